This design comes from an exercise in tuning for a short achievable clock period and few clock cycles on the open sky130 flow, not from production work.
At most, simulation tests tie the RTL to the original design; equivalence was not proved.
The runs stand in the order in which they began. Some may have run side by side, so a run need not build on the results above it, and the first need not be the original design.
Not every run is shown, and edits may drop behaviour that the tests do not exercise.
Only the layout flow was run in runs 2, 5, 7, 8, 10, 11, 16 to 19, 21, 22, 24 to 26, 28, 30, 31, 33 and 36; the RTL was not checked for function there.
The clock port is modelled as an ideal driver; clocking choices that lean on that would not hold on a real chip.
Power figures rest on the tool's default switching activity, not on a simulated workload.

==> design.v <==
module riscv_if(
	input				clk,
	input				rst,
	input		[4:0]		stall,
	input				br_i,	 
	input		[31:0]	pc_i,	 
	output	reg	[31:0]	pc_o	 
);
always @(posedge clk or posedge rst) begin
	if (rst) begin
		pc_o <= 0;
	end else if (stall[0]) begin
	end else if (br_i) begin
		pc_o <= pc_i;
	end else begin
		pc_o <= pc_o + 4;
	end
end
endmodule
module riscv_id(
	input		[31:0]	pc_i,
	input		[31:0]	inst_i,
	input		[31:0]	rs1_val_i,
	input		[31:0]	rs2_val_i,
	output		[4:0]	rs1_idx_o,
	output		[4:0]	rs2_idx_o,
	output	reg			rs_re_o,
	output		[4:0]	rd_idx_o,
	output	reg			rd_we_o,
	output	reg	[7:0]	alu_op_o,
	output	reg	[31:0]	alu_a_o,
	output	reg	[31:0]	alu_b_o,
	output	reg	[31:0]	offset_o,
	output	reg			br_o,
	output	reg			zero_en_o,
	output		[31:0]	data_o,
	output	reg			data_we_o,
	output	reg			data_re_o
);
wire	[31:0]	I_imm;
wire	[31:0]	S_imm;
wire	[31:0]	B_imm;
wire	[31:0]	J_imm;
wire	[31:0]	U_imm;
assign	I_imm	= {{20{inst_i[31]}}, inst_i[31:20]};
assign	S_imm	= {{20{inst_i[31]}}, inst_i[31:25], inst_i[11:7]};
assign	B_imm	= {{20{inst_i[31]}}, inst_i[7], inst_i[30:25], inst_i[11:8], 1'b0};
assign	J_imm	= {{12{inst_i[31]}}, inst_i[19:12], inst_i[20], inst_i[30:21], 1'b0};
assign	U_imm	= {inst_i[31:12], 12'b0};
assign	rs1_idx_o	= inst_i[19:15];
assign	rs2_idx_o	= inst_i[24:20];
assign	rd_idx_o	= inst_i[11:7];
assign	data_o		= rs2_val_i;
always @(*) begin
	alu_op_o	= 4'b0000;
	alu_a_o		= rs1_val_i;
	alu_b_o		= rs2_val_i;
	offset_o	= 32'b0;
	data_we_o	= 1'b0;
	data_re_o	= 1'b0;
	rs_re_o		= 1'b1;
	rd_we_o		= 1'b1;
	br_o		= 1'b0;
	zero_en_o	= 1'b1;
	if ((inst_i & 32'hfe00707f) == 32'h33) begin  
		alu_op_o	= 4'b0100;
	end else if ((inst_i & 32'hfe00707f) == 32'h40000033) begin  
		alu_op_o	= 4'b0110;
	end else if ((inst_i & 32'hfe00707f) == 32'h4033) begin  
		alu_op_o	= 4'b1001;
	end else if ((inst_i & 32'hfe00707f) == 32'h6033) begin  
		alu_op_o	= 4'b1000;
	end else if ((inst_i & 32'hfe00707f) == 32'h7033) begin  
		alu_op_o	= 4'b0111;
	end else if ((inst_i & 32'hfe00707f) == 32'h1033) begin  
		alu_op_o	= 4'b0001;
	end else if ((inst_i & 32'hfe00707f) == 32'h5033) begin  
		alu_op_o	= 4'b0010;
	end else if ((inst_i & 32'hfe00707f) == 32'h40005033) begin  
		alu_op_o	= 4'b0011;
	end else if ((inst_i & 32'hfe00707f) == 32'h2033) begin  
		alu_op_o	= 4'b1011;
	end else if ((inst_i & 32'hfe00707f) == 32'h3033) begin  
		alu_op_o	= 4'b1010;
	end else if ((inst_i & 32'h707f) == 32'h13) begin  
		alu_op_o	= 4'b0100;
		alu_b_o		= I_imm;
	end else if ((inst_i & 32'h707f) == 32'h4013) begin  
		alu_op_o	= 4'b1001;
		alu_b_o		= I_imm;
	end else if ((inst_i & 32'h707f) == 32'h6013) begin  
		alu_op_o	= 4'b1000;
		alu_b_o		= I_imm;
	end else if ((inst_i & 32'h707f) == 32'h7013) begin  
		alu_op_o	= 4'b0111;
		alu_b_o		= I_imm;
	end else if ((inst_i & 32'hfc00707f) == 32'h1013) begin  
		alu_op_o	= 4'b0001;
		alu_b_o		= I_imm;
	end else if ((inst_i & 32'hfc00707f) == 32'h5013) begin  
		alu_op_o	= 4'b0010;
		alu_b_o		= I_imm;
	end else if ((inst_i & 32'hfc00707f) == 32'h40005013) begin  
		alu_op_o	= 4'b0011;
		alu_b_o		= I_imm;
	end else if ((inst_i & 32'h707f) == 32'h2013) begin  
		alu_op_o	= 4'b1011;
		alu_b_o		= I_imm;
	end else if ((inst_i & 32'h707f) == 32'h3013) begin  
		alu_op_o	= 4'b1010;
		alu_b_o		= I_imm;
	end else if ((inst_i & 32'h707f) == 32'h3) begin  
		alu_op_o	= 4'b0100;
		alu_b_o		= I_imm;
		data_re_o	= 1'b1;
	end else if ((inst_i & 32'h707f) == 32'h1003) begin  
		alu_op_o	= 4'b0100;
		alu_b_o		= I_imm;
		data_re_o	= 1'b1;
	end else if ((inst_i & 32'h707f) == 32'h2003) begin  
		alu_op_o	= 4'b0100;
		alu_b_o		= I_imm;
		data_re_o	= 1'b1;
	end else if ((inst_i & 32'h707f) == 32'h4003) begin  
		alu_op_o	= 4'b0100;
		alu_b_o		= I_imm;
		data_re_o	= 1'b1;
	end else if ((inst_i & 32'h707f) == 32'h5003) begin  
		alu_op_o	= 4'b0100;
		alu_b_o		= I_imm;
		data_re_o	= 1'b1;
	end else if ((inst_i & 32'h707f) == 32'h23) begin  
		alu_op_o	= 4'b0100;
		alu_b_o		= S_imm;
		data_we_o	= 1'b1;
		rd_we_o		= 1'b0;
	end else if ((inst_i & 32'h707f) == 32'h1023) begin  
		alu_op_o	= 4'b0100;
		alu_b_o		= S_imm;
		data_we_o	= 1'b1;
		rd_we_o		= 1'b0;
	end else if ((inst_i & 32'h707f) == 32'h2023) begin  
		alu_op_o	= 4'b0100;
		alu_b_o		= S_imm;
		data_we_o	= 1'b1;
		rd_we_o		= 1'b0;
	end else if ((inst_i & 32'h707f) == 32'h63) begin  
		alu_op_o	= 4'b0110;
		offset_o	= B_imm;
		br_o		= 1'b1;
		rd_we_o		= 1'b0;
	end else if ((inst_i & 32'h707f) == 32'h1063) begin  
		alu_op_o	= 4'b0110;
		offset_o	= B_imm;
		br_o		= 1'b1;
		zero_en_o	= 1'b0;
		rd_we_o		= 1'b0;
	end else if ((inst_i & 32'h707f) == 32'h4063) begin  
		alu_op_o	= 4'b1011;
		offset_o	= B_imm;
		br_o		= 1'b1;
		zero_en_o	= 1'b0;
		rd_we_o		= 1'b0;
	end else if ((inst_i & 32'h707f) == 32'h5063) begin  
		alu_op_o	= 4'b1011;
		offset_o	= B_imm;
		br_o		= 1'b1;
		rd_we_o		= 1'b0;
	end else if ((inst_i & 32'h707f) == 32'h6063) begin  
		alu_op_o	= 4'b1010;
		offset_o	= B_imm;
		br_o		= 1'b1;
		zero_en_o	= 1'b0;
		rd_we_o		= 1'b0;
	end else if ((inst_i & 32'h707f) == 32'h7063) begin  
		alu_op_o	= 4'b1010;
		offset_o	= B_imm;
		br_o		= 1'b1;
		rd_we_o		= 1'b0;
	end else if ((inst_i & 32'h7f) == 32'h6f) begin  
		alu_op_o	= 4'b0100;
		alu_a_o		= pc_i;
		alu_b_o		= 4;
		rs_re_o		= 1'b0;
		offset_o	= J_imm;
		br_o		= 1'b1;
		zero_en_o	= 1'b0;
	end else if ((inst_i & 32'h707f) == 32'h67) begin  
		alu_op_o	= 4'b0100;
		alu_a_o		= pc_i;
		alu_b_o		= 4;
		offset_o	= ((I_imm + rs1_val_i) & 32'hfffffffe) - pc_i;
		br_o		= 1'b1;
		zero_en_o	= 1'b0;
	end else if ((inst_i & 32'h7f) == 32'h37) begin  
		alu_op_o	= 4'b0100;
		alu_a_o		= 32'b0;
		alu_b_o		= U_imm;
		rs_re_o		= 1'b0;
	end else if ((inst_i & 32'h7f) == 32'h17) begin  
		alu_op_o	= 4'b0100;
		alu_a_o		= pc_i;
		alu_b_o		= U_imm;
		rs_re_o		= 1'b0;
	end
end
endmodule
module riscv_alu(
	input	[7:0]	alu_op_i,
	input	[31:0]	alu_a_i,
	input	[31:0]	alu_b_i,
	output			zero_o,
	output	[31:0]	alu_p_o
);
reg	[31:0]	result_r;
reg	[31:16]		shift_right_fill_r;
reg	[31:0]	shift_right_1_r;
reg	[31:0]	shift_right_2_r;
reg	[31:0]	shift_right_4_r;
reg	[31:0]	shift_right_8_r;
reg	[31:0]	shift_left_1_r;
reg	[31:0]	shift_left_2_r;
reg	[31:0]	shift_left_4_r;
reg	[31:0]	shift_left_8_r;
wire	[31:0]	sub_res_w = alu_a_i - alu_b_i;
always @ (*) begin
	shift_right_fill_r = 16'b0;
	shift_right_1_r = 32'b0;
	shift_right_2_r = 32'b0;
	shift_right_4_r = 32'b0;
	shift_right_8_r = 32'b0;
	shift_left_1_r = 32'b0;
	shift_left_2_r = 32'b0;
	shift_left_4_r = 32'b0;
	shift_left_8_r = 32'b0;
	case (alu_op_i)
	4'b0001 : begin
		if (alu_b_i[0] == 1'b1)
			shift_left_1_r = {alu_a_i[30:0],1'b0};
		else
			shift_left_1_r = alu_a_i;
		if (alu_b_i[1] == 1'b1)
			shift_left_2_r = {shift_left_1_r[29:0],2'b00};
		else
			shift_left_2_r = shift_left_1_r;
		if (alu_b_i[2] == 1'b1)
			shift_left_4_r = {shift_left_2_r[27:0],4'b0000};
		else
			shift_left_4_r = shift_left_2_r;
		if (alu_b_i[3] == 1'b1)
			shift_left_8_r = {shift_left_4_r[23:0],8'b00000000};
		else
			shift_left_8_r = shift_left_4_r;
		if (alu_b_i[4] == 1'b1)
			result_r = {shift_left_8_r[15:0],16'b0000000000000000};
		else
			result_r = shift_left_8_r;
	end
	4'b0010, 4'b0011: begin
		if (alu_a_i[31] == 1'b1 && alu_op_i == 4'b0011)
			shift_right_fill_r = 16'b1111111111111111;
		else
			shift_right_fill_r = 16'b0000000000000000;
		if (alu_b_i[0] == 1'b1)
			shift_right_1_r = {shift_right_fill_r[31], alu_a_i[31:1]};
		else
			shift_right_1_r = alu_a_i;
		if (alu_b_i[1] == 1'b1)
			shift_right_2_r = {shift_right_fill_r[31:30], shift_right_1_r[31:2]};
		else
			shift_right_2_r = shift_right_1_r;
		if (alu_b_i[2] == 1'b1)
			shift_right_4_r = {shift_right_fill_r[31:28], shift_right_2_r[31:4]};
		else
			shift_right_4_r = shift_right_2_r;
		if (alu_b_i[3] == 1'b1)
			shift_right_8_r = {shift_right_fill_r[31:24], shift_right_4_r[31:8]};
		else
			shift_right_8_r = shift_right_4_r;
		if (alu_b_i[4] == 1'b1)
			result_r = {shift_right_fill_r[31:16], shift_right_8_r[31:16]};
		else
			result_r = shift_right_8_r;
	end
	4'b0100 : begin
		result_r	= (alu_a_i + alu_b_i);
	end
	4'b0110 : begin
		result_r	= sub_res_w;
	end
	4'b0111 : begin
		result_r	= (alu_a_i & alu_b_i);
	end
	4'b1000  : begin
		result_r	= (alu_a_i | alu_b_i);
	end
	4'b1001 : begin
		result_r	= (alu_a_i ^ alu_b_i);
	end
	4'b1010 : begin
		result_r	  = (alu_a_i < alu_b_i) ? 32'h1 : 32'h0;
	end
	4'b1011  : begin
		if (alu_a_i[31] != alu_b_i[31])
			result_r  = alu_a_i[31] ? 32'h1 : 32'h0;
		else
			result_r  = sub_res_w[31] ? 32'h1 : 32'h0;		
	end
	default  : begin
		result_r	  = alu_a_i;
	end
	endcase
end
assign alu_p_o	= result_r;
assign zero_o	= (result_r == 32'h0);
endmodule
module riscv_ex (
	input		[31:0]	pc_i,
	input		[7:0]	alu_op_i,
	input		[31:0]	alu_a_i,
	input		[31:0]	alu_b_i,
	input		[31:0]	offset_i,
	input				br_i,
	input				zero_en_i,
	output				br_o,
	output		[31:0]	pc_o,
	output		[31:0]	data_addr_o
);
wire	zero;
riscv_alu ALU(
	.alu_op_i(alu_op_i),
	.alu_a_i(alu_a_i),
	.alu_b_i(alu_b_i),
	.zero_o(zero),
	.alu_p_o(data_addr_o)
);
assign br_o = (br_i == 1'b1 && zero == zero_en_i);
assign pc_o = pc_i + offset_i;
endmodule
module riscv_wb(
	input		[31:0]	data_i,
	input		[31:0]	data_addr_i,
	input				data_re_i,
	output	reg	[31:0]	rd_val_o
);
always @(*) begin
	if (data_re_i == 1'b1) begin
		rd_val_o = data_i;
	end else begin
		rd_val_o = data_addr_i;
	end
end
endmodule
module riscv_register(
	input				clk,
	input				rst,
	input		[4:0]	rs1_idx_i,
	input		[4:0]	rs2_idx_i,
	input		[4:0]	rd_idx_i,
	input				rd_we_i,
	input		[31:0]	rd_val_i,
	output	reg	[31:0]	rs1_val_o,
	output	reg	[31:0]	rs2_val_o
);
reg	[31:0]	x0;
reg	[31:0]	x1;
reg	[31:0]	x2;
reg	[31:0]	x3;
reg	[31:0]	x4;
reg	[31:0]	x5;
reg	[31:0]	x6;
reg	[31:0]	x7;
reg	[31:0]	x8;
reg	[31:0]	x9;
reg	[31:0]	x10;
reg	[31:0]	x11;
reg	[31:0]	x12;
reg	[31:0]	x13;
reg	[31:0]	x14;
reg	[31:0]	x15;
reg	[31:0]	x16;
reg	[31:0]	x17;
reg	[31:0]	x18;
reg	[31:0]	x19;
reg	[31:0]	x20;
reg	[31:0]	x21;
reg	[31:0]	x22;
reg	[31:0]	x23;
reg	[31:0]	x24;
reg	[31:0]	x25;
reg	[31:0]	x26;
reg	[31:0]	x27;
reg	[31:0]	x28;
reg	[31:0]	x29;
reg	[31:0]	x30;
reg	[31:0]	x31;
always @(posedge clk or posedge rst) begin
	if (rst) begin
		x0 <= 0;
		x1 <= 0;
		x2 <= 0;
		x3 <= 0;
		x4 <= 0;
		x5 <= 0;
		x6 <= 0;
		x7 <= 0;
		x8 <= 0;
		x9 <= 0;
		x10 <= 0;
		x11 <= 0;
		x12 <= 0;
		x13 <= 0;
		x14 <= 0;
		x15 <= 0;
		x16 <= 0;
		x17 <= 0;
		x18 <= 0;
		x19 <= 0;
		x20 <= 0;
		x21 <= 0;
		x22 <= 0;
		x23 <= 0;
		x24 <= 0;
		x25 <= 0;
		x26 <= 0;
		x27 <= 0;
		x28 <= 0;
		x29 <= 0;
		x30 <= 0;
		x31 <= 0;
	end else if (rd_we_i) begin
		case (rd_idx_i)
			1:	x1 <= rd_val_i;
			2:	x2 <= rd_val_i;
			3:	x3 <= rd_val_i;
			4:	x4 <= rd_val_i;
			5:	x5 <= rd_val_i;
			6:	x6 <= rd_val_i;
			7:	x7 <= rd_val_i;
			8:	x8 <= rd_val_i;
			9:	x9 <= rd_val_i;
			10:	x10 <= rd_val_i;
			11:	x11 <= rd_val_i;
			12:	x12 <= rd_val_i;
			13:	x13 <= rd_val_i;
			14:	x14 <= rd_val_i;
			15:	x15 <= rd_val_i;
			16:	x16 <= rd_val_i;
			17:	x17 <= rd_val_i;
			18:	x18 <= rd_val_i;
			19:	x19 <= rd_val_i;
			20:	x20 <= rd_val_i;
			21:	x21 <= rd_val_i;
			22:	x22 <= rd_val_i;
			23:	x23 <= rd_val_i;
			24:	x24 <= rd_val_i;
			25:	x25 <= rd_val_i;
			26:	x26 <= rd_val_i;
			27:	x27 <= rd_val_i;
			28:	x28 <= rd_val_i;
			29:	x29 <= rd_val_i;
			30:	x30 <= rd_val_i;
			31:	x31 <= rd_val_i;
		endcase
	end
end
always @(*) begin
	case (rs1_idx_i)
		1:	rs1_val_o = x1;
		2:	rs1_val_o = x2;
		3:	rs1_val_o = x3;
		4:	rs1_val_o = x4;
		5:	rs1_val_o = x5;
		6:	rs1_val_o = x6;
		7:	rs1_val_o = x7;
		8:	rs1_val_o = x8;
		9:	rs1_val_o = x9;
		10:	rs1_val_o = x10;
		11:	rs1_val_o = x11;
		12:	rs1_val_o = x12;
		13:	rs1_val_o = x13;
		14:	rs1_val_o = x14;
		15:	rs1_val_o = x15;
		16:	rs1_val_o = x16;
		17:	rs1_val_o = x17;
		18:	rs1_val_o = x18;
		19:	rs1_val_o = x19;
		20:	rs1_val_o = x20;
		21:	rs1_val_o = x21;
		22:	rs1_val_o = x22;
		23:	rs1_val_o = x23;
		24:	rs1_val_o = x24;
		25:	rs1_val_o = x25;
		26:	rs1_val_o = x26;
		27:	rs1_val_o = x27;
		28:	rs1_val_o = x28;
		29:	rs1_val_o = x29;
		30:	rs1_val_o = x30;
		31:	rs1_val_o = x31;
		default: rs1_val_o = 0;
	endcase
	case (rs2_idx_i)
		1:	rs2_val_o = x1;
		2:	rs2_val_o = x2;
		3:	rs2_val_o = x3;
		4:	rs2_val_o = x4;
		5:	rs2_val_o = x5;
		6:	rs2_val_o = x6;
		7:	rs2_val_o = x7;
		8:	rs2_val_o = x8;
		9:	rs2_val_o = x9;
		10:	rs2_val_o = x10;
		11:	rs2_val_o = x11;
		12:	rs2_val_o = x12;
		13:	rs2_val_o = x13;
		14:	rs2_val_o = x14;
		15:	rs2_val_o = x15;
		16:	rs2_val_o = x16;
		17:	rs2_val_o = x17;
		18:	rs2_val_o = x18;
		19:	rs2_val_o = x19;
		20:	rs2_val_o = x20;
		21:	rs2_val_o = x21;
		22:	rs2_val_o = x22;
		23:	rs2_val_o = x23;
		24:	rs2_val_o = x24;
		25:	rs2_val_o = x25;
		26:	rs2_val_o = x26;
		27:	rs2_val_o = x27;
		28:	rs2_val_o = x28;
		29:	rs2_val_o = x29;
		30:	rs2_val_o = x30;
		31:	rs2_val_o = x31;
		default: rs2_val_o = 0;
	endcase
end
endmodule
module riscv_id_ex(
	input				clk,
	input				rst,
	input		[4:0]		stall,
	input		[31:0]	pc_i,
	input		[4:0]	rd_idx_i,
	input				rd_we_i,
	input		[7:0]	alu_op_i,
	input		[31:0]	alu_a_i,
	input		[31:0]	alu_b_i,
	input		[31:0]	offset_i,
	input				br_i,
	input				zero_en_i,
	input		[31:0]	data_i,
	input				data_we_i,
	input				data_re_i,
	output	reg	[31:0]	pc_o,
	output	reg	[4:0]	rd_idx_o,
	output	reg			rd_we_o,
	output	reg	[7:0]	alu_op_o,
	output	reg	[31:0]	alu_a_o,
	output	reg	[31:0]	alu_b_o,
	output	reg	[31:0]	offset_o,
	output	reg			br_o,
	output	reg			zero_en_o,
	output	reg	[31:0]	data_o,
	output	reg			data_we_o,
	output	reg			data_re_o
);
always @(posedge clk or posedge rst) begin
	if (rst) begin
		pc_o		<= 0;
		rd_idx_o	<= 0;
		rd_we_o		<= 0;
		alu_op_o	<= 4'b0000;
		alu_a_o		<= 0;
		alu_b_o		<= 0;
		offset_o	<= 0;
		br_o		<= 0;
		zero_en_o	<= 0;
		data_o		<= 0;
		data_we_o	<= 0;
		data_re_o	<= 0;
	end else if (stall[1] && !stall[2]) begin
		pc_o		<= 0;
		rd_idx_o	<= 0;
		rd_we_o		<= 0;
		alu_op_o	<= 4'b0000;
		alu_a_o		<= 0;
		alu_b_o		<= 0;
		offset_o	<= 0;
		br_o		<= 0;
		zero_en_o	<= 0;
		data_o		<= 0;
		data_we_o	<= 0;
		data_re_o	<= 0;
	end else if (!stall[1]) begin
		pc_o		<= pc_i;
		rd_idx_o	<= rd_idx_i;
		rd_we_o		<= rd_we_i;
		alu_op_o	<= alu_op_i;
		alu_a_o		<= alu_a_i;
		alu_b_o		<= alu_b_i;
		offset_o	<= offset_i;
		br_o		<= br_i;
		zero_en_o	<= zero_en_i;
		data_o		<= data_i;
		data_we_o	<= data_we_i;
		data_re_o	<= data_re_i;
	end
end
endmodule
module riscv_ex_mem(
	input				clk,
	input				rst,
	input		[4:0]		stall,
	input		[4:0]	rd_idx_i,
	input				rd_we_i,
	input		[31:0]	data_i,
	input				data_we_i,
	input				data_re_i,
	input		[31:0]	data_addr_i,
	output	reg	[4:0]	rd_idx_o,
	output	reg			rd_we_o,
	output	reg	[31:0]	data_o,
	output	reg			data_we_o,
	output	reg			data_re_o,
	output	reg	[31:0]	data_addr_o
);
always @(posedge clk or posedge rst) begin
	if (rst) begin
		rd_idx_o <= 0;
		rd_we_o <= 0;
		data_o <= 0;
		data_we_o <= 0;
		data_re_o <= 0;
		data_addr_o <= 0;
	end else if (stall[2] && !stall[3]) begin
		rd_idx_o <= 0;
		rd_we_o <= 0;
		data_o <= 0;
		data_we_o <= 0;
		data_re_o <= 0;
		data_addr_o <= 0;
	end else if (!stall[2]) begin
		rd_idx_o <= rd_idx_i;
		rd_we_o <= rd_we_i;
		data_o <= data_i;
		data_we_o <= data_we_i;
		data_re_o <= data_re_i;
		data_addr_o <= data_addr_i;
	end
end
endmodule
module riscv_mem_wb(
	input				clk,
	input				rst,
	input		[4:0]		stall,
	input		[4:0]	rd_idx_i,
	input				rd_we_i,
	input		[31:0]	data_i,
	input		[31:0]	data_addr_i,
	input				data_re_i,
	output	reg	[4:0]	rd_idx_o,
	output	reg			rd_we_o,
	output	reg	[31:0]	data_o,
	output	reg	[31:0]	data_addr_o,
	output	reg			data_re_o
);
always @(posedge clk or posedge rst) begin
	if (rst) begin
		rd_idx_o <= 0;
		rd_we_o <= 0;
		data_o <= 0;
		data_addr_o <= 0;
		data_re_o <= 0;
	end else if (stall[3] && !stall[4]) begin
		rd_idx_o <= 0;
		rd_we_o <= 0;
		data_o <= 0;
		data_addr_o <= 0;
		data_re_o <= 0;
	end else if (!stall[3]) begin
		rd_idx_o <= rd_idx_i;
		rd_we_o <= rd_we_i;
		data_o <= data_i;
		data_addr_o <= data_addr_i;
		data_re_o <= data_re_i;
	end
end
endmodule
module riscv_stall(
	input				rst,
	input				inst_busy_i,
	input				data_busy_i,
	input				rs_re_id_i,
	input		[4:0]	rs1_idx_id_i,
	input		[4:0]	rs2_idx_id_i,
	input				is_load_ex_i,
	input		[4:0]	rd_idx_ex_i,
	input				br_i,
	output	reg	[4:0]		stall
);
wire	is_data_hazard;
assign	is_data_hazard = rs_re_id_i && is_load_ex_i && (rs1_idx_id_i == rd_idx_ex_i || rs2_idx_id_i == rd_idx_ex_i);
always @ (*) begin
	if (rst) begin
		stall = 5'b00000;
	end else if (data_busy_i) begin
		stall = 5'b01111;
	end else if (is_data_hazard) begin
		stall = 5'b00011;
	end else if (br_i) begin
		stall = 5'b00010;
	end else if (inst_busy_i) begin
		stall = 5'b00001;
	end else begin
		stall = 5'b00000;
	end
end
endmodule
module riscv_forward(
	input				rd_we_ex_i,
	input		[4:0]	rd_idx_ex_i,
	input		[31:0]	rd_val_ex_i,
	input				rd_we_mem_i,
	input		[4:0]	rd_idx_mem_i,
	input				data_re_mem_i,
	input		[31:0]	data_addr_mem_i,
	input		[31:0]	data_mem_i,
	input				rd_we_wb_i,
	input		[4:0]	rd_idx_wb_i,
	input		[31:0]	rd_val_wb_i,
	input		[4:0]	rs1_idx_id_i,
	input		[31:0]	rs1_val_reg_i,
	input		[4:0]	rs2_idx_id_i,
	input		[31:0]	rs2_val_reg_i,
	output	reg	[31:0]	rs1_val_o,
	output	reg	[31:0]	rs2_val_o
);
wire	[31:0]	rd_val_mem;
assign	rd_val_mem = data_re_mem_i ? data_mem_i : data_addr_mem_i;
always @(*) begin
	rs1_val_o = rs1_val_reg_i;
	rs2_val_o = rs2_val_reg_i;
	if (rd_we_wb_i && rd_idx_wb_i != 5'd0) begin		 
		if (rd_idx_wb_i == rs1_idx_id_i) begin	 
			rs1_val_o = rd_val_wb_i;
		end
		if (rd_idx_wb_i == rs2_idx_id_i) begin	 
			rs2_val_o = rd_val_wb_i;
		end
	end
	if (rd_we_mem_i && rd_idx_mem_i != 5'd0) begin		 
		if (rd_idx_mem_i == rs1_idx_id_i) begin	 
			rs1_val_o = rd_val_mem;
		end
		if (rd_idx_mem_i == rs2_idx_id_i) begin	 
			rs2_val_o = rd_val_mem;
		end
	end
	if (rd_we_ex_i && rd_idx_ex_i != 5'd0) begin		 
		if (rd_idx_ex_i == rs1_idx_id_i) begin	 
			rs1_val_o = rd_val_ex_i;
		end
		if (rd_idx_ex_i == rs2_idx_id_i) begin	 
			rs2_val_o = rd_val_ex_i;
		end
	end
end
endmodule
module riscv(
	input	wire		clk,
	input	wire		rst,		 
	input	wire	[31:0]	inst_i,		 
	output	wire	[31:0]	inst_addr_o,	 
	output	wire		inst_ce_o,	 
	input	wire	[31:0]	data_i,		 
	output	wire		data_we_o,	 
	output	wire		data_ce_o,	 
	output	wire	[31:0]	data_addr_o,	 
	output	wire	[31:0]	data_o		 
);
wire	[4:0]		stall;		 
wire			br_o_id;	 
wire			br_i_ex;
wire			br_o_ex;
wire	[31:0]	pc_i_ex;	 
wire	[31:0]	pc_next;
wire	[31:0]	rs1_val_id;	 
wire	[31:0]	rs1_val_reg;
wire	[31:0]	rs2_val_id;	 
wire	[31:0]	rs2_val_reg;
wire	[4:0]	rs1_idx_id;	 
wire	[4:0]	rs2_idx_id;	 
wire			rs_re_id;	 
wire	[4:0]	rd_idx_o_id;	 
wire	[4:0]	rd_idx_ex;
wire	[4:0]	rd_idx_mem;
wire	[4:0]	rd_idx_wb;
wire	[31:0]	rd_val_wb;	 
wire			rd_we_o_id;	 
wire			rd_we_ex;
wire			rd_we_mem;
wire			rd_we_wb;
wire	[7:0]	alu_op_o_id;	 
wire	[7:0]	alu_op_i_ex;
wire	[31:0]	alu_a_o_id;	 
wire	[31:0]	alu_a_i_ex;
wire	[31:0]	alu_b_o_id;	 
wire	[31:0]	alu_b_i_ex;
wire	[31:0]	offset_o_id;	 
wire	[31:0]	offset_i_ex;
wire			zero_en_o_id;	 
wire			zero_en_i_ex;
wire	[31:0]	data_o_id;	 
wire	[31:0]	data_ex;
wire	[31:0]	data_i_wb;	 
wire			data_we_o_id;	 
wire			data_we_ex;
wire			data_re_o_id;	 
wire			data_re_ex;
wire			data_re_mem;
wire	[31:0]	data_addr_o_ex;	 
wire	[31:0]	data_addr_i_wb;	 
wire			data_we_i_wb;	 
wire			data_re_i_wb;	 
assign	inst_ce_o = 1;			 
assign	data_ce_o = 1;			 
riscv_stall STALL(
	.rst(rst),
	.inst_busy_i(1'b0),
	.data_busy_i(1'b0),
	.rs_re_id_i(rs_re_id),
	.rs1_idx_id_i(rs1_idx_id),
	.rs2_idx_id_i(rs2_idx_id),
	.is_load_ex_i(data_re_ex),
	.rd_idx_ex_i(rd_idx_ex),
	.br_i(br_o_ex),
	.stall(stall)
);
riscv_forward FORWARD(
	.rd_we_ex_i(rd_we_ex),
	.rd_idx_ex_i(rd_idx_ex),
	.rd_val_ex_i(data_addr_o_ex),
	.rd_we_mem_i(rd_we_mem),
	.rd_idx_mem_i(rd_idx_mem),
	.data_re_mem_i(data_re_mem),
	.data_addr_mem_i(data_addr_o),
	.data_mem_i(data_i),
	.rd_we_wb_i(rd_we_wb),
	.rd_idx_wb_i(rd_idx_wb),
	.rd_val_wb_i(rd_val_wb),
	.rs1_idx_id_i(rs1_idx_id),
	.rs1_val_reg_i(rs1_val_reg),
	.rs2_idx_id_i(rs2_idx_id),
	.rs2_val_reg_i(rs2_val_reg),
	.rs1_val_o(rs1_val_id),
	.rs2_val_o(rs2_val_id)
);
riscv_if IF(
	.clk(clk),
	.rst(rst),
	.stall(stall),
	.br_i(br_o_ex),
	.pc_i(pc_next),
	.pc_o(inst_addr_o)
);
riscv_id ID(
	.pc_i(inst_addr_o),
	.inst_i(inst_i),
	.rs1_val_i(rs1_val_id),
	.rs2_val_i(rs2_val_id),
	.rs1_idx_o(rs1_idx_id),
	.rs2_idx_o(rs2_idx_id),
	.rs_re_o(rs_re_id),
	.rd_idx_o(rd_idx_o_id),
	.rd_we_o(rd_we_o_id),
	.alu_op_o(alu_op_o_id),
	.alu_a_o(alu_a_o_id),
	.alu_b_o(alu_b_o_id),
	.offset_o(offset_o_id),
	.br_o(br_o_id),
	.zero_en_o(zero_en_o_id),
	.data_o(data_o_id),
	.data_we_o(data_we_o_id),
	.data_re_o(data_re_o_id)
);
riscv_register REG(
	.clk(clk),
	.rst(rst),
	.rs1_idx_i(rs1_idx_id),
	.rs2_idx_i(rs2_idx_id),
	.rd_idx_i(rd_idx_wb),
	.rd_we_i(rd_we_wb),
	.rd_val_i(rd_val_wb),
	.rs1_val_o(rs1_val_reg),
	.rs2_val_o(rs2_val_reg)
);
riscv_id_ex ID_EX(
	.clk(clk),
	.rst(rst),
	.stall(stall),
	.pc_i(inst_addr_o),
	.rd_idx_i(rd_idx_o_id),
	.rd_we_i(rd_we_o_id),
	.alu_op_i(alu_op_o_id),
	.alu_a_i(alu_a_o_id),
	.alu_b_i(alu_b_o_id),
	.offset_i(offset_o_id),
	.br_i(br_o_id),
	.zero_en_i(zero_en_o_id),
	.data_i(data_o_id),
	.data_we_i(data_we_o_id),
	.data_re_i(data_re_o_id),
	.pc_o(pc_i_ex),
	.rd_idx_o(rd_idx_ex),
	.rd_we_o(rd_we_ex),
	.alu_op_o(alu_op_i_ex),
	.alu_a_o(alu_a_i_ex),
	.alu_b_o(alu_b_i_ex),
	.offset_o(offset_i_ex),
	.br_o(br_i_ex),
	.zero_en_o(zero_en_i_ex),
	.data_o(data_ex),
	.data_we_o(data_we_ex),
	.data_re_o(data_re_ex)
);
riscv_ex EX(
	.pc_i(pc_i_ex),
	.alu_op_i(alu_op_i_ex),
	.alu_a_i(alu_a_i_ex),
	.alu_b_i(alu_b_i_ex),
	.offset_i(offset_i_ex),
	.br_i(br_i_ex),
	.zero_en_i(zero_en_i_ex),
	.br_o(br_o_ex),
	.pc_o(pc_next),
	.data_addr_o(data_addr_o_ex)
);
riscv_ex_mem EX_MEM(
	.clk(clk),
	.rst(rst),
	.stall(stall),
	.rd_idx_i(rd_idx_ex),
	.rd_we_i(rd_we_ex),
	.data_i(data_ex),
	.data_we_i(data_we_ex),
	.data_re_i(data_re_ex),
	.data_addr_i(data_addr_o_ex),
	.rd_idx_o(rd_idx_mem),
	.rd_we_o(rd_we_mem),
	.data_o(data_o),
	.data_we_o(data_we_o),
	.data_re_o(data_re_mem),
	.data_addr_o(data_addr_o)
);
riscv_mem_wb MEM_WB(
	.clk(clk),
	.rst(rst),
	.stall(stall),
	.rd_idx_i(rd_idx_mem),
	.rd_we_i(rd_we_mem),
	.data_i(data_i),
	.data_addr_i(data_addr_o),
	.data_re_i(data_re_mem),
	.rd_idx_o(rd_idx_wb),
	.rd_we_o(rd_we_wb),
	.data_o(data_i_wb),
	.data_addr_o(data_addr_i_wb),
	.data_re_o(data_re_i_wb)
);
riscv_wb WB(
	.data_i(data_i_wb),
	.data_addr_i(data_addr_i_wb),
	.data_re_i(data_re_i_wb),
	.rd_val_o(rd_val_wb)
);
endmodule
==> run.sh <==
#!/bin/bash
# synth_recipe.tcl (not shown) runs the flow's synth.tcl, then flattens the netlist and writes it again
# the make line also repeats each setting of config.mk as NAME=value (left out here)
make -C /OpenROAD-flow-scripts/flow DESIGN_CONFIG=/design/flow/config.mk WORK_HOME=/design/flow/orfs CLKGATE_MAP_FILE= SYNTH_SCRIPT=/design/flow/synth_recipe.tcl finish
==> config.mk <==
export PLATFORM = sky130hd
export DESIGN_NAME = riscv
export DESIGN_NICKNAME = riscv
export VERILOG_FILES = /design/flow/design.v
export SDC_FILE = /design/flow/constraint.sdc
export NUM_CORES = 8
export LEC_CHECK = 0
export CAP_MARGIN = 20
export CORE_MARGIN = 2
export CORE_UTILIZATION = 40
export PLACE_DENSITY = 0.6
export SLEW_MARGIN = 20
==> constraint.sdc <==
create_clock -name core_clock -period 10.0 [get_ports {clk}]
set_input_delay 2.0000 -clock core_clock [delete_from_list [all_inputs] [get_ports {clk}]]
set_output_delay 2.0000 -clock core_clock [all_outputs]
set_load 0.01 [all_outputs]
==> results of run 1 <==
## worst max-delay path: cells and delay by family (launching register included)
family	cells	cell delay, ns
simple gates	7	1.06
xor+xnor	2	0.39
fa+ha+maj	4	1.50
compound gates	22	5.37
flops	1	0.41
buf+inv	1	0.56
## stage by stage
step	power [W]	hold WS, ns	utilization [%]	setup WS [ns]
2_1_floorplan	0.0132	0.331	-	-14.53
3_3_place_gp	0.0176	0.335	44.4	0.0105
3_5_place_dp	0.0176	0.335	44.4	0.0456
4_1_cts	0.0234	0.341	47.1	0.237
5_1_grt	0.0248	0.353	47.3	0.00126
6_report	0.0239	0.345	47.3	0.525
## cells by family after synthesis
logic type	after synthesis	share of synthesized area, %
buffers and inverters	917	4.77
adders and majority gates	198	3.33
and+or+nand+nor	2552	15.4
DFF	1341	44.3
xor gates and xnor gates	121	1.40
muxes	223	3.62
other	1	0.00495
AOI/OAI and AO/OA	3086	27.2
## synthesized netlist by cell type (46+ instances only)
| cell | instances |
|---|---|
| nand3_1 | 193 |
| a221oi_1 | 315 |
| ha_1 | 192 |
| a222oi_1 | 59 |
| nand4_1 | 115 |
| nand2b_1 | 46 |
| a211oi_1 | 49 |
| dfrtp_1 | 1341 |
| buf_2 | 51 |
| mux2i_1 | 150 |
| o21ai_0 | 598 |
| o211ai_1 | 53 |
| clkbuf_1 | 628 |
| and2_1 | 90 |
| a21o_1 | 47 |
| a22o_1 | 295 |
| o22ai_1 | 98 |
| nor2b_1 | 85 |
| xnor2_1 | 89 |
| a22oi_1 | 368 |
| nand2_1 | 658 |
| inv_1 | 174 |
| nor2_1 | 995 |
| nor3_1 | 124 |
| a21oi_1 | 874 |
## repair_timing
item                                    4_1_cts  5_1_grt
setup buffers                                 0        0
hold buffers                                  0        0
endpoints found under the setup margin        0        8
gates resized for setup                       0        6
## power breakdown
part	switching (W)	leakage [nW]	internal, W
Clock	0.00249	2.52	0.00338
Sequential	0.00180	16.3	0.00695
Combinational	0.00583	18.1	0.00350
Total	0.0101	36.9	0.0138
## worst max path at each step
stage / slack [ns] / endpoint / depth (start not counted)
floorplan: -14.53 / IF.pc_o[31]$_DFFE_PP0N_ / 8
global placement: 0.01 / ID_EX.offset_o[24]$_DFF_PP0_ / 37
detailed placement: 0.05 / ID_EX.offset_o[24]$_DFF_PP0_ / 37
CTS: 0.24 / ID_EX.offset_o[24]$_DFF_PP0_ / 44
global route: 0.001 / ID_EX.offset_o[24]$_DFF_PP0_ / 45
finish: 0.53 / ID_EX.offset_o[29]$_DFF_PP0_ / 36
## layout make-up
| class | instances | area (sq um) | share of cell area [%] |
|---|---|---|---|
| Inverter | 176 | 664 | 0.747 |
| Clock inverter | 58 | 786 | 0.884 |
| Multi-Input combinational cell | 6182 | 39800 | 44.7 |
| Antenna cell | 19 | 47.5 | 0.0535 |
| Timing Repair Buffer | 757 | 6560 | 7.38 |
| Tap cell | 2495 | 3120 | 3.51 |
| Sequential cell | 1341 | 33600 | 37.8 |
| Clock buffer | 214 | 4370 | 4.92 |
## routing by layer
metal	share of wire [%]	routed length, um	up-vias	global-route usage [%]
met1	39	161000	38112	56.3
met4	7.9	32900	28	25.8
met3	14	59300	1788	15.8
met5	0.048	198	-	0.273
li1	-	-	31599	-
met2	39	163000	6611	56.8
==> qor.yml, run 1 <==
outcome:
  run_status: "no timing/DRC/antenna violations"
clocking:
  clk_path_buf_depth: 3
  htreeDepth: 4
  cts_made_buffers: 150
  cts_tree: "built"
  cts_root_buffer: "clkbuf_16"
  clk_pin_slew_worst_paths_ns: 0.07
  worstSkewPairLatency_ns: 0.85
  cts.sinks: 1341
sta:
  skew_ns: 0.0392
  timing.fmax_ghz: 0.106
  finalHoldViolCount: 0
  setup_violations: 0
  fin_setup_tns_ns: 0
  worstMarginPinSlew_ns: 1.24
  relSlewSlack_pct: 16.6
  finalCritPeriodShare_pct: 94.7
  grt_setup_unrepaired: "false"
  fin_crit_ns: 9.47
  drv_slew: 0
cells_and_area:
  area_growth_pct: 17.3
  final_common_cell: "dfrtp_1"
  drive_gt1_share_pct: 13.0
  fin_cells: 11242
  fill_cells: 17854
  final_cell_mix: "1335 x dfrtp_1, 916 x nor2_1, 873 x a21oi_1, 647 x nand2_1, 597 x o21ai_0"
  post-route-cell-area_sq_um: 88900
  nNetsFinal: 8872
synth:
  synth.area.top_cells: "dfrtp_1 44%, a21oi_1 5.8%, nor2_1 4.9%"
  synthArstFlopShare_pct: 100
  synth_largest_area_cell: "dfrtp_1"
  yosys.cell_types.count: 97
  synth_area_sq_um: 75800
  yosys_warnings: 10
  yosys.area.top_type_share_pct: 44.3
  synthFlopType: "dfrtp_1"
  synth_edf_count: 0
  syn_inst: 8439
  ys_seq_area_share_pct: 44.3
  synth_seq_cells: 1341
  syn_area_per_cell_sq_um: 8.98
power:
  leakage_nw: 36.9
  vdd_ir_drop_max_uv: 196
  p_per_area_nw_per_um2: 269
global_routing:
  grt_antenna_before_repair: 32
  grt_max_degree: 156
  overflow: 0
  grt_pass1_vias: 73061
  grt_util_all_layers_pct: 42.0
  grt_pass1_wl_um: 576000
worst_hold_path:
  holdCritStartpoint: "ID_EX.data_o[25]$_DFF_PP0_"
  worstHoldPathCells: 0
  whs_endpoint: "EX_MEM.data_o[25]$_DFF_PP0_"
  hp-class: "flop to flop"
routing:
  drcViolationCount: 0
  vias_per_cell: 6.95
  drtIter0Drc: 14075
  ant_nets: 0
  vias: 78138
  drtPass1Iterations: 12
  routed_wl_um: 417000
  wl_per_cell_um: 37.1
worst_setup_path:
  worst_ep_required_time_ns: 10.68
  rrSetupSlack_ns: 0.53
  arrival_ns: 10.15
  rr_worst_depth: 36
  crit_type: "flop to flop"
  crit_start: "ID_EX.alu_b_o[0]$_DFF_PP0_"
  r2r-start: "ID_EX.alu_b_o[0]$_DFF_PP0_"
  critPathMaxFanout: 39
  cpPeakStageDelay_ns: 0.66
  rr_endpoint: "ID_EX.offset_o[29]$_DFF_PP0_"
  worst_setup_path_end_kind: "flop"
  slowest_stage: "o21ai_0"
  cp-start-kind: "flop"
placed_design:
  placed_cell_area_sq_um: 83400
  dp_cells: 10944
  place_congestion: 1.09
  port_buffers: 162
  dp.final_hpwl_um: 281000
die:
  dieArea_sq_um: 193000
  pin_count: 165
  die_width_um: 439
  die_h_um: 439
  core-area_sq_um: 188000
  initial_utilization_pct: 40.3
  num_rows: 159
flow_run:
  maxCapViolCount: 0
Testbench counts, summed over its fixed seeds: cycles 172,680.
==> run 2, diff against run 1 <==
==> design.v (replaced) <==
module riscv_if(
	input	[31:0]			pc_i,
	input	[32-1:0]		v_i,
	input	[32-1:0]		unc_i,
	input	[32-1:0]		ret_i,
	input	[32*7-1:0]	tag_i,
	input	[32*12-1:0]	tgt_i,
	input	[32*2-1:0]		ctr_i,
	input	[12+1:2]		ras_i,
	output				hit_o,
	output				pred_o,
	output	[1:0]			ctr_o,
	output	[12+1:2]		ptgt_o
);
wire	[5-1:0]	idx = pc_i[5+1:2];
wire	[7-1:0]	tag = pc_i[5+7+1:5+2];
assign	hit_o  = v_i[idx] & (tag_i[idx*7 +: 7] == tag);
assign	ctr_o  = ctr_i[idx*2 +: 2];
assign	pred_o = hit_o & (unc_i[idx] | ctr_o[1]);
assign	ptgt_o = ret_i[idx] ? ras_i : tgt_i[idx*12 +: 12];
endmodule
module riscv_id(
	input	[31:0]		inst_i,
	output	[4:0]		rd_o,
	output	[4:0]		rs1_o,
	output	[4:0]		rs2_o,
	output			lui_o,
	output			auipc_o,
	output			jal_o,
	output			jalr_o,
	output			br_o,
	output			load_o,
	output			store_o,
	output			use1_o,		 
	output			use2_o,		 
	output			wr_o,		 
	output			rs2b_o,		 
	output			call_o,
	output			ret_o,
	output	[31:0]		imm_o,		 
	output	[31:0]		timm_o,		 
	output	[5:0]		brc_o,		 
	output	[11-1:0]	op_o
);
wire	[31:0]	inst = inst_i;
wire	[4:0]	opc  = inst[6:2];
wire	[2:0]	f3   = inst[14:12];
assign	rd_o  = inst[11:7];
assign	rs1_o = inst[19:15];
assign	rs2_o = inst[24:20];
wire	opimm = (opc == 5'b00100);
wire	op    = (opc == 5'b01100);
assign	lui_o   = (opc == 5'b01101);
assign	auipc_o = (opc == 5'b00101);
assign	jal_o   = (opc == 5'b11011);
assign	jalr_o  = (opc == 5'b11001);
assign	br_o    = (opc == 5'b11000);
assign	load_o  = (opc == 5'b00000);
assign	store_o = (opc == 5'b01000);
assign	use1_o  = jalr_o | br_o | load_o | store_o | opimm | op;
assign	use2_o  = br_o | store_o | op;
assign	wr_o    = lui_o | auipc_o | jal_o | jalr_o | load_o | opimm | op;
assign	rs2b_o  = br_o | op;
wire	rd_link  = (rd_o == 5'd1) | (rd_o == 5'd5);
wire	rs1_link = (rs1_o == 5'd1) | (rs1_o == 5'd5);
assign	call_o  = (jal_o | jalr_o) & rd_link;
assign	ret_o   = jalr_o & rs1_link & ~rd_link;
wire	[31:0]	imm_i = {{20{inst[31]}}, inst[31:20]};
wire	[31:0]	imm_s = {{20{inst[31]}}, inst[31:25], inst[11:7]};
wire	[31:0]	imm_b = {{20{inst[31]}}, inst[7], inst[30:25], inst[11:8], 1'b0};
wire	[31:0]	imm_u = {inst[31:12], 12'b0};
wire	[31:0]	imm_j = {{12{inst[31]}}, inst[19:12], inst[20], inst[30:21], 1'b0};
assign	imm_o  = store_o ? imm_s : (lui_o | auipc_o) ? imm_u : imm_i;
assign	timm_o = jal_o ? imm_j : imm_b;
assign	brc_o = {f3 == 3'd7, f3 == 3'd6, f3 == 3'd5, f3 == 3'd4, f3 == 3'd1, f3 == 3'd0} & {6{br_o}};
wire	alu = op | opimm;
assign	op_o[0]  = lui_o | auipc_o | load_o | store_o | (opimm & f3 == 3'd0) | (op & f3 == 3'd0 & ~inst[30]);
assign	op_o[1]  = op & f3 == 3'd0 & inst[30];
assign	op_o[2]  = alu & f3 == 3'd2;
assign	op_o[3] = alu & f3 == 3'd3;
assign	op_o[4]  = alu & f3 == 3'd4;
assign	op_o[5]   = alu & f3 == 3'd6;
assign	op_o[6]  = alu & f3 == 3'd7;
assign	op_o[7]  = alu & f3 == 3'd1;
assign	op_o[8]  = alu & f3 == 3'd5 & ~inst[30];
assign	op_o[9]  = alu & f3 == 3'd5 & inst[30];
assign	op_o[10] = jal_o | jalr_o;
endmodule
module riscv_alu(
	input	[31:0]		a_i,
	input	[31:0]		b_i,
	input	[11-1:0]	op_i,
	input	[31:0]		pc4_i,
	output	[31:0]		res_o
);
wire	[31:0]	a = a_i;
wire	[31:0]	b = b_i;
wire	[31:0]	sum  = a + b;
wire	[31:0]	diff = a - b;
wire		ltu  = (a < b);
wire		lts  = (a[31] != b[31]) ? a[31] : ltu;
wire	[31:0]	sll  = a << b[4:0];
wire	[31:0]	srl  = a >> b[4:0];
wire	[31:0]	sra  = $signed(a) >>> b[4:0];
assign	res_o = ({32{op_i[0]}}  & sum) |
		({32{op_i[1]}}  & diff) |
		{31'd0, (op_i[2] & lts) | (op_i[3] & ltu)} |
		({32{op_i[4]}}  & (a ^ b)) |
		({32{op_i[5]}}   & (a | b)) |
		({32{op_i[6]}}  & (a & b)) |
		({32{op_i[7]}}  & sll) |
		({32{op_i[8]}}  & srl) |
		({32{op_i[9]}}  & sra) |
		({32{op_i[10]}} & pc4_i);
endmodule
module riscv_ex(
	input		valid_i,
	input	[31:0]	a_i,
	input	[31:0]	b_i,
	input	[31:0]	pc_i,
	input	[31:0]	pc4_i,
	input	[31:0]	timm_i,
	input		br_i,
	input		jal_i,
	input		jalr_i,
	input	[5:0]	brc_i,
	input		pred_i,		 
	input	[31:2]	ptgt_i,		 
	output		mispred_o,
	output		taken_o,
	output	[31:0]	tgt_o,
	output	[31:0]	redir_o
);
function automatic sum_eq;
	input [31:0] a;
	input [31:0] b;
	input [31:0] k;
	reg   [31:0] r;
	reg   [31:0] g;
	integer i;
	begin
		r = a ^ b ^ k;			 
		g = (a & b) | ((a ^ b) & r);	 
		sum_eq = (r[1] == (a[0] & b[0]));
		for (i = 1; i < 31; i = i + 1)
			sum_eq = sum_eq & (r[i+1] == g[i]);
	end
endfunction
wire	eq  = (a_i == b_i);
wire	ltu = (a_i < b_i);
wire	lts = (a_i[31] != b_i[31]) ? a_i[31] : ltu;
wire	taken = (brc_i[0] & eq) | (brc_i[1] & ~eq) | (brc_i[2] & lts) | (brc_i[3] & ~lts) |
		(brc_i[4] & ltu) | (brc_i[5] & ~ltu);
wire	[31:0]	jalr_sum = a_i + b_i;
wire	[31:0]	br_tgt   = pc_i + timm_i;
assign	taken_o = jal_i | jalr_i | (br_i & taken);
assign	tgt_o   = jalr_i ? {jalr_sum[31:1], 1'b0} : br_tgt;
wire	tgt_ok = jalr_i ? sum_eq(a_i, b_i, {ptgt_i, 2'b00}) : sum_eq(pc_i, timm_i, {ptgt_i, 2'b00});
assign	mispred_o = valid_i & ((taken_o != pred_i) | (taken_o & ~tgt_ok));
assign	redir_o = taken_o ? tgt_o : pc4_i;
endmodule
module riscv_wb(
	input	[31:0]		pc_i,
	input			mispred_i,
	input	[31:0]		redir_i,
	input			stall_i,
	input			pred_i,
	input	[12+1:2]	ptgt_i,
	output	[31:0]		next_o,
	output	[31:0]		pc4_o
);
assign	pc4_o  = pc_i + 32'd4;
assign	next_o = mispred_i ? redir_i :
		 stall_i   ? pc_i :
		 pred_i    ? {pc_i[31:12+2], ptgt_i, 2'b00} : pc4_o;
endmodule
module riscv_register(
	input	[32*32-1:0]	rf_i,
	input	[4:0]		idx_i,
	output	[31:0]		val_o
);
assign	val_o = rf_i[idx_i*32 +: 32];
endmodule
module riscv_stall(
	input	[4:0]	rs1_i,
	input	[4:0]	rs2_i,
	input		use1_i,
	input		use2_i,
	input		e_fwd_i,	 
	input		e_load_i,	 
	input	[4:0]	e_rd_i,
	input		m_fwd_i,	 
	input	[4:0]	m_rd_i,
	output		s1_e_o,
	output		s1_m_o,
	output		s1_r_o,
	output		s2_e_o,
	output		s2_m_o,
	output		s2_r_o,
	output		stall_o
);
wire	h1e = e_fwd_i & (e_rd_i == rs1_i);
wire	h1m = m_fwd_i & (m_rd_i == rs1_i);
wire	h2e = e_fwd_i & (e_rd_i == rs2_i);
wire	h2m = m_fwd_i & (m_rd_i == rs2_i);
assign	s1_e_o = h1e;
assign	s1_m_o = ~h1e & h1m;
assign	s1_r_o = ~h1e & ~h1m;
assign	s2_e_o = h2e;
assign	s2_m_o = ~h2e & h2m;
assign	s2_r_o = ~h2e & ~h2m;
assign	stall_o = e_load_i & ((use1_i & (e_rd_i == rs1_i)) | (use2_i & (e_rd_i == rs2_i)));
endmodule
module riscv_forward(
	input		sel_e_i,	 
	input		sel_m_i,	 
	input		sel_r_i,	 
	input		sel_x_i,	 
	input	[31:0]	e_i,
	input	[31:0]	m_i,
	input	[31:0]	r_i,
	input	[31:0]	x_i,
	output	[31:0]	val_o
);
assign	val_o = ({32{sel_e_i}} & e_i) | ({32{sel_m_i}} & m_i) |
		({32{sel_r_i}} & r_i) | ({32{sel_x_i}} & x_i);
endmodule
module riscv(
	input	wire		clk,
	input	wire		rst,		 
	input	wire	[31:0]	inst_i,		 
	output	wire	[31:0]	inst_addr_o,	 
	output	wire		inst_ce_o,	 
	input	wire	[31:0]	data_i,		 
	output	wire		data_we_o,	 
	output	wire		data_ce_o,	 
	output	wire	[31:0]	data_addr_o,	 
	output	wire	[31:0]	data_o		 
);
assign	inst_ce_o = 1'b1;
assign	data_ce_o = 1'b1;
reg	[31:0]	pc_out;
reg	[31:0]	pc_n;
wire	[31:0]	pc = ~pc_n;
reg		e_valid;
reg	[31:0]	e_pc;
reg	[31:0]	e_pc4;
reg	[31:0]	e_a;		 
reg	[31:0]	e_b;		 
reg	[31:0]	e_s;		 
reg	[31:0]	e_timm;		 
reg	[4:0]	e_rd;
reg		e_we;		 
reg		e_load;
reg		e_store;
reg		e_br;
reg		e_jal;
reg		e_jalr;
reg		e_call;
reg		e_ret;
reg	[5:0]	e_brc;		 
reg	[11-1:0]	e_op;	 
reg		e_pred;		 
reg	[31:2]	e_ptgt;		 
reg		e_hit;		 
reg	[1:0]	e_ctr;		 
reg		m_valid;
reg	[31:0]	m_addr;
reg	[31:0]	m_res_n;
reg	[31:0]	m_sd;
reg		m_we_mem;
reg	[4:0]	m_rd;
reg		m_we;
reg		m_load;
reg	[31:0]	rf [1:31];
reg		btb_v   [0:32-1];
reg	[7-1:0]	btb_tag [0:32-1];
reg	[12+1:2]	btb_tgt [0:32-1];
reg	[1:0]	btb_ctr [0:32-1];
reg		btb_unc [0:32-1];	 
reg		btb_ret [0:32-1];	 
reg	[12+1:2]	ras0, ras1, ras2, ras3;
reg		u_btb;
reg	[5-1:0]	u_idx;
reg	[7-1:0]	u_tag;
reg	[12+1:2]	u_tgt;
reg		u_v, u_unc, u_ret;
reg	[1:0]	u_ctr;
reg		u_call, u_pop;
reg	[12+1:2]	u_link;
wire	[31:0]	m_res = ~m_res_n;
wire	[31:0]	m_val = m_load ? data_i : m_res;
wire	[31:0]	res;
riscv_alu ALU(
	.a_i(e_a),
	.b_i(e_b),
	.op_i(e_op),
	.pc4_i(e_pc4),
	.res_o(res)
);
wire		mispred;
wire		act_taken;
wire	[31:0]	act_tgt;
wire	[31:0]	redir_pc;
riscv_ex BR(
	.valid_i(e_valid),
	.a_i(e_a),
	.b_i(e_b),
	.pc_i(e_pc),
	.pc4_i(e_pc4),
	.timm_i(e_timm),
	.br_i(e_br),
	.jal_i(e_jal),
	.jalr_i(e_jalr),
	.brc_i(e_brc),
	.pred_i(e_pred),
	.ptgt_i({e_pc[31:12+2], e_ptgt[12+1:2]}),
	.mispred_o(mispred),
	.taken_o(act_taken),
	.tgt_o(act_tgt),
	.redir_o(redir_pc)
);
wire	[4:0]	rd, rs1, rs2;
wire		d_lui, d_auipc, d_jal, d_jalr, d_br, d_load, d_store;
wire		d_use1, d_use2, d_wr, d_rs2b, d_call, d_ret;
wire	[31:0]	d_imm, d_timm;
wire	[5:0]	d_brc;
wire	[11-1:0]	d_op;
riscv_id DEC(
	.inst_i(inst_i),
	.rd_o(rd),
	.rs1_o(rs1),
	.rs2_o(rs2),
	.lui_o(d_lui),
	.auipc_o(d_auipc),
	.jal_o(d_jal),
	.jalr_o(d_jalr),
	.br_o(d_br),
	.load_o(d_load),
	.store_o(d_store),
	.use1_o(d_use1),
	.use2_o(d_use2),
	.wr_o(d_wr),
	.rs2b_o(d_rs2b),
	.call_o(d_call),
	.ret_o(d_ret),
	.imm_o(d_imm),
	.timm_o(d_timm),
	.brc_o(d_brc),
	.op_o(d_op)
);
wire	[32*32-1:0]	rf_flat;
assign	rf_flat[31:0] = 32'd0;
genvar gi;
generate
	for (gi = 1; gi < 32; gi = gi + 1) begin : g_rf
		assign rf_flat[gi*32 +: 32] = rf[gi];
	end
endgenerate
wire	[31:0]	rf1, rf2;
riscv_register RD1(.rf_i(rf_flat), .idx_i(rs1), .val_o(rf1));
riscv_register RD2(.rf_i(rf_flat), .idx_i(rs2), .val_o(rf2));
wire	s1_e, s1_m, s1_r, s2_e, s2_m, s2_r, stall;
riscv_stall HAZ(
	.rs1_i(rs1),
	.rs2_i(rs2),
	.use1_i(d_use1),
	.use2_i(d_use2),
	.e_fwd_i(e_valid & e_we),
	.e_load_i(e_valid & e_load & e_we),
	.e_rd_i(e_rd),
	.m_fwd_i(m_valid & m_we),
	.m_rd_i(m_rd),
	.s1_e_o(s1_e),
	.s1_m_o(s1_m),
	.s1_r_o(s1_r),
	.s2_e_o(s2_e),
	.s2_m_o(s2_m),
	.s2_r_o(s2_r),
	.stall_o(stall)
);
wire	[31:0]	opa, opb, ops;
riscv_forward FA(
	.sel_e_i(s1_e & ~d_auipc & ~d_lui),
	.sel_m_i(s1_m & ~d_auipc & ~d_lui),
	.sel_r_i(s1_r & ~d_auipc & ~d_lui),
	.sel_x_i(d_auipc),
	.e_i(res),
	.m_i(m_val),
	.r_i(rf1),
	.x_i(pc),
	.val_o(opa)
);
riscv_forward FB(
	.sel_e_i(s2_e & d_rs2b),
	.sel_m_i(s2_m & d_rs2b),
	.sel_r_i(s2_r & d_rs2b),
	.sel_x_i(~d_rs2b),
	.e_i(res),
	.m_i(m_val),
	.r_i(rf2),
	.x_i(d_imm),
	.val_o(opb)
);
riscv_forward FS(
	.sel_e_i(s2_e),
	.sel_m_i(s2_m),
	.sel_r_i(s2_r),
	.sel_x_i(1'b0),
	.e_i(res),
	.m_i(m_val),
	.r_i(rf2),
	.x_i(32'd0),
	.val_o(ops)
);
wire	[32-1:0]		bv_flat, bu_flat, br_flat;
wire	[32*7-1:0]	bt_flat;
wire	[32*12-1:0]	bg_flat;
wire	[32*2-1:0]		bc_flat;
generate
	for (gi = 0; gi < 32; gi = gi + 1) begin : g_btb
		assign bv_flat[gi] = btb_v[gi];
		assign bu_flat[gi] = btb_unc[gi];
		assign br_flat[gi] = btb_ret[gi];
		assign bt_flat[gi*7 +: 7] = btb_tag[gi];
		assign bg_flat[gi*12 +: 12] = btb_tgt[gi];
		assign bc_flat[gi*2 +: 2] = btb_ctr[gi];
	end
endgenerate
wire		f_hit, f_pred;
wire	[1:0]	f_ctr;
wire	[12+1:2]	f_ptgt;
riscv_if BTB(
	.pc_i(pc),
	.v_i(bv_flat),
	.unc_i(bu_flat),
	.ret_i(br_flat),
	.tag_i(bt_flat),
	.tgt_i(bg_flat),
	.ctr_i(bc_flat),
	.ras_i(ras0),
	.hit_o(f_hit),
	.pred_o(f_pred),
	.ctr_o(f_ctr),
	.ptgt_o(f_ptgt)
);
wire	[31:0]	next_pc, pc4;
riscv_wb NPC(
	.pc_i(pc),
	.mispred_i(mispred),
	.redir_i(redir_pc),
	.stall_i(stall),
	.pred_i(f_pred),
	.ptgt_i(f_ptgt),
	.next_o(next_pc),
	.pc4_o(pc4)
);
always @(posedge clk or posedge rst) begin
	if (rst) begin
		pc_out <= 32'd0;
		pc_n   <= 32'hffffffff;
	end else begin
		pc_out <= next_pc;
		pc_n   <= ~next_pc;
	end
end
assign	inst_addr_o = pc_out;
always @(posedge clk or posedge rst) begin
	if (rst) begin
		e_valid <= 1'b0;
	end else begin
		e_valid <= ~mispred & ~stall;
	end
end
always @(posedge clk) begin
	e_pc    <= pc;
	e_pc4   <= pc4;
	e_a     <= opa;
	e_b     <= opb;
	e_s     <= ops;
	e_timm  <= d_timm;
	e_rd    <= rd;
	e_we    <= d_wr & (rd != 5'd0);
	e_load  <= d_load;
	e_store <= d_store;
	e_br    <= d_br;
	e_jal   <= d_jal;
	e_jalr  <= d_jalr;
	e_call  <= d_call;
	e_ret   <= d_ret;
	e_brc   <= d_brc;
	e_op    <= d_op;
	e_pred  <= f_pred;
	e_ptgt  <= {pc[31:12+2], f_ptgt};
	e_hit   <= f_hit;
	e_ctr   <= f_ctr;
end
always @(posedge clk or posedge rst) begin
	if (rst) begin
		m_valid  <= 1'b0;
		m_we_mem <= 1'b0;
	end else begin
		m_valid  <= e_valid;
		m_we_mem <= e_valid & e_store;
	end
end
always @(posedge clk) begin
	m_addr  <= res;
	m_res_n <= ~res;
	m_sd    <= e_s;
	m_rd    <= e_rd;
	m_we    <= e_we;
	m_load  <= e_load;
end
assign	data_addr_o = m_addr;
assign	data_o      = m_sd;
assign	data_we_o   = m_we_mem;
integer k;
always @(posedge clk or posedge rst) begin
	if (rst) begin
		for (k = 1; k < 32; k = k + 1)
			rf[k] <= 32'd0;
	end else if (m_valid & m_we) begin
		rf[m_rd] <= m_val;
	end
end
wire	e_ctl = e_br | e_jal | e_jalr;
always @(posedge clk or posedge rst) begin
	if (rst) begin
		u_btb  <= 1'b0;
		u_call <= 1'b0;
		u_pop  <= 1'b0;
	end else begin
		u_btb  <= e_valid & (act_taken | e_hit);
		u_call <= e_valid & e_call;
		u_pop  <= e_valid & e_ret;
	end
end
always @(posedge clk) begin
	u_idx  <= e_pc[5+1:2];
	u_tag  <= e_pc[5+7+1:5+2];
	u_tgt  <= act_taken ? act_tgt[12+1:2] : e_ptgt[12+1:2];
	u_v    <= e_ctl;
	u_unc  <= e_jal | e_jalr;
	u_ret  <= e_ret;
	u_ctr  <= ~e_hit ? 2'd2 :
		  act_taken ? ((e_ctr == 2'd3) ? 2'd3 : e_ctr + 2'd1) :
			      ((e_ctr == 2'd0) ? 2'd0 : e_ctr - 2'd1);
	u_link <= e_pc4[12+1:2];
end
integer j;
always @(posedge clk or posedge rst) begin
	if (rst) begin
		for (j = 0; j < 32; j = j + 1)
			btb_v[j] <= 1'b0;
	end else if (u_btb) begin
		btb_v[u_idx] <= u_v;
	end
end
always @(posedge clk) begin
	if (u_btb) begin
		btb_tag[u_idx] <= u_tag;
		btb_tgt[u_idx] <= u_tgt;
		btb_unc[u_idx] <= u_unc;
		btb_ret[u_idx] <= u_ret;
		btb_ctr[u_idx] <= u_ctr;
	end
end
always @(posedge clk or posedge rst) begin
	if (rst) begin
		ras0 <= {12{1'b0}};
		ras1 <= {12{1'b0}};
		ras2 <= {12{1'b0}};
		ras3 <= {12{1'b0}};
	end else if (u_call & u_pop) begin
		ras0 <= u_link;
	end else if (u_call) begin
		ras0 <= u_link;
		ras1 <= ras0;
		ras2 <= ras1;
		ras3 <= ras2;
	end else if (u_pop) begin
		ras0 <= ras1;
		ras1 <= ras2;
		ras2 <= ras3;
	end
end
endmodule
==> flow/run.sh (new file) <==
#!/bin/bash
set -u
bash standard.sh SETUP_SLACK_MARGIN=6.7 finish > standard_flow.log 2>&1
==> standard.sh (new file) <==
#!/bin/bash
# synth_recipe.tcl (not shown) runs the flow's synth.tcl, then flattens the netlist and writes it again
# the make line also repeats each setting of config.mk as NAME=value (left out here)
make -C /OpenROAD-flow-scripts/flow DESIGN_CONFIG=/design/flow/config.mk WORK_HOME=/design/flow/orfs CLKGATE_MAP_FILE= SYNTH_SCRIPT=/design/flow/synth_recipe.tcl "${@:-finish}"
--- a/config.mk
+++ b/config.mk
@@ -12 +12,3 @@
 export SLEW_MARGIN = 20
+export SYNTH_HIERARCHICAL = 1
+export TNS_END_PERCENT = 100
removed: run.sh
==> run 2 against run 1 <==
  * Still clean
  * Combinational power up 6.9%
  * Critical path depth down 17
  * Clock power up 61%
  * Hold slack worse by 0.053 ns
  * Final cell count up 28%
  * Register-to-register slack better by 5.2 ns
  * Utilization up 2.0 points
  * Sequential power up 43%
  * Final area up 63%
  * Critical endpoint is now pc_n[17]$_DFF_PP1_
  * Largest cell class unchanged
==> qor.yml, run 2 <==
worst_setup_path:
  crit_start: "e_b[19]$_DFF_P_"
  rr_worst_depth: 19  # -47%
  cp_cell_sequence: "buf_8 -> inv_4 -> ha_4 -> a21o_1 -> a221o_1 -> a211oi_2 -> o21ai_2 -> o31ai_4 -> mux2_4 -> o41a_4 -> nand3_2 -> o211a_4 -> buf_12 -> clkinvlp_4 -> buf_12 -> buf_8 -> o211ai_1 -> nand3_4 -> inv_2"
  cpLargestDelayFamily: "compound AO/OA/AOI/OAI gates"
  crit_type: "flop to flop"
  cpPeakStageDelay_ns: 0.45  # -0.21 ns
  critPathBufInv: 7  # +6
  rr_endpoint: "pc_n[17]$_DFF_PP1_"
  r2r-start: "e_b[19]$_DFF_P_"
  cp-start-kind: "flop"
  arrival_ns: 5.07  # -5.08 ns
  rrSetupSlack_ns: 5.77  # +5.24 ns
  worst_setup_path_end_kind: "flop"
  critPathMaxFanout: 7  # -82%
  worst_ep_required_time_ns: 10.84  # +0.16 ns
  slowest_stage: "o41a_4"
die:
  core-area_sq_um: 294000  # +57%
  die_h_um: 548  # +25%
  pin_count: 165  # unchanged
  die_width_um: 548  # +25%
  num_rows: 199  # +25%
  dieArea_sq_um: 301000  # +56%
  initial_utilization_pct: 40.3  # about the same
routing:
  routed_wl_um: 506000  # +21%
  ant_nets: 0  # unchanged
  drcViolationCount: 0  # unchanged
  vias_per_cell: 6.28  # -9.6%
  wl_per_cell_um: 35.3  # -4.8%
  vias: 90131  # +15%
  drtPass1Iterations: 6  # -6
  drtIter0Drc: 10710  # -24%
global_routing:
  grt_pass1_wl_um: 687000  # +19%
  grt_max_degree: 178  # +14%
  grt-busiest-layer: "met2"
  grt_antenna_before_repair: 42  # +31%
  grt_util_all_layers_pct: 32.2  # -9.8 points
  grt_use_met2_pct: 49.0  # -7.8 points
  grt_use_met3_pct: 6.91  # -8.8 points
  use_met1_pct: 41.2  # -15 points
  overflow: 0  # unchanged
  grt_pass1_vias: 88666  # +21%
clocking:
  cts_tree: "built"
  worstSkewPairLatency_ns: 0.95  # +0.10 ns
  hold_buffers: 0  # unchanged
  clk_pin_slew_worst_paths_ns: 0.07  # about the same
  clk_path_buf_depth: 4  # +1
  cts_root_buffer: "clkbuf_16"
  cts_made_buffers: 243  # +62%
  htreeDepth: 4  # unchanged
  cts.sinks: 2260  # +69%
cells_and_area:
  fin_cells: 14351  # +28%
  largest_register: "rf"
  area_growth_pct: 22.3
  top_regs: "rf x992, btb_tgt x384, btb_tag x224"
  final_common_cell: "mux2i_1"
  final_cell_mix: "1115 x mux2i_1, 1108 x dfrtp_1, 1084 x mux2_2, 736 x edfxtp_1, 617 x nand2_1"
  drive_gt1_share_pct: 33.1  # +20 points
  nNetsFinal: 10524  # +19%
  largest_register_ff_count: 992
flow_run:
  maxCapViolCount: 0  # unchanged
sta:
  fin_crit_ns: 4.23  # -5.24 ns
  relSlewSlack_pct: 21.2  # +4.6 points
  timing.fmax_ghz: 0.236  # +120%
  whs_ns: 0.292  # -0.0526 ns
  finalCritPeriodShare_pct: 42.3  # -52 points
  finalHoldViolCount: 0  # unchanged
  setup_violations: 0  # unchanged
  worstMarginPinSlew_ns: 1.18  # -0.0596 ns
  skew_ns: 0.112  # +0.0732 ns
  drv_slew: 0  # unchanged
  finalWorstSetupSlack_ns: 5.77  # +5.24 ns
  grt_setup_unrepaired: "true"
power:
  vdd_ir_drop_max_uv: 209  # +6.9%
  leakage_nw: 58.1  # +57%
  p_per_area_nw_per_um2: 220  # -18%
outcome:
  run_status: "no timing/DRC/antenna violations"
placed_design:
  place_congestion: 1.03  # -5.4%
  dp_cells: 13375  # +22%
  dp.final_hpwl_um: 295000  # +5.1%
  dp_slack_ns: 3.75  # +3.71 ns
  port_buffers: 160  # -1.2%
worst_hold_path:
  whs_endpoint: "m_sd[4]$_DFF_P_"
  hp-class: "flop to flop"
  worstHoldPathCells: 0  # unchanged
  holdCritStartpoint: "e_s[4]$_DFF_P_"
synth:
  synth_area_sq_um: 119000  # +56%
  syn_area_per_cell_sq_um: 12.3  # +37%
  syn_inst: 9673  # +15%
  yosys_warnings: 10  # unchanged
-- run 2: through the flow --
stage          power [W]  setup TNS [ns]  utilization (%)  instance area (sq um)
3_5_place_dp      0.0208               0             42.3                 124000
3_3_place_gp      0.0206               0             42.3                 124000
4_1_cts           0.0313               0             48.0                 141000
2_1_floorplan     0.0176        -8692.29                -                 119000
6_report          0.0319               0             49.3                 145000
5_1_grt           0.0329               0             49.3                 145000
-- run 2: timing repair --
item | CTS | global route
endpoints found under the setup margin | 712 | 587
buffers inserted | 270 | 122
gates resized for setup | 1389 | 451
gates cloned | 75 | 29
pin swaps | 177 | 209
-- run 2: worst max-delay path by stage --
stage	depth (start not counted)	slack, ns	endpoint
after detailed placement	10	3.75	e_s[10]$_DFF_P_
after floorplan	1	-7.74	btb_v[0]$_DFFE_PP0P_
after global placement	9	3.64	e_s[30]$_DFF_P_
after global routing	15	5.73	pc_n[16]$_DFF_PP1_
after CTS	18	5.84	pc_n[22]$_DFF_PP1_
final	19	5.77	pc_n[17]$_DFF_PP1_
-- run 2: final cells by class --
type                            count  area [sq um]
Inverter                          342          1370
Multi-Input combinational cell   6413         59600
Antenna cell                       32          80.1
Fill cell                       25697        149000
Clock buffer                      330          6930
Timing Repair inverter              4          35.0
Sequential cell                  2260         58500
Clock inverter                    116          1380
Tap cell                         3919          4900
Timing Repair Buffer              935         12200
-- run 2: power by group --
group / total (W) / switching [W] / leakage (nW) / internal, W
Combinational: 0.00998 / 0.00570 / 31.2 / 0.00428
Clock: 0.00945 / 0.00392 / 4.08 / 0.00554
Sequential: 0.0125 / 0.00138 / 22.8 / 0.0111
-- run 2: per-layer routing --
metal / part of all wire [%] / routed length [um]
met1: 39 / 195000
met2: 44 / 222000
met3: 9.4 / 47400
met4: 8.2 / 41300
met5: 0.033 / 165
==> run 3, diff against run 2 <==
--- a/design.v
+++ b/design.v
@@ -103,3 +103,3 @@
 wire	[31:0]	srl  = a >> b[4:0];
-wire	[31:0]	sra  = $signed(a) >>> b[4:0];
+wire	[31:0]	sra  = srl | ({32{a[31]}} & ~(32'hffffffff >> b[4:0]));
 assign	res_o = ({32{op_i[0]}}  & sum) |
==> run 3 against run 2 <==
  * Routed wire length fell by 6.8%
  * Still clean
  * Final cell count fell by 0.13%
  * Critical path depth fell by 2
  * Highest routed layer unchanged
  * Largest cell class unchanged
  * Hold slack improved by 0.035 ns
  * Utilization fell by 0.39 points
  * Non-clock buffer count fell by 12
  * Global-route usage fell by 2.0 points
==> qor.yml, run 3 <==
sta:
  finalCritPeriodShare_pct: 40.4  # -2.0 points
  grt_setup_unrepaired: "true"
  finalHoldViolCount: 0  # unchanged
  drv_slew: 0  # unchanged
  setup_violations: 0  # unchanged
  worstMarginPinSlew_ns: 1.26  # +0.0738 ns
  fin_crit_ns: 4.04  # -0.197 ns
  timing.fmax_ghz: 0.248  # +4.9%
  relSlewSlack_pct: 16.2  # -5.0 points
  fin_setup_tns_ns: 0  # unchanged
  whs_ns: 0.327  # +0.0350 ns
  skew_ns: 0.0895  # -0.0229 ns
power:
  p_per_area_nw_per_um2: 219  # -0.34%
  leakage_nw: 57.7  # -0.70%
  vdd_ir_drop_max_uv: 199  # -5.1%
  power_w: 0.0315  # -1.1%
cells_and_area:
  post-route-util_pct: 48.9  # -0.39 points
  top_regs: "rf x992, btb_tgt x384, btb_tag x224"
  multiInputGateArea_sq_um: 59200  # -0.64%
  fill_cells: 25485  # -0.82%
  final_common_cell: "mux2i_1"
  nNetsFinal: 10518  # -0.057%
  post-route-cell-area_sq_um: 144000  # -0.80%
  seq_area_sq_um: 58600  # +0.12%
  final_cell_mix: "1151 x mux2i_1, 1108 x dfrtp_1, 1071 x mux2_2, 736 x edfxtp_1, 618 x nand2_1"
  area_growth_pct: 21.5
  largest_register_ff_count: 992  # unchanged
  largest_register: "rf"
  drive_gt1_share_pct: 33.1  # about the same
synth:
  synth_area_sq_um: 118000  # -0.12%
  syn_area_per_cell_sq_um: 12.2  # -0.19%
  syn_inst: 9680  # +0.072%
  yosys_warnings: 10  # unchanged
worst_setup_path:
  critPathMaxFanout: 6  # -1
  worst_setup_path_end_kind: "flop"
  cp-start-kind: "flop"
  arrival_ns: 4.85  # -0.22 ns
  rrSetupSlack_ns: 5.96  # +0.20 ns
  cp_cell_sequence: "inv_1 -> ha_4 -> nand4_1 -> nor3_4 -> nand4_1 -> buf_6 -> a21oi_4 -> nor2_4 -> mux2_4 -> o41a_4 -> nand3_2 -> o211a_4 -> buf_12 -> clkinvlp_4 -> buf_12 -> buf_8 -> mux2_4"
  cpLargestDelayFamily: "compound AO/OA/AOI/OAI gates"
  cpPeakStageDelay_ns: 0.56  # +0.11 ns
  worst_ep_required_time_ns: 10.82  # -0.02 ns
  crit_type: "flop to flop"
  slowest_stage: "o41a_4"
  critPathBufInv: 6  # -1
routing:
  drtIter0Drc: 11164  # +4.2%
  vias: 89005  # -1.2%
  ant_nets: 0  # unchanged
  drcViolationCount: 0  # unchanged
  routed_wl_um: 472000  # -6.8%
  wl_per_cell_um: 32.9  # -6.7%
  drtPass1Iterations: 6  # unchanged
  vias_per_cell: 6.21  # -1.1%
outcome:
  run_status: "no timing/DRC/antenna violations"
die:
  num_rows: 199  # unchanged
  die_width_um: 548  # about the same
  die_h_um: 548  # about the same
  pin_count: 165  # unchanged
  core-area_sq_um: 294000  # unchanged
  dieArea_sq_um: 300000  # -0.11%
  initial_utilization_pct: 40.2  # -0.047 points
clocking:
  clk_pin_slew_worst_paths_ns: 0.06  # about the same
  cts.sinks: 2260  # unchanged
  clk_path_buf_depth: 4  # unchanged
  hold_buffers: 0  # unchanged
  cts_tree: "built"
  cts_root_buffer: "clkbuf_16"
  htreeDepth: 4  # unchanged
  worstSkewPairLatency_ns: 0.94  # about the same
  cts_made_buffers: 241  # -0.82%
placed_design:
  placed_cell_area_sq_um: 124000  # -0.34%
  place_congestion: 1.03  # -0.21%
  dp.final_hpwl_um: 268000  # -9.1%
  port_buffers: 160  # unchanged
global_routing:
  grt_max_degree: 162  # -9.0%
  grt_pass1_wl_um: 654000  # -4.7%
  grt_pass1_vias: 87237  # -1.6%
  overflow: 0  # unchanged
  grt_util_all_layers_pct: 30.2  # -2.0 points
  grt_antenna_before_repair: 21  # -50%
worst_hold_path:
  hp-class: "flop to flop"
flow_run:
  maxCapViolCount: 0  # unchanged
## run 3: final timing paths
check	depth (start not counted)	start	end
worst max-delay path	17	e_b[25]$_DFF_P_	pc_out[2]$_DFF_PP0_
worst max register to register	17	e_b[25]$_DFF_P_	pc_out[2]$_DFF_PP0_
worst min-delay path	0	e_s[28]$_DFF_P_	m_sd[28]$_DFF_P_
min in group asynchronous	2	rst	rf[22][7]$_DFFE_PP0P_
worst min register to register	0	e_s[28]$_DFF_P_	m_sd[28]$_DFF_P_
max in group asynchronous	4	rst	rf[17][13]$_DFFE_PP0P_
## run 3: power by group
| part | total, W | internal (W) | leakage [nW] | switching, W |
|---|---|---|---|---|
| logic | 0.00982 | 0.00430 | 30.8 | 0.00552 |
| registers | 0.0125 | 0.0111 | 22.9 | 0.00137 |
| clock network | 0.00926 | 0.00534 | 4.00 | 0.00391 |
| total | 0.0315 | 0.0207 | 57.7 | 0.0108 |
## run 3: routing by layer
layer / global-route usage, % / wire length, um
met1: 39.7 / 187000
met5: 0 / 99
met3: 6.91 / 45500
met2: 45.0 / 207000
met4: 18.8 / 32400
## run 3: area by class of cell
class / count / area share, %
sequential: 2260 / 40.7
multi-input combinational: 6424 / 41.2
clock buffer: 352 / 4.88
clock inverter: 96 / 0.797
timing repair inverter: 5 / 0.0330
timing repair buffer: 923 / 8.01
tap: 3919 / 3.41
inverter: 338 / 0.940
antenna: 15 / 0.0261
## run 3: repair_timing
action                                  4_1_cts  5_1_grt
endpoints found under the setup margin      718      832
resized for setup                          1497      326
gates cloned                                 78       17
buffers inserted                            284      140
pin swaps                                   202      199
## run 3: per-stage QoR
stage | cells | setup WS [ns]
CTS | 14159 | 6.09
detailed placement | 13349 | 3.68
floorplan | 9781 | -7.74
global placement | 13349 | 3.65
global route | 14319 | 5.94
finish | 14332 | 5.96
Testbench counts for the RTL of run 3, summed over its fixed seeds: cycles 155,029.
==> run 4, diff against run 3 <==
==> design.v (replaced) <==
module riscv_if(
	input	[12+1:2]		pc_i,
	input	[16-1:0]		v_i,
	input	[16-1:0]		tk_i,	 
	input	[16-1:0]		ret_i,
	input	[16*12-1:0]	tag_i,
	input	[16*12-1:0]	tgt_i,
	input	[16*2-1:0]		ctr_i,
	input	[12+1:2]		ras_i,
	output	[16-1:0]		match_o,
	output				hit_o,
	output				pred_o,
	output	[1:0]			ctr_o,
	output	[12+1:2]		ptgt_o
);
integer i;
reg	[12+1:2]	t;
reg	[1:0]		c;
reg			r;
always @(*) begin
	t = {12{1'b0}};
	c = 2'd0;
	r = 1'b0;
	for (i = 0; i < 16; i = i + 1) begin
		t = t | ({12{match_o[i]}} & tgt_i[i*12 +: 12]);
		c = c | ({2{match_o[i]}} & ctr_i[i*2 +: 2]);
		r = r | (match_o[i] & ret_i[i]);
	end
end
genvar gi;
generate
	for (gi = 0; gi < 16; gi = gi + 1) begin : g_m
		assign match_o[gi] = v_i[gi] & (tag_i[gi*12 +: 12] == pc_i);
	end
endgenerate
assign	hit_o  = |match_o;
assign	pred_o = |(match_o & tk_i);
assign	ctr_o  = c;
assign	ptgt_o = r ? ras_i : t;
endmodule
module riscv_if_static(
	input	[31:0]		pc_i,
	input	[31:0]		inst_i,
	input	[12+1:2]	ras_i,
	output			pred_o,
	output	[31:2]		tgt_o
);
wire	[4:0]	opc = inst_i[6:2];
wire	[4:0]	rd  = inst_i[11:7];
wire	[4:0]	rs1 = inst_i[19:15];
wire	s   = inst_i[31];
wire	jal = (opc == 5'b11011) & (inst_i[19:12] == {8{s}});
wire	bb  = (opc == 5'b11000) & s;
wire	ret = (opc == 5'b11001) & ((rs1 == 5'd1) | (rs1 == 5'd5)) & ~((rd == 5'd1) | (rd == 5'd5));
wire	[12:1]	jimm = {s, inst_i[20], inst_i[30:21]};
wire	[12:1]	bimm = {s, inst_i[7], inst_i[30:25], inst_i[11:8]};
wire	[12:1]	jlo, blo;
wire		jc, bc;
riscv_if_add12 JA(.a_i(pc_i[12:1]), .b_i(jimm), .s_o(jlo), .c_o(jc));
riscv_if_add12 BA(.a_i(pc_i[12:1]), .b_i(bimm), .s_o(blo), .c_o(bc));
wire	[31:13]	hi_p, hi_m;
riscv_if_inc19 HI(.pc_i(pc_i[31:13]), .inc_o(hi_p), .dec_o(hi_m));
riscv_if_ssel SEL(
	.jal_i(jal),
	.bb_i(bb),
	.s_i(s),
	.jc_i(jc),
	.bc_i(bc),
	.jlo_i(jlo[12:2]),
	.blo_i(blo[12:2]),
	.hi_i(pc_i[31:13]),
	.hi_p_i(hi_p),
	.hi_m_i(hi_m),
	.ret_i({pc_i[31:12+2], ras_i}),
	.tgt_o(tgt_o)
);
assign	pred_o = jal | bb | ret;
endmodule
module riscv_if_ssel(
	input		jal_i,
	input		bb_i,
	input		s_i,
	input		jc_i,
	input		bc_i,
	input	[12:2]	jlo_i,
	input	[12:2]	blo_i,
	input	[31:13]	hi_i,
	input	[31:13]	hi_p_i,
	input	[31:13]	hi_m_i,
	input	[31:2]	ret_i,
	output	[31:2]	tgt_o
);
wire	[31:13]	jhi = (jc_i == s_i) ? hi_i : jc_i ? hi_p_i : hi_m_i;
wire	[31:13]	bhi = bc_i ? hi_i : hi_m_i;
assign	tgt_o = jal_i ? {jhi, jlo_i} : bb_i ? {bhi, blo_i} : ret_i;
endmodule
module riscv_if_inc19(
	input	[31:13]	pc_i,
	output	[31:13]	inc_o,
	output	[31:13]	dec_o
);
assign	inc_o = pc_i + 19'd1;
assign	dec_o = pc_i - 19'd1;
endmodule
module riscv_if_add12(
	input	[11:0]	a_i,
	input	[11:0]	b_i,
	output	[11:0]	s_o,
	output		c_o
);
wire	[11:0]	g0, p0, g1, p1, g2, p2, g3, p3, g4, p4;
riscv_if_pg12 PG(.a_i(a_i), .b_i(b_i), .g_o(g0), .p_o(p0));
riscv_alu_pfx #(.D(1), .INV(0), .W(12)) L1(.g_i(g0), .p_i(p0), .g_o(g1), .p_o(p1));
riscv_alu_pfx #(.D(2), .INV(1), .W(12)) L2(.g_i(g1), .p_i(p1), .g_o(g2), .p_o(p2));
riscv_alu_pfx #(.D(4), .INV(0), .W(12)) L3(.g_i(g2), .p_i(p2), .g_o(g3), .p_o(p3));
riscv_alu_pfx #(.D(8), .INV(1), .W(12)) L4(.g_i(g3), .p_i(p3), .g_o(g4), .p_o(p4));
riscv_if_sum12 SU(.p_i(p0), .c_i(g4), .s_o(s_o), .c_o(c_o));
endmodule
module riscv_if_pg12(
	input	[11:0]	a_i,
	input	[11:0]	b_i,
	output	[11:0]	g_o,
	output	[11:0]	p_o
);
assign	g_o = a_i & b_i;
assign	p_o = a_i ^ b_i;
endmodule
module riscv_if_sum12(
	input	[11:0]	p_i,
	input	[11:0]	c_i,
	output	[11:0]	s_o,
	output		c_o
);
assign	s_o = p_i ^ {c_i[10:0], 1'b0};
assign	c_o = c_i[11];
endmodule
module riscv_id(
	input	[31:0]		inst_i,
	output	[4:0]		rd_o,
	output	[4:0]		rs1_o,
	output	[4:0]		rs2_o,
	output			lui_o,
	output			auipc_o,
	output			jal_o,
	output			jalr_o,
	output			br_o,
	output			load_o,
	output			store_o,
	output			use1_o,		 
	output			use2_o,		 
	output			wr_o,		 
	output			rs2b_o,		 
	output			call_o,
	output			ret_o,
	output	[31:0]		imm_o,		 
	output	[31:0]		timm_o,		 
	output	[5:0]		brc_o,		 
	output	[11-1:0]	op_o
);
wire	[31:0]	inst = inst_i;
wire	[4:0]	opc  = inst[6:2];
wire	[2:0]	f3   = inst[14:12];
assign	rd_o  = inst[11:7];
assign	rs1_o = inst[19:15];
assign	rs2_o = inst[24:20];
wire	opimm = (opc == 5'b00100);
wire	op    = (opc == 5'b01100);
assign	lui_o   = (opc == 5'b01101);
assign	auipc_o = (opc == 5'b00101);
assign	jal_o   = (opc == 5'b11011);
assign	jalr_o  = (opc == 5'b11001);
assign	br_o    = (opc == 5'b11000);
assign	load_o  = (opc == 5'b00000);
assign	store_o = (opc == 5'b01000);
assign	use1_o  = jalr_o | br_o | load_o | store_o | opimm | op;
assign	use2_o  = br_o | store_o | op;
assign	wr_o    = lui_o | auipc_o | jal_o | jalr_o | load_o | opimm | op;
assign	rs2b_o  = br_o | op;
wire	rd_link  = (rd_o == 5'd1) | (rd_o == 5'd5);
wire	rs1_link = (rs1_o == 5'd1) | (rs1_o == 5'd5);
assign	call_o  = (jal_o | jalr_o) & rd_link;
assign	ret_o   = jalr_o & rs1_link & ~rd_link;
wire	[31:0]	imm_i = {{20{inst[31]}}, inst[31:20]};
wire	[31:0]	imm_s = {{20{inst[31]}}, inst[31:25], inst[11:7]};
wire	[31:0]	imm_b = {{20{inst[31]}}, inst[7], inst[30:25], inst[11:8], 1'b0};
wire	[31:0]	imm_u = {inst[31:12], 12'b0};
wire	[31:0]	imm_j = {{12{inst[31]}}, inst[19:12], inst[20], inst[30:21], 1'b0};
assign	imm_o  = store_o ? imm_s : (lui_o | auipc_o) ? imm_u : imm_i;
assign	timm_o = jal_o ? imm_j : imm_b;
assign	brc_o = {f3 == 3'd7, f3 == 3'd6, f3 == 3'd5, f3 == 3'd4, f3 == 3'd1, f3 == 3'd0} & {6{br_o}};
wire	alu = op | opimm;
assign	op_o[0]  = lui_o | auipc_o | load_o | store_o | (opimm & f3 == 3'd0) | (op & f3 == 3'd0 & ~inst[30]);
assign	op_o[1]  = op & f3 == 3'd0 & inst[30];
assign	op_o[2]  = alu & f3 == 3'd2;
assign	op_o[3] = alu & f3 == 3'd3;
assign	op_o[4]  = alu & f3 == 3'd4;
assign	op_o[5]   = alu & f3 == 3'd6;
assign	op_o[6]  = alu & f3 == 3'd7;
assign	op_o[7]  = alu & f3 == 3'd1;
assign	op_o[8]  = alu & f3 == 3'd5 & ~inst[30];
assign	op_o[9]  = alu & f3 == 3'd5 & inst[30];
assign	op_o[10] = jal_o | jalr_o;
endmodule
module riscv_alu(
	input	[31:0]		a_i,
	input	[31:0]		b_i,
	input	[11-1:0]	op_i,
	input	[31:0]		pc4_i,
	input	[31:0]		sum_i,		 
	input	[31:0]		diff_i,		 
	input			ltu_i,
	input			lts_i,
	output	[31:0]		res_o
);
wire	[31:0]	sh;
riscv_alu_shift SH(
	.a_i(a_i),
	.sh_i(b_i[4:0]),
	.left_i(op_i[7]),
	.arith_i(op_i[9]),
	.res_o(sh)
);
wire	[31:0]	other;
riscv_alu_other OTH(
	.a_i(a_i),
	.b_i(b_i),
	.op_i(op_i),
	.pc4_i(pc4_i),
	.sh_i(sh),
	.res_o(other)
);
riscv_alu_mux MUX(
	.add_i(op_i[0]),
	.sub_i(op_i[1]),
	.slt_i(op_i[2]),
	.sltu_i(op_i[3]),
	.sum_i(sum_i),
	.diff_i(diff_i),
	.lts_i(lts_i),
	.ltu_i(ltu_i),
	.other_i(other),
	.res_o(res_o)
);
endmodule
module riscv_alu_other(
	input	[31:0]		a_i,
	input	[31:0]		b_i,
	input	[11-1:0]	op_i,
	input	[31:0]		pc4_i,
	input	[31:0]		sh_i,
	output	[31:0]		res_o
);
assign	res_o = ({32{op_i[4]}}  & (a_i ^ b_i)) |
		({32{op_i[5]}}   & (a_i | b_i)) |
		({32{op_i[6]}}  & (a_i & b_i)) |
		({32{op_i[7] | op_i[8] | op_i[9]}} & sh_i) |
		({32{op_i[10]}} & pc4_i);
endmodule
module riscv_alu_mux(
	input		add_i,
	input		sub_i,
	input		slt_i,
	input		sltu_i,
	input	[31:0]	sum_i,
	input	[31:0]	diff_i,
	input		lts_i,
	input		ltu_i,
	input	[31:0]	other_i,
	output	[31:0]	res_o
);
assign	res_o = ({32{add_i}} & sum_i) | ({32{sub_i}} & diff_i) | other_i |
		{31'd0, (slt_i & lts_i) | (sltu_i & ltu_i)};
endmodule
module riscv_alu_shift(
	input	[31:0]	a_i,
	input	[4:0]	sh_i,
	input		left_i,
	input		arith_i,
	output	[31:0]	res_o
);
wire	[31:0]	sl  = a_i << sh_i;
wire	[31:0]	sr  = a_i >> sh_i;
wire	[31:0]	sra = sr | ({32{a_i[31]}} & ~(32'hffffffff >> sh_i));
assign	res_o = left_i ? sl : arith_i ? sra : sr;
endmodule
module riscv_alu_add #(
	parameter SUB = 0
)(
	input	[31:0]	a_i,
	input	[31:0]	b_i,
	output	[31:0]	s_o
);
wire	[31:0]	p0, g0, g1, p1, g2, p2, g3, p3, g4, p4, g5, p5;
riscv_alu_pg #(.SUB(SUB)) PG(.a_i(a_i), .b_i(b_i), .g_o(g0), .p_o(p0));
riscv_alu_pfx #(.D(1),  .INV(0)) L1(.g_i(g0), .p_i(p0), .g_o(g1), .p_o(p1));
riscv_alu_pfx #(.D(2),  .INV(1)) L2(.g_i(g1), .p_i(p1), .g_o(g2), .p_o(p2));
riscv_alu_pfx #(.D(4),  .INV(0)) L3(.g_i(g2), .p_i(p2), .g_o(g3), .p_o(p3));
riscv_alu_pfx #(.D(8),  .INV(1)) L4(.g_i(g3), .p_i(p3), .g_o(g4), .p_o(p4));
riscv_alu_pfx #(.D(16), .INV(0)) L5(.g_i(g4), .p_i(p4), .g_o(g5), .p_o(p5));
riscv_alu_xsum #(.SUB(SUB)) XS(.p_i(p0), .nc_i(g5), .s_o(s_o));
endmodule
module riscv_alu_pg #(
	parameter SUB = 0
)(
	input	[31:0]	a_i,
	input	[31:0]	b_i,
	output	[31:0]	g_o,
	output	[31:0]	p_o
);
wire	[31:0]	b = SUB ? ~b_i : b_i;
assign	p_o = a_i ^ b;
assign	g_o = SUB ? {a_i[31:1] & b[31:1], a_i[0] | b[0]} : (a_i & b);
endmodule
module riscv_alu_pfx #(
	parameter D = 1,
	parameter INV = 0,
	parameter W = 32
)(
	input	[W-1:0]	g_i,
	input	[W-1:0]	p_i,
	output	[W-1:0]	g_o,
	output	[W-1:0]	p_o
);
genvar i;
generate
	for (i = 0; i < W; i = i + 1) begin : g_b
		if (i < D) begin : g_pass
			assign g_o[i] = ~g_i[i];
			assign p_o[i] = ~p_i[i];
		end else if (INV == 0) begin : g_aoi
			assign g_o[i] = ~(g_i[i] | (p_i[i] & g_i[i-D]));
			assign p_o[i] = ~(p_i[i] & p_i[i-D]);
		end else begin : g_oai
			assign g_o[i] = ~(g_i[i] & (p_i[i] | g_i[i-D]));
			assign p_o[i] = ~(p_i[i] | p_i[i-D]);
		end
	end
endgenerate
endmodule
module riscv_alu_xsum #(
	parameter SUB = 0
)(
	input	[31:0]	p_i,
	input	[31:0]	nc_i,
	output	[31:0]	s_o
);
assign	s_o = p_i ^ {~nc_i[30:0], SUB ? 1'b1 : 1'b0};
endmodule
module riscv_ex(
	input		valid_i,
	input		btaken_i,	 
	input	[31:0]	jsum_i,		 
	input		jok_i,		 
	input	[31:0]	btgt_i,		 
	input		bok_i,		 
	input	[31:0]	pc4_i,
	input		br_i,
	input		jal_i,
	input		jalr_i,
	input		pred_i,		 
	output		mispred_o,
	output		taken_o,
	output	[31:0]	tgt_o,
	output	[31:0]	redir_o
);
wire	mis_t   = ~(pred_i & bok_i);
wire	mis_oth = jal_i  ? mis_t :
		  jalr_i ? ~(pred_i & jok_i) : pred_i;
wire	mis_br  = btaken_i ? mis_t : pred_i;
assign	mispred_o = valid_i & (br_i ? mis_br : mis_oth);
assign	taken_o   = jal_i | jalr_i | (br_i & btaken_i);
assign	tgt_o     = jalr_i ? {jsum_i[31:1], 1'b0} : btgt_i;
assign	redir_o   = br_i ? (btaken_i ? btgt_i : pc4_i) : (jal_i | jalr_i) ? tgt_o : pc4_i;
endmodule
module riscv_ex_cmp(
	input	[31:0]	a_i,
	input	[31:0]	b_i,
	input	[5:0]	brc_i,		 
	output		eq_o,
	output		ltu_o,
	output		lts_o,
	output		taken_o		 
);
wire	[31:0]	g0 = {1'b0, ~a_i[30:0] & b_i[30:0]};
wire	[31:0]	e0 = {1'b1, ~(a_i[30:0] ^ b_i[30:0])};
wire	[15:0]	g1, e1;
wire	[7:0]	g2, e2;
wire	[3:0]	g3, e3;
wire	[1:0]	g4, e4;
wire		g5, e5;
riscv_ex_cmpl #(.W(16), .INV(0)) C1(.g_i(g0), .e_i(e0), .g_o(g1), .e_o(e1));
riscv_ex_cmpl #(.W(8),  .INV(1)) C2(.g_i(g1), .e_i(e1), .g_o(g2), .e_o(e2));
riscv_ex_cmpl #(.W(4),  .INV(0)) C3(.g_i(g2), .e_i(e2), .g_o(g3), .e_o(e3));
riscv_ex_cmpl #(.W(2),  .INV(1)) C4(.g_i(g3), .e_i(e3), .g_o(g4), .e_o(e4));
riscv_ex_cmpl #(.W(1),  .INV(0)) C5(.g_i(g4), .e_i(e4), .g_o(g5), .e_o(e5));
riscv_ex_cmpf CF(.a31_i(a_i[31]), .b31_i(b_i[31]), .ng_i(g5), .ne_i(e5), .brc_i(brc_i),
	.eq_o(eq_o), .ltu_o(ltu_o), .lts_o(lts_o), .taken_o(taken_o));
endmodule
module riscv_ex_cmpl #(
	parameter W = 1,
	parameter INV = 0
)(
	input	[2*W-1:0]	g_i,
	input	[2*W-1:0]	e_i,
	output	[W-1:0]		g_o,
	output	[W-1:0]		e_o
);
genvar i;
generate
	for (i = 0; i < W; i = i + 1) begin : g_b
		if (INV == 0) begin : g_aoi
			assign g_o[i] = ~(g_i[2*i+1] | (e_i[2*i+1] & g_i[2*i]));
			assign e_o[i] = ~(e_i[2*i+1] & e_i[2*i]);
		end else begin : g_oai
			assign g_o[i] = ~(g_i[2*i+1] & (e_i[2*i+1] | g_i[2*i]));
			assign e_o[i] = ~(e_i[2*i+1] | e_i[2*i]);
		end
	end
endgenerate
endmodule
module riscv_ex_cmpf(
	input		a31_i,
	input		b31_i,
	input		ng_i,
	input		ne_i,
	input	[5:0]	brc_i,
	output		eq_o,
	output		ltu_o,
	output		lts_o,
	output		taken_o
);
wire	e31 = ~(a31_i ^ b31_i);
assign	eq_o  = e31 & ~ne_i;
assign	ltu_o = (~a31_i & b31_i) | (e31 & ~ng_i);
assign	lts_o = (a31_i & ~b31_i) | (e31 & ~ng_i);
assign	taken_o = (brc_i[0] & eq_o) | (brc_i[1] & ~eq_o) | (brc_i[2] & lts_o) | (brc_i[3] & ~lts_o) |
		  (brc_i[4] & ltu_o) | (brc_i[5] & ~ltu_o);
endmodule
module riscv_ex_sumeq(
	input	[31:0]	a_i,
	input	[31:0]	b_i,
	input	[31:0]	k_i,
	output		eq_o
);
wire	[31:0]	x, r, g;
wire	[30:0]	ok;
riscv_ex_xor2 X1(.a_i(a_i), .b_i(b_i), .y_o(x));
riscv_ex_xor2 X2(.a_i(x), .b_i(k_i), .y_o(r));
riscv_ex_sumeq_g G(.a_i(a_i), .b_i(b_i), .x_i(x), .r_i(r), .g_o(g));
riscv_ex_sumeq_ok K(.r_i(r), .g_i(g), .a0_i(a_i[0]), .b0_i(b_i[0]), .ok_o(ok));
riscv_ex_and31 A(.x_i(ok), .y_o(eq_o));
endmodule
module riscv_ex_xor2(
	input	[31:0]	a_i,
	input	[31:0]	b_i,
	output	[31:0]	y_o
);
assign	y_o = a_i ^ b_i;
endmodule
module riscv_ex_sumeq_g(
	input	[31:0]	a_i,
	input	[31:0]	b_i,
	input	[31:0]	x_i,
	input	[31:0]	r_i,
	output	[31:0]	g_o
);
assign	g_o = (a_i & b_i) | (x_i & r_i);
endmodule
module riscv_ex_sumeq_ok(
	input	[31:0]	r_i,
	input	[31:0]	g_i,
	input		a0_i,
	input		b0_i,
	output	[30:0]	ok_o
);
assign	ok_o = {~(r_i[31:2] ^ g_i[30:1]), ~(r_i[1] ^ (a0_i & b0_i))};
endmodule
module riscv_ex_and31(
	input	[30:0]	x_i,
	output		y_o
);
wire	[7:0]	n1;
wire	[1:0]	a2;
wire		n3;
riscv_ex_nand4 #(.W(8)) L1(.x_i({1'b1, x_i}), .y_o(n1));
riscv_ex_nor4  #(.W(2)) L2(.x_i(n1), .y_o(a2));
riscv_ex_nand2 #(.W(1)) L3(.x_i(a2), .y_o(n3));
assign	y_o = ~n3;
endmodule
module riscv_ex_nand4 #(
	parameter W = 1
)(
	input	[4*W-1:0]	x_i,
	output	[W-1:0]		y_o
);
genvar i;
generate
	for (i = 0; i < W; i = i + 1) begin : g_b
		assign y_o[i] = ~&x_i[4*i +: 4];
	end
endgenerate
endmodule
module riscv_ex_nor4 #(
	parameter W = 1
)(
	input	[4*W-1:0]	x_i,
	output	[W-1:0]		y_o
);
genvar i;
generate
	for (i = 0; i < W; i = i + 1) begin : g_b
		assign y_o[i] = ~|x_i[4*i +: 4];
	end
endgenerate
endmodule
module riscv_ex_nor2 #(
	parameter W = 1
)(
	input	[2*W-1:0]	x_i,
	output	[W-1:0]		y_o
);
genvar i;
generate
	for (i = 0; i < W; i = i + 1) begin : g_b
		assign y_o[i] = ~|x_i[2*i +: 2];
	end
endgenerate
endmodule
module riscv_ex_nand2 #(
	parameter W = 1
)(
	input	[2*W-1:0]	x_i,
	output	[W-1:0]		y_o
);
genvar i;
generate
	for (i = 0; i < W; i = i + 1) begin : g_b
		assign y_o[i] = ~&x_i[2*i +: 2];
	end
endgenerate
endmodule
module riscv_wb(
	input	[31:0]		pc_i,
	input			stall_i,
	input			pred_i,
	input	[12+1:2]	ptgt_i,
	output	[31:0]		next_o,
	output	[31:0]		pc4_o
);
assign	pc4_o  = pc_i + 32'd4;
assign	next_o = stall_i ? pc_i :
		 pred_i  ? {pc_i[31:12+2], ptgt_i, 2'b00} : pc4_o;
endmodule
module riscv_wb_s(
	input			en_i,
	input			stall_i,
	input			pred_i,		 
	input			spred_i,	 
	input	[31:2]		stgt_i,
	input	[31:0]		next_i,
	output	[31:0]		next_o
);
wire	use_s = ~stall_i & ~pred_i & spred_i;
wire	sel_s = en_i & use_s;
wire	sel_o = en_i & ~use_s;
assign	next_o = ({32{sel_s}} & {stgt_i, 2'b00}) | ({32{sel_o}} & next_i);
endmodule
module riscv_wb_f(
	input			mispred_i,
	input	[31:0]		redir_i,
	input	[31:0]		next_i,
	output	[31:0]		next_o
);
assign	next_o = mispred_i ? redir_i : next_i;
endmodule
module riscv_register(
	input	[32*32-1:0]	rf_i,
	input	[4:0]		idx_i,
	output	[31:0]		val_o
);
wire	[31:0]	sel;
riscv_register_dec DEC(.idx_i(idx_i), .sel_o(sel));
genvar b;
generate
	for (b = 0; b < 32; b = b + 1) begin : g_bit
		wire	[31:0]	col;
		wire	[15:0]	l1;
		wire	[3:0]	l2;
		wire	[1:0]	l3;
		genvar r;
		for (r = 0; r < 32; r = r + 1) begin : g_col
			assign col[r] = rf_i[r*32 + b];
		end
		riscv_register_aoi22 L1(.s_i(sel), .d_i(col), .y_o(l1));
		riscv_ex_nand4 #(.W(4)) L2(.x_i(l1), .y_o(l2));
		riscv_ex_nor2  #(.W(2)) L3(.x_i(l2), .y_o(l3));
		riscv_ex_nand2 #(.W(1)) L4(.x_i(l3), .y_o(val_o[b]));
	end
endgenerate
endmodule
module riscv_register_dec(
	input	[4:0]	idx_i,
	output	[31:0]	sel_o
);
genvar i;
generate
	for (i = 0; i < 32; i = i + 1) begin : g_d
		assign sel_o[i] = (i != 0) && (idx_i == i);
	end
endgenerate
endmodule
module riscv_register_aoi22(
	input	[31:0]	s_i,
	input	[31:0]	d_i,
	output	[15:0]	y_o
);
genvar i;
generate
	for (i = 0; i < 16; i = i + 1) begin : g_b
		assign y_o[i] = ~((s_i[2*i] & d_i[2*i]) | (s_i[2*i+1] & d_i[2*i+1]));
	end
endgenerate
endmodule
module riscv_stall(
	input	[4:0]	rs1_i,
	input	[4:0]	rs2_i,
	input		use1_i,
	input		use2_i,
	input		e_fwd_i,	 
	input		e_load_i,	 
	input	[4:0]	e_rd_i,
	input		m_fwd_i,	 
	input	[4:0]	m_rd_i,
	output		h1e_o,
	output		h1m_o,
	output		h2e_o,
	output		h2m_o,
	output		stall_o
);
wire	eq1 = (e_rd_i == rs1_i);
wire	eq2 = (e_rd_i == rs2_i);
assign	h1e_o = e_fwd_i & eq1;
assign	h1m_o = m_fwd_i & (m_rd_i == rs1_i);
assign	h2e_o = e_fwd_i & eq2;
assign	h2m_o = m_fwd_i & (m_rd_i == rs2_i);
assign	stall_o = e_load_i & ((use1_i & eq1) | (use2_i & eq2));
endmodule
module riscv_forward(
	input		sel_e_i,
	input	[31:0]	e_i,
	input	[31:0]	pre_i,
	output	[31:0]	val_o
);
assign	val_o = sel_e_i ? e_i : pre_i;
endmodule
module riscv_forward_pre(
	input		sel_m_i,	 
	input		sel_r_i,	 
	input		sel_x_i,	 
	input	[31:0]	m_i,
	input	[31:0]	r_i,
	input	[31:0]	x_i,
	output	[31:0]	val_o
);
assign	val_o = ({32{sel_m_i}} & m_i) | ({32{sel_r_i}} & r_i) | ({32{sel_x_i}} & x_i);
endmodule
module riscv(
	input	wire		clk,
	input	wire		rst,		 
	input	wire	[31:0]	inst_i,		 
	output	wire	[31:0]	inst_addr_o,	 
	output	wire		inst_ce_o,	 
	input	wire	[31:0]	data_i,		 
	output	wire		data_we_o,	 
	output	wire		data_ce_o,	 
	output	wire	[31:0]	data_addr_o,	 
	output	wire	[31:0]	data_o		 
);
assign	inst_ce_o = 1'b1;
assign	data_ce_o = 1'b1;
reg	[31:0]	pc_out;
reg	[31:0]	pc;
reg		e_valid;
reg	[31:0]	e_pc;
reg	[31:0]	e_pc4;
reg	[31:0]	e_a;		 
reg	[31:0]	e_b;		 
reg	[31:0]	e_s;		 
reg	[31:0]	e_timm;		 
reg	[4:0]	e_rd;
reg		e_we;		 
reg		e_load;
reg		e_store;
reg		e_br;
reg		e_jal;
reg		e_jalr;
reg		e_call;
reg		e_ret;
reg	[5:0]	e_brc;		 
reg	[11-1:0]	e_op;	 
reg		e_pred;		 
reg	[31:2]	e_ptgt;		 
reg		e_hit;		 
reg	[16-1:0]	e_match;	 
reg	[1:0]	e_ctr;		 
reg		m_valid;
reg	[31:0]	m_addr;
reg	[31:0]	m_res_n;
reg	[31:0]	m_sd;
reg		m_we_mem;
reg	[4:0]	m_rd;
reg		m_we;
reg		m_load;
reg	[31:0]	rf [1:31];
reg	[16-1:0]	btb_v;
reg	[16-1:0]	btb_tk;		 
reg	[16-1:0]	btb_ret;	 
reg	[12+1:2]	btb_tag [0:16-1];
reg	[12+1:2]	btb_tgt [0:16-1];
reg	[1:0]	btb_ctr [0:16-1];
reg	[16-1:0]	btb_rr;		 
reg	[12+1:2]	ras0, ras1, ras2, ras3;
reg		u_btb;
reg		u_alloc;
reg	[16-1:0]	u_sel;
reg	[12+1:2]	u_tag;
reg	[12+1:2]	u_atgt;		 
reg	[12+1:2]	u_ptgt;		 
reg		u_taken, u_hit, u_v, u_jmp, u_ret;
reg	[1:0]	u_octr;
reg		u_call, u_pop;
reg	[12+1:2]	u_link;
wire	[31:0]	m_res = ~m_res_n;
wire	[31:0]	m_val = m_load ? data_i : m_res;
wire	[31:0]	sum, diff;
wire		ltu, lts, eq, btaken;
riscv_alu_add #(.SUB(0)) ADD(.a_i(e_a), .b_i(e_b), .s_o(sum));
riscv_alu_add #(.SUB(1)) SUB(.a_i(e_a), .b_i(e_b), .s_o(diff));
riscv_ex_cmp CMP(.a_i(e_a), .b_i(e_b), .brc_i(e_brc), .eq_o(eq), .ltu_o(ltu), .lts_o(lts), .taken_o(btaken));
wire	[31:0]	res;
riscv_alu ALU(
	.a_i(e_a),
	.b_i(e_b),
	.op_i(e_op),
	.pc4_i(e_pc4),
	.sum_i(sum),
	.diff_i(diff),
	.ltu_i(ltu),
	.lts_i(lts),
	.res_o(res)
);
wire	[31:0]	e_pfull = {e_ptgt, 2'b00};
wire	[31:0]	btgt;
wire		jok, bok;
riscv_alu_add BTGT(.a_i(e_pc), .b_i(e_timm), .s_o(btgt));
riscv_ex_sumeq JOK(.a_i(e_a), .b_i(e_b), .k_i(e_pfull), .eq_o(jok));
riscv_ex_sumeq BOK(.a_i(e_pc), .b_i(e_timm), .k_i(e_pfull), .eq_o(bok));
wire		mispred;
wire		act_taken;
wire	[31:0]	act_tgt;
wire	[31:0]	redir_pc;
riscv_ex BR(
	.valid_i(e_valid),
	.btaken_i(btaken),
	.jsum_i(sum),
	.jok_i(jok),
	.btgt_i(btgt),
	.bok_i(bok),
	.pc4_i(e_pc4),
	.br_i(e_br),
	.jal_i(e_jal),
	.jalr_i(e_jalr),
	.pred_i(e_pred),
	.mispred_o(mispred),
	.taken_o(act_taken),
	.tgt_o(act_tgt),
	.redir_o(redir_pc)
);
wire	[4:0]	rd, rs1, rs2;
wire		d_lui, d_auipc, d_jal, d_jalr, d_br, d_load, d_store;
wire		d_use1, d_use2, d_wr, d_rs2b, d_call, d_ret;
wire	[31:0]	d_imm, d_timm;
wire	[5:0]	d_brc;
wire	[11-1:0]	d_op;
riscv_id DEC(
	.inst_i(inst_i),
	.rd_o(rd),
	.rs1_o(rs1),
	.rs2_o(rs2),
	.lui_o(d_lui),
	.auipc_o(d_auipc),
	.jal_o(d_jal),
	.jalr_o(d_jalr),
	.br_o(d_br),
	.load_o(d_load),
	.store_o(d_store),
	.use1_o(d_use1),
	.use2_o(d_use2),
	.wr_o(d_wr),
	.rs2b_o(d_rs2b),
	.call_o(d_call),
	.ret_o(d_ret),
	.imm_o(d_imm),
	.timm_o(d_timm),
	.brc_o(d_brc),
	.op_o(d_op)
);
wire	[32*32-1:0]	rf_flat;
assign	rf_flat[31:0] = 32'd0;
genvar gi;
generate
	for (gi = 1; gi < 32; gi = gi + 1) begin : g_rf
		assign rf_flat[gi*32 +: 32] = rf[gi];
	end
endgenerate
wire	[31:0]	rf1, rf2;
riscv_register RD1(.rf_i(rf_flat), .idx_i(rs1), .val_o(rf1));
riscv_register RD2(.rf_i(rf_flat), .idx_i(rs2), .val_o(rf2));
wire	h1e, h1m, h2e, h2m, stall;
riscv_stall HAZ(
	.rs1_i(rs1),
	.rs2_i(rs2),
	.use1_i(d_use1),
	.use2_i(d_use2),
	.e_fwd_i(e_valid & e_we),
	.e_load_i(e_valid & e_load & e_we),
	.e_rd_i(e_rd),
	.m_fwd_i(m_valid & m_we),
	.m_rd_i(m_rd),
	.h1e_o(h1e),
	.h1m_o(h1m),
	.h2e_o(h2e),
	.h2m_o(h2m),
	.stall_o(stall)
);
wire	a_reg = ~d_auipc & ~d_lui;
wire	[31:0]	pre_a, pre_b, pre_s, opa, opb, ops;
riscv_forward_pre PA(
	.sel_m_i(a_reg & h1m),
	.sel_r_i(a_reg & ~h1m),
	.sel_x_i(d_auipc),
	.m_i(m_val),
	.r_i(rf1),
	.x_i(pc),
	.val_o(pre_a)
);
riscv_forward_pre PB(
	.sel_m_i(d_rs2b & h2m),
	.sel_r_i(d_rs2b & ~h2m),
	.sel_x_i(~d_rs2b),
	.m_i(m_val),
	.r_i(rf2),
	.x_i(d_imm),
	.val_o(pre_b)
);
riscv_forward_pre PS(
	.sel_m_i(h2m),
	.sel_r_i(~h2m),
	.sel_x_i(1'b0),
	.m_i(m_val),
	.r_i(rf2),
	.x_i(32'd0),
	.val_o(pre_s)
);
riscv_forward FA(.sel_e_i(a_reg & h1e), .e_i(res), .pre_i(pre_a), .val_o(opa));
riscv_forward FB(.sel_e_i(d_rs2b & h2e), .e_i(res), .pre_i(pre_b), .val_o(opb));
riscv_forward FS(.sel_e_i(h2e), .e_i(res), .pre_i(pre_s), .val_o(ops));
wire	[16*12-1:0]	bt_flat;
wire	[16*12-1:0]	bg_flat;
wire	[16*2-1:0]		bc_flat;
generate
	for (gi = 0; gi < 16; gi = gi + 1) begin : g_btb
		assign bt_flat[gi*12 +: 12] = btb_tag[gi];
		assign bg_flat[gi*12 +: 12] = btb_tgt[gi];
		assign bc_flat[gi*2 +: 2] = btb_ctr[gi];
	end
endgenerate
wire	[16-1:0]	f_match;
wire		f_hit, f_pred;
wire	[1:0]	f_ctr;
wire	[12+1:2]	f_ptgt;
riscv_if BTB(
	.pc_i(pc[12+1:2]),
	.v_i(btb_v),
	.tk_i(btb_tk),
	.ret_i(btb_ret),
	.tag_i(bt_flat),
	.tgt_i(bg_flat),
	.ctr_i(bc_flat),
	.ras_i(ras0),
	.match_o(f_match),
	.hit_o(f_hit),
	.pred_o(f_pred),
	.ctr_o(f_ctr),
	.ptgt_o(f_ptgt)
);
wire		s_pred;
wire	[31:2]	s_tgt;
riscv_if_static SP(
	.pc_i(pc),
	.inst_i(inst_i),
	.ras_i(ras0),
	.pred_o(s_pred),
	.tgt_o(s_tgt)
);
wire	s_use = ~f_hit & s_pred;
wire	[31:0]	next_pc, next_pc_out, next_pc_b, next_pc_s, next_pc_so, pc4;
riscv_wb NPC(
	.pc_i(pc),
	.stall_i(stall),
	.pred_i(f_pred),
	.ptgt_i(f_ptgt),
	.next_o(next_pc_b),
	.pc4_o(pc4)
);
riscv_wb_s NPCS(
	.en_i(1'b1),
	.stall_i(stall),
	.pred_i(f_pred),
	.spred_i(s_use),
	.stgt_i(s_tgt),
	.next_i(next_pc_b),
	.next_o(next_pc_s)
);
riscv_wb_f NPCF(.mispred_i(mispred), .redir_i(redir_pc), .next_i(next_pc_s), .next_o(next_pc));
riscv_wb_s NPCSO(
	.en_i(~rst),
	.stall_i(stall),
	.pred_i(f_pred),
	.spred_i(s_use),
	.stgt_i(s_tgt),
	.next_i(next_pc_b),
	.next_o(next_pc_so)
);
riscv_wb_f NPCFO(.mispred_i(mispred), .redir_i(redir_pc), .next_i(next_pc_so), .next_o(next_pc_out));
always @(posedge clk) begin
	pc_out <= next_pc_out;
end
always @(posedge clk or posedge rst) begin
	if (rst) begin
		pc <= 32'd0;
	end else begin
		pc <= next_pc;
	end
end
assign	inst_addr_o = pc_out;
always @(posedge clk or posedge rst) begin
	if (rst) begin
		e_valid <= 1'b0;
	end else begin
		e_valid <= ~mispred & ~stall;
	end
end
always @(posedge clk) begin
	e_pc    <= pc;
	e_pc4   <= pc4;
	e_a     <= opa;
	e_b     <= opb;
	e_s     <= ops;
	e_timm  <= d_timm;
	e_rd    <= rd;
	e_we    <= d_wr & (rd != 5'd0);
	e_load  <= d_load;
	e_store <= d_store;
	e_br    <= d_br;
	e_jal   <= d_jal;
	e_jalr  <= d_jalr;
	e_call  <= d_call;
	e_ret   <= d_ret;
	e_brc   <= d_brc;
	e_op    <= d_op;
	e_pred  <= f_pred | s_use;
	e_ptgt  <= f_hit ? {pc[31:12+2], f_ptgt} : s_tgt;
	e_hit   <= f_hit;
	e_match <= f_match;
	e_ctr   <= f_ctr;
end
always @(posedge clk or posedge rst) begin
	if (rst) begin
		m_valid  <= 1'b0;
	end else begin
		m_valid  <= e_valid;
	end
end
always @(posedge clk) begin
	m_we_mem <= ~rst & e_valid & e_store;
	m_addr   <= res;
	m_res_n  <= ~res;
	m_sd     <= e_s;
	m_rd     <= e_rd;
	m_we     <= e_we;
	m_load   <= e_load;
end
assign	data_addr_o = m_addr;
assign	data_o      = m_sd;
assign	data_we_o   = m_we_mem;
integer k;
always @(posedge clk or posedge rst) begin
	if (rst) begin
		for (k = 1; k < 32; k = k + 1)
			rf[k] <= 32'd0;
	end else if (m_valid & m_we) begin
		rf[m_rd] <= m_val;
	end
end
wire	e_ctl = e_br | e_jal | e_jalr;
always @(posedge clk or posedge rst) begin
	if (rst) begin
		u_btb   <= 1'b0;
		u_alloc <= 1'b0;
		u_call  <= 1'b0;
		u_pop   <= 1'b0;
	end else begin
		u_btb   <= e_valid & (act_taken | e_hit);
		u_alloc <= e_valid & act_taken & ~e_hit;
		u_call  <= e_valid & e_call;
		u_pop   <= e_valid & e_ret;
	end
end
always @(posedge clk) begin
	u_sel   <= e_hit ? e_match : btb_rr;
	u_tag   <= e_pc[12+1:2];
	u_atgt  <= act_tgt[12+1:2];
	u_ptgt  <= e_ptgt[12+1:2];
	u_taken <= act_taken;
	u_hit   <= e_hit;
	u_octr  <= e_ctr;
	u_v     <= e_ctl;
	u_jmp   <= e_jal | e_jalr;
	u_ret   <= e_ret;
	u_link  <= e_pc4[12+1:2];
end
wire	[1:0]	u_ctr = ~u_hit ? 2'd2 :
			u_taken ? ((u_octr == 2'd3) ? 2'd3 : u_octr + 2'd1) :
				  ((u_octr == 2'd0) ? 2'd0 : u_octr - 2'd1);
wire		u_tk  = u_jmp | u_ctr[1];
wire	[12+1:2]	u_tgt = u_taken ? u_atgt : u_ptgt;
integer j;
always @(posedge clk or posedge rst) begin
	if (rst) begin
		btb_v  <= {16{1'b0}};
		btb_rr <= {{(16-1){1'b0}}, 1'b1};
	end else begin
		if (u_btb)
			btb_v <= (btb_v & ~u_sel) | ({16{u_v}} & u_sel);
		if (u_alloc)
			btb_rr <= {btb_rr[16-2:0], btb_rr[16-1]};
	end
end
always @(posedge clk) begin
	for (j = 0; j < 16; j = j + 1) begin
		if (u_btb & u_sel[j]) begin
			btb_tk[j]  <= u_tk;
			btb_ret[j] <= u_ret;
			btb_tag[j] <= u_tag;
			btb_tgt[j] <= u_tgt;
			btb_ctr[j] <= u_ctr;
		end
	end
end
always @(posedge clk or posedge rst) begin
	if (rst) begin
		ras0 <= {12{1'b0}};
		ras1 <= {12{1'b0}};
		ras2 <= {12{1'b0}};
		ras3 <= {12{1'b0}};
	end else if (u_call & u_pop) begin
		ras0 <= u_link;
	end else if (u_call) begin
		ras0 <= u_link;
		ras1 <= ras0;
		ras2 <= ras1;
		ras3 <= ras2;
	end else if (u_pop) begin
		ras0 <= ras1;
		ras1 <= ras2;
		ras2 <= ras3;
	end
end
endmodule
--- a/config.mk
+++ b/config.mk
@@ -10,2 +10,4 @@
 export CORE_UTILIZATION = 40
+export CTS_CLUSTER_DIAMETER = 100
+export CTS_CLUSTER_SIZE = 24
 export PLACE_DENSITY = 0.6
==> run 4 against run 3 <==
  * Sequential power is 18% lower
  * Clock skew is 0.0024 ns lower
  * Flip-flop and latch count is 223 lower
  * Via count up 3.7%
  * Clock-buffer cell count decreased by 192
  * Sequential share of layout area fell by 3.8 points
  * Critical path depth fell by 3
  * Utilization fell by 0.91 points
  * Critical path type is now input pin to flop
  * Largest power group unchanged
==> qor.yml, run 4 <==
cells_and_area:
  final_cell_mix: "1097 x mux2_2, 1096 x dfrtp_1, 1041 x a22oi_2, 577 x nand2_1, 448 x edfxtp_1"
  final_common_cell: "mux2_2"
  largest_register: "rf"
  area_growth_pct: 19.3
  fin_cells: 14341  # +0.063%
  top_regs: "rf x992, btb_tag x192, btb_tgt x192"
  nNetsFinal: 10758  # +2.3%
  fill_cells: 25281  # -0.80%
  seq_area_sq_um: 51000  # -13%
  post-route-cell-area_sq_um: 138000  # -3.9%
  drive_gt1_share_pct: 41.7  # +8.7 points
  multiInputGateArea_sq_um: 64000  # +8.1%
  largest_register_ff_count: 992  # unchanged
die:
  dieArea_sq_um: 294000  # -2.2%
  die_h_um: 542  # -1.1%
  core-area_sq_um: 288000  # -2.1%
  num_rows: 197  # -1.0%
  initial_utilization_pct: 40.2  # about the same
  pin_count: 165  # unchanged
  die_width_um: 542  # -1.1%
worst_setup_path:
  critPathBufInv: 6  # unchanged
  worst_setup_path_end_kind: "flop"
  cp-start-kind: "input pin"
  rr_endpoint: "pc_out[30]$_DFF_P_"
  crit_type: "input pin to flop"
  cp_cell_sequence: "buf_12 -> buf_16 -> or3b_4 -> buf_12 -> nor2_4 -> buf_6 -> buf_16 -> a22oi_2 -> nand4_1 -> nor2_4 -> nand2_4 -> a222oi_1 -> inv_1 -> mux2_4"
  rr_worst_depth: 18  # +1
  worst_ep_required_time_ns: 10.72  # -0.10 ns
  slowest_stage: "a222oi_1"
  r2r-start: "pc[9]$_DFF_PP0_"
  cpPeakStageDelay_ns: 0.31  # -0.25 ns
  cpLargestDelayFamily: "simple AND/OR/NAND/NOR gates"
  arrival_ns: 4.74  # -0.11 ns
  rrSetupSlack_ns: 6.12  # +0.16 ns
  critPathMaxFanout: 8  # +2
sta:
  finalCritPeriodShare_pct: 40.2  # -0.13 points
  fin_setup_tns_ns: 0  # unchanged
  finalHoldViolCount: 0  # unchanged
  setup_violations: 0  # unchanged
  relSlewSlack_pct: 13.0  # -3.2 points
  fin_crit_ns: 4.02  # -0.0128 ns
  grt_setup_unrepaired: "true"
  finalWorstSetupSlack_ns: 5.98  # +0.0128 ns
  worstMarginPinSlew_ns: 1.30  # +0.0472 ns
  drv_slew: 0  # unchanged
  timing.fmax_ghz: 0.249  # +0.32%
  skew_ns: 0.0871  # -0.00236 ns
synth:
  syn_area_per_cell_sq_um: 11.8  # -3.4%
  syn_inst: 9799  # +1.2%
  yosys_warnings: 12  # +2
  synth_area_sq_um: 116000  # -2.2%
placed_design:
  dp_slack_ns: 3.49  # -0.193 ns
  place_congestion: 1.00  # -2.6%
  dp.final_hpwl_um: 289000  # +7.7%
  dp_cells: 13559  # +1.6%
  placed_cell_area_sq_um: 122000  # -1.9%
  port_buffers: 160  # unchanged
worst_hold_path:
  worstHoldPathCells: 0  # unchanged
  hp-class: "flop to flop"
  holdCritStartpoint: "e_s[0]$_DFF_P_"
  whs_endpoint: "m_sd[0]$_DFF_P_"
routing:
  ant_nets: 0  # unchanged
  drcViolationCount: 0  # unchanged
  drtIter0Drc: 11659  # +4.4%
  vias_per_cell: 6.44  # +3.6%
  routed_wl_um: 502000  # +6.5%
  vias: 92305  # +3.7%
  drtPass1Iterations: 11  # +5
  wl_per_cell_um: 35.0  # +6.4%
global_routing:
  grt_pass1_wl_um: 687000  # +5.1%
  grt_antenna_before_repair: 50  # +140%
  grt_pass1_vias: 89243  # +2.3%
  grt_max_degree: 172  # +6.2%
  grt_util_all_layers_pct: 32.7  # +2.6 points
  overflow: 0  # unchanged
clocking:
  clk_pin_slew_worst_paths_ns: 0.10  # +0.04 ns
  cts_tree: "built"
  htreeDepth: 3  # -1
  clk_path_buf_depth: 3  # -1
  cts.sinks: 2037  # -9.9%
  cts_root_buffer: "clkbuf_16"
  hold_buffers: 0  # unchanged
  cts_made_buffers: 102  # -58%
  worstSkewPairLatency_ns: 0.83  # -0.11 ns
power:
  leakage_nw: 51.9  # -10%
  p_per_area_nw_per_um2: 151  # -31%
  vdd_ir_drop_max_uv: 142  # -28%
outcome:
  run_status: "no timing/DRC/antenna violations"
flow_run:
  maxCapViolCount: 0  # unchanged
[run 4: what timing repair did]
| item | in CTS | in global routing |
|---|---|---|
| gates cloned | 101 | 21 |
| endpoints found under the setup margin | 940 | 716 |
| setup buffers | 310 | 150 |
| pin swaps | 414 | 327 |
| gates resized for setup | 1722 | 320 |
[run 4: area by class of cell]
| type | count | area share (%) |
|---|---|---|
| multi-input cells | 6867 | 46.3 |
| flip-flops and latches | 2037 | 36.9 |
| repair buffers | 1017 | 9.82 |
| well taps | 3781 | 3.42 |
| clock buffers | 160 | 2.08 |
| inverters | 444 | 1.22 |
| clock inverters | 17 | 0.242 |
| diodes | 18 | 0.0326 |
[run 4: worst reg2reg max path, stage by stage (launching register included)]
cell	delay [ns]
dfrtp_2	0.53
buf_12	0.19
buf_12	0.14
buf_8	0.13
xnor2_4	0.12
nand3_2	0.09
and4bb_4	0.30
a22o_1	0.24
a221oi_2	0.20
nand4_1	0.21
buf_12	0.20
or2_4	0.28
buf_12	0.14
nor2_4	0.13
nand4_1	0.16
xnor2_2	0.24
nand2_1	0.11
mux2i_1	0.08
mux2_4	0.29
[run 4: report_power, final]
| group | internal (W) | switching (W) | total, W | leakage, nW |
|---|---|---|---|---|
| clock | 0.00208 | 0.00295 | 0.00502 | 1.53 |
| combinational | 0.00231 | 0.00332 | 0.00563 | 29.3 |
| sequential | 0.00927 | 0.000920 | 0.0102 | 21.1 |
| total | 0.0137 | 0.00719 | 0.0209 | 51.9 |
[run 4: worst max path at each step]
| stage | to | cells past startpoint | from |
|---|---|---|---|
| 2_1_floorplan | m_we_mem$_DFF_P_ | 2 | rst |
| 3_3_place_gp | pc[26]$_DFF_PP0_ | 11 | inst_i[4] |
| 3_5_place_dp | pc[26]$_DFF_PP0_ | 11 | inst_i[5] |
| 4_1_cts | e_s[2]$_DFF_P_ | 14 | inst_i[21] |
| 5_1_grt | e_b[29]$_DFF_P_ | 14 | inst_i[21] |
| 6_report | e_b[29]$_DFF_P_ | 14 | inst_i[21] |
[run 4: routing by layer]
metal  wire (um)  GRT usage, %  vias to the layer above
li1            -             -                    37902
met1      187000          40.5                    47107
met2      221000          50.1                     5638
met3       51400          8.07                     1624
met5         379             0                        -
met4       41800          22.8                       34
[run 4: through the flow]
step | utilization, % | hold WS [ns] | total power [W]
2_1_floorplan | - | 0.310 | 0.0132
5_1_grt | 48.0 | 0.314 | 0.0215
3_3_place_gp | 42.2 | 0.313 | 0.0149
3_5_place_dp | 42.2 | 0.312 | 0.0150
6_report | 48.0 | 0.315 | 0.0209
4_1_cts | 46.8 | 0.316 | 0.0205
Testbench counts for the RTL of run 4, summed over its fixed seeds: cycles 151,806.
==> run 5, diff against run 4 <==
--- a/design.v
+++ b/design.v
@@ -1,3 +1,3 @@
 module riscv_if(
-	input	[12+1:2]		pc_i,
+	input	[12+1:2]		pcn_i,	 
 	input	[16-1:0]		v_i,
@@ -32,3 +32,3 @@
 	for (gi = 0; gi < 16; gi = gi + 1) begin : g_m
-		assign match_o[gi] = v_i[gi] & (tag_i[gi*12 +: 12] == pc_i);
+		assign match_o[gi] = v_i[gi] & (tag_i[gi*12 +: 12] == ~pcn_i);
 	end
@@ -44,2 +44,5 @@
 	input	[12+1:2]	ras_i,
+	input			fus_i,		 
+	input	[31:0]		epc_i,		 
+	input	[31:12]		esum_i,		 
 	output			pred_o,
@@ -60,7 +63,13 @@
 riscv_if_add12 BA(.a_i(pc_i[12:1]), .b_i(bimm), .s_o(blo), .c_o(bc));
-wire	[31:13]	hi_p, hi_m;
-riscv_if_inc19 HI(.pc_i(pc_i[31:13]), .inc_o(hi_p), .dec_o(hi_m));
+wire	[11:0]	flo;
+wire		fc;
+riscv_if_add12 FA(.a_i(epc_i[11:0]), .b_i(inst_i[31:20]), .s_o(flo), .c_o(fc));
 riscv_if_ssel SEL(
+	.fus_i(fus_i),
+	.fc_i(fc),
+	.flo_i(flo[11:2]),
+	.fhi_i(esum_i),
 	.jal_i(jal),
 	.bb_i(bb),
+	.ret_i(ret),
 	.s_i(s),
@@ -71,12 +80,15 @@
 	.hi_i(pc_i[31:13]),
-	.hi_p_i(hi_p),
-	.hi_m_i(hi_m),
-	.ret_i({pc_i[31:12+2], ras_i}),
+	.ras_i(ras_i),
+	.pred_o(pred_o),
 	.tgt_o(tgt_o)
 );
-assign	pred_o = jal | bb | ret;
 endmodule
 module riscv_if_ssel(
+	input		fus_i,
+	input		fc_i,
+	input	[11:2]	flo_i,
+	input	[31:12]	fhi_i,
 	input		jal_i,
 	input		bb_i,
+	input		ret_i,
 	input		s_i,
@@ -87,18 +99,9 @@
 	input	[31:13]	hi_i,
-	input	[31:13]	hi_p_i,
-	input	[31:13]	hi_m_i,
-	input	[31:2]	ret_i,
+	input	[12+1:2]	ras_i,
+	output		pred_o,
 	output	[31:2]	tgt_o
 );
-wire	[31:13]	jhi = (jc_i == s_i) ? hi_i : jc_i ? hi_p_i : hi_m_i;
-wire	[31:13]	bhi = bc_i ? hi_i : hi_m_i;
-assign	tgt_o = jal_i ? {jhi, jlo_i} : bb_i ? {bhi, blo_i} : ret_i;
-endmodule
-module riscv_if_inc19(
-	input	[31:13]	pc_i,
-	output	[31:13]	inc_o,
-	output	[31:13]	dec_o
-);
-assign	inc_o = pc_i + 19'd1;
-assign	dec_o = pc_i - 19'd1;
+assign	pred_o = (jal_i & (jc_i == s_i)) | (bb_i & bc_i) | (fus_i & (fc_i == s_i)) | ret_i;
+assign	tgt_o  = jal_i ? {hi_i, jlo_i} : bb_i ? {hi_i, blo_i} : fus_i ? {fhi_i, flo_i} :
+		 {hi_i[31:12+2], ras_i};
 endmodule
@@ -577,2 +580,3 @@
 	input	[32*32-1:0]	rf_i,
+	input	[31:0]		v_i,		 
 	input	[4:0]		idx_i,
@@ -581,3 +585,3 @@
 wire	[31:0]	sel;
-riscv_register_dec DEC(.idx_i(idx_i), .sel_o(sel));
+riscv_register_dec DEC(.idx_i(idx_i), .v_i(v_i), .sel_o(sel));
 genvar b;
@@ -602,2 +606,3 @@
 	input	[4:0]	idx_i,
+	input	[31:0]	v_i,
 	output	[31:0]	sel_o
@@ -607,3 +612,3 @@
 	for (i = 0; i < 32; i = i + 1) begin : g_d
-		assign sel_o[i] = (i != 0) && (idx_i == i);
+		assign sel_o[i] = (i != 0) && (idx_i == i) && v_i[i];
 	end
@@ -650,6 +655,8 @@
 	input	[31:0]	e_i,
-	input	[31:0]	pre_i,
+	input		sel_r_i,
+	input	[31:0]	r_i,
+	input	[31:0]	o_i,
 	output	[31:0]	val_o
 );
-assign	val_o = sel_e_i ? e_i : pre_i;
+assign	val_o = sel_e_i ? e_i : sel_r_i ? r_i : o_i;
 endmodule
@@ -657,6 +664,4 @@
 	input		sel_m_i,	 
-	input		sel_r_i,	 
 	input		sel_x_i,	 
 	input	[31:0]	m_i,
-	input	[31:0]	r_i,
 	input	[31:0]	x_i,
@@ -664,3 +669,3 @@
 );
-assign	val_o = ({32{sel_m_i}} & m_i) | ({32{sel_r_i}} & r_i) | ({32{sel_x_i}} & x_i);
+assign	val_o = ({32{sel_m_i}} & m_i) | ({32{sel_x_i}} & x_i);
 endmodule
@@ -682,2 +687,3 @@
 reg	[31:0]	pc;
+reg	[12+1:2]	pc_btb_n;	 
 reg		e_valid;
@@ -696,2 +702,3 @@
 reg		e_jalr;
+reg		e_auipc;
 reg		e_call;
@@ -714,2 +721,3 @@
 reg	[31:0]	rf [1:31];
+reg	[31:0]	rf_v;		 
 reg	[16-1:0]	btb_v;
@@ -816,4 +824,4 @@
 wire	[31:0]	rf1, rf2;
-riscv_register RD1(.rf_i(rf_flat), .idx_i(rs1), .val_o(rf1));
-riscv_register RD2(.rf_i(rf_flat), .idx_i(rs2), .val_o(rf2));
+riscv_register RD1(.rf_i(rf_flat), .v_i(rf_v), .idx_i(rs1), .val_o(rf1));
+riscv_register RD2(.rf_i(rf_flat), .v_i(rf_v), .idx_i(rs2), .val_o(rf2));
 wire	h1e, h1m, h2e, h2m, stall;
@@ -837,32 +845,8 @@
 wire	[31:0]	pre_a, pre_b, pre_s, opa, opb, ops;
-riscv_forward_pre PA(
-	.sel_m_i(a_reg & h1m),
-	.sel_r_i(a_reg & ~h1m),
-	.sel_x_i(d_auipc),
-	.m_i(m_val),
-	.r_i(rf1),
-	.x_i(pc),
-	.val_o(pre_a)
-);
-riscv_forward_pre PB(
-	.sel_m_i(d_rs2b & h2m),
-	.sel_r_i(d_rs2b & ~h2m),
-	.sel_x_i(~d_rs2b),
-	.m_i(m_val),
-	.r_i(rf2),
-	.x_i(d_imm),
-	.val_o(pre_b)
-);
-riscv_forward_pre PS(
-	.sel_m_i(h2m),
-	.sel_r_i(~h2m),
-	.sel_x_i(1'b0),
-	.m_i(m_val),
-	.r_i(rf2),
-	.x_i(32'd0),
-	.val_o(pre_s)
-);
-riscv_forward FA(.sel_e_i(a_reg & h1e), .e_i(res), .pre_i(pre_a), .val_o(opa));
-riscv_forward FB(.sel_e_i(d_rs2b & h2e), .e_i(res), .pre_i(pre_b), .val_o(opb));
-riscv_forward FS(.sel_e_i(h2e), .e_i(res), .pre_i(pre_s), .val_o(ops));
+riscv_forward_pre PA(.sel_m_i(a_reg & h1m), .sel_x_i(d_auipc), .m_i(m_val), .x_i(pc), .val_o(pre_a));
+riscv_forward_pre PB(.sel_m_i(d_rs2b & h2m), .sel_x_i(~d_rs2b), .m_i(m_val), .x_i(d_imm), .val_o(pre_b));
+riscv_forward_pre PS(.sel_m_i(h2m), .sel_x_i(1'b0), .m_i(m_val), .x_i(32'd0), .val_o(pre_s));
+riscv_forward FA(.sel_e_i(a_reg & h1e), .e_i(res), .sel_r_i(a_reg & ~h1m), .r_i(rf1), .o_i(pre_a), .val_o(opa));
+riscv_forward FB(.sel_e_i(d_rs2b & h2e), .e_i(res), .sel_r_i(d_rs2b & ~h2m), .r_i(rf2), .o_i(pre_b), .val_o(opb));
+riscv_forward FS(.sel_e_i(h2e), .e_i(res), .sel_r_i(~h2m), .r_i(rf2), .o_i(pre_s), .val_o(ops));
 wire	[16*12-1:0]	bt_flat;
@@ -882,3 +866,3 @@
 riscv_if BTB(
-	.pc_i(pc[12+1:2]),
+	.pcn_i(pc_btb_n),
 	.v_i(btb_v),
@@ -902,2 +886,5 @@
 	.ras_i(ras0),
+	.fus_i(d_jalr & e_auipc & h1e),
+	.epc_i(e_pc),
+	.esum_i(sum[31:12]),
 	.pred_o(s_pred),
@@ -936,3 +923,4 @@
 always @(posedge clk) begin
-	pc_out <= next_pc_out;
+	pc_out   <= next_pc_out;
+	pc_btb_n <= ~next_pc_out[12+1:2];
 end
@@ -967,2 +955,3 @@
 	e_jalr  <= d_jalr;
+	e_auipc <= d_auipc;
 	e_call  <= d_call;
@@ -996,2 +985,6 @@
 assign	data_we_o   = m_we_mem;
+always @(posedge clk) begin
+	if (m_valid & m_we)
+		rf[m_rd] <= m_val;
+end
 integer k;
@@ -999,6 +992,7 @@
 	if (rst) begin
-		for (k = 1; k < 32; k = k + 1)
-			rf[k] <= 32'd0;
+		rf_v <= 32'd0;
 	end else if (m_valid & m_we) begin
-		rf[m_rd] <= m_val;
+		for (k = 1; k < 32; k = k + 1)
+			if (m_rd == k)
+				rf_v[k] <= 1'b1;
 	end
==> run 5 against run 4 <==
  * Combinational power decreased by 24%
  * Via count is 0.75% higher
  * Sequential power is essentially flat
  * Global-route usage grew 4.5 points
  * Utilization increased by 2.9 points
  * Synthesized cell count decreased by 8.6%
  * Hold slack gained 0.0025 ns
  * Power down 7.1%
  * Fmax is 3.2% lower
  * Non-clock buffer count up 483
  * Final area increased by 0.89%
  * Clock power up 4%
==> qor.yml, run 5 <==
sta:
  timing.fmax_ghz: 0.241  # -3.2%
  relSlewSlack_pct: 10.4  # -2.6 points
  finalHoldViolCount: 0  # unchanged
  worstMarginPinSlew_ns: 1.34  # +0.0409 ns
  skew_ns: 0.100  # +0.0132 ns
  grt_setup_unrepaired: "true"
  whs_ns: 0.318  # +0.00249 ns
  fin_setup_tns_ns: 0  # unchanged
  fin_crit_ns: 4.15  # +0.132 ns
  drv_slew: 0  # unchanged
  finalCritPeriodShare_pct: 41.5  # +1.3 points
  setup_violations: 0  # unchanged
worst_setup_path:
  rr_worst_depth: 16  # -2
  cpPeakStageDelay_ns: 0.71  # +0.40 ns
  worst_ep_required_time_ns: 10.73  # about the same
  cp_cell_sequence: "buf_6 -> buf_12 -> buf_4 -> buf_12 -> buf_4 -> nor2b_4 -> buf_12 -> and3_2 -> buf_4 -> a22oi_2 -> nand4_1 -> nor2_4 -> nand2_2 -> mux2i_1 -> o21ai_2"
  critPathMaxFanout: 8  # unchanged
  worst_setup_path_end_kind: "flop"
  slowest_stage: "and3_2"
  path_depth: 15  # +1
  cpLargestDelayFamily: "simple AND/OR/NAND/NOR gates"
  critPathBufInv: 7  # +1
  crit_type: "input pin to flop"
  cp-start-kind: "input pin"
  arrival_ns: 4.89  # +0.15 ns
clocking:
  cts_tree: "built"
  hold_buffers: 0  # unchanged
  cts_made_buffers: 106  # +3.9%
  htreeDepth: 3  # unchanged
  clk_pin_slew_worst_paths_ns: 0.10  # about the same
  clk_path_buf_depth: 3  # unchanged
  cts_root_buffer: "clkbuf_16"
  worstSkewPairLatency_ns: 0.87  # +0.04 ns
  cts.sinks: 2081  # +2.2%
placed_design:
  placed_cell_area_sq_um: 117000  # -3.6%
  port_buffers: 160  # unchanged
  place_congestion: 0.949  # -5.5%
  dp.final_hpwl_um: 295000  # +2.1%
cells_and_area:
  largest_register_ff_count: 992  # unchanged
  final_cell_mix: "1440 x edfxtp_1, 1025 x a22oi_2, 795 x buf_4, 640 x nand2_1, 503 x nand4_1"
  final_common_cell: "edfxtp_1"
  post-route-cell-area_sq_um: 139000  # +0.89%
  top_regs: "rf x992, btb_tag x192, btb_tgt x192"
  largest_register: "rf"
  area_growth_pct: 26.5
  nNetsFinal: 10665  # -0.86%
  post-route-util_pct: 50.9  # +2.9 points
  drive_gt1_share_pct: 38.8  # -2.9 points
worst_hold_path:
  hp-class: "flop to flop"
  worstHoldPathCells: 0  # unchanged
global_routing:
  grt_util_all_layers_pct: 37.3  # +4.5 points
  overflow: 0  # unchanged
  grt_pass1_wl_um: 724000  # +5.3%
  grt_antenna_before_repair: 38  # -24%
  grt_max_degree: 73  # -58%
  grt_pass1_vias: 87671  # -1.8%
routing:
  dr_wl_met2_um: 237000  # +6.9%
  vias: 92998  # +0.75%
  drtPass1Iterations: 7  # -4
  ant_nets: 0  # unchanged
  vias_per_cell: 6.61  # +2.7%
  routed_wl_um: 543000  # +8.1%
  wl_per_cell_um: 38.6  # +10%
  drt-met1-wl_um: 182000  # -3.1%
  drtIter0Drc: 14066  # +21%
  top_layer_used: "met5"
  met3_length_um: 60100  # +17%
  drcViolationCount: 0  # unchanged
power:
  vdd_ir_drop_max_uv: 163  # +15%
  power_w: 0.0194  # -7.1%
  p_per_area_nw_per_um2: 139  # -7.9%
  leakage_nw: 49.9  # -4.0%
flow_run:
  maxCapViolCount: 0  # unchanged
die:
  die_h_um: 529  # -2.4%
  initial_utilization_pct: 40.3  # +0.057 points
  num_rows: 192  # -2.5%
  die_width_um: 529  # -2.4%
  dieArea_sq_um: 280000  # -4.8%
  core-area_sq_um: 274000  # -5.0%
  pin_count: 165  # unchanged
synth:
  syn_area_per_cell_sq_um: 12.3  # +4.1%
  synth_area_sq_um: 110000  # -4.8%
  yosys_warnings: 11  # -1
  syn_inst: 8957  # -8.6%
outcome:
  run_status: "no timing/DRC/antenna violations"
==> run 5: where the power goes <==
group | internal, W | switching (W) | total [W] | leakage (nW)
sequential | 0.00948 | 0.000401 | 0.00988 | 19.5
clock | 0.00211 | 0.00310 | 0.00521 | 1.61
combinational | 0.00156 | 0.00273 | 0.00429 | 28.8
==> run 5: cell type report <==
class,instances,area (sq um)
Antenna cell,26,65.1
Multi-Input combinational cell,6279,55300
Clock inverter,32,458
Tap cell,3589,4490
Timing Repair Buffer,1500,17600
Inverter,398,1520
Sequential cell,2081,57100
Clock buffer,168,2920
Fill cell,23352,134000
==> run 5: layer usage <==
metal	up-vias	global-route usage [%]
met5	-	0.364
met4	26	35.5
met3	2444	10.8
met2	7200	56.8
met1	45976	41.6
li1	37352	-
==> run 5: metrics by stage <==
stage	std cells	worst slack, ns
2_1_floorplan	9062	4.89
3_5_place_dp	12660	3.25
5_1_grt	14054	5.95
4_1_cts	13787	6.06
3_3_place_gp	12660	3.28
6_report	14073	5.85
==> run 5: timing repair <==
action,4_1_cts,5_1_grt
gates resized for setup,1688,389
pin swaps,480,352
endpoints found under the setup margin,473,302
gates cloned,139,15
setup buffers,788,242
==> run 5: worst paths after layout <==
| kind | startpoint | endpoint | slack (ns) |
|---|---|---|---|
| max in group asynchronous | rst | ras2[3]$_DFFE_PP0P_ | 7.23 |
| worst min-delay path | e_s[29]$_DFF_P_ | m_sd[29]$_DFF_P_ | 0.32 |
| worst max register to register | pc_btb_n[4]$_DFF_P_ | pc_out[12]$_DFF_P_ | 6.01 |
| min in group asynchronous | rst | asynchronous set/reset pin | 1.71 |
| worst max-delay path | inst_i[24] | e_s[23]$_DFF_P_ | 5.85 |
| worst min register to register | e_s[29]$_DFF_P_ | m_sd[29]$_DFF_P_ | 0.32 |
==> run 6, diff against run 5 <==
==> design.v: back to that of run 4 <==
--- a/config.mk
+++ b/config.mk
@@ -10,4 +10,4 @@
 export CORE_UTILIZATION = 40
-export CTS_CLUSTER_DIAMETER = 100
-export CTS_CLUSTER_SIZE = 24
+export CTS_CLUSTER_DIAMETER = 150
+export CTS_CLUSTER_SIZE = 20
 export PLACE_DENSITY = 0.6
==> run 6 against run 5 <==
  * Power increased by 7.8%
  * Combinational power up about 30%
  * Still clean
  * Sequential share of layout area fell by 3.8 points
  * Routed wire length is 8.4% lower
  * Critical path depth is 2 lower
  * Global-route usage down 4.7 points
  * Flip-flop and latch count down 44
  * Hold slack worse by 0.0030 ns
  * Sequential power barely moved
  * Highest routed layer unchanged
  * Synthesized area rose by 5.1%
==> qor.yml, run 6 <==
routing:
  drcViolationCount: 0  # unchanged
  wl_per_cell_um: 34.8  # -9.9%
  drtIter0Drc: 11133  # -21%
  drtPass1Iterations: 10  # +3
  vias_per_cell: 6.42  # -2.8%
  vias: 91919  # -1.2%
  ant_nets: 0  # unchanged
  routed_wl_um: 498000  # -8.4%
worst_setup_path:
  worst_ep_required_time_ns: 10.74  # about the same
  cp-start-kind: "input pin"
  worst_setup_path_end_kind: "flop"
  arrival_ns: 4.68  # -0.21 ns
  critPathMaxFanout: 6  # -2
  crit_type: "input pin to flop"
die:
  pin_count: 165  # unchanged
  die_h_um: 542  # +2.5%
  die_width_um: 542  # +2.5%
  initial_utilization_pct: 40.2  # -0.057 points
  core-area_sq_um: 288000  # +5.2%
  dieArea_sq_um: 294000  # +5.0%
  num_rows: 197  # +2.6%
cells_and_area:
  nNetsFinal: 10722  # +0.53%
  final_common_cell: "dfrtp_1"
  post-route-util_pct: 47.7  # -3.3 points
  multiInputGateArea_sq_um: 63700  # +15%
  area_growth_pct: 18.6
  largest_register_ff_count: 992  # unchanged
  top_regs: "rf x992, btb_tag x192, btb_tgt x192"
  largest_register: "rf"
  seq_area_sq_um: 51000  # -11%
  fin_cells: 14313  # +1.7%
  final_cell_mix: "1096 x dfrtp_1, 1094 x mux2_2, 1038 x a22oi_2, 577 x nand2_1, 448 x edfxtp_1"
  drive_gt1_share_pct: 41.1  # +2.3 points
  fill_cells: 25419  # +8.9%
sta:
  skew_ns: 0.136  # +0.0352 ns
  drv_slew: 0  # unchanged
  finalWorstSetupSlack_ns: 6.06  # +0.214 ns
  fin_setup_tns_ns: 0  # unchanged
  relSlewSlack_pct: 13.0  # +2.6 points
  finalHoldViolCount: 0  # unchanged
  grt_setup_unrepaired: "true"
  finalCritPeriodShare_pct: 39.4  # -2.1 points
  worstMarginPinSlew_ns: 1.30  # -0.0412 ns
  timing.fmax_ghz: 0.254  # +5.4%
  setup_violations: 0  # unchanged
  whs_ns: 0.315  # -0.00297 ns
  fin_crit_ns: 3.94  # -0.214 ns
global_routing:
  grt_pass1_vias: 89444  # +2.0%
  overflow: 0  # unchanged
  grt_pass1_wl_um: 686000  # -5.2%
  grt_max_degree: 172  # +140%
  grt_antenna_before_repair: 42  # +11%
  grt_util_all_layers_pct: 32.6  # -4.7 points
clocking:
  cts_tree: "built"
  hold_buffers: 0  # unchanged
  htreeDepth: 3  # unchanged
  clk_path_buf_depth: 4  # +1
  worstSkewPairLatency_ns: 0.95  # +0.08 ns
  cts_made_buffers: 116  # +9.4%
  clk_pin_slew_worst_paths_ns: 0.09  # about the same
  cts.sinks: 2037  # -2.1%
  cts_root_buffer: "clkbuf_16"
power:
  p_int_w: 0.0138  # +4.6%
  power_frac_seq_pct: 48.8  # -2.2 points
  clock_power_share_pct: 24.5  # -2.4 points
  p_sw_w: 0.00714  # +15%
  vdd_ir_drop_max_uv: 160  # -2.1%
  p_per_area_nw_per_um2: 152  # +9.5%
  p_sw_share_pct: 34.2  # +2.0 points
  leakage_nw: 51.5  # +3.2%
  combPwrFrac_pct: 26.7  # +4.6 points
synth:
  synth_area_sq_um: 116000  # +5.1%
  syn_inst: 9799  # +9.4%
  syn_area_per_cell_sq_um: 11.8  # -4.0%
  yosys_warnings: 12  # +1
worst_hold_path:
  hp-class: "flop to flop"
placed_design:
  dp_slack_ns: 3.49  # +0.241 ns
  dp_cells: 13559  # +7.1%
  dp.final_hpwl_um: 289000  # -2.1%
  place_congestion: 1.00  # +5.8%
  port_buffers: 160  # unchanged
flow_run:
  maxCapViolCount: 0  # unchanged
outcome:
  run_status: "no timing/DRC/antenna violations"
run 6: worst paths after layout:
| kind | startpoint | end | slack [ns] | depth (start not counted) |
|---|---|---|---|---|
| worst max-delay path | inst_i[21] | e_b[4]$_DFF_P_ | 6.06 | 13 |
| worst min-delay path | e_s[0]$_DFF_P_ | m_sd[0]$_DFF_P_ | 0.31 | 0 |
| worst max register to register | pc[13]$_DFF_PP0_ | pc_out[3]$_DFF_P_ | 6.14 | 16 |
| worst min register to register | e_s[0]$_DFF_P_ | m_sd[0]$_DFF_P_ | 0.31 | 0 |
| max in group asynchronous | rst | rf[10][4]$_DFFE_PP0P_ | 6.79 | 4 |
| min in group asynchronous | rst | rf[28][30]$_DFFE_PP0P_ | 2.12 | 3 |
run 6: per-stage QoR:
stage               total power (W)  instance area [sq um]
CTS                          0.0205                 135000
finish                       0.0209                 137000
detailed placement           0.0150                 122000
floorplan                    0.0132                 116000
global placement             0.0149                 122000
global route                 0.0215                 137000
run 6: metal layers:
metal	vias up	track usage, %	wire, um
met5	-	0	157
met4	24	23.2	43400
met3	1712	7.67	48900
met2	5396	50.1	218000
met1	46962	40.3	187000
li1	37825	-	-
run 6: repair_timing:
action,in CTS,in global routing
gates cloned,96,11
buffers inserted,299,127
setup endpoints to repair,940,864
pin swaps,404,311
hold endpoints to repair,0,0
gates resized for setup,1695,304
run 6: power by group through the flow:
stage / combinational [W] / sequential (W) / clock, W
final: 0.00557 / 0.0102 / 0.00513
after global routing: 0.00578 / 0.0103 / 0.00546
after CTS: 0.00520 / 0.0102 / 0.00516
after detailed placement: 0.00470 / 0.0103 / 0
after global placement: 0.00463 / 0.0102 / 0
after floorplan: 0.00304 / 0.0101 / 0
run 6: critical path: stages:
cell	delay, ns
buf_8	0.10
buf_12	0.14
buf_12	0.14
or3b_4	0.31
nor2_4	0.12
buf_12	0.18
a22oi_2	0.16
nand4_1	0.20
nor2_4	0.34
nand2_2	0.13
a222oi_1	0.44
inv_1	0.10
mux2_4	0.28
run 6: final cells by class:
class                           count  area share [%]
Antenna cell                       27          0.0492
Clock buffer                      185            2.33
Clock inverter                      5          0.0583
Inverter                          444            1.23
Multi-Input combinational cell   6865            46.4
Sequential cell                  2037            37.1
Tap cell                         3781            3.45
Timing Repair Buffer              969            9.37
Testbench counts for the RTL of run 6, summed over its fixed seeds: cycles 151,806.
==> run 7, diff against run 6 <==
--- a/design.v
+++ b/design.v
@@ -1,3 +1,3 @@
 module riscv_if(
-	input	[12+1:2]		pc_i,
+	input	[12+1:2]		pcn_i,	 
 	input	[16-1:0]		v_i,
@@ -32,3 +32,3 @@
 	for (gi = 0; gi < 16; gi = gi + 1) begin : g_m
-		assign match_o[gi] = v_i[gi] & (tag_i[gi*12 +: 12] == pc_i);
+		assign match_o[gi] = v_i[gi] & (tag_i[gi*12 +: 12] == ~pcn_i);
 	end
@@ -44,2 +44,5 @@
 	input	[12+1:2]	ras_i,
+	input			fus_i,		 
+	input	[31:0]		epc_i,		 
+	input	[31:12]		esum_i,		 
 	output			pred_o,
@@ -60,7 +63,13 @@
 riscv_if_add12 BA(.a_i(pc_i[12:1]), .b_i(bimm), .s_o(blo), .c_o(bc));
-wire	[31:13]	hi_p, hi_m;
-riscv_if_inc19 HI(.pc_i(pc_i[31:13]), .inc_o(hi_p), .dec_o(hi_m));
+wire	[11:0]	flo;
+wire		fc;
+riscv_if_add12 FA(.a_i(epc_i[11:0]), .b_i(inst_i[31:20]), .s_o(flo), .c_o(fc));
 riscv_if_ssel SEL(
+	.fus_i(fus_i),
+	.fc_i(fc),
+	.flo_i(flo[11:2]),
+	.fhi_i(esum_i),
 	.jal_i(jal),
 	.bb_i(bb),
+	.ret_i(ret),
 	.s_i(s),
@@ -71,12 +80,15 @@
 	.hi_i(pc_i[31:13]),
-	.hi_p_i(hi_p),
-	.hi_m_i(hi_m),
-	.ret_i({pc_i[31:12+2], ras_i}),
+	.ras_i(ras_i),
+	.pred_o(pred_o),
 	.tgt_o(tgt_o)
 );
-assign	pred_o = jal | bb | ret;
 endmodule
 module riscv_if_ssel(
+	input		fus_i,
+	input		fc_i,
+	input	[11:2]	flo_i,
+	input	[31:12]	fhi_i,
 	input		jal_i,
 	input		bb_i,
+	input		ret_i,
 	input		s_i,
@@ -87,18 +99,9 @@
 	input	[31:13]	hi_i,
-	input	[31:13]	hi_p_i,
-	input	[31:13]	hi_m_i,
-	input	[31:2]	ret_i,
+	input	[12+1:2]	ras_i,
+	output		pred_o,
 	output	[31:2]	tgt_o
 );
-wire	[31:13]	jhi = (jc_i == s_i) ? hi_i : jc_i ? hi_p_i : hi_m_i;
-wire	[31:13]	bhi = bc_i ? hi_i : hi_m_i;
-assign	tgt_o = jal_i ? {jhi, jlo_i} : bb_i ? {bhi, blo_i} : ret_i;
-endmodule
-module riscv_if_inc19(
-	input	[31:13]	pc_i,
-	output	[31:13]	inc_o,
-	output	[31:13]	dec_o
-);
-assign	inc_o = pc_i + 19'd1;
-assign	dec_o = pc_i - 19'd1;
+assign	pred_o = (jal_i & (jc_i == s_i)) | (bb_i & bc_i) | (fus_i & (fc_i == s_i)) | ret_i;
+assign	tgt_o  = jal_i ? {hi_i, jlo_i} : bb_i ? {hi_i, blo_i} : fus_i ? {fhi_i, flo_i} :
+		 {hi_i[31:12+2], ras_i};
 endmodule
@@ -577,2 +580,3 @@
 	input	[32*32-1:0]	rf_i,
+	input	[31:0]		v_i,		 
 	input	[4:0]		idx_i,
@@ -580,4 +584,5 @@
 );
-wire	[31:0]	sel;
-riscv_register_dec DEC(.idx_i(idx_i), .sel_o(sel));
+wire	[31:0]	sel_lo, sel_hi;
+riscv_register_dec DECL(.idx_i(idx_i), .v_i(v_i), .sel_o(sel_lo));
+riscv_register_dec DECH(.idx_i(idx_i), .v_i(v_i), .sel_o(sel_hi));
 genvar b;
@@ -593,3 +598,3 @@
 		end
-		riscv_register_aoi22 L1(.s_i(sel), .d_i(col), .y_o(l1));
+		riscv_register_aoi22 L1(.s_i(b < 16 ? sel_lo : sel_hi), .d_i(col), .y_o(l1));
 		riscv_ex_nand4 #(.W(4)) L2(.x_i(l1), .y_o(l2));
@@ -602,2 +607,3 @@
 	input	[4:0]	idx_i,
+	input	[31:0]	v_i,
 	output	[31:0]	sel_o
@@ -607,3 +613,3 @@
 	for (i = 0; i < 32; i = i + 1) begin : g_d
-		assign sel_o[i] = (i != 0) && (idx_i == i);
+		assign sel_o[i] = (i != 0) && (idx_i == i) && v_i[i];
 	end
@@ -650,6 +656,8 @@
 	input	[31:0]	e_i,
-	input	[31:0]	pre_i,
+	input		sel_r_i,
+	input	[31:0]	r_i,
+	input	[31:0]	o_i,
 	output	[31:0]	val_o
 );
-assign	val_o = sel_e_i ? e_i : pre_i;
+assign	val_o = sel_e_i ? e_i : sel_r_i ? r_i : o_i;
 endmodule
@@ -657,6 +665,4 @@
 	input		sel_m_i,	 
-	input		sel_r_i,	 
 	input		sel_x_i,	 
 	input	[31:0]	m_i,
-	input	[31:0]	r_i,
 	input	[31:0]	x_i,
@@ -664,3 +670,3 @@
 );
-assign	val_o = ({32{sel_m_i}} & m_i) | ({32{sel_r_i}} & r_i) | ({32{sel_x_i}} & x_i);
+assign	val_o = ({32{sel_m_i}} & m_i) | ({32{sel_x_i}} & x_i);
 endmodule
@@ -682,2 +688,3 @@
 reg	[31:0]	pc;
+reg	[12+1:2]	pc_btb_n;	 
 reg		e_valid;
@@ -696,2 +703,3 @@
 reg		e_jalr;
+reg		e_auipc;
 reg		e_call;
@@ -705,2 +713,4 @@
 reg	[1:0]	e_ctr;		 
+reg	[2:0]	e_it, e_tr;	 
+reg		e_lc;
 reg		m_valid;
@@ -714,2 +724,3 @@
 reg	[31:0]	rf [1:31];
+reg	[31:0]	rf_v;		 
 reg	[16-1:0]	btb_v;
@@ -720,2 +731,5 @@
 reg	[1:0]	btb_ctr [0:16-1];
+reg	[2:0]	btb_it  [0:16-1];
+reg	[2:0]	btb_tr  [0:16-1];
+reg	[16-1:0]	btb_lc;
 reg	[16-1:0]	btb_rr;		 
@@ -730,2 +744,5 @@
 reg	[1:0]	u_octr;
+reg		u_bwd;
+reg	[2:0]	u_oit, u_otr;
+reg		u_olc;
 reg		u_call, u_pop;
@@ -816,4 +833,4 @@
 wire	[31:0]	rf1, rf2;
-riscv_register RD1(.rf_i(rf_flat), .idx_i(rs1), .val_o(rf1));
-riscv_register RD2(.rf_i(rf_flat), .idx_i(rs2), .val_o(rf2));
+riscv_register RD1(.rf_i(rf_flat), .v_i(rf_v), .idx_i(rs1), .val_o(rf1));
+riscv_register RD2(.rf_i(rf_flat), .v_i(rf_v), .idx_i(rs2), .val_o(rf2));
 wire	h1e, h1m, h2e, h2m, stall;
@@ -837,32 +854,8 @@
 wire	[31:0]	pre_a, pre_b, pre_s, opa, opb, ops;
-riscv_forward_pre PA(
-	.sel_m_i(a_reg & h1m),
-	.sel_r_i(a_reg & ~h1m),
-	.sel_x_i(d_auipc),
-	.m_i(m_val),
-	.r_i(rf1),
-	.x_i(pc),
-	.val_o(pre_a)
-);
-riscv_forward_pre PB(
-	.sel_m_i(d_rs2b & h2m),
-	.sel_r_i(d_rs2b & ~h2m),
-	.sel_x_i(~d_rs2b),
-	.m_i(m_val),
-	.r_i(rf2),
-	.x_i(d_imm),
-	.val_o(pre_b)
-);
-riscv_forward_pre PS(
-	.sel_m_i(h2m),
-	.sel_r_i(~h2m),
-	.sel_x_i(1'b0),
-	.m_i(m_val),
-	.r_i(rf2),
-	.x_i(32'd0),
-	.val_o(pre_s)
-);
-riscv_forward FA(.sel_e_i(a_reg & h1e), .e_i(res), .pre_i(pre_a), .val_o(opa));
-riscv_forward FB(.sel_e_i(d_rs2b & h2e), .e_i(res), .pre_i(pre_b), .val_o(opb));
-riscv_forward FS(.sel_e_i(h2e), .e_i(res), .pre_i(pre_s), .val_o(ops));
+riscv_forward_pre PA(.sel_m_i(a_reg & h1m), .sel_x_i(d_auipc), .m_i(m_val), .x_i(pc), .val_o(pre_a));
+riscv_forward_pre PB(.sel_m_i(d_rs2b & h2m), .sel_x_i(~d_rs2b), .m_i(m_val), .x_i(d_imm), .val_o(pre_b));
+riscv_forward_pre PS(.sel_m_i(h2m), .sel_x_i(1'b0), .m_i(m_val), .x_i(32'd0), .val_o(pre_s));
+riscv_forward FA(.sel_e_i(a_reg & h1e), .e_i(res), .sel_r_i(a_reg & ~h1m), .r_i(rf1), .o_i(pre_a), .val_o(opa));
+riscv_forward FB(.sel_e_i(d_rs2b & h2e), .e_i(res), .sel_r_i(d_rs2b & ~h2m), .r_i(rf2), .o_i(pre_b), .val_o(opb));
+riscv_forward FS(.sel_e_i(h2e), .e_i(res), .sel_r_i(~h2m), .r_i(rf2), .o_i(pre_s), .val_o(ops));
 wire	[16*12-1:0]	bt_flat;
@@ -878,2 +871,12 @@
 wire	[16-1:0]	f_match;
+reg	[2:0]	f_it, f_tr;
+integer fi;
+always @(*) begin
+	f_it = 3'd0;
+	f_tr = 3'd0;
+	for (fi = 0; fi < 16; fi = fi + 1) begin
+		f_it = f_it | ({3{f_match[fi]}} & btb_it[fi]);
+		f_tr = f_tr | ({3{f_match[fi]}} & btb_tr[fi]);
+	end
+end
 wire		f_hit, f_pred;
@@ -882,3 +885,3 @@
 riscv_if BTB(
-	.pc_i(pc[12+1:2]),
+	.pcn_i(pc_btb_n),
 	.v_i(btb_v),
@@ -902,2 +905,5 @@
 	.ras_i(ras0),
+	.fus_i(d_jalr & e_auipc & h1e),
+	.epc_i(e_pc),
+	.esum_i(sum[31:12]),
 	.pred_o(s_pred),
@@ -936,3 +942,4 @@
 always @(posedge clk) begin
-	pc_out <= next_pc_out;
+	pc_out   <= next_pc_out;
+	pc_btb_n <= ~next_pc_out[12+1:2];
 end
@@ -967,2 +974,3 @@
 	e_jalr  <= d_jalr;
+	e_auipc <= d_auipc;
 	e_call  <= d_call;
@@ -976,2 +984,5 @@
 	e_ctr   <= f_ctr;
+	e_it    <= f_it;
+	e_tr    <= f_tr;
+	e_lc    <= |(f_match & btb_lc);
 end
@@ -996,2 +1007,6 @@
 assign	data_we_o   = m_we_mem;
+always @(posedge clk) begin
+	if (m_valid & m_we)
+		rf[m_rd] <= m_val;
+end
 integer k;
@@ -999,6 +1014,7 @@
 	if (rst) begin
-		for (k = 1; k < 32; k = k + 1)
-			rf[k] <= 32'd0;
+		rf_v <= 32'd0;
 	end else if (m_valid & m_we) begin
-		rf[m_rd] <= m_val;
+		for (k = 1; k < 32; k = k + 1)
+			if (m_rd == k)
+				rf_v[k] <= 1'b1;
 	end
@@ -1027,2 +1043,6 @@
 	u_octr  <= e_ctr;
+	u_bwd   <= e_br & e_timm[31];
+	u_oit   <= e_it;
+	u_otr   <= e_tr;
+	u_olc   <= e_lc;
 	u_v     <= e_ctl;
@@ -1035,3 +1055,6 @@
 				  ((u_octr == 2'd0) ? 2'd0 : u_octr - 2'd1);
-wire		u_tk  = u_jmp | u_ctr[1];
+wire	[2:0]	u_it  = ~u_taken ? 3'd0 : ~u_hit ? 3'd1 : (u_oit == 3'd7) ? 3'd7 : u_oit + 3'd1;
+wire	[2:0]	u_tr  = ~u_hit ? 3'd7 : ~u_taken ? u_oit : u_otr;
+wire		u_lc  = ~u_hit ? 1'b0 : u_taken ? u_olc : (u_oit == u_otr) & (u_oit != 3'd7);
+wire		u_tk  = u_jmp | (u_ctr[1] & ~(u_bwd & u_lc & (u_it == u_tr)));
 wire	[12+1:2]	u_tgt = u_taken ? u_atgt : u_ptgt;
@@ -1057,2 +1080,5 @@
 			btb_ctr[j] <= u_ctr;
+			btb_it[j]  <= u_it;
+			btb_tr[j]  <= u_tr;
+			btb_lc[j]  <= u_lc;
 		end
==> run 7 against run 6 <==
  * Largest cell class is now flip-flops and latches
  * Power fell by 2.5%
  * First-iteration DRC count increased by 9.9%
  * Routed wire length decreased by 1.8%
  * Non-clock buffer count rose by 218
  * Critical endpoint is now pc_out[8]$_DFF_P_
==> qor.yml, run 7 <==
sta:
  setup_violations: 0  # unchanged
  finalCritPeriodShare_pct: 41.3  # +1.9 points
  timing.fmax_ghz: 0.242  # -4.7%
  worstMarginPinSlew_ns: 1.15  # -0.151 ns
  fin_crit_ns: 4.13  # +0.193 ns
  finalHoldViolCount: 0  # unchanged
  skew_ns: 0.0748  # -0.0608 ns
  drv_slew: 0  # unchanged
  fin_setup_tns_ns: 0  # unchanged
  finalWorstSetupSlack_ns: 5.87  # -0.193 ns
  grt_setup_unrepaired: "true"
  relSlewSlack_pct: 22.9  # +9.9 points
global_routing:
  grt_use_met2_pct: 49.6  # -0.50 points
  grt_pass1_vias: 87310  # -2.4%
  grt_util_all_layers_pct: 31.7  # -0.92 points
  grt_max_degree: 163  # -5.2%
  overflow: 0  # unchanged
  use_met1_pct: 39.9  # -0.41 points
  grt_use_met3_pct: 7.32  # -0.35 points
  grt_pass1_wl_um: 663000  # -3.3%
  grt_antenna_before_repair: 43  # +2.4%
  grt-busiest-layer: "met2"
clocking:
  cts_made_buffers: 134  # +16%
  cts.sinks: 2208  # +8.4%
  worstSkewPairLatency_ns: 0.88  # -0.07 ns
  hold_buffers: 0  # unchanged
  htreeDepth: 4  # +1
  clk_path_buf_depth: 4  # unchanged
  cts_tree: "built"
  cts_root_buffer: "clkbuf_16"
  clk_pin_slew_worst_paths_ns: 0.09  # about the same
worst_setup_path:
  critPathMaxFanout: 8  # +2
  worst_ep_required_time_ns: 10.69  # -0.05 ns
  cp-start-kind: "input pin"
  crit_type: "input pin to flop"
  worst_setup_path_end_kind: "flop"
  rrSetupSlack_ns: 6.07  # -0.07 ns
  arrival_ns: 4.83  # +0.15 ns
cells_and_area:
  multiInputGateArea_sq_um: 55600  # -13%
  seq_area_sq_um: 60700  # +19%
  nNetsFinal: 10652  # -0.65%
  top_regs: "rf x992, btb_tag x192, btb_tgt x192"
  final_cell_mix: "1552 x edfxtp_1, 1025 x a22oi_2, 650 x nand2_1, 649 x buf_4, 517 x nand4_1"
  drive_gt1_share_pct: 35.8  # -5.3 points
  largest_register_ff_count: 992  # unchanged
  area_growth_pct: 21.1
  fill_cells: 25057  # -1.4%
  post-route-util_pct: 48.6  # +0.95 points
  largest_register: "rf"
  final_common_cell: "edfxtp_1"
placed_design:
  dp.final_hpwl_um: 299000  # +3.2%
  port_buffers: 160  # unchanged
  place_congestion: 0.965  # -3.9%
  dp_slack_ns: 3.80  # +0.313 ns
die:
  dieArea_sq_um: 293000  # -0.30%
  initial_utilization_pct: 40.1  # -0.052 points
  die_width_um: 541  # -0.15%
  core-area_sq_um: 288000  # -0.17%
  die_h_um: 541  # -0.15%
  num_rows: 197  # unchanged
  pin_count: 165  # unchanged
routing:
  drcViolationCount: 0  # unchanged
  routed_wl_um: 489000  # -1.8%
  vias_per_cell: 6.37  # -0.89%
  ant_nets: 0  # unchanged
  drtIter0Drc: 12239  # +9.9%
  drtPass1Iterations: 9  # -1
  vias: 90689  # -1.3%
  wl_per_cell_um: 34.3  # -1.4%
power:
  leakage_nw: 49.1  # -4.6%
  p_int_w: 0.0142  # +3.3%
  p_per_area_nw_per_um2: 146  # -4.3%
  power_frac_seq_pct: 51.1  # +2.3 points
  p_sw_w: 0.00616  # -14%
  combPwrFrac_pct: 20.0  # -6.7 points
  p_sw_share_pct: 30.2  # -4.0 points
  power_w: 0.0204  # -2.5%
  clock_power_share_pct: 28.8  # +4.3 points
  vdd_ir_drop_max_uv: 136  # -15%
synth:
  synth_area_sq_um: 115000  # -0.30%
  syn_inst: 9297  # -5.1%
  yosys_warnings: 13  # +1
  syn_area_per_cell_sq_um: 12.4  # +5.1%
outcome:
  run_status: "no timing/DRC/antenna violations"
flow_run:
  maxCapViolCount: 0  # unchanged
worst_hold_path:
  hp-class: "flop to flop"
[run 7: worst max-delay path, stage by stage]
cell and delay, ns:
buf_12 0.10, buf_12 0.14, ha_4 0.29, a21oi_4 0.06
o21ai_2 0.18, inv_2 0.07, o21ai_4 0.17, xnor2_2 0.09
a221oi_2 0.37, nand2_1 0.10, nor2b_4 0.15, nor3b_4 0.17
buf_12 0.16, buf_4 0.15, buf_16 0.16, mux2i_1 0.12
mux2_4 0.29
[run 7: final timing paths]
path | startpoint | to | cells past startpoint
setup / recovery | inst_i[22] | pc_out[8]$_DFF_P_ | 17
hold / removal | e_s[29]$_DFF_P_ | m_sd[29]$_DFF_P_ | 0
setup reg to reg | pc_btb_n[12]$_DFF_P_ | pc_out[1]$_DFF_P_ | 19
hold reg to reg | e_s[29]$_DFF_P_ | m_sd[29]$_DFF_P_ | 0
max in group asynchronous | rst | rf_v[6]$_DFFE_PP0P_ | 4
min in group asynchronous | rst | u_call$_DFF_PP0_ | 3
[run 7: final cells by class]
cell class	instances	share of cell area, %
multi-input cells	6417	39.7
repair buffers	1187	9.49
well taps	3781	3.38
clock inverters	14	0.150
inverters	402	1.12
diodes	25	0.0447
repair inverters	2	0.0134
flip-flops and latches	2208	43.4
clock buffers	212	2.66
[run 7: what timing repair did]
item / in CTS / in global routing
pin swaps: 342 / 345
cloned: 56 / 22
endpoints found under the setup margin: 375 / 333
setup buffers: 546 / 181
gates resized for setup: 1634 / 325
[run 7: layer usage]
layer / part of all wire, % / wire length (um) / vias up
met4: 7.3 / 35500 / 18
met2: 45 / 219000 / 5562
met1: 38 / 184000 / 45759
met3: 10 / 49700 / 1454
li1: - / - / 37896
met5: 0.056 / 272 / -
[run 7: stage by stage]
| stage | std cells | hold slack [ns] | cell area [sq um] |
|---|---|---|---|
| after floorplan | 9402 | 0.310 | 117000 |
| after global placement | 13192 | 0.313 | 123000 |
| after detailed placement | 13192 | 0.313 | 123000 |
| after CTS | 14020 | 0.325 | 137000 |
| after global routing | 14239 | 0.333 | 140000 |
| final | 14248 | 0.326 | 140000 |
[run 7: power groups by stage]
stage,Clock [W],Combinational (W),Sequential (W)
after floorplan,0,0.00199,0.0104
after global placement,0,0.00327,0.0105
after detailed placement,0,0.00330,0.0105
after CTS,0.00592,0.00374,0.0104
after global routing,0.00621,0.00422,0.0104
final,0.00587,0.00408,0.0104
==> run 8, diff against run 7 <==
--- a/design.v
+++ b/design.v
@@ -103,3 +103,3 @@
 );
-assign	pred_o = (jal_i & (jc_i == s_i)) | (bb_i & bc_i) | (fus_i & (fc_i == s_i)) | ret_i;
+assign	pred_o = jal_i | bb_i | fus_i | ret_i;
 assign	tgt_o  = jal_i ? {hi_i, jlo_i} : bb_i ? {hi_i, blo_i} : fus_i ? {fhi_i, flo_i} :
@@ -580,3 +580,2 @@
 	input	[32*32-1:0]	rf_i,
-	input	[31:0]		v_i,		 
 	input	[4:0]		idx_i,
@@ -585,4 +584,4 @@
 wire	[31:0]	sel_lo, sel_hi;
-riscv_register_dec DECL(.idx_i(idx_i), .v_i(v_i), .sel_o(sel_lo));
-riscv_register_dec DECH(.idx_i(idx_i), .v_i(v_i), .sel_o(sel_hi));
+riscv_register_dec DECL(.idx_i(idx_i), .sel_o(sel_lo));
+riscv_register_dec DECH(.idx_i(idx_i), .sel_o(sel_hi));
 genvar b;
@@ -607,3 +606,2 @@
 	input	[4:0]	idx_i,
-	input	[31:0]	v_i,
 	output	[31:0]	sel_o
@@ -613,3 +611,3 @@
 	for (i = 0; i < 32; i = i + 1) begin : g_d
-		assign sel_o[i] = (i != 0) && (idx_i == i) && v_i[i];
+		assign sel_o[i] = (i != 0) && (idx_i == i);
 	end
@@ -689,2 +687,13 @@
 reg	[12+1:2]	pc_btb_n;	 
+reg		d_valid;
+reg	[31:0]	d_inst;
+reg	[31:0]	d_pc;
+reg	[31:0]	d_pc4;
+reg		d_pred;		 
+reg	[31:2]	d_ptgt;		 
+reg		d_hit;
+reg	[16-1:0]	d_match;
+reg	[1:0]	d_ctr;
+reg	[2:0]	d_it, d_tr;
+reg		d_lc;
 reg		e_valid;
@@ -802,3 +811,3 @@
 riscv_id DEC(
-	.inst_i(inst_i),
+	.inst_i(d_inst),
 	.rd_o(rd),
@@ -829,3 +838,3 @@
 	for (gi = 1; gi < 32; gi = gi + 1) begin : g_rf
-		assign rf_flat[gi*32 +: 32] = rf[gi];
+		assign rf_flat[gi*32 +: 32] = rf[gi] & {32{rf_v[gi]}};
 	end
@@ -833,5 +842,5 @@
 wire	[31:0]	rf1, rf2;
-riscv_register RD1(.rf_i(rf_flat), .v_i(rf_v), .idx_i(rs1), .val_o(rf1));
-riscv_register RD2(.rf_i(rf_flat), .v_i(rf_v), .idx_i(rs2), .val_o(rf2));
-wire	h1e, h1m, h2e, h2m, stall;
+riscv_register RD1(.rf_i(rf_flat), .idx_i(rs1), .val_o(rf1));
+riscv_register RD2(.rf_i(rf_flat), .idx_i(rs2), .val_o(rf2));
+wire	h1e, h1m, h2e, h2m, stall_raw;
 riscv_stall HAZ(
@@ -850,7 +859,8 @@
 	.h2m_o(h2m),
-	.stall_o(stall)
+	.stall_o(stall_raw)
 );
+wire	stall = d_valid & stall_raw;
 wire	a_reg = ~d_auipc & ~d_lui;
 wire	[31:0]	pre_a, pre_b, pre_s, opa, opb, ops;
-riscv_forward_pre PA(.sel_m_i(a_reg & h1m), .sel_x_i(d_auipc), .m_i(m_val), .x_i(pc), .val_o(pre_a));
+riscv_forward_pre PA(.sel_m_i(a_reg & h1m), .sel_x_i(d_auipc), .m_i(m_val), .x_i(d_pc), .val_o(pre_a));
 riscv_forward_pre PB(.sel_m_i(d_rs2b & h2m), .sel_x_i(~d_rs2b), .m_i(m_val), .x_i(d_imm), .val_o(pre_b));
@@ -902,4 +912,4 @@
 riscv_if_static SP(
-	.pc_i(pc),
-	.inst_i(inst_i),
+	.pc_i(d_pc),
+	.inst_i(d_inst),
 	.ras_i(ras0),
@@ -911,3 +921,4 @@
 );
-wire	s_use = ~f_hit & s_pred;
+wire	s_use = ~d_hit & s_pred;
+wire	dred  = d_valid & s_use & ~stall;
 wire	[31:0]	next_pc, next_pc_out, next_pc_b, next_pc_s, next_pc_so, pc4;
@@ -923,5 +934,5 @@
 	.en_i(1'b1),
-	.stall_i(stall),
-	.pred_i(f_pred),
-	.spred_i(s_use),
+	.stall_i(1'b0),
+	.pred_i(1'b0),
+	.spred_i(dred),
 	.stgt_i(s_tgt),
@@ -933,5 +944,5 @@
 	.en_i(~rst),
-	.stall_i(stall),
-	.pred_i(f_pred),
-	.spred_i(s_use),
+	.stall_i(1'b0),
+	.pred_i(1'b0),
+	.spred_i(dred),
 	.stgt_i(s_tgt),
@@ -953,2 +964,27 @@
 assign	inst_addr_o = pc_out;
+wire	d_take = ~stall | mispred;
+always @(posedge clk or posedge rst) begin
+	if (rst) begin
+		d_valid <= 1'b0;
+	end else if (mispred | dred) begin
+		d_valid <= 1'b0;
+	end else if (~stall) begin
+		d_valid <= 1'b1;
+	end
+end
+always @(posedge clk) begin
+	if (d_take) begin
+		d_inst  <= inst_i;
+		d_pc    <= pc;
+		d_pc4   <= pc4;
+		d_pred  <= f_pred;
+		d_ptgt  <= {pc[31:12+2], f_ptgt};
+		d_hit   <= f_hit;
+		d_match <= f_match;
+		d_ctr   <= f_ctr;
+		d_it    <= f_it;
+		d_tr    <= f_tr;
+		d_lc    <= |(f_match & btb_lc);
+	end
+end
 always @(posedge clk or posedge rst) begin
@@ -957,3 +993,3 @@
 	end else begin
-		e_valid <= ~mispred & ~stall;
+		e_valid <= d_valid & ~mispred & ~stall;
 	end
@@ -961,4 +997,4 @@
 always @(posedge clk) begin
-	e_pc    <= pc;
-	e_pc4   <= pc4;
+	e_pc    <= d_pc;
+	e_pc4   <= d_pc4;
 	e_a     <= opa;
@@ -979,10 +1015,10 @@
 	e_op    <= d_op;
-	e_pred  <= f_pred | s_use;
-	e_ptgt  <= f_hit ? {pc[31:12+2], f_ptgt} : s_tgt;
-	e_hit   <= f_hit;
-	e_match <= f_match;
-	e_ctr   <= f_ctr;
-	e_it    <= f_it;
-	e_tr    <= f_tr;
-	e_lc    <= |(f_match & btb_lc);
+	e_pred  <= d_pred | s_use;
+	e_ptgt  <= d_hit ? d_ptgt : s_tgt;
+	e_hit   <= d_hit;
+	e_match <= d_match;
+	e_ctr   <= d_ctr;
+	e_it    <= d_it;
+	e_tr    <= d_tr;
+	e_lc    <= d_lc;
 end
@@ -1086,2 +1122,4 @@
 end
+wire	r_call = e_valid & e_call;
+wire	r_pop  = e_valid & e_ret;
 always @(posedge clk or posedge rst) begin
@@ -1092,6 +1130,6 @@
 		ras3 <= {12{1'b0}};
-	end else if (u_call & u_pop) begin
-		ras0 <= u_link;
-	end else if (u_call) begin
-		ras0 <= u_link;
+	end else if (r_call & r_pop) begin
+		ras0 <= e_pc4[12+1:2];
+	end else if (r_call) begin
+		ras0 <= e_pc4[12+1:2];
 		ras1 <= ras0;
@@ -1099,3 +1137,3 @@
 		ras3 <= ras2;
-	end else if (u_pop) begin
+	end else if (r_pop) begin
 		ras0 <= ras1;
==> run 8 against run 7 <==
  * Fmax increased by 9.7%
  * Critical path depth decreased by 2
  * Utilization decreased by 1.7 points
  * Worst setup slack improved by 0.36 ns
  * Routed wire length increased by 4.9%
  * Highest routed layer unchanged
  * Die area increased by 8.3%
  * Clock-buffer cell count increased by 20
  * Still clean
  * Flip-flop and latch count increased by 120
  * Sequential power increased by 7%
  * Via count increased by 4.9%
==> qor.yml, run 8 <==
worst_setup_path:
  worst_setup_path_end_kind: "flop"
  crit_type: "flop to flop"
  cpPeakStageDelay_ns: 0.51  # +0.14 ns
  critPathMaxFanout: 9  # +1
  cp_cell_sequence: "xor2_4 -> xor2_2 -> a22o_1 -> xnor2_1 -> nand4_1 -> nor4_4 -> nand2_2 -> inv_2 -> nand2_2 -> o311ai_4 -> a21boi_4 -> nand3b_1 -> buf_4 -> buf_12 -> clkbuf_16"
  slowest_stage: "nor4_4"
  arrival_ns: 4.35  # -0.48 ns
  crit_path_frequent_cell: "nand2_2"
  cp-start-kind: "flop"
  worst_ep_required_time_ns: 10.59  # -0.10 ns
routing:
  vias_per_cell: 6.16  # -3.3%
  dr_wl_met2_um: 221000  # +0.66%
  drcViolationCount: 0  # unchanged
  drtIter0Drc: 11842  # -3.2%
  ant_nets: 0  # unchanged
  drt-met1-wl_um: 211000  # +15%
  drtPass1Iterations: 6  # -3
  met3_length_um: 50600  # +1.9%
  vias: 95099  # +4.9%
  wl_per_cell_um: 33.2  # -3.3%
  top_layer_used: "met5"
  routed_wl_um: 513000  # +4.9%
sta:
  setup_violations: 0  # unchanged
  relSlewSlack_pct: 25.2  # +2.3 points
  fin_setup_tns_ns: 0  # unchanged
  timing.fmax_ghz: 0.265  # +9.7%
  finalCritPeriodShare_pct: 37.7  # -3.6 points
  finalHoldViolCount: 0  # unchanged
  drv_slew: 0  # unchanged
  grt_setup_unrepaired: "true"
  worstMarginPinSlew_ns: 1.12  # -0.0311 ns
  fin_crit_ns: 3.77  # -0.364 ns
  skew_ns: 0.0924  # +0.0177 ns
synth:
  syn_area_per_cell_sq_um: 12.0  # -3.7%
  synth_area_sq_um: 125000  # +8.4%
  yosys_warnings: 13  # unchanged
  syn_inst: 10464  # +13%
die:
  core-area_sq_um: 312000  # +8.3%
  pin_count: 165  # unchanged
  die_h_um: 563  # +4.1%
  die_width_um: 563  # +4.1%
  dieArea_sq_um: 317000  # +8.3%
  initial_utilization_pct: 40.2  # about the same
  num_rows: 205  # +4.1%
cells_and_area:
  final_common_cell: "edfxtp_1"
  fill_cells: 27957  # +12%
  nNetsFinal: 11494  # +7.9%
  area_growth_pct: 16.7
  top_regs: "rf x992, btb_tag x192, btb_tgt x192"
  largest_register_ff_count: 992  # unchanged
  drive_gt1_share_pct: 30.5  # -5.3 points
  final_cell_mix: "1685 x edfxtp_1, 1028 x a22oi_2, 1004 x and2_1, 682 x nand2_1, 621 x buf_4"
  multiInputGateArea_sq_um: 60400  # +8.8%
  post-route-cell-area_sq_um: 146000  # +4.5%
  seq_area_sq_um: 64600  # +6.4%
  largest_register: "rf"
clocking:
  cts_made_buffers: 140  # +4.5%
  hold_buffers: 0  # unchanged
  htreeDepth: 4  # unchanged
  clk_pin_slew_worst_paths_ns: 0.10  # about the same
  clk_path_buf_depth: 4  # unchanged
  cts_root_buffer: "clkbuf_16"
  cts_tree: "built"
  worstSkewPairLatency_ns: 0.88  # about the same
  cts.sinks: 2328  # +5.4%
placed_design:
  placed_cell_area_sq_um: 133000  # +8.6%
  port_buffers: 160  # unchanged
  dp.final_hpwl_um: 336000  # +12%
  place_congestion: 1.01  # +4.6%
flow_run:
  maxCapViolCount: 0  # unchanged
power:
  power_w: 0.0222  # +8.9%
  p_per_area_nw_per_um2: 152  # +4.3%
  leakage_nw: 52.0  # +5.9%
  vdd_ir_drop_max_uv: 150  # +10%
global_routing:
  grt_util_all_layers_pct: 31.0  # -0.74 points
  overflow: 0  # unchanged
  grt_pass1_wl_um: 699000  # +5.3%
  grt_max_degree: 66  # -60%
  grt_pass1_vias: 89782  # +2.8%
  grt_antenna_before_repair: 40  # -7.0%
worst_hold_path:
  hp-class: "flop to flop"
outcome:
  run_status: "no timing/DRC/antenna violations"
==> run 8: cell types whose count changed in the layout (fill, tap and decap cells not counted), sizes merged, moves of 11 or more <==
cell	delta
dfxtp	-12
buf	-233
a211oi	+11
nor2	+116
clkbuf	+21
edfxtp	+133
and2	+978
and3b	-11
nand3b	+12
a21oi	-11
and3	-151
clkdlybuf4s50	+30
or3b	+11
o21ai	-23
==> run 8: final cells by class <==
type	count	share of cell area, %
Tap cell	4140	3.55
Timing Repair Buffer	988	7.02
Antenna cell	17	0.0291
Inverter	400	1.05
Clock inverter	8	0.0694
Timing Repair inverter	1	0.00514
Clock buffer	232	2.69
Multi-Input combinational cell	7336	41.4
Sequential cell	2328	44.2
==> run 8: per-layer routing <==
layer,up-vias,track usage (%)
met5,-,0
met4,10,15.1
met3,989,6.96
met2,5262,46.4
met1,48256,42.2
li1,40582,-
==> run 8: final timing paths <==
path | startpoint | to | slack, ns | cells after the start
setup / recovery | e_b[16]$_DFF_P_ | d_ptgt[6]$_DFFE_PP_ | 6.23 | 15
hold / removal | d_pc4[20]$_DFFE_PP_ | e_pc4[20]$_DFF_P_ | 0.32 | 0
setup reg to reg | e_b[16]$_DFF_P_ | d_ptgt[6]$_DFFE_PP_ | 6.23 | 15
hold reg to reg | d_pc4[20]$_DFFE_PP_ | e_pc4[20]$_DFF_P_ | 0.32 | 0
max in group asynchronous | rst | ras1[11]$_DFFE_PP0P_ | 6.92 | 6
min in group asynchronous | rst | pc[3]$_DFF_PP0_ | 1.65 | 4
==> run 8: report_power, final <==
part | total (W) | internal, W | switching, W
Clock | 0.00608 | 0.00273 | 0.00335
Sequential | 0.0111 | 0.0106 | 0.000488
Combinational | 0.00500 | 0.00175 | 0.00325
Total | 0.0222 | 0.0151 | 0.00709
==> run 8: metrics by stage <==
stage          std cells  util (%)  worst slack [ns]  hold WS (ns)
2_1_floorplan      10573         -              3.47         0.310
3_3_place_gp       14718      42.7              4.46         0.310
3_5_place_dp       14721      42.7              4.45         0.312
4_1_cts            15264      45.9              6.35         0.325
5_1_grt            15434      46.9              6.16         0.331
6_report           15450      46.9              6.23         0.322
==> run 8: worst max-delay path, delay by kind of cell, from the launching register on <==
family	cells	cell delay, ns
AOI/OAI and AO/OA	3	0.63
xor gates and xnor gates	3	0.57
buffers and inverters	4	0.65
DFF	1	0.43
and+or+nand+nor	5	1.16
==> run 8: repair_timing <==
item	CTS	global route
gates resized for setup	1034	336
setup buffers	270	151
gates cloned	33	16
pin swaps	77	125
endpoints found under the setup margin	575	506
==> run 9, diff against run 8 <==
--- a/design.v
+++ b/design.v
@@ -687,13 +687,2 @@
 reg	[12+1:2]	pc_btb_n;	 
-reg		d_valid;
-reg	[31:0]	d_inst;
-reg	[31:0]	d_pc;
-reg	[31:0]	d_pc4;
-reg		d_pred;		 
-reg	[31:2]	d_ptgt;		 
-reg		d_hit;
-reg	[16-1:0]	d_match;
-reg	[1:0]	d_ctr;
-reg	[2:0]	d_it, d_tr;
-reg		d_lc;
 reg		e_valid;
@@ -811,3 +800,3 @@
 riscv_id DEC(
-	.inst_i(d_inst),
+	.inst_i(inst_i),
 	.rd_o(rd),
@@ -844,3 +833,3 @@
 riscv_register RD2(.rf_i(rf_flat), .idx_i(rs2), .val_o(rf2));
-wire	h1e, h1m, h2e, h2m, stall_raw;
+wire	h1e, h1m, h2e, h2m, stall;
 riscv_stall HAZ(
@@ -859,8 +848,7 @@
 	.h2m_o(h2m),
-	.stall_o(stall_raw)
+	.stall_o(stall)
 );
-wire	stall = d_valid & stall_raw;
 wire	a_reg = ~d_auipc & ~d_lui;
 wire	[31:0]	pre_a, pre_b, pre_s, opa, opb, ops;
-riscv_forward_pre PA(.sel_m_i(a_reg & h1m), .sel_x_i(d_auipc), .m_i(m_val), .x_i(d_pc), .val_o(pre_a));
+riscv_forward_pre PA(.sel_m_i(a_reg & h1m), .sel_x_i(d_auipc), .m_i(m_val), .x_i(pc), .val_o(pre_a));
 riscv_forward_pre PB(.sel_m_i(d_rs2b & h2m), .sel_x_i(~d_rs2b), .m_i(m_val), .x_i(d_imm), .val_o(pre_b));
@@ -912,4 +900,4 @@
 riscv_if_static SP(
-	.pc_i(d_pc),
-	.inst_i(d_inst),
+	.pc_i(pc),
+	.inst_i(inst_i),
 	.ras_i(ras0),
@@ -921,4 +909,3 @@
 );
-wire	s_use = ~d_hit & s_pred;
-wire	dred  = d_valid & s_use & ~stall;
+wire	s_use = ~f_hit & s_pred;
 wire	[31:0]	next_pc, next_pc_out, next_pc_b, next_pc_s, next_pc_so, pc4;
@@ -934,5 +921,5 @@
 	.en_i(1'b1),
-	.stall_i(1'b0),
-	.pred_i(1'b0),
-	.spred_i(dred),
+	.stall_i(stall),
+	.pred_i(f_pred),
+	.spred_i(s_use),
 	.stgt_i(s_tgt),
@@ -944,5 +931,5 @@
 	.en_i(~rst),
-	.stall_i(1'b0),
-	.pred_i(1'b0),
-	.spred_i(dred),
+	.stall_i(stall),
+	.pred_i(f_pred),
+	.spred_i(s_use),
 	.stgt_i(s_tgt),
@@ -964,27 +951,2 @@
 assign	inst_addr_o = pc_out;
-wire	d_take = ~stall | mispred;
-always @(posedge clk or posedge rst) begin
-	if (rst) begin
-		d_valid <= 1'b0;
-	end else if (mispred | dred) begin
-		d_valid <= 1'b0;
-	end else if (~stall) begin
-		d_valid <= 1'b1;
-	end
-end
-always @(posedge clk) begin
-	if (d_take) begin
-		d_inst  <= inst_i;
-		d_pc    <= pc;
-		d_pc4   <= pc4;
-		d_pred  <= f_pred;
-		d_ptgt  <= {pc[31:12+2], f_ptgt};
-		d_hit   <= f_hit;
-		d_match <= f_match;
-		d_ctr   <= f_ctr;
-		d_it    <= f_it;
-		d_tr    <= f_tr;
-		d_lc    <= |(f_match & btb_lc);
-	end
-end
 always @(posedge clk or posedge rst) begin
@@ -993,3 +955,3 @@
 	end else begin
-		e_valid <= d_valid & ~mispred & ~stall;
+		e_valid <= ~mispred & ~stall;
 	end
@@ -997,4 +959,4 @@
 always @(posedge clk) begin
-	e_pc    <= d_pc;
-	e_pc4   <= d_pc4;
+	e_pc    <= pc;
+	e_pc4   <= pc4;
 	e_a     <= opa;
@@ -1015,10 +977,10 @@
 	e_op    <= d_op;
-	e_pred  <= d_pred | s_use;
-	e_ptgt  <= d_hit ? d_ptgt : s_tgt;
-	e_hit   <= d_hit;
-	e_match <= d_match;
-	e_ctr   <= d_ctr;
-	e_it    <= d_it;
-	e_tr    <= d_tr;
-	e_lc    <= d_lc;
+	e_pred  <= f_pred | s_use;
+	e_ptgt  <= f_hit ? {pc[31:12+2], f_ptgt} : s_tgt;
+	e_hit   <= f_hit;
+	e_match <= f_match;
+	e_ctr   <= f_ctr;
+	e_it    <= f_it;
+	e_tr    <= f_tr;
+	e_lc    <= |(f_match & btb_lc);
 end
@@ -1122,4 +1084,2 @@
 end
-wire	r_call = e_valid & e_call;
-wire	r_pop  = e_valid & e_ret;
 always @(posedge clk or posedge rst) begin
@@ -1130,6 +1090,6 @@
 		ras3 <= {12{1'b0}};
-	end else if (r_call & r_pop) begin
-		ras0 <= e_pc4[12+1:2];
-	end else if (r_call) begin
-		ras0 <= e_pc4[12+1:2];
+	end else if (u_call & u_pop) begin
+		ras0 <= u_link;
+	end else if (u_call) begin
+		ras0 <= u_link;
 		ras1 <= ras0;
@@ -1137,3 +1097,3 @@
 		ras3 <= ras2;
-	end else if (r_pop) begin
+	end else if (u_pop) begin
 		ras0 <= ras1;
==> run 9 against run 8 <==
  * Hold slack improved by 0.0064 ns
  * Die area decreased by 2.9%
  * Synthesized area decreased by 2.9%
  * Highest routed layer unchanged
  * Register-to-register slack about the same
  * Largest cell class is now multi-input gates
==> qor.yml, run 9 <==
cells_and_area:
  area_growth_pct: 24.6
  final_common_cell: "edfxtp_1"
  final_cell_mix: "1552 x edfxtp_1, 1028 x a22oi_2, 1007 x and2_1, 716 x buf_4, 635 x nand2_1"
  post-route-util_pct: 50.1  # +3.2 points
  fin_cells: 15641  # +1.2%
  nNetsFinal: 11864  # +3.2%
  largest_register: "rf"
  largest_register_ff_count: 992  # unchanged
  fill_cells: 26176  # -6.4%
  seq_area_sq_um: 60800  # -5.8%
  drive_gt1_share_pct: 35.3  # +4.7 points
  multiInputGateArea_sq_um: 62200  # +3.0%
  top_regs: "rf x992, btb_tag x192, btb_tgt x192"
worst_setup_path:
  critPathMaxFanout: 8  # -1
  cp-start-kind: "input pin"
  arrival_ns: 4.55  # +0.20 ns
  rr_worst_depth: 18  # +3
  crit_type: "input pin to flop"
  worst_ep_required_time_ns: 10.77  # +0.18 ns
  worst_setup_path_end_kind: "flop"
routing:
  ant_nets: 0  # unchanged
  wl_per_cell_um: 34.0  # +2.5%
  vias: 97419  # +2.4%
  vias_per_cell: 6.23  # +1.2%
  drcViolationCount: 0  # unchanged
  drtPass1Iterations: 8  # +2
  drtIter0Drc: 11499  # -2.9%
  routed_wl_um: 532000  # +3.7%
power:
  power_w: 0.0216  # -2.6%
  vdd_ir_drop_max_uv: 161  # +7.3%
  p_per_area_nw_per_um2: 143  # -6.1%
  leakage_nw: 53.8  # +3.5%
global_routing:
  grt_pass1_wl_um: 723000  # +3.5%
  overflow: 0  # unchanged
  grt_antenna_before_repair: 37  # -7.5%
  grt_util_all_layers_pct: 33.0  # +2.0 points
  grt_pass1_vias: 93816  # +4.5%
  grt_max_degree: 74  # +12%
worst_hold_path:
  hp-class: "flop to flop"
  worstHoldPathCells: 0  # unchanged
placed_design:
  place_congestion: 0.973  # -3.6%
  dp.final_hpwl_um: 322000  # -4.2%
  dp_cells: 14345  # -2.6%
  port_buffers: 160  # unchanged
sta:
  setup_violations: 0  # unchanged
  finalHoldViolCount: 0  # unchanged
  fin_crit_ns: 3.78  # +0.0131 ns
  grt_setup_unrepaired: "true"
  timing.fmax_ghz: 0.264  # -0.35%
  worstMarginPinSlew_ns: 1.18  # +0.0577 ns
  finalCritPeriodShare_pct: 37.8  # +0.13 points
  skew_ns: 0.0733  # -0.0191 ns
  relSlewSlack_pct: 21.3  # -3.9 points
  fin_setup_tns_ns: 0  # unchanged
  whs_ns: 0.329  # +0.00635 ns
  drv_slew: 0  # unchanged
clocking:
  clk_pin_slew_worst_paths_ns: 0.09  # about the same
  clk_path_buf_depth: 4  # unchanged
  cts_made_buffers: 134  # -4.3%
  cts.sinks: 2208  # -5.2%
  cts_tree: "built"
  htreeDepth: 4  # unchanged
  cts_root_buffer: "clkbuf_16"
  worstSkewPairLatency_ns: 0.89  # about the same
die:
  pin_count: 165  # unchanged
  core-area_sq_um: 303000  # -2.9%
  num_rows: 202  # -1.5%
  initial_utilization_pct: 40.2  # about the same
  die_width_um: 555  # -1.5%
  die_h_um: 555  # -1.5%
  dieArea_sq_um: 308000  # -2.9%
flow_run:
  maxCapViolCount: 0  # unchanged
synth:
  syn_inst: 10351  # -1.1%
  syn_area_per_cell_sq_um: 11.7  # -1.9%
  yosys_warnings: 13  # unchanged
  synth_area_sq_um: 122000  # -2.9%
outcome:
  run_status: "no timing/DRC/antenna violations"
## run 9: per-layer routing
metal	GRT usage [%]	part of all wire [%]
met5	0	0.0098
met4	21.4	8.1
met3	5.94	8.7
met2	54.3	47
met1	39.7	36
## run 9: cell type report
class,count,share of cell area [%]
Sequential cell,2208,40.2
Tap cell,3978,3.29
Timing Repair Buffer,1474,11.9
Clock inverter,12,0.101
Multi-Input combinational cell,7344,41.1
Inverter,402,1.02
Antenna cell,14,0.0231
Clock buffer,209,2.46
## run 9: critical path: stages
cell	delay [ns]
buf_16	0.13
buf_12	0.14
buf_16	0.16
nand3b_1	0.15
buf_4	0.14
buf_6	0.11
nor2_4	0.04
buf_12	0.12
buf_12	0.14
a22oi_2	0.15
nand4_1	0.46
nor2_2	0.31
nand2_4	0.17
mux2i_1	0.20
o21ai_1	0.08
## run 9: metrics by stage
| step | worst slack, ns | area (sq um) |
|---|---|---|
| after floorplan | 4.89 | 123000 |
| after CTS | 6.36 | 147000 |
| after detailed placement | 3.45 | 129000 |
| after global routing | 6.16 | 151000 |
| after global placement | 3.52 | 129000 |
| final | 6.22 | 151000 |
## run 9: timing repair
action,4_1_cts,5_1_grt
pin swaps,407,430
hold buffers,0,0
resized for setup,1710,474
gates cloned,57,11
setup endpoints to repair,447,334
setup buffers,777,213
## run 9: final timing paths
path | startpoint | to | slack [ns]
max in group asynchronous | rst | btb_rr[12]$_DFFE_PP0P_ | 7.22
max | inst_i[22] | e_b[6]$_DFF_P_ | 6.22
min in group asynchronous | rst | e_valid$_DFF_PP0_ | 1.62
min | e_s[27]$_DFF_P_ | m_sd[27]$_DFF_P_ | 0.33
min reg2reg | e_s[27]$_DFF_P_ | m_sd[27]$_DFF_P_ | 0.33
max reg2reg | pc_btb_n[4]$_DFF_P_ | pc_out[30]$_DFF_P_ | 6.23
## run 9: power by group
part           leakage (nW)  switching, W  internal (W)
Sequential             20.6      0.000582        0.0101
Combinational          31.4       0.00316       0.00196
Clock                  1.86       0.00322       0.00261
Testbench counts for the RTL of run 9, summed over its fixed seeds: cycles 149,965.
==> run 10, diff against run 9 <==
--- a/design.v
+++ b/design.v
@@ -687,2 +687,13 @@
 reg	[12+1:2]	pc_btb_n;	 
+reg		d_valid;
+reg	[31:0]	d_inst;
+reg	[31:0]	d_pc;
+reg	[31:0]	d_pc4;
+reg		d_pred;		 
+reg	[31:2]	d_ptgt;		 
+reg		d_hit;
+reg	[16-1:0]	d_match;
+reg	[1:0]	d_ctr;
+reg	[2:0]	d_it, d_tr;
+reg		d_lc;
 reg		e_valid;
@@ -800,3 +811,3 @@
 riscv_id DEC(
-	.inst_i(inst_i),
+	.inst_i(d_inst),
 	.rd_o(rd),
@@ -833,3 +844,3 @@
 riscv_register RD2(.rf_i(rf_flat), .idx_i(rs2), .val_o(rf2));
-wire	h1e, h1m, h2e, h2m, stall;
+wire	h1e, h1m, h2e, h2m, stall_raw;
 riscv_stall HAZ(
@@ -848,7 +859,8 @@
 	.h2m_o(h2m),
-	.stall_o(stall)
+	.stall_o(stall_raw)
 );
+wire	stall = d_valid & stall_raw;
 wire	a_reg = ~d_auipc & ~d_lui;
 wire	[31:0]	pre_a, pre_b, pre_s, opa, opb, ops;
-riscv_forward_pre PA(.sel_m_i(a_reg & h1m), .sel_x_i(d_auipc), .m_i(m_val), .x_i(pc), .val_o(pre_a));
+riscv_forward_pre PA(.sel_m_i(a_reg & h1m), .sel_x_i(d_auipc), .m_i(m_val), .x_i(d_pc), .val_o(pre_a));
 riscv_forward_pre PB(.sel_m_i(d_rs2b & h2m), .sel_x_i(~d_rs2b), .m_i(m_val), .x_i(d_imm), .val_o(pre_b));
@@ -900,4 +912,4 @@
 riscv_if_static SP(
-	.pc_i(pc),
-	.inst_i(inst_i),
+	.pc_i(d_pc),
+	.inst_i(d_inst),
 	.ras_i(ras0),
@@ -909,3 +921,4 @@
 );
-wire	s_use = ~f_hit & s_pred;
+wire	s_use = ~d_hit & s_pred;
+wire	dred  = d_valid & s_use & ~stall;
 wire	[31:0]	next_pc, next_pc_out, next_pc_b, next_pc_s, next_pc_so, pc4;
@@ -921,5 +934,5 @@
 	.en_i(1'b1),
-	.stall_i(stall),
-	.pred_i(f_pred),
-	.spred_i(s_use),
+	.stall_i(1'b0),
+	.pred_i(1'b0),
+	.spred_i(dred),
 	.stgt_i(s_tgt),
@@ -931,5 +944,5 @@
 	.en_i(~rst),
-	.stall_i(stall),
-	.pred_i(f_pred),
-	.spred_i(s_use),
+	.stall_i(1'b0),
+	.pred_i(1'b0),
+	.spred_i(dred),
 	.stgt_i(s_tgt),
@@ -951,2 +964,27 @@
 assign	inst_addr_o = pc_out;
+wire	d_take = ~stall;
+always @(posedge clk or posedge rst) begin
+	if (rst) begin
+		d_valid <= 1'b0;
+	end else if (mispred | dred) begin
+		d_valid <= 1'b0;
+	end else if (~stall) begin
+		d_valid <= 1'b1;
+	end
+end
+always @(posedge clk) begin
+	if (d_take) begin
+		d_inst  <= inst_i;
+		d_pc    <= pc;
+		d_pc4   <= pc4;
+		d_pred  <= f_pred;
+		d_ptgt  <= {pc[31:12+2], f_ptgt};
+		d_hit   <= f_hit;
+		d_match <= f_match;
+		d_ctr   <= f_ctr;
+		d_it    <= f_it;
+		d_tr    <= f_tr;
+		d_lc    <= |(f_match & btb_lc);
+	end
+end
 always @(posedge clk or posedge rst) begin
@@ -955,3 +993,3 @@
 	end else begin
-		e_valid <= ~mispred & ~stall;
+		e_valid <= d_valid & ~mispred & ~stall;
 	end
@@ -959,4 +997,4 @@
 always @(posedge clk) begin
-	e_pc    <= pc;
-	e_pc4   <= pc4;
+	e_pc    <= d_pc;
+	e_pc4   <= d_pc4;
 	e_a     <= opa;
@@ -977,10 +1015,10 @@
 	e_op    <= d_op;
-	e_pred  <= f_pred | s_use;
-	e_ptgt  <= f_hit ? {pc[31:12+2], f_ptgt} : s_tgt;
-	e_hit   <= f_hit;
-	e_match <= f_match;
-	e_ctr   <= f_ctr;
-	e_it    <= f_it;
-	e_tr    <= f_tr;
-	e_lc    <= |(f_match & btb_lc);
+	e_pred  <= d_pred | s_use;
+	e_ptgt  <= d_hit ? d_ptgt : s_tgt;
+	e_hit   <= d_hit;
+	e_match <= d_match;
+	e_ctr   <= d_ctr;
+	e_it    <= d_it;
+	e_tr    <= d_tr;
+	e_lc    <= d_lc;
 end
@@ -1084,2 +1122,4 @@
 end
+wire	r_call = e_valid & e_call;
+wire	r_pop  = e_valid & e_ret;
 always @(posedge clk or posedge rst) begin
@@ -1090,6 +1130,6 @@
 		ras3 <= {12{1'b0}};
-	end else if (u_call & u_pop) begin
-		ras0 <= u_link;
-	end else if (u_call) begin
-		ras0 <= u_link;
+	end else if (r_call & r_pop) begin
+		ras0 <= e_pc4[12+1:2];
+	end else if (r_call) begin
+		ras0 <= e_pc4[12+1:2];
 		ras1 <= ras0;
@@ -1097,3 +1137,3 @@
 		ras3 <= ras2;
-	end else if (u_pop) begin
+	end else if (r_pop) begin
 		ras0 <= ras1;
==> run 10 against run 9 <==
  * Clock power grew 5.5%
  * Routed wire length shrank 4.7%
  * First-iteration DRC count grew 15%
  * Sequential share of layout area grew 4.2 points
  * Global-route usage shrank 2.3 points
  * Synthesized area grew 3.0%
  * Combinational power shrank 5.5%
  * Register-to-register slack gained 0.08 ns
  * Worst setup slack gained 0.092 ns
  * Flip-flop and latch count grew 120
  * Largest cell class is now flip-flops and latches
==> qor.yml, run 10 <==
routing:
  ant_nets: 0  # unchanged
  routed_wl_um: 507000  # -4.7%
  drtIter0Drc: 13267  # +15%
  vias: 95584  # -1.9%
  drtPass1Iterations: 8  # unchanged
  drcViolationCount: 0  # unchanged
  wl_per_cell_um: 32.8  # -3.5%
  vias_per_cell: 6.19  # -0.64%
worst_setup_path:
  worst_ep_required_time_ns: 10.76  # about the same
  rr_worst_depth: 16  # -2
  r2r-start: "e_a[16]$_DFF_P_"
  worst_setup_path_end_kind: "flop"
  rrSetupSlack_ns: 6.31  # +0.08 ns
  rr_endpoint: "pc[3]$_DFF_PP0_"
  cp-start-kind: "flop"
  critPathMaxFanout: 8  # unchanged
  slowest_stage: "nor4_4"
  crit_type: "flop to flop"
  arrival_ns: 4.45  # -0.10 ns
  cpPeakStageDelay_ns: 0.53  # +0.07 ns
  crit_path_frequent_cell: "buf_12"
  cp_cell_sequence: "buf_12 -> xor2_2 -> xor2_1 -> a22o_1 -> xnor2_1 -> nand4_1 -> nor4_4 -> nand2_1 -> inv_1 -> nand2_2 -> o311ai_4 -> a21boi_4 -> buf_12 -> buf_12 -> buf_16 -> mux2_4"
cells_and_area:
  drive_gt1_share_pct: 30.3  # -5.0 points
  post-route-cell-area_sq_um: 145000  # -3.9%
  final_cell_mix: "1685 x edfxtp_1, 1027 x a22oi_2, 1001 x and2_1, 679 x nand2_1, 639 x buf_4"
  top_regs: "rf x992, btb_tag x192, btb_tgt x192"
  fill_cells: 27866  # +6.5%
  largest_register: "rf"
  largest_register_ff_count: 992  # unchanged
  nNetsFinal: 11493  # -3.1%
  fin_cells: 15446  # -1.2%
  final_common_cell: "edfxtp_1"
  area_growth_pct: 16.2
global_routing:
  grt_max_degree: 137  # +85%
  grt_antenna_before_repair: 29  # -22%
  grt_util_all_layers_pct: 30.7  # -2.3 points
  overflow: 0  # unchanged
  grt_pass1_vias: 89449  # -4.7%
  grt_pass1_wl_um: 695000  # -3.9%
die:
  dieArea_sq_um: 317000  # +3.0%
  initial_utilization_pct: 40.2  # about the same
  pin_count: 165  # unchanged
  num_rows: 205  # +1.5%
  die_h_um: 563  # +1.5%
  core-area_sq_um: 312000  # +3.0%
  die_width_um: 563  # +1.5%
synth:
  syn_inst: 10465  # +1.1%
  yosys_warnings: 13  # unchanged
  synth_area_sq_um: 125000  # +3.0%
  syn_area_per_cell_sq_um: 12.0  # +1.9%
power:
  leakage_nw: 51.5  # -4.4%
  power_w: 0.0220  # +1.8%
  p_per_area_nw_per_um2: 151  # +5.9%
  vdd_ir_drop_max_uv: 152  # -5.5%
sta:
  fin_crit_ns: 3.69  # -0.0922 ns
  setup_violations: 0  # unchanged
  finalHoldViolCount: 0  # unchanged
  timing.fmax_ghz: 0.271  # +2.5%
  worstMarginPinSlew_ns: 1.36  # +0.182 ns
  fin_setup_tns_ns: 0  # unchanged
  skew_ns: 0.0916  # +0.0183 ns
  finalCritPeriodShare_pct: 36.9  # -0.92 points
  grt_setup_unrepaired: "true"
  drv_slew: 0  # unchanged
  relSlewSlack_pct: 8.59  # -13 points
clocking:
  cts_made_buffers: 141  # +5.2%
  worstSkewPairLatency_ns: 0.88  # about the same
  cts_tree: "built"
  cts.sinks: 2328  # +5.4%
  htreeDepth: 4  # unchanged
  clk_path_buf_depth: 4  # unchanged
  clk_pin_slew_worst_paths_ns: 0.09  # about the same
  cts_root_buffer: "clkbuf_16"
worst_hold_path:
  whs_endpoint: "m_sd[12]$_DFF_P_"
  worstHoldPathCells: 0  # unchanged
  holdCritStartpoint: "e_s[12]$_DFF_P_"
  hp-class: "flop to flop"
placed_design:
  port_buffers: 160  # unchanged
  dp.final_hpwl_um: 332000  # +3.2%
  placed_cell_area_sq_um: 133000  # +3.2%
  dp_cells: 14762  # +2.9%
  place_congestion: 1.00  # +3.1%
outcome:
  run_status: "no timing/DRC/antenna violations"
flow_run:
  maxCapViolCount: 0  # unchanged
run 10: report_power, final:
part	total, W	switching [W]	leakage (nW)	internal (W)
sequential	0.0110	0.000383	22.0	0.0106
combinational	0.00484	0.00314	27.5	0.00170
clock	0.00615	0.00341	1.95	0.00274
total	0.0220	0.00694	51.5	0.0150
run 10: how the worst max path moves through the flow:
stage	from	slack [ns]	cells past startpoint	endpoint
after detailed placement	pc_btb_n[13]$_DFF_P_	4.17	15	pc_btb_n[12]$_DFF_P_
after global placement	pc_btb_n[13]$_DFF_P_	4.25	15	pc_btb_n[12]$_DFF_P_
after global routing	pc_btb_n[11]$_DFF_P_	6.23	17	pc_out[18]$_DFF_P_
after floorplan	rst	4.91	6	pc_out[2]$_DFF_P_
final	e_a[16]$_DFF_P_	6.31	16	pc[3]$_DFF_PP0_
after CTS	e_a[16]$_DFF_P_	6.39	15	pc_out[2]$_DFF_P_
run 10: what timing repair did:
| action | in CTS | in global routing |
|---|---|---|
| resized for setup | 998 | 451 |
| gates cloned | 29 | 10 |
| setup endpoints to repair | 504 | 307 |
| setup buffers | 241 | 146 |
| pin swaps | 76 | 112 |
| hold buffers | 0 | 0 |
| hold endpoints to repair | 0 | 0 |
run 10: layer usage:
layer | routed length, um | GRT usage (%) | vias to the layer above | share of wire, %
met5 | 167 | 0 | - | 0.033
met1 | 210000 | 43.0 | 48367 | 41
met4 | 27100 | 13.3 | 14 | 5.3
li1 | - | - | 40603 | -
met3 | 53600 | 6.74 | 1011 | 11
met2 | 216000 | 45.5 | 5589 | 43
run 10: cell type report:
type	count	area, sq um	share of cell area [%]
sequential	2328	64500	44.3
clock buffer	228	3920	2.69
timing repair buffer	983	9960	6.84
clock inverter	13	173	0.119
antenna	14	35.0	0.0241
inverter	400	1540	1.06
multi-input combinational	7340	60200	41.4
tap	4140	5180	3.56
run 10: worst max-delay path: cells and delay by family (launching register included):
kind | cells | cell delay, ns
AO/OA/AOI/OAI | 3 | 0.66
XOR/XNOR | 3 | 0.52
buffers and inverters | 5 | 0.68
flip-flops | 1 | 0.39
multiplexers | 1 | 0.30
AND/OR/NAND/NOR | 4 | 1.01
run 10: stage by stage:
step	utilization (%)	worst slack (ns)	hold WS (ns)
detailed placement	42.7	4.17	0.312
CTS	45.5	6.39	0.320
global placement	42.7	4.25	0.313
floorplan	-	4.91	0.310
global route	46.7	6.23	0.329
finish	46.7	6.31	0.316
==> run 11, diff against run 10 <==
--- a/design.v
+++ b/design.v
@@ -29,2 +29,16 @@
 end
+wire	[16-1:0]	match_p;
+riscv_if_match MP(.pcn_i(pcn_i), .v_i(v_i), .tag_i(tag_i), .match_o(match_p));
+riscv_if_match MT(.pcn_i(pcn_i), .v_i(v_i), .tag_i(tag_i), .match_o(match_o));
+assign	hit_o  = |match_p;
+assign	pred_o = |(match_p & tk_i);
+assign	ctr_o  = c;
+assign	ptgt_o = r ? ras_i : t;
+endmodule
+module riscv_if_match(
+	input	[12+1:2]		pcn_i,	 
+	input	[16-1:0]		v_i,
+	input	[16*12-1:0]	tag_i,
+	output	[16-1:0]		match_o
+);
 genvar gi;
@@ -35,6 +49,2 @@
 endgenerate
-assign	hit_o  = |match_o;
-assign	pred_o = |(match_o & tk_i);
-assign	ctr_o  = c;
-assign	ptgt_o = r ? ras_i : t;
 endmodule
@@ -355,5 +365,5 @@
 	input	[31:0]	jsum_i,		 
-	input		jok_i,		 
+	input		jne_i,		 
 	input	[31:0]	btgt_i,		 
-	input		bok_i,		 
+	input		bne_i,		 
 	input	[31:0]	pc4_i,
@@ -368,5 +378,5 @@
 );
-wire	mis_t   = ~(pred_i & bok_i);
+wire	mis_t   = ~pred_i | bne_i;
 wire	mis_oth = jal_i  ? mis_t :
-		  jalr_i ? ~(pred_i & jok_i) : pred_i;
+		  jalr_i ? (~pred_i | jne_i) : pred_i;
 wire	mis_br  = btaken_i ? mis_t : pred_i;
@@ -445,3 +455,3 @@
 	input	[31:0]	k_i,
-	output		eq_o
+	output		ne_o
 );
@@ -453,3 +463,3 @@
 riscv_ex_sumeq_ok K(.r_i(r), .g_i(g), .a0_i(a_i[0]), .b0_i(b_i[0]), .ok_o(ok));
-riscv_ex_and31 A(.x_i(ok), .y_o(eq_o));
+riscv_ex_and31 A(.x_i(ok), .yn_o(ne_o));
 endmodule
@@ -482,11 +492,9 @@
 	input	[30:0]	x_i,
-	output		y_o
+	output		yn_o
 );
 wire	[7:0]	n1;
-wire	[1:0]	a2;
-wire		n3;
+wire	[3:0]	a2;
 riscv_ex_nand4 #(.W(8)) L1(.x_i({1'b1, x_i}), .y_o(n1));
-riscv_ex_nor4  #(.W(2)) L2(.x_i(n1), .y_o(a2));
-riscv_ex_nand2 #(.W(1)) L3(.x_i(a2), .y_o(n3));
-assign	y_o = ~n3;
+riscv_ex_nor2  #(.W(4)) L2(.x_i(n1), .y_o(a2));
+riscv_ex_nand4 #(.W(1)) L3(.x_i(a2), .y_o(yn_o));
 endmodule
@@ -545,6 +553,7 @@
 module riscv_wb(
+	input			en_i,
 	input	[31:0]		pc_i,
+	input			dred_i,
+	input	[31:2]		stgt_i,
 	input			stall_i,
-	input			pred_i,
-	input	[12+1:2]	ptgt_i,
 	output	[31:0]		next_o,
@@ -553,11 +562,10 @@
 assign	pc4_o  = pc_i + 32'd4;
-assign	next_o = stall_i ? pc_i :
-		 pred_i  ? {pc_i[31:12+2], ptgt_i, 2'b00} : pc4_o;
+assign	next_o = ~en_i   ? 32'd0 :
+		 dred_i  ? {stgt_i, 2'b00} :
+		 stall_i ? pc_i : pc4_o;
 endmodule
 module riscv_wb_s(
-	input			en_i,
-	input			stall_i,
-	input			pred_i,		 
-	input			spred_i,	 
-	input	[31:2]		stgt_i,
+	input			sel_i,
+	input	[31:12+2]	hi_i,
+	input	[12+1:2]	ptgt_i,
 	input	[31:0]		next_i,
@@ -565,6 +573,3 @@
 );
-wire	use_s = ~stall_i & ~pred_i & spred_i;
-wire	sel_s = en_i & use_s;
-wire	sel_o = en_i & ~use_s;
-assign	next_o = ({32{sel_s}} & {stgt_i, 2'b00}) | ({32{sel_o}} & next_i);
+assign	next_o = sel_i ? {hi_i, ptgt_i, 2'b00} : next_i;
 endmodule
@@ -779,6 +784,6 @@
 wire	[31:0]	btgt;
-wire		jok, bok;
+wire		jne, bne;
 riscv_alu_add BTGT(.a_i(e_pc), .b_i(e_timm), .s_o(btgt));
-riscv_ex_sumeq JOK(.a_i(e_a), .b_i(e_b), .k_i(e_pfull), .eq_o(jok));
-riscv_ex_sumeq BOK(.a_i(e_pc), .b_i(e_timm), .k_i(e_pfull), .eq_o(bok));
+riscv_ex_sumeq JOK(.a_i(e_a), .b_i(e_b), .k_i(e_pfull), .ne_o(jne));
+riscv_ex_sumeq BOK(.a_i(e_pc), .b_i(e_timm), .k_i(e_pfull), .ne_o(bne));
 wire		mispred;
@@ -791,5 +796,5 @@
 	.jsum_i(sum),
-	.jok_i(jok),
+	.jne_i(jne),
 	.btgt_i(btgt),
-	.bok_i(bok),
+	.bne_i(bne),
 	.pc4_i(e_pc4),
@@ -923,31 +928,11 @@
 wire	dred  = d_valid & s_use & ~stall;
-wire	[31:0]	next_pc, next_pc_out, next_pc_b, next_pc_s, next_pc_so, pc4;
-riscv_wb NPC(
-	.pc_i(pc),
-	.stall_i(stall),
-	.pred_i(f_pred),
-	.ptgt_i(f_ptgt),
-	.next_o(next_pc_b),
-	.pc4_o(pc4)
-);
-riscv_wb_s NPCS(
-	.en_i(1'b1),
-	.stall_i(1'b0),
-	.pred_i(1'b0),
-	.spred_i(dred),
-	.stgt_i(s_tgt),
-	.next_i(next_pc_b),
-	.next_o(next_pc_s)
-);
-riscv_wb_f NPCF(.mispred_i(mispred), .redir_i(redir_pc), .next_i(next_pc_s), .next_o(next_pc));
-riscv_wb_s NPCSO(
-	.en_i(~rst),
-	.stall_i(1'b0),
-	.pred_i(1'b0),
-	.spred_i(dred),
-	.stgt_i(s_tgt),
-	.next_i(next_pc_b),
-	.next_o(next_pc_so)
-);
-riscv_wb_f NPCFO(.mispred_i(mispred), .redir_i(redir_pc), .next_i(next_pc_so), .next_o(next_pc_out));
+wire	[31:0]	next_pc, next_pc_out, next_x, next_xo, next_b, next_bo, pc4;
+wire	btb_q = ~dred & ~stall;
+riscv_wb NPCX(.en_i(1'b1), .pc_i(pc), .dred_i(dred), .stgt_i(s_tgt), .stall_i(stall), .next_o(next_x), .pc4_o(pc4));
+riscv_wb_s NPCB(.sel_i(f_pred & btb_q), .hi_i(pc[31:12+2]), .ptgt_i(f_ptgt), .next_i(next_x), .next_o(next_b));
+riscv_wb_f NPCF(.mispred_i(mispred), .redir_i(redir_pc), .next_i(next_b), .next_o(next_pc));
+wire	[31:0]	pc4_unused;
+riscv_wb NPCXO(.en_i(~rst), .pc_i(pc), .dred_i(dred), .stgt_i(s_tgt), .stall_i(stall), .next_o(next_xo), .pc4_o(pc4_unused));
+riscv_wb_s NPCBO(.sel_i(f_pred & btb_q & ~rst), .hi_i(pc[31:12+2]), .ptgt_i(f_ptgt), .next_i(next_xo), .next_o(next_bo));
+riscv_wb_f NPCFO(.mispred_i(mispred), .redir_i(redir_pc), .next_i(next_bo), .next_o(next_pc_out));
 always @(posedge clk) begin
==> run 11 against run 10 <==
  * Clock power about the same
  * Sequential power barely moved
  * Die area grew 1.4%
  * Clock-buffer cell count down 1
  * Largest cell class unchanged
  * Largest power group unchanged
==> qor.yml, run 11 <==
outcome:
  run_status: "no timing/DRC/antenna violations"
global_routing:
  grt_pass1_wl_um: 697000  # +0.30%
  use_met1_pct: 39.8  # -3.2 points
  grt_use_met3_pct: 6.46  # -0.27 points
  grt-busiest-layer: "met2"
  overflow: 0  # unchanged
  grt_use_met2_pct: 46.1  # +0.57 points
  grt_pass1_vias: 91737  # +2.6%
  grt_max_degree: 66  # -52%
  grt_antenna_before_repair: 36  # +24%
  grt_util_all_layers_pct: 30.3  # -0.45 points
clocking:
  clk_path_buf_depth: 4  # unchanged
  worstSkewPairLatency_ns: 0.89  # about the same
  hold_buffers: 0  # unchanged
  clk_pin_slew_worst_paths_ns: 0.11  # +0.02 ns
  cts_root_buffer: "clkbuf_16"
  cts_made_buffers: 139  # -1.4%
  cts.sinks: 2328  # unchanged
  cts_tree: "built"
  htreeDepth: 4  # unchanged
worst_setup_path:
  r2r-start: "e_a[26]$_DFF_P_"
  crit_type: "flop to flop"
  cpLargestDelayFamily: "simple AND/OR/NAND/NOR gates"
  slowest_stage: "or4b_1"
  worst_setup_path_end_kind: "flop"
  cp-start-kind: "flop"
  rrSetupSlack_ns: 6.20  # -0.11 ns
  worst_ep_required_time_ns: 10.76  # about the same
  crit_path_frequent_cell: "buf_12"
  critPathMaxFanout: 7  # -1
  cpPeakStageDelay_ns: 0.60  # +0.07 ns
  cp_cell_sequence: "buf_12 -> xor2_4 -> xor2_2 -> a22o_1 -> xnor2_2 -> nand4_1 -> nor2_4 -> nand4_1 -> or4b_1 -> o211ai_1 -> a21boi_4 -> buf_12 -> buf_12 -> buf_16 -> mux2_4"
  rr_worst_depth: 15  # -1
  critPathBufInv: 4  # -1
  rr_endpoint: "pc_out[29]$_DFF_P_"
  arrival_ns: 4.56  # +0.11 ns
worst_hold_path:
  hp-class: "flop to flop"
  worstHoldPathCells: 0  # unchanged
  whs_endpoint: "m_sd[31]$_DFF_P_"
  holdCritStartpoint: "e_s[31]$_DFF_P_"
sta:
  finalHoldViolCount: 0  # unchanged
  timing.fmax_ghz: 0.263  # -2.9%
  grt_setup_unrepaired: "true"
  finalCritPeriodShare_pct: 38.0  # +1.1 points
  setup_violations: 0  # unchanged
  relSlewSlack_pct: 19.2  # +11 points
  fin_setup_tns_ns: 0  # unchanged
  worstMarginPinSlew_ns: 1.21  # -0.150 ns
  skew_ns: 0.0931  # +0.00151 ns
  fin_crit_ns: 3.80  # +0.110 ns
  drv_slew: 0  # unchanged
routing:
  drcViolationCount: 0  # unchanged
  drtIter0Drc: 12224  # -7.9%
  wl_per_cell_um: 33.2  # +1.1%
  ant_nets: 0  # unchanged
  vias_per_cell: 6.21  # +0.37%
  drtPass1Iterations: 8  # unchanged
  routed_wl_um: 509000  # +0.35%
  vias: 95268  # -0.33%
flow_run:
  maxCapViolCount: 0  # unchanged
synth:
  synth_area_sq_um: 127000  # +1.4%
  syn_area_per_cell_sq_um: 12.1  # +1.0%
  yosys_warnings: 13  # unchanged
  syn_inst: 10505  # +0.38%
cells_and_area:
  top_regs: "rf x992, btb_tag x192, btb_tgt x192"
  largest_register: "rf"
  nNetsFinal: 11363  # -1.1%
  final_cell_mix: "1685 x edfxtp_1, 1027 x a22oi_2, 1002 x and2_1, 622 x nand2_1, 536 x xor2_1"
  largest_register_ff_count: 992  # unchanged
  final_common_cell: "edfxtp_1"
  drive_gt1_share_pct: 28.5  # -1.8 points
  multiInputGateArea_sq_um: 61000  # +1.3%
  seq_area_sq_um: 64500  # about the same
  area_growth_pct: 13.9
  fill_cells: 28521  # +2.4%
power:
  vdd_ir_drop_max_uv: 160  # +5.3%
  power_w: 0.0221  # +0.39%
  leakage_nw: 50.4  # -2.0%
  p_per_area_nw_per_um2: 153  # +0.97%
die:
  die_h_um: 567  # +0.71%
  die_width_um: 567  # +0.71%
  initial_utilization_pct: 40.2  # +0.078 points
  core-area_sq_um: 315000  # +1.2%
  pin_count: 165  # unchanged
  dieArea_sq_um: 322000  # +1.4%
  num_rows: 206  # +0.49%
placed_design:
  port_buffers: 160  # unchanged
  dp.final_hpwl_um: 325000  # -2.0%
  place_congestion: 0.981  # -2.2%
==> run 11: final cells by class <==
class,count,share of cell area [%]
diodes,18,0.0311
clock buffers,227,2.69
clock inverters,11,0.131
inverters,379,1.00
multi-input cells,7409,42.1
flip-flops and latches,2328,44.6
well taps,4160,3.60
repair buffers,805,5.80
repair inverters,1,0.00519
==> run 11: worst max path at each step <==
| stage | from | end | slack [ns] | depth (start not counted) |
|---|---|---|---|---|
| 6_report | e_a[26]$_DFF_P_ | pc_out[29]$_DFF_P_ | 6.20 | 15 |
| 2_1_floorplan | rst | pc_out[10]$_DFF_P_ | 4.30 | 6 |
| 3_5_place_dp | d_inst[4]$_DFFE_PN_ | pc[31]$_DFF_PP0_ | 4.63 | 16 |
| 3_3_place_gp | d_inst[4]$_DFFE_PN_ | pc[31]$_DFF_PP0_ | 4.70 | 16 |
| 5_1_grt | e_a[22]$_DFF_P_ | pc_out[29]$_DFF_P_ | 6.20 | 15 |
| 4_1_cts | e_a[24]$_DFF_P_ | pc_out[5]$_DFF_P_ | 6.26 | 14 |
==> run 11: layer usage <==
layer  routed length (um)  part of all wire (%)
met3                50200                   9.9
met4                34400                   6.8
met1               202000                    40
met2               222000                    44
met5                  270                 0.053
==> run 11: through the flow <==
stage | instances | hold WS [ns] | setup WS, ns | area (sq um) | util (%)
floorplan | 10610 | 0.310 | 4.30 | 128000 | -
global placement | 14787 | 0.312 | 4.70 | 135000 | 42.7
detailed placement | 14787 | 0.313 | 4.63 | 135000 | 42.7
CTS | 15202 | 0.299 | 6.26 | 142000 | 45.0
global route | 15328 | 0.284 | 6.20 | 145000 | 45.8
finish | 15338 | 0.290 | 6.20 | 145000 | 45.9
==> run 11: timing repair <==
item	4_1_cts	5_1_grt
setup buffers	150	95
endpoints found under the setup margin	431	267
hold endpoints to repair	0	0
cloned	27	14
gates resized for setup	878	290
pin swaps	42	41
==> run 11: where the power goes <==
part	internal, W	total [W]	switching (W)	leakage (nW)
Sequential	0.0106	0.0111	0.000426	22.1
Clock	0.00274	0.00613	0.00339	1.94
Combinational	0.00171	0.00487	0.00316	26.3
==> run 12, diff against run 11 <==
==> design.v: back to that of run 9 <==
--- a/config.mk
+++ b/config.mk
@@ -7,3 +7,3 @@
 export LEC_CHECK = 0
-export CAP_MARGIN = 20
+export CAP_MARGIN = 40
 export CORE_MARGIN = 2
@@ -13,3 +13,3 @@
 export PLACE_DENSITY = 0.6
-export SLEW_MARGIN = 20
+export SLEW_MARGIN = 60
 export SYNTH_HIERARCHICAL = 1
==> run 12 against run 11 <==
  * Routed wire length increased by 3.2%
  * Synthesized area decreased by 4.3%
  * Register-to-register slack about the same
  * Die area decreased by 4.2%
  * Combinational power increased by 3%
  * Highest routed layer unchanged
==> qor.yml, run 12 <==
synth:
  synth_area_sq_um: 122000  # -4.3%
  syn_area_per_cell_sq_um: 11.7  # -2.9%
  syn_inst: 10351  # -1.5%
  yosys_warnings: 13  # unchanged
cells_and_area:
  largest_register_ff_count: 992  # unchanged
  final_cell_mix: "1552 x edfxtp_1, 1029 x a22oi_2, 1007 x and2_1, 619 x nand2_1, 572 x buf_4"
  final_common_cell: "edfxtp_1"
  fin_cells: 15600  # +1.7%
  drive_gt1_share_pct: 35.7  # +7.2 points
  area_growth_pct: 24.3
  nNetsFinal: 11809  # +3.9%
  top_regs: "rf x992, btb_tag x192, btb_tgt x192"
  largest_register: "rf"
die:
  pin_count: 165  # unchanged
  initial_utilization_pct: 40.2  # -0.072 points
  die_width_um: 555  # -2.1%
  core-area_sq_um: 303000  # -4.1%
  dieArea_sq_um: 308000  # -4.2%
  die_h_um: 555  # -2.1%
  num_rows: 202  # -1.9%
power:
  vdd_ir_drop_max_uv: 188  # +18%
  p_per_area_nw_per_um2: 142  # -6.7%
  leakage_nw: 53.6  # +6.4%
  clock_power_share_pct: 27.2  # -0.6 points
  p_sw_share_pct: 32.2  # +0.60 points
  combPwrFrac_pct: 23.4  # +1.3 points
  power_w: 0.0215  # -2.5%
  p_int_w: 0.0146  # -3.4%
  p_sw_w: 0.00692  # -0.68%
  power_frac_seq_pct: 49.4  # -0.7 points
routing:
  vias_per_cell: 6.20  # -0.14%
  drcViolationCount: 0  # unchanged
  ant_nets: 0  # unchanged
  vias: 96760  # +1.6%
  drtPass1Iterations: 9  # +1
  drtIter0Drc: 11652  # -4.7%
  wl_per_cell_um: 33.6  # +1.5%
  routed_wl_um: 525000  # +3.2%
outcome:
  run_status: "no timing/DRC/antenna violations"
clocking:
  cts.sinks: 2208  # -5.2%
  worstSkewPairLatency_ns: 0.89  # about the same
  clk_path_buf_depth: 4  # unchanged
  htreeDepth: 4  # unchanged
  cts_made_buffers: 135  # -2.9%
  cts_root_buffer: "clkbuf_16"
  cts_tree: "built"
  clk_pin_slew_worst_paths_ns: 0.09  # -0.02 ns
sta:
  worstMarginPinSlew_ns: 0.676  # -0.534 ns
  grt_setup_unrepaired: "true"
  setup_violations: 0  # unchanged
  skew_ns: 0.0931  # +0.0000645 ns
  relSlewSlack_pct: 54.6  # +35 points
  timing.fmax_ghz: 0.263  # -0.19%
  finalHoldViolCount: 0  # unchanged
  fin_setup_tns_ns: 0  # unchanged
  drv_slew: 0  # unchanged
  fin_crit_ns: 3.81  # +0.00716 ns
  finalCritPeriodShare_pct: 38.1  # +0.072 points
worst_setup_path:
  critPathMaxFanout: 6  # -1
  worst_ep_required_time_ns: 10.72  # -0.04 ns
  rr_worst_depth: 19  # +4
  worst_setup_path_end_kind: "flop"
  rr_endpoint: "pc_out[30]$_DFF_P_"
  rrSetupSlack_ns: 6.19  # about the same
  arrival_ns: 4.53  # -0.03 ns
  r2r-start: "pc_btb_n[5]$_DFF_P_"
  cp-start-kind: "flop"
  crit_type: "flop to flop"
global_routing:
  grt_antenna_before_repair: 33  # -8.3%
  grt_util_all_layers_pct: 32.7  # +2.4 points
  grt_pass1_wl_um: 717000  # +2.9%
  overflow: 0  # unchanged
  grt_max_degree: 74  # +12%
  grt_pass1_vias: 93516  # +1.9%
worst_hold_path:
  worstHoldPathCells: 0  # unchanged
  hp-class: "flop to flop"
  whs_endpoint: "m_sd[25]$_DFF_P_"
  holdCritStartpoint: "e_s[25]$_DFF_P_"
flow_run:
  maxCapViolCount: 0  # unchanged
placed_design:
  place_congestion: 0.973  # -0.79%
  dp.final_hpwl_um: 340000  # +4.6%
  dp_cells: 14610  # -1.2%
  port_buffers: 160  # unchanged
-- run 12: how the worst max path moves through the flow --
stage	depth (start not counted)	slack, ns	startpoint	to
after detailed placement	10	4.27	inst_i[5]	pc_out[27]$_DFF_P_
after global placement	12	3.52	inst_i[15]	pc[0]$_DFF_PP0_
final	19	6.19	pc_btb_n[5]$_DFF_P_	pc_out[30]$_DFF_P_
after floorplan	6	4.89	rst	pc_out[2]$_DFF_P_
after global routing	20	6.06	pc_btb_n[8]$_DFF_P_	pc[30]$_DFF_PP0_
after CTS	19	6.27	pc_btb_n[4]$_DFF_P_	pc_out[30]$_DFF_P_
-- run 12: critical path: stages (launching register included) --
cell	delay [ns]
dfxtp_4	0.37
buf_12	0.15
buf_4	0.17
xnor2_2	0.16
nor4_2	0.08
buf_4	0.15
nand4_1	0.22
o32ai_2	0.15
a221oi_2	0.20
nand4_1	0.23
buf_12	0.21
or2_4	0.28
nor4_4	0.15
buf_6	0.19
buf_6	0.14
nand4_1	0.14
xnor2_2	0.20
nand2_1	0.09
mux2i_1	0.06
mux2_4	0.26
-- run 12: power groups by stage --
stage	Clock, W	Sequential [W]	Combinational [W]
2_1_floorplan	0	0.0104	0.00265
3_3_place_gp	0	0.0108	0.00397
3_5_place_dp	0	0.0108	0.00416
4_1_cts	0.00591	0.0106	0.00468
5_1_grt	0.00620	0.0106	0.00522
6_report	0.00584	0.0106	0.00504
-- run 12: per-stage QoR --
step / worst slack (ns) / util [%] / instance area (sq um) / hold slack (ns)
detailed placement: 4.27 / 43.9 / 133000 / 0.312
floorplan: 4.89 / - / 123000 / 0.310
global placement: 3.52 / 42.7 / 129000 / 0.312
global route: 6.06 / 49.9 / 151000 / 0.334
finish: 6.19 / 49.9 / 151000 / 0.330
CTS: 6.27 / 48.6 / 147000 / 0.330
-- run 12: cell type report --
class | instances | area [sq um]
Antenna cell | 26 | 65.1
Clock buffer | 211 | 3730
Clock inverter | 13 | 176
Fill cell | 26296 | 151000
Inverter | 402 | 1540
Multi-Input combinational cell | 7340 | 62500
Sequential cell | 2208 | 60900
Tap cell | 3978 | 4980
Timing Repair Buffer | 1422 | 17100
-- run 12: what timing repair did --
action,CTS,global route
cloned,61,11
setup endpoints to repair,374,318
hold buffers,0,0
buffers inserted,457,208
pin swaps,430,427
resized for setup,1649,435
-- run 12: per-layer routing --
| metal | global-route usage, % | up-vias | wire, um |
|---|---|---|---|
| li1 | - | 41009 | - |
| met1 | 39.5 | 48919 | 194000 |
| met2 | 53.6 | 5397 | 247000 |
| met3 | 5.47 | 1429 | 41700 |
| met4 | 21.8 | 6 | 42100 |
| met5 | 0 | - | 37 |
Testbench counts for the RTL of run 12, summed over its fixed seeds: cycles 149,965.
==> run 13, diff against run 12 <==
--- a/design.v
+++ b/design.v
@@ -29,2 +29,16 @@
 end
+wire	[16-1:0]	match_p;
+riscv_if_match MP(.pcn_i(pcn_i), .v_i(v_i), .tag_i(tag_i), .match_o(match_p));
+riscv_if_match MT(.pcn_i(pcn_i), .v_i(v_i), .tag_i(tag_i), .match_o(match_o));
+assign	hit_o  = |match_p;
+assign	pred_o = |(match_p & tk_i);
+assign	ctr_o  = c;
+assign	ptgt_o = r ? ras_i : t;
+endmodule
+module riscv_if_match(
+	input	[12+1:2]		pcn_i,	 
+	input	[16-1:0]		v_i,
+	input	[16*12-1:0]	tag_i,
+	output	[16-1:0]		match_o
+);
 genvar gi;
@@ -35,6 +49,2 @@
 endgenerate
-assign	hit_o  = |match_o;
-assign	pred_o = |(match_o & tk_i);
-assign	ctr_o  = c;
-assign	ptgt_o = r ? ras_i : t;
 endmodule
@@ -355,5 +365,5 @@
 	input	[31:0]	jsum_i,		 
-	input		jok_i,		 
+	input		jne_i,		 
 	input	[31:0]	btgt_i,		 
-	input		bok_i,		 
+	input		bne_i,		 
 	input	[31:0]	pc4_i,
@@ -368,5 +378,5 @@
 );
-wire	mis_t   = ~(pred_i & bok_i);
+wire	mis_t   = ~pred_i | bne_i;
 wire	mis_oth = jal_i  ? mis_t :
-		  jalr_i ? ~(pred_i & jok_i) : pred_i;
+		  jalr_i ? (~pred_i | jne_i) : pred_i;
 wire	mis_br  = btaken_i ? mis_t : pred_i;
@@ -445,3 +455,3 @@
 	input	[31:0]	k_i,
-	output		eq_o
+	output		ne_o
 );
@@ -453,3 +463,3 @@
 riscv_ex_sumeq_ok K(.r_i(r), .g_i(g), .a0_i(a_i[0]), .b0_i(b_i[0]), .ok_o(ok));
-riscv_ex_and31 A(.x_i(ok), .y_o(eq_o));
+riscv_ex_and31 A(.x_i(ok), .yn_o(ne_o));
 endmodule
@@ -482,11 +492,9 @@
 	input	[30:0]	x_i,
-	output		y_o
+	output		yn_o
 );
 wire	[7:0]	n1;
-wire	[1:0]	a2;
-wire		n3;
+wire	[3:0]	a2;
 riscv_ex_nand4 #(.W(8)) L1(.x_i({1'b1, x_i}), .y_o(n1));
-riscv_ex_nor4  #(.W(2)) L2(.x_i(n1), .y_o(a2));
-riscv_ex_nand2 #(.W(1)) L3(.x_i(a2), .y_o(n3));
-assign	y_o = ~n3;
+riscv_ex_nor2  #(.W(4)) L2(.x_i(n1), .y_o(a2));
+riscv_ex_nand4 #(.W(1)) L3(.x_i(a2), .y_o(yn_o));
 endmodule
@@ -768,6 +776,6 @@
 wire	[31:0]	btgt;
-wire		jok, bok;
+wire		jne, bne;
 riscv_alu_add BTGT(.a_i(e_pc), .b_i(e_timm), .s_o(btgt));
-riscv_ex_sumeq JOK(.a_i(e_a), .b_i(e_b), .k_i(e_pfull), .eq_o(jok));
-riscv_ex_sumeq BOK(.a_i(e_pc), .b_i(e_timm), .k_i(e_pfull), .eq_o(bok));
+riscv_ex_sumeq JOK(.a_i(e_a), .b_i(e_b), .k_i(e_pfull), .ne_o(jne));
+riscv_ex_sumeq BOK(.a_i(e_pc), .b_i(e_timm), .k_i(e_pfull), .ne_o(bne));
 wire		mispred;
@@ -780,5 +788,5 @@
 	.jsum_i(sum),
-	.jok_i(jok),
+	.jne_i(jne),
 	.btgt_i(btgt),
-	.bok_i(bok),
+	.bne_i(bne),
 	.pc4_i(e_pc4),
--- a/config.mk
+++ b/config.mk
@@ -7,3 +7,3 @@
 export LEC_CHECK = 0
-export CAP_MARGIN = 40
+export CAP_MARGIN = 20
 export CORE_MARGIN = 2
@@ -13,3 +13,3 @@
 export PLACE_DENSITY = 0.6
-export SLEW_MARGIN = 60
+export SLEW_MARGIN = 20
 export SYNTH_HIERARCHICAL = 1
==> run 13 against run 12 <==
  * Register-to-register slack improved by 0.21 ns
  * Largest power group unchanged
  * Utilization rose by 0.58 points
  * Via count rose by 1.1%
  * Flip-flop and latch count did not move
  * Critical endpoint is now e_a[29]$_DFF_P_
==> qor.yml, run 13 <==
die:
  pin_count: 165  # unchanged
  die_width_um: 556  # +0.11%
  initial_utilization_pct: 40.2  # +0.059 points
  die_h_um: 556  # +0.11%
  core-area_sq_um: 303000  # about the same
  dieArea_sq_um: 309000  # +0.23%
  num_rows: 202  # unchanged
placed_design:
  dp_cells: 14206  # -2.8%
  dp.final_hpwl_um: 306000  # -10%
  place_congestion: 0.998  # +2.5%
  port_buffers: 160  # unchanged
worst_hold_path:
  whs_endpoint: "u_oit[2]$_DFF_P_"
  worstHoldPathCells: 0  # unchanged
  holdCritStartpoint: "e_it[2]$_DFF_P_"
  hp-class: "flop to flop"
cells_and_area:
  largest_register_ff_count: 992  # unchanged
  largest_register: "rf"
  fin_cells: 15640  # +0.26%
  final_cell_mix: "1552 x edfxtp_1, 1030 x a22oi_2, 1004 x and2_1, 710 x buf_4, 657 x nand2_1"
  fill_cells: 25793  # -1.9%
  nNetsFinal: 11836  # +0.23%
  top_regs: "rf x992, btb_tag x192, btb_tgt x192"
  drive_gt1_share_pct: 35.5  # -0.23 points
  final_common_cell: "edfxtp_1"
  area_growth_pct: 25.6
power:
  p_sw_w: 0.00688  # -0.58%
  power_w: 0.0213  # -0.95%
  leakage_nw: 53.9  # +0.51%
  power_frac_seq_pct: 49.8  # +0.4 points
  p_per_area_nw_per_um2: 139  # -2.2%
  p_sw_share_pct: 32.3  # +0.12 points
  vdd_ir_drop_max_uv: 152  # -19%
  combPwrFrac_pct: 24.0  # +0.6 points
  p_int_w: 0.0144  # -1.1%
  clock_power_share_pct: 26.2  # -1.0 points
global_routing:
  grt_pass1_vias: 94038  # +0.56%
  grt_max_degree: 72  # -2.7%
  overflow: 0  # unchanged
  grt_util_all_layers_pct: 32.5  # -0.18 points
  grt_antenna_before_repair: 46  # +39%
  grt_pass1_wl_um: 717000  # -0.11%
flow_run:
  maxCapViolCount: 0  # unchanged
clocking:
  htreeDepth: 3  # -1
  clk_pin_slew_worst_paths_ns: 0.09  # about the same
  cts_tree: "built"
  clk_path_buf_depth: 4  # unchanged
  worstSkewPairLatency_ns: 0.97  # +0.08 ns
  cts_root_buffer: "clkbuf_16"
  cts_made_buffers: 125  # -7.4%
  hold_buffers: 0  # unchanged
  cts.sinks: 2208  # unchanged
routing:
  vias: 97810  # +1.1%
  ant_nets: 0  # unchanged
  routed_wl_um: 530000  # +0.97%
  vias_per_cell: 6.25  # +0.83%
  drcViolationCount: 0  # unchanged
  drtIter0Drc: 12423  # +6.6%
  drtPass1Iterations: 6  # -3
  wl_per_cell_um: 33.9  # +0.71%
sta:
  fin_setup_tns_ns: 0  # unchanged
  finalHoldViolCount: 0  # unchanged
  grt_setup_unrepaired: "true"
  timing.fmax_ghz: 0.264  # +0.51%
  skew_ns: 0.123  # +0.0303 ns
  worstMarginPinSlew_ns: 1.23  # +0.554 ns
  fin_crit_ns: 3.79  # -0.0192 ns
  drv_slew: 0  # unchanged
  setup_violations: 0  # unchanged
  finalCritPeriodShare_pct: 37.9  # -0.19 points
  relSlewSlack_pct: 17.9  # -37 points
outcome:
  run_status: "no timing/DRC/antenna violations"
worst_setup_path:
  crit_type: "input pin to flop"
  worst_ep_required_time_ns: 10.73  # about the same
  rr_endpoint: "pc_out[30]$_DFF_P_"
  rrSetupSlack_ns: 6.40  # +0.21 ns
  cp-start-kind: "input pin"
  critPathMaxFanout: 5  # -1
  worst_setup_path_end_kind: "flop"
  rr_worst_depth: 16  # -3
  r2r-start: "pc_btb_n[4]$_DFF_P_"
  arrival_ns: 4.52  # about the same
synth:
  syn_area_per_cell_sq_um: 11.9  # +1.4%
  synth_area_sq_um: 122000  # +0.23%
  syn_inst: 10231  # -1.2%
  yosys_warnings: 13  # unchanged
[run 13: what timing repair did]
item | in CTS | in global routing
hold endpoints to repair | 0 | 0
setup endpoints to repair | 368 | 363
resized for setup | 1712 | 462
cloned | 90 | 29
pin swaps | 431 | 476
buffers inserted | 789 | 261
[run 13: power groups by stage]
stage	logic [W]	clock network (W)	registers (W)
after detailed placement	0.00402	0	0.0108
after global routing	0.00529	0.00593	0.0106
final	0.00510	0.00559	0.0106
after CTS	0.00468	0.00562	0.0106
after floorplan	0.00267	0	0.0104
after global placement	0.00396	0	0.0108
[run 13: stage by stage]
stage | instance area (sq um) | hold WS [ns] | setup slack, ns | utilization (%)
2_1_floorplan | 123000 | 0.310 | 4.89 | -
3_3_place_gp | 129000 | 0.316 | 3.58 | 42.5
3_5_place_dp | 129000 | 0.313 | 3.59 | 42.6
4_1_cts | 148000 | 0.308 | 6.46 | 48.8
5_1_grt | 153000 | 0.309 | 6.19 | 50.5
6_report | 153000 | 0.301 | 6.21 | 50.5
[run 13: cell type report]
cell class	count	area (sq um)	share of cell area, %
multi-input cells	7291	62100	40.6
clock inverters	6	92.6	0.0605
repair buffers	1537	19900	13.0
inverters	373	1420	0.930
clock buffers	219	3520	2.30
diodes	28	70.1	0.0458
flip-flops and latches	2208	60800	39.8
well taps	3978	4980	3.25
[run 13: worst max-delay path by stage]
stage / to / slack (ns) / cells past startpoint / startpoint
finish: e_a[29]$_DFF_P_ / 6.21 / 15 / inst_i[15]
global route: e_a[29]$_DFF_P_ / 6.19 / 15 / inst_i[15]
CTS: pc_out[0]$_DFF_P_ / 6.46 / 13 / inst_i[14]
detailed placement: pc_out[0]$_DFF_P_ / 3.59 / 12 / inst_i[16]
global placement: pc_out[0]$_DFF_P_ / 3.58 / 12 / inst_i[16]
floorplan: pc_out[2]$_DFF_P_ / 4.89 / 6 / rst
[run 13: critical path, cell delays in order]
cell,delay [ns]
buf_12,0.10
buf_12,0.14
buf_6,0.12
buf_12,0.14
or3b_4,0.29
buf_12,0.12
buf_4,0.12
nor2_4,0.05
buf_12,0.15
a22oi_2,0.15
nand4_1,0.35
nor2_1,0.31
nand2_2,0.20
mux2i_1,0.18
o21ai_1,0.08
[run 13: per-layer routing]
| metal | GRT usage [%] | wire length, um | vias to the layer above |
|---|---|---|---|
| met5 | 0 | 131 | - |
| met1 | 41.2 | 200000 | 49490 |
| li1 | - | - | 40760 |
| met4 | 19.1 | 37700 | 20 |
| met2 | 50.8 | 238000 | 6059 |
| met3 | 7.27 | 54200 | 1481 |
Testbench counts for the RTL of run 13, summed over its fixed seeds: cycles 149,965.
==> run 14, diff against run 13 <==
--- a/design.v
+++ b/design.v
@@ -591,5 +591,7 @@
 );
-wire	[31:0]	sel_lo, sel_hi;
-riscv_register_dec DECL(.idx_i(idx_i), .sel_o(sel_lo));
-riscv_register_dec DECH(.idx_i(idx_i), .sel_o(sel_hi));
+wire	[31:0]	sel0, sel1, sel2, sel3;
+riscv_register_dec DEC0(.idx_i(idx_i), .sel_o(sel0));
+riscv_register_dec DEC1(.idx_i(idx_i), .sel_o(sel1));
+riscv_register_dec DEC2(.idx_i(idx_i), .sel_o(sel2));
+riscv_register_dec DEC3(.idx_i(idx_i), .sel_o(sel3));
 genvar b;
@@ -605,3 +607,3 @@
 		end
-		riscv_register_aoi22 L1(.s_i(b < 16 ? sel_lo : sel_hi), .d_i(col), .y_o(l1));
+		riscv_register_aoi22 L1(.s_i(b < 8 ? sel0 : b < 16 ? sel1 : b < 24 ? sel2 : sel3), .d_i(col), .y_o(l1));
 		riscv_ex_nand4 #(.W(4)) L2(.x_i(l1), .y_o(l2));
==> flow/run.sh (replaced) <==
#!/bin/bash
set -u
bash standard.sh SETUP_SLACK_MARGIN=6.3 finish > standard_flow.log 2>&1
==> run 14 against run 13 <==
  * Combinational power is 6.5% lower
  * Non-clock buffer count fell by 887
  * Global-route usage decreased by 3.1 points
  * Highest routed layer unchanged
  * Final area shrank 8.2%
  * Critical path depth decreased by 4
  * Routed wire length shrank 9.5%
  * Sequential power hardly changed
  * Flip-flop and latch count did not move
  * Utilization decreased by 4.6 points
  * Clock skew increased by 0.00082 ns
  * Power decreased by 1.4%
  * Clock power is 5.0% higher
==> qor.yml, run 14 <==
cells_and_area:
  largest_register_ff_count: 992  # unchanged
  fin_cells: 15055  # -3.7%
  area_growth_pct: 14.4
  final_cell_mix: "1552 x edfxtp_1, 1025 x a22oi_2, 1006 x and2_1, 721 x nand2_1, 552 x xor2_1"
  nNetsFinal: 11130  # -6.0%
  largest_register: "rf"
  drive_gt1_share_pct: 26.4  # -9.1 points
  final_common_cell: "edfxtp_1"
  top_regs: "rf x992, btb_tag x192, btb_tgt x192"
routing:
  ant_nets: 0  # unchanged
  vias_per_cell: 6.06  # -3.1%
  wl_per_cell_um: 31.9  # -6.0%
  drtPass1Iterations: 7  # +1
  drtIter0Drc: 10343  # -17%
  drcViolationCount: 0  # unchanged
  vias: 91199  # -6.8%
  routed_wl_um: 480000  # -9.5%
power:
  p_per_area_nw_per_um2: 150  # +7.4%
  leakage_nw: 47.7  # -11%
  vdd_ir_drop_max_uv: 133  # -12%
die:
  initial_utilization_pct: 40.2  # -0.065 points
  die_width_um: 558  # +0.37%
  dieArea_sq_um: 311000  # +0.75%
  core-area_sq_um: 306000  # +0.91%
  die_h_um: 558  # +0.37%
  num_rows: 203  # +0.50%
  pin_count: 165  # unchanged
global_routing:
  overflow: 0  # unchanged
  grt_util_all_layers_pct: 29.4  # -3.1 points
  grt_antenna_before_repair: 39  # -15%
  grt_pass1_wl_um: 659000  # -8.0%
  grt_max_degree: 154  # +110%
  grt_pass1_vias: 88547  # -5.8%
flow_run:
  maxCapViolCount: 0  # unchanged
sta:
  worstMarginPinSlew_ns: 1.21  # -0.0175 ns
  timing.fmax_ghz: 0.260  # -1.6%
  fin_setup_tns_ns: 0  # unchanged
  drv_slew: 0  # unchanged
  skew_ns: 0.124  # +0.000821 ns
  whs_ns: 0.318  # +0.0170 ns
  setup_violations: 0  # unchanged
  finalHoldViolCount: 0  # unchanged
  relSlewSlack_pct: 19.1  # +1.2 points
  grt_setup_unrepaired: "true"
  fin_crit_ns: 3.85  # +0.0632 ns
  finalCritPeriodShare_pct: 38.5  # +0.63 points
synth:
  yosys_warnings: 13  # unchanged
  syn_inst: 10423  # +1.9%
  syn_area_per_cell_sq_um: 11.8  # -1.1%
  synth_area_sq_um: 123000  # +0.75%
outcome:
  run_status: "no timing/DRC/antenna violations"
clocking:
  htreeDepth: 4  # +1
  cts_tree: "built"
  cts_made_buffers: 134  # +7.2%
  worstSkewPairLatency_ns: 0.93  # -0.04 ns
  cts_root_buffer: "clkbuf_16"
  clk_path_buf_depth: 4  # unchanged
  clk_pin_slew_worst_paths_ns: 0.09  # about the same
  cts.sinks: 2208  # unchanged
placed_design:
  dp.final_hpwl_um: 320000  # +4.7%
  dp_cells: 14522  # +2.2%
  place_congestion: 0.989  # -0.82%
  port_buffers: 160  # unchanged
worst_setup_path:
  crit_type: "input pin to flop"
  cp-start-kind: "input pin"
  critPathMaxFanout: 18  # +13
  worst_ep_required_time_ns: 10.71  # -0.02 ns
  arrival_ns: 4.56  # +0.04 ns
  worst_setup_path_end_kind: "flop"
worst_hold_path:
  hp-class: "flop to flop"
run 14: power breakdown:
part           switching [W]  total (W)  internal (W)
sequential          0.000311     0.0104        0.0101
combinational        0.00315    0.00477       0.00161
clock                0.00323    0.00587       0.00263
run 14: per-layer routing:
layer	vias up	part of all wire, %	GRT usage (%)	wire (um)
met5	-	0.012	0	58
met4	8	5.2	12.9	24800
met3	869	7.3	4.11	34900
met2	4082	46	47.3	222000
met1	46803	41	39.3	198000
li1	39437	-	-	-
run 14: final timing paths:
| path | start | to | slack [ns] | cells past startpoint |
|---|---|---|---|---|
| max | inst_i[19] | e_a[28]$_DFF_P_ | 6.15 | 11 |
| min | e_s[22]$_DFF_P_ | m_sd[22]$_DFF_P_ | 0.32 | 0 |
| max reg2reg | e_b[1]$_DFF_P_ | e_s[19]$_DFF_P_ | 6.30 | 13 |
| min reg2reg | e_s[22]$_DFF_P_ | m_sd[22]$_DFF_P_ | 0.32 | 0 |
| max in group asynchronous | rst | pc[27]$_DFF_PP0_ | 6.96 | 4 |
| min in group asynchronous | rst | rf_v[24]$_DFFE_PP0P_ | 1.68 | 3 |
run 14: metrics by stage:
| step | util, % | area [sq um] | power [W] | worst slack (ns) |
|---|---|---|---|---|
| 6_report | 46.0 | 140000 | 0.0210 | 6.15 |
| 5_1_grt | 45.9 | 140000 | 0.0216 | 6.21 |
| 4_1_cts | 44.9 | 137000 | 0.0208 | 6.26 |
| 3_5_place_dp | 42.3 | 129000 | 0.0148 | 3.49 |
| 3_3_place_gp | 42.3 | 129000 | 0.0147 | 3.58 |
| 2_1_floorplan | - | 124000 | 0.0131 | 4.89 |
run 14: critical path: stages:
cell and delay, ns:
buf_4 0.25, buf_16 0.29, nand2b_4 0.34, nor2_4 0.08
buf_12 0.15, a22oi_2 0.17, nand4_1 0.21, nor2_1 0.43
nand2_1 0.28, mux2i_1 0.21, o21ai_1 0.07
run 14: final cells by class:
class	instances	area [sq um]
diodes	33	82.6
clock buffers	218	3770
clock inverters	10	130
fillers	27795	165000
inverters	373	1420
multi-input cells	7462	61600
flip-flops and latches	2208	60600
well taps	4100	5130
repair buffers	650	7640
repair inverters	1	5.00
run 14: what timing repair did:
action	in CTS	in global routing
gates resized for setup	827	327
setup buffers	104	105
setup endpoints to repair	366	177
pin swaps	48	54
hold buffers	0	0
gates cloned	27	27
Testbench counts for the RTL of run 14, summed over its fixed seeds: cycles 149,965.
==> run 15, diff against run 14 <==
==> flow/run.sh (replaced) <==
#!/bin/bash
set -u
bash standard.sh SETUP_SLACK_MARGIN=7.2 finish > standard_flow.log 2>&1
==> run 15 against run 14 <==
  * Still clean
  * Clock power shrank 6.6%
  * Clock-buffer cell count down 7
  * Hold slack worse by 0.012 ns
  * Fmax up 3.0%
  * Die area stayed put
  * Sequential power barely moved
  * Combinational power rose by 18%
  * Non-clock buffer count grew 608
  * Final cell count rose by 3.9%
  * Critical path type unchanged
  * Critical endpoint is now pc_out[24]$_DFF_P_
  * Largest power group unchanged
  * Highest routed layer unchanged
==> qor.yml, run 15 <==
outcome:
  run_status: "no timing/DRC/antenna violations"
clocking:
  cts_tree: "built"
  worstSkewPairLatency_ns: 0.99  # +0.06 ns
  cts_made_buffers: 124  # -7.5%
  cts.sinks: 2208  # unchanged
  cts_root_buffer: "clkbuf_16"
  htreeDepth: 3  # -1
  clk_pin_slew_worst_paths_ns: 0.10  # about the same
  clk_path_buf_depth: 4  # unchanged
worst_hold_path:
  whs_endpoint: "m_load$_DFF_P_"
  hp-class: "flop to flop"
  worstHoldPathCells: 0  # unchanged
  holdCritStartpoint: "e_load$_DFF_P_"
cells_and_area:
  largest_register: "rf"
  final_common_cell: "edfxtp_1"
  final_cell_mix: "1552 x edfxtp_1, 1029 x a22oi_2, 1002 x and2_1, 627 x nand2_1, 562 x buf_4"
  largest_register_ff_count: 992  # unchanged
  nNetsFinal: 11739  # +5.5%
  area_growth_pct: 24.0
  post-route-cell-area_sq_um: 152000  # +8.4%
  top_regs: "rf x992, btb_tag x192, btb_tgt x192"
  post-route-util_pct: 49.8  # +3.9 points
  drive_gt1_share_pct: 36.5  # +10 points
flow_run:
  maxCapViolCount: 0  # unchanged
synth:
  synth_area_sq_um: 123000  # unchanged
  yosys_warnings: 13  # unchanged
  syn_inst: 10423  # unchanged
  syn_area_per_cell_sq_um: 11.8  # unchanged
worst_setup_path:
  rrSetupSlack_ns: 6.29  # about the same
  rr_worst_depth: 18  # +5
  rr_endpoint: "pc_out[24]$_DFF_P_"
  worst_ep_required_time_ns: 10.77  # +0.06 ns
  worst_setup_path_end_kind: "flop"
  crit_type: "input pin to flop"
  r2r-start: "pc_btb_n[5]$_DFF_P_"
  arrival_ns: 4.51  # -0.05 ns
  cp-start-kind: "input pin"
  critPathMaxFanout: 5  # -13
sta:
  finalCritPeriodShare_pct: 37.4  # -1.1 points
  worstMarginPinSlew_ns: 1.21  # -0.00185 ns
  fin_crit_ns: 3.74  # -0.111 ns
  fin_setup_tns_ns: 0  # unchanged
  grt_setup_unrepaired: "true"
  timing.fmax_ghz: 0.267  # +3.0%
  whs_ns: 0.306  # -0.0121 ns
  finalHoldViolCount: 0  # unchanged
  relSlewSlack_pct: 19.2  # +0.12 points
  skew_ns: 0.122  # -0.00191 ns
  drv_slew: 0  # unchanged
  setup_violations: 0  # unchanged
die:
  initial_utilization_pct: 40.2  # unchanged
  core-area_sq_um: 306000  # unchanged
  die_width_um: 558  # unchanged
  num_rows: 203  # unchanged
  dieArea_sq_um: 311000  # unchanged
  die_h_um: 558  # unchanged
  pin_count: 165  # unchanged
power:
  p_per_area_nw_per_um2: 141  # -5.5%
  power_w: 0.0215  # +2.4%
  vdd_ir_drop_max_uv: 202  # +52%
  leakage_nw: 52.4  # +9.8%
routing:
  drtIter0Drc: 12143  # +17%
  drcViolationCount: 0  # unchanged
  wl_per_cell_um: 33.0  # +3.6%
  drtPass1Iterations: 6  # -1
  ant_nets: 0  # unchanged
  routed_wl_um: 516000  # +7.7%
  vias: 96047  # +5.3%
  vias_per_cell: 6.14  # +1.3%
global_routing:
  grt_antenna_before_repair: 39  # unchanged
  grt_pass1_wl_um: 699000  # +6.0%
  grt_max_degree: 73  # -53%
  grt_util_all_layers_pct: 31.4  # +2.0 points
  grt_pass1_vias: 92080  # +4.0%
  overflow: 0  # unchanged
placed_design:
  port_buffers: 160  # unchanged
  place_congestion: 1.00  # +1.1%
  placed_cell_area_sq_um: 130000  # +0.85%
  dp.final_hpwl_um: 323000  # +0.75%
[run 15: stage by stage]
stage,setup slack (ns),std cells
2_1_floorplan,4.89,10528
3_3_place_gp,3.80,14510
3_5_place_dp,3.76,14512
4_1_cts,6.36,15354
5_1_grt,6.25,15639
6_report,6.26,15646
[run 15: timing repair]
action,4_1_cts,5_1_grt
buffers inserted,552,241
pin swaps,547,502
resized for setup,2088,489
cloned,76,27
hold buffers,0,0
endpoints found under the setup margin,620,599
[run 15: worst max path at each step]
| stage | endpoint | startpoint |
|---|---|---|
| finish | pc_out[24]$_DFF_P_ | inst_i[17] |
| global placement | pc_out[1]$_DFF_P_ | inst_i[31] |
| CTS | pc_out[24]$_DFF_P_ | inst_i[2] |
| detailed placement | pc_out[0]$_DFF_P_ | inst_i[31] |
| floorplan | pc_out[2]$_DFF_P_ | rst |
| global route | pc_out[30]$_DFF_P_ | inst_i[17] |
[run 15: per-layer routing]
metal  global-route usage (%)  share of wire (%)
met1                     40.6                 39
met2                     50.5                 46
met3                     5.17                8.3
met4                     16.5                6.7
met5                        0              0.013
[run 15: power breakdown]
part           leakage [nW]  internal (W)  total, W  switching [W]
clock                  1.66       0.00236   0.00548        0.00312
sequential             20.6        0.0101    0.0104       0.000346
combinational          30.1       0.00211   0.00561        0.00350
[run 15: critical path, cell delays in order]
cell	delay, ns
buf_16	0.11
buf_16	0.15
buf_8	0.14
xnor2_4	0.13
nand3_2	0.10
o22ai_4	0.08
and2_4	0.21
or2_4	0.27
nor4_4	0.22
buf_6	0.18
buf_12	0.14
nand4_1	0.12
xnor2_1	0.20
nand2_1	0.10
mux2i_1	0.08
mux2_4	0.27
[run 15: final cells by class]
cell class              instances  area [sq um]
fillers                     26641        153000
multi-input cells            7474         65300
flip-flops and latches       2208         60800
repair buffers               1258         15900
well taps                    4100          5130
clock buffers                 211          3470
inverters                     373          1480
diodes                         19          47.5
clock inverters                 3          21.3
==> run 16, diff against run 15 <==
--- a/design.v
+++ b/design.v
@@ -552,2 +552,29 @@
 endmodule
+module riscv_ex_opmux(
+	input		sel_i,
+	input	[31:0]	m_i,
+	input	[31:0]	r_i,
+	output	[31:0]	val_o
+);
+assign	val_o = sel_i ? m_i : r_i;
+endmodule
+module riscv_ex_csel(
+	input		fa_i,
+	input		fb_i,
+	input	[5:0]	brc_i,
+	input	[3:0]	c0_i,
+	input	[3:0]	c1_i,
+	input	[3:0]	c2_i,
+	output		eq_o,
+	output		ltu_o,
+	output		lts_o,
+	output		taken_o
+);
+wire	[3:0]	c3 = {brc_i[0] | brc_i[3] | brc_i[5], 1'b0, 1'b0, 1'b1};
+wire	[3:0]	c  = (fa_i & fb_i) ? c3 : fa_i ? c1_i : fb_i ? c2_i : c0_i;
+assign	eq_o    = c[0];
+assign	ltu_o   = c[1];
+assign	lts_o   = c[2];
+assign	taken_o = c[3];
+endmodule
 module riscv_wb(
@@ -662,4 +689,2 @@
 module riscv_forward(
-	input		sel_e_i,
-	input	[31:0]	e_i,
 	input		sel_r_i,
@@ -669,3 +694,3 @@
 );
-assign	val_o = sel_e_i ? e_i : sel_r_i ? r_i : o_i;
+assign	val_o = sel_r_i ? r_i : o_i;
 endmodule
@@ -703,2 +728,3 @@
 reg	[31:0]	e_s;		 
+reg		e_fa, e_fb, e_fs;	 
 reg	[31:0]	e_timm;		 
@@ -759,11 +785,19 @@
 wire	[31:0]	m_val = m_load ? data_i : m_res;
+wire	[31:0]	opa, opb;
+riscv_ex_opmux OA(.sel_i(e_fa), .m_i(m_res), .r_i(e_a), .val_o(opa));
+riscv_ex_opmux OB(.sel_i(e_fb), .m_i(m_res), .r_i(e_b), .val_o(opb));
 wire	[31:0]	sum, diff;
 wire		ltu, lts, eq, btaken;
-riscv_alu_add #(.SUB(0)) ADD(.a_i(e_a), .b_i(e_b), .s_o(sum));
-riscv_alu_add #(.SUB(1)) SUB(.a_i(e_a), .b_i(e_b), .s_o(diff));
-riscv_ex_cmp CMP(.a_i(e_a), .b_i(e_b), .brc_i(e_brc), .eq_o(eq), .ltu_o(ltu), .lts_o(lts), .taken_o(btaken));
+riscv_alu_add #(.SUB(0)) ADD(.a_i(opa), .b_i(opb), .s_o(sum));
+riscv_alu_add #(.SUB(1)) SUB(.a_i(opa), .b_i(opb), .s_o(diff));
+wire	[3:0]	c0, c1, c2;
+riscv_ex_cmp CMP0(.a_i(e_a), .b_i(e_b), .brc_i(e_brc), .eq_o(c0[0]), .ltu_o(c0[1]), .lts_o(c0[2]), .taken_o(c0[3]));
+riscv_ex_cmp CMP1(.a_i(m_res), .b_i(e_b), .brc_i(e_brc), .eq_o(c1[0]), .ltu_o(c1[1]), .lts_o(c1[2]), .taken_o(c1[3]));
+riscv_ex_cmp CMP2(.a_i(e_a), .b_i(m_res), .brc_i(e_brc), .eq_o(c2[0]), .ltu_o(c2[1]), .lts_o(c2[2]), .taken_o(c2[3]));
+riscv_ex_csel CS(.fa_i(e_fa), .fb_i(e_fb), .brc_i(e_brc), .c0_i(c0), .c1_i(c1), .c2_i(c2),
+	.eq_o(eq), .ltu_o(ltu), .lts_o(lts), .taken_o(btaken));
 wire	[31:0]	res;
 riscv_alu ALU(
-	.a_i(e_a),
-	.b_i(e_b),
+	.a_i(opa),
+	.b_i(opb),
 	.op_i(e_op),
@@ -780,3 +814,6 @@
 riscv_alu_add BTGT(.a_i(e_pc), .b_i(e_timm), .s_o(btgt));
-riscv_ex_sumeq JOK(.a_i(e_a), .b_i(e_b), .k_i(e_pfull), .ne_o(jne));
+wire		jne0, jne1;
+riscv_ex_sumeq JOK0(.a_i(e_a), .b_i(e_b), .k_i(e_pfull), .ne_o(jne0));
+riscv_ex_sumeq JOK1(.a_i(m_res), .b_i(e_b), .k_i(e_pfull), .ne_o(jne1));
+assign	jne = e_fa ? jne1 : jne0;
 riscv_ex_sumeq BOK(.a_i(e_pc), .b_i(e_timm), .k_i(e_pfull), .ne_o(bne));
@@ -861,3 +898,3 @@
 wire	a_reg = ~d_auipc & ~d_lui;
-wire	[31:0]	pre_a, pre_b, pre_s, opa, opb, ops;
+wire	[31:0]	pre_a, pre_b, pre_s;
 riscv_forward_pre PA(.sel_m_i(a_reg & h1m), .sel_x_i(d_auipc), .m_i(m_val), .x_i(pc), .val_o(pre_a));
@@ -865,5 +902,6 @@
 riscv_forward_pre PS(.sel_m_i(h2m), .sel_x_i(1'b0), .m_i(m_val), .x_i(32'd0), .val_o(pre_s));
-riscv_forward FA(.sel_e_i(a_reg & h1e), .e_i(res), .sel_r_i(a_reg & ~h1m), .r_i(rf1), .o_i(pre_a), .val_o(opa));
-riscv_forward FB(.sel_e_i(d_rs2b & h2e), .e_i(res), .sel_r_i(d_rs2b & ~h2m), .r_i(rf2), .o_i(pre_b), .val_o(opb));
-riscv_forward FS(.sel_e_i(h2e), .e_i(res), .sel_r_i(~h2m), .r_i(rf2), .o_i(pre_s), .val_o(ops));
+wire	[31:0]	fopa, fopb, fops;
+riscv_forward FA(.sel_r_i(a_reg & ~h1m), .r_i(rf1), .o_i(pre_a), .val_o(fopa));
+riscv_forward FB(.sel_r_i(d_rs2b & ~h2m), .r_i(rf2), .o_i(pre_b), .val_o(fopb));
+riscv_forward FS(.sel_r_i(~h2m), .r_i(rf2), .o_i(pre_s), .val_o(fops));
 wire	[16*12-1:0]	bt_flat;
@@ -971,5 +1009,8 @@
 	e_pc4   <= pc4;
-	e_a     <= opa;
-	e_b     <= opb;
-	e_s     <= ops;
+	e_a     <= fopa;
+	e_b     <= fopb;
+	e_s     <= fops;
+	e_fa    <= a_reg & h1e;
+	e_fb    <= d_rs2b & h2e;
+	e_fs    <= h2e;
 	e_timm  <= d_timm;
@@ -1007,3 +1048,3 @@
 	m_res_n  <= ~res;
-	m_sd     <= e_s;
+	m_sd     <= e_fs ? m_res : e_s;
 	m_rd     <= e_rd;
==> flow/run.sh (replaced) <==
#!/bin/bash
set -u
bash standard.sh SETUP_SLACK_MARGIN=6.7 finish > standard_flow.log 2>&1
==> run 16 against run 15 <==
  * Critical endpoint is now pc_btb_n[12]$_DFF_P_
  * Final cell count rose by 0.58%
  * Worst setup slack got worse by 0.12 ns
  * Largest power group unchanged
  * Still clean on timing, DRC and antenna
  * Die area rose by 3.6%
  * Sequential share of layout area rose by 0.45 points
  * Hold slack improved by 0.022 ns
  * Clock skew fell by 0.053 ns
  * Clock power rose by 8.6%
  * Critical path type is now flop to flop
  * Power rose by 3.0%
  * Synthesized cell count rose by 3.5%
==> qor.yml, run 16 <==
outcome:
  run_status: "no timing/DRC/antenna violations"
placed_design:
  port_buffers: 160  # unchanged
  dp_slack_ns: 3.89  # +0.138 ns
  dp.final_hpwl_um: 335000  # +3.7%
  place_congestion: 0.946  # -5.4%
power:
  power_w: 0.0222  # +3.0%
  leakage_nw: 51.8  # -1.2%
  vdd_ir_drop_max_uv: 117  # -42%
  clock_power_share_pct: 26.8  # +1.3 points
  p_per_area_nw_per_um2: 147  # +4.1%
  power_frac_seq_pct: 47.2  # -1.2 points
  combPwrFrac_pct: 25.9  # -0.2 points
  p_sw_w: 0.00727  # +4.4%
  p_sw_share_pct: 32.8  # +0.42 points
  p_int_w: 0.0149  # +2.4%
routing:
  routed_wl_um: 502000  # -2.8%
  drcViolationCount: 0  # unchanged
  vias_per_cell: 6.06  # -1.3%
  drtPass1Iterations: 8  # +2
  drtIter0Drc: 10390  # -14%
  ant_nets: 0  # unchanged
  vias: 95359  # -0.72%
  wl_per_cell_um: 31.9  # -3.3%
sta:
  drv_slew: 0  # unchanged
  grt_setup_unrepaired: "true"
  timing.fmax_ghz: 0.259  # -3.0%
  fin_setup_tns_ns: 0  # unchanged
  setup_violations: 0  # unchanged
  worstMarginPinSlew_ns: 1.23  # +0.0205 ns
  finalHoldViolCount: 0  # unchanged
  finalWorstSetupSlack_ns: 6.14  # -0.117 ns
  finalCritPeriodShare_pct: 38.6  # +1.2 points
  relSlewSlack_pct: 17.8  # -1.4 points
  fin_crit_ns: 3.86  # +0.117 ns
  skew_ns: 0.0694  # -0.0530 ns
die:
  pin_count: 165  # unchanged
  num_rows: 207  # +2.0%
  core-area_sq_um: 317000  # +3.8%
  die_width_um: 568  # +1.8%
  die_h_um: 568  # +1.8%
  initial_utilization_pct: 40.1  # -0.081 points
  dieArea_sq_um: 322000  # +3.6%
synth:
  syn_area_per_cell_sq_um: 11.8  # +0.15%
  syn_inst: 10785  # +3.5%
  yosys_warnings: 13  # unchanged
  synth_area_sq_um: 127000  # +3.6%
clocking:
  cts_root_buffer: "clkbuf_16"
  cts_made_buffers: 136  # +9.7%
  cts.sinks: 2211  # +0.14%
  clk_pin_slew_worst_paths_ns: 0.09  # about the same
  hold_buffers: 0  # unchanged
  htreeDepth: 4  # +1
  clk_path_buf_depth: 4  # unchanged
  cts_tree: "built"
  worstSkewPairLatency_ns: 0.89  # -0.10 ns
cells_and_area:
  final_common_cell: "edfxtp_1"
  final_cell_mix: "1552 x edfxtp_1, 1027 x a22oi_2, 1004 x and2_1, 607 x xor2_1, 597 x nand2_1"
  top_regs: "rf x992, btb_tag x192, btb_tgt x192"
  drive_gt1_share_pct: 35.1  # -1.3 points
  largest_register: "rf"
  area_growth_pct: 18.4
  largest_register_ff_count: 992  # unchanged
  nNetsFinal: 11801  # +0.53%
  fill_cells: 28131  # +5.6%
  post-route-util_pct: 47.5  # -2.3 points
global_routing:
  overflow: 0  # unchanged
  grt_pass1_wl_um: 694000  # -0.69%
  grt_util_all_layers_pct: 29.8  # -1.6 points
  grt_pass1_vias: 94076  # +2.2%
  grt_antenna_before_repair: 46  # +18%
  grt_max_degree: 70  # -4.1%
worst_setup_path:
  crit_start: "e_b[3]$_DFF_P_"
  arrival_ns: 4.64  # +0.13 ns
  worst_ep_required_time_ns: 10.78  # about the same
  rrSetupSlack_ns: 6.14  # -0.15 ns
  r2r-start: "e_b[3]$_DFF_P_"
  crit_type: "flop to flop"
  worst_setup_path_end_kind: "flop"
  critPathMaxFanout: 9  # +4
  cp-start-kind: "flop"
worst_hold_path:
  hp-class: "flop to flop"
  holdCritStartpoint: "e_ctr[0]$_DFF_P_"
flow_run:
  maxCapViolCount: 0  # unchanged
==> run 16: changes by cell type in the layout (fill, tap and decap cells not counted), sizes merged, moves of 41 or more <==
cell,change
ha,+66
inv,+108
xor2,+63
nand2,-52
mux2,+200
o21ai,-77
mux2i,-91
a21oi,+41
buf,-367
==> run 16: layout make-up <==
class	instances	area, sq um	share of cell area, %
clock inverter	10	146	0.0972
antenna	38	95.1	0.0631
timing repair buffer	877	10300	6.83
multi-input combinational	7734	68300	45.3
tap	4180	5230	3.47
clock buffer	211	3790	2.52
inverter	475	1880	1.25
sequential	2211	60900	40.4
==> run 16: path summary, 6_finish.rpt <==
check	cells past startpoint	end
min in group asynchronous	3	e_valid$_DFF_PP0_
setup reg to reg	18	pc_btb_n[12]$_DFF_P_
setup / recovery	18	pc_btb_n[12]$_DFF_P_
hold reg to reg	0	u_octr[0]$_DFF_P_
max in group asynchronous	4	pc[25]$_DFF_PP0_
hold / removal	0	u_octr[0]$_DFF_P_
==> run 16: metrics by stage <==
stage / hold WS [ns] / std cells / area, sq um
2_1_floorplan: 0.310 / 10893 / 128000
3_3_place_gp: 0.316 / 14920 / 134000
3_5_place_dp: 0.312 / 14923 / 134000
4_1_cts: 0.329 / 15533 / 147000
5_1_grt: 0.335 / 15726 / 151000
6_report: 0.328 / 15736 / 151000
==> run 16: what timing repair did <==
| action | CTS | global route |
|---|---|---|
| buffers inserted | 334 | 141 |
| gates cloned | 55 | 17 |
| endpoints found under the setup margin | 381 | 367 |
| pin swaps | 259 | 343 |
| resized for setup | 1875 | 450 |
==> run 16: power by group through the flow <==
stage,combinational [W],clock [W],sequential (W)
after floorplan,0.00311,0,0.0104
after global placement,0.00456,0,0.0106
after detailed placement,0.00463,0,0.0106
after CTS,0.00533,0.00604,0.0104
after global routing,0.00598,0.00635,0.0105
final,0.00575,0.00595,0.0105
==> run 16: critical path, cell delays in order (launching register included) <==
cell,delay [ns]
dfxtp_4,0.54
ha_1,0.32
a21oi_2,0.15
o21ai_2,0.08
a21oi_2,0.25
o21ai_4,0.13
a21oi_2,0.14
nand2b_4,0.15
o221a_1,0.18
o211ai_2,0.09
mux2i_1,0.15
o22ai_1,0.10
buf_4,0.20
and2_4,0.21
buf_12,0.17
nor2b_4,0.39
a221o_1,0.26
mux2_4,0.21
inv_1,0.05
==> run 16: layer usage <==
metal  vias to the layer above  GRT usage (%)  wire length, um
met1                     48599           37.8           199000
li1                      41124              -                -
met5                         -              0              151
met3                      1180           5.17            38000
met2                      4438           48.8           234000
met4                        18           15.4            30800
==> run 17, diff against run 16 <==
--- a/design.v
+++ b/design.v
@@ -552,32 +552,4 @@
 endmodule
-module riscv_ex_opmux(
-	input		sel_i,
-	input	[31:0]	m_i,
-	input	[31:0]	r_i,
-	output	[31:0]	val_o
-);
-assign	val_o = sel_i ? m_i : r_i;
-endmodule
-module riscv_ex_csel(
-	input		fa_i,
-	input		fb_i,
-	input	[5:0]	brc_i,
-	input	[3:0]	c0_i,
-	input	[3:0]	c1_i,
-	input	[3:0]	c2_i,
-	output		eq_o,
-	output		ltu_o,
-	output		lts_o,
-	output		taken_o
-);
-wire	[3:0]	c3 = {brc_i[0] | brc_i[3] | brc_i[5], 1'b0, 1'b0, 1'b1};
-wire	[3:0]	c  = (fa_i & fb_i) ? c3 : fa_i ? c1_i : fb_i ? c2_i : c0_i;
-assign	eq_o    = c[0];
-assign	ltu_o   = c[1];
-assign	lts_o   = c[2];
-assign	taken_o = c[3];
-endmodule
 module riscv_wb(
 	input	[31:0]		pc_i,
-	input			stall_i,
 	input			pred_i,
@@ -588,4 +560,3 @@
 assign	pc4_o  = pc_i + 32'd4;
-assign	next_o = stall_i ? pc_i :
-		 pred_i  ? {pc_i[31:12+2], ptgt_i, 2'b00} : pc4_o;
+assign	next_o = pred_i ? {pc_i[31:12+2], ptgt_i, 2'b00} : pc4_o;
 endmodule
@@ -593,4 +564,4 @@
 	input			en_i,
+	input	[31:0]		pc_i,
 	input			stall_i,
-	input			pred_i,		 
 	input			spred_i,	 
@@ -600,6 +571,6 @@
 );
-wire	use_s = ~stall_i & ~pred_i & spred_i;
-wire	sel_s = en_i & use_s;
-wire	sel_o = en_i & ~use_s;
-assign	next_o = ({32{sel_s}} & {stgt_i, 2'b00}) | ({32{sel_o}} & next_i);
+wire	sel_p = en_i & stall_i;
+wire	sel_s = en_i & ~stall_i & spred_i;
+wire	sel_o = en_i & ~stall_i & ~spred_i;
+assign	next_o = ({32{sel_p}} & pc_i) | ({32{sel_s}} & {stgt_i, 2'b00}) | ({32{sel_o}} & next_i);
 endmodule
@@ -689,2 +660,4 @@
 module riscv_forward(
+	input		sel_e_i,
+	input	[31:0]	e_i,
 	input		sel_r_i,
@@ -694,3 +667,3 @@
 );
-assign	val_o = sel_r_i ? r_i : o_i;
+assign	val_o = sel_e_i ? e_i : sel_r_i ? r_i : o_i;
 endmodule
@@ -728,3 +701,2 @@
 reg	[31:0]	e_s;		 
-reg		e_fa, e_fb, e_fs;	 
 reg	[31:0]	e_timm;		 
@@ -785,19 +757,11 @@
 wire	[31:0]	m_val = m_load ? data_i : m_res;
-wire	[31:0]	opa, opb;
-riscv_ex_opmux OA(.sel_i(e_fa), .m_i(m_res), .r_i(e_a), .val_o(opa));
-riscv_ex_opmux OB(.sel_i(e_fb), .m_i(m_res), .r_i(e_b), .val_o(opb));
 wire	[31:0]	sum, diff;
 wire		ltu, lts, eq, btaken;
-riscv_alu_add #(.SUB(0)) ADD(.a_i(opa), .b_i(opb), .s_o(sum));
-riscv_alu_add #(.SUB(1)) SUB(.a_i(opa), .b_i(opb), .s_o(diff));
-wire	[3:0]	c0, c1, c2;
-riscv_ex_cmp CMP0(.a_i(e_a), .b_i(e_b), .brc_i(e_brc), .eq_o(c0[0]), .ltu_o(c0[1]), .lts_o(c0[2]), .taken_o(c0[3]));
-riscv_ex_cmp CMP1(.a_i(m_res), .b_i(e_b), .brc_i(e_brc), .eq_o(c1[0]), .ltu_o(c1[1]), .lts_o(c1[2]), .taken_o(c1[3]));
-riscv_ex_cmp CMP2(.a_i(e_a), .b_i(m_res), .brc_i(e_brc), .eq_o(c2[0]), .ltu_o(c2[1]), .lts_o(c2[2]), .taken_o(c2[3]));
-riscv_ex_csel CS(.fa_i(e_fa), .fb_i(e_fb), .brc_i(e_brc), .c0_i(c0), .c1_i(c1), .c2_i(c2),
-	.eq_o(eq), .ltu_o(ltu), .lts_o(lts), .taken_o(btaken));
+riscv_alu_add #(.SUB(0)) ADD(.a_i(e_a), .b_i(e_b), .s_o(sum));
+riscv_alu_add #(.SUB(1)) SUB(.a_i(e_a), .b_i(e_b), .s_o(diff));
+riscv_ex_cmp CMP(.a_i(e_a), .b_i(e_b), .brc_i(e_brc), .eq_o(eq), .ltu_o(ltu), .lts_o(lts), .taken_o(btaken));
 wire	[31:0]	res;
 riscv_alu ALU(
-	.a_i(opa),
-	.b_i(opb),
+	.a_i(e_a),
+	.b_i(e_b),
 	.op_i(e_op),
@@ -814,6 +778,3 @@
 riscv_alu_add BTGT(.a_i(e_pc), .b_i(e_timm), .s_o(btgt));
-wire		jne0, jne1;
-riscv_ex_sumeq JOK0(.a_i(e_a), .b_i(e_b), .k_i(e_pfull), .ne_o(jne0));
-riscv_ex_sumeq JOK1(.a_i(m_res), .b_i(e_b), .k_i(e_pfull), .ne_o(jne1));
-assign	jne = e_fa ? jne1 : jne0;
+riscv_ex_sumeq JOK(.a_i(e_a), .b_i(e_b), .k_i(e_pfull), .ne_o(jne));
 riscv_ex_sumeq BOK(.a_i(e_pc), .b_i(e_timm), .k_i(e_pfull), .ne_o(bne));
@@ -898,3 +859,3 @@
 wire	a_reg = ~d_auipc & ~d_lui;
-wire	[31:0]	pre_a, pre_b, pre_s;
+wire	[31:0]	pre_a, pre_b, pre_s, opa, opb, ops;
 riscv_forward_pre PA(.sel_m_i(a_reg & h1m), .sel_x_i(d_auipc), .m_i(m_val), .x_i(pc), .val_o(pre_a));
@@ -902,6 +863,5 @@
 riscv_forward_pre PS(.sel_m_i(h2m), .sel_x_i(1'b0), .m_i(m_val), .x_i(32'd0), .val_o(pre_s));
-wire	[31:0]	fopa, fopb, fops;
-riscv_forward FA(.sel_r_i(a_reg & ~h1m), .r_i(rf1), .o_i(pre_a), .val_o(fopa));
-riscv_forward FB(.sel_r_i(d_rs2b & ~h2m), .r_i(rf2), .o_i(pre_b), .val_o(fopb));
-riscv_forward FS(.sel_r_i(~h2m), .r_i(rf2), .o_i(pre_s), .val_o(fops));
+riscv_forward FA(.sel_e_i(a_reg & h1e), .e_i(res), .sel_r_i(a_reg & ~h1m), .r_i(rf1), .o_i(pre_a), .val_o(opa));
+riscv_forward FB(.sel_e_i(d_rs2b & h2e), .e_i(res), .sel_r_i(d_rs2b & ~h2m), .r_i(rf2), .o_i(pre_b), .val_o(opb));
+riscv_forward FS(.sel_e_i(h2e), .e_i(res), .sel_r_i(~h2m), .r_i(rf2), .o_i(pre_s), .val_o(ops));
 wire	[16*12-1:0]	bt_flat;
@@ -961,3 +921,2 @@
 	.pc_i(pc),
-	.stall_i(stall),
 	.pred_i(f_pred),
@@ -969,4 +928,4 @@
 	.en_i(1'b1),
+	.pc_i(pc),
 	.stall_i(stall),
-	.pred_i(f_pred),
 	.spred_i(s_use),
@@ -979,4 +938,4 @@
 	.en_i(~rst),
+	.pc_i(pc),
 	.stall_i(stall),
-	.pred_i(f_pred),
 	.spred_i(s_use),
@@ -1009,8 +968,5 @@
 	e_pc4   <= pc4;
-	e_a     <= fopa;
-	e_b     <= fopb;
-	e_s     <= fops;
-	e_fa    <= a_reg & h1e;
-	e_fb    <= d_rs2b & h2e;
-	e_fs    <= h2e;
+	e_a     <= opa;
+	e_b     <= opb;
+	e_s     <= ops;
 	e_timm  <= d_timm;
@@ -1048,3 +1004,3 @@
 	m_res_n  <= ~res;
-	m_sd     <= e_fs ? m_res : e_s;
+	m_sd     <= e_s;
 	m_rd     <= e_rd;
==> flow/run.sh (replaced) <==
#!/bin/bash
set -u
here=$(pwd)
bash standard.sh SETUP_SLACK_MARGIN=6.7 POST_CTS_TCL="$here/flow/post_cts.tcl" finish > standard_flow.log 2>&1
==> flow/post_cts.tcl (new file) <==
# Sourced by ORFS at the end of its CTS step: one more setup repair, this
# time without the platform's cell-footprint restriction, then legalize.
puts "post_cts.tcl: extra repair_timing"
repair_timing -setup -setup_margin 6.7 -repair_tns 100 -max_passes 50 -verbose
detailed_placement
check_placement -verbose
==> run 17 against run 16 <==
  * Still clean on timing, DRC and antenna
  * First-iteration DRC count grew 6.8%
  * Synthesized cell count down 3.6%
  * Fmax grew 2.1%
  * Die area shrank 2.9%
  * Flip-flop and latch count down 3
  * Combinational power is 13% lower
  * Global-route usage increased by 1.4 points
  * Synthesized area is 3.0% lower
  * Clock-buffer cell count grew 1
  * Utilization up 2.0 points
  * Worst setup slack improved by 0.078 ns
  * Via count down 0.45%
  * Critical path type unchanged
  * Critical endpoint is now pc_btb_n[11]$_DFF_P_
  * Largest cell class unchanged
  * Largest power group unchanged
==> qor.yml, run 17 <==
die:
  dieArea_sq_um: 313000  # -2.9%
  num_rows: 203  # -1.9%
  core-area_sq_um: 306000  # -3.5%
  die_h_um: 559  # -1.5%
  pin_count: 165  # unchanged
  initial_utilization_pct: 40.3  # +0.20 points
  die_width_um: 559  # -1.5%
power:
  vdd_ir_drop_max_uv: 133  # +13%
  clock_power_share_pct: 27.4  # +0.6 points
  p_sw_w: 0.00680  # -6.6%
  p_sw_share_pct: 31.9  # -0.88 points
  combPwrFrac_pct: 23.6  # -2.3 points
  p_int_w: 0.0145  # -2.7%
  p_per_area_nw_per_um2: 140  # -4.6%
  leakage_nw: 53.7  # +3.7%
  power_frac_seq_pct: 49.0  # +1.8 points
sta:
  fin_crit_ns: 3.78  # -0.0777 ns
  finalHoldViolCount: 0  # unchanged
  timing.fmax_ghz: 0.265  # +2.1%
  setup_violations: 0  # unchanged
  worstMarginPinSlew_ns: 1.21  # -0.0186 ns
  relSlewSlack_pct: 18.5  # +0.66 points
  finalWorstSetupSlack_ns: 6.22  # +0.0777 ns
  fin_setup_tns_ns: 0  # unchanged
  finalCritPeriodShare_pct: 37.8  # -0.78 points
  grt_setup_unrepaired: "true"
  drv_slew: 0  # unchanged
  skew_ns: 0.122  # +0.0524 ns
routing:
  drtPass1Iterations: 6  # -2
  routed_wl_um: 510000  # +1.6%
  drcViolationCount: 0  # unchanged
  wl_per_cell_um: 32.7  # +2.4%
  vias_per_cell: 6.08  # +0.35%
  ant_nets: 0  # unchanged
  vias: 94928  # -0.45%
  drtIter0Drc: 11099  # +6.8%
worst_setup_path:
  arrival_ns: 4.59  # -0.05 ns
  cpPeakStageDelay_ns: 0.47  # -0.07 ns
  crit_path_frequent_cell: "mux2_4"
  worst_setup_path_end_kind: "flop"
  slowest_stage: "nor4_4"
  critPathBufInv: 5  # +2
  rr_endpoint: "pc_btb_n[11]$_DFF_P_"
  cp_cell_sequence: "buf_12 -> buf_6 -> xor2_1 -> nand4_1 -> nor4_4 -> buf_12 -> a221oi_4 -> buf_6 -> and4_4 -> mux2_4 -> mux2_4 -> mux2_4 -> o211a_1 -> mux2_4 -> inv_2"
  cp-start-kind: "flop"
  cpLargestDelayFamily: "multiplexers"
  crit_type: "flop to flop"
  rrSetupSlack_ns: 6.22  # +0.08 ns
  r2r-start: "pc_btb_n[13]$_DFF_P_"
  critPathMaxFanout: 8  # -1
  worst_ep_required_time_ns: 10.81  # +0.03 ns
  rr_worst_depth: 15  # -3
global_routing:
  overflow: 0  # unchanged
  grt_pass1_vias: 93090  # -1.0%
  grt_antenna_before_repair: 36  # -22%
  grt_max_degree: 125  # +79%
  grt_pass1_wl_um: 704000  # +1.5%
  grt_util_all_layers_pct: 31.2  # +1.4 points
cells_and_area:
  largest_register_ff_count: 992  # unchanged
  post-route-util_pct: 49.5  # +2.0 points
  top_regs: "rf x992, btb_tag x192, btb_tgt x192"
  nNetsFinal: 11702  # -0.84%
  largest_register: "rf"
  drive_gt1_share_pct: 34.9  # -0.25 points
  final_common_cell: "edfxtp_1"
  final_cell_mix: "1552 x edfxtp_1, 1026 x a22oi_2, 1003 x and2_1, 578 x xor2_1, 556 x buf_4"
  fill_cells: 26896  # -4.4%
  area_growth_pct: 22.8
placed_design:
  dp_slack_ns: 2.97  # -0.929 ns
  port_buffers: 160  # unchanged
  place_congestion: 0.989  # +4.5%
  dp.final_hpwl_um: 326000  # -2.7%
worst_hold_path:
  hp-class: "flop to flop"
  worstHoldPathCells: 0  # unchanged
  whs_endpoint: "u_otr[2]$_DFF_P_"
  holdCritStartpoint: "e_tr[2]$_DFF_P_"
flow_run:
  maxCapViolCount: 0  # unchanged
clocking:
  cts_tree: "built"
  cts.sinks: 2208  # -0.14%
  worstSkewPairLatency_ns: 0.90  # about the same
  clk_pin_slew_worst_paths_ns: 0.08  # about the same
outcome:
  run_status: "no timing/DRC/antenna violations"
synth:
  synth_area_sq_um: 123000  # -3.0%
  syn_area_per_cell_sq_um: 11.9  # +0.70%
  syn_inst: 10392  # -3.6%
  yosys_warnings: 13  # unchanged
[run 17: power groups by stage]
stage,Sequential [W],Combinational [W],Clock [W]
final,0.0104,0.00501,0.00584
after detailed placement,0.0106,0.00413,0
after global placement,0.0106,0.00407,0
after floorplan,0.0104,0.00267,0
after global routing,0.0104,0.00522,0.00620
[run 17: final cells by class]
class	count	area, sq um	area share (%)
Multi-Input combinational cell	7435	64700	42.7
Sequential cell	2208	60700	40.1
Timing Repair Buffer	1253	15700	10.4
Tap cell	4100	5130	3.39
Clock buffer	212	3710	2.45
Inverter	370	1410	0.927
Clock inverter	13	170	0.112
Antenna cell	19	47.5	0.0314
[run 17: metal layers]
layer  routed length [um]  global-route usage (%)  share of wire (%)  vias up
met5                   22                       0             0.0043        -
met4                31100                    16.2                6.1        4
met3                38600                    4.63                7.6     1066
met2               234000                    50.0                 46     4525
met1               206000                    40.8                 40    48632
li1                     -                       -                  -    40701
[run 17: worst max path at each step]
stage	startpoint	to	slack, ns	cells after the start
2_1_floorplan	rst	pc_out[10]$_DFF_P_	4.97	4
3_5_place_dp	inst_i[31]	pc[23]$_DFF_PP0_	2.97	14
6_report	pc_btb_n[13]$_DFF_P_	pc_btb_n[11]$_DFF_P_	6.22	15
5_1_grt	pc_btb_n[13]$_DFF_P_	pc_btb_n[11]$_DFF_P_	6.20	15
3_3_place_gp	inst_i[31]	pc[26]$_DFF_PP0_	2.96	14
[run 17: stage by stage]
| stage | total power (W) | cell area [sq um] | std cells | hold WS (ns) |
|---|---|---|---|---|
| final | 0.0213 | 152000 | 15610 | 0.311 |
| after global routing | 0.0219 | 152000 | 15605 | 0.330 |
| after detailed placement | 0.0147 | 131000 | 14484 | 0.312 |
| after global placement | 0.0147 | 131000 | 14481 | 0.314 |
| after floorplan | 0.0131 | 126000 | 10501 | 0.310 |
==> run 18, diff against run 17 <==
--- a/config.mk
+++ b/config.mk
@@ -9,6 +9,6 @@
 export CORE_MARGIN = 2
-export CORE_UTILIZATION = 40
+export CORE_UTILIZATION = 35
 export CTS_CLUSTER_DIAMETER = 150
 export CTS_CLUSTER_SIZE = 20
-export PLACE_DENSITY = 0.6
+export PLACE_DENSITY = 0.5
 export SLEW_MARGIN = 20
==> run 18 against run 17 <==
  * Fmax shrank 6.1%
  * Clock-buffer cell count shrank 2
  * Critical path depth grew 3
==> qor.yml, run 18 <==
outcome:
  run_status: "no timing/DRC/antenna violations"
die:
  dieArea_sq_um: 357000  # +14%
  die_h_um: 598  # +6.9%
  pin_count: 165  # unchanged
  num_rows: 218  # +7.4%
  die_width_um: 598  # +6.9%
  initial_utilization_pct: 35.1  # -5.2 points
  core-area_sq_um: 352000  # +15%
worst_setup_path:
  crit_type: "input pin to flop"
  worst_ep_required_time_ns: 10.78  # -0.03 ns
  arrival_ns: 4.80  # +0.21 ns
  cp-start-kind: "input pin"
  cp_cell_sequence: "buf_16 -> buf_12 -> buf_8 -> buf_6 -> xnor2_4 -> nand3_2 -> nor2_2 -> and3_4 -> buf_6 -> nor2_4 -> nand2_2 -> nor2b_4 -> buf_12 -> buf_8 -> buf_16 -> mux2_4 -> o211a_1 -> mux2_4"
  critPathMaxFanout: 8  # unchanged
  cpPeakStageDelay_ns: 0.30  # -0.17 ns
  worst_setup_path_end_kind: "flop"
  slowest_stage: "mux2_4"
routing:
  ant_nets: 0  # unchanged
  routed_wl_um: 528000  # +3.6%
  vias: 92719  # -2.3%
  vias_per_cell: 5.80  # -4.6%
  drcViolationCount: 0  # unchanged
  drtIter0Drc: 9550  # -14%
  drtPass1Iterations: 5  # -1
  wl_per_cell_um: 33.1  # +1.2%
sta:
  grt_setup_unrepaired: "true"
  drv_slew: 0  # unchanged
  worstMarginPinSlew_ns: 1.17  # -0.0418 ns
  skew_ns: 0.147  # +0.0256 ns
  timing.fmax_ghz: 0.248  # -6.1%
  setup_violations: 0  # unchanged
  finalCritPeriodShare_pct: 40.3  # +2.5 points
  fin_crit_ns: 4.03  # +0.246 ns
  fin_setup_tns_ns: 0  # unchanged
  relSlewSlack_pct: 21.3  # +2.8 points
  finalHoldViolCount: 0  # unchanged
power:
  vdd_ir_drop_max_uv: 196  # +47%
  p_per_area_nw_per_um2: 142  # +0.99%
  power_w: 0.0212  # -0.38%
  leakage_nw: 52.4  # -2.3%
cells_and_area:
  final_cell_mix: "1552 x edfxtp_1, 1026 x a22oi_2, 1002 x and2_1, 578 x xor2_1, 552 x nand2_1"
  post-route-util_pct: 42.5  # -7.0 points
  nNetsFinal: 11544  # -1.4%
  largest_register: "rf"
  drive_gt1_share_pct: 33.8  # -1.1 points
  final_common_cell: "edfxtp_1"
  top_regs: "rf x992, btb_tag x192, btb_tgt x192"
  area_growth_pct: 21.1
  largest_register_ff_count: 992  # unchanged
global_routing:
  overflow: 0  # unchanged
  grt_util_all_layers_pct: 28.5  # -2.7 points
  grt_antenna_before_repair: 38  # +5.6%
  grt_pass1_vias: 91393  # -1.8%
  grt_pass1_wl_um: 723000  # +2.6%
  grt_max_degree: 80  # -36%
flow_run:
  maxCapViolCount: 0  # unchanged
synth:
  synth_area_sq_um: 123000  # unchanged
  yosys_warnings: 13  # unchanged
  syn_inst: 10392  # unchanged
  syn_area_per_cell_sq_um: 11.9  # unchanged
placed_design:
  port_buffers: 160  # unchanged
  place_congestion: 0.950  # -3.9%
  dp.final_hpwl_um: 339000  # +4.1%
worst_hold_path:
  hp-class: "flop to flop"
clocking:
  cts.sinks: 2208  # unchanged
  cts_tree: "built"
  worstSkewPairLatency_ns: 0.98  # +0.08 ns
  clk_pin_slew_worst_paths_ns: 0.09  # about the same
[run 18: area by class of cell]
class | count | area, sq um
clock inverters | 5 | 101
multi-input cells | 7436 | 64300
flip-flops and latches | 2208 | 60800
repair buffers | 1104 | 13600
diodes | 23 | 57.6
inverters | 370 | 1430
fillers | 32694 | 202000
clock buffers | 210 | 3460
well taps | 4620 | 5780
[run 18: final timing paths]
kind                                 startpoint                endpoint  slack (ns)  cells past startpoint
setup / recovery                     inst_i[18]      pc_out[17]$_DFF_P_        5.97                     18
hold / removal                  e_tr[2]$_DFF_P_        u_otr[2]$_DFF_P_        0.27                      0
setup reg to reg           pc_btb_n[10]$_DFF_P_        pc[25]$_DFF_PP0_        6.12                     16
hold reg to reg                 e_tr[2]$_DFF_P_        u_otr[2]$_DFF_P_        0.27                      0
max in group asynchronous                   rst    rf_v[14]$_DFFE_PP0P_        7.16                      4
min in group asynchronous                   rst  btb_rr[15]$_DFFE_PP0P_        1.51                      3
[run 18: worst max-delay path, delay by kind of cell]
kind / cells / cell delay [ns]
multiplexers: 2 / 0.56
AO/OA/AOI/OAI: 1 / 0.22
XOR/XNOR: 1 / 0.18
buffers and inverters: 8 / 1.07
AND/OR/NAND/NOR: 6 / 0.72
[run 18: through the flow]
step | cells | cell area [sq um] | hold slack [ns] | setup WS (ns)
6_report | 15976 | 149000 | 0.268 | 5.97
5_1_grt | 15970 | 149000 | 0.277 | 5.97
3_5_place_dp | 15019 | 132000 | 0.312 | 3.61
3_3_place_gp | 15018 | 132000 | 0.317 | 3.67
2_1_floorplan | 10501 | 126000 | 0.310 | 4.97
[run 18: report_power, final]
group	internal (W)	switching, W	total, W	leakage (nW)
Sequential	0.0101	0.000395	0.0104	20.9
Combinational	0.00189	0.00327	0.00516	29.8
Clock	0.00241	0.00318	0.00559	1.69
Total	0.0143	0.00684	0.0212	52.4
[run 18: metal layers]
metal	track usage [%]	up-vias	routed length, um
li1	-	40305	-
met1	38.0	47868	222000
met2	46.2	3679	244000
met3	4.03	857	34500
met4	12.5	10	27400
met5	0	-	72
==> run 19, diff against run 18 <==
--- a/config.mk
+++ b/config.mk
@@ -9,6 +9,6 @@
 export CORE_MARGIN = 2
-export CORE_UTILIZATION = 35
+export CORE_UTILIZATION = 45
 export CTS_CLUSTER_DIAMETER = 150
 export CTS_CLUSTER_SIZE = 20
-export PLACE_DENSITY = 0.5
+export PLACE_DENSITY = 0.65
 export SLEW_MARGIN = 20
==> run 19 against run 18 <==
  * Still clean
  * Final cell count fell by 6.9%
  * Utilization increased by 11 points
  * First-iteration DRC count rose by 19%
  * Die area fell by 22%
  * Largest power group unchanged
==> qor.yml, run 19 <==
global_routing:
  grt_antenna_before_repair: 46  # +21%
  grt_pass1_vias: 91408  # +0.016%
  grt_max_degree: 115  # +44%
  overflow: 0  # unchanged
  grt_util_all_layers_pct: 33.5  # +5.0 points
  grt_pass1_wl_um: 674000  # -6.8%
cells_and_area:
  fill_cells: 22935  # -30%
  largest_register: "rf"
  nNetsFinal: 11471  # -0.63%
  area_growth_pct: 18.9
  drive_gt1_share_pct: 32.9  # -0.88 points
  largest_register_ff_count: 992  # unchanged
  final_common_cell: "edfxtp_1"
  post-route-cell-area_sq_um: 147000  # -1.8%
  final_cell_mix: "1552 x edfxtp_1, 1026 x a22oi_2, 1004 x and2_1, 581 x xor2_1, 541 x nand2_1"
  top_regs: "rf x992, btb_tag x192, btb_tgt x192"
power:
  vdd_ir_drop_max_uv: 167  # -15%
  p_per_area_nw_per_um2: 141  # -0.25%
  leakage_nw: 51.7  # -1.4%
clocking:
  cts.sinks: 2208  # unchanged
  cts_tree: "built"
  worstSkewPairLatency_ns: 0.89  # -0.09 ns
  clk_pin_slew_worst_paths_ns: 0.09  # about the same
routing:
  drtIter0Drc: 11355  # +19%
  vias_per_cell: 6.29  # +8.4%
  wl_per_cell_um: 32.4  # -2.0%
  ant_nets: 0  # unchanged
  vias: 93544  # +0.89%
  drtPass1Iterations: 6  # +1
  drcViolationCount: 0  # unchanged
  routed_wl_um: 482000  # -8.8%
sta:
  finalCritPeriodShare_pct: 39.6  # -0.62 points
  skew_ns: 0.0706  # -0.0766 ns
  drv_slew: 0  # unchanged
  fin_crit_ns: 3.96  # -0.0624 ns
  fin_setup_tns_ns: 0  # unchanged
  worstMarginPinSlew_ns: 1.21  # +0.0382 ns
  finalHoldViolCount: 0  # unchanged
  timing.fmax_ghz: 0.252  # +1.6%
  grt_setup_unrepaired: "true"
  finalWorstSetupSlack_ns: 6.04  # +0.0624 ns
  relSlewSlack_pct: 19.3  # -2.0 points
  setup_violations: 0  # unchanged
worst_setup_path:
  worst_ep_required_time_ns: 10.73  # -0.05 ns
  worst_setup_path_end_kind: "flop"
  critPathMaxFanout: 13  # +5
  r2r-start: "pc_btb_n[12]$_DFF_P_"
  rr_endpoint: "pc_out[25]$_DFF_P_"
  cp-start-kind: "input pin"
  crit_type: "input pin to flop"
  rrSetupSlack_ns: 6.17  # +0.05 ns
  rr_worst_depth: 15  # -1
  arrival_ns: 4.70  # -0.10 ns
worst_hold_path:
  holdCritStartpoint: "e_tr[2]$_DFF_P_"
  whs_endpoint: "u_otr[2]$_DFF_P_"
  worstHoldPathCells: 0  # unchanged
  hp-class: "flop to flop"
die:
  die_width_um: 528  # -12%
  initial_utilization_pct: 45.2  # +10 points
  die_h_um: 528  # -12%
  core-area_sq_um: 273000  # -22%
  num_rows: 192  # -12%
  dieArea_sq_um: 278000  # -22%
  pin_count: 165  # unchanged
placed_design:
  port_buffers: 160  # unchanged
  dp.final_hpwl_um: 312000  # -7.9%
  placed_cell_area_sq_um: 130000  # -1.1%
  dp_slack_ns: 3.41  # -0.199 ns
  place_congestion: 0.999  # +5.2%
flow_run:
  maxCapViolCount: 0  # unchanged
synth:
  syn_area_per_cell_sq_um: 11.9  # unchanged
  syn_inst: 10392  # unchanged
  synth_area_sq_um: 123000  # unchanged
  yosys_warnings: 13  # unchanged
outcome:
  run_status: "no timing/DRC/antenna violations"
run 19: cell count changes in the layout (fill, tap and decap cells not counted), moves of 12 or more:
| cell | delta |
|---|---|
| inv_2 | -22 |
| o2111ai_1 | +14 |
| inv_1 | +27 |
| o21ai_2 | +17 |
| nor2_1 | -20 |
| buf_4 | -72 |
| dfxtp_4 | -24 |
| nor2_2 | +15 |
| o2111ai_2 | -12 |
| dfxtp_1 | +22 |
| buf_12 | -17 |
| clkbuf_16 | -24 |
| o21ai_1 | -20 |
| buf_6 | +48 |
run 19: power by group:
group          switching, W  total [W]  internal, W  leakage [nW]
Clock               0.00315    0.00544      0.00229          1.66
Sequential         0.000357     0.0104       0.0101          20.9
Combinational       0.00314    0.00490      0.00176          29.2
run 19: final cells by class:
cell class	instances	area, sq um	area share (%)
sequential	2208	60700	41.3
timing repair buffer	1037	12500	8.53
tap	3589	4490	3.06
clock buffer	204	3320	2.26
timing repair inverter	1	7.51	0.00512
antenna	18	45.0	0.0307
clock inverter	9	215	0.147
multi-input combinational	7433	64100	43.7
inverter	370	1410	0.961
run 19: critical path, stage by stage:
cell             delay (ns)
clkdlybuf4s15_2        0.36
inv_1                  0.13
nor3b_4                0.24
and3_4                 0.26
nor3b_4                0.22
buf_12                 0.18
buf_12                 0.12
buf_16                 0.11
mux2_4                 0.31
mux2_4                 0.26
o211a_1                0.22
mux2_4                 0.26
run 19: metrics by stage:
stage          power, W  util [%]  cells  hold WS, ns
3_3_place_gp     0.0146      47.7  13969        0.315
2_1_floorplan    0.0131         -  10501        0.310
5_1_grt          0.0213      53.7  14863        0.331
3_5_place_dp     0.0147      47.7  13970        0.312
6_report         0.0207      53.7  14869        0.324
run 19: per-layer routing:
| metal | part of all wire (%) | vias to the layer above | track usage [%] |
|---|---|---|---|
| li1 | - | 40165 | - |
| met1 | 40 | 47442 | 43.8 |
| met2 | 46 | 4743 | 53.1 |
| met3 | 8.6 | 1182 | 5.84 |
| met4 | 6.1 | 12 | 17.8 |
| met5 | 0.015 | - | 0 |
run 19: how the worst max path moves through the flow:
stage | cells after the start | slack (ns) | end | from
detailed placement | 11 | 3.41 | pc_out[31]$_DFF_P_ | inst_i[5]
finish | 12 | 6.04 | pc_out[26]$_DFF_P_ | inst_i[2]
global placement | 11 | 3.45 | pc_out[31]$_DFF_P_ | inst_i[5]
floorplan | 4 | 4.97 | pc_out[10]$_DFF_P_ | rst
global route | 15 | 6.00 | pc_out[19]$_DFF_P_ | inst_i[15]
==> run 20, diff against run 19 <==
--- a/design.v
+++ b/design.v
@@ -554,2 +554,3 @@
 	input	[31:0]		pc_i,
+	input			stall_i,
 	input			pred_i,
@@ -560,3 +561,4 @@
 assign	pc4_o  = pc_i + 32'd4;
-assign	next_o = pred_i ? {pc_i[31:12+2], ptgt_i, 2'b00} : pc4_o;
+assign	next_o = stall_i ? pc_i :
+		 pred_i  ? {pc_i[31:12+2], ptgt_i, 2'b00} : pc4_o;
 endmodule
@@ -564,4 +566,4 @@
 	input			en_i,
-	input	[31:0]		pc_i,
 	input			stall_i,
+	input			pred_i,		 
 	input			spred_i,	 
@@ -571,6 +573,6 @@
 );
-wire	sel_p = en_i & stall_i;
-wire	sel_s = en_i & ~stall_i & spred_i;
-wire	sel_o = en_i & ~stall_i & ~spred_i;
-assign	next_o = ({32{sel_p}} & pc_i) | ({32{sel_s}} & {stgt_i, 2'b00}) | ({32{sel_o}} & next_i);
+wire	use_s = ~stall_i & ~pred_i & spred_i;
+wire	sel_s = en_i & use_s;
+wire	sel_o = en_i & ~use_s;
+assign	next_o = ({32{sel_s}} & {stgt_i, 2'b00}) | ({32{sel_o}} & next_i);
 endmodule
@@ -921,2 +923,3 @@
 	.pc_i(pc),
+	.stall_i(stall),
 	.pred_i(f_pred),
@@ -928,4 +931,4 @@
 	.en_i(1'b1),
-	.pc_i(pc),
 	.stall_i(stall),
+	.pred_i(f_pred),
 	.spred_i(s_use),
@@ -938,4 +941,4 @@
 	.en_i(~rst),
-	.pc_i(pc),
 	.stall_i(stall),
+	.pred_i(f_pred),
 	.spred_i(s_use),
==> flow/run.sh (replaced) <==
#!/bin/bash
set -u
bash standard.sh SETUP_SLACK_MARGIN=6.7 finish > standard_flow.log 2>&1
--- a/config.mk
+++ b/config.mk
@@ -9,6 +9,6 @@
 export CORE_MARGIN = 2
-export CORE_UTILIZATION = 45
+export CORE_UTILIZATION = 40
 export CTS_CLUSTER_DIAMETER = 150
 export CTS_CLUSTER_SIZE = 20
-export PLACE_DENSITY = 0.65
+export PLACE_DENSITY = 0.6
 export SLEW_MARGIN = 20
removed: flow/post_cts.tcl
==> run 20 against run 19 <==
  * Via count grew 1.0%
  * Register-to-register slack gained 0.16 ns
  * Clock-buffer cell count grew 5
  * Worst setup slack gained 0.25 ns
  * Final cell count grew 4.3%
  * Fmax grew 6.6%
  * Clock skew grew 0.080 ns
  * Combinational power grew 8.0%
  * Still clean
  * Final area grew 1.9%
  * Sequential power is essentially flat
  * Flip-flop and latch count is the same
  * Critical path depth grew 4
==> qor.yml, run 20 <==
outcome:
  run_status: "no timing/DRC/antenna violations"
routing:
  wl_per_cell_um: 32.4  # +0.11%
  ant_nets: 0  # unchanged
  routed_wl_um: 503000  # +4.4%
  drtIter0Drc: 11185  # -1.5%
  vias: 94499  # +1.0%
  drcViolationCount: 0  # unchanged
  vias_per_cell: 6.09  # -3.1%
  drtPass1Iterations: 8  # +2
worst_hold_path:
  whs_endpoint: "u_otr[1]$_DFF_P_"
  worstHoldPathCells: 0  # unchanged
  holdCritStartpoint: "e_tr[1]$_DFF_P_"
  hp-class: "flop to flop"
cells_and_area:
  area_growth_pct: 21.9
  top_regs: "rf x992, btb_tag x192, btb_tgt x192"
  final_cell_mix: "1552 x edfxtp_1, 1031 x a22oi_2, 1001 x and2_1, 631 x nand2_1, 549 x xor2_1"
  largest_register_ff_count: 992  # unchanged
  drive_gt1_share_pct: 34.5  # +1.6 points
  final_common_cell: "edfxtp_1"
  post-route-util_pct: 49.0  # -4.8 points
  nNetsFinal: 11596  # +1.1%
  post-route-cell-area_sq_um: 150000  # +1.9%
  largest_register: "rf"
global_routing:
  grt_antenna_before_repair: 39  # -15%
  grt_pass1_vias: 90916  # -0.54%
  grt_util_all_layers_pct: 31.0  # -2.6 points
  grt_pass1_wl_um: 690000  # +2.3%
  overflow: 0  # unchanged
  grt_max_degree: 69  # -40%
sta:
  fin_crit_ns: 3.72  # -0.247 ns
  setup_violations: 0  # unchanged
  timing.fmax_ghz: 0.269  # +6.6%
  drv_slew: 0  # unchanged
  fin_setup_tns_ns: 0  # unchanged
  finalCritPeriodShare_pct: 37.2  # -2.5 points
  finalHoldViolCount: 0  # unchanged
  worstMarginPinSlew_ns: 1.22  # +0.00710 ns
  whs_ns: 0.280  # -0.0436 ns
  relSlewSlack_pct: 18.8  # -0.47 points
  grt_setup_unrepaired: "true"
  skew_ns: 0.150  # +0.0798 ns
worst_setup_path:
  arrival_ns: 4.50  # -0.20 ns
  critPathMaxFanout: 8  # -5
  crit_start: "inst_i[15]"
  rr_endpoint: "pc_out[30]$_DFF_P_"
  worst_setup_path_end_kind: "flop"
  rrSetupSlack_ns: 6.33  # +0.16 ns
  worst_ep_required_time_ns: 10.78  # +0.05 ns
  crit_type: "input pin to flop"
  crit_path_frequent_cell: "buf_6"
  cp-start-kind: "input pin"
  cp_cell_sequence: "buf_6 -> buf_12 -> buf_6 -> xnor2_2 -> nand3_2 -> o22ai_4 -> and2_4 -> or2_4 -> nor4_4 -> buf_6 -> buf_12 -> nand4_1 -> xnor2_1 -> nand2_1 -> mux2i_1 -> mux2_4"
  rr_worst_depth: 18  # +3
  slowest_stage: "or2_4"
  r2r-start: "pc_btb_n[2]$_DFF_P_"
  cpPeakStageDelay_ns: 0.28  # -0.08 ns
clocking:
  cts.sinks: 2208  # unchanged
  clk_pin_slew_worst_paths_ns: 0.09  # about the same
  cts_made_buffers: 125
  cts_tree: "built"
  worstSkewPairLatency_ns: 0.98  # +0.09 ns
  htreeDepth: 3
  cts_root_buffer: "clkbuf_16"
  clk_path_buf_depth: 4
placed_design:
  placed_cell_area_sq_um: 130000  # about the same
  place_congestion: 1.02  # +2.6%
  dp.final_hpwl_um: 325000  # +4.0%
  port_buffers: 160  # unchanged
die:
  die_h_um: 558  # +5.7%
  pin_count: 165  # unchanged
  die_width_um: 558  # +5.7%
  initial_utilization_pct: 40.2  # -5.0 points
  dieArea_sq_um: 311000  # +12%
  core-area_sq_um: 306000  # +12%
  num_rows: 203  # +5.7%
synth:
  syn_area_per_cell_sq_um: 11.8  # -0.85%
  yosys_warnings: 13  # unchanged
  synth_area_sq_um: 123000  # -0.55%
  syn_inst: 10423  # +0.30%
power:
  leakage_nw: 51.3  # -0.70%
  p_per_area_nw_per_um2: 142  # +0.37%
  vdd_ir_drop_max_uv: 153  # -8.3%
flow_run:
  maxCapViolCount: 0  # unchanged
[run 20: per-stage QoR]
stage          worst slack (ns)  power, W  std cells
2_1_floorplan              4.89    0.0132      10528
3_3_place_gp               3.34    0.0148      14505
3_5_place_dp               3.34    0.0148      14509
4_1_cts                    6.36    0.0209      15222
5_1_grt                    6.20    0.0218      15498
6_report                   6.28    0.0212      15505
[run 20: how the worst max path moves through the flow]
stage	endpoint	slack (ns)	cells after the start
after global placement	pc_out[1]$_DFF_P_	3.34	11
after detailed placement	pc_out[1]$_DFF_P_	3.34	11
final	pc_out[30]$_DFF_P_	6.28	16
after global routing	pc_out[30]$_DFF_P_	6.20	18
after floorplan	pc_out[2]$_DFF_P_	4.89	6
after CTS	pc_out[30]$_DFF_P_	6.36	17
[run 20: layout make-up]
class / instances / area (sq um)
Antenna cell: 20 / 50.0
Clock buffer: 209 / 3460
Clock inverter: 7 / 92.6
Fill cell: 26757 / 156000
Inverter: 373 / 1430
Multi-Input combinational cell: 7461 / 64200
Sequential cell: 2208 / 60700
Tap cell: 4100 / 5130
Timing Repair Buffer: 1127 / 14500
[run 20: power by group]
group          switching [W]  internal [W]  total [W]
registers           0.000359        0.0101     0.0104
clock network        0.00312       0.00239    0.00551
logic                0.00334       0.00195    0.00529
[run 20: metal layers]
layer	up-vias	track usage, %	part of all wire, %
met3	1067	4.48	7.9
met4	16	14.2	5.8
met1	48316	41.0	40
li1	40389	-	-
met2	4711	50.0	46
met5	-	0	0.018
[run 20: worst max-delay path, delay by kind of cell]
family          cells  cell delay (ns)
compound gates      1             0.09
xor+xnor            2             0.32
buf+inv             5             0.71
mux                 2             0.35
simple gates        6             0.98
[run 20: timing repair]
| action | CTS | global route |
|---|---|---|
| setup endpoints to repair | 423 | 328 |
| gates resized for setup | 1733 | 519 |
| setup buffers | 415 | 240 |
| cloned | 82 | 17 |
| pin swaps | 256 | 431 |
| hold buffers | 0 | 0 |
Testbench counts for the RTL of run 20, summed over its fixed seeds: cycles 149,965.
==> run 21, diff against run 20 <==
--- a/design.v
+++ b/design.v
@@ -554,3 +554,2 @@
 	input	[31:0]		pc_i,
-	input			stall_i,
 	input			pred_i,
@@ -561,4 +560,3 @@
 assign	pc4_o  = pc_i + 32'd4;
-assign	next_o = stall_i ? pc_i :
-		 pred_i  ? {pc_i[31:12+2], ptgt_i, 2'b00} : pc4_o;
+assign	next_o = pred_i ? {pc_i[31:12+2], ptgt_i, 2'b00} : pc4_o;
 endmodule
@@ -566,4 +564,4 @@
 	input			en_i,
+	input	[31:0]		pc_i,
 	input			stall_i,
-	input			pred_i,		 
 	input			spred_i,	 
@@ -573,6 +571,6 @@
 );
-wire	use_s = ~stall_i & ~pred_i & spred_i;
-wire	sel_s = en_i & use_s;
-wire	sel_o = en_i & ~use_s;
-assign	next_o = ({32{sel_s}} & {stgt_i, 2'b00}) | ({32{sel_o}} & next_i);
+wire	sel_p = en_i & stall_i;
+wire	sel_s = en_i & ~stall_i & spred_i;
+wire	sel_o = en_i & ~stall_i & ~spred_i;
+assign	next_o = ({32{sel_p}} & pc_i) | ({32{sel_s}} & {stgt_i, 2'b00}) | ({32{sel_o}} & next_i);
 endmodule
@@ -695,3 +693,3 @@
 reg	[31:0]	pc_out;
-reg	[31:0]	pc;
+wire	[31:0]	pc = pc_out;
 reg	[12+1:2]	pc_btb_n;	 
@@ -920,6 +918,5 @@
 wire	s_use = ~f_hit & s_pred;
-wire	[31:0]	next_pc, next_pc_out, next_pc_b, next_pc_s, next_pc_so, pc4;
+wire	[31:0]	next_pc_out, next_pc_b, next_pc_so, pc4;
 riscv_wb NPC(
 	.pc_i(pc),
-	.stall_i(stall),
 	.pred_i(f_pred),
@@ -929,16 +926,6 @@
 );
-riscv_wb_s NPCS(
-	.en_i(1'b1),
-	.stall_i(stall),
-	.pred_i(f_pred),
-	.spred_i(s_use),
-	.stgt_i(s_tgt),
-	.next_i(next_pc_b),
-	.next_o(next_pc_s)
-);
-riscv_wb_f NPCF(.mispred_i(mispred), .redir_i(redir_pc), .next_i(next_pc_s), .next_o(next_pc));
 riscv_wb_s NPCSO(
 	.en_i(~rst),
+	.pc_i(pc),
 	.stall_i(stall),
-	.pred_i(f_pred),
 	.spred_i(s_use),
@@ -953,9 +940,2 @@
 end
-always @(posedge clk or posedge rst) begin
-	if (rst) begin
-		pc <= 32'd0;
-	end else begin
-		pc <= next_pc;
-	end
-end
 assign	inst_addr_o = pc_out;
==> flow/run.sh (replaced) <==
#!/bin/bash
set -u
here=$(pwd)
bash standard.sh SETUP_SLACK_MARGIN=6.7 POST_CTS_TCL="$here/flow/post_cts.tcl" finish > standard_flow.log 2>&1
==> flow/post_cts.tcl (new file) <==
# Sourced by ORFS at the end of its CTS step: one more setup repair, this
# time without the platform's cell-footprint restriction, then legalize.
puts "post_cts.tcl: extra repair_timing"
repair_timing -setup -setup_margin 6.7 -repair_tns 100 -max_passes 50 -verbose
detailed_placement
check_placement -verbose
==> run 21 against run 20 <==
  * Still clean on timing, DRC and antenna
  * Non-clock buffer count down 98
  * Sequential power about the same
  * Fmax down 4.2%
  * Worst setup slack worse by 0.16 ns
  * Sequential share of layout area up 0.72 points
  * Register-to-register slack worse by 0.10 ns
  * Utilization down 0.65 points
  * Clock skew down 0.025 ns
  * Routed wire length down 2.7%
  * Synthesized cell count down 1.9%
  * Critical path depth down 2
  * Critical endpoint is now pc_out[17]$_DFF_P_
  * Largest power group unchanged
==> qor.yml, run 21 <==
outcome:
  run_status: "no timing/DRC/antenna violations"
die:
  initial_utilization_pct: 40.3  # +0.11 points
  die_h_um: 554  # -0.68%
  core-area_sq_um: 301000  # -1.6%
  dieArea_sq_um: 307000  # -1.4%
  die_width_um: 554  # -0.68%
  pin_count: 165  # unchanged
  num_rows: 201  # -0.99%
sta:
  grt_setup_unrepaired: "true"
  fin_crit_ns: 3.88  # +0.163 ns
  finalHoldViolCount: 0  # unchanged
  setup_violations: 0  # unchanged
  worstMarginPinSlew_ns: 1.26  # +0.0484 ns
  finalWorstSetupSlack_ns: 6.12  # -0.163 ns
  skew_ns: 0.125  # -0.0249 ns
  drv_slew: 0  # unchanged
  timing.fmax_ghz: 0.258  # -4.2%
  relSlewSlack_pct: 15.6  # -3.2 points
  fin_setup_tns_ns: 0  # unchanged
  finalCritPeriodShare_pct: 38.8  # +1.6 points
worst_hold_path:
  hp-class: "flop to flop"
  whs_endpoint: "u_oit[0]$_DFF_P_"
  holdCritStartpoint: "e_it[0]$_DFF_P_"
  worstHoldPathCells: 0  # unchanged
global_routing:
  grt_max_degree: 67  # -2.9%
  grt_util_all_layers_pct: 30.4  # -0.56 points
  grt_antenna_before_repair: 40  # +2.6%
  grt_pass1_vias: 88752  # -2.4%
  grt_pass1_wl_um: 672000  # -2.5%
  overflow: 0  # unchanged
routing:
  wl_per_cell_um: 32.5  # about the same
  ant_nets: 0  # unchanged
  vias: 92304  # -2.3%
  drtPass1Iterations: 8  # unchanged
  drtIter0Drc: 10937  # -2.2%
  drt-met1-wl_um: 195000  # -3.7%
  drcViolationCount: 0  # unchanged
  top_layer_used: "met5"
  dr_wl_met2_um: 224000  # -2.9%
  routed_wl_um: 489000  # -2.7%
  met3_length_um: 40400  # +1.0%
  vias_per_cell: 6.12  # +0.45%
cells_and_area:
  largest_register_ff_count: 992  # unchanged
  largest_register: "rf"
  area_growth_pct: 19.9
  nNetsFinal: 11317  # -2.4%
  top_regs: "rf x992, btb_tag x192, btb_tgt x192"
  final_cell_mix: "1552 x edfxtp_1, 1026 x a22oi_2, 1003 x and2_1, 582 x xor2_1, 547 x nand2_1"
  drive_gt1_share_pct: 32.8  # -1.7 points
  fin_cells: 15077  # -2.8%
  final_common_cell: "edfxtp_1"
worst_setup_path:
  critPathMaxFanout: 9  # +1
  worst_ep_required_time_ns: 10.78  # about the same
  cpPeakStageDelay_ns: 0.31  # +0.03 ns
  path_depth: 14  # -2
  crit_type: "input pin to flop"
  arrival_ns: 4.65  # +0.15 ns
  worst_setup_path_end_kind: "flop"
  rr_worst_depth: 16  # -2
  rr_endpoint: "pc_out[19]$_DFF_P_"
  r2r-start: "pc_btb_n[13]$_DFF_P_"
  cp-start-kind: "input pin"
  crit_path_frequent_cell: "buf_12"
  slowest_stage: "mux2_4"
  cpLargestDelayFamily: "multiplexers"
  cp_cell_sequence: "buf_12 -> buf_12 -> buf_12 -> xnor2_4 -> nand3_2 -> nor2_2 -> and3_4 -> nor3b_4 -> buf_12 -> buf_16 -> mux2_4 -> mux2_4 -> o211a_1 -> mux2_4"
  rrSetupSlack_ns: 6.23  # -0.10 ns
  critPathBufInv: 5  # unchanged
placed_design:
  place_congestion: 0.968  # -5.6%
  port_buffers: 160  # unchanged
  dp.final_hpwl_um: 315000  # -3.1%
  dp_cells: 14202  # -2.1%
  dp_slack_ns: 3.74  # +0.394 ns
clocking:
  clk_pin_slew_worst_paths_ns: 0.09  # about the same
  cts_tree: "built"
  worstSkewPairLatency_ns: 0.97  # about the same
  cts.sinks: 2176  # -1.4%
synth:
  syn_inst: 10227  # -1.9%
  yosys_warnings: 13  # unchanged
  synth_area_sq_um: 121000  # -1.4%
  syn_area_per_cell_sq_um: 11.8  # +0.52%
flow_run:
  maxCapViolCount: 0  # unchanged
power:
  p_per_area_nw_per_um2: 143  # +0.44%
  power_w: 0.0207  # -2.5%
  vdd_ir_drop_max_uv: 185  # +21%
  leakage_nw: 50.6  # -1.5%
[run 21: cell count changes in the layout (fill, tap and decap cells not counted), sizes merged, moves of 17 or more]
| cell | before | now |
|---|---|---|
| or2b | 2 | 20 |
| xnor2 | 208 | 179 |
| nand3 | 101 | 83 |
| nand2b | 65 | 83 |
| nand2 | 742 | 624 |
| xor2 | 560 | 587 |
| mux2i | 245 | 185 |
| buf | 1040 | 936 |
| dfrtp | 148 | 116 |
| o211a | 1 | 31 |
| bufbuf | 30 | 13 |
| clkbuf | 231 | 249 |
[run 21: worst max path at each step]
| stage | from | endpoint | slack, ns |
|---|---|---|---|
| after floorplan | rst | pc_out[10]$_DFF_P_ | 5.44 |
| after detailed placement | inst_i[31] | pc_out[31]$_DFF_P_ | 3.74 |
| after global placement | inst_i[31] | pc_out[2]$_DFF_P_ | 3.78 |
| final | inst_i[19] | pc_out[17]$_DFF_P_ | 6.12 |
| after global routing | inst_i[19] | pc_out[16]$_DFF_P_ | 6.10 |
[run 21: metal layers]
metal  track usage, %  vias to the layer above
li1                 -                    39603
met1             40.1                    46990
met2             48.7                     4665
met3             4.76                     1036
met4             14.7                       10
met5                0                        -
[run 21: report_power, final]
group,internal [W],switching (W),total (W)
clock,0.00238,0.00312,0.00550
sequential,0.00992,0.000308,0.0102
combinational,0.00178,0.00318,0.00496
total,0.0141,0.00661,0.0207
[run 21: area by class of cell]
cell class                 count  area, sq um
fill                       26386       155000
multi-input combinational   7314        62300
sequential                  2176        60000
timing repair buffer        1029        12900
tap                         3958         4950
clock buffer                 204         3470
inverter                     370         1420
clock inverter                 6         93.8
antenna                       19         47.5
timing repair inverter         1         7.51
[run 21: through the flow]
step	utilization, %	cell area [sq um]	hold slack, ns
detailed placement	42.8	129000	0.312
global route	48.3	145000	0.274
floorplan	-	123000	0.310
global placement	42.8	129000	0.313
finish	48.3	145000	0.261
==> run 22, diff against run 21 <==
--- a/design.v
+++ b/design.v
@@ -54,3 +54,4 @@
 	input	[12+1:2]	ras_i,
-	input			fus_i,		 
+	input			eauipc_i,	 
+	input	[4:0]		erd_i,		 
 	input	[31:0]		epc_i,		 
@@ -67,2 +68,3 @@
 wire	ret = (opc == 5'b11001) & ((rs1 == 5'd1) | (rs1 == 5'd5)) & ~((rd == 5'd1) | (rd == 5'd5));
+wire	fus_i = (opc == 5'b11001) & eauipc_i & (rs1 == erd_i);
 wire	[12:1]	jimm = {s, inst_i[20], inst_i[30:21]};
@@ -114,4 +116,5 @@
 assign	pred_o = jal_i | bb_i | fus_i | ret_i;
-assign	tgt_o  = jal_i ? {hi_i, jlo_i} : bb_i ? {hi_i, blo_i} : fus_i ? {fhi_i, flo_i} :
-		 {hi_i[31:12+2], ras_i};
+wire	ret_s = ret_i & ~fus_i;
+assign	tgt_o  = ({30{jal_i}} & {hi_i, jlo_i}) | ({30{bb_i}} & {hi_i, blo_i}) |
+		 ({30{fus_i}} & {fhi_i, flo_i}) | ({30{ret_s}} & {hi_i[31:12+2], ras_i});
 endmodule
@@ -693,3 +696,3 @@
 reg	[31:0]	pc_out;
-wire	[31:0]	pc = pc_out;
+reg	[31:0]	pc;
 reg	[12+1:2]	pc_btb_n;	 
@@ -911,3 +914,4 @@
 	.ras_i(ras0),
-	.fus_i(d_jalr & e_auipc & h1e),
+	.eauipc_i(e_valid & e_we & e_auipc),
+	.erd_i(e_rd),
 	.epc_i(e_pc),
@@ -918,3 +922,3 @@
 wire	s_use = ~f_hit & s_pred;
-wire	[31:0]	next_pc_out, next_pc_b, next_pc_so, pc4;
+wire	[31:0]	next_pc, next_pc_out, next_pc_b, next_pc_s, next_pc_so, pc4;
 riscv_wb NPC(
@@ -926,2 +930,12 @@
 );
+riscv_wb_s NPCS(
+	.en_i(1'b1),
+	.pc_i(pc),
+	.stall_i(stall),
+	.spred_i(s_use),
+	.stgt_i(s_tgt),
+	.next_i(next_pc_b),
+	.next_o(next_pc_s)
+);
+riscv_wb_f NPCF(.mispred_i(mispred), .redir_i(redir_pc), .next_i(next_pc_s), .next_o(next_pc));
 riscv_wb_s NPCSO(
@@ -940,2 +954,9 @@
 end
+always @(posedge clk or posedge rst) begin
+	if (rst) begin
+		pc <= 32'd0;
+	end else begin
+		pc <= next_pc;
+	end
+end
 assign	inst_addr_o = pc_out;
==> run 22 against run 21 <==
  * Register-to-register slack got worse by 0.11 ns
  * Largest cell class unchanged
  * Fmax decreased by 5.4%
  * Non-clock buffer count decreased by 107
==> qor.yml, run 22 <==
sta:
  setup_violations: 0  # unchanged
  finalHoldViolCount: 0  # unchanged
  relSlewSlack_pct: 21.8  # +6.2 points
  finalCritPeriodShare_pct: 41.0  # +2.2 points
  finalWorstSetupSlack_ns: 5.90  # -0.221 ns
  grt_setup_unrepaired: "true"
  timing.fmax_ghz: 0.244  # -5.4%
  fin_crit_ns: 4.10  # +0.221 ns
  skew_ns: 0.150  # +0.0246 ns
  worstMarginPinSlew_ns: 1.17  # -0.0930 ns
  drv_slew: 0  # unchanged
  fin_setup_tns_ns: 0  # unchanged
clocking:
  cts.sinks: 2208  # +1.5%
  cts_tree: "built"
  worstSkewPairLatency_ns: 0.96  # about the same
  clk_pin_slew_worst_paths_ns: 0.09  # about the same
synth:
  syn_inst: 10387  # +1.6%
  syn_area_per_cell_sq_um: 11.9  # +0.21%
  yosys_warnings: 13  # unchanged
  synth_area_sq_um: 123000  # +1.8%
worst_setup_path:
  worst_ep_required_time_ns: 10.85  # +0.07 ns
  slowest_stage: "a222oi_1"
  crit_type: "input pin to flop"
  cpPeakStageDelay_ns: 0.77  # +0.46 ns
  critPathMaxFanout: 3  # -6
  cp_cell_sequence: "buf_16 -> buf_16 -> ha_4 -> buf_6 -> a21oi_4 -> o21ai_2 -> a21oi_2 -> o21ai_2 -> xor2_1 -> a222oi_1 -> nand2_1 -> mux2_4 -> o211a_1 -> mux2_4"
  worst_setup_path_end_kind: "flop"
  arrival_ns: 4.95  # +0.30 ns
  cp-start-kind: "input pin"
global_routing:
  grt_util_all_layers_pct: 29.9  # -0.50 points
  grt_pass1_vias: 90941  # +2.5%
  grt_max_degree: 108  # +61%
  overflow: 0  # unchanged
  grt_pass1_wl_um: 678000  # +0.87%
  grt_antenna_before_repair: 28  # -30%
placed_design:
  port_buffers: 160  # unchanged
  dp.final_hpwl_um: 322000  # +2.2%
  placed_cell_area_sq_um: 131000  # +2.1%
  dp_slack_ns: 3.51  # -0.229 ns
  place_congestion: 0.985  # +1.8%
routing:
  ant_nets: 0  # unchanged
  drt-met1-wl_um: 199000  # +2.0%
  dr_wl_met2_um: 224000  # -0.32%
  drtPass1Iterations: 8  # unchanged
  routed_wl_um: 486000  # -0.68%
  vias_per_cell: 6.06  # -1.0%
  met3_length_um: 36300  # -10%
  top_layer_used: "met5"
  drcViolationCount: 0  # unchanged
  vias: 92565  # +0.28%
  wl_per_cell_um: 31.8  # -1.9%
  drtIter0Drc: 10585  # -3.2%
cells_and_area:
  area_growth_pct: 18.6
  largest_register: "rf"
  nNetsFinal: 11358  # +0.36%
  top_regs: "rf x992, btb_tag x192, btb_tgt x192"
  largest_register_ff_count: 992  # unchanged
  final_common_cell: "edfxtp_1"
  post-route-cell-area_sq_um: 146000  # +0.66%
  final_cell_mix: "1552 x edfxtp_1, 1026 x a22oi_2, 1004 x and2_1, 586 x xor2_1, 565 x nand2_1"
  drive_gt1_share_pct: 32.4  # -0.41 points
  post-route-util_pct: 47.7  # -0.56 points
flow_run:
  maxCapViolCount: 0  # unchanged
worst_hold_path:
  hp-class: "flop to flop"
power:
  p_per_area_nw_per_um2: 142  # -0.43%
  leakage_nw: 51.1  # +1.0%
  vdd_ir_drop_max_uv: 176  # -4.7%
die:
  die_width_um: 559  # +0.88%
  dieArea_sq_um: 312000  # +1.8%
  core-area_sq_um: 306000  # +1.8%
  pin_count: 165  # unchanged
  die_h_um: 559  # +0.88%
  initial_utilization_pct: 40.2  # about the same
  num_rows: 203  # +1.0%
outcome:
  run_status: "no timing/DRC/antenna violations"
## run 22: final cells by class
type | count | area, sq um
Antenna cell | 24 | 60.1
Sequential cell | 2208 | 60700
Tap cell | 4100 | 5130
Clock inverter | 7 | 88.8
Inverter | 372 | 1420
Multi-Input combinational cell | 7429 | 63800
Timing Repair Buffer | 922 | 11400
Fill cell | 27097 | 160000
Clock buffer | 210 | 3470
## run 22: path summary, 6_finish.rpt
check / from / end / slack, ns / depth (start not counted)
setup / recovery: inst_i[23] / pc_out[10]$_DFF_P_ / 5.90 / 14
hold / removal: e_tr[2]$_DFF_P_ / u_otr[2]$_DFF_P_ / 0.27 / 0
setup reg to reg: pc_btb_n[9]$_DFF_P_ / pc_out[23]$_DFF_P_ / 6.12 / 15
hold reg to reg: e_tr[2]$_DFF_P_ / u_otr[2]$_DFF_P_ / 0.27 / 0
max in group asynchronous: rst / btb_rr[0]$_DFFE_PP1P_ / 6.90 / 4
min in group asynchronous: rst / ras1[5]$_DFFE_PP0P_ / 1.42 / 2
## run 22: critical path: cells and delay by family
kind	cells	cell delay, ns
adder cells (fa/ha/maj)	1	0.17
XOR/XNOR	1	0.14
multiplexers	2	0.58
AND/OR/NAND/NOR	1	0.24
buffers and inverters	3	0.37
AO/OA/AOI/OAI	6	1.42
## run 22: layer usage
metal  vias up  GRT usage [%]
met2      4334           48.1
li1      39958              -
met1     47319           39.8
met4         8           14.1
met5         -              0
met3       946           4.25
## run 22: per-stage QoR
step / instances / total power [W] / hold slack, ns
after floorplan: 10496 / 0.0131 / 0.310
after global placement: 14480 / 0.0146 / 0.315
after detailed placement: 14481 / 0.0147 / 0.313
final: 15272 / 0.0207 / 0.269
after global routing: 15265 / 0.0214 / 0.272
## run 22: power by group
group          internal [W]  switching (W)  total [W]
logic               0.00175        0.00313    0.00488
registers            0.0100       0.000326     0.0104
clock network       0.00239        0.00310    0.00550
total                0.0142        0.00656     0.0207
==> run 23, diff against run 22 <==
--- a/design.v
+++ b/design.v
@@ -54,4 +54,3 @@
 	input	[12+1:2]	ras_i,
-	input			eauipc_i,	 
-	input	[4:0]		erd_i,		 
+	input			fus_i,		 
 	input	[31:0]		epc_i,		 
@@ -68,3 +67,2 @@
 wire	ret = (opc == 5'b11001) & ((rs1 == 5'd1) | (rs1 == 5'd5)) & ~((rd == 5'd1) | (rd == 5'd5));
-wire	fus_i = (opc == 5'b11001) & eauipc_i & (rs1 == erd_i);
 wire	[12:1]	jimm = {s, inst_i[20], inst_i[30:21]};
@@ -116,5 +114,4 @@
 assign	pred_o = jal_i | bb_i | fus_i | ret_i;
-wire	ret_s = ret_i & ~fus_i;
-assign	tgt_o  = ({30{jal_i}} & {hi_i, jlo_i}) | ({30{bb_i}} & {hi_i, blo_i}) |
-		 ({30{fus_i}} & {fhi_i, flo_i}) | ({30{ret_s}} & {hi_i[31:12+2], ras_i});
+assign	tgt_o  = jal_i ? {hi_i, jlo_i} : bb_i ? {hi_i, blo_i} : fus_i ? {fhi_i, flo_i} :
+		 {hi_i[31:12+2], ras_i};
 endmodule
@@ -557,2 +554,3 @@
 	input	[31:0]		pc_i,
+	input			stall_i,
 	input			pred_i,
@@ -563,3 +561,4 @@
 assign	pc4_o  = pc_i + 32'd4;
-assign	next_o = pred_i ? {pc_i[31:12+2], ptgt_i, 2'b00} : pc4_o;
+assign	next_o = stall_i ? pc_i :
+		 pred_i  ? {pc_i[31:12+2], ptgt_i, 2'b00} : pc4_o;
 endmodule
@@ -567,4 +566,4 @@
 	input			en_i,
-	input	[31:0]		pc_i,
 	input			stall_i,
+	input			pred_i,		 
 	input			spred_i,	 
@@ -574,6 +573,6 @@
 );
-wire	sel_p = en_i & stall_i;
-wire	sel_s = en_i & ~stall_i & spred_i;
-wire	sel_o = en_i & ~stall_i & ~spred_i;
-assign	next_o = ({32{sel_p}} & pc_i) | ({32{sel_s}} & {stgt_i, 2'b00}) | ({32{sel_o}} & next_i);
+wire	use_s = ~stall_i & ~pred_i & spred_i;
+wire	sel_s = en_i & use_s;
+wire	sel_o = en_i & ~use_s;
+assign	next_o = ({32{sel_s}} & {stgt_i, 2'b00}) | ({32{sel_o}} & next_i);
 endmodule
@@ -914,4 +913,3 @@
 	.ras_i(ras0),
-	.eauipc_i(e_valid & e_we & e_auipc),
-	.erd_i(e_rd),
+	.fus_i(d_jalr & e_auipc & h1e),
 	.epc_i(e_pc),
@@ -925,2 +923,3 @@
 	.pc_i(pc),
+	.stall_i(stall),
 	.pred_i(f_pred),
@@ -932,4 +931,4 @@
 	.en_i(1'b1),
-	.pc_i(pc),
 	.stall_i(stall),
+	.pred_i(f_pred),
 	.spred_i(s_use),
@@ -942,4 +941,4 @@
 	.en_i(~rst),
-	.pc_i(pc),
 	.stall_i(stall),
+	.pred_i(f_pred),
 	.spred_i(s_use),
==> run 23 against run 22 <==
  * Clock power is essentially flat
  * Synthesized area shrank 0.37%
  * Largest cell class unchanged
  * Power increased by 2.3%
  * Combinational power grew 8.0%
  * Via count rose by 1.7%
  * Fmax is 10% higher
  * Non-clock buffer count rose by 149
  * Final area rose by 2.0%
  * Global-route usage up 1.3 points
==> qor.yml, run 23 <==
sta:
  whs_ns: 0.282  # +0.0136 ns
  timing.fmax_ghz: 0.269  # +10%
  setup_violations: 0  # unchanged
  worstMarginPinSlew_ns: 1.22  # +0.0520 ns
  relSlewSlack_pct: 18.3  # -3.5 points
  fin_crit_ns: 3.71  # -0.386 ns
  skew_ns: 0.140  # -0.00980 ns
  fin_setup_tns_ns: 0  # unchanged
  finalWorstSetupSlack_ns: 6.29  # +0.386 ns
  finalHoldViolCount: 0  # unchanged
  finalCritPeriodShare_pct: 37.1  # -3.9 points
  grt_setup_unrepaired: "true"
  drv_slew: 0  # unchanged
global_routing:
  grt_use_met3_pct: 4.69  # +0.44 points
  grt_pass1_wl_um: 694000  # +2.4%
  grt_use_met2_pct: 50.2  # +2.2 points
  overflow: 0  # unchanged
  grt-busiest-layer: "met2"
  grt_pass1_vias: 91395  # +0.50%
  grt_antenna_before_repair: 38  # +36%
  grt_util_all_layers_pct: 31.2  # +1.3 points
  grt_max_degree: 69  # -36%
  use_met1_pct: 41.1  # +1.4 points
worst_hold_path:
  hp-class: "flop to flop"
  holdCritStartpoint: "e_tr[1]$_DFF_P_"
  whs_endpoint: "u_otr[1]$_DFF_P_"
  worstHoldPathCells: 0  # unchanged
die:
  pin_count: 165  # unchanged
  initial_utilization_pct: 40.2  # -0.084 points
  num_rows: 203  # unchanged
  die_width_um: 558  # -0.19%
  dieArea_sq_um: 311000  # -0.37%
  core-area_sq_um: 306000  # -0.17%
  die_h_um: 558  # -0.19%
worst_setup_path:
  worst_setup_path_end_kind: "flop"
  slowest_stage: "or2_4"
  rr_worst_depth: 18  # +3
  cpLargestDelayFamily: "simple AND/OR/NAND/NOR gates"
  rrSetupSlack_ns: 6.35  # +0.23 ns
  cpPeakStageDelay_ns: 0.28  # -0.49 ns
  critPathMaxFanout: 6  # +3
  worst_ep_required_time_ns: 10.78  # -0.07 ns
  cp-start-kind: "input pin"
  rr_endpoint: "pc_out[30]$_DFF_P_"
  cp_cell_sequence: "buf_6 -> buf_12 -> buf_6 -> xnor2_2 -> nand3_2 -> o22ai_4 -> and2_4 -> or2_4 -> nor4_4 -> buf_4 -> buf_12 -> nand4_1 -> xnor2_1 -> nand2_1 -> mux2i_1 -> mux2_4"
  critPathBufInv: 5  # +2
  r2r-start: "pc_btb_n[9]$_DFF_P_"
  arrival_ns: 4.50  # -0.45 ns
  crit_type: "input pin to flop"
routing:
  vias_per_cell: 6.09  # +0.51%
  wl_per_cell_um: 32.5  # +2.1%
  drcViolationCount: 0  # unchanged
  routed_wl_um: 502000  # +3.3%
  drtIter0Drc: 11129  # +5.1%
  ant_nets: 0  # unchanged
  drtPass1Iterations: 6  # -2
  vias: 94124  # +1.7%
synth:
  syn_area_per_cell_sq_um: 11.8  # -0.72%
  syn_inst: 10423  # +0.35%
  synth_area_sq_um: 123000  # -0.37%
  yosys_warnings: 13  # unchanged
cells_and_area:
  largest_register_ff_count: 992  # unchanged
  fill_cells: 26795  # -1.1%
  nNetsFinal: 11540  # +1.6%
  area_growth_pct: 21.4
  largest_register: "rf"
  final_cell_mix: "1552 x edfxtp_1, 1030 x a22oi_2, 1001 x and2_1, 637 x nand2_1, 550 x xor2_1"
  drive_gt1_share_pct: 34.1  # +1.8 points
  final_common_cell: "edfxtp_1"
  top_regs: "rf x992, btb_tag x192, btb_tgt x192"
clocking:
  clk_pin_slew_worst_paths_ns: 0.09  # about the same
  worstSkewPairLatency_ns: 0.97  # about the same
  cts.sinks: 2208  # unchanged
  cts_tree: "built"
power:
  power_w: 0.0212  # +2.3%
  vdd_ir_drop_max_uv: 153  # -13%
  p_per_area_nw_per_um2: 142  # +0.33%
  leakage_nw: 51.0  # about the same
placed_design:
  place_congestion: 1.02  # +4.1%
  port_buffers: 160  # unchanged
  dp.final_hpwl_um: 325000  # +0.96%
  dp_slack_ns: 3.34  # -0.165 ns
flow_run:
  maxCapViolCount: 0  # unchanged
outcome:
  run_status: "no timing/DRC/antenna violations"
[run 23: per-stage QoR]
stage | util [%] | instance area, sq um | cells
floorplan | - | 125000 | 10528
global placement | 42.6 | 130000 | 14505
detailed placement | 42.6 | 130000 | 14509
global route | 48.8 | 149000 | 15443
finish | 48.8 | 149000 | 15450
[run 23: worst max-delay path by stage]
| stage | slack, ns | startpoint | to | cells after the start |
|---|---|---|---|---|
| 6_report | 6.29 | inst_i[15] | pc_out[30]$_DFF_P_ | 16 |
| 5_1_grt | 6.18 | pc_btb_n[9]$_DFF_P_ | pc_out[30]$_DFF_P_ | 18 |
| 3_5_place_dp | 3.34 | inst_i[5] | pc_out[1]$_DFF_P_ | 11 |
| 3_3_place_gp | 3.34 | inst_i[5] | pc_out[1]$_DFF_P_ | 11 |
| 2_1_floorplan | 4.89 | rst | pc_out[2]$_DFF_P_ | 6 |
[run 23: layout make-up]
| type | count | area [sq um] | area share [%] |
|---|---|---|---|
| diodes | 21 | 52.6 | 0.0353 |
| clock buffers | 209 | 3460 | 2.33 |
| clock inverters | 7 | 92.6 | 0.0621 |
| inverters | 373 | 1430 | 0.962 |
| multi-input cells | 7461 | 64100 | 43.0 |
| flip-flops and latches | 2208 | 60700 | 40.8 |
| well taps | 4100 | 5130 | 3.44 |
| repair buffers | 1071 | 13900 | 9.36 |
[run 23: routing by layer]
layer  wire (um)  share of wire, %
met5          79             0.016
met4       28500               5.7
met3       39900               7.9
met2      231000                46
met1      203000                40
[run 23: power breakdown]
part | internal, W | total (W) | switching [W] | leakage, nW
combinational | 0.00193 | 0.00527 | 0.00334 | 28.7
clock | 0.00239 | 0.00552 | 0.00313 | 1.69
sequential | 0.0101 | 0.0104 | 0.000355 | 20.6
Testbench counts for the RTL of run 23, summed over its fixed seeds: cycles 149,965.
==> run 24, diff against run 23 <==
--- a/design.v
+++ b/design.v
@@ -54,3 +54,4 @@
 	input	[12+1:2]	ras_i,
-	input			fus_i,		 
+	input			eauipc_i,	 
+	input	[4:0]		erd_i,		 
 	input	[31:0]		epc_i,		 
@@ -67,2 +68,3 @@
 wire	ret = (opc == 5'b11001) & ((rs1 == 5'd1) | (rs1 == 5'd5)) & ~((rd == 5'd1) | (rd == 5'd5));
+wire	fus_i = (opc == 5'b11001) & eauipc_i & (rs1 == erd_i);
 wire	[12:1]	jimm = {s, inst_i[20], inst_i[30:21]};
@@ -554,3 +556,2 @@
 	input	[31:0]		pc_i,
-	input			stall_i,
 	input			pred_i,
@@ -561,4 +562,3 @@
 assign	pc4_o  = pc_i + 32'd4;
-assign	next_o = stall_i ? pc_i :
-		 pred_i  ? {pc_i[31:12+2], ptgt_i, 2'b00} : pc4_o;
+assign	next_o = pred_i ? {pc_i[31:12+2], ptgt_i, 2'b00} : pc4_o;
 endmodule
@@ -566,4 +566,4 @@
 	input			en_i,
+	input	[31:0]		pc_i,
 	input			stall_i,
-	input			pred_i,		 
 	input			spred_i,	 
@@ -573,6 +573,6 @@
 );
-wire	use_s = ~stall_i & ~pred_i & spred_i;
-wire	sel_s = en_i & use_s;
-wire	sel_o = en_i & ~use_s;
-assign	next_o = ({32{sel_s}} & {stgt_i, 2'b00}) | ({32{sel_o}} & next_i);
+wire	sel_p = en_i & stall_i;
+wire	sel_s = en_i & ~stall_i & spred_i;
+wire	sel_o = en_i & ~stall_i & ~spred_i;
+assign	next_o = ({32{sel_p}} & pc_i) | ({32{sel_s}} & {stgt_i, 2'b00}) | ({32{sel_o}} & next_i);
 endmodule
@@ -589,3 +589,3 @@
 	input	[4:0]		idx_i,
-	output	[31:0]		val_o
+	output	[63:0]		nval_o		 
 );
@@ -602,3 +602,2 @@
 		wire	[3:0]	l2;
-		wire	[1:0]	l3;
 		genvar r;
@@ -609,4 +608,3 @@
 		riscv_ex_nand4 #(.W(4)) L2(.x_i(l1), .y_o(l2));
-		riscv_ex_nor2  #(.W(2)) L3(.x_i(l2), .y_o(l3));
-		riscv_ex_nand2 #(.W(1)) L4(.x_i(l3), .y_o(val_o[b]));
+		riscv_ex_nor2  #(.W(2)) L3(.x_i(l2), .y_o(nval_o[2*b +: 2]));
 	end
@@ -665,3 +663,3 @@
 	input		sel_r_i,
-	input	[31:0]	r_i,
+	input	[63:0]	nr_i,		 
 	input	[31:0]	o_i,
@@ -669,3 +667,9 @@
 );
-assign	val_o = sel_e_i ? e_i : sel_r_i ? r_i : o_i;
+genvar i;
+generate
+	for (i = 0; i < 32; i = i + 1) begin : g_b
+		wire	r = ~(nr_i[2*i] & nr_i[2*i+1]);
+		assign val_o[i] = sel_e_i ? e_i[i] : sel_r_i ? r : o_i[i];
+	end
+endgenerate
 endmodule
@@ -840,5 +844,5 @@
 endgenerate
-wire	[31:0]	rf1, rf2;
-riscv_register RD1(.rf_i(rf_flat), .idx_i(rs1), .val_o(rf1));
-riscv_register RD2(.rf_i(rf_flat), .idx_i(rs2), .val_o(rf2));
+wire	[63:0]	rf1n, rf2n;
+riscv_register RD1(.rf_i(rf_flat), .idx_i(rs1), .nval_o(rf1n));
+riscv_register RD2(.rf_i(rf_flat), .idx_i(rs2), .nval_o(rf2n));
 wire	h1e, h1m, h2e, h2m, stall;
@@ -865,5 +869,5 @@
 riscv_forward_pre PS(.sel_m_i(h2m), .sel_x_i(1'b0), .m_i(m_val), .x_i(32'd0), .val_o(pre_s));
-riscv_forward FA(.sel_e_i(a_reg & h1e), .e_i(res), .sel_r_i(a_reg & ~h1m), .r_i(rf1), .o_i(pre_a), .val_o(opa));
-riscv_forward FB(.sel_e_i(d_rs2b & h2e), .e_i(res), .sel_r_i(d_rs2b & ~h2m), .r_i(rf2), .o_i(pre_b), .val_o(opb));
-riscv_forward FS(.sel_e_i(h2e), .e_i(res), .sel_r_i(~h2m), .r_i(rf2), .o_i(pre_s), .val_o(ops));
+riscv_forward FA(.sel_e_i(a_reg & h1e), .e_i(res), .sel_r_i(a_reg & ~h1m), .nr_i(rf1n), .o_i(pre_a), .val_o(opa));
+riscv_forward FB(.sel_e_i(d_rs2b & h2e), .e_i(res), .sel_r_i(d_rs2b & ~h2m), .nr_i(rf2n), .o_i(pre_b), .val_o(opb));
+riscv_forward FS(.sel_e_i(h2e), .e_i(res), .sel_r_i(~h2m), .nr_i(rf2n), .o_i(pre_s), .val_o(ops));
 wire	[16*12-1:0]	bt_flat;
@@ -913,3 +917,4 @@
 	.ras_i(ras0),
-	.fus_i(d_jalr & e_auipc & h1e),
+	.eauipc_i(e_valid & e_we & e_auipc),
+	.erd_i(e_rd),
 	.epc_i(e_pc),
@@ -923,3 +928,2 @@
 	.pc_i(pc),
-	.stall_i(stall),
 	.pred_i(f_pred),
@@ -931,4 +935,4 @@
 	.en_i(1'b1),
+	.pc_i(pc),
 	.stall_i(stall),
-	.pred_i(f_pred),
 	.spred_i(s_use),
@@ -941,4 +945,4 @@
 	.en_i(~rst),
+	.pc_i(pc),
 	.stall_i(stall),
-	.pred_i(f_pred),
 	.spred_i(s_use),
==> run 24 against run 23 <==
  * Still clean on timing, DRC and antenna
  * Critical path depth is 1 higher
  * Combinational power is 9.3% lower
  * Synthesized cell count is 0.15% higher
  * Routed wire length is 2.0% lower
  * Global-route usage is 1.0 points lower
  * Final cell count is 0.16% higher
  * Register-to-register slack worse by 0.38 ns
  * Utilization is 0.75 points lower
  * Final area is 0.64% lower
  * Synthesized area is 0.91% higher
  * Non-clock buffer count is 3 lower
  * Largest cell class unchanged
  * Largest power group unchanged
  * Highest routed layer unchanged
==> qor.yml, run 24 <==
outcome:
  run_status: "no timing/DRC/antenna violations"
die:
  die_width_um: 560  # +0.45%
  dieArea_sq_um: 314000  # +0.91%
  num_rows: 204  # +0.49%
  die_h_um: 560  # +0.45%
  core-area_sq_um: 308000  # +0.91%
  pin_count: 165  # unchanged
  initial_utilization_pct: 40.2  # about the same
cells_and_area:
  nNetsFinal: 11537  # -0.026%
  top_regs: "rf x992, btb_tag x192, btb_tgt x192"
  drive_gt1_share_pct: 33.3  # -0.87 points
  final_cell_mix: "1552 x edfxtp_1, 1025 x a22oi_2, 1004 x and2_1, 579 x xor2_1, 548 x nand2_1"
  area_growth_pct: 19.5
  multiInputGateArea_sq_um: 64100  # -0.10%
  final_common_cell: "edfxtp_1"
  largest_register_ff_count: 992  # unchanged
  fill_cells: 27274  # +1.8%
  seq_area_sq_um: 60700  # about the same
  largest_register: "rf"
power:
  power_w: 0.0207  # -2.5%
  vdd_ir_drop_max_uv: 181  # +18%
  p_per_area_nw_per_um2: 140  # -1.8%
  leakage_nw: 51.4  # +0.81%
worst_setup_path:
  worst_ep_required_time_ns: 10.73  # -0.05 ns
  critPathMaxFanout: 7  # +1
  cp-start-kind: "input pin"
  worst_setup_path_end_kind: "flop"
  arrival_ns: 4.92  # +0.42 ns
  crit_type: "input pin to flop"
synth:
  yosys_warnings: 13  # unchanged
  synth_area_sq_um: 124000  # +0.91%
  syn_area_per_cell_sq_um: 11.9  # +0.76%
  syn_inst: 10439  # +0.15%
global_routing:
  grt_max_degree: 72  # +4.3%
  grt_antenna_before_repair: 36  # -5.3%
  overflow: 0  # unchanged
  grt_pass1_vias: 92468  # +1.2%
  grt_util_all_layers_pct: 30.1  # -1.0 points
  grt_pass1_wl_um: 686000  # -1.1%
worst_hold_path:
  hp-class: "flop to flop"
routing:
  ant_nets: 0  # unchanged
  routed_wl_um: 492000  # -2.0%
  vias: 94515  # +0.42%
  wl_per_cell_um: 31.8  # -2.2%
  drcViolationCount: 0  # unchanged
  drtPass1Iterations: 7  # +1
  drtIter0Drc: 10749  # -3.4%
  vias_per_cell: 6.11  # +0.25%
sta:
  skew_ns: 0.0845  # -0.0558 ns
  relSlewSlack_pct: 17.8  # -0.56 points
  whs_ns: 0.268  # -0.0144 ns
  fin_crit_ns: 4.19  # +0.478 ns
  finalCritPeriodShare_pct: 41.9  # +4.8 points
  setup_violations: 0  # unchanged
  finalHoldViolCount: 0  # unchanged
  fin_setup_tns_ns: 0  # unchanged
  grt_setup_unrepaired: "true"
  drv_slew: 0  # unchanged
  timing.fmax_ghz: 0.239  # -11%
  worstMarginPinSlew_ns: 1.23  # +0.00836 ns
placed_design:
  port_buffers: 160  # unchanged
  place_congestion: 1.00  # -2.0%
  dp.final_hpwl_um: 320000  # -1.5%
clocking:
  clk_pin_slew_worst_paths_ns: 0.09  # about the same
  worstSkewPairLatency_ns: 0.89  # -0.08 ns
  cts_tree: "built"
  cts.sinks: 2208  # unchanged
flow_run:
  maxCapViolCount: 0  # unchanged
==> run 24: layout make-up <==
class                   count  share of cell area (%)
clock inverters             9                   0.151
repair buffers           1068                    8.81
inverters                 372                   0.957
multi-input cells        7467                    43.3
well taps                4120                    3.48
clock buffers             208                    2.25
flip-flops and latches   2208                    41.0
diodes                     23                  0.0389
==> run 24: where the power goes <==
part           internal, W  switching (W)
logic              0.00175        0.00303
registers           0.0100       0.000381
clock network      0.00229        0.00318
==> run 24: critical path, stage by stage <==
cell and delay, ns:
buf_16 0.13, buf_16 0.15, buf_6 0.11, buf_8 0.13
nor2_4 0.08, nand3_2 0.10, a2111oi_4 0.48, buf_6 0.18
nor2_4 0.03, nand2_1 0.05, nor2b_4 0.18, buf_12 0.17
buf_12 0.14, buf_16 0.14, mux2_4 0.30, o211a_1 0.21
mux2_4 0.26
==> run 24: stage by stage <==
stage | utilization, % | area (sq um) | worst slack [ns] | std cells
3_5_place_dp | 42.9 | 132000 | 3.01 | 14539
5_1_grt | 48.0 | 148000 | 5.75 | 15463
2_1_floorplan | - | 127000 | 4.97 | 10548
3_3_place_gp | 42.9 | 132000 | 3.10 | 14536
6_report | 48.0 | 148000 | 5.81 | 15475
==> run 24: layer usage <==
| metal | track usage [%] | part of all wire (%) | vias to the layer above |
|---|---|---|---|
| li1 | - | - | 40414 |
| met1 | 38.8 | 40 | 48339 |
| met2 | 48.0 | 46 | 4683 |
| met3 | 6.01 | 8.4 | 1077 |
| met4 | 15.6 | 6.2 | 2 |
| met5 | 0 | 0.0028 | - |
==> run 24: path summary, 6_finish.rpt <==
check | from | endpoint | slack (ns) | cells past startpoint
max | inst_i[17] | pc_out[28]$_DFF_P_ | 5.81 | 17
min | e_tr[2]$_DFF_P_ | u_otr[2]$_DFF_P_ | 0.27 | 0
max reg2reg | pc_btb_n[7]$_DFF_P_ | pc[1]$_DFF_PP0_ | 5.97 | 17
min reg2reg | e_tr[2]$_DFF_P_ | u_otr[2]$_DFF_P_ | 0.27 | 0
max in group asynchronous | rst | pc[21]$_DFF_PP0_ | 6.89 | 4
min in group asynchronous | rst | rf_v[3]$_DFFE_PP0P_ | 1.74 | 3
==> run 25, diff against run 24 <==
--- a/design.v
+++ b/design.v
@@ -65,6 +65,6 @@
 wire	s   = inst_i[31];
-wire	jal = (opc == 5'b11011) & (inst_i[19:12] == {8{s}});
-wire	bb  = (opc == 5'b11000) & s;
-wire	ret = (opc == 5'b11001) & ((rs1 == 5'd1) | (rs1 == 5'd5)) & ~((rd == 5'd1) | (rd == 5'd5));
-wire	fus_i = (opc == 5'b11001) & eauipc_i & (rs1 == erd_i);
+wire	jal  = (opc == 5'b11011);
+wire	jalr = (opc == 5'b11001);
+wire	bb   = (opc == 5'b11000) & s;
+wire	fus_i = eauipc_i & (rs1 == erd_i);
 wire	[12:1]	jimm = {s, inst_i[20], inst_i[30:21]};
@@ -85,3 +85,2 @@
 	.bb_i(bb),
-	.ret_i(ret),
 	.s_i(s),
@@ -93,2 +92,3 @@
 	.ras_i(ras_i),
+	.jalr_i(jalr),
 	.pred_o(pred_o),
@@ -104,3 +104,2 @@
 	input		bb_i,
-	input		ret_i,
 	input		s_i,
@@ -112,2 +111,3 @@
 	input	[12+1:2]	ras_i,
+	input		jalr_i,
 	output		pred_o,
@@ -115,3 +115,3 @@
 );
-assign	pred_o = jal_i | bb_i | fus_i | ret_i;
+assign	pred_o = jal_i | bb_i | jalr_i;
 assign	tgt_o  = jal_i ? {hi_i, jlo_i} : bb_i ? {hi_i, blo_i} : fus_i ? {fhi_i, flo_i} :
==> run 25 against run 24 <==
  * Sequential power about the same
  * Power grew 3.1%
  * Synthesized area barely moved
  * Utilization grew 1.4 points
  * Critical endpoint is now e_a[3]$_DFF_P_
  * Highest routed layer unchanged
==> qor.yml, run 25 <==
worst_setup_path:
  r2r-start: "pc_btb_n[8]$_DFF_P_"
  worst_ep_required_time_ns: 10.73  # about the same
  crit_path_frequent_cell: "buf_8"
  cpPeakStageDelay_ns: 0.30  # -0.18 ns
  crit_type: "input pin to flop"
  critPathMaxFanout: 8  # +1
  cp_cell_sequence: "buf_12 -> buf_16 -> buf_4 -> buf_8 -> buf_6 -> buf_8 -> buf_8 -> or3b_4 -> buf_4 -> nor2_4 -> buf_12 -> a22oi_2 -> nand4_1 -> nor2_4 -> and3_4 -> o31ai_2"
  cp-start-kind: "input pin"
  worst_setup_path_end_kind: "flop"
  crit_start: "inst_i[16]"
  critPathBufInv: 9  # +1
  slowest_stage: "a22oi_2"
  arrival_ns: 4.70  # -0.22 ns
  cpLargestDelayFamily: "buffers and inverters"
cells_and_area:
  nNetsFinal: 11702  # +1.4%
  fin_cells: 15634  # +1.0%
  largest_register: "rf"
  post-route-cell-area_sq_um: 152000  # +2.8%
  final_common_cell: "edfxtp_1"
  final_cell_mix: "1552 x edfxtp_1, 1026 x a22oi_2, 1003 x and2_1, 584 x xor2_1, 574 x buf_4"
  largest_register_ff_count: 992  # unchanged
  top_regs: "rf x992, btb_tag x192, btb_tgt x192"
  drive_gt1_share_pct: 35.8  # +2.6 points
  area_growth_pct: 23.0
placed_design:
  port_buffers: 160  # unchanged
  placed_cell_area_sq_um: 132000  # +0.19%
  dp_slack_ns: 3.56  # +0.551 ns
  place_congestion: 0.986  # -1.8%
  dp_cells: 14531  # -0.055%
  dp.final_hpwl_um: 320000  # +0.16%
global_routing:
  grt_pass1_wl_um: 708000  # +3.2%
  overflow: 0  # unchanged
  grt_pass1_vias: 93733  # +1.4%
  grt_antenna_before_repair: 27  # -25%
  grt_max_degree: 68  # -5.6%
  grt_util_all_layers_pct: 31.3  # +1.1 points
synth:
  syn_inst: 10426  # -0.12%
  syn_area_per_cell_sq_um: 11.9  # about the same
  yosys_warnings: 13  # unchanged
  synth_area_sq_um: 124000  # about the same
worst_hold_path:
  holdCritStartpoint: "e_s[27]$_DFF_P_"
  hp-class: "flop to flop"
flow_run:
  maxCapViolCount: 0  # unchanged
clocking:
  cts.sinks: 2208  # unchanged
  clk_pin_slew_worst_paths_ns: 0.08  # about the same
  worstSkewPairLatency_ns: 0.97  # +0.08 ns
  cts_tree: "built"
sta:
  skew_ns: 0.112  # +0.0275 ns
  drv_slew: 0  # unchanged
  finalHoldViolCount: 0  # unchanged
  worstMarginPinSlew_ns: 1.22  # -0.0107 ns
  relSlewSlack_pct: 18.5  # +0.71 points
  setup_violations: 0  # unchanged
  grt_setup_unrepaired: "true"
  fin_setup_tns_ns: 0  # unchanged
  finalCritPeriodShare_pct: 39.6  # -2.3 points
  finalWorstSetupSlack_ns: 6.04  # +0.229 ns
  timing.fmax_ghz: 0.252  # +5.8%
  fin_crit_ns: 3.96  # -0.229 ns
power:
  power_w: 0.0213  # +3.1%
  vdd_ir_drop_max_uv: 178  # -1.4%
  leakage_nw: 53.6  # +4.2%
  p_per_area_nw_per_um2: 140  # +0.30%
routing:
  wl_per_cell_um: 32.8  # +3.2%
  routed_wl_um: 512000  # +4.2%
  drtPass1Iterations: 6  # -1
  drtIter0Drc: 10799  # +0.47%
  vias: 95734  # +1.3%
  drcViolationCount: 0  # unchanged
  ant_nets: 0  # unchanged
  vias_per_cell: 6.12  # +0.26%
die:
  num_rows: 204  # unchanged
  pin_count: 165  # unchanged
  die_h_um: 560  # about the same
  core-area_sq_um: 308000  # unchanged
  die_width_um: 560  # about the same
  dieArea_sq_um: 314000  # about the same
  initial_utilization_pct: 40.1  # about the same
outcome:
  run_status: "no timing/DRC/antenna violations"
-- run 25: final timing paths --
kind	endpoint	slack (ns)	cells past startpoint
hold reg to reg	m_sd[27]$_DFF_P_	0.33	0
setup / recovery	e_a[3]$_DFF_P_	6.04	16
max in group asynchronous	pc[15]$_DFF_PP0_	7.17	4
hold / removal	m_sd[27]$_DFF_P_	0.33	0
min in group asynchronous	pc[2]$_DFF_PP0_	1.66	3
setup reg to reg	pc[25]$_DFF_PP0_	6.16	16
-- run 25: where the power goes --
group	total, W	internal, W	switching [W]
logic	0.00531	0.00202	0.00328
registers	0.0105	0.0101	0.000422
clock network	0.00553	0.00238	0.00315
total	0.0213	0.0145	0.00686
-- run 25: layout make-up --
cell class                 instances  area, sq um
timing repair inverter             1         5.00
tap                             4120         5150
multi-input combinational       7463        65400
inverter                         370         1420
sequential                      2208        60800
clock buffer                     215         3490
antenna                           19         47.5
timing repair buffer            1233        15900
clock inverter                     5         70.1
fill                           26941       156000
-- run 25: layer usage --
layer  share of wire [%]  routed length (um)  GRT usage [%]
met3                 8.6               44200           5.45
met2                  46              233000           49.9
met4                 6.3               32000           16.0
met5               0.012                  62              0
met1                  40              203000           40.7
-- run 25: per-stage QoR --
step / util (%) / hold slack (ns)
5_1_grt: 49.4 / 0.335
6_report: 49.4 / 0.329
3_3_place_gp: 42.9 / 0.316
2_1_floorplan: - / 0.310
3_5_place_dp: 42.9 / 0.312
==> run 26, diff against run 25 <==
--- a/design.v
+++ b/design.v
@@ -85,2 +85,3 @@
 	.bb_i(bb),
+	.jalr_i(jalr),
 	.s_i(s),
@@ -92,3 +93,2 @@
 	.ras_i(ras_i),
-	.jalr_i(jalr),
 	.pred_o(pred_o),
@@ -104,2 +104,3 @@
 	input		bb_i,
+	input		jalr_i,
 	input		s_i,
@@ -111,3 +112,2 @@
 	input	[12+1:2]	ras_i,
-	input		jalr_i,
 	output		pred_o,
@@ -556,2 +556,3 @@
 	input	[31:0]		pc_i,
+	input			stall_i,
 	input			pred_i,
@@ -562,3 +563,4 @@
 assign	pc4_o  = pc_i + 32'd4;
-assign	next_o = pred_i ? {pc_i[31:12+2], ptgt_i, 2'b00} : pc4_o;
+assign	next_o = stall_i ? pc_i :
+		 pred_i  ? {pc_i[31:12+2], ptgt_i, 2'b00} : pc4_o;
 endmodule
@@ -566,4 +568,4 @@
 	input			en_i,
-	input	[31:0]		pc_i,
 	input			stall_i,
+	input			pred_i,		 
 	input			spred_i,	 
@@ -573,6 +575,6 @@
 );
-wire	sel_p = en_i & stall_i;
-wire	sel_s = en_i & ~stall_i & spred_i;
-wire	sel_o = en_i & ~stall_i & ~spred_i;
-assign	next_o = ({32{sel_p}} & pc_i) | ({32{sel_s}} & {stgt_i, 2'b00}) | ({32{sel_o}} & next_i);
+wire	use_s = ~stall_i & ~pred_i & spred_i;
+wire	sel_s = en_i & use_s;
+wire	sel_o = en_i & ~use_s;
+assign	next_o = ({32{sel_s}} & {stgt_i, 2'b00}) | ({32{sel_o}} & next_i);
 endmodule
@@ -589,3 +591,3 @@
 	input	[4:0]		idx_i,
-	output	[63:0]		nval_o		 
+	output	[31:0]		val_o
 );
@@ -602,2 +604,3 @@
 		wire	[3:0]	l2;
+		wire	[1:0]	l3;
 		genvar r;
@@ -608,3 +611,4 @@
 		riscv_ex_nand4 #(.W(4)) L2(.x_i(l1), .y_o(l2));
-		riscv_ex_nor2  #(.W(2)) L3(.x_i(l2), .y_o(nval_o[2*b +: 2]));
+		riscv_ex_nor2  #(.W(2)) L3(.x_i(l2), .y_o(l3));
+		riscv_ex_nand2 #(.W(1)) L4(.x_i(l3), .y_o(val_o[b]));
 	end
@@ -663,3 +667,3 @@
 	input		sel_r_i,
-	input	[63:0]	nr_i,		 
+	input	[31:0]	r_i,
 	input	[31:0]	o_i,
@@ -667,9 +671,3 @@
 );
-genvar i;
-generate
-	for (i = 0; i < 32; i = i + 1) begin : g_b
-		wire	r = ~(nr_i[2*i] & nr_i[2*i+1]);
-		assign val_o[i] = sel_e_i ? e_i[i] : sel_r_i ? r : o_i[i];
-	end
-endgenerate
+assign	val_o = sel_e_i ? e_i : sel_r_i ? r_i : o_i;
 endmodule
@@ -844,5 +842,5 @@
 endgenerate
-wire	[63:0]	rf1n, rf2n;
-riscv_register RD1(.rf_i(rf_flat), .idx_i(rs1), .nval_o(rf1n));
-riscv_register RD2(.rf_i(rf_flat), .idx_i(rs2), .nval_o(rf2n));
+wire	[31:0]	rf1, rf2;
+riscv_register RD1(.rf_i(rf_flat), .idx_i(rs1), .val_o(rf1));
+riscv_register RD2(.rf_i(rf_flat), .idx_i(rs2), .val_o(rf2));
 wire	h1e, h1m, h2e, h2m, stall;
@@ -869,5 +867,5 @@
 riscv_forward_pre PS(.sel_m_i(h2m), .sel_x_i(1'b0), .m_i(m_val), .x_i(32'd0), .val_o(pre_s));
-riscv_forward FA(.sel_e_i(a_reg & h1e), .e_i(res), .sel_r_i(a_reg & ~h1m), .nr_i(rf1n), .o_i(pre_a), .val_o(opa));
-riscv_forward FB(.sel_e_i(d_rs2b & h2e), .e_i(res), .sel_r_i(d_rs2b & ~h2m), .nr_i(rf2n), .o_i(pre_b), .val_o(opb));
-riscv_forward FS(.sel_e_i(h2e), .e_i(res), .sel_r_i(~h2m), .nr_i(rf2n), .o_i(pre_s), .val_o(ops));
+riscv_forward FA(.sel_e_i(a_reg & h1e), .e_i(res), .sel_r_i(a_reg & ~h1m), .r_i(rf1), .o_i(pre_a), .val_o(opa));
+riscv_forward FB(.sel_e_i(d_rs2b & h2e), .e_i(res), .sel_r_i(d_rs2b & ~h2m), .r_i(rf2), .o_i(pre_b), .val_o(opb));
+riscv_forward FS(.sel_e_i(h2e), .e_i(res), .sel_r_i(~h2m), .r_i(rf2), .o_i(pre_s), .val_o(ops));
 wire	[16*12-1:0]	bt_flat;
@@ -928,2 +926,3 @@
 	.pc_i(pc),
+	.stall_i(stall),
 	.pred_i(f_pred),
@@ -935,4 +934,4 @@
 	.en_i(1'b1),
-	.pc_i(pc),
 	.stall_i(stall),
+	.pred_i(f_pred),
 	.spred_i(s_use),
@@ -945,4 +944,4 @@
 	.en_i(~rst),
-	.pc_i(pc),
 	.stall_i(stall),
+	.pred_i(f_pred),
 	.spred_i(s_use),
==> flow/run.sh (replaced) <==
#!/bin/bash
set -u
bash standard.sh SETUP_SLACK_MARGIN=6.7 finish > standard_flow.log 2>&1
removed: flow/post_cts.tcl
==> run 26 against run 25 <==
  * Clock power barely moved
  * Final area fell by 0.93%
  * Synthesized cell count hardly changed
  * Via count down 0.90%
  * Clock-buffer cell count is 5 lower
  * Routed wire length fell by 1.2%
  * Utilization barely moved
  * Non-clock buffer count is 26 higher
  * Hold slack got worse by 0.054 ns
  * Critical path type is now flop to flop
==> qor.yml, run 26 <==
outcome:
  run_status: "no timing/DRC/antenna violations"
clocking:
  cts.sinks: 2208  # unchanged
  clk_path_buf_depth: 4
  clk_pin_slew_worst_paths_ns: 0.10  # +0.02 ns
  hold_buffers: 0
  cts_made_buffers: 125
  cts_root_buffer: "clkbuf_16"
  worstSkewPairLatency_ns: 0.97  # about the same
  cts_tree: "built"
  htreeDepth: 3
routing:
  met3_length_um: 42800  # -3.3%
  vias: 94871  # -0.90%
  drtPass1Iterations: 6  # unchanged
  drt-met1-wl_um: 201000  # -1.1%
  vias_per_cell: 6.07  # -0.92%
  routed_wl_um: 506000  # -1.2%
  top_layer_used: "met5"
  wl_per_cell_um: 32.4  # -1.2%
  dr_wl_met2_um: 231000  # -0.81%
  drtIter0Drc: 11338  # +5.0%
  drcViolationCount: 0  # unchanged
  ant_nets: 0  # unchanged
cells_and_area:
  post-route-cell-area_sq_um: 151000  # -0.93%
  nNetsFinal: 11721  # +0.16%
  area_growth_pct: 22.9  # about the same
  drive_gt1_share_pct: 34.5  # -1.3 points
  top_regs: "rf x992, btb_tag x192, btb_tgt x192"
  final_common_cell: "edfxtp_1"
  largest_register: "rf"
  final_cell_mix: "1552 x edfxtp_1, 1029 x a22oi_2, 1004 x and2_1, 643 x nand2_1, 608 x buf_4"
  post-route-util_pct: 49.3  # about the same
  fill_cells: 26662  # -1.0%
  fin_cells: 15637  # +0.019%
  largest_register_ff_count: 992  # unchanged
worst_hold_path:
  holdCritStartpoint: "e_tr[1]$_DFF_P_"
  worstHoldPathCells: 0  # unchanged
  hp-class: "flop to flop"
  whs_endpoint: "u_otr[1]$_DFF_P_"
placed_design:
  place_congestion: 0.976  # -1.1%
  placed_cell_area_sq_um: 130000  # -1.5%
  port_buffers: 160  # unchanged
  dp.final_hpwl_um: 320000  # -0.22%
  dp_cells: 14512  # -0.13%
sta:
  whs_ns: 0.275  # -0.0544 ns
  relSlewSlack_pct: 16.7  # -1.7 points
  timing.fmax_ghz: 0.265  # +5.2%
  drv_slew: 0  # unchanged
  skew_ns: 0.124  # +0.0121 ns
  fin_setup_tns_ns: 0  # unchanged
  setup_violations: 0  # unchanged
  fin_crit_ns: 3.77  # -0.195 ns
  finalHoldViolCount: 0  # unchanged
  worstMarginPinSlew_ns: 1.25  # +0.0262 ns
  finalCritPeriodShare_pct: 37.7  # -1.9 points
  grt_setup_unrepaired: "true"
global_routing:
  grt_antenna_before_repair: 48  # +78%
  grt_pass1_wl_um: 699000  # -1.3%
  grt_max_degree: 128  # +88%
  grt_util_all_layers_pct: 31.5  # +0.21 points
  grt_pass1_vias: 92048  # -1.8%
  overflow: 0  # unchanged
flow_run:
  maxCapViolCount: 0  # unchanged
worst_setup_path:
  crit_type: "flop to flop"
  rr_worst_depth: 10  # -6
  worst_ep_required_time_ns: 10.75  # +0.02 ns
  critPathMaxFanout: 8  # unchanged
  arrival_ns: 4.51  # -0.19 ns
  rr_endpoint: "pc_out[20]$_DFF_P_"
  rrSetupSlack_ns: 6.23  # +0.07 ns
  r2r-start: "pc[2]$_DFF_PP0_"
  cp-start-kind: "flop"
  worst_setup_path_end_kind: "flop"
synth:
  yosys_warnings: 13  # unchanged
  syn_area_per_cell_sq_um: 11.8  # -0.76%
  syn_inst: 10416  # -0.096%
  synth_area_sq_um: 123000  # -0.85%
die:
  core-area_sq_um: 306000  # -0.90%
  die_h_um: 558  # -0.42%
  pin_count: 165  # unchanged
  num_rows: 203  # -0.49%
  die_width_um: 558  # -0.42%
  dieArea_sq_um: 311000  # -0.85%
  initial_utilization_pct: 40.2  # about the same
power:
  vdd_ir_drop_max_uv: 194  # +9.1%
  p_per_area_nw_per_um2: 138  # -1.2%
  leakage_nw: 52.2  # -2.6%
[run 26: per-stage QoR]
stage	setup WS [ns]	total power, W
after floorplan	4.89	0.0130
after global placement	4.01	0.0145
after detailed placement	4.06	0.0145
after CTS	6.37	0.0207
after global routing	6.18	0.0214
final	6.23	0.0209
[run 26: critical path, cell delays in order (launching register included)]
cell     delay, ns
dfrtp_1       0.82
ha_1          0.46
nand4_1       0.69
nor4_4        0.45
buf_6         0.19
buf_12        0.15
nand3_2       0.10
xnor2_2       0.19
nand2_1       0.10
mux2i_1       0.09
mux2_4        0.30
[run 26: worst max path at each step]
stage,cells past startpoint,startpoint,slack (ns),endpoint
global placement,14,inst_i[4],4.01,pc_out[24]$_DFF_P_
floorplan,6,rst,4.89,pc_out[10]$_DFF_P_
detailed placement,14,inst_i[4],4.06,pc_out[24]$_DFF_P_
global route,17,pc_btb_n[5]$_DFF_P_,6.18,pc_out[24]$_DFF_P_
CTS,18,pc_btb_n[2]$_DFF_P_,6.37,pc_out[24]$_DFF_P_
finish,10,pc[2]$_DFF_PP0_,6.23,pc_out[20]$_DFF_P_
[run 26: layer usage]
metal / vias up / track usage, %
met5: - / 0
met1: 48340 / 40.9
li1: 40661 / -
met3: 1128 / 5.46
met4: 12 / 16.7
met2: 4730 / 49.9
[run 26: repair_timing]
action,in CTS,in global routing
setup endpoints to repair,392,329
hold endpoints to repair,0,0
pin swaps,370,408
setup buffers,583,189
resized for setup,1782,336
gates cloned,98,5
[run 26: area by class of cell]
cell class	instances	area, sq um	share of cell area (%)
Timing Repair Buffer	1259	16100	10.7
Timing Repair inverter	1	5.00	0.00332
Clock buffer	210	3480	2.31
Multi-Input combinational cell	7453	63700	42.2
Tap cell	4100	5130	3.40
Antenna cell	28	70.1	0.0465
Inverter	373	1430	0.949
Sequential cell	2208	60800	40.3
Clock inverter	5	91.3	0.0606
[run 26: power by group]
group | switching [W] | internal (W)
registers | 0.000376 | 0.0100
clock network | 0.00315 | 0.00238
logic | 0.00308 | 0.00185
total | 0.00660 | 0.0143
==> run 27, diff against run 26 <==
--- a/design.v
+++ b/design.v
@@ -54,4 +54,3 @@
 	input	[12+1:2]	ras_i,
-	input			eauipc_i,	 
-	input	[4:0]		erd_i,		 
+	input			fus_i,		 
 	input	[31:0]		epc_i,		 
@@ -68,3 +67,2 @@
 wire	bb   = (opc == 5'b11000) & s;
-wire	fus_i = eauipc_i & (rs1 == erd_i);
 wire	[12:1]	jimm = {s, inst_i[20], inst_i[30:21]};
@@ -915,4 +913,3 @@
 	.ras_i(ras0),
-	.eauipc_i(e_valid & e_we & e_auipc),
-	.erd_i(e_rd),
+	.fus_i(d_jalr & e_auipc & h1e),
 	.epc_i(e_pc),
==> run 27 against run 26 <==
  * Synthesized area hardly changed
  * Routed wire length is 2.3% lower
  * Still clean
  * Worst setup slack gained 0.12 ns
  * Critical path type unchanged
==> qor.yml, run 27 <==
routing:
  vias_per_cell: 6.10  # +0.56%
  vias: 94045  # -0.87%
  drcViolationCount: 0  # unchanged
  drt-met1-wl_um: 197000  # -1.9%
  routed_wl_um: 494000  # -2.3%
  drtIter0Drc: 11193  # -1.3%
  wl_per_cell_um: 32.1  # -0.93%
  drtPass1Iterations: 8  # +2
  met3_length_um: 39700  # -7.1%
  dr_wl_met2_um: 229000  # -1.1%
  ant_nets: 0  # unchanged
  top_layer_used: "met5"
global_routing:
  grt_pass1_vias: 90544  # -1.6%
  grt_pass1_wl_um: 675000  # -3.4%
  grt_antenna_before_repair: 48  # unchanged
  grt_max_degree: 74  # -42%
  overflow: 0  # unchanged
  grt_util_all_layers_pct: 30.2  # -1.3 points
die:
  num_rows: 203  # unchanged
  pin_count: 165  # unchanged
  die_width_um: 558  # about the same
  die_h_um: 558  # about the same
  initial_utilization_pct: 40.1  # about the same
  core-area_sq_um: 306000  # unchanged
  dieArea_sq_um: 311000  # about the same
placed_design:
  dp.final_hpwl_um: 319000  # -0.10%
  port_buffers: 160  # unchanged
  place_congestion: 0.997  # +2.2%
  placed_cell_area_sq_um: 130000  # -0.22%
clocking:
  clk_pin_slew_worst_paths_ns: 0.09  # about the same
  cts_made_buffers: 125  # unchanged
  cts_root_buffer: "clkbuf_16"
  htreeDepth: 3  # unchanged
  cts.sinks: 2208  # unchanged
  worstSkewPairLatency_ns: 0.97  # about the same
  clk_path_buf_depth: 4  # unchanged
  cts_tree: "built"
worst_setup_path:
  arrival_ns: 4.47  # -0.04 ns
  rrSetupSlack_ns: 6.35  # +0.12 ns
  critPathMaxFanout: 7  # -1
  crit_type: "flop to flop"
  critPathBufInv: 5  # +3
  worst_setup_path_end_kind: "flop"
  cp_cell_sequence: "buf_12 -> xor2_2 -> xor2_1 -> a22o_1 -> xnor2_1 -> nand4_1 -> nor2_2 -> nand4_1 -> or4b_1 -> o211ai_1 -> a21boi_4 -> buf_12 -> buf_12 -> buf_12 -> buf_16 -> mux2_4"
  cpPeakStageDelay_ns: 0.49  # -0.33 ns
  slowest_stage: "or4b_1"
  cp-start-kind: "flop"
  crit_path_frequent_cell: "buf_12"
  worst_ep_required_time_ns: 10.82  # +0.07 ns
  cpLargestDelayFamily: "simple AND/OR/NAND/NOR gates"
sta:
  fin_crit_ns: 3.65  # -0.118 ns
  skew_ns: 0.124  # +0.0000130 ns
  relSlewSlack_pct: 20.7  # +4.0 points
  fin_setup_tns_ns: 0  # unchanged
  drv_slew: 0  # unchanged
  setup_violations: 0  # unchanged
  finalCritPeriodShare_pct: 36.5  # -1.2 points
  grt_setup_unrepaired: "true"
  finalHoldViolCount: 0  # unchanged
  timing.fmax_ghz: 0.274  # +3.2%
  worstMarginPinSlew_ns: 1.19  # -0.0599 ns
cells_and_area:
  largest_register_ff_count: 992  # unchanged
  nNetsFinal: 11504  # -1.9%
  final_cell_mix: "1552 x edfxtp_1, 1027 x a22oi_2, 1004 x and2_1, 655 x nand2_1, 538 x xor2_1"
  top_regs: "rf x992, btb_tag x192, btb_tgt x192"
  largest_register: "rf"
  post-route-cell-area_sq_um: 147000  # -2.2%
  post-route-util_pct: 48.2  # -1.1 points
  drive_gt1_share_pct: 32.6  # -1.9 points
  fill_cells: 27121  # +1.7%
  final_common_cell: "edfxtp_1"
  area_growth_pct: 20.2
synth:
  yosys_warnings: 13  # unchanged
  syn_area_per_cell_sq_um: 11.8  # about the same
  syn_inst: 10409  # -0.067%
  synth_area_sq_um: 123000  # about the same
power:
  leakage_nw: 50.5  # -3.3%
  p_per_area_nw_per_um2: 141  # +1.5%
  vdd_ir_drop_max_uv: 177  # -8.8%
flow_run:
  maxCapViolCount: 0  # unchanged
outcome:
  run_status: "no timing/DRC/antenna violations"
worst_hold_path:
  hp-class: "flop to flop"
==> run 27: final cells by class <==
class                           instances  area, sq um  area share, %
Inverter                              373         1420          0.964
Clock buffer                          211         3470           2.36
Sequential cell                      2208        60700           41.2
Clock inverter                          3         52.6         0.0356
Multi-Input combinational cell       7449        63400           43.0
Antenna cell                           24         60.1         0.0407
Tap cell                             4100         5130           3.48
Timing Repair Buffer                 1047        13200           8.95
==> run 27: report_power, final <==
part           switching (W)  internal (W)  total (W)
Sequential          0.000344        0.0100     0.0104
Combinational        0.00309       0.00177    0.00485
Clock                0.00310       0.00237    0.00547
Total                0.00653        0.0142     0.0207
==> run 27: repair_timing <==
item                       in CTS  in global routing
resized for setup            1635                359
gates cloned                   50                 30
pin swaps                     361                327
setup endpoints to repair     410                319
buffers inserted              390                197
hold buffers                    0                  0
==> run 27: final timing paths <==
kind | startpoint | endpoint | cells after the start
max | e_b[3]$_DFF_P_ | pc_out[2]$_DFF_P_ | 16
min | e_tr[2]$_DFF_P_ | u_otr[2]$_DFF_P_ | 0
max reg2reg | e_b[3]$_DFF_P_ | pc_out[2]$_DFF_P_ | 16
min reg2reg | e_tr[2]$_DFF_P_ | u_otr[2]$_DFF_P_ | 0
max in group asynchronous | rst | rf_v[2]$_DFFE_PP0P_ | 5
min in group asynchronous | rst | e_valid$_DFF_PP0_ | 3
==> run 27: layer usage <==
layer / GRT usage (%) / up-vias
met4: 13.8 / 16
met3: 4.45 / 1064
li1: - / 40208
met1: 39.6 / 48009
met2: 49.2 / 4748
met5: 0 / -
==> run 27: per-stage QoR <==
| stage | hold WS, ns | setup WS (ns) | std cells | total power [W] |
|---|---|---|---|---|
| 3_3_place_gp | 0.313 | 4.06 | 14498 | 0.0144 |
| 2_1_floorplan | 0.310 | 4.89 | 10514 | 0.0130 |
| 6_report | 0.309 | 6.35 | 15415 | 0.0207 |
| 4_1_cts | 0.315 | 6.43 | 15156 | 0.0204 |
| 5_1_grt | 0.319 | 6.28 | 15406 | 0.0213 |
| 3_5_place_dp | 0.313 | 4.08 | 14502 | 0.0145 |
Testbench counts for the RTL of run 27, summed over its fixed seeds: cycles 149,965.
==> run 28, diff against run 27 <==
--- a/design.v
+++ b/design.v
@@ -552,5 +552,28 @@
 endmodule
+module riscv_ex_mt(
+	input		valid_i,
+	input		br_i,
+	input		jal_i,
+	input		jalr_i,
+	input		pred_i,
+	output	[4:0]	t_o
+);
+assign	t_o[0] = valid_i & br_i & ~pred_i;
+assign	t_o[1] = valid_i & br_i & pred_i;
+assign	t_o[2] = valid_i & ((jal_i | jalr_i) & ~pred_i | ~(br_i | jal_i | jalr_i) & pred_i);
+assign	t_o[3] = valid_i & jal_i & pred_i;
+assign	t_o[4] = valid_i & jalr_i & pred_i;
+endmodule
+module riscv_ex_fin(
+	input	[4:0]	t_i,
+	input		btaken_i,
+	input		bne_i,
+	input		jne_i,
+	output		mispred_o
+);
+assign	mispred_o = (btaken_i & (t_i[0] | (t_i[1] & bne_i))) | (~btaken_i & t_i[1]) | t_i[2] |
+		    (t_i[3] & bne_i) | (t_i[4] & jne_i);
+endmodule
 module riscv_wb(
 	input	[31:0]		pc_i,
-	input			stall_i,
 	input			pred_i,
@@ -560,5 +583,4 @@
 );
-assign	pc4_o  = pc_i + 32'd4;
-assign	next_o = stall_i ? pc_i :
-		 pred_i  ? {pc_i[31:12+2], ptgt_i, 2'b00} : pc4_o;
+riscv_wb_inc INC(.pc_i(pc_i), .pc4_o(pc4_o));
+assign	next_o = pred_i ? {pc_i[31:12+2], ptgt_i, 2'b00} : pc4_o;
 endmodule
@@ -566,4 +588,4 @@
 	input			en_i,
+	input	[31:0]		pc_i,
 	input			stall_i,
-	input			pred_i,		 
 	input			spred_i,	 
@@ -573,6 +595,4 @@
 );
-wire	use_s = ~stall_i & ~pred_i & spred_i;
-wire	sel_s = en_i & use_s;
-wire	sel_o = en_i & ~use_s;
-assign	next_o = ({32{sel_s}} & {stgt_i, 2'b00}) | ({32{sel_o}} & next_i);
+wire	[31:0]	n = stall_i ? pc_i : spred_i ? {stgt_i, 2'b00} : next_i;
+assign	next_o = n & {32{en_i}};
 endmodule
@@ -586,2 +606,8 @@
 endmodule
+module riscv_wb_inc(
+	input	[31:0]	pc_i,
+	output	[31:0]	pc4_o
+);
+assign	pc4_o = pc_i + 32'd4;
+endmodule
 module riscv_register(
@@ -798,3 +824,3 @@
 	.pred_i(e_pred),
-	.mispred_o(mispred),
+	.mispred_o(),
 	.taken_o(act_taken),
@@ -803,2 +829,7 @@
 );
+wire	[4:0]	mt;
+wire		mispred_o;
+riscv_ex_mt MT(.valid_i(e_valid), .br_i(e_br), .jal_i(e_jal), .jalr_i(e_jalr), .pred_i(e_pred), .t_o(mt));
+riscv_ex_fin MF(.t_i(mt), .btaken_i(btaken), .bne_i(bne), .jne_i(jne), .mispred_o(mispred));
+riscv_ex_fin MFO(.t_i(mt), .btaken_i(btaken), .bne_i(bne), .jne_i(jne), .mispred_o(mispred_o));
 wire	[4:0]	rd, rs1, rs2;
@@ -923,3 +954,2 @@
 	.pc_i(pc),
-	.stall_i(stall),
 	.pred_i(f_pred),
@@ -931,4 +961,4 @@
 	.en_i(1'b1),
+	.pc_i(pc),
 	.stall_i(stall),
-	.pred_i(f_pred),
 	.spred_i(s_use),
@@ -941,4 +971,4 @@
 	.en_i(~rst),
+	.pc_i(pc),
 	.stall_i(stall),
-	.pred_i(f_pred),
 	.spred_i(s_use),
@@ -948,3 +978,3 @@
 );
-riscv_wb_f NPCFO(.mispred_i(mispred), .redir_i(redir_pc), .next_i(next_pc_so), .next_o(next_pc_out));
+riscv_wb_f NPCFO(.mispred_i(mispred_o), .redir_i(redir_pc), .next_i(next_pc_so), .next_o(next_pc_out));
 always @(posedge clk) begin
==> run 28 against run 27 <==
  * Combinational power grew 1%
  * Largest cell class unchanged
  * Register-to-register slack lost 0.19 ns
  * Highest routed layer unchanged
  * Clock power is essentially flat
  * Still clean
  * Hold slack gained 0.018 ns
  * Flip-flop and latch count is the same
  * Fmax shrank 5.0%
  * Utilization shrank 0.63 points
  * Critical path type is now input pin to flop
  * Sequential power is essentially flat
  * Non-clock buffer count shrank 156
==> qor.yml, run 28 <==
outcome:
  run_status: "no timing/DRC/antenna violations"
routing:
  ant_nets: 0  # unchanged
  drcViolationCount: 0  # unchanged
  vias_per_cell: 6.07  # -0.47%
  routed_wl_um: 491000  # -0.70%
  top_layer_used: "met5"
  drtIter0Drc: 10810  # -3.4%
  dr_wl_met2_um: 229000  # about the same
  drt-met1-wl_um: 201000  # +2.1%
  vias: 92269  # -1.9%
  drtPass1Iterations: 6  # -2
  met3_length_um: 37700  # -5.2%
  wl_per_cell_um: 32.3  # +0.73%
die:
  core-area_sq_um: 306000  # +0.25%
  dieArea_sq_um: 313000  # +0.59%
  die_width_um: 559  # +0.29%
  die_h_um: 559  # +0.29%
  pin_count: 165  # unchanged
  num_rows: 203  # unchanged
  initial_utilization_pct: 40.3  # +0.14 points
global_routing:
  grt_pass1_vias: 89165  # -1.5%
  grt_pass1_wl_um: 671000  # -0.57%
  grt_antenna_before_repair: 29  # -40%
  grt_max_degree: 71  # -4.1%
  grt_util_all_layers_pct: 29.6  # -0.55 points
  overflow: 0  # unchanged
placed_design:
  place_congestion: 1.00  # +0.28%
  placed_cell_area_sq_um: 131000  # +0.54%
  dp.final_hpwl_um: 319000  # about the same
  port_buffers: 160  # unchanged
worst_setup_path:
  cp_cell_sequence: "buf_2 -> and3b_2 -> nor3b_4 -> and3_4 -> nor3b_4 -> buf_12 -> buf_16 -> mux2_4 -> mux2_4 -> o211a_1 -> mux2_4"
  cpPeakStageDelay_ns: 0.33  # -0.16 ns
  arrival_ns: 4.60  # +0.13 ns
  slowest_stage: "mux2_4"
  crit_type: "input pin to flop"
  worst_ep_required_time_ns: 10.76  # -0.06 ns
  cpLargestDelayFamily: "simple AND/OR/NAND/NOR gates"
  worst_setup_path_end_kind: "flop"
  critPathMaxFanout: 10  # +3
  crit_path_frequent_cell: "mux2_4"
  critPathBufInv: 3  # -2
  cp-start-kind: "input pin"
clocking:
  htreeDepth: 3  # unchanged
  hold_buffers: 0  # unchanged
  cts_root_buffer: "clkbuf_16"
  cts_made_buffers: 125  # unchanged
  clk_pin_slew_worst_paths_ns: 0.09  # about the same
  cts.sinks: 2208  # unchanged
  clk_path_buf_depth: 4  # unchanged
  cts_tree: "built"
  worstSkewPairLatency_ns: 0.97  # about the same
cells_and_area:
  post-route-util_pct: 47.6  # -0.63 points
  largest_register_ff_count: 992  # unchanged
  nNetsFinal: 11300  # -1.8%
  final_common_cell: "edfxtp_1"
  final_cell_mix: "1552 x edfxtp_1, 1026 x a22oi_2, 1002 x and2_1, 553 x xor2_1, 545 x nand2_1"
  area_growth_pct: 18.2
  multiInputGateArea_sq_um: 63800  # +0.74%
  fill_cells: 27310  # +0.70%
  seq_area_sq_um: 60700  # about the same
  drive_gt1_share_pct: 32.0  # -0.69 points
  top_regs: "rf x992, btb_tag x192, btb_tgt x192"
  post-route-cell-area_sq_um: 146000  # -1.1%
  largest_register: "rf"
power:
  vdd_ir_drop_max_uv: 181  # +1.9%
  power_w: 0.0208  # +0.47%
  leakage_nw: 50.9  # +0.76%
  p_per_area_nw_per_um2: 143  # +1.6%
sta:
  setup_violations: 0  # unchanged
  timing.fmax_ghz: 0.260  # -5.0%
  grt_setup_unrepaired: "true"
  relSlewSlack_pct: 18.9  # -1.9 points
  skew_ns: 0.118  # -0.00623 ns
  finalCritPeriodShare_pct: 38.4  # +1.9 points
  worstMarginPinSlew_ns: 1.22  # +0.0280 ns
  drv_slew: 0  # unchanged
  fin_setup_tns_ns: 0  # unchanged
  finalHoldViolCount: 0  # unchanged
  fin_crit_ns: 3.84  # +0.191 ns
  whs_ns: 0.328  # +0.0183 ns
synth:
  syn_area_per_cell_sq_um: 11.9  # +1.1%
  syn_inst: 10353  # -0.54%
  synth_area_sq_um: 123000  # +0.59%
  yosys_warnings: 13  # unchanged
flow_run:
  maxCapViolCount: 0  # unchanged
worst_hold_path:
  hp-class: "flop to flop"
run 28: cell types whose count changed in the layout (fill, tap and decap cells not counted), moves of 14 or more:
cell and delta:
buf_12 -53, buf_4 -50, buf_6 -46, dfxtp_1 +18, dfxtp_2 -21, diode_2 -15, mux2_4 +88, mux2i_1 -56
nand2_1 -110, nand2_2 -14, nand2b_1 +29, o211a_1 +60, or2b_1 +36, xor2_1 +15
run 28: path summary, 6_finish.rpt:
path / startpoint / end / slack, ns / cells after the start
min: e_it[1]$_DFF_P_ / u_oit[1]$_DFF_P_ / 0.33 / 0
max reg2reg: pc_btb_n[13]$_DFF_P_ / pc_out[16]$_DFF_P_ / 6.16 / 14
min reg2reg: e_it[1]$_DFF_P_ / u_oit[1]$_DFF_P_ / 0.33 / 0
min in group asynchronous: rst / rf_v[14]$_DFFE_PP0P_ / 1.69 / 4
max: inst_i[6] / pc[17]$_DFF_PP0_ / 6.16 / 11
max in group asynchronous: rst / pc[25]$_DFF_PP0_ / 7.38 / 5
run 28: layout make-up:
class	count	area share [%]
antenna	9	0.0154
clock buffer	209	2.38
clock inverter	5	0.0420
inverter	371	0.969
multi-input combinational	7403	43.8
sequential	2208	41.6
tap	4100	3.52
timing repair buffer	891	7.68
run 28: report_power, final:
part,internal [W],switching (W)
logic,0.00175,0.00315
registers,0.0101,0.000351
clock network,0.00236,0.00313
run 28: worst reg2reg max path: stages (launching register included):
cell and delay [ns]:
dfxtp_4 0.42, bufbuf_16 0.37, xor2_1 0.19, nand4_1 0.15, nor4_2 0.48, nor4_1 0.11
nand4_1 0.16, buf_12 0.24, nor2b_4 0.18, buf_12 0.15, buf_12 0.15, bufbuf_16 0.28
mux2_4 0.29, o211a_1 0.21, mux2_4 0.27
run 28: stage by stage:
stage	setup slack, ns	cells
after floorplan	4.97	10462
after global placement	3.26	14455
after detailed placement	3.20	14456
after CTS	6.20	15004
after global routing	6.13	15191
final	6.16	15196
run 28: what timing repair did:
action,CTS,global route
gates cloned,48,33
gates resized for setup,1472,389
pin swaps,182,278
endpoints found under the setup margin,378,313
setup buffers,286,143
run 28: per-layer routing:
metal	track usage (%)	vias to the layer above
met3	4.16	853
met2	48.0	4310
met5	0	-
li1	-	39739
met4	12.6	2
met1	39.5	47365
==> run 29, diff against run 28 <==
--- a/design.v
+++ b/design.v
@@ -578,2 +578,3 @@
 	input	[31:0]		pc_i,
+	input			stall_i,
 	input			pred_i,
@@ -584,3 +585,4 @@
 riscv_wb_inc INC(.pc_i(pc_i), .pc4_o(pc4_o));
-assign	next_o = pred_i ? {pc_i[31:12+2], ptgt_i, 2'b00} : pc4_o;
+assign	next_o = stall_i ? pc_i :
+		 pred_i  ? {pc_i[31:12+2], ptgt_i, 2'b00} : pc4_o;
 endmodule
@@ -588,4 +590,4 @@
 	input			en_i,
-	input	[31:0]		pc_i,
 	input			stall_i,
+	input			pred_i,		 
 	input			spred_i,	 
@@ -595,4 +597,6 @@
 );
-wire	[31:0]	n = stall_i ? pc_i : spred_i ? {stgt_i, 2'b00} : next_i;
-assign	next_o = n & {32{en_i}};
+wire	use_s = ~stall_i & ~pred_i & spred_i;
+wire	sel_s = en_i & use_s;
+wire	sel_o = en_i & ~use_s;
+assign	next_o = ({32{sel_s}} & {stgt_i, 2'b00}) | ({32{sel_o}} & next_i);
 endmodule
@@ -954,2 +958,3 @@
 	.pc_i(pc),
+	.stall_i(stall),
 	.pred_i(f_pred),
@@ -961,4 +966,4 @@
 	.en_i(1'b1),
-	.pc_i(pc),
 	.stall_i(stall),
+	.pred_i(f_pred),
 	.spred_i(s_use),
@@ -971,4 +976,4 @@
 	.en_i(~rst),
-	.pc_i(pc),
 	.stall_i(stall),
+	.pred_i(f_pred),
 	.spred_i(s_use),
==> run 29 against run 28 <==
  * Routed wire length grew 3.3%
  * Clock skew decreased by 0.020 ns
  * Sequential share of layout area is 1.1 points lower
  * Clock-buffer cell count stayed put
  * Still clean on timing, DRC and antenna
  * Worst setup slack improved by 0.29 ns
  * Sequential power is essentially flat
  * Flip-flop and latch count is the same
  * Clock power about the same
  * Fmax increased by 8.1%
  * Synthesized area decreased by 0.68%
  * Die area fell by 0.68%
  * Largest cell class unchanged
  * Highest routed layer unchanged
  * Combinational power up 5.1%
==> qor.yml, run 29 <==
outcome:
  run_status: "no timing/DRC/antenna violations"
worst_setup_path:
  rrSetupSlack_ns: 6.53  # +0.37 ns
  cp-start-kind: "input pin"
  rr_endpoint: "pc_out[31]$_DFF_P_"
  worst_ep_required_time_ns: 10.76  # about the same
  critPathMaxFanout: 8  # -2
  slowest_stage: "or3b_4"
  arrival_ns: 4.31  # -0.29 ns
  rr_worst_depth: 8  # -6
  crit_type: "input pin to flop"
  cp_cell_sequence: "buf_16 -> buf_16 -> buf_12 -> buf_12 -> buf_8 -> or3b_4 -> nor2_4 -> a22oi_2 -> nand4_1 -> nor2_4 -> nand2_2 -> mux2i_2 -> o21ai_2"
  r2r-start: "pc[13]$_DFF_PP0_"
  worst_setup_path_end_kind: "flop"
  cpPeakStageDelay_ns: 0.34  # about the same
  crit_start: "inst_i[15]"
clocking:
  htreeDepth: 3  # unchanged
  worstSkewPairLatency_ns: 0.96  # about the same
  cts_root_buffer: "clkbuf_16"
  clk_pin_slew_worst_paths_ns: 0.09  # about the same
  cts_made_buffers: 125  # unchanged
  clk_path_buf_depth: 4  # unchanged
  cts_tree: "built"
  cts.sinks: 2208  # unchanged
power:
  power_frac_seq_pct: 49.5  # -0.6 points
  p_sw_share_pct: 32.1  # +0.29 points
  p_sw_w: 0.00680  # +2.6%
  clock_power_share_pct: 26.1  # -0.3 points
  leakage_nw: 52.0  # +2.3%
  power_w: 0.0212  # +1.7%
  vdd_ir_drop_max_uv: 194  # +7.5%
  combPwrFrac_pct: 24.3  # +0.8 points
  p_int_w: 0.0144  # +1.3%
  p_per_area_nw_per_um2: 141  # -1.1%
die:
  pin_count: 165  # unchanged
  dieArea_sq_um: 311000  # -0.68%
  num_rows: 203  # unchanged
  die_width_um: 558  # -0.34%
  core-area_sq_um: 305000  # -0.33%
  initial_utilization_pct: 40.1  # -0.14 points
  die_h_um: 558  # -0.34%
worst_hold_path:
  holdCritStartpoint: "e_tr[1]$_DFF_P_"
  worstHoldPathCells: 0  # unchanged
  whs_endpoint: "u_otr[1]$_DFF_P_"
  hp-class: "flop to flop"
sta:
  relSlewSlack_pct: 15.7  # -3.2 points
  setup_violations: 0  # unchanged
  drv_slew: 0  # unchanged
  finalHoldViolCount: 0  # unchanged
  timing.fmax_ghz: 0.281  # +8.1%
  fin_setup_tns_ns: 0  # unchanged
  grt_setup_unrepaired: "true"
  fin_crit_ns: 3.55  # -0.287 ns
  skew_ns: 0.0980  # -0.0199 ns
  worstMarginPinSlew_ns: 1.26  # +0.0474 ns
  finalCritPeriodShare_pct: 35.5  # -2.9 points
global_routing:
  grt_pass1_wl_um: 688000  # +2.4%
  grt_util_all_layers_pct: 30.9  # +1.3 points
  grt_antenna_before_repair: 47  # +62%
  grt_pass1_vias: 90762  # +1.8%
  grt_max_degree: 78  # +9.9%
  overflow: 0  # unchanged
synth:
  syn_inst: 10357  # +0.039%
  yosys_warnings: 13  # unchanged
  syn_area_per_cell_sq_um: 11.8  # -0.72%
  synth_area_sq_um: 123000  # -0.68%
routing:
  routed_wl_um: 507000  # +3.3%
  vias_per_cell: 6.11  # +0.55%
  wl_per_cell_um: 32.7  # +1.2%
  vias: 94746  # +2.7%
  drcViolationCount: 0  # unchanged
  drtPass1Iterations: 7  # +1
  ant_nets: 0  # unchanged
  drtIter0Drc: 11703  # +8.3%
flow_run:
  maxCapViolCount: 0  # unchanged
cells_and_area:
  largest_register_ff_count: 992  # unchanged
  fin_cells: 15518  # +2.1%
  multiInputGateArea_sq_um: 63900  # +0.17%
  seq_area_sq_um: 60800  # about the same
  top_regs: "rf x992, btb_tag x192, btb_tgt x192"
  largest_register: "rf"
  nNetsFinal: 11610  # +2.7%
  drive_gt1_share_pct: 34.8  # +2.9 points
  fill_cells: 26798  # -1.9%
  area_growth_pct: 22.4
  final_common_cell: "edfxtp_1"
  post-route-util_pct: 49.1  # +1.5 points
  final_cell_mix: "1552 x edfxtp_1, 1026 x a22oi_2, 1003 x and2_1, 624 x nand2_1, 601 x buf_4"
  post-route-cell-area_sq_um: 150000  # +2.8%
placed_design:
  port_buffers: 160  # unchanged
  place_congestion: 0.993  # -0.72%
  dp_cells: 14449  # -0.048%
  placed_cell_area_sq_um: 130000  # -0.67%
  dp.final_hpwl_um: 316000  # -1.0%
run 29: how the worst max path moves through the flow:
stage	end	slack, ns	depth (start not counted)
finish	e_a[12]$_DFF_P_	6.45	13
global route	pc_out[19]$_DFF_P_	6.46	13
detailed placement	e_b[2]$_DFF_P_	4.12	11
CTS	inst_addr_o[5]	6.51	1
floorplan	pc_out[10]$_DFF_P_	4.89	6
global placement	e_b[0]$_DFF_P_	4.18	11
run 29: final cells by class:
cell class	instances	share of cell area, %
Clock inverter	7	0.0701
Clock buffer	209	2.30
Multi-Input combinational cell	7413	42.6
Tap cell	4100	3.42
Sequential cell	2208	40.5
Timing Repair Buffer	1190	10.0
Timing Repair inverter	1	0.00334
Inverter	371	0.949
Antenna cell	19	0.0317
run 29: timing repair:
action                                  in CTS  in global routing
pin swaps                                  216                500
hold buffers                                 0                  0
resized for setup                         1721                483
endpoints found under the hold margin        0                  0
setup buffers                              406                307
endpoints found under the setup margin     402                346
gates cloned                                81                 32
run 29: layer usage:
layer	up-vias	global-route usage [%]	share of wire [%]
met5	-	0	0.020
met4	16	15.1	6.1
met3	1175	5.62	8.9
met2	5027	49.8	46
met1	48195	39.9	39
li1	40333	-	-
run 29: worst max-delay path: cells and delay by family:
kind | cells | cell delay (ns)
and+or+nand+nor | 5 | 1.16
buffers and inverters | 5 | 0.67
AOI/OAI and AO/OA | 2 | 0.23
muxes | 1 | 0.21
run 29: power groups by stage:
stage               Clock [W]  Combinational [W]  Sequential [W]
floorplan                   0            0.00268          0.0104
global placement            0            0.00395          0.0107
detailed placement          0            0.00401          0.0107
CTS                   0.00558            0.00469          0.0105
global route          0.00588            0.00533          0.0105
finish                0.00553            0.00515          0.0105
run 29: per-stage QoR:
stage / hold WS (ns) / worst slack [ns]
5_1_grt: 0.295 / 6.46
6_report: 0.276 / 6.45
2_1_floorplan: 0.310 / 4.89
3_5_place_dp: 0.312 / 4.12
3_3_place_gp: 0.314 / 4.18
4_1_cts: 0.283 / 6.51
Testbench counts for the RTL of run 29, summed over its fixed seeds: cycles 149,965.
==> run 30, diff against run 29 <==
--- a/design.v
+++ b/design.v
@@ -578,3 +578,2 @@
 	input	[31:0]		pc_i,
-	input			stall_i,
 	input			pred_i,
@@ -585,4 +584,3 @@
 riscv_wb_inc INC(.pc_i(pc_i), .pc4_o(pc4_o));
-assign	next_o = stall_i ? pc_i :
-		 pred_i  ? {pc_i[31:12+2], ptgt_i, 2'b00} : pc4_o;
+assign	next_o = pred_i ? {pc_i[31:12+2], ptgt_i, 2'b00} : pc4_o;
 endmodule
@@ -590,4 +588,4 @@
 	input			en_i,
+	input	[31:0]		pc_i,
 	input			stall_i,
-	input			pred_i,		 
 	input			spred_i,	 
@@ -597,6 +595,4 @@
 );
-wire	use_s = ~stall_i & ~pred_i & spred_i;
-wire	sel_s = en_i & use_s;
-wire	sel_o = en_i & ~use_s;
-assign	next_o = ({32{sel_s}} & {stgt_i, 2'b00}) | ({32{sel_o}} & next_i);
+wire	[31:0]	n = stall_i ? pc_i : spred_i ? {stgt_i, 2'b00} : next_i;
+assign	next_o = n & {32{en_i}};
 endmodule
@@ -619,3 +615,3 @@
 	input	[4:0]		idx_i,
-	output	[31:0]		val_o
+	output	[63:0]		nval_o		 
 );
@@ -632,3 +628,2 @@
 		wire	[3:0]	l2;
-		wire	[1:0]	l3;
 		genvar r;
@@ -639,4 +634,3 @@
 		riscv_ex_nand4 #(.W(4)) L2(.x_i(l1), .y_o(l2));
-		riscv_ex_nor2  #(.W(2)) L3(.x_i(l2), .y_o(l3));
-		riscv_ex_nand2 #(.W(1)) L4(.x_i(l3), .y_o(val_o[b]));
+		riscv_ex_nor2  #(.W(2)) L3(.x_i(l2), .y_o(nval_o[2*b +: 2]));
 	end
@@ -695,3 +689,3 @@
 	input		sel_r_i,
-	input	[31:0]	r_i,
+	input	[63:0]	nr_i,		 
 	input	[31:0]	o_i,
@@ -699,3 +693,9 @@
 );
-assign	val_o = sel_e_i ? e_i : sel_r_i ? r_i : o_i;
+genvar i;
+generate
+	for (i = 0; i < 32; i = i + 1) begin : g_b
+		wire	r = ~(nr_i[2*i] & nr_i[2*i+1]);
+		assign val_o[i] = sel_e_i ? e_i[i] : sel_r_i ? r : o_i[i];
+	end
+endgenerate
 endmodule
@@ -875,5 +875,5 @@
 endgenerate
-wire	[31:0]	rf1, rf2;
-riscv_register RD1(.rf_i(rf_flat), .idx_i(rs1), .val_o(rf1));
-riscv_register RD2(.rf_i(rf_flat), .idx_i(rs2), .val_o(rf2));
+wire	[63:0]	rf1n, rf2n;
+riscv_register RD1(.rf_i(rf_flat), .idx_i(rs1), .nval_o(rf1n));
+riscv_register RD2(.rf_i(rf_flat), .idx_i(rs2), .nval_o(rf2n));
 wire	h1e, h1m, h2e, h2m, stall;
@@ -900,5 +900,5 @@
 riscv_forward_pre PS(.sel_m_i(h2m), .sel_x_i(1'b0), .m_i(m_val), .x_i(32'd0), .val_o(pre_s));
-riscv_forward FA(.sel_e_i(a_reg & h1e), .e_i(res), .sel_r_i(a_reg & ~h1m), .r_i(rf1), .o_i(pre_a), .val_o(opa));
-riscv_forward FB(.sel_e_i(d_rs2b & h2e), .e_i(res), .sel_r_i(d_rs2b & ~h2m), .r_i(rf2), .o_i(pre_b), .val_o(opb));
-riscv_forward FS(.sel_e_i(h2e), .e_i(res), .sel_r_i(~h2m), .r_i(rf2), .o_i(pre_s), .val_o(ops));
+riscv_forward FA(.sel_e_i(a_reg & h1e), .e_i(res), .sel_r_i(a_reg & ~h1m), .nr_i(rf1n), .o_i(pre_a), .val_o(opa));
+riscv_forward FB(.sel_e_i(d_rs2b & h2e), .e_i(res), .sel_r_i(d_rs2b & ~h2m), .nr_i(rf2n), .o_i(pre_b), .val_o(opb));
+riscv_forward FS(.sel_e_i(h2e), .e_i(res), .sel_r_i(~h2m), .nr_i(rf2n), .o_i(pre_s), .val_o(ops));
 wire	[16*12-1:0]	bt_flat;
@@ -958,3 +958,2 @@
 	.pc_i(pc),
-	.stall_i(stall),
 	.pred_i(f_pred),
@@ -966,4 +965,4 @@
 	.en_i(1'b1),
+	.pc_i(pc),
 	.stall_i(stall),
-	.pred_i(f_pred),
 	.spred_i(s_use),
@@ -976,4 +975,4 @@
 	.en_i(~rst),
+	.pc_i(pc),
 	.stall_i(stall),
-	.pred_i(f_pred),
 	.spred_i(s_use),
==> run 30 against run 29 <==
  * Still clean
  * Clock skew shrank 0.0032 ns
  * Fmax fell by 6.5%
  * Power increased by 3.1%
  * Final cell count is 0.19% higher
  * Sequential share of layout area decreased by 0.19 points
  * Flip-flop and latch count unchanged
  * Critical path type unchanged
==> qor.yml, run 30 <==
placed_design:
  port_buffers: 160  # unchanged
  place_congestion: 0.986  # -0.71%
  dp_cells: 14485  # +0.25%
  dp.final_hpwl_um: 316000  # +0.11%
synth:
  syn_inst: 10382  # +0.24%
  synth_area_sq_um: 124000  # +0.95%
  yosys_warnings: 13  # unchanged
  syn_area_per_cell_sq_um: 11.9  # +0.70%
cells_and_area:
  final_common_cell: "edfxtp_1"
  largest_register_ff_count: 992  # unchanged
  final_cell_mix: "1552 x edfxtp_1, 1025 x a22oi_2, 1003 x and2_1, 556 x xor2_1, 553 x buf_4"
  drive_gt1_share_pct: 34.7  # -0.19 points
  top_regs: "rf x992, btb_tag x192, btb_tgt x192"
  largest_register: "rf"
  area_growth_pct: 21.7
  fill_cells: 27071  # +1.0%
  nNetsFinal: 11625  # +0.13%
  fin_cells: 15548  # +0.19%
worst_setup_path:
  arrival_ns: 4.54  # +0.23 ns
  slowest_stage: "mux2_4"
  critPathMaxFanout: 5  # -3
  cp_cell_sequence: "buf_12 -> buf_16 -> xnor2_4 -> nand3_4 -> nor2_4 -> and3_4 -> nor3b_4 -> buf_12 -> buf_16 -> mux2_4 -> mux2_4 -> o211a_1 -> mux2_4"
  crit_path_frequent_cell: "mux2_4"
  worst_setup_path_end_kind: "flop"
  rr_worst_depth: 13  # +5
  cpPeakStageDelay_ns: 0.32  # -0.02 ns
  worst_ep_required_time_ns: 10.74  # -0.02 ns
  cp-start-kind: "input pin"
  crit_type: "input pin to flop"
outcome:
  run_status: "no timing/DRC/antenna violations"
routing:
  top_layer_used: "met5"
  dr_wl_met2_um: 229000  # -1.6%
  ant_nets: 0  # unchanged
  drtPass1Iterations: 8  # +1
  vias: 95382  # +0.67%
  drtIter0Drc: 10288  # -12%
  drt-met1-wl_um: 198000  # about the same
  routed_wl_um: 507000  # -0.13%
  drcViolationCount: 0  # unchanged
  met3_length_um: 45800  # +1.8%
  vias_per_cell: 6.13  # +0.48%
  wl_per_cell_um: 32.6  # -0.32%
clocking:
  clk_pin_slew_worst_paths_ns: 0.09  # about the same
  worstSkewPairLatency_ns: 0.91  # -0.05 ns
  htreeDepth: 4  # +1
  clk_path_buf_depth: 4  # unchanged
  cts_tree: "built"
  hold_buffers: 0  # unchanged
  cts_made_buffers: 138  # +10%
  cts_root_buffer: "clkbuf_16"
  cts.sinks: 2208  # unchanged
power:
  p_per_area_nw_per_um2: 145  # +2.6%
  leakage_nw: 52.9  # +1.7%
  vdd_ir_drop_max_uv: 151  # -22%
die:
  die_width_um: 560  # +0.47%
  initial_utilization_pct: 40.1  # about the same
  num_rows: 204  # +0.49%
  pin_count: 165  # unchanged
  dieArea_sq_um: 314000  # +0.94%
  die_h_um: 560  # +0.47%
  core-area_sq_um: 308000  # +0.99%
worst_hold_path:
  worstHoldPathCells: 0  # unchanged
  hp-class: "flop to flop"
global_routing:
  grt_pass1_wl_um: 701000  # +1.9%
  grt_util_all_layers_pct: 31.0  # +0.080 points
  overflow: 0  # unchanged
  grt_pass1_vias: 93140  # +2.6%
  grt_antenna_before_repair: 36  # -23%
  grt_max_degree: 72  # -7.7%
sta:
  fin_setup_tns_ns: 0  # unchanged
  finalHoldViolCount: 0  # unchanged
  worstMarginPinSlew_ns: 1.18  # -0.0851 ns
  drv_slew: 0  # unchanged
  relSlewSlack_pct: 21.4  # +5.7 points
  finalCritPeriodShare_pct: 38.0  # +2.5 points
  grt_setup_unrepaired: "true"
  timing.fmax_ghz: 0.263  # -6.5%
  fin_crit_ns: 3.80  # +0.245 ns
  skew_ns: 0.0948  # -0.00319 ns
  setup_violations: 0  # unchanged
flow_run:
  maxCapViolCount: 0  # unchanged
## run 30: path summary, 6_finish.rpt
kind                                      from              endpoint  slack [ns]
max in group asynchronous                  rst  ras2[11]$_DFFE_PP0P_        7.36
setup / recovery                    inst_i[19]      pc[15]$_DFF_PP0_        6.20
min in group asynchronous                  rst     u_alloc$_DFF_PP0_        1.81
hold reg to reg                e_tr[1]$_DFF_P_      u_otr[1]$_DFF_P_        0.30
hold / removal                 e_tr[1]$_DFF_P_      u_otr[1]$_DFF_P_        0.30
setup reg to reg           pc_btb_n[3]$_DFF_P_    pc_out[13]$_DFF_P_        6.23
## run 30: per-stage QoR
stage / hold WS [ns] / total power (W) / utilization (%) / worst slack, ns / instance area [sq um]
final: 0.301 / 0.0218 / 48.8 / 6.20 / 151000
after global routing: 0.291 / 0.0224 / 48.8 / 6.19 / 151000
after CTS: 0.296 / 0.0215 / 47.8 / 6.23 / 147000
after detailed placement: 0.314 / 0.0151 / 42.8 / 3.33 / 132000
after global placement: 0.315 / 0.0150 / 42.8 / 3.39 / 132000
after floorplan: 0.310 / 0.0134 / - / 4.97 / 127000
## run 30: area by class of cell
class                           count  area, sq um  share of cell area, %
Antenna cell                       18         45.0                 0.0299
Clock buffer                      216         3810                   2.53
Clock inverter                      9          114                 0.0756
Inverter                          371         1410                  0.936
Multi-Input combinational cell   7428        64600                   42.9
Sequential cell                  2208        60700                   40.3
Tap cell                         4120         5150                   3.42
Timing Repair Buffer             1178        14800                   9.80
## run 30: what timing repair did
action / CTS / global route
gates cloned: 62 / 6
pin swaps: 406 / 334
buffers inserted: 587 / 159
endpoints found under the setup margin: 403 / 372
gates resized for setup: 1591 / 268
hold endpoints to repair: 0 / 0
## run 30: critical path: cells and delay by family
family                    cells  cell delay (ns)
buffers and inverters         4             0.61
xor gates and xnor gates      1             0.17
muxes                         3             0.84
AOI/OAI and AO/OA             1             0.22
and+or+nand+nor               4             0.67
## run 30: metal layers
layer | GRT usage [%] | vias up
met4 | 17.1 | 10
met3 | 6.23 | 1248
li1 | - | 40564
met2 | 49.0 | 4934
met1 | 39.8 | 48626
met5 | 0 | -
## run 30: report_power, final
group | switching (W) | internal, W
clock network | 0.00326 | 0.00266
logic | 0.00331 | 0.00202
registers | 0.000465 | 0.0101
==> run 31, diff against run 30 <==
--- a/design.v
+++ b/design.v
@@ -578,2 +578,3 @@
 	input	[31:0]		pc_i,
+	input			stall_i,
 	input			pred_i,
@@ -584,3 +585,4 @@
 riscv_wb_inc INC(.pc_i(pc_i), .pc4_o(pc4_o));
-assign	next_o = pred_i ? {pc_i[31:12+2], ptgt_i, 2'b00} : pc4_o;
+assign	next_o = stall_i ? pc_i :
+		 pred_i  ? {pc_i[31:12+2], ptgt_i, 2'b00} : pc4_o;
 endmodule
@@ -588,4 +590,4 @@
 	input			en_i,
-	input	[31:0]		pc_i,
 	input			stall_i,
+	input			pred_i,		 
 	input			spred_i,	 
@@ -595,4 +597,6 @@
 );
-wire	[31:0]	n = stall_i ? pc_i : spred_i ? {stgt_i, 2'b00} : next_i;
-assign	next_o = n & {32{en_i}};
+wire	use_s = ~stall_i & ~pred_i & spred_i;
+wire	sel_s = en_i & use_s;
+wire	sel_o = en_i & ~use_s;
+assign	next_o = ({32{sel_s}} & {stgt_i, 2'b00}) | ({32{sel_o}} & next_i);
 endmodule
@@ -958,2 +962,3 @@
 	.pc_i(pc),
+	.stall_i(stall),
 	.pred_i(f_pred),
@@ -965,4 +970,4 @@
 	.en_i(1'b1),
-	.pc_i(pc),
 	.stall_i(stall),
+	.pred_i(f_pred),
 	.spred_i(s_use),
@@ -975,4 +980,4 @@
 	.en_i(~rst),
-	.pc_i(pc),
 	.stall_i(stall),
+	.pred_i(f_pred),
 	.spred_i(s_use),
==> run 31 against run 30 <==
  * Synthesized area shrank 0.63%
  * Sequential share of layout area shrank 0.055 points
  * Synthesized cell count grew 0.15%
  * Critical path type unchanged
  * Combinational power shrank 2%
  * Worst setup slack gained 0.13 ns
  * Still clean
  * Die area shrank 0.63%
  * Clock-buffer cell count shrank 3
  * Fmax grew 3.5%
==> qor.yml, run 31 <==
global_routing:
  grt_use_met3_pct: 6.18  # -0.048 points
  grt_max_degree: 65  # -9.7%
  grt-busiest-layer: "met2"
  grt_antenna_before_repair: 44  # +22%
  overflow: 0  # unchanged
  grt_use_met2_pct: 49.7  # +0.76 points
  grt_pass1_wl_um: 698000  # -0.44%
  grt_util_all_layers_pct: 31.3  # +0.33 points
  use_met1_pct: 40.0  # +0.20 points
  grt_pass1_vias: 92477  # -0.71%
sta:
  finalCritPeriodShare_pct: 36.7  # -1.3 points
  worstMarginPinSlew_ns: 1.18  # +0.00185 ns
  skew_ns: 0.0911  # -0.00377 ns
  drv_slew: 0  # unchanged
  setup_violations: 0  # unchanged
  fin_crit_ns: 3.67  # -0.129 ns
  finalHoldViolCount: 0  # unchanged
  grt_setup_unrepaired: "true"
  timing.fmax_ghz: 0.273  # +3.5%
  fin_setup_tns_ns: 0  # unchanged
  finalWorstSetupSlack_ns: 6.33  # +0.129 ns
  relSlewSlack_pct: 21.3  # -0.12 points
die:
  pin_count: 165  # unchanged
  die_h_um: 558  # -0.31%
  die_width_um: 558  # -0.31%
  core-area_sq_um: 306000  # -0.82%
  num_rows: 203  # -0.49%
  initial_utilization_pct: 40.2  # +0.077 points
  dieArea_sq_um: 312000  # -0.63%
worst_setup_path:
  crit_type: "input pin to flop"
  arrival_ns: 4.39  # -0.15 ns
  crit_path_frequent_cell: "buf_16"
  crit_start: "inst_i[17]"
  critPathMaxFanout: 8  # +3
  slowest_stage: "mux2_4"
  worst_ep_required_time_ns: 10.72  # -0.02 ns
  cp-start-kind: "input pin"
  cp_cell_sequence: "buf_16 -> buf_16 -> xnor2_4 -> nand3_2 -> nor2_4 -> and3_4 -> nor3b_4 -> buf_12 -> buf_16 -> mux2_4 -> nand2_1 -> mux2i_1 -> mux2_4"
  worst_setup_path_end_kind: "flop"
  r2r-start: "e_a[7]$_DFF_P_"
  cpPeakStageDelay_ns: 0.32  # about the same
clocking:
  hold_buffers: 0  # unchanged
  worstSkewPairLatency_ns: 0.91  # about the same
  clk_path_buf_depth: 4  # unchanged
  clk_pin_slew_worst_paths_ns: 0.09  # about the same
  htreeDepth: 4  # unchanged
  cts_root_buffer: "clkbuf_16"
  cts_made_buffers: 134  # -2.9%
  cts.sinks: 2208  # unchanged
  cts_tree: "built"
routing:
  drtIter0Drc: 11303  # +9.9%
  drcViolationCount: 0  # unchanged
  vias: 95357  # -0.026%
  drtPass1Iterations: 6  # -2
  ant_nets: 0  # unchanged
  vias_per_cell: 6.12  # -0.30%
  wl_per_cell_um: 32.9  # +0.93%
  routed_wl_um: 513000  # +1.2%
power:
  leakage_nw: 52.3  # -1.3%
  p_per_area_nw_per_um2: 143  # -1.1%
  vdd_ir_drop_max_uv: 116  # -23%
cells_and_area:
  final_common_cell: "edfxtp_1"
  area_growth_pct: 22.7
  largest_register: "rf"
  post-route-cell-area_sq_um: 151000  # +0.20%
  largest_register_ff_count: 992  # unchanged
  top_regs: "rf x992, btb_tag x192, btb_tgt x192"
  final_cell_mix: "1552 x edfxtp_1, 1026 x a22oi_2, 1003 x and2_1, 636 x nand2_1, 564 x buf_4"
  fill_cells: 26597  # -1.8%
  drive_gt1_share_pct: 34.9  # +0.26 points
  nNetsFinal: 11667  # +0.36%
placed_design:
  place_congestion: 0.983  # -0.25%
  placed_cell_area_sq_um: 131000  # -0.61%
  dp_slack_ns: 4.20  # +0.874 ns
  port_buffers: 160  # unchanged
  dp.final_hpwl_um: 321000  # +1.5%
synth:
  synth_area_sq_um: 123000  # -0.63%
  yosys_warnings: 13  # unchanged
  syn_inst: 10398  # +0.15%
  syn_area_per_cell_sq_um: 11.8  # -0.78%
flow_run:
  maxCapViolCount: 0  # unchanged
outcome:
  run_status: "no timing/DRC/antenna violations"
worst_hold_path:
  holdCritStartpoint: "e_s[25]$_DFF_P_"
  hp-class: "flop to flop"
[run 31: metrics by stage]
step / cells / total power, W / hold slack (ns) / util [%]
6_report: 15591 / 0.0216 / 0.316 / 49.3
5_1_grt: 15577 / 0.0222 / 0.316 / 49.3
4_1_cts: 15375 / 0.0213 / 0.327 / 48.1
3_5_place_dp: 14480 / 0.0149 / 0.312 / 42.9
3_3_place_gp: 14479 / 0.0149 / 0.314 / 42.9
2_1_floorplan: 10503 / 0.0133 / 0.310 / -
[run 31: timing repair]
action,4_1_cts,5_1_grt
endpoints found under the setup margin,435,314
buffers inserted,597,145
gates cloned,75,27
gates resized for setup,1573,345
pin swaps,311,357
[run 31: worst paths after layout]
path                                         to  slack, ns  cells past startpoint
setup / recovery             pc_out[15]$_DFF_P_       6.33                     13
hold / removal                 m_sd[25]$_DFF_P_       0.32                      0
setup reg to reg             pc_out[26]$_DFF_P_       6.50                     13
hold reg to reg                m_sd[25]$_DFF_P_       0.32                      0
max in group asynchronous  ras3[10]$_DFFE_PP0P_       7.08                      6
min in group asynchronous       pc[5]$_DFF_PP0_       1.51                      2
[run 31: cell type report]
type | instances | area, sq um | area share [%]
Timing Repair Buffer | 1208 | 15800 | 10.4
Inverter | 371 | 1410 | 0.937
Sequential cell | 2208 | 60800 | 40.3
Tap cell | 4100 | 5130 | 3.40
Antenna cell | 37 | 92.6 | 0.0614
Clock inverter | 10 | 135 | 0.0896
Timing Repair inverter | 1 | 7.51 | 0.00498
Clock buffer | 213 | 3730 | 2.48
Multi-Input combinational cell | 7443 | 63800 | 42.3
[run 31: critical path: cells and delay by family]
kind / cells / cell delay (ns)
muxes: 3 / 0.69
and+or+nand+nor: 5 / 0.75
xor gates and xnor gates: 1 / 0.23
buffers and inverters: 4 / 0.60
[run 31: power breakdown]
part	leakage, nW	total [W]	internal, W	switching (W)
Clock	1.85	0.00585	0.00261	0.00324
Sequential	20.7	0.0105	0.0101	0.000466
Combinational	29.7	0.00522	0.00197	0.00325
[run 31: per-layer routing]
metal / up-vias / wire [um]
li1: 40576 / -
met1: 48406 / 199000
met2: 5074 / 233000
met5: - / 270
met4: 12 / 35500
met3: 1289 / 45400
==> run 32, diff against run 31 <==
--- a/design.v
+++ b/design.v
@@ -619,3 +619,3 @@
 	input	[4:0]		idx_i,
-	output	[63:0]		nval_o		 
+	output	[31:0]		val_o
 );
@@ -632,2 +632,3 @@
 		wire	[3:0]	l2;
+		wire	[1:0]	l3;
 		genvar r;
@@ -638,3 +639,4 @@
 		riscv_ex_nand4 #(.W(4)) L2(.x_i(l1), .y_o(l2));
-		riscv_ex_nor2  #(.W(2)) L3(.x_i(l2), .y_o(nval_o[2*b +: 2]));
+		riscv_ex_nor2  #(.W(2)) L3(.x_i(l2), .y_o(l3));
+		riscv_ex_nand2 #(.W(1)) L4(.x_i(l3), .y_o(val_o[b]));
 	end
@@ -693,3 +695,3 @@
 	input		sel_r_i,
-	input	[63:0]	nr_i,		 
+	input	[31:0]	r_i,
 	input	[31:0]	o_i,
@@ -697,9 +699,3 @@
 );
-genvar i;
-generate
-	for (i = 0; i < 32; i = i + 1) begin : g_b
-		wire	r = ~(nr_i[2*i] & nr_i[2*i+1]);
-		assign val_o[i] = sel_e_i ? e_i[i] : sel_r_i ? r : o_i[i];
-	end
-endgenerate
+assign	val_o = sel_e_i ? e_i : sel_r_i ? r_i : o_i;
 endmodule
@@ -879,5 +875,5 @@
 endgenerate
-wire	[63:0]	rf1n, rf2n;
-riscv_register RD1(.rf_i(rf_flat), .idx_i(rs1), .nval_o(rf1n));
-riscv_register RD2(.rf_i(rf_flat), .idx_i(rs2), .nval_o(rf2n));
+wire	[31:0]	rf1, rf2;
+riscv_register RD1(.rf_i(rf_flat), .idx_i(rs1), .val_o(rf1));
+riscv_register RD2(.rf_i(rf_flat), .idx_i(rs2), .val_o(rf2));
 wire	h1e, h1m, h2e, h2m, stall;
@@ -904,5 +900,5 @@
 riscv_forward_pre PS(.sel_m_i(h2m), .sel_x_i(1'b0), .m_i(m_val), .x_i(32'd0), .val_o(pre_s));
-riscv_forward FA(.sel_e_i(a_reg & h1e), .e_i(res), .sel_r_i(a_reg & ~h1m), .nr_i(rf1n), .o_i(pre_a), .val_o(opa));
-riscv_forward FB(.sel_e_i(d_rs2b & h2e), .e_i(res), .sel_r_i(d_rs2b & ~h2m), .nr_i(rf2n), .o_i(pre_b), .val_o(opb));
-riscv_forward FS(.sel_e_i(h2e), .e_i(res), .sel_r_i(~h2m), .nr_i(rf2n), .o_i(pre_s), .val_o(ops));
+riscv_forward FA(.sel_e_i(a_reg & h1e), .e_i(res), .sel_r_i(a_reg & ~h1m), .r_i(rf1), .o_i(pre_a), .val_o(opa));
+riscv_forward FB(.sel_e_i(d_rs2b & h2e), .e_i(res), .sel_r_i(d_rs2b & ~h2m), .r_i(rf2), .o_i(pre_b), .val_o(opb));
+riscv_forward FS(.sel_e_i(h2e), .e_i(res), .sel_r_i(~h2m), .r_i(rf2), .o_i(pre_s), .val_o(ops));
 wire	[16*12-1:0]	bt_flat;
--- a/config.mk
+++ b/config.mk
@@ -10,4 +10,4 @@
 export CORE_UTILIZATION = 40
-export CTS_CLUSTER_DIAMETER = 150
-export CTS_CLUSTER_SIZE = 20
+export CTS_CLUSTER_DIAMETER = 120
+export CTS_CLUSTER_SIZE = 24
 export PLACE_DENSITY = 0.6
==> run 32 against run 31 <==
  * Clock skew rose by 0.0026 ns
  * Synthesized area down 0.31%
  * Via count fell by 1.2%
  * Flip-flop and latch count stayed put
  * Highest routed layer unchanged
  * Utilization down 0.59 points
  * Critical path depth up 2
  * First-iteration DRC count is 4.8% higher
  * Final area down 1.4%
  * Combinational power is 3% lower
  * Largest cell class unchanged
==> qor.yml, run 32 <==
power:
  vdd_ir_drop_max_uv: 193  # +67%
  power_w: 0.0207  # -4.2%
  p_per_area_nw_per_um2: 139  # -2.9%
  leakage_nw: 51.6  # -1.3%
placed_design:
  dp_cells: 14449  # -0.21%
  place_congestion: 0.993  # +0.97%
  dp.final_hpwl_um: 316000  # -1.6%
  port_buffers: 160  # unchanged
worst_setup_path:
  worst_ep_required_time_ns: 10.77  # +0.05 ns
  worst_setup_path_end_kind: "flop"
  crit_path_end: "e_a[4]$_DFF_P_"
  arrival_ns: 4.41  # +0.02 ns
  rr_endpoint: "pc_out[31]$_DFF_P_"
  rr_worst_depth: 8  # -5
  crit_type: "input pin to flop"
  cp-start-kind: "input pin"
  r2r-start: "pc[13]$_DFF_PP0_"
  crit_start: "inst_i[15]"
  rrSetupSlack_ns: 6.48  # -0.02 ns
  critPathMaxFanout: 8  # unchanged
routing:
  routed_wl_um: 504000  # -1.7%
  ant_nets: 0  # unchanged
  drtIter0Drc: 11849  # +4.8%
  drcViolationCount: 0  # unchanged
  drtPass1Iterations: 7  # +1
  vias: 94221  # -1.2%
  vias_per_cell: 6.09  # -0.40%
  wl_per_cell_um: 32.6  # -0.86%
  top_layer_used: "met5"
  drt-met1-wl_um: 197000  # -1.1%
  dr_wl_met2_um: 232000  # -0.31%
  met3_length_um: 44800  # -1.2%
die:
  num_rows: 203  # unchanged
  dieArea_sq_um: 311000  # -0.31%
  core-area_sq_um: 305000  # -0.17%
  die_h_um: 558  # -0.15%
  pin_count: 165  # unchanged
  die_width_um: 558  # -0.15%
  initial_utilization_pct: 40.1  # -0.057 points
sta:
  fin_crit_ns: 3.64  # -0.0264 ns
  timing.fmax_ghz: 0.274  # +0.73%
  worstMarginPinSlew_ns: 1.28  # +0.0984 ns
  skew_ns: 0.0937  # +0.00262 ns
  whs_ns: 0.311  # -0.00532 ns
  fin_setup_tns_ns: 0  # unchanged
  setup_violations: 0  # unchanged
  finalCritPeriodShare_pct: 36.4  # -0.26 points
  finalHoldViolCount: 0  # unchanged
  relSlewSlack_pct: 14.7  # -6.6 points
  grt_setup_unrepaired: "true"
  drv_slew: 0  # unchanged
cells_and_area:
  largest_register: "rf"
  post-route-util_pct: 48.7  # -0.59 points
  area_growth_pct: 21.4
  fill_cells: 26831  # +0.88%
  drive_gt1_share_pct: 33.9  # -1.1 points
  largest_register_ff_count: 992  # unchanged
  final_common_cell: "edfxtp_1"
  nNetsFinal: 11572  # -0.81%
  fin_cells: 15467  # -0.80%
  final_cell_mix: "1552 x edfxtp_1, 1026 x a22oi_2, 1001 x and2_1, 641 x nand2_1, 560 x buf_4"
  top_regs: "rf x992, btb_tag x192, btb_tgt x192"
synth:
  synth_area_sq_um: 123000  # -0.31%
  syn_inst: 10357  # -0.39%
  yosys_warnings: 13  # unchanged
  syn_area_per_cell_sq_um: 11.8  # about the same
global_routing:
  grt_util_all_layers_pct: 30.9  # -0.38 points
  grt_max_degree: 78  # +20%
  overflow: 0  # unchanged
  grt_antenna_before_repair: 48  # +9.1%
  grt_pass1_vias: 90645  # -2.0%
  grt_pass1_wl_um: 688000  # -1.4%
clocking:
  worstSkewPairLatency_ns: 0.95  # +0.04 ns
  hold_buffers: 0  # unchanged
  clk_pin_slew_worst_paths_ns: 0.10  # about the same
  cts_made_buffers: 109  # -19%
  cts_tree: "built"
  cts_root_buffer: "clkbuf_16"
  clk_path_buf_depth: 4  # unchanged
  cts.sinks: 2208  # unchanged
  htreeDepth: 3  # -1
flow_run:
  maxCapViolCount: 0  # unchanged
worst_hold_path:
  hp-class: "flop to flop"
outcome:
  run_status: "no timing/DRC/antenna violations"
==> run 32: report_power, final <==
part           internal (W)  switching [W]  leakage (nW)
combinational       0.00188        0.00317          29.4
clock               0.00209        0.00309          1.50
sequential           0.0101       0.000422          20.7
total                0.0140        0.00668          51.6
==> run 32: layout make-up <==
class | instances | area, sq um | share of cell area [%]
timing repair buffer | 1168 | 14900 | 10.0
clock buffer | 174 | 2990 | 2.01
inverter | 371 | 1430 | 0.958
antenna | 17 | 42.5 | 0.0286
multi-input combinational | 7413 | 63400 | 42.6
tap | 4100 | 5130 | 3.45
sequential | 2208 | 60800 | 40.8
clock inverter | 15 | 151 | 0.102
timing repair inverter | 1 | 5.00 | 0.00336
==> run 32: per-stage QoR <==
stage               cell area (sq um)  setup WS (ns)
finish                         149000           6.36
global route                   149000           6.40
CTS                            144000           6.47
detailed placement             130000           4.12
global placement               130000           4.18
floorplan                      125000           4.89
==> run 32: worst min-delay path by stage <==
| stage | depth (start not counted) | to | from |
|---|---|---|---|
| after floorplan | 0 | m_sd[0]$_DFF_P_ | e_s[0]$_DFF_P_ |
| after global placement | 0 | u_otr[1]$_DFF_P_ | e_tr[1]$_DFF_P_ |
| after detailed placement | 0 | m_sd[16]$_DFF_P_ | e_s[16]$_DFF_P_ |
| after CTS | 0 | u_otr[1]$_DFF_P_ | e_tr[1]$_DFF_P_ |
| after global routing | 0 | u_otr[1]$_DFF_P_ | e_tr[1]$_DFF_P_ |
| final | 0 | u_otr[1]$_DFF_P_ | e_tr[1]$_DFF_P_ |
==> run 32: what timing repair did <==
item | in CTS | in global routing
buffers inserted | 431 | 267
resized for setup | 1750 | 330
pin swaps | 286 | 375
endpoints found under the setup margin | 402 | 342
gates cloned | 82 | 25
==> run 32: routing by layer <==
metal | global-route usage [%] | vias to the layer above
met5 | 0 | -
met4 | 15.4 | 12
met3 | 5.51 | 1141
met2 | 49.9 | 4887
met1 | 40.0 | 47958
li1 | - | 40223
==> run 32: critical path, stage by stage <==
cell and delay (ns):
buf_12 0.11, buf_16 0.14, buf_4 0.15, buf_12 0.15, buf_6 0.12, or3b_4 0.34
buf_6 0.13, nor2_4 0.04, buf_12 0.15, a22oi_2 0.17, nand4_1 0.29, nor2_2 0.23
nand2_4 0.10, mux2i_2 0.19, o21ai_1 0.08
Testbench counts for the RTL of run 32, summed over its fixed seeds: cycles 149,965.
==> run 33, diff against run 32 <==
--- a/design.v
+++ b/design.v
@@ -621,7 +621,5 @@
 );
-wire	[31:0]	sel0, sel1, sel2, sel3;
-riscv_register_dec DEC0(.idx_i(idx_i), .sel_o(sel0));
-riscv_register_dec DEC1(.idx_i(idx_i), .sel_o(sel1));
-riscv_register_dec DEC2(.idx_i(idx_i), .sel_o(sel2));
-riscv_register_dec DEC3(.idx_i(idx_i), .sel_o(sel3));
+wire	[31:0]	sel_lo, sel_hi;
+riscv_register_dec DECL(.idx_i(idx_i), .sel_o(sel_lo));
+riscv_register_dec DECH(.idx_i(idx_i), .sel_o(sel_hi));
 genvar b;
@@ -637,3 +635,3 @@
 		end
-		riscv_register_aoi22 L1(.s_i(b < 8 ? sel0 : b < 16 ? sel1 : b < 24 ? sel2 : sel3), .d_i(col), .y_o(l1));
+		riscv_register_aoi22 L1(.s_i(b < 16 ? sel_lo : sel_hi), .d_i(col), .y_o(l1));
 		riscv_ex_nand4 #(.W(4)) L2(.x_i(l1), .y_o(l2));
--- a/config.mk
+++ b/config.mk
@@ -10,4 +10,4 @@
 export CORE_UTILIZATION = 40
-export CTS_CLUSTER_DIAMETER = 120
-export CTS_CLUSTER_SIZE = 24
+export CTS_CLUSTER_DIAMETER = 150
+export CTS_CLUSTER_SIZE = 20
 export PLACE_DENSITY = 0.6
==> run 33 against run 32 <==
  * Hold slack worse by 0.011 ns
  * Utilization is 0.93 points higher
  * Clock-buffer cell count is 37 higher
  * Sequential power hardly changed
  * Clock power is 13% higher
  * Final area is 1.1% higher
  * First-iteration DRC count is 2.0% lower
  * Synthesized area is 0.70% lower
  * Via count is 1.1% higher
  * Synthesized cell count is 1.7% lower
  * Non-clock buffer count is 167 higher
  * Register-to-register slack better by 0.05 ns
  * Critical endpoint is now e_a[27]$_DFF_P_
  * Largest cell class unchanged
  * Highest routed layer unchanged
==> qor.yml, run 33 <==
outcome:
  run_status: "no timing/DRC/antenna violations"
placed_design:
  dp_slack_ns: 3.60  # -0.517 ns
  port_buffers: 160  # unchanged
  place_congestion: 0.974  # -1.9%
  dp.final_hpwl_um: 303000  # -3.9%
power:
  power_w: 0.0214  # +3.2%
  leakage_nw: 52.9  # +2.5%
  vdd_ir_drop_max_uv: 133  # -31%
  p_per_area_nw_per_um2: 142  # +2.1%
worst_setup_path:
  critPathMaxFanout: 11  # +3
  worst_ep_required_time_ns: 10.74  # -0.03 ns
  arrival_ns: 4.43  # +0.02 ns
  worst_setup_path_end_kind: "flop"
  crit_type: "input pin to flop"
  cp-start-kind: "input pin"
die:
  num_rows: 202  # -0.49%
  initial_utilization_pct: 40.2  # +0.051 points
  pin_count: 165  # unchanged
  core-area_sq_um: 303000  # -0.82%
  dieArea_sq_um: 309000  # -0.69%
  die_h_um: 556  # -0.35%
  die_width_um: 556  # -0.35%
sta:
  drv_slew: 0  # unchanged
  whs_ns: 0.300  # -0.0105 ns
  skew_ns: 0.0437  # -0.0500 ns
  setup_violations: 0  # unchanged
  fin_crit_ns: 3.69  # +0.0483 ns
  finalHoldViolCount: 0  # unchanged
  fin_setup_tns_ns: 0  # unchanged
  finalCritPeriodShare_pct: 36.9  # +0.48 points
  relSlewSlack_pct: 17.6  # +2.9 points
  worstMarginPinSlew_ns: 1.23  # -0.0428 ns
  finalWorstSetupSlack_ns: 6.31  # -0.0483 ns
  timing.fmax_ghz: 0.271  # -1.3%
  grt_setup_unrepaired: "true"
cells_and_area:
  final_common_cell: "edfxtp_1"
  top_regs: "rf x992, btb_tag x192, btb_tgt x192"
  largest_register: "rf"
  multiInputGateArea_sq_um: 61700  # -2.7%
  final_cell_mix: "1552 x edfxtp_1, 1025 x a22oi_2, 1004 x and2_1, 623 x nand2_1, 621 x buf_4"
  largest_register_ff_count: 992  # unchanged
  fill_cells: 25983  # -3.2%
  drive_gt1_share_pct: 34.5  # +0.66 points
  seq_area_sq_um: 60800  # about the same
  area_growth_pct: 23.6
  nNetsFinal: 11596  # +0.21%
clocking:
  cts.sinks: 2208  # unchanged
  cts_tree: "built"
  htreeDepth: 4  # +1
  worstSkewPairLatency_ns: 0.88  # -0.07 ns
  cts_root_buffer: "clkbuf_16"
  clk_path_buf_depth: 4  # unchanged
  clk_pin_slew_worst_paths_ns: 0.09  # about the same
  cts_made_buffers: 134  # +23%
  hold_buffers: 0  # unchanged
routing:
  ant_nets: 0  # unchanged
  drcViolationCount: 0  # unchanged
  vias: 95271  # +1.1%
  routed_wl_um: 515000  # +2.1%
  vias_per_cell: 6.19  # +1.6%
  drtPass1Iterations: 9  # +2
  drtIter0Drc: 11611  # -2.0%
  wl_per_cell_um: 33.4  # +2.6%
synth:
  syn_area_per_cell_sq_um: 12.0  # +1.1%
  yosys_warnings: 13  # unchanged
  synth_area_sq_um: 122000  # -0.70%
  syn_inst: 10177  # -1.7%
flow_run:
  maxCapViolCount: 0  # unchanged
global_routing:
  grt_pass1_wl_um: 703000  # +2.3%
  grt_max_degree: 80  # +2.6%
  grt_util_all_layers_pct: 31.9  # +1.0 points
  grt_antenna_before_repair: 35  # -27%
  grt_pass1_vias: 92239  # +1.8%
  overflow: 0  # unchanged
worst_hold_path:
  hp-class: "flop to flop"
-- run 33: metrics by stage --
stage	cells	area, sq um	util [%]
floorplan	10282	123000	-
global placement	14159	129000	42.5
detailed placement	14163	129000	42.5
CTS	15181	147000	48.5
global route	15374	150000	49.7
finish	15387	150000	49.7
-- run 33: repair_timing --
item                                    4_1_cts  5_1_grt
pin swaps                                   443      347
endpoints found under the setup margin      403      345
setup buffers                               719      150
endpoints found under the hold margin         0        0
cloned                                       76       15
gates resized for setup                    1614      312
-- run 33: critical path: stages --
cell and delay, ns:
buf_12 0.14, bufbuf_16 0.34, nand3b_1 0.14, buf_6 0.15, buf_6 0.13, nor2_4 0.05, buf_12 0.17, a22oi_2 0.19
nand4_1 0.31, nor2_1 0.29, nand2_2 0.18, mux2i_1 0.23, o21ai_1 0.09
-- run 33: layout make-up --
class | count | share of cell area, %
clock inverters | 12 | 0.120
diodes | 26 | 0.0433
clock buffers | 211 | 2.46
multi-input cells | 7246 | 41.0
well taps | 3978 | 3.31
repair buffers | 1335 | 11.7
inverters | 371 | 0.938
flip-flops and latches | 2208 | 40.4
-- run 33: final timing paths --
| kind | slack, ns | from | end | cells past startpoint |
|---|---|---|---|---|
| min in group asynchronous | 1.77 | rst | pc[7]$_DFF_PP0_ | 4 |
| max reg2reg | 6.53 | e_b[8]$_DFF_P_ | pc_out[29]$_DFF_P_ | 11 |
| max in group asynchronous | 7.23 | rst | pc[30]$_DFF_PP0_ | 5 |
| max | 6.31 | inst_i[16] | e_a[27]$_DFF_P_ | 13 |
| min | 0.30 | e_tr[2]$_DFF_P_ | u_otr[2]$_DFF_P_ | 0 |
| min reg2reg | 0.30 | e_tr[2]$_DFF_P_ | u_otr[2]$_DFF_P_ | 0 |
-- run 33: per-layer routing --
| metal | vias up | track usage, % | wire [um] |
|---|---|---|---|
| met5 | - | 0 | 101 |
| met4 | 12 | 17.4 | 34400 |
| met3 | 1276 | 6.46 | 49500 |
| met2 | 5497 | 51.1 | 234000 |
| met1 | 48355 | 40.5 | 196000 |
| li1 | 40131 | - | - |
-- run 33: report_power, final --
| group | leakage [nW] | switching [W] | internal (W) | total, W |
|---|---|---|---|---|
| combinational | 30.3 | 0.00301 | 0.00187 | 0.00488 |
| clock | 1.86 | 0.00324 | 0.00261 | 0.00585 |
| sequential | 20.7 | 0.000578 | 0.0101 | 0.0106 |
| total | 52.9 | 0.00683 | 0.0145 | 0.0214 |
==> run 34, diff against run 33 <==
--- a/design.v
+++ b/design.v
@@ -621,5 +621,7 @@
 );
-wire	[31:0]	sel_lo, sel_hi;
-riscv_register_dec DECL(.idx_i(idx_i), .sel_o(sel_lo));
-riscv_register_dec DECH(.idx_i(idx_i), .sel_o(sel_hi));
+wire	[31:0]	sel0, sel1, sel2, sel3;
+riscv_register_dec DEC0(.idx_i(idx_i), .sel_o(sel0));
+riscv_register_dec DEC1(.idx_i(idx_i), .sel_o(sel1));
+riscv_register_dec DEC2(.idx_i(idx_i), .sel_o(sel2));
+riscv_register_dec DEC3(.idx_i(idx_i), .sel_o(sel3));
 genvar b;
@@ -635,3 +637,3 @@
 		end
-		riscv_register_aoi22 L1(.s_i(b < 16 ? sel_lo : sel_hi), .d_i(col), .y_o(l1));
+		riscv_register_aoi22 L1(.s_i(b < 8 ? sel0 : b < 16 ? sel1 : b < 24 ? sel2 : sel3), .d_i(col), .y_o(l1));
 		riscv_ex_nand4 #(.W(4)) L2(.x_i(l1), .y_o(l2));
==> flow/run.sh (replaced) <==
#!/bin/bash
set -u
here=$(pwd)
bash standard.sh SETUP_SLACK_MARGIN=6.7 POST_CTS_TCL="$here/flow/post_cts.tcl" finish > standard_flow.log 2>&1
==> flow/post_cts.tcl (new file) <==
# Sourced by ORFS at the end of its CTS step: one more setup repair, this
# time without the platform's cell-footprint restriction, then legalize.
puts "post_cts.tcl: extra repair_timing"
repair_timing -setup -setup_margin 6.7 -repair_tns 100 -max_passes 50 -verbose
detailed_placement
check_placement -verbose
==> run 34 against run 33 <==
  * Still clean
  * Synthesized area grew 0.70%
  * Power down 1.1%
  * Combinational power rose by 5.1%
  * Sequential power about the same
  * Clock-buffer cell count is 2 lower
  * Clock skew is 0.051 ns higher
  * Synthesized cell count grew 1.8%
  * Final cell count rose by 0.53%
  * Hold slack worse by 0.019 ns
  * Highest routed layer unchanged
==> qor.yml, run 34 <==
outcome:
  run_status: "no timing/DRC/antenna violations"
synth:
  synth_area_sq_um: 123000  # +0.70%
  yosys_warnings: 13  # unchanged
  syn_area_per_cell_sq_um: 11.8  # -1.0%
  syn_inst: 10357  # +1.8%
cells_and_area:
  area_growth_pct: 22.1
  drive_gt1_share_pct: 34.5  # +0.041 points
  post-route-cell-area_sq_um: 150000  # -0.51%
  largest_register: "rf"
  nNetsFinal: 11569  # -0.23%
  final_common_cell: "edfxtp_1"
  fin_cells: 15468  # +0.53%
  largest_register_ff_count: 992  # unchanged
  top_regs: "rf x992, btb_tag x192, btb_tgt x192"
  final_cell_mix: "1552 x edfxtp_1, 1026 x a22oi_2, 1002 x and2_1, 629 x nand2_1, 556 x buf_4"
routing:
  routed_wl_um: 506000  # -1.6%
  drtIter0Drc: 11545  # -0.57%
  drcViolationCount: 0  # unchanged
  ant_nets: 0  # unchanged
  vias: 94550  # -0.76%
  wl_per_cell_um: 32.7  # -2.1%
  vias_per_cell: 6.11  # -1.3%
  drtPass1Iterations: 7  # -2
global_routing:
  grt_pass1_wl_um: 690000  # -1.9%
  grt_max_degree: 78  # -2.5%
  grt_util_all_layers_pct: 31.0  # -0.91 points
  grt_pass1_vias: 91228  # -1.1%
  overflow: 0  # unchanged
  grt_antenna_before_repair: 46  # +31%
worst_setup_path:
  cpPeakStageDelay_ns: 0.34  # about the same
  critPathMaxFanout: 18  # +7
  arrival_ns: 4.31  # -0.12 ns
  worst_ep_required_time_ns: 10.76  # +0.02 ns
  cp_cell_sequence: "buf_16 -> buf_4 -> buf_12 -> buf_16 -> or3b_4 -> nor2_4 -> buf_4 -> a22oi_2 -> nand4_1 -> nor2_4 -> nand2_2 -> mux2i_2 -> o21ai_2"
  worst_setup_path_end_kind: "flop"
  cp-start-kind: "input pin"
  slowest_stage: "or3b_4"
  crit_type: "input pin to flop"
  rrSetupSlack_ns: 6.55  # +0.02 ns
worst_hold_path:
  hp-class: "flop to flop"
placed_design:
  placed_cell_area_sq_um: 130000  # +0.91%
  dp_cells: 14449  # +2.0%
  place_congestion: 0.993  # +1.9%
  port_buffers: 160  # unchanged
  dp_slack_ns: 4.12  # +0.517 ns
  dp.final_hpwl_um: 316000  # +4.1%
clocking:
  cts_tree: "built"
  worstSkewPairLatency_ns: 0.96  # +0.08 ns
  cts.sinks: 2208  # unchanged
  clk_pin_slew_worst_paths_ns: 0.09  # about the same
power:
  p_per_area_nw_per_um2: 141  # -0.55%
  clock_power_share_pct: 26.1  # -1.3 points
  p_sw_w: 0.00679  # -0.56%
  combPwrFrac_pct: 24.3  # +1.5 points
  p_sw_share_pct: 32.1  # +0.16 points
  leakage_nw: 51.8  # -2.0%
  p_int_w: 0.0144  # -1.3%
  power_frac_seq_pct: 49.6  # -0.2 points
  vdd_ir_drop_max_uv: 194  # +45%
sta:
  relSlewSlack_pct: 14.9  # -2.6 points
  setup_violations: 0  # unchanged
  timing.fmax_ghz: 0.282  # +4.1%
  finalHoldViolCount: 0  # unchanged
  skew_ns: 0.0949  # +0.0512 ns
  finalCritPeriodShare_pct: 35.5  # -1.4 points
  fin_setup_tns_ns: 0  # unchanged
  drv_slew: 0  # unchanged
  grt_setup_unrepaired: "true"
  worstMarginPinSlew_ns: 1.27  # +0.0391 ns
  fin_crit_ns: 3.55  # -0.144 ns
  finalWorstSetupSlack_ns: 6.45  # +0.144 ns
die:
  dieArea_sq_um: 311000  # +0.70%
  die_width_um: 558  # +0.35%
  core-area_sq_um: 305000  # +0.83%
  initial_utilization_pct: 40.1  # -0.051 points
  die_h_um: 558  # +0.35%
  pin_count: 165  # unchanged
  num_rows: 203  # +0.50%
flow_run:
  maxCapViolCount: 0  # unchanged
## run 34: critical path, delay by kind of cell
family          cells  cell delay, ns
simple gates        5            1.10
buf+inv             5            0.73
compound gates      2            0.25
mux                 1            0.21
## run 34: power by group through the flow
stage / Clock [W] / Sequential (W) / Combinational, W
5_1_grt: 0.00588 / 0.0105 / 0.00531
3_3_place_gp: 0 / 0.0107 / 0.00395
3_5_place_dp: 0 / 0.0107 / 0.00401
6_report: 0.00552 / 0.0105 / 0.00513
2_1_floorplan: 0 / 0.0104 / 0.00268
## run 34: area by class of cell
type | instances | area, sq um
Fill cell | 26794 | 156000
Multi-Input combinational cell | 7413 | 63800
Sequential cell | 2208 | 60800
Timing Repair Buffer | 1149 | 14900
Tap cell | 4100 | 5130
Clock buffer | 209 | 3450
Inverter | 371 | 1430
Clock inverter | 7 | 105
Antenna cell | 10 | 25.0
Timing Repair inverter | 1 | 5.00
## run 34: worst paths after layout
kind | from | end | cells after the start
worst max-delay path | inst_i[17] | e_a[12]$_DFF_P_ | 13
max in group asynchronous | rst | rf_v[8]$_DFFE_PP0P_ | 5
worst max register to register | e_b[24]$_DFF_P_ | pc_out[14]$_DFF_P_ | 16
worst min register to register | e_tr[1]$_DFF_P_ | u_otr[1]$_DFF_P_ | 0
worst min-delay path | e_tr[1]$_DFF_P_ | u_otr[1]$_DFF_P_ | 0
min in group asynchronous | rst | asynchronous set/reset pin | 2
## run 34: through the flow
stage | total power [W] | util (%) | hold slack (ns)
6_report | 0.0211 | 49.0 | 0.281
5_1_grt | 0.0217 | 49.0 | 0.301
3_5_place_dp | 0.0147 | 42.6 | 0.312
3_3_place_gp | 0.0146 | 42.5 | 0.314
2_1_floorplan | 0.0131 | - | 0.310
## run 34: per-layer routing
metal	GRT usage, %	share of wire [%]	up-vias
li1	-	-	40248
met1	40.2	39	48223
met2	49.9	46	4872
met3	5.43	8.7	1183
met4	15.5	6.3	24
met5	0	0.032	-
Testbench counts for the RTL of run 34, summed over its fixed seeds: cycles 149,965.
==> run 35, diff against run 34 <==
==> flow/run.sh (replaced) <==
#!/bin/bash
set -u
bash standard.sh SETUP_SLACK_MARGIN=6.9 finish > standard_flow.log 2>&1
removed: flow/post_cts.tcl
==> run 35 against run 34 <==
  * Still clean
  * Sequential share of layout area decreased by 0.49 points
  * Sequential power about the same
  * First-iteration DRC count decreased by 6.4%
  * Via count increased by 0.65%
  * Register-to-register slack got worse by 0.12 ns
  * Synthesized area unchanged
  * Flip-flop and latch count unchanged
  * Global-route usage increased by 0.74 points
  * Utilization increased by 0.61 points
  * Combinational power increased by 3%
  * Largest power group unchanged
==> qor.yml, run 35 <==
cells_and_area:
  largest_register_ff_count: 992  # unchanged
  final_common_cell: "edfxtp_1"
  top_regs: "rf x992, btb_tag x192, btb_tgt x192"
  seq_area_sq_um: 60800  # about the same
  final_cell_mix: "1552 x edfxtp_1, 1028 x a22oi_2, 1001 x and2_1, 647 x nand2_1, 570 x buf_4"
  multiInputGateArea_sq_um: 64200  # +0.61%
  drive_gt1_share_pct: 35.3  # +0.71 points
  largest_register: "rf"
  nNetsFinal: 11656  # +0.75%
  area_growth_pct: 23.6
  fill_cells: 26733  # -0.23%
clocking:
  clk_pin_slew_worst_paths_ns: 0.09  # about the same
  cts_tree: "built"
  hold_buffers: 0
  cts_root_buffer: "clkbuf_16"
  htreeDepth: 4
  worstSkewPairLatency_ns: 0.90  # -0.06 ns
  clk_path_buf_depth: 4
  cts.sinks: 2208  # unchanged
  cts_made_buffers: 134
global_routing:
  use_met1_pct: 41.1  # +0.88 points
  grt_use_met2_pct: 50.8  # +0.92 points
  grt_use_met3_pct: 5.89  # +0.46 points
  grt_util_all_layers_pct: 31.8  # +0.74 points
  grt_pass1_vias: 92325  # +1.2%
  grt_max_degree: 152  # +95%
  grt_antenna_before_repair: 48  # +4.3%
  grt-busiest-layer: "met2"
  overflow: 0  # unchanged
  grt_pass1_wl_um: 705000  # +2.2%
worst_hold_path:
  hp-class: "flop to flop"
routing:
  ant_nets: 0  # unchanged
  routed_wl_um: 513000  # +1.4%
  drtPass1Iterations: 6  # -1
  vias_per_cell: 6.11  # about the same
  drtIter0Drc: 10805  # -6.4%
  vias: 95165  # +0.65%
  drcViolationCount: 0  # unchanged
  wl_per_cell_um: 33.0  # +0.73%
sta:
  fin_setup_tns_ns: 0  # unchanged
  finalHoldViolCount: 0  # unchanged
  skew_ns: 0.0821  # -0.0128 ns
  drv_slew: 0  # unchanged
  relSlewSlack_pct: 15.8  # +0.82 points
  whs_ns: 0.289  # +0.00766 ns
  worstMarginPinSlew_ns: 1.26  # -0.0122 ns
  fin_crit_ns: 3.65  # +0.104 ns
  setup_violations: 0  # unchanged
  timing.fmax_ghz: 0.274  # -2.8%
  grt_setup_unrepaired: "true"
  finalCritPeriodShare_pct: 36.5  # +1.0 points
die:
  num_rows: 203  # unchanged
  core-area_sq_um: 305000  # unchanged
  die_width_um: 558  # unchanged
  dieArea_sq_um: 311000  # unchanged
  die_h_um: 558  # unchanged
  pin_count: 165  # unchanged
  initial_utilization_pct: 40.1  # unchanged
outcome:
  run_status: "no timing/DRC/antenna violations"
placed_design:
  place_congestion: 0.982  # -1.1%
  port_buffers: 160  # unchanged
  dp.final_hpwl_um: 318000  # +0.58%
worst_setup_path:
  worst_ep_required_time_ns: 10.75  # about the same
  critPathMaxFanout: 5  # -13
  cp-start-kind: "input pin"
  worst_setup_path_end_kind: "flop"
  crit_type: "input pin to flop"
  arrival_ns: 4.40  # +0.09 ns
synth:
  syn_area_per_cell_sq_um: 11.8  # unchanged
  synth_area_sq_um: 123000  # unchanged
  yosys_warnings: 13  # unchanged
  syn_inst: 10357  # unchanged
power:
  p_per_area_nw_per_um2: 143  # +0.99%
  vdd_ir_drop_max_uv: 115  # -41%
  power_w: 0.0216  # +2.2%
  leakage_nw: 52.6  # +1.5%
flow_run:
  maxCapViolCount: 0  # unchanged
## run 35: layout make-up
type | instances | area share, %
tap | 4100 | 3.39
clock inverter | 9 | 0.0735
sequential | 2208 | 40.1
inverter | 371 | 0.941
timing repair inverter | 1 | 0.00330
multi-input combinational | 7412 | 42.4
clock buffer | 215 | 2.48
timing repair buffer | 1228 | 10.6
antenna | 24 | 0.0396
## run 35: timing repair
action	4_1_cts	5_1_grt
buffers inserted	581	163
pin swaps	398	287
endpoints found under the setup margin	407	410
gates resized for setup	1915	381
gates cloned	103	12
## run 35: path summary, 6_finish.rpt
path / depth (start not counted) / slack [ns] / endpoint / startpoint
min in group asynchronous: 4 / 1.68 / btb_rr[8]$_DFFE_PP0P_ / rst
max in group asynchronous: 4 / 7.50 / pc[22]$_DFF_PP0_ / rst
worst min register to register: 0 / 0.29 / u_oit[1]$_DFF_P_ / e_it[1]$_DFF_P_
worst max register to register: 18 / 6.43 / pc_out[17]$_DFF_P_ / e_a[29]$_DFF_P_
worst max-delay path: 14 / 6.35 / pc_out[18]$_DFF_P_ / inst_i[19]
worst min-delay path: 0 / 0.29 / u_oit[1]$_DFF_P_ / e_it[1]$_DFF_P_
## run 35: through the flow
| stage | worst slack (ns) | std cells | util (%) | cell area, sq um |
|---|---|---|---|---|
| 6_report | 6.35 | 15568 | 49.6 | 151000 |
| 3_3_place_gp | 4.40 | 14451 | 42.6 | 130000 |
| 3_5_place_dp | 4.35 | 14453 | 42.6 | 130000 |
| 2_1_floorplan | 4.89 | 10462 | - | 125000 |
| 5_1_grt | 6.32 | 15552 | 49.6 | 151000 |
| 4_1_cts | 6.39 | 15361 | 48.4 | 148000 |
## run 35: power by group
group	internal, W	switching, W
clock	0.00263	0.00324
sequential	0.0101	0.000411
combinational	0.00200	0.00328
total	0.0147	0.00693
## run 35: layer usage
| layer | routed length, um | part of all wire, % | up-vias |
|---|---|---|---|
| met5 | 101 | 0.020 | - |
| met3 | 45400 | 8.8 | 1232 |
| met1 | 201000 | 39 | 48468 |
| met2 | 235000 | 46 | 5018 |
| met4 | 31600 | 6.1 | 14 |
| li1 | - | - | 40433 |
## run 35: critical path: stages
cell and delay (ns):
buf_12 0.10, buf_16 0.16, xnor2_4 0.19, nand3_2 0.10
nor2_2 0.11, and3_4 0.22, nor3b_4 0.23, buf_12 0.17
buf_12 0.13, buf_16 0.13, mux2_4 0.32, nand2_1 0.08
mux2i_1 0.10, mux2_4 0.27
==> run 36, diff against run 35 <==
--- a/design.v
+++ b/design.v
@@ -733,2 +733,3 @@
 reg	[31:0]	e_s;		 
+reg		e_sld;		 
 reg	[31:0]	e_timm;		 
@@ -883,3 +884,3 @@
 	.use1_i(d_use1),
-	.use2_i(d_use2),
+	.use2_i(d_rs2b),	 
 	.e_fwd_i(e_valid & e_we),
@@ -1014,2 +1015,3 @@
 	e_store <= d_store;
+	e_sld   <= d_store & h2e & e_load;
 	e_br    <= d_br;
@@ -1042,3 +1044,3 @@
 	m_res_n  <= ~res;
-	m_sd     <= e_s;
+	m_sd     <= e_sld ? data_i : e_s;
 	m_rd     <= e_rd;
@@ -1095,3 +1097,3 @@
 end
-wire	[1:0]	u_ctr = ~u_hit ? 2'd2 :
+wire	[1:0]	u_ctr = ~u_hit ? 2'd3 :
 			u_taken ? ((u_octr == 2'd3) ? 2'd3 : u_octr + 2'd1) :
==> flow/run.sh (replaced) <==
#!/bin/bash
set -u
bash standard.sh SETUP_SLACK_MARGIN=6.7 finish > standard_flow.log 2>&1
==> run 36 against run 35 <==
  * Clock-buffer cell count is 3 lower
  * Highest routed layer unchanged
  * Routed wire length shrank 1.0%
  * Critical endpoint is now pc_out[16]$_DFF_P_
  * First-iteration DRC count up 5.9%
  * Hold slack lost 0.015 ns
  * Clock skew up 0.0053 ns
  * Worst setup slack got worse by 0.018 ns
==> qor.yml, run 36 <==
outcome:
  run_status: "no timing/DRC/antenna violations"
cells_and_area:
  largest_register_ff_count: 992  # unchanged
  top_regs: "rf x992, btb_tag x192, btb_tgt x192"
  fill_cells: 26759  # +0.097%
  final_cell_mix: "1552 x edfxtp_1, 1024 x a22oi_2, 1003 x and2_1, 619 x nand2_1, 557 x xor2_1"
  largest_register: "rf"
  final_common_cell: "edfxtp_1"
  area_growth_pct: 21.2
  drive_gt1_share_pct: 33.6  # -1.7 points
  nNetsFinal: 11547  # -0.94%
worst_setup_path:
  rr_endpoint: "pc_out[17]$_DFF_P_"
  cp_cell_sequence: "buf_12 -> buf_16 -> xnor2_4 -> nand3_4 -> nor2_4 -> and3_4 -> nor3b_4 -> buf_12 -> buf_12 -> buf_16 -> mux2_4 -> nand2_1 -> mux2i_1 -> mux2_4"
  cpLargestDelayFamily: "simple AND/OR/NAND/NOR gates"
  crit_start: "inst_i[15]"
  slowest_stage: "mux2_4"
  critPathMaxFanout: 6  # +1
  cp-start-kind: "input pin"
  rrSetupSlack_ns: 6.45  # +0.02 ns
  crit_path_frequent_cell: "buf_12"
  arrival_ns: 4.42  # +0.02 ns
  worst_ep_required_time_ns: 10.75  # about the same
  cpPeakStageDelay_ns: 0.31  # about the same
  r2r-start: "pc[4]$_DFF_PP0_"
  worst_setup_path_end_kind: "flop"
  critPathBufInv: 5  # unchanged
  rr_worst_depth: 8  # -10
  crit_type: "input pin to flop"
placed_design:
  port_buffers: 160  # unchanged
  dp.final_hpwl_um: 318000  # about the same
  place_congestion: 1.01  # +3.2%
sta:
  relSlewSlack_pct: 15.4  # -0.34 points
  skew_ns: 0.0874  # +0.00534 ns
  fin_setup_tns_ns: 0  # unchanged
  fin_crit_ns: 3.67  # +0.0183 ns
  grt_setup_unrepaired: "true"
  worstMarginPinSlew_ns: 1.27  # +0.00516 ns
  setup_violations: 0  # unchanged
  drv_slew: 0  # unchanged
  timing.fmax_ghz: 0.273  # -0.50%
  finalHoldViolCount: 0  # unchanged
  finalCritPeriodShare_pct: 36.7  # +0.18 points
power:
  vdd_ir_drop_max_uv: 127  # +11%
  power_w: 0.0213  # -1.3%
  p_per_area_nw_per_um2: 143  # +0.22%
  leakage_nw: 51.6  # -1.9%
die:
  die_width_um: 559  # +0.19%
  die_h_um: 559  # +0.19%
  initial_utilization_pct: 40.2  # +0.087 points
  num_rows: 203  # unchanged
  dieArea_sq_um: 312000  # +0.38%
  pin_count: 165  # unchanged
  core-area_sq_um: 306000  # +0.17%
routing:
  routed_wl_um: 508000  # -1.0%
  vias: 94668  # -0.52%
  ant_nets: 0  # unchanged
  drcViolationCount: 0  # unchanged
  drtIter0Drc: 11447  # +5.9%
  drtPass1Iterations: 6  # unchanged
  wl_per_cell_um: 32.9  # -0.33%
  vias_per_cell: 6.12  # +0.18%
clocking:
  cts_tree: "built"
  clk_pin_slew_worst_paths_ns: 0.11  # +0.02 ns
  cts.sinks: 2209  # +0.045%
  cts_made_buffers: 134  # unchanged
  htreeDepth: 4  # unchanged
  hold_buffers: 0  # unchanged
  cts_root_buffer: "clkbuf_16"
  clk_path_buf_depth: 4  # unchanged
  worstSkewPairLatency_ns: 0.91  # about the same
synth:
  synth_area_sq_um: 123000  # +0.38%
  syn_inst: 10391  # +0.33%
  yosys_warnings: 13  # unchanged
  syn_area_per_cell_sq_um: 11.8  # about the same
global_routing:
  grt_util_all_layers_pct: 30.7  # -1.1 points
  grt_max_degree: 69  # -55%
  overflow: 0  # unchanged
  grt_pass1_wl_um: 683000  # -3.2%
  grt_antenna_before_repair: 34  # -29%
  grt_pass1_vias: 90425  # -2.1%
worst_hold_path:
  hp-class: "flop to flop"
  worstHoldPathCells: 0  # unchanged
  holdCritStartpoint: "e_it[1]$_DFF_P_"
  whs_endpoint: "u_oit[1]$_DFF_P_"
flow_run:
  maxCapViolCount: 0  # unchanged
-- run 36: timing repair --
item / 4_1_cts / 5_1_grt
gates cloned: 63 / 36
endpoints found under the setup margin: 392 / 327
resized for setup: 1631 / 388
pin swaps: 268 / 368
hold endpoints to repair: 0 / 0
buffers inserted: 371 / 254
-- run 36: routing by layer --
| layer | vias up | routed length [um] | GRT usage (%) |
|---|---|---|---|
| li1 | 40305 | - | - |
| met1 | 48308 | 200000 | 39.7 |
| met2 | 4949 | 233000 | 49.4 |
| met3 | 1098 | 44100 | 5.28 |
| met4 | 8 | 30900 | 15.2 |
| met5 | - | 57 | 0 |
-- run 36: where the power goes --
part	total [W]	switching (W)	internal (W)
registers	0.0105	0.000454	0.0101
logic	0.00498	0.00313	0.00185
clock network	0.00583	0.00323	0.00259
total	0.0213	0.00682	0.0145
-- run 36: worst reg2reg max path, cell delays in order (launching register included) --
cell and delay [ns]:
dfrtp_1 0.83, nand4_1 0.46, nor4_4 0.88, nand4_1 0.26, xnor2_1 0.20, mux2_4 0.29
nand2_1 0.07, mux2i_1 0.08, mux2_4 0.30
-- run 36: cell type report --
class	count	area, sq um	share of cell area (%)
Clock buffer	212	3710	2.49
Sequential cell	2209	60800	40.7
Multi-Input combinational cell	7416	63900	42.8
Timing Repair inverter	1	5.00	0.00336
Timing Repair Buffer	1084	13900	9.35
Inverter	401	1530	1.02
Tap cell	4100	5130	3.44
Clock inverter	11	141	0.0948
Antenna cell	25	62.6	0.0419
-- run 36: metrics by stage --
stage / hold WS [ns] / cells / area, sq um / utilization (%) / worst slack (ns)
final: 0.274 / 15459 / 149000 / 48.8 / 6.33
after global routing: 0.294 / 15451 / 149000 / 48.8 / 6.31
after CTS: 0.281 / 15142 / 144000 / 47.1 / 6.41
after detailed placement: 0.315 / 14485 / 131000 / 42.7 / 4.27
after global placement: 0.312 / 14472 / 130000 / 42.6 / 4.29
after floorplan: 0.310 / 10496 / 125000 / - / 4.89
-- run 36: worst max-delay path by stage --
stage	to	slack, ns	cells past startpoint
5_1_grt	pc_out[28]$_DFF_P_	6.31	14
3_3_place_gp	e_s[12]$_DFF_P_	4.29	10
4_1_cts	pc_out[16]$_DFF_P_	6.41	14
6_report	pc_out[16]$_DFF_P_	6.33	14
2_1_floorplan	pc_out[10]$_DFF_P_	4.89	6
3_5_place_dp	e_s[12]$_DFF_P_	4.27	10

[what the ideal ports hide]
The results above use ideal ports. As a check the final layouts listed here were re-extracted and re-timed, cells and wires unchanged. Step 1 sets driving cells, clkbuf_16 on the clock port and buf_2 on the other inputs (assumed; they add their load-dependent delay and slew). Step 2 times the ports against the registers' clock, not the clock port: input delays grow and output delays shrink by t, the midpoint of the rising clock arrivals with the driver on. Three values: ideal ports, drivers, drivers and shift; two values: the first two.
| run | t (ns) | slack for setup (ns) | hold slack, ns |
|---|---|---|---|
| run 1 | 0.923 | 0.525 / 0.525 / -0.272 | 0.345 / 0.345 / 0.345 |
| run 2 | 1.000 | 5.768 / 5.768 / 5.036 | 0.292 / 0.292 / 0.292 |
| run 3 | 0.992 | 5.965 / 5.965 / 5.124 | 0.327 / 0.327 / 0.327 |
| run 4 | 0.881 | 5.978 / 6.018 / 5.136 | 0.315 / 0.315 / 0.315 |
| run 5 | 0.922 | 5.846 / 5.915 / 4.993 | 0.318 / 0.318 / 0.318 |
| run 6 | 0.985 | 6.060 / 6.049 / 5.064 | 0.315 / 0.315 / 0.315 |
| run 7 | 0.942 | 5.866 / 5.818 / 4.876 | 0.326 / 0.326 / 0.326 |
| run 8 | 0.932 | 6.231 / 6.231 / 5.958 | 0.322 / 0.322 / 0.322 |
| run 9 | 0.978 | 6.218 / 6.232 / 5.299 | 0.329 / 0.329 / 0.329 |
| run 10 | 0.939 | 6.310 / 6.310 / 5.960 | 0.316 / 0.316 / 0.316 |
| run 11 | 0.949 | 6.200 / 6.200 / 5.507 | 0.290 / 0.290 / 0.290 |
| run 12 | 0.962 | 6.193 / 6.180 / 5.218 | 0.330 / 0.330 / 0.330 |
| run 13 | 1.008 | 6.212 / 6.240 / 5.232 | 0.301 / 0.301 / 0.301 |
| run 14 | 0.968 | 6.149 / 6.177 / 5.209 | 0.318 / 0.318 / 0.318 |
| run 15 | 1.024 | 6.260 / 6.179 / 5.155 | 0.306 / 0.306 / 0.306 |
| run 16 | 0.946 | 6.143 / 6.143 / 5.223 | 0.328 / 0.328 / 0.328 |
| run 17 | 0.956 | 6.221 / 6.144 / 5.188 | 0.311 / 0.311 / 0.311 |
| run 18 | 1.026 | 5.975 / 5.832 / 4.806 | 0.268 / 0.268 / 0.268 |
| run 19 | 0.971 | 6.037 / 5.964 / 4.994 | 0.324 / 0.324 / 0.324 |
| run 20 | 1.002 | 6.284 / 6.225 / 5.223 | 0.280 / 0.280 / 0.280 |
| run 21 | 1.007 | 6.122 / 6.068 / 5.061 | 0.261 / 0.261 / 0.261 |
| run 22 | 0.988 | 5.901 / 5.850 / 4.862 | 0.269 / 0.269 / 0.269 |
| run 23 | 0.998 | 6.286 / 6.231 / 5.233 | 0.282 / 0.282 / 0.282 |
| run 24 | 0.951 | 5.809 / 5.686 / 4.735 | 0.268 / 0.268 / 0.268 |
| run 25 | 1.018 | 6.038 / 6.103 / 5.084 | 0.329 / 0.329 / 0.329 |
| run 26 | 1.016 | 6.233 / 6.233 / 5.220 | 0.275 / 0.275 / 0.275 |
| run 27 | 0.994 | 6.351 / 6.351 / 5.364 | 0.309 / 0.309 / 0.309 |
| run 28 | 1.030 | 6.160 / 6.101 / 5.071 | 0.328 / 0.328 / 0.328 |
| run 29 | 1.036 | 6.447 / 6.413 / 5.379 | 0.276 / 0.276 / 0.276 |
| run 30 | 0.953 | 6.202 / 6.134 / 5.181 | 0.301 / 0.301 / 0.301 |
| run 31 | 0.982 | 6.330 / 6.367 / 5.385 | 0.316 / 0.316 / 0.316 |
| run 32 | 0.997 | 6.357 / 6.335 / 5.338 | 0.311 / 0.311 / 0.311 |
| run 33 | 0.978 | 6.308 / 6.360 / 5.382 | 0.300 / 0.300 / 0.300 |
| run 34 | 1.010 | 6.452 / 6.414 / 5.403 | 0.281 / 0.281 / 0.281 |
| run 35 | 0.974 | 6.349 / 6.368 / 5.395 | 0.289 / 0.289 / 0.289 |
| run 36 | 0.974 | 6.330 / 6.329 / 5.355 | 0.274 / 0.274 / 0.274 |
With both steps, setup timing fails in run 1, where it was met with ideal ports. For run 18, which loses most, drivers alone change the setup slack by -0.143 ns; drivers and shift together by -1.169 ns.
